This is an optimization exercise on Yosys and OpenROAD, whose aim is small area, a short achievable clock period and few clock cycles, not a production implementation. The RTL was checked by simulation tests, not by an equivalence proof against the original design. Order is by start time. A run may have started before the one above it ended, and the first run may already hold edits. Not every run is shown, and edits may drop behaviour that the tests do not exercise.

`design.v`:
```
`timescale 1ns / 1ps
module matrix_mult_3x3 #(
    parameter M = 3,
    parameter N = 3,
    parameter P = 3,
    parameter DATA_WIDTH = 32,
    parameter ACC_WIDTH = 66  
)(
    input  wire clk,
    input  wire rst,
    input  wire start,
    input  wire signed [DATA_WIDTH-1:0] a_in,
    input  wire [3:0] a_addr,
    input  wire a_wen,
    input  wire signed [DATA_WIDTH-1:0] b_in,
    input  wire [3:0] b_addr,
    input  wire b_wen,
    output reg signed [ACC_WIDTH-1:0] c_out,
    output reg c_valid,
    output reg done,
    output reg [1:0] row,
    output reg [1:0] col
);
    reg signed [DATA_WIDTH-1:0] a_ram [0:M*N-1];
    reg signed [DATA_WIDTH-1:0] b_ram [0:N*P-1];
    reg signed [ACC_WIDTH-1:0] c_acc;
    localparam STATE_IDLE = 0;
    localparam STATE_RUN  = 1;
    localparam STATE_DONE = 2;
    reg [1:0] state;
    reg [1:0] i_row;  
    reg [1:0] j_col;  
    reg [1:0] k_sum;  
    always @(posedge clk) begin
        if (a_wen) a_ram[a_addr] <= a_in;
        if (b_wen) b_ram[b_addr] <= b_in;
    end
    always @(posedge clk or posedge rst) begin
        if (rst) begin
            state <= STATE_IDLE;
            done <= 0;
            c_valid <= 0;
            c_out <= 0;
            c_acc <= 0;
            i_row <= 0;
            j_col <= 0;
            k_sum <= 0;
            row <= 0;
            col <= 0;
        end else begin
            c_valid <= 0;
            done <= 0;
            case (state)
                STATE_IDLE: begin
                    if (start) begin
                        i_row <= 0;
                        j_col <= 0;
                        k_sum <= 0;
                        c_acc <= 0;  
                        state <= STATE_RUN;
                    end
                end
                STATE_RUN: begin
                    c_acc <= c_acc + (a_ram[i_row*N + k_sum] * b_ram[k_sum*P + j_col]);
                    if (k_sum == N-1) begin
                        c_valid <= 1;  
                        c_out <= c_acc + (a_ram[i_row*N + k_sum] * b_ram[k_sum*P + j_col]);
                        row <= i_row;
                        col <= j_col;
                        c_acc <= 0;  
                        if (j_col == P-1) begin
                            if (i_row == M-1) begin
                                state <= STATE_DONE;  
                            end else begin
                                i_row <= i_row + 1;  
                                j_col <= 0;
                                k_sum <= 0;
                            end
                        end else begin
                            j_col <= j_col + 1;  
                            k_sum <= 0;
                        end
                    end else begin
                        k_sum <= k_sum + 1;
                    end
                end
                STATE_DONE: begin
                    done <= 1;
                    if (!start) begin
                        state <= STATE_IDLE;
                    end
                end
                default: state <= STATE_IDLE;
            endcase
        end
    end
endmodule
module matrix_add_sub_3x3 #(
    parameter M = 3,
    parameter P = 3,
    parameter DATA_WIDTH = 32
)(
    input  wire clk,
    input  wire rst,
    input  wire start,
    input  wire op,  
    input  wire signed [DATA_WIDTH-1:0] a_in,
    input  wire [3:0] a_addr,  
    input  wire a_wen,
    input  wire signed [DATA_WIDTH-1:0] b_in,
    input  wire [3:0] b_addr, 
    input  wire b_wen,
    output reg signed [DATA_WIDTH-1:0] c_out,
    output reg c_valid,
    output reg done,
    output reg [3:0] i_count_out  
);
    localparam MAT_SIZE = M*P;
    reg signed [DATA_WIDTH-1:0] A [0:MAT_SIZE-1];
    reg signed [DATA_WIDTH-1:0] B [0:MAT_SIZE-1];
    reg [3:0] i_count;  
    localparam S_IDLE    = 0;
    localparam S_OUTPUT  = 1;
    localparam S_DONE    = 2;
    reg [1:0] state;
    wire signed [DATA_WIDTH-1:0] result;
    assign result = (op == 0) ? ($signed(A[i_count]) + $signed(B[i_count])) 
                              : ($signed(A[i_count]) - $signed(B[i_count]));
    always @(posedge clk) begin
        if (a_wen) A[a_addr] <= a_in;
        if (b_wen) B[b_addr] <= b_in;
    end
    always @(posedge clk) begin
        if (rst) begin
            i_count_out <= 0;
        end else if (state == S_OUTPUT) begin
             i_count_out <= i_count;
        end
    end
    always @(posedge clk or posedge rst) begin
        if (rst) begin
            state <= S_IDLE;
            i_count <= 0;
            c_valid <= 0;
            done <= 0;
            c_out <= 0;
        end else begin
            c_valid <= 0;  
            done <= 0;     
            case (state)
                S_IDLE: begin
                    if (start) begin
                        i_count <= 0;
                        state <= S_OUTPUT;
                    end
                end
                S_OUTPUT: begin
                    c_out <= result;
                    c_valid <= 1; 
                    if (i_count == (MAT_SIZE - 1)) begin
                        state <= S_DONE;  
                    end else begin
                        i_count <= i_count + 1;
                        state <= S_OUTPUT; 
                    end
                end
                S_DONE: begin
                    done <= 1;
                    state <= S_IDLE;
                end
                default: state <= S_IDLE;
            endcase
        end
    end
endmodule
`timescale 1ns / 1ps
module kalman_fsm_3d #(
    parameter DATA_WIDTH = 32,
    parameter K_SCALED = 137
)(
    input  wire clk,
    input  wire rst,
    input  wire start,
    input  wire signed [DATA_WIDTH-1:0] z_in_x,
    input  wire signed [DATA_WIDTH-1:0] z_in_y,
    input  wire signed [DATA_WIDTH-1:0] z_in_z,
    output reg signed [DATA_WIDTH-1:0] x_out_x,
    output reg signed [DATA_WIDTH-1:0] x_out_y,
    output reg signed [DATA_WIDTH-1:0] x_out_z,
    output reg done
);
    localparam W = DATA_WIDTH;
    reg signed [W-1:0] x_state_x, x_state_y, x_state_z;
    reg ready;
    function signed [W-1:0] scale1000;
        input signed [W-1:0] v;
        reg signed [W+9:0] e, m;
        begin
            e = v;
            m = (e <<< 10) - (e <<< 4) - (e <<< 3);
            scale1000 = m[W+9:10];
        end
    endfunction
    function signed [W-1:0] update;
        input signed [W-1:0] xp;
        input signed [W-1:0] err;
        reg signed [W+9:0] p, e, m;
        begin
            p = xp;
            e = err;
            m = (p <<< 10) + (e * K_SCALED);
            update = m[W+9:10];
        end
    endfunction
    wire signed [W-1:0] xp_x = scale1000(x_state_x);
    wire signed [W-1:0] xp_y = scale1000(x_state_y);
    wire signed [W-1:0] xp_z = scale1000(x_state_z);
    wire signed [W-1:0] xn_x = update(xp_x, z_in_x - scale1000(xp_x));
    wire signed [W-1:0] xn_y = update(xp_y, z_in_y - scale1000(xp_y));
    wire signed [W-1:0] xn_z = update(xp_z, z_in_z - scale1000(xp_z));
    wire go = start & ~done & ready;
    always @(posedge clk or posedge rst) begin
        if (rst) begin
            x_state_x <= 0;
            x_state_y <= 0;
            x_state_z <= 0;
            done <= 1'b0;
            ready <= 1'b0;
        end else begin
            ready <= 1'b1;
            if (go) begin
                x_state_x <= xn_x;
                x_state_y <= xn_y;
                x_state_z <= xn_z;
                done <= 1'b1;
            end else if (!start) begin
                done <= 1'b0;
            end
        end
    end
    always @(*) begin
        x_out_x = x_state_x;
        x_out_y = x_state_y;
        x_out_z = x_state_z;
    end
endmodule
```
`run.sh`:
```
#!/bin/bash
# synth_recipe.tcl (not shown) runs the flow's synth.tcl, then flattens the netlist and writes it again
# the make line also repeats each setting of config.mk as NAME=value (left out here)
make -C /OpenROAD-flow-scripts/flow DESIGN_CONFIG=/design/flow/config.mk WORK_HOME=/design/flow/orfs CLKGATE_MAP_FILE= SYNTH_SCRIPT=/design/flow/synth_recipe.tcl finish
```
`constraint.sdc`:
```
create_clock -name core_clock -period 10.0 [get_ports {clk}]
set_input_delay 2.0000 -clock core_clock [delete_from_list [all_inputs] [get_ports {clk}]]
set_output_delay 2.0000 -clock core_clock [all_outputs]
set_load 0.01 [all_outputs]
```
`config.mk`:
```
export PLATFORM = sky130hd
export DESIGN_NAME = kalman_fsm_3d
export DESIGN_NICKNAME = kalman_fsm_3d
export VERILOG_FILES = /design/flow/design.v
export SDC_FILE = /design/flow/constraint.sdc
export NUM_CORES = 4
export LEC_CHECK = 0
export CAP_MARGIN = 20
export CORE_MARGIN = 2
export CORE_UTILIZATION = 40
export PLACE_DENSITY = 0.6
export SLEW_MARGIN = 20
```
==> results of run 1 <==
state kept, by name, summed over array words and instances, names as in the netlist:
name	cells
x_state_x	32
x_state_z	32
done	1
ready	1
x_state_y	32
synth_stat cells, types with 52 or more instances:
| library cell | instances |
|---|---|
| xnor2_1 | 267 |
| nor3_1 | 55 |
| nand3_1 | 89 |
| xor2_1 | 153 |
| nor2_1 | 206 |
| clkbuf_1 | 79 |
| o21a_1 | 52 |
| nand2_1 | 288 |
| a21o_1 | 214 |
| fa_1 | 279 |
| ha_1 | 726 |
| o21bai_1 | 74 |
| dfrtp_1 | 98 |
| a21oi_1 | 386 |
| o21ai_0 | 283 |
| inv_1 | 725 |
kinds of logic (layout without fill, tap and decap cells):
kind of cell | count (synthesis) | count (layout)
other cells | 1 | 1
buf+inv | 815 | 2667
mux | 16 | 16
xor+xnor | 426 | 426
flops | 98 | 98
compound gates | 1320 | 1320
fa+ha+maj | 1007 | 1007
simple gates | 921 | 921
repair_timing:
action / 4_1_cts / 5_1_grt
setup endpoints to repair: 78 / 83
setup buffers: 144 / 85
pin swaps: 419 / 386
gates resized for setup: 543 / 365
hold buffers: 0 / 0
routing by layer:
layer,GRT usage [%],vias up,share of wire [%]
li1,-,19600,-
met1,33.1,18900,44
met2,47.2,558,51
met3,2.73,131,3.3
met4,4.63,0,1.8
met5,0,-,0
worst max-delay path: cells and delay by family, from the launching register on:
family	cells	cell delay [ns]
AOI/OAI and AO/OA	24	3.85
adders and majority gates	10	3.55
DFF	1	0.44
buffers and inverters	13	1.36
xor gates and xnor gates	5	0.91
and+or+nand+nor	5	0.69
final timing paths:
path / slack [ns] / depth (start not counted) / start / to
min: 0.50 / 1 / ready / done
max in group asynchronous: 6.50 / 3 / rst / x_state_y[0]
min reg2reg: 0.50 / 1 / ready / done
max: -0.96 / 57 / x_state_y[7] / x_state_y[31]
max reg2reg: -0.96 / 57 / x_state_y[7] / x_state_y[31]
min in group asynchronous: 2.13 / 2 / rst / x_state_z[13]
final cells by class:
type | count | area (um2)
multi-input combinational | 3691 | 37000
sequential | 98 | 2480
inverter | 726 | 2740
clock buffer | 9 | 225
timing repair buffer | 1925 | 15100
clock inverter | 7 | 93.8
fill | 7720 | 32500
tap | 1243 | 1560
metrics by stage:
step | setup slack (ns) | setup TNS [ns]
3_3_place_gp | -1.22 | -50.43
5_1_grt | -1.62 | -68.86
6_report | -0.962 | -31.49
4_1_cts | -0.801 | -22.58
3_5_place_dp | -1.35 | -58.94
2_1_floorplan | -0.569 | -2.68
==> results.py, run 1 <==
metrics = {
    "status": {
        "status": "complete, but fails checks",
        "violations": "setup timing",
    },
    "cts": {
        "clkTransAtPathRegs_ns": 0.09,
        "clock-sinks": 98,
        "htreeDepth": 3,
        "clockBufferDepth": 2,
        "cts_tree": "done",
        "cts_made_buffers": 9,
        "cts_root_buf": "clkbuf_16",
        "clock_latency_ns": 0.39,
    },
    "detailed_routing": {
        "routed_wirelength_um": 126000,
        "drcViolationCount": 0,
        "vias": 39200,
        "viasPerCell": 5.09,
        "post_drt_wl_per_cell_um": 16.3,
        "ant_nets": 0,
        "drtIter0Drc": 1561,
        "drtPass1Iterations": 5,
    },
    "grt": {
        "gr-total-overflow": 0,
        "groute.usage.overall_pct": 25.9,
        "antenna_found_initial": 1,
        "grt_pass1_wl_um": 201000,
        "grt_max_degree": 92,
        "grt_pass1_vias": 40200,
    },
    "logic_synthesis": {
        "syn_avg_cell_area_um2": 8.05,
        "ys_seq_area_share_pct": 6.61,
        "synth_fa_ha_area_share_pct": 39.6,
        "yosysTopAreaCell": "ha_1",
        "synth_nets": 5708,
        "synth_edf_count": 0,
        "synthTopCellsByArea": "ha_1 24%, fa_1 15%, inv_1 7.3%, dfrtp_1 6.6%, xnor2_1 6.3%",
        "ys_ff_latch": 98,
        "synthCells": 4604,
        "synth_xor_area_share_pct": 10.3,
        "synth_top_family_by_area": "adder cells",
        "synth.area.mux_share_pct": 0.442,
        "synth_compound_area_share_pct": 22.8,
        "yosys_warnings": 1,
        "ys_types": 97,
        "synth_simple_gate_area_share_pct": 11.9,
        "async_flop_share_pct": 100,
        "synth_top_cell_area_share_pct": 24.5,
        "ys_dominant_reg_cell": "dfrtp_1",
        "syn-cell-area_mm2": 0.0371,
    },
    "sta": {
        "hold_viol": 0,
        "fin_crit_ns": 10.96,
        "rsz0062_at_grt": "yes",
        "clock_skew_ns": 0.0184,
        "tightest_slew_ns": 0.926,
        "setup_viol_count_final": 60,
        "setup_ws_ns": -0.962,
        "fmax_mhz": 91.2,
        "slew_violations": 0,
        "min_period_over_period_pct": 110,
        "max-slew-margin-rel_pct": 38.2,
        "hold_ws_ns": 0.495,
    },
    "critical_path": {
        "cp-end-kind": "flip-flop",
        "crit_top_cell": "buf_4",
        "arrival_ns": 11.20,
        "crit_path_max_incr_delay_ns": 0.55,
        "cp_slowest_cell": "fa_1",
        "cp.required_ns": 10.24,
        "start_kind": "flip-flop",
        "crit_path_max_fanout": 4,
        "critical_path_class": "reg2reg",
    },
    "cells_and_area": {
        "final-instance-count-excl-fill": 7699,
        "num_antenna_cells": 0,
        "drive_gt1_share_pct": 41.1,
        "final_common_cell": "buf_4",
        "fin_util_pct": 64.6,
        "nets": 7555,
        "final_area_mm2": 0.0593,
        "mostFrequentLayoutCells": "1676 x buf_4, 634 x inv_1, 589 x ha_1",
        "area_growth_pct": 59.9,
    },
    "placement": {
        "port_buffers": 195,
        "gp_congestion": 0.923,
        "place_hpwl_um": 103000,
        "dp.cells": 7476,
        "place_area_mm2": 0.0528,
    },
    "floorplanning": {
        "die_area_mm2": 0.0952,
        "core.rowCount": 111,
        "start_util_pct": 40.4,
        "die_y_um": 308,
        "die_w_um": 308,
        "num_io_pins": 196,
        "core_area_mm2": 0.0918,
    },
    "job": {
        "max-cap-violations": 0,
    },
    "min_path": {
        "hp-class": "reg2reg",
    },
}
Testbench counts, summed over its fixed seeds: cycles 4,088.
Power of run 1 is left out: the tool's default activity adds up to more than one toggle a clock period on the data nets, which glitch-free logic cannot reach.
==> run 2, diff against run 1 <==
--- a/design.v
+++ b/design.v
@@ -193,2 +193,3 @@
     reg signed [W-1:0] x_state_x, x_state_y, x_state_z;
+    reg signed [W-1:0] hx_x, hx_y, hx_z;
     reg ready;
@@ -217,5 +218,5 @@
     wire signed [W-1:0] xp_z = scale1000(x_state_z);
-    wire signed [W-1:0] xn_x = update(xp_x, z_in_x - scale1000(xp_x));
-    wire signed [W-1:0] xn_y = update(xp_y, z_in_y - scale1000(xp_y));
-    wire signed [W-1:0] xn_z = update(xp_z, z_in_z - scale1000(xp_z));
+    wire signed [W-1:0] xn_x = update(xp_x, z_in_x - hx_x);
+    wire signed [W-1:0] xn_y = update(xp_y, z_in_y - hx_y);
+    wire signed [W-1:0] xn_z = update(xp_z, z_in_z - hx_z);
     wire go = start & ~done & ready;
@@ -240,2 +241,7 @@
     end
+    always @(posedge clk) begin
+        hx_x <= scale1000(xp_x);
+        hx_y <= scale1000(xp_y);
+        hx_z <= scale1000(xp_z);
+    end
     always @(*) begin
==> run 2 against run 1 <==
The run now finishes clean; cell count down 19%; maximum frequency up 19%; critical endpoint is now x_state_z[31]; synthesized cell count grew 4.1%.
==> results.py, run 2 <==
metrics = {
    "critical_path": {
        "arrival_ns": 9.57,
        "crit_top_cell": "ha_1",
        "crit_path_max_incr_delay_ns": 0.48,
        "cp_top_family": "compound AO/OA/AOI/OAI gates",
        "critical_path_class": "in2reg",
        "start_kind": "primary input",
        "crit_path_max_fanout": 4,
        "cp_slowest_cell": "fa_1",
        "cp.required_ns": 10.37,
        "crit_buf_inv": 3,
        "cp-end-kind": "flip-flop",
    },
    "detailed_routing": {
        "drcViolationCount": 0,
        "drtPass1Iterations": 5,
        "vias": 33100,
        "drtIter0Drc": 1778,
        "post_drt_wl_per_cell_um": 16.8,
        "viasPerCell": 5.30,
        "ant_nets": 0,
        "routed_wirelength_um": 105000,
    },
    "grt": {
        "gr-total-overflow": 0,
        "grt_pass1_vias": 32400,
        "grt_max_degree": 96,
        "antenna_found_initial": 2,
        "grt_pass1_wl_um": 169000,
        "groute.usage.overall_pct": 21.2,
    },
    "sta": {
        "tightest_slew_ns": 1.12,
        "rsz0062_at_grt": "no",
        "fmax_mhz": 109,
        "clock_skew_ns": 0.0233,
        "hold_viol": 0,
        "slew_violations": 0,
        "fin_tns_setup_ns": 0,
        "setup_viol_count_final": 0,
        "fin_crit_ns": 9.20,
        "min_period_over_period_pct": 92.0,
        "setup_ws_ns": 0.800,
        "max-slew-margin-rel_pct": 25.0,
    },
    "logic_synthesis": {
        "synthTopCellsByArea": "ha_1 23%, fa_1 15%, inv_1 7.7%, dfrtp_1 6.3%, xnor2_1 5.6%",
        "ys_ff_latch": 194,
        "async_flop_share_pct": 50.5,
        "synthCells": 4792,
        "synth_edf_count": 0,
        "synth_common_cells": "803 x inv_1, 715 x ha_1, 382 x a21oi_1, 331 x nand2_1, 293 x fa_1",
        "ys_seq_area_share_pct": 11.2,
        "syn_avg_cell_area_um2": 8.17,
        "synth_nets": 5899,
        "synth_top_cell_area_share_pct": 22.9,
        "ys_types": 82,
        "yosys_warnings": 1,
        "ys_dominant_reg_cell": "dfrtp_1",
        "yosysTopAreaCell": "ha_1",
        "yosysMostFrequentCell": "inv_1",
        "syn-cell-area_mm2": 0.0391,
    },
    "cells_and_area": {
        "mostFrequentLayoutCells": "802 x inv_1, 715 x ha_1, 382 x a21oi_1",
        "nets": 6054,
        "area_growth_pct": 10.4,
        "final_common_cell": "inv_1",
        "drive_gt1_share_pct": 1.90,
    },
    "cts": {
        "cts_made_buffers": 17,
        "clock_latency_ns": 0.53,
        "postCtsSetupRepairBufs": 0,
        "htreeDepth": 4,
        "cts_root_buf": "clkbuf_16",
        "clockBufferDepth": 2,
        "cts_tree": "done",
        "cts_resized": 0,
        "clkTransAtPathRegs_ns": 0.09,
        "clock-sinks": 194,
        "holdBufCountCts": 0,
    },
    "placement": {
        "place_hpwl_um": 90100,
        "port_buffers": 195,
        "gp_congestion": 0.923,
        "dp_slack_ns": 0.411,
    },
    "floorplanning": {
        "die_y_um": 317,
        "start_util_pct": 40.4,
        "die_area_mm2": 0.100,
        "num_io_pins": 196,
        "core.rowCount": 114,
        "core_area_mm2": 0.0969,
        "die_w_um": 317,
    },
    "min_path": {
        "hp-class": "reg2reg",
    },
    "status": {
        "status": "finished clean",
    },
    "job": {
        "max-cap-violations": 0,
    },
}
-- run 2: cell types whose count changed after synthesis, sizes merged, moves of 14 or more --
cell / before / now
nor2b: 40 / 55
xnor2: 272 / 254
nand2: 288 / 331
o21bai: 74 / 60
xor2: 153 / 183
nor2: 206 / 233
inv: 726 / 804
dfxtp: 0 / 96
fa: 279 / 293
nand3: 89 / 72
-- run 2: cells by family (layout without fill, tap and decap cells) --
| logic type | Yosys count | after routing | share of synthesized area [%] |
|---|---|---|---|
| AOI/OAI and AO/OA | 1271 | 1271 | 20.4 |
| adders and majority gates | 1008 | 1008 | 37.9 |
| and+or+nand+nor | 974 | 974 | 11.7 |
| buffers and inverters | 892 | 1060 | 8.56 |
| xor gates and xnor gates | 437 | 437 | 9.84 |
| DFF | 194 | 194 | 11.2 |
| muxes | 15 | 15 | 0.406 |
| other | 1 | 2 | 0.00958 |
-- run 2: final cells by class --
cell class / count / area (um2)
clock inverter: 15 / 218
timing repair buffer: 224 / 2170
multi-input combinational: 3706 / 31400
antenna: 1 / 2.50
tap: 1276 / 1600
sequential: 194 / 4370
fill: 9843 / 53600
clock buffer: 17 / 425
inverter: 804 / 3020
-- run 2: layer usage --
metal  GRT usage, %  vias to the layer above  wire (um)
met4           5.32                        0       2120
met5              0                        -          0
met3           3.47                       96       5200
met1           27.5                    15700      47600
met2           36.7                      633      50200
li1               -                    16600          -
-- run 2: worst paths after layout --
check / slack [ns] / cells past startpoint / startpoint / end
worst max-delay path: 0.80 / 31 / z_in_z[2] / x_state_z[31]
worst min-delay path: 0.50 / 1 / ready / done
worst max register to register: 2.23 / 27 / x_state_z[0] / hx_z[30]
worst min register to register: 0.50 / 1 / ready / done
max in group asynchronous: 6.80 / 3 / rst / x_state_y[18]
min in group asynchronous: 1.89 / 2 / rst / x_state_x[8]
-- run 2: per-stage QoR --
step	utilization, %	hold WS (ns)	cells	instance area (um2)
after floorplan	-	0.451	4792	39100
after global placement	44.0	0.458	6204	42600
after detailed placement	44.0	0.478	6204	42600
after CTS	44.6	0.501	6236	43200
after global routing	44.6	0.519	6236	43200
final	44.6	0.496	6237	43200
Testbench counts for the RTL of run 2, summed over its fixed seeds: cycles 4,088.
Power of run 2 is left out for the same reason.
==> run 3, diff against run 2 <==
--- a/design.v
+++ b/design.v
@@ -191,32 +191,15 @@
 );
-    localparam W = DATA_WIDTH;
-    reg signed [W-1:0] x_state_x, x_state_y, x_state_z;
-    reg signed [W-1:0] hx_x, hx_y, hx_z;
+    reg [31:0] x_state_x, x_state_y, x_state_z;
+    reg [31:0] xp_x, xp_y, xp_z;
+    reg [31:0] hx_x, hx_y, hx_z;
     reg ready;
-    function signed [W-1:0] scale1000;
-        input signed [W-1:0] v;
-        reg signed [W+9:0] e, m;
-        begin
-            e = v;
-            m = (e <<< 10) - (e <<< 4) - (e <<< 3);
-            scale1000 = m[W+9:10];
-        end
-    endfunction
-    function signed [W-1:0] update;
-        input signed [W-1:0] xp;
-        input signed [W-1:0] err;
-        reg signed [W+9:0] p, e, m;
-        begin
-            p = xp;
-            e = err;
-            m = (p <<< 10) + (e * K_SCALED);
-            update = m[W+9:10];
-        end
-    endfunction
-    wire signed [W-1:0] xp_x = scale1000(x_state_x);
-    wire signed [W-1:0] xp_y = scale1000(x_state_y);
-    wire signed [W-1:0] xp_z = scale1000(x_state_z);
-    wire signed [W-1:0] xn_x = update(xp_x, z_in_x - hx_x);
-    wire signed [W-1:0] xn_y = update(xp_y, z_in_y - hx_y);
-    wire signed [W-1:0] xn_z = update(xp_z, z_in_z - hx_z);
+    wire [31:0] xpn_x, xpn_y, xpn_z;
+    wire [31:0] hxn_x, hxn_y, hxn_z;
+    wire [31:0] xn_x, xn_y, xn_z;
+    kalman_axis ax (.x(x_state_x), .z(z_in_x), .xp(xp_x), .hx(hx_x),
+                    .xp_next(xpn_x), .hx_next(hxn_x), .x_new(xn_x));
+    kalman_axis ay (.x(x_state_y), .z(z_in_y), .xp(xp_y), .hx(hx_y),
+                    .xp_next(xpn_y), .hx_next(hxn_y), .x_new(xn_y));
+    kalman_axis az (.x(x_state_z), .z(z_in_z), .xp(xp_z), .hx(hx_z),
+                    .xp_next(xpn_z), .hx_next(hxn_z), .x_new(xn_z));
     wire go = start & ~done & ready;
@@ -242,5 +225,4 @@
     always @(posedge clk) begin
-        hx_x <= scale1000(xp_x);
-        hx_y <= scale1000(xp_y);
-        hx_z <= scale1000(xp_z);
+        xp_x <= xpn_x; xp_y <= xpn_y; xp_z <= xpn_z;
+        hx_x <= hxn_x; hx_y <= hxn_y; hx_z <= hxn_z;
     end
@@ -252 +234,1254 @@
 endmodule
+module kalman_axis (
+    input  wire [31:0] x,         
+    input  wire [31:0] z,         
+    input  wire [31:0] xp,        
+    input  wire [31:0] hx,        
+    output wire [31:0] xp_next,
+    output wire [31:0] hx_next,
+    output wire [31:0] x_new
+);
+    wire [31:0] err;
+    wire n1 = x[24] ^ x[31];
+    wire n2 = x[24] & x[31];
+    wire n3 = 1'b1 ^ ~x[0];
+    wire n4 = 1'b1 & ~x[0];
+    wire n5 = ~x[1] ^ ~x[2];
+    wire n6 = ~x[1] & ~x[2];
+    wire n7 = ~x[2] ^ ~x[3];
+    wire n8 = ~x[2] & ~x[3];
+    wire n9 = ~x[3] ^ ~x[4];
+    wire n10 = ~x[3] & ~x[4];
+    wire n11 = ~x[4] ^ ~x[5];
+    wire n12 = ~x[4] & ~x[5];
+    wire n13 = ~x[5] ^ ~x[6];
+    wire n14 = ~x[5] & ~x[6];
+    wire n15 = x[0] ^ ~x[6] ^ ~x[7];
+    wire n16 = (x[0] & ~x[6]) | (x[0] & ~x[7]) | (~x[6] & ~x[7]);
+    wire n17 = x[1] ^ ~x[7] ^ ~x[8];
+    wire n18 = (x[1] & ~x[7]) | (x[1] & ~x[8]) | (~x[7] & ~x[8]);
+    wire n19 = x[2] ^ ~x[8] ^ ~x[9];
+    wire n20 = (x[2] & ~x[8]) | (x[2] & ~x[9]) | (~x[8] & ~x[9]);
+    wire n21 = x[3] ^ ~x[9] ^ ~x[10];
+    wire n22 = (x[3] & ~x[9]) | (x[3] & ~x[10]) | (~x[9] & ~x[10]);
+    wire n23 = x[4] ^ ~x[10] ^ ~x[11];
+    wire n24 = (x[4] & ~x[10]) | (x[4] & ~x[11]) | (~x[10] & ~x[11]);
+    wire n25 = x[5] ^ ~x[11] ^ ~x[12];
+    wire n26 = (x[5] & ~x[11]) | (x[5] & ~x[12]) | (~x[11] & ~x[12]);
+    wire n27 = x[6] ^ ~x[12] ^ ~x[13];
+    wire n28 = (x[6] & ~x[12]) | (x[6] & ~x[13]) | (~x[12] & ~x[13]);
+    wire n29 = x[7] ^ ~x[13] ^ ~x[14];
+    wire n30 = (x[7] & ~x[13]) | (x[7] & ~x[14]) | (~x[13] & ~x[14]);
+    wire n31 = x[8] ^ ~x[14] ^ ~x[15];
+    wire n32 = (x[8] & ~x[14]) | (x[8] & ~x[15]) | (~x[14] & ~x[15]);
+    wire n33 = x[9] ^ ~x[15] ^ ~x[16];
+    wire n34 = (x[9] & ~x[15]) | (x[9] & ~x[16]) | (~x[15] & ~x[16]);
+    wire n35 = x[10] ^ ~x[16] ^ ~x[17];
+    wire n36 = (x[10] & ~x[16]) | (x[10] & ~x[17]) | (~x[16] & ~x[17]);
+    wire n37 = x[11] ^ ~x[17] ^ ~x[18];
+    wire n38 = (x[11] & ~x[17]) | (x[11] & ~x[18]) | (~x[17] & ~x[18]);
+    wire n39 = x[12] ^ ~x[18] ^ ~x[19];
+    wire n40 = (x[12] & ~x[18]) | (x[12] & ~x[19]) | (~x[18] & ~x[19]);
+    wire n41 = x[13] ^ ~x[19] ^ ~x[20];
+    wire n42 = (x[13] & ~x[19]) | (x[13] & ~x[20]) | (~x[19] & ~x[20]);
+    wire n43 = x[14] ^ ~x[20] ^ ~x[21];
+    wire n44 = (x[14] & ~x[20]) | (x[14] & ~x[21]) | (~x[20] & ~x[21]);
+    wire n45 = x[15] ^ ~x[21] ^ ~x[22];
+    wire n46 = (x[15] & ~x[21]) | (x[15] & ~x[22]) | (~x[21] & ~x[22]);
+    wire n47 = x[16] ^ ~x[22] ^ ~x[23];
+    wire n48 = (x[16] & ~x[22]) | (x[16] & ~x[23]) | (~x[22] & ~x[23]);
+    wire n49 = x[17] ^ ~x[23] ^ ~x[24];
+    wire n50 = (x[17] & ~x[23]) | (x[17] & ~x[24]) | (~x[23] & ~x[24]);
+    wire n51 = x[18] ^ ~x[24] ^ ~x[25];
+    wire n52 = (x[18] & ~x[24]) | (x[18] & ~x[25]) | (~x[24] & ~x[25]);
+    wire n53 = x[19] ^ ~x[25] ^ ~x[26];
+    wire n54 = (x[19] & ~x[25]) | (x[19] & ~x[26]) | (~x[25] & ~x[26]);
+    wire n55 = x[20] ^ ~x[26] ^ ~x[27];
+    wire n56 = (x[20] & ~x[26]) | (x[20] & ~x[27]) | (~x[26] & ~x[27]);
+    wire n57 = x[21] ^ ~x[27] ^ ~x[28];
+    wire n58 = (x[21] & ~x[27]) | (x[21] & ~x[28]) | (~x[27] & ~x[28]);
+    wire n59 = x[22] ^ ~x[28] ^ ~x[29];
+    wire n60 = (x[22] & ~x[28]) | (x[22] & ~x[29]) | (~x[28] & ~x[29]);
+    wire n61 = x[23] ^ ~x[29] ^ ~x[30];
+    wire n62 = (x[23] & ~x[29]) | (x[23] & ~x[30]) | (~x[29] & ~x[30]);
+    wire n63 = 1'b1 ^ ~x[30] ^ n1;
+    wire n64 = (1'b1 & ~x[30]) | (1'b1 & n1) | (~x[30] & n1);
+    wire n65 = x[25] ^ x[31] ^ n2;
+    wire n66 = (x[25] & x[31]) | (x[25] & n2) | (x[31] & n2);
+    wire n67 = x[26] ^ 1'b1;
+    wire n68 = x[26] & 1'b1;
+    wire n69 = x[27] ^ 1'b1;
+    wire n70 = x[27] & 1'b1;
+    wire n71 = x[28] ^ 1'b1;
+    wire n72 = x[28] & 1'b1;
+    wire n73 = x[29] ^ 1'b1;
+    wire n74 = x[29] & 1'b1;
+    wire n75 = x[30] ^ 1'b1;
+    wire n76 = x[30] & 1'b1;
+    wire n77 = 1'b1 ^ ~x[0];
+    wire n78 = 1'b1 & ~x[0];
+    wire n79 = ~x[1] ^ n3;
+    wire n80 = ~x[1] & n3;
+    wire n81 = n5 ^ n4;
+    wire n82 = n5 & n4;
+    wire n83 = n7 ^ n6;
+    wire n84 = n7 & n6;
+    wire n85 = n9 ^ n8;
+    wire n86 = n9 & n8;
+    wire n87 = n11 ^ n10;
+    wire n88 = n11 & n10;
+    wire n89 = n13 ^ n12;
+    wire n90 = n13 & n12;
+    wire n91 = n15 ^ n14;
+    wire n92 = n15 & n14;
+    wire n93 = n17 ^ n16;
+    wire n94 = n17 & n16;
+    wire n95 = n19 ^ n18;
+    wire n96 = n19 & n18;
+    wire n97 = n21 ^ n20;
+    wire n98 = n21 & n20;
+    wire n99 = n23 ^ n22;
+    wire n100 = n23 & n22;
+    wire n101 = n25 ^ n24;
+    wire n102 = n25 & n24;
+    wire n103 = n27 ^ n26;
+    wire n104 = n27 & n26;
+    wire n105 = n29 ^ n28;
+    wire n106 = n29 & n28;
+    wire n107 = n31 ^ n30;
+    wire n108 = n31 & n30;
+    wire n109 = n33 ^ n32;
+    wire n110 = n33 & n32;
+    wire n111 = n35 ^ n34;
+    wire n112 = n35 & n34;
+    wire n113 = n37 ^ n36;
+    wire n114 = n37 & n36;
+    wire n115 = n39 ^ n38;
+    wire n116 = n39 & n38;
+    wire n117 = n41 ^ n40;
+    wire n118 = n41 & n40;
+    wire n119 = n43 ^ n42;
+    wire n120 = n43 & n42;
+    wire n121 = n45 ^ n44;
+    wire n122 = n45 & n44;
+    wire n123 = n47 ^ n46;
+    wire n124 = n47 & n46;
+    wire n125 = n49 ^ n48;
+    wire n126 = n49 & n48;
+    wire n127 = n51 ^ n50;
+    wire n128 = n51 & n50;
+    wire n129 = n53 ^ n52;
+    wire n130 = n53 & n52;
+    wire n131 = n55 ^ n54;
+    wire n132 = n55 & n54;
+    wire n133 = n57 ^ n56;
+    wire n134 = n57 & n56;
+    wire n135 = n59 ^ n58;
+    wire n136 = n59 & n58;
+    wire n137 = n61 ^ n60;
+    wire n138 = n61 & n60;
+    wire n139 = n63 ^ n62;
+    wire n140 = n63 & n62;
+    wire n141 = n65 ^ n64;
+    wire n142 = n65 & n64;
+    wire n143 = n67 ^ n66;
+    wire n144 = n67 & n66;
+    wire n145 = n69 ^ n68;
+    wire n146 = n69 & n68;
+    wire n147 = n71 ^ n70;
+    wire n148 = n71 & n70;
+    wire n149 = n73 ^ n72;
+    wire n150 = n73 & n72;
+    wire n151 = n75 ^ n74;
+    wire n152 = n75 & n74;
+    wire n153 = ~x[31] ^ n76;
+    wire n154 = ~x[31] & n76;
+    wire n155 = n82 | (n81 & n80);
+    wire n156 = n81 & n79;
+    wire n157 = n86 | (n85 & n84);
+    wire n158 = n85 & n83;
+    wire n159 = n90 | (n89 & n88);
+    wire n160 = n89 & n87;
+    wire n161 = n94 | (n93 & n92);
+    wire n162 = n93 & n91;
+    wire n163 = n98 | (n97 & n96);
+    wire n164 = n97 & n95;
+    wire n165 = n102 | (n101 & n100);
+    wire n166 = n101 & n99;
+    wire n167 = n106 | (n105 & n104);
+    wire n168 = n105 & n103;
+    wire n169 = n110 | (n109 & n108);
+    wire n170 = n109 & n107;
+    wire n171 = n114 | (n113 & n112);
+    wire n172 = n113 & n111;
+    wire n173 = n118 | (n117 & n116);
+    wire n174 = n117 & n115;
+    wire n175 = n122 | (n121 & n120);
+    wire n176 = n121 & n119;
+    wire n177 = n126 | (n125 & n124);
+    wire n178 = n125 & n123;
+    wire n179 = n130 | (n129 & n128);
+    wire n180 = n129 & n127;
+    wire n181 = n134 | (n133 & n132);
+    wire n182 = n133 & n131;
+    wire n183 = n138 | (n137 & n136);
+    wire n184 = n137 & n135;
+    wire n185 = n142 | (n141 & n140);
+    wire n186 = n141 & n139;
+    wire n187 = n146 | (n145 & n144);
+    wire n188 = n145 & n143;
+    wire n189 = n150 | (n149 & n148);
+    wire n190 = n149 & n147;
+    wire n191 = n154 | (n153 & n152);
+    wire n192 = n153 & n151;
+    wire n193 = n157 | (n158 & n155);
+    wire n194 = n158 & n156;
+    wire n195 = n161 | (n162 & n159);
+    wire n196 = n162 & n160;
+    wire n197 = n165 | (n166 & n163);
+    wire n198 = n166 & n164;
+    wire n199 = n169 | (n170 & n167);
+    wire n200 = n170 & n168;
+    wire n201 = n173 | (n174 & n171);
+    wire n202 = n174 & n172;
+    wire n203 = n177 | (n178 & n175);
+    wire n204 = n178 & n176;
+    wire n205 = n181 | (n182 & n179);
+    wire n206 = n182 & n180;
+    wire n207 = n185 | (n186 & n183);
+    wire n208 = n186 & n184;
+    wire n209 = n189 | (n190 & n187);
+    wire n210 = n190 & n188;
+    wire n211 = n193 | (n194 & n78);
+    wire n212 = n197 | (n198 & n195);
+    wire n213 = n198 & n196;
+    wire n214 = n201 | (n202 & n199);
+    wire n215 = n202 & n200;
+    wire n216 = n205 | (n206 & n203);
+    wire n217 = n206 & n204;
+    wire n218 = n209 | (n210 & n207);
+    wire n219 = n210 & n208;
+    wire n220 = n212 | (n213 & n211);
+    wire n221 = n216 | (n217 & n214);
+    wire n222 = n217 & n215;
+    wire n223 = n221 | (n222 & n220);
+    wire n224 = n214 | (n215 & n220);
+    wire n225 = n218 | (n219 & n223);
+    wire n226 = n195 | (n196 & n211);
+    wire n227 = n199 | (n200 & n220);
+    wire n228 = n203 | (n204 & n224);
+    wire n229 = n207 | (n208 & n223);
+    wire n230 = n155 | (n156 & n78);
+    wire n231 = n159 | (n160 & n211);
+    wire n232 = n163 | (n164 & n226);
+    wire n233 = n167 | (n168 & n220);
+    wire n234 = n171 | (n172 & n227);
+    wire n235 = n175 | (n176 & n224);
+    wire n236 = n179 | (n180 & n228);
+    wire n237 = n183 | (n184 & n223);
+    wire n238 = n187 | (n188 & n229);
+    wire n239 = n191 | (n192 & n225);
+    wire n240 = n80 | (n79 & n78);
+    wire n241 = n84 | (n83 & n230);
+    wire n242 = n88 | (n87 & n211);
+    wire n243 = n92 | (n91 & n231);
+    wire n244 = n96 | (n95 & n226);
+    wire n245 = n100 | (n99 & n232);
+    wire n246 = n104 | (n103 & n220);
+    wire n247 = n108 | (n107 & n233);
+    wire n248 = n112 | (n111 & n227);
+    wire n249 = n116 | (n115 & n234);
+    wire n250 = n120 | (n119 & n224);
+    wire n251 = n124 | (n123 & n235);
+    wire n252 = n128 | (n127 & n228);
+    wire n253 = n132 | (n131 & n236);
+    wire n254 = n136 | (n135 & n223);
+    wire n255 = n140 | (n139 & n237);
+    wire n256 = n144 | (n143 & n229);
+    wire n257 = n148 | (n147 & n238);
+    wire n258 = n152 | (n151 & n225);
+    wire n259 = n91 ^ n231;
+    wire n260 = n93 ^ n243;
+    wire n261 = n95 ^ n226;
+    wire n262 = n97 ^ n244;
+    wire n263 = n99 ^ n232;
+    wire n264 = n101 ^ n245;
+    wire n265 = n103 ^ n220;
+    wire n266 = n105 ^ n246;
+    wire n267 = n107 ^ n233;
+    wire n268 = n109 ^ n247;
+    wire n269 = n111 ^ n227;
+    wire n270 = n113 ^ n248;
+    wire n271 = n115 ^ n234;
+    wire n272 = n117 ^ n249;
+    wire n273 = n119 ^ n224;
+    wire n274 = n121 ^ n250;
+    wire n275 = n123 ^ n235;
+    wire n276 = n125 ^ n251;
+    wire n277 = n127 ^ n228;
+    wire n278 = n129 ^ n252;
+    wire n279 = n131 ^ n236;
+    wire n280 = n133 ^ n253;
+    wire n281 = n135 ^ n223;
+    wire n282 = n137 ^ n254;
+    wire n283 = n139 ^ n237;
+    wire n284 = n141 ^ n255;
+    wire n285 = n143 ^ n229;
+    wire n286 = n145 ^ n256;
+    wire n287 = n147 ^ n238;
+    wire n288 = n149 ^ n257;
+    wire n289 = n151 ^ n225;
+    wire n290 = n153 ^ n258;
+    assign xp_next = {n290, n289, n288, n287, n286, n285, n284, n283, n282, n281, n280, n279, n278, n277, n276, n275, n274, n273, n272, n271, n270, n269, n268, n267, n266, n265, n264, n263, n262, n261, n260, n259};
+    wire n291 = 1'b1 ^ xp_next[24];
+    wire n292 = 1'b1 & xp_next[24];
+    wire n293 = 1'b1 ^ ~xp_next[0];
+    wire n294 = 1'b1 & ~xp_next[0];
+    wire n295 = ~xp_next[1] ^ ~xp_next[2];
+    wire n296 = ~xp_next[1] & ~xp_next[2];
+    wire n297 = ~xp_next[2] ^ ~xp_next[3];
+    wire n298 = ~xp_next[2] & ~xp_next[3];
+    wire n299 = ~xp_next[3] ^ ~xp_next[4];
+    wire n300 = ~xp_next[3] & ~xp_next[4];
+    wire n301 = ~xp_next[4] ^ ~xp_next[5];
+    wire n302 = ~xp_next[4] & ~xp_next[5];
+    wire n303 = ~xp_next[5] ^ ~xp_next[6];
+    wire n304 = ~xp_next[5] & ~xp_next[6];
+    wire n305 = xp_next[0] ^ ~xp_next[6] ^ ~xp_next[7];
+    wire n306 = (xp_next[0] & ~xp_next[6]) | (xp_next[0] & ~xp_next[7]) | (~xp_next[6] & ~xp_next[7]);
+    wire n307 = xp_next[1] ^ ~xp_next[7] ^ ~xp_next[8];
+    wire n308 = (xp_next[1] & ~xp_next[7]) | (xp_next[1] & ~xp_next[8]) | (~xp_next[7] & ~xp_next[8]);
+    wire n309 = xp_next[2] ^ ~xp_next[8] ^ ~xp_next[9];
+    wire n310 = (xp_next[2] & ~xp_next[8]) | (xp_next[2] & ~xp_next[9]) | (~xp_next[8] & ~xp_next[9]);
+    wire n311 = xp_next[3] ^ ~xp_next[9] ^ ~xp_next[10];
+    wire n312 = (xp_next[3] & ~xp_next[9]) | (xp_next[3] & ~xp_next[10]) | (~xp_next[9] & ~xp_next[10]);
+    wire n313 = xp_next[4] ^ ~xp_next[10] ^ ~xp_next[11];
+    wire n314 = (xp_next[4] & ~xp_next[10]) | (xp_next[4] & ~xp_next[11]) | (~xp_next[10] & ~xp_next[11]);
+    wire n315 = xp_next[5] ^ ~xp_next[11] ^ ~xp_next[12];
+    wire n316 = (xp_next[5] & ~xp_next[11]) | (xp_next[5] & ~xp_next[12]) | (~xp_next[11] & ~xp_next[12]);
+    wire n317 = xp_next[6] ^ ~xp_next[12] ^ ~xp_next[13];
+    wire n318 = (xp_next[6] & ~xp_next[12]) | (xp_next[6] & ~xp_next[13]) | (~xp_next[12] & ~xp_next[13]);
+    wire n319 = xp_next[7] ^ ~xp_next[13] ^ ~xp_next[14];
+    wire n320 = (xp_next[7] & ~xp_next[13]) | (xp_next[7] & ~xp_next[14]) | (~xp_next[13] & ~xp_next[14]);
+    wire n321 = xp_next[8] ^ ~xp_next[14] ^ ~xp_next[15];
+    wire n322 = (xp_next[8] & ~xp_next[14]) | (xp_next[8] & ~xp_next[15]) | (~xp_next[14] & ~xp_next[15]);
+    wire n323 = xp_next[9] ^ ~xp_next[15] ^ ~xp_next[16];
+    wire n324 = (xp_next[9] & ~xp_next[15]) | (xp_next[9] & ~xp_next[16]) | (~xp_next[15] & ~xp_next[16]);
+    wire n325 = xp_next[10] ^ ~xp_next[16] ^ ~xp_next[17];
+    wire n326 = (xp_next[10] & ~xp_next[16]) | (xp_next[10] & ~xp_next[17]) | (~xp_next[16] & ~xp_next[17]);
+    wire n327 = xp_next[11] ^ ~xp_next[17] ^ ~xp_next[18];
+    wire n328 = (xp_next[11] & ~xp_next[17]) | (xp_next[11] & ~xp_next[18]) | (~xp_next[17] & ~xp_next[18]);
+    wire n329 = xp_next[12] ^ ~xp_next[18] ^ ~xp_next[19];
+    wire n330 = (xp_next[12] & ~xp_next[18]) | (xp_next[12] & ~xp_next[19]) | (~xp_next[18] & ~xp_next[19]);
+    wire n331 = xp_next[13] ^ ~xp_next[19] ^ ~xp_next[20];
+    wire n332 = (xp_next[13] & ~xp_next[19]) | (xp_next[13] & ~xp_next[20]) | (~xp_next[19] & ~xp_next[20]);
+    wire n333 = xp_next[14] ^ ~xp_next[20] ^ ~xp_next[21];
+    wire n334 = (xp_next[14] & ~xp_next[20]) | (xp_next[14] & ~xp_next[21]) | (~xp_next[20] & ~xp_next[21]);
+    wire n335 = xp_next[15] ^ ~xp_next[21] ^ ~xp_next[22];
+    wire n336 = (xp_next[15] & ~xp_next[21]) | (xp_next[15] & ~xp_next[22]) | (~xp_next[21] & ~xp_next[22]);
+    wire n337 = xp_next[16] ^ ~xp_next[22] ^ ~xp_next[23];
+    wire n338 = (xp_next[16] & ~xp_next[22]) | (xp_next[16] & ~xp_next[23]) | (~xp_next[22] & ~xp_next[23]);
+    wire n339 = xp_next[17] ^ ~xp_next[23] ^ ~xp_next[24];
+    wire n340 = (xp_next[17] & ~xp_next[23]) | (xp_next[17] & ~xp_next[24]) | (~xp_next[23] & ~xp_next[24]);
+    wire n341 = xp_next[18] ^ ~xp_next[24] ^ ~xp_next[25];
+    wire n342 = (xp_next[18] & ~xp_next[24]) | (xp_next[18] & ~xp_next[25]) | (~xp_next[24] & ~xp_next[25]);
+    wire n343 = xp_next[19] ^ ~xp_next[25] ^ ~xp_next[26];
+    wire n344 = (xp_next[19] & ~xp_next[25]) | (xp_next[19] & ~xp_next[26]) | (~xp_next[25] & ~xp_next[26]);
+    wire n345 = xp_next[20] ^ ~xp_next[26] ^ ~xp_next[27];
+    wire n346 = (xp_next[20] & ~xp_next[26]) | (xp_next[20] & ~xp_next[27]) | (~xp_next[26] & ~xp_next[27]);
+    wire n347 = xp_next[21] ^ ~xp_next[27] ^ ~xp_next[28];
+    wire n348 = (xp_next[21] & ~xp_next[27]) | (xp_next[21] & ~xp_next[28]) | (~xp_next[27] & ~xp_next[28]);
+    wire n349 = xp_next[22] ^ ~xp_next[28] ^ ~xp_next[29];
+    wire n350 = (xp_next[22] & ~xp_next[28]) | (xp_next[22] & ~xp_next[29]) | (~xp_next[28] & ~xp_next[29]);
+    wire n351 = xp_next[23] ^ ~xp_next[29] ^ ~xp_next[30];
+    wire n352 = (xp_next[23] & ~xp_next[29]) | (xp_next[23] & ~xp_next[30]) | (~xp_next[29] & ~xp_next[30]);
+    wire n353 = xp_next[31] ^ ~xp_next[30] ^ n291;
+    wire n354 = (xp_next[31] & ~xp_next[30]) | (xp_next[31] & n291) | (~xp_next[30] & n291);
+    wire n355 = xp_next[25] ^ xp_next[31] ^ n292;
+    wire n356 = (xp_next[25] & xp_next[31]) | (xp_next[25] & n292) | (xp_next[31] & n292);
+    wire n357 = 1'b1 ^ xp_next[26];
+    wire n358 = 1'b1 & xp_next[26];
+    wire n359 = 1'b1 ^ xp_next[27];
+    wire n360 = 1'b1 & xp_next[27];
+    wire n361 = 1'b1 ^ xp_next[28];
+    wire n362 = 1'b1 & xp_next[28];
+    wire n363 = 1'b1 ^ xp_next[29];
+    wire n364 = 1'b1 & xp_next[29];
+    wire n365 = 1'b1 ^ xp_next[30];
+    wire n366 = 1'b1 & xp_next[30];
+    wire n367 = 1'b1 ^ ~xp_next[0];
+    wire n368 = 1'b1 & ~xp_next[0];
+    wire n369 = ~xp_next[1] ^ n293;
+    wire n370 = ~xp_next[1] & n293;
+    wire n371 = n295 ^ n294;
+    wire n372 = n295 & n294;
+    wire n373 = n297 ^ n296;
+    wire n374 = n297 & n296;
+    wire n375 = n299 ^ n298;
+    wire n376 = n299 & n298;
+    wire n377 = n301 ^ n300;
+    wire n378 = n301 & n300;
+    wire n379 = n303 ^ n302;
+    wire n380 = n303 & n302;
+    wire n381 = n305 ^ n304;
+    wire n382 = n305 & n304;
+    wire n383 = n307 ^ n306;
+    wire n384 = n307 & n306;
+    wire n385 = n309 ^ n308;
+    wire n386 = n309 & n308;
+    wire n387 = n311 ^ n310;
+    wire n388 = n311 & n310;
+    wire n389 = n313 ^ n312;
+    wire n390 = n313 & n312;
+    wire n391 = n315 ^ n314;
+    wire n392 = n315 & n314;
+    wire n393 = n317 ^ n316;
+    wire n394 = n317 & n316;
+    wire n395 = n319 ^ n318;
+    wire n396 = n319 & n318;
+    wire n397 = n321 ^ n320;
+    wire n398 = n321 & n320;
+    wire n399 = n323 ^ n322;
+    wire n400 = n323 & n322;
+    wire n401 = n325 ^ n324;
+    wire n402 = n325 & n324;
+    wire n403 = n327 ^ n326;
+    wire n404 = n327 & n326;
+    wire n405 = n329 ^ n328;
+    wire n406 = n329 & n328;
+    wire n407 = n331 ^ n330;
+    wire n408 = n331 & n330;
+    wire n409 = n333 ^ n332;
+    wire n410 = n333 & n332;
+    wire n411 = n335 ^ n334;
+    wire n412 = n335 & n334;
+    wire n413 = n337 ^ n336;
+    wire n414 = n337 & n336;
+    wire n415 = n339 ^ n338;
+    wire n416 = n339 & n338;
+    wire n417 = n341 ^ n340;
+    wire n418 = n341 & n340;
+    wire n419 = n343 ^ n342;
+    wire n420 = n343 & n342;
+    wire n421 = n345 ^ n344;
+    wire n422 = n345 & n344;
+    wire n423 = n347 ^ n346;
+    wire n424 = n347 & n346;
+    wire n425 = n349 ^ n348;
+    wire n426 = n349 & n348;
+    wire n427 = n351 ^ n350;
+    wire n428 = n351 & n350;
+    wire n429 = n353 ^ n352;
+    wire n430 = n353 & n352;
+    wire n431 = n355 ^ n354;
+    wire n432 = n355 & n354;
+    wire n433 = n357 ^ n356;
+    wire n434 = n357 & n356;
+    wire n435 = n359 ^ n358;
+    wire n436 = n359 & n358;
+    wire n437 = n361 ^ n360;
+    wire n438 = n361 & n360;
+    wire n439 = n363 ^ n362;
+    wire n440 = n363 & n362;
+    wire n441 = n365 ^ n364;
+    wire n442 = n365 & n364;
+    wire n443 = ~xp_next[31] ^ n366;
+    wire n444 = ~xp_next[31] & n366;
+    wire n445 = n372 | (n371 & n370);
+    wire n446 = n371 & n369;
+    wire n447 = n376 | (n375 & n374);
+    wire n448 = n375 & n373;
+    wire n449 = n380 | (n379 & n378);
+    wire n450 = n379 & n377;
+    wire n451 = n384 | (n383 & n382);
+    wire n452 = n383 & n381;
+    wire n453 = n388 | (n387 & n386);
+    wire n454 = n387 & n385;
+    wire n455 = n392 | (n391 & n390);
+    wire n456 = n391 & n389;
+    wire n457 = n396 | (n395 & n394);
+    wire n458 = n395 & n393;
+    wire n459 = n400 | (n399 & n398);
+    wire n460 = n399 & n397;
+    wire n461 = n404 | (n403 & n402);
+    wire n462 = n403 & n401;
+    wire n463 = n408 | (n407 & n406);
+    wire n464 = n407 & n405;
+    wire n465 = n412 | (n411 & n410);
+    wire n466 = n411 & n409;
+    wire n467 = n416 | (n415 & n414);
+    wire n468 = n415 & n413;
+    wire n469 = n420 | (n419 & n418);
+    wire n470 = n419 & n417;
+    wire n471 = n424 | (n423 & n422);
+    wire n472 = n423 & n421;
+    wire n473 = n428 | (n427 & n426);
+    wire n474 = n427 & n425;
+    wire n475 = n432 | (n431 & n430);
+    wire n476 = n431 & n429;
+    wire n477 = n436 | (n435 & n434);
+    wire n478 = n435 & n433;
+    wire n479 = n440 | (n439 & n438);
+    wire n480 = n439 & n437;
+    wire n481 = n444 | (n443 & n442);
+    wire n482 = n443 & n441;
+    wire n483 = n447 | (n448 & n445);
+    wire n484 = n448 & n446;
+    wire n485 = n451 | (n452 & n449);
+    wire n486 = n452 & n450;
+    wire n487 = n455 | (n456 & n453);
+    wire n488 = n456 & n454;
+    wire n489 = n459 | (n460 & n457);
+    wire n490 = n460 & n458;
+    wire n491 = n463 | (n464 & n461);
+    wire n492 = n464 & n462;
+    wire n493 = n467 | (n468 & n465);
+    wire n494 = n468 & n466;
+    wire n495 = n471 | (n472 & n469);
+    wire n496 = n472 & n470;
+    wire n497 = n475 | (n476 & n473);
+    wire n498 = n476 & n474;
+    wire n499 = n479 | (n480 & n477);
+    wire n500 = n480 & n478;
+    wire n501 = n483 | (n484 & n368);
+    wire n502 = n487 | (n488 & n485);
+    wire n503 = n488 & n486;
+    wire n504 = n491 | (n492 & n489);
+    wire n505 = n492 & n490;
+    wire n506 = n495 | (n496 & n493);
+    wire n507 = n496 & n494;
+    wire n508 = n499 | (n500 & n497);
+    wire n509 = n500 & n498;
+    wire n510 = n502 | (n503 & n501);
+    wire n511 = n506 | (n507 & n504);
+    wire n512 = n507 & n505;
+    wire n513 = n511 | (n512 & n510);
+    wire n514 = n504 | (n505 & n510);
+    wire n515 = n508 | (n509 & n513);
+    wire n516 = n485 | (n486 & n501);
+    wire n517 = n489 | (n490 & n510);
+    wire n518 = n493 | (n494 & n514);
+    wire n519 = n497 | (n498 & n513);
+    wire n520 = n445 | (n446 & n368);
+    wire n521 = n449 | (n450 & n501);
+    wire n522 = n453 | (n454 & n516);
+    wire n523 = n457 | (n458 & n510);
+    wire n524 = n461 | (n462 & n517);
+    wire n525 = n465 | (n466 & n514);
+    wire n526 = n469 | (n470 & n518);
+    wire n527 = n473 | (n474 & n513);
+    wire n528 = n477 | (n478 & n519);
+    wire n529 = n481 | (n482 & n515);
+    wire n530 = n370 | (n369 & n368);
+    wire n531 = n374 | (n373 & n520);
+    wire n532 = n378 | (n377 & n501);
+    wire n533 = n382 | (n381 & n521);
+    wire n534 = n386 | (n385 & n516);
+    wire n535 = n390 | (n389 & n522);
+    wire n536 = n394 | (n393 & n510);
+    wire n537 = n398 | (n397 & n523);
+    wire n538 = n402 | (n401 & n517);
+    wire n539 = n406 | (n405 & n524);
+    wire n540 = n410 | (n409 & n514);
+    wire n541 = n414 | (n413 & n525);
+    wire n542 = n418 | (n417 & n518);
+    wire n543 = n422 | (n421 & n526);
+    wire n544 = n426 | (n425 & n513);
+    wire n545 = n430 | (n429 & n527);
+    wire n546 = n434 | (n433 & n519);
+    wire n547 = n438 | (n437 & n528);
+    wire n548 = n442 | (n441 & n515);
+    wire n549 = n381 ^ n521;
+    wire n550 = n383 ^ n533;
+    wire n551 = n385 ^ n516;
+    wire n552 = n387 ^ n534;
+    wire n553 = n389 ^ n522;
+    wire n554 = n391 ^ n535;
+    wire n555 = n393 ^ n510;
+    wire n556 = n395 ^ n536;
+    wire n557 = n397 ^ n523;
+    wire n558 = n399 ^ n537;
+    wire n559 = n401 ^ n517;
+    wire n560 = n403 ^ n538;
+    wire n561 = n405 ^ n524;
+    wire n562 = n407 ^ n539;
+    wire n563 = n409 ^ n514;
+    wire n564 = n411 ^ n540;
+    wire n565 = n413 ^ n525;
+    wire n566 = n415 ^ n541;
+    wire n567 = n417 ^ n518;
+    wire n568 = n419 ^ n542;
+    wire n569 = n421 ^ n526;
+    wire n570 = n423 ^ n543;
+    wire n571 = n425 ^ n513;
+    wire n572 = n427 ^ n544;
+    wire n573 = n429 ^ n527;
+    wire n574 = n431 ^ n545;
+    wire n575 = n433 ^ n519;
+    wire n576 = n435 ^ n546;
+    wire n577 = n437 ^ n528;
+    wire n578 = n439 ^ n547;
+    wire n579 = n441 ^ n515;
+    wire n580 = n443 ^ n548;
+    assign hx_next = {n580, n579, n578, n577, n576, n575, n574, n573, n572, n571, n570, n569, n568, n567, n566, n565, n564, n563, n562, n561, n560, n559, n558, n557, n556, n555, n554, n553, n552, n551, n550, n549};
+    wire n581 = 1'b1 ^ ~hx[0];
+    wire n582 = 1'b1 & ~hx[0];
+    wire n583 = ~hx[1] ^ z[1];
+    wire n584 = ~hx[1] & z[1];
+    wire n585 = ~hx[2] ^ z[2];
+    wire n586 = ~hx[2] & z[2];
+    wire n587 = ~hx[3] ^ z[3];
+    wire n588 = ~hx[3] & z[3];
+    wire n589 = ~hx[4] ^ z[4];
+    wire n590 = ~hx[4] & z[4];
+    wire n591 = ~hx[5] ^ z[5];
+    wire n592 = ~hx[5] & z[5];
+    wire n593 = ~hx[6] ^ z[6];
+    wire n594 = ~hx[6] & z[6];
+    wire n595 = ~hx[7] ^ z[7];
+    wire n596 = ~hx[7] & z[7];
+    wire n597 = ~hx[8] ^ z[8];
+    wire n598 = ~hx[8] & z[8];
+    wire n599 = ~hx[9] ^ z[9];
+    wire n600 = ~hx[9] & z[9];
+    wire n601 = ~hx[10] ^ z[10];
+    wire n602 = ~hx[10] & z[10];
+    wire n603 = ~hx[11] ^ z[11];
+    wire n604 = ~hx[11] & z[11];
+    wire n605 = ~hx[12] ^ z[12];
+    wire n606 = ~hx[12] & z[12];
+    wire n607 = ~hx[13] ^ z[13];
+    wire n608 = ~hx[13] & z[13];
+    wire n609 = ~hx[14] ^ z[14];
+    wire n610 = ~hx[14] & z[14];
+    wire n611 = ~hx[15] ^ z[15];
+    wire n612 = ~hx[15] & z[15];
+    wire n613 = ~hx[16] ^ z[16];
+    wire n614 = ~hx[16] & z[16];
+    wire n615 = ~hx[17] ^ z[17];
+    wire n616 = ~hx[17] & z[17];
+    wire n617 = ~hx[18] ^ z[18];
+    wire n618 = ~hx[18] & z[18];
+    wire n619 = ~hx[19] ^ z[19];
+    wire n620 = ~hx[19] & z[19];
+    wire n621 = ~hx[20] ^ z[20];
+    wire n622 = ~hx[20] & z[20];
+    wire n623 = ~hx[21] ^ z[21];
+    wire n624 = ~hx[21] & z[21];
+    wire n625 = ~hx[22] ^ z[22];
+    wire n626 = ~hx[22] & z[22];
+    wire n627 = ~hx[23] ^ z[23];
+    wire n628 = ~hx[23] & z[23];
+    wire n629 = ~hx[24] ^ z[24];
+    wire n630 = ~hx[24] & z[24];
+    wire n631 = ~hx[25] ^ z[25];
+    wire n632 = ~hx[25] & z[25];
+    wire n633 = ~hx[26] ^ z[26];
+    wire n634 = ~hx[26] & z[26];
+    wire n635 = ~hx[27] ^ z[27];
+    wire n636 = ~hx[27] & z[27];
+    wire n637 = ~hx[28] ^ z[28];
+    wire n638 = ~hx[28] & z[28];
+    wire n639 = ~hx[29] ^ z[29];
+    wire n640 = ~hx[29] & z[29];
+    wire n641 = ~hx[30] ^ z[30];
+    wire n642 = ~hx[30] & z[30];
+    wire n643 = hx[31] ^ ~z[31];
+    wire n644 = z[0] ^ n581;
+    wire n645 = z[0] & n581;
+    wire n646 = n583 ^ n582;
+    wire n647 = n583 & n582;
+    wire n648 = n585 ^ n584;
+    wire n649 = n585 & n584;
+    wire n650 = n587 ^ n586;
+    wire n651 = n587 & n586;
+    wire n652 = n589 ^ n588;
+    wire n653 = n589 & n588;
+    wire n654 = n591 ^ n590;
+    wire n655 = n591 & n590;
+    wire n656 = n593 ^ n592;
+    wire n657 = n593 & n592;
+    wire n658 = n595 ^ n594;
+    wire n659 = n595 & n594;
+    wire n660 = n597 ^ n596;
+    wire n661 = n597 & n596;
+    wire n662 = n599 ^ n598;
+    wire n663 = n599 & n598;
+    wire n664 = n601 ^ n600;
+    wire n665 = n601 & n600;
+    wire n666 = n603 ^ n602;
+    wire n667 = n603 & n602;
+    wire n668 = n605 ^ n604;
+    wire n669 = n605 & n604;
+    wire n670 = n607 ^ n606;
+    wire n671 = n607 & n606;
+    wire n672 = n609 ^ n608;
+    wire n673 = n609 & n608;
+    wire n674 = n611 ^ n610;
+    wire n675 = n611 & n610;
+    wire n676 = n613 ^ n612;
+    wire n677 = n613 & n612;
+    wire n678 = n615 ^ n614;
+    wire n679 = n615 & n614;
+    wire n680 = n617 ^ n616;
+    wire n681 = n617 & n616;
+    wire n682 = n619 ^ n618;
+    wire n683 = n619 & n618;
+    wire n684 = n621 ^ n620;
+    wire n685 = n621 & n620;
+    wire n686 = n623 ^ n622;
+    wire n687 = n623 & n622;
+    wire n688 = n625 ^ n624;
+    wire n689 = n625 & n624;
+    wire n690 = n627 ^ n626;
+    wire n691 = n627 & n626;
+    wire n692 = n629 ^ n628;
+    wire n693 = n629 & n628;
+    wire n694 = n631 ^ n630;
+    wire n695 = n631 & n630;
+    wire n696 = n633 ^ n632;
+    wire n697 = n633 & n632;
+    wire n698 = n635 ^ n634;
+    wire n699 = n635 & n634;
+    wire n700 = n637 ^ n636;
+    wire n701 = n637 & n636;
+    wire n702 = n639 ^ n638;
+    wire n703 = n639 & n638;
+    wire n704 = n641 ^ n640;
+    wire n705 = n641 & n640;
+    wire n706 = n643 ^ n642;
+    wire n707 = n643 & n642;
+    wire n708 = n647 | (n646 & n645);
+    wire n709 = n646 & n644;
+    wire n710 = n651 | (n650 & n649);
+    wire n711 = n650 & n648;
+    wire n712 = n655 | (n654 & n653);
+    wire n713 = n654 & n652;
+    wire n714 = n659 | (n658 & n657);
+    wire n715 = n658 & n656;
+    wire n716 = n663 | (n662 & n661);
+    wire n717 = n662 & n660;
+    wire n718 = n667 | (n666 & n665);
+    wire n719 = n666 & n664;
+    wire n720 = n671 | (n670 & n669);
+    wire n721 = n670 & n668;
+    wire n722 = n675 | (n674 & n673);
+    wire n723 = n674 & n672;
+    wire n724 = n679 | (n678 & n677);
+    wire n725 = n678 & n676;
+    wire n726 = n683 | (n682 & n681);
+    wire n727 = n682 & n680;
+    wire n728 = n687 | (n686 & n685);
+    wire n729 = n686 & n684;
+    wire n730 = n691 | (n690 & n689);
+    wire n731 = n690 & n688;
+    wire n732 = n695 | (n694 & n693);
+    wire n733 = n694 & n692;
+    wire n734 = n699 | (n698 & n697);
+    wire n735 = n698 & n696;
+    wire n736 = n703 | (n702 & n701);
+    wire n737 = n702 & n700;
+    wire n738 = n707 | (n706 & n705);
+    wire n739 = n706 & n704;
+    wire n740 = n710 | (n711 & n708);
+    wire n741 = n711 & n709;
+    wire n742 = n714 | (n715 & n712);
+    wire n743 = n715 & n713;
+    wire n744 = n718 | (n719 & n716);
+    wire n745 = n719 & n717;
+    wire n746 = n722 | (n723 & n720);
+    wire n747 = n723 & n721;
+    wire n748 = n726 | (n727 & n724);
+    wire n749 = n727 & n725;
+    wire n750 = n730 | (n731 & n728);
+    wire n751 = n731 & n729;
+    wire n752 = n734 | (n735 & n732);
+    wire n753 = n735 & n733;
+    wire n754 = n738 | (n739 & n736);
+    wire n755 = n739 & n737;
+    wire n756 = n742 | (n743 & n740);
+    wire n757 = n743 & n741;
+    wire n758 = n746 | (n747 & n744);
+    wire n759 = n747 & n745;
+    wire n760 = n750 | (n751 & n748);
+    wire n761 = n751 & n749;
+    wire n762 = n754 | (n755 & n752);
+    wire n763 = n755 & n753;
+    wire n764 = n758 | (n759 & n756);
+    wire n765 = n759 & n757;
+    wire n766 = n762 | (n763 & n760);
+    wire n767 = n763 & n761;
+    wire n768 = n766 | (n767 & n764);
+    wire n769 = n767 & n765;
+    wire n770 = n760 | (n761 & n764);
+    wire n771 = n761 & n765;
+    wire n772 = n744 | (n745 & n756);
+    wire n773 = n745 & n757;
+    wire n774 = n748 | (n749 & n764);
+    wire n775 = n749 & n765;
+    wire n776 = n752 | (n753 & n770);
+    wire n777 = n753 & n771;
+    wire n778 = n712 | (n713 & n740);
+    wire n779 = n713 & n741;
+    wire n780 = n716 | (n717 & n756);
+    wire n781 = n717 & n757;
+    wire n782 = n720 | (n721 & n772);
+    wire n783 = n721 & n773;
+    wire n784 = n724 | (n725 & n764);
+    wire n785 = n725 & n765;
+    wire n786 = n728 | (n729 & n774);
+    wire n787 = n729 & n775;
+    wire n788 = n732 | (n733 & n770);
+    wire n789 = n733 & n771;
+    wire n790 = n736 | (n737 & n776);
+    wire n791 = n737 & n777;
+    wire n792 = n649 | (n648 & n708);
+    wire n793 = n648 & n709;
+    wire n794 = n653 | (n652 & n740);
+    wire n795 = n652 & n741;
+    wire n796 = n657 | (n656 & n778);
+    wire n797 = n656 & n779;
+    wire n798 = n661 | (n660 & n756);
+    wire n799 = n660 & n757;
+    wire n800 = n665 | (n664 & n780);
+    wire n801 = n664 & n781;
+    wire n802 = n669 | (n668 & n772);
+    wire n803 = n668 & n773;
+    wire n804 = n673 | (n672 & n782);
+    wire n805 = n672 & n783;
+    wire n806 = n677 | (n676 & n764);
+    wire n807 = n676 & n765;
+    wire n808 = n681 | (n680 & n784);
+    wire n809 = n680 & n785;
+    wire n810 = n685 | (n684 & n774);
+    wire n811 = n684 & n775;
+    wire n812 = n689 | (n688 & n786);
+    wire n813 = n688 & n787;
+    wire n814 = n693 | (n692 & n770);
+    wire n815 = n692 & n771;
+    wire n816 = n697 | (n696 & n788);
+    wire n817 = n696 & n789;
+    wire n818 = n701 | (n700 & n776);
+    wire n819 = n700 & n777;
+    wire n820 = n705 | (n704 & n790);
+    wire n821 = n704 & n791;
+    wire n822 = n646 ^ n645;
+    wire n823 = n648 ^ n708;
+    wire n824 = n650 ^ n792;
+    wire n825 = n652 ^ n740;
+    wire n826 = n654 ^ n794;
+    wire n827 = n656 ^ n778;
+    wire n828 = n658 ^ n796;
+    wire n829 = n660 ^ n756;
+    wire n830 = n662 ^ n798;
+    wire n831 = n664 ^ n780;
+    wire n832 = n666 ^ n800;
+    wire n833 = n668 ^ n772;
+    wire n834 = n670 ^ n802;
+    wire n835 = n672 ^ n782;
+    wire n836 = n674 ^ n804;
+    wire n837 = n676 ^ n764;
+    wire n838 = n678 ^ n806;
+    wire n839 = n680 ^ n784;
+    wire n840 = n682 ^ n808;
+    wire n841 = n684 ^ n774;
+    wire n842 = n686 ^ n810;
+    wire n843 = n688 ^ n786;
+    wire n844 = n690 ^ n812;
+    wire n845 = n692 ^ n770;
+    wire n846 = n694 ^ n814;
+    wire n847 = n696 ^ n788;
+    wire n848 = n698 ^ n816;
+    wire n849 = n700 ^ n776;
+    wire n850 = n702 ^ n818;
+    wire n851 = n704 ^ n790;
+    wire n852 = n706 ^ n820;
+    assign err = {n852, n851, n850, n849, n848, n847, n846, n845, n844, n843, n842, n841, n840, n839, n838, n837, n836, n835, n834, n833, n832, n831, n830, n829, n828, n827, n826, n825, n824, n823, n822, n644};
+    wire n853 = xp[21] ^ 1'b1;
+    wire n854 = xp[21] & 1'b1;
+    wire n855 = xp[22] ^ 1'b1;
+    wire n856 = xp[22] & 1'b1;
+    wire n857 = xp[23] ^ 1'b1;
+    wire n858 = xp[23] & 1'b1;
+    wire n859 = xp[0] ^ err[10];
+    wire n860 = xp[0] & err[10];
+    wire n861 = xp[1] ^ err[11] ^ err[8];
+    wire n862 = (xp[1] & err[11]) | (xp[1] & err[8]) | (err[11] & err[8]);
+    wire n863 = xp[2] ^ err[12] ^ err[9];
+    wire n864 = (xp[2] & err[12]) | (xp[2] & err[9]) | (err[12] & err[9]);
+    wire n865 = xp[3] ^ err[13] ^ err[10];
+    wire n866 = (xp[3] & err[13]) | (xp[3] & err[10]) | (err[13] & err[10]);
+    wire n867 = xp[4] ^ err[14] ^ err[11];
+    wire n868 = (xp[4] & err[14]) | (xp[4] & err[11]) | (err[14] & err[11]);
+    wire n869 = xp[5] ^ err[15] ^ err[12];
+    wire n870 = (xp[5] & err[15]) | (xp[5] & err[12]) | (err[15] & err[12]);
+    wire n871 = xp[6] ^ err[16] ^ err[13];
+    wire n872 = (xp[6] & err[16]) | (xp[6] & err[13]) | (err[16] & err[13]);
+    wire n873 = xp[7] ^ err[17] ^ err[14];
+    wire n874 = (xp[7] & err[17]) | (xp[7] & err[14]) | (err[17] & err[14]);
+    wire n875 = xp[8] ^ err[18] ^ err[15];
+    wire n876 = (xp[8] & err[18]) | (xp[8] & err[15]) | (err[18] & err[15]);
+    wire n877 = xp[9] ^ err[19] ^ err[16];
+    wire n878 = (xp[9] & err[19]) | (xp[9] & err[16]) | (err[19] & err[16]);
+    wire n879 = xp[10] ^ err[20] ^ err[17];
+    wire n880 = (xp[10] & err[20]) | (xp[10] & err[17]) | (err[20] & err[17]);
+    wire n881 = xp[11] ^ err[21] ^ err[18];
+    wire n882 = (xp[11] & err[21]) | (xp[11] & err[18]) | (err[21] & err[18]);
+    wire n883 = xp[12] ^ err[22] ^ err[19];
+    wire n884 = (xp[12] & err[22]) | (xp[12] & err[19]) | (err[22] & err[19]);
+    wire n885 = xp[13] ^ err[23] ^ err[20];
+    wire n886 = (xp[13] & err[23]) | (xp[13] & err[20]) | (err[23] & err[20]);
+    wire n887 = xp[14] ^ err[24] ^ err[21];
+    wire n888 = (xp[14] & err[24]) | (xp[14] & err[21]) | (err[24] & err[21]);
+    wire n889 = xp[15] ^ err[25] ^ err[22];
+    wire n890 = (xp[15] & err[25]) | (xp[15] & err[22]) | (err[25] & err[22]);
+    wire n891 = xp[16] ^ err[26] ^ err[23];
+    wire n892 = (xp[16] & err[26]) | (xp[16] & err[23]) | (err[26] & err[23]);
+    wire n893 = xp[17] ^ err[27] ^ err[24];
+    wire n894 = (xp[17] & err[27]) | (xp[17] & err[24]) | (err[27] & err[24]);
+    wire n895 = xp[18] ^ err[28] ^ err[25];
+    wire n896 = (xp[18] & err[28]) | (xp[18] & err[25]) | (err[28] & err[25]);
+    wire n897 = xp[19] ^ err[29] ^ err[26];
+    wire n898 = (xp[19] & err[29]) | (xp[19] & err[26]) | (err[29] & err[26]);
+    wire n899 = xp[20] ^ err[30] ^ err[27];
+    wire n900 = (xp[20] & err[30]) | (xp[20] & err[27]) | (err[30] & err[27]);
+    wire n901 = n853 ^ err[28] ^ err[24];
+    wire n902 = (n853 & err[28]) | (n853 & err[24]) | (err[28] & err[24]);
+    wire n903 = n855 ^ n854 ^ err[29];
+    wire n904 = (n855 & n854) | (n855 & err[29]) | (n854 & err[29]);
+    wire n905 = n857 ^ n856 ^ err[30];
+    wire n906 = (n857 & n856) | (n857 & err[30]) | (n856 & err[30]);
+    wire n907 = xp[24] ^ n858 ^ err[27];
+    wire n908 = (xp[24] & n858) | (xp[24] & err[27]) | (n858 & err[27]);
+    wire n909 = xp[25] ^ 1'b1;
+    wire n910 = xp[25] & 1'b1;
+    wire n911 = xp[26] ^ 1'b1;
+    wire n912 = xp[26] & 1'b1;
+    wire n913 = xp[27] ^ 1'b1;
+    wire n914 = xp[27] & 1'b1;
+    wire n915 = err[7] ^ err[4];
+    wire n916 = err[7] & err[4];
+    wire n917 = err[8] ^ err[5] ^ err[1];
+    wire n918 = (err[8] & err[5]) | (err[8] & err[1]) | (err[5] & err[1]);
+    wire n919 = err[9] ^ err[6] ^ err[2];
+    wire n920 = (err[9] & err[6]) | (err[9] & err[2]) | (err[6] & err[2]);
+    wire n921 = err[7] ^ err[3] ^ n859;
+    wire n922 = (err[7] & err[3]) | (err[7] & n859) | (err[3] & n859);
+    wire n923 = err[4] ^ n860 ^ n861;
+    wire n924 = (err[4] & n860) | (err[4] & n861) | (n860 & n861);
+    wire n925 = err[5] ^ n862 ^ n863;
+    wire n926 = (err[5] & n862) | (err[5] & n863) | (n862 & n863);
+    wire n927 = err[6] ^ n864 ^ n865;
+    wire n928 = (err[6] & n864) | (err[6] & n865) | (n864 & n865);
+    wire n929 = err[7] ^ n866 ^ n867;
+    wire n930 = (err[7] & n866) | (err[7] & n867) | (n866 & n867);
+    wire n931 = err[8] ^ n868 ^ n869;
+    wire n932 = (err[8] & n868) | (err[8] & n869) | (n868 & n869);
+    wire n933 = err[9] ^ n870 ^ n871;
+    wire n934 = (err[9] & n870) | (err[9] & n871) | (n870 & n871);
+    wire n935 = err[10] ^ n872 ^ n873;
+    wire n936 = (err[10] & n872) | (err[10] & n873) | (n872 & n873);
+    wire n937 = err[11] ^ n874 ^ n875;
+    wire n938 = (err[11] & n874) | (err[11] & n875) | (n874 & n875);
+    wire n939 = err[12] ^ n876 ^ n877;
+    wire n940 = (err[12] & n876) | (err[12] & n877) | (n876 & n877);
+    wire n941 = err[13] ^ n878 ^ n879;
+    wire n942 = (err[13] & n878) | (err[13] & n879) | (n878 & n879);
+    wire n943 = err[14] ^ n880 ^ n881;
+    wire n944 = (err[14] & n880) | (err[14] & n881) | (n880 & n881);
+    wire n945 = err[15] ^ n882 ^ n883;
+    wire n946 = (err[15] & n882) | (err[15] & n883) | (n882 & n883);
+    wire n947 = err[16] ^ n884 ^ n885;
+    wire n948 = (err[16] & n884) | (err[16] & n885) | (n884 & n885);
+    wire n949 = err[17] ^ n886 ^ n887;
+    wire n950 = (err[17] & n886) | (err[17] & n887) | (n886 & n887);
+    wire n951 = err[18] ^ n888 ^ n889;
+    wire n952 = (err[18] & n888) | (err[18] & n889) | (n888 & n889);
+    wire n953 = err[19] ^ n890 ^ n891;
+    wire n954 = (err[19] & n890) | (err[19] & n891) | (n890 & n891);
+    wire n955 = err[20] ^ n892 ^ n893;
+    wire n956 = (err[20] & n892) | (err[20] & n893) | (n892 & n893);
+    wire n957 = err[21] ^ n894 ^ n895;
+    wire n958 = (err[21] & n894) | (err[21] & n895) | (n894 & n895);
+    wire n959 = err[22] ^ n896 ^ n897;
+    wire n960 = (err[22] & n896) | (err[22] & n897) | (n896 & n897);
+    wire n961 = err[23] ^ n898 ^ n899;
+    wire n962 = (err[23] & n898) | (err[23] & n899) | (n898 & n899);
+    wire n963 = ~err[31] ^ n900 ^ n901;
+    wire n964 = (~err[31] & n900) | (~err[31] & n901) | (n900 & n901);
+    wire n965 = err[25] ^ n902 ^ n903;
+    wire n966 = (err[25] & n902) | (err[25] & n903) | (n902 & n903);
+    wire n967 = err[26] ^ n904 ^ n905;
+    wire n968 = (err[26] & n904) | (err[26] & n905) | (n904 & n905);
+    wire n969 = ~err[31] ^ n906 ^ n907;
+    wire n970 = (~err[31] & n906) | (~err[31] & n907) | (n906 & n907);
+    wire n971 = n909 ^ err[28] ^ n908;
+    wire n972 = (n909 & err[28]) | (n909 & n908) | (err[28] & n908);
+    wire n973 = n911 ^ n910 ^ err[29];
+    wire n974 = (n911 & n910) | (n911 & err[29]) | (n910 & err[29]);
+    wire n975 = n913 ^ n912 ^ err[30];
+    wire n976 = (n913 & n912) | (n913 & err[30]) | (n912 & err[30]);
+    wire n977 = xp[28] ^ n914 ^ ~err[31];
+    wire n978 = (xp[28] & n914) | (xp[28] & ~err[31]) | (n914 & ~err[31]);
+    wire n979 = xp[29] ^ 1'b1;
+    wire n980 = xp[29] & 1'b1;
+    wire n981 = xp[30] ^ 1'b1;
+    wire n982 = xp[30] & 1'b1;
+    wire n983 = err[3] ^ err[0];
+    wire n984 = err[3] & err[0];
+    wire n985 = err[4] ^ err[1];
+    wire n986 = err[4] & err[1];
+    wire n987 = err[5] ^ err[2];
+    wire n988 = err[5] & err[2];
+    wire n989 = err[6] ^ err[3];
+    wire n990 = err[6] & err[3];
+    wire n991 = err[0] ^ n915;
+    wire n992 = err[0] & n915;
+    wire n993 = n917 ^ n916;
+    wire n994 = n917 & n916;
+    wire n995 = n919 ^ n918;
+    wire n996 = n919 & n918;
+    wire n997 = n921 ^ n920;
+    wire n998 = n921 & n920;
+    wire n999 = n923 ^ n922;
+    wire n1000 = n923 & n922;
+    wire n1001 = n925 ^ n924;
+    wire n1002 = n925 & n924;
+    wire n1003 = n927 ^ n926;
+    wire n1004 = n927 & n926;
+    wire n1005 = n929 ^ n928;
+    wire n1006 = n929 & n928;
+    wire n1007 = n931 ^ n930;
+    wire n1008 = n931 & n930;
+    wire n1009 = n933 ^ n932;
+    wire n1010 = n933 & n932;
+    wire n1011 = n935 ^ n934;
+    wire n1012 = n935 & n934;
+    wire n1013 = n937 ^ n936;
+    wire n1014 = n937 & n936;
+    wire n1015 = n939 ^ n938;
+    wire n1016 = n939 & n938;
+    wire n1017 = n941 ^ n940;
+    wire n1018 = n941 & n940;
+    wire n1019 = n943 ^ n942;
+    wire n1020 = n943 & n942;
+    wire n1021 = n945 ^ n944;
+    wire n1022 = n945 & n944;
+    wire n1023 = n947 ^ n946;
+    wire n1024 = n947 & n946;
+    wire n1025 = n949 ^ n948;
+    wire n1026 = n949 & n948;
+    wire n1027 = n951 ^ n950;
+    wire n1028 = n951 & n950;
+    wire n1029 = n953 ^ n952;
+    wire n1030 = n953 & n952;
+    wire n1031 = n955 ^ n954;
+    wire n1032 = n955 & n954;
+    wire n1033 = n957 ^ n956;
+    wire n1034 = n957 & n956;
+    wire n1035 = n959 ^ n958;
+    wire n1036 = n959 & n958;
+    wire n1037 = n961 ^ n960;
+    wire n1038 = n961 & n960;
+    wire n1039 = n963 ^ n962;
+    wire n1040 = n963 & n962;
+    wire n1041 = n965 ^ n964;
+    wire n1042 = n965 & n964;
+    wire n1043 = n967 ^ n966;
+    wire n1044 = n967 & n966;
+    wire n1045 = n969 ^ n968;
+    wire n1046 = n969 & n968;
+    wire n1047 = n971 ^ n970;
+    wire n1048 = n971 & n970;
+    wire n1049 = n973 ^ n972;
+    wire n1050 = n973 & n972;
+    wire n1051 = n975 ^ n974;
+    wire n1052 = n975 & n974;
+    wire n1053 = n977 ^ n976;
+    wire n1054 = n977 & n976;
+    wire n1055 = n979 ^ n978;
+    wire n1056 = n979 & n978;
+    wire n1057 = n981 ^ n980;
+    wire n1058 = n981 & n980;
+    wire n1059 = ~xp[31] ^ n982;
+    wire n1060 = ~xp[31] & n982;
+    wire n1061 = err[1] & err[0];
+    wire n1062 = n983 & err[2];
+    wire n1063 = n988 | (n987 & n986);
+    wire n1064 = n987 & n985;
+    wire n1065 = n992 | (n991 & n990);
+    wire n1066 = n991 & n989;
+    wire n1067 = n996 | (n995 & n994);
+    wire n1068 = n995 & n993;
+    wire n1069 = n1000 | (n999 & n998);
+    wire n1070 = n999 & n997;
+    wire n1071 = n1004 | (n1003 & n1002);
+    wire n1072 = n1003 & n1001;
+    wire n1073 = n1008 | (n1007 & n1006);
+    wire n1074 = n1007 & n1005;
+    wire n1075 = n1012 | (n1011 & n1010);
+    wire n1076 = n1011 & n1009;
+    wire n1077 = n1016 | (n1015 & n1014);
+    wire n1078 = n1015 & n1013;
+    wire n1079 = n1020 | (n1019 & n1018);
+    wire n1080 = n1019 & n1017;
+    wire n1081 = n1024 | (n1023 & n1022);
+    wire n1082 = n1023 & n1021;
+    wire n1083 = n1028 | (n1027 & n1026);
+    wire n1084 = n1027 & n1025;
+    wire n1085 = n1032 | (n1031 & n1030);
+    wire n1086 = n1031 & n1029;
+    wire n1087 = n1036 | (n1035 & n1034);
+    wire n1088 = n1035 & n1033;
+    wire n1089 = n1040 | (n1039 & n1038);
+    wire n1090 = n1039 & n1037;
+    wire n1091 = n1044 | (n1043 & n1042);
+    wire n1092 = n1043 & n1041;
+    wire n1093 = n1048 | (n1047 & n1046);
+    wire n1094 = n1047 & n1045;
+    wire n1095 = n1052 | (n1051 & n1050);
+    wire n1096 = n1051 & n1049;
+    wire n1097 = n1056 | (n1055 & n1054);
+    wire n1098 = n1055 & n1053;
+    wire n1099 = n1060 | (n1059 & n1058);
+    wire n1100 = n1059 & n1057;
+    wire n1101 = n1062 & n1061;
+    wire n1102 = n1065 | (n1066 & n1063);
+    wire n1103 = n1066 & n1064;
+    wire n1104 = n1069 | (n1070 & n1067);
+    wire n1105 = n1070 & n1068;
+    wire n1106 = n1073 | (n1074 & n1071);
+    wire n1107 = n1074 & n1072;
+    wire n1108 = n1077 | (n1078 & n1075);
+    wire n1109 = n1078 & n1076;
+    wire n1110 = n1081 | (n1082 & n1079);
+    wire n1111 = n1082 & n1080;
+    wire n1112 = n1085 | (n1086 & n1083);
+    wire n1113 = n1086 & n1084;
+    wire n1114 = n1089 | (n1090 & n1087);
+    wire n1115 = n1090 & n1088;
+    wire n1116 = n1093 | (n1094 & n1091);
+    wire n1117 = n1094 & n1092;
+    wire n1118 = n1097 | (n1098 & n1095);
+    wire n1119 = n1098 & n1096;
+    wire n1120 = n1102 | (n1103 & n984);
+    wire n1121 = n1103 & n1101;
+    wire n1122 = n1106 | (n1107 & n1104);
+    wire n1123 = n1107 & n1105;
+    wire n1124 = n1110 | (n1111 & n1108);
+    wire n1125 = n1111 & n1109;
+    wire n1126 = n1114 | (n1115 & n1112);
+    wire n1127 = n1115 & n1113;
+    wire n1128 = n1118 | (n1119 & n1116);
+    wire n1129 = n1119 & n1117;
+    wire n1130 = n1122 | (n1123 & n1120);
+    wire n1131 = n1123 & n1121;
+    wire n1132 = n1126 | (n1127 & n1124);
+    wire n1133 = n1127 & n1125;
+    wire n1134 = n1132 | (n1133 & n1130);
+    wire n1135 = n1133 & n1131;
+    wire n1136 = n1124 | (n1125 & n1130);
+    wire n1137 = n1125 & n1131;
+    wire n1138 = n1128 | (n1129 & n1134);
+    wire n1139 = n1129 & n1135;
+    wire n1140 = n1104 | (n1105 & n1120);
+    wire n1141 = n1105 & n1121;
+    wire n1142 = n1108 | (n1109 & n1130);
+    wire n1143 = n1109 & n1131;
+    wire n1144 = n1112 | (n1113 & n1136);
+    wire n1145 = n1113 & n1137;
+    wire n1146 = n1116 | (n1117 & n1134);
+    wire n1147 = n1117 & n1135;
+    wire n1148 = n1063 | (n1064 & n984);
+    wire n1149 = n1064 & n1101;
+    wire n1150 = n1067 | (n1068 & n1120);
+    wire n1151 = n1068 & n1121;
+    wire n1152 = n1071 | (n1072 & n1140);
+    wire n1153 = n1072 & n1141;
+    wire n1154 = n1075 | (n1076 & n1130);
+    wire n1155 = n1076 & n1131;
+    wire n1156 = n1079 | (n1080 & n1142);
+    wire n1157 = n1080 & n1143;
+    wire n1158 = n1083 | (n1084 & n1136);
+    wire n1159 = n1084 & n1137;
+    wire n1160 = n1087 | (n1088 & n1144);
+    wire n1161 = n1088 & n1145;
+    wire n1162 = n1091 | (n1092 & n1134);
+    wire n1163 = n1092 & n1135;
+    wire n1164 = n1095 | (n1096 & n1146);
+    wire n1165 = n1096 & n1147;
+    wire n1166 = n1099 | (n1100 & n1138);
+    wire n1167 = n1100 & n1139;
+    wire n1168 = err[2] & n1061;
+    wire n1169 = n986 | (n985 & n984);
+    wire n1170 = n985 & n1101;
+    wire n1171 = n990 | (n989 & n1148);
+    wire n1172 = n989 & n1149;
+    wire n1173 = n994 | (n993 & n1120);
+    wire n1174 = n993 & n1121;
+    wire n1175 = n998 | (n997 & n1150);
+    wire n1176 = n997 & n1151;
+    wire n1177 = n1002 | (n1001 & n1140);
+    wire n1178 = n1001 & n1141;
+    wire n1179 = n1006 | (n1005 & n1152);
+    wire n1180 = n1005 & n1153;
+    wire n1181 = n1010 | (n1009 & n1130);
+    wire n1182 = n1009 & n1131;
+    wire n1183 = n1014 | (n1013 & n1154);
+    wire n1184 = n1013 & n1155;
+    wire n1185 = n1018 | (n1017 & n1142);
+    wire n1186 = n1017 & n1143;
+    wire n1187 = n1022 | (n1021 & n1156);
+    wire n1188 = n1021 & n1157;
+    wire n1189 = n1026 | (n1025 & n1136);
+    wire n1190 = n1025 & n1137;
+    wire n1191 = n1030 | (n1029 & n1158);
+    wire n1192 = n1029 & n1159;
+    wire n1193 = n1034 | (n1033 & n1144);
+    wire n1194 = n1033 & n1145;
+    wire n1195 = n1038 | (n1037 & n1160);
+    wire n1196 = n1037 & n1161;
+    wire n1197 = n1042 | (n1041 & n1134);
+    wire n1198 = n1041 & n1135;
+    wire n1199 = n1046 | (n1045 & n1162);
+    wire n1200 = n1045 & n1163;
+    wire n1201 = n1050 | (n1049 & n1146);
+    wire n1202 = n1049 & n1147;
+    wire n1203 = n1054 | (n1053 & n1164);
+    wire n1204 = n1053 & n1165;
+    wire n1205 = n1058 | (n1057 & n1138);
+    wire n1206 = n1057 & n1139;
+    wire n1207 = n997 ^ n1150;
+    wire n1208 = n999 ^ n1175;
+    wire n1209 = n1001 ^ n1140;
+    wire n1210 = n1003 ^ n1177;
+    wire n1211 = n1005 ^ n1152;
+    wire n1212 = n1007 ^ n1179;
+    wire n1213 = n1009 ^ n1130;
+    wire n1214 = n1011 ^ n1181;
+    wire n1215 = n1013 ^ n1154;
+    wire n1216 = n1015 ^ n1183;
+    wire n1217 = n1017 ^ n1142;
+    wire n1218 = n1019 ^ n1185;
+    wire n1219 = n1021 ^ n1156;
+    wire n1220 = n1023 ^ n1187;
+    wire n1221 = n1025 ^ n1136;
+    wire n1222 = n1027 ^ n1189;
+    wire n1223 = n1029 ^ n1158;
+    wire n1224 = n1031 ^ n1191;
+    wire n1225 = n1033 ^ n1144;
+    wire n1226 = n1035 ^ n1193;
+    wire n1227 = n1037 ^ n1160;
+    wire n1228 = n1039 ^ n1195;
+    wire n1229 = n1041 ^ n1134;
+    wire n1230 = n1043 ^ n1197;
+    wire n1231 = n1045 ^ n1162;
+    wire n1232 = n1047 ^ n1199;
+    wire n1233 = n1049 ^ n1146;
+    wire n1234 = n1051 ^ n1201;
+    wire n1235 = n1053 ^ n1164;
+    wire n1236 = n1055 ^ n1203;
+    wire n1237 = n1057 ^ n1138;
+    wire n1238 = n1059 ^ n1205;
+    assign x_new = {n1238, n1237, n1236, n1235, n1234, n1233, n1232, n1231, n1230, n1229, n1228, n1227, n1226, n1225, n1224, n1223, n1222, n1221, n1220, n1219, n1218, n1217, n1216, n1215, n1214, n1213, n1212, n1211, n1210, n1209, n1208, n1207};
+endmodule
==> run 3 against run 2 <==
Still clean; die area decreased by 11%; first-iteration DRC count shrank 53%; worst setup slack got worse by 0.034 ns; utilization grew 1.2 points; maximum frequency is 0.37% lower; routed wire length shrank 25%; hold slack got worse by 0.020 ns; global-route usage shrank 2.7 points; critical path depth grew 3.
==> results.py, run 3 <==
metrics = {
    "logic_synthesis": {
        "ys_dominant_reg_cell": "dfxtp_1",
        "ys_types": 76,
        "yosysTopAreaCell": "fa_1",
        "synth_common_cells": "875 x inv_1, 567 x ha_1, 498 x fa_1, 192 x dfxtp_1, 165 x a21oi_1",
        "syn-cell-area_mm2": 0.0348,
        "yosys_warnings": 1,
        "synth_top_cell_area_share_pct": 28.6,
        "synthCells": 3489,
        "synthTopCellsByArea": "fa_1 29%, ha_1 20%, dfxtp_1 11%, inv_1 9.4%, dfrtp_1 7.0%",
        "ys_ff_latch": 290,
        "ys_seq_area_share_pct": 18.1,
        "async_flop_share_pct": 33.8,
        "synth_nets": 4653,
        "synth_edf_count": 0,
        "syn_avg_cell_area_um2": 9.98,
        "yosysMostFrequentCell": "inv_1",
    },
    "critical_path": {
        "crit_buf_inv": 3,
        "arrival_ns": 9.63,
        "cp-startpoint": "z_in_y[2]",
        "reg2reg_slack_ns": 2.08,
        "cp_top_family": "compound AO/OA/AOI/OAI gates",
        "reg2reg_from": "x_state_z[10]",
        "cp.required_ns": 10.40,
        "crit_path_max_incr_delay_ns": 0.57,
        "cp_slowest_cell": "fa_1",
        "critical_path_class": "in2reg",
        "crit_path_max_fanout": 4,
        "r2r_end": "hx_z[29]",
        "start_kind": "primary input",
        "critical_path_cell_count": 34,
        "cp-end-kind": "flip-flop",
        "reg2regPathDepth": 29,
    },
    "detailed_routing": {
        "highest_layer": "met4",
        "post_drt_wl_per_cell_um": 16.2,
        "drtPass1Iterations": 5,
        "drcViolationCount": 0,
        "vias": 23400,
        "wl_met3_um": 2760,
        "drtIter0Drc": 839,
        "routed_wirelength_um": 79200,
        "route.met2.wl_um": 36700,
        "viasPerCell": 4.77,
        "met1_length_um": 37900,
        "ant_nets": 0,
    },
    "floorplanning": {
        "die_y_um": 299,
        "core.rowCount": 108,
        "die_w_um": 299,
        "core_area_mm2": 0.0865,
        "start_util_pct": 40.3,
        "num_io_pins": 196,
        "die_area_mm2": 0.0894,
    },
    "cells_and_area": {
        "final_common_cell": "inv_1",
        "nets": 4876,
        "mostFrequentLayoutCells": "874 x inv_1, 567 x ha_1, 498 x fa_1",
        "num_antenna_cells": 0,
        "area_growth_pct": 13.7,
        "drive_gt1_share_pct": 4.27,
        "fin_util_pct": 45.8,
    },
    "cts": {
        "cts_tree": "done",
        "cts_made_buffers": 42,
        "clock-sinks": 290,
        "cts_resized": 0,
        "holdBufCountCts": 0,
        "clock_latency_ns": 0.56,
        "cts_root_buf": "clkbuf_16",
        "postCtsSetupRepairBufs": 0,
        "clockBufferDepth": 3,
        "htreeDepth": 2,
        "clkTransAtPathRegs_ns": 0.05,
    },
    "sta": {
        "slew_violations": 0,
        "fmax_mhz": 108,
        "setup_viol_count_final": 0,
        "clock_skew_ns": 0.0246,
        "fin_tns_setup_ns": 0,
        "max-slew-margin-rel_pct": 35.3,
        "hold_ws_ns": 0.475,
        "setup_ws_ns": 0.766,
        "hold_viol": 0,
        "rsz0062_at_grt": "no",
        "min_period_over_period_pct": 92.3,
        "tightest_slew_ns": 0.946,
        "fin_crit_ns": 9.23,
    },
    "placement": {
        "gp_congestion": 0.847,
        "place_hpwl_um": 68700,
        "port_buffers": 195,
        "dp_slack_ns": 0.136,
    },
    "grt": {
        "gr-total-overflow": 0,
        "grt_pass1_vias": 25000,
        "grt_pass1_wl_um": 132000,
        "grt_max_degree": 82,
        "groute.usage.overall_pct": 18.5,
        "antenna_found_initial": 0,
    },
    "min_path": {
        "hold_path_depth": 1,
        "hp-class": "reg2reg",
        "hp-start": "ready",
        "worst_hold_path.endpoint": "done",
    },
    "status": {
        "status": "finished clean",
    },
    "job": {
        "max-cap-violations": 0,
    },
}
-- run 3: cell count changes after synthesis, moves of 98 or more --
cell | before | now
fa_1 | 293 | 498
a21o_1 | 222 | 124
ha_1 | 715 | 567
nor2_1 | 233 | 90
a21oi_1 | 382 | 165
o21ai_0 | 263 | 121
xnor2_1 | 251 | 81
nand2_1 | 331 | 106
-- run 3: worst max path at each step --
| stage | end | slack, ns |
|---|---|---|
| after floorplan | x_state_y[28] | 1.23 |
| after global placement | x_state_y[31] | 0.22 |
| after detailed placement | x_state_y[31] | 0.14 |
| after global routing | x_state_y[31] | 0.02 |
| after CTS | x_state_y[31] | 0.75 |
| final | x_state_y[31] | 0.77 |
-- run 3: layout make-up --
class	instances	area, um2
inverters	875	3290
clock inverters	18	219
fillers	8266	46900
multi-input cells	2289	25000
clock buffers	60	1210
flip-flops and latches	290	6300
repair buffers	214	2090
well taps	1155	1450
-- run 3: cell families (layout without fill, tap and decap cells) --
logic type,after synthesis,count (layout),synth area share (%)
AOI/OAI and AO/OA,570,570,10.6
xor gates and xnor gates,216,216,5.43
DFF,290,290,18.1
muxes,33,33,1.07
buffers and inverters,910,1167,10.0
and+or+nand+nor,401,401,5.71
adders and majority gates,1068,1068,49.1
other,1,1,0.0108
-- run 3: worst reg2reg max path: cells and delay by family (launching register included) --
family / cells / cell delay [ns]
xor gates and xnor gates: 2 / 0.77
adders and majority gates: 6 / 2.45
AOI/OAI and AO/OA: 12 / 2.80
and+or+nand+nor: 7 / 1.06
DFF: 1 / 0.51
buffers and inverters: 2 / 0.21
-- run 3: per-layer routing --
layer  track usage [%]  vias up
met5                 0        -
met4              4.20        0
met3              2.41       85
met2              30.5      293
met1              25.9    11400
li1                  -    11600
-- run 3: through the flow --
| stage | area [um2] | std cells |
|---|---|---|
| 3_5_place_dp | 38200 | 4823 |
| 6_report | 39600 | 4901 |
| 4_1_cts | 39600 | 4901 |
| 2_1_floorplan | 34800 | 3489 |
| 5_1_grt | 39600 | 4901 |
| 3_3_place_gp | 38200 | 4823 |
Testbench counts for the RTL of run 3, summed over its fixed seeds: cycles 4,088.
Power of run 3 is left out for the same reason.
--- run 4: outline of the changes from run 3 ---
design.v: 1487 -> 1543 lines; modules unchanged: 2
  kalman_fsm_3d: edited, 58 -> 55 lines
  kalman_axis: edited, 1253 -> 1312 lines, shown in part
==> module kalman_fsm_3d, changes in run 4 <==
@@ -17,13 +17,11 @@
     reg [31:0] xp_x, xp_y, xp_z;
-    reg [31:0] hx_x, hx_y, hx_z;
     reg ready;
     wire [31:0] xpn_x, xpn_y, xpn_z;
-    wire [31:0] hxn_x, hxn_y, hxn_z;
     wire [31:0] xn_x, xn_y, xn_z;
-    kalman_axis ax (.x(x_state_x), .z(z_in_x), .xp(xp_x), .hx(hx_x),
-                    .xp_next(xpn_x), .hx_next(hxn_x), .x_new(xn_x));
-    kalman_axis ay (.x(x_state_y), .z(z_in_y), .xp(xp_y), .hx(hx_y),
-                    .xp_next(xpn_y), .hx_next(hxn_y), .x_new(xn_y));
-    kalman_axis az (.x(x_state_z), .z(z_in_z), .xp(xp_z), .hx(hx_z),
-                    .xp_next(xpn_z), .hx_next(hxn_z), .x_new(xn_z));
+    kalman_axis ax (.x(x_state_x), .z(z_in_x), .xp(xp_x), 
+                    .xp_next(xpn_x), .x_new(xn_x));
+    kalman_axis ay (.x(x_state_y), .z(z_in_y), .xp(xp_y), 
+                    .xp_next(xpn_y), .x_new(xn_y));
+    kalman_axis az (.x(x_state_z), .z(z_in_z), .xp(xp_z), 
+                    .xp_next(xpn_z), .x_new(xn_z));
     wire go = start & ~done & ready;
@@ -50,3 +48,2 @@
         xp_x <= xpn_x; xp_y <= xpn_y; xp_z <= xpn_z;
-        hx_x <= hxn_x; hx_y <= hxn_y; hx_z <= hxn_z;
     end
==> module kalman_axis as of run 4, first 45 of 1312 lines <==
module kalman_axis (
    input  wire [31:0] x,         
    input  wire [31:0] z,         
    input  wire [31:0] xp,        
    output wire [31:0] xp_next,
    output wire [31:0] x_new
);
    wire [31:0] err;
    wire n1 = x[24] ^ ~x[30];
    wire n2 = x[24] & ~x[30];
    wire n3 = x[0] ^ x[1];
    wire n4 = x[0] | x[1];
    wire n5 = x[1] ^ x[2];
    wire n6 = x[1] | x[2];
    wire n7 = x[2] ^ x[3];
    wire n8 = x[2] | x[3];
    wire n9 = x[3] ^ x[4];
    wire n10 = x[3] | x[4];
    wire n11 = x[4] ^ x[5];
    wire n12 = x[4] | x[5];
    wire n13 = x[5] ^ x[6];
    wire n14 = x[5] | x[6];
    wire n15 = ~x[0] ^ x[6] ^ x[7];
    wire n16 = (~x[0] & x[6]) | (~x[0] & x[7]) | (x[6] & x[7]);
    wire n17 = ~x[1] ^ x[7] ^ x[8];
    wire n18 = (~x[1] & x[7]) | (~x[1] & x[8]) | (x[7] & x[8]);
    wire n19 = ~x[2] ^ x[8] ^ x[9];
    wire n20 = (~x[2] & x[8]) | (~x[2] & x[9]) | (x[8] & x[9]);
    wire n21 = ~x[3] ^ x[9] ^ x[10];
    wire n22 = (~x[3] & x[9]) | (~x[3] & x[10]) | (x[9] & x[10]);
    wire n23 = ~x[4] ^ x[10] ^ x[11];
    wire n24 = (~x[4] & x[10]) | (~x[4] & x[11]) | (x[10] & x[11]);
    wire n25 = ~x[5] ^ x[11] ^ x[12];
    wire n26 = (~x[5] & x[11]) | (~x[5] & x[12]) | (x[11] & x[12]);
    wire n27 = ~x[6] ^ x[12] ^ x[13];
    wire n28 = (~x[6] & x[12]) | (~x[6] & x[13]) | (x[12] & x[13]);
    wire n29 = ~x[7] ^ x[13] ^ x[14];
    wire n30 = (~x[7] & x[13]) | (~x[7] & x[14]) | (x[13] & x[14]);
    wire n31 = ~x[8] ^ x[14] ^ x[15];
    wire n32 = (~x[8] & x[14]) | (~x[8] & x[15]) | (x[14] & x[15]);
    wire n33 = ~x[9] ^ x[15] ^ x[16];
    wire n34 = (~x[9] & x[15]) | (~x[9] & x[16]) | (x[15] & x[16]);
    wire n35 = ~x[10] ^ x[16] ^ x[17];
    wire n36 = (~x[10] & x[16]) | (~x[10] & x[17]) | (x[16] & x[17]);
    wire n37 = ~x[11] ^ x[17] ^ x[18];
==> run 4 against run 3 <==
Critical path type unchanged; still clean; largest cell class unchanged; non-clock buffer count fell by 6; register-to-register slack got worse by 0.68 ns; synthesized cell count fell by 6.8%; area after synthesis fell by 13%; critical endpoint unchanged.
==> results.py, run 4 <==
metrics = {
    "sta": {
        "min_period_over_period_pct": 93.0,
        "clock_skew_ns": 0.0140,
        "rsz0062_at_grt": "no",
        "fmax_mhz": 108,
        "fin_crit_ns": 9.30,
        "max-slew-margin-rel_pct": 34.0,
        "setup_viol_count_final": 0,
        "hold_viol": 0,
        "slew_violations": 0,
        "tightest_slew_ns": 0.989,
        "fin_tns_setup_ns": 0,
    },
    "grt": {
        "grt_pass1_vias": 22600,
        "groute.usage.overall_pct": 19.4,
        "antenna_found_initial": 0,
        "grt_max_degree": 102,
        "grt_pass1_wl_um": 118000,
        "gr-total-overflow": 0,
    },
    "critical_path": {
        "cp-startpoint": "z_in_y[1]",
        "crit_buf_inv": 6,
        "cp.required_ns": 10.32,
        "start_kind": "primary input",
        "arrival_ns": 9.62,
        "reg2reg_from": "xp_y[1]",
        "crit_path_max_fanout": 5,
        "cp_top_family": "compound AO/OA/AOI/OAI gates",
        "critical_path_class": "in2reg",
        "crit_path_max_incr_delay_ns": 0.53,
        "cp_slowest_cell": "or4_1",
        "cp-end-kind": "flip-flop",
        "crit_top_cell": "inv_1",
    },
    "cts": {
        "clock_latency_ns": 0.47,
        "holdBufCountCts": 0,
        "clock-sinks": 194,
        "cts_resized": 0,
        "cts_made_buffers": 17,
        "cts_tree": "done",
        "htreeDepth": 4,
        "cts_root_buf": "clkbuf_16",
        "postCtsSetupRepairBufs": 0,
        "clockBufferDepth": 2,
        "clkTransAtPathRegs_ns": 0.08,
    },
    "detailed_routing": {
        "drcViolationCount": 0,
        "post_drt_wl_per_cell_um": 16.3,
        "drtPass1Iterations": 5,
        "viasPerCell": 4.90,
        "vias": 21700,
        "routed_wirelength_um": 72000,
        "drtIter0Drc": 939,
        "ant_nets": 0,
    },
    "min_path": {
        "hp-class": "reg2reg",
        "hp-start": "ready",
    },
    "cells_and_area": {
        "drive_gt1_share_pct": 2.20,
        "nets": 4423,
        "num_antenna_cells": 0,
        "final_common_cell": "inv_1",
        "mostFrequentLayoutCells": "785 x inv_1, 456 x ha_1, 423 x fa_1",
        "area_growth_pct": 12.1,
    },
    "logic_synthesis": {
        "synth_nets": 4231,
        "synth_top_cell_area_share_pct": 28.0,
        "ys_ff_latch": 194,
        "synthTopCellsByArea": "fa_1 28%, ha_1 19%, inv_1 9.8%, dfrtp_1 8.1%, dfxtp_1 6.4%",
        "synth_edf_count": 0,
        "synthCells": 3253,
        "synth_common_cells": "786 x inv_1, 456 x ha_1, 423 x fa_1, 167 x nand2_1, 164 x a21oi_1",
        "yosysMostFrequentCell": "inv_1",
        "ys_seq_area_share_pct": 14.5,
        "syn-cell-area_mm2": 0.0302,
        "yosysTopAreaCell": "fa_1",
        "yosys_warnings": 1,
        "syn_avg_cell_area_um2": 9.29,
        "ys_types": 72,
        "ys_dominant_reg_cell": "dfrtp_1",
        "async_flop_share_pct": 50.5,
    },
    "job": {
        "max-cap-violations": 0,
    },
    "placement": {
        "gp_congestion": 0.928,
        "port_buffers": 195,
        "place_hpwl_um": 63300,
    },
    "floorplanning": {
        "core_area_mm2": 0.0746,
        "die_area_mm2": 0.0778,
        "die_w_um": 279,
        "core.rowCount": 100,
        "die_y_um": 279,
        "start_util_pct": 40.5,
        "num_io_pins": 196,
    },
    "status": {
        "status": "finished clean",
    },
}
## run 4: area by class of cell
| class | instances | area [um2] |
|---|---|---|
| Fill cell | 7324 | 40700 |
| Multi-Input combinational cell | 2237 | 22700 |
| Sequential cell | 194 | 4370 |
| Inverter | 787 | 2960 |
| Timing Repair Buffer | 208 | 2050 |
| Tap cell | 969 | 1210 |
| Clock buffer | 19 | 453 |
| Clock inverter | 13 | 120 |
## run 4: routing by layer
| metal | share of wire [%] | vias to the layer above | track usage (%) | wire length, um |
|---|---|---|---|---|
| li1 | - | 10800 | - | - |
| met1 | 47 | 10500 | 26.5 | 33500 |
| met2 | 48 | 293 | 32.9 | 34400 |
| met3 | 4.5 | 46 | 3.12 | 3270 |
| met4 | 1.1 | 0 | 3.41 | 811 |
| met5 | 0 | - | 0 | 0 |
## run 4: per-stage QoR
step | util [%] | worst slack (ns) | hold WS, ns | instances | instance area, um2
after global routing | 45.4 | 0.208 | 0.501 | 4427 | 33900
after floorplan | - | 1.36 | 0.451 | 3253 | 30200
after CTS | 45.4 | 0.731 | 0.492 | 4427 | 33900
after detailed placement | 44.6 | 0.230 | 0.473 | 4395 | 33300
final | 45.4 | 0.703 | 0.495 | 4427 | 33900
after global placement | 44.6 | 0.275 | 0.461 | 4395 | 33300
## run 4: worst register-to-register path, delay by kind of cell, from the launching register on
kind	cells	cell delay [ns]
DFF	1	0.39
buffers and inverters	6	0.55
and+or+nand+nor	6	1.92
adders and majority gates	7	2.91
AOI/OAI and AO/OA	11	2.36
xor gates and xnor gates	2	0.34
## run 4: kinds of logic after synthesis
group | count (synthesis) | synth area share, %
AOI/OAI and AO/OA | 607 | 12.9
xor gates and xnor gates | 264 | 7.65
and+or+nand+nor | 483 | 7.54
DFF | 194 | 14.5
other | 1 | 0.0124
adders and majority gates | 879 | 46.9
buffers and inverters | 822 | 10.4
muxes | 3 | 0.112
## run 4: path summary, 6_finish.rpt
check / slack [ns] / cells after the start / end
hold reg to reg: 0.49 / 1 / done
max in group asynchronous: 6.80 / 3 / x_state_z[7]
setup / recovery: 0.70 / 30 / x_state_y[31]
hold / removal: 0.49 / 1 / done
setup reg to reg: 1.40 / 32 / x_state_y[31]
min in group asynchronous: 2.00 / 2 / done
Testbench counts for the RTL of run 4, summed over its fixed seeds: cycles 4,088.
Power of run 4 is left out for the same reason.
==> run 5, diff against run 4 <==
--- a/config.mk
+++ b/config.mk
@@ -7,2 +7,3 @@
 export LEC_CHECK = 0
+export ABC_CLOCK_PERIOD_IN_PS = 6000
 export CAP_MARGIN = 20
==> run 5 against run 4 <==
Global-route usage unchanged; synthesized cell count is the same; first-iteration DRC count unchanged; critical path depth did not move; worst setup slack is the same; via count stayed put; critical path type unchanged; critical endpoint unchanged.
==> results.py, run 5 <==
metrics = {
    "critical_path": {
        "crit_top_cell": "inv_1",
        "cp-startpoint": "z_in_y[1]",
        "cp.required_ns": 10.32,
        "reg2reg_slack_ns": 1.40,
        "critical_path_class": "in2reg",
        "arrival_ns": 9.62,
        "crit_path_max_fanout": 5,
        "cp-end-kind": "flip-flop",
        "start_kind": "primary input",
        "crit_path_max_incr_delay_ns": 0.53,
        "reg2reg_from": "xp_y[1]",
        "cp_slowest_cell": "or4_1",
    },
    "cts": {
        "clock-sinks": 194,
        "clkTransAtPathRegs_ns": 0.08,
        "cts_root_buf": "clkbuf_16",
        "holdBufCountCts": 0,
        "htreeDepth": 4,
        "cts_tree": "done",
        "clockBufferDepth": 2,
        "cts_made_buffers": 17,
        "clock_latency_ns": 0.47,
        "cts_resized": 0,
        "postCtsSetupRepairBufs": 0,
    },
    "placement": {
        "dp_slack_ns": 0.230,
        "port_buffers": 195,
        "place_hpwl_um": 63300,
        "gp_congestion": 0.928,
        "dp.cells": 4395,
    },
    "detailed_routing": {
        "post_drt_wl_per_cell_um": 16.3,
        "drcViolationCount": 0,
        "drtPass1Iterations": 5,
        "routed_wirelength_um": 72000,
        "ant_nets": 0,
        "drtIter0Drc": 939,
        "vias": 21700,
        "viasPerCell": 4.90,
    },
    "logic_synthesis": {
        "synth_nets": 4231,
        "synth_edf_count": 0,
        "ys_dominant_reg_cell": "dfrtp_1",
        "synthTopCellsByArea": "fa_1 28%, ha_1 19%, inv_1 9.8%, dfrtp_1 8.1%, dfxtp_1 6.4%",
        "ys_ff_latch": 194,
        "ys_seq_area_share_pct": 14.5,
        "ys_types": 72,
        "syn_avg_cell_area_um2": 9.29,
        "synth_common_cells": "786 x inv_1, 456 x ha_1, 423 x fa_1, 167 x nand2_1, 164 x a21oi_1",
        "synth_top_cell_area_share_pct": 28.0,
        "async_flop_share_pct": 50.5,
        "yosysTopAreaCell": "fa_1",
        "syn-cell-area_mm2": 0.0302,
        "yosysMostFrequentCell": "inv_1",
        "synthCells": 3253,
        "yosys_warnings": 1,
    },
    "sta": {
        "setup_ws_ns": 0.703,
        "clock_skew_ns": 0.0140,
        "fin_tns_setup_ns": 0,
        "hold_ws_ns": 0.495,
        "max-slew-margin-rel_pct": 34.0,
        "tightest_slew_ns": 0.989,
        "fmax_mhz": 108,
        "rsz0062_at_grt": "no",
        "slew_violations": 0,
        "setup_viol_count_final": 0,
        "min_period_over_period_pct": 93.0,
        "fin_crit_ns": 9.30,
        "hold_viol": 0,
    },
    "min_path": {
        "hp-class": "reg2reg",
        "hp-start": "ready",
    },
    "job": {
        "max-cap-violations": 0,
    },
    "floorplanning": {
        "core.rowCount": 100,
        "num_io_pins": 196,
        "die_area_mm2": 0.0778,
        "core_area_mm2": 0.0746,
        "die_w_um": 279,
        "die_y_um": 279,
        "start_util_pct": 40.5,
    },
    "grt": {
        "grt_pass1_wl_um": 118000,
        "grt_max_degree": 102,
        "antenna_found_initial": 0,
        "grt_pass1_vias": 22600,
        "groute.usage.overall_pct": 19.4,
        "gr-total-overflow": 0,
    },
    "cells_and_area": {
        "final-instance-count-excl-fill": 4427,
        "num_antenna_cells": 0,
        "nets": 4423,
        "drive_gt1_share_pct": 2.20,
        "mostFrequentLayoutCells": "785 x inv_1, 456 x ha_1, 423 x fa_1",
        "final_common_cell": "inv_1",
        "area_growth_pct": 12.1,
    },
    "status": {
        "status": "finished clean",
    },
}
## run 5: cell counts after synthesis
Identical to the previous run, type by type.
## run 5: cells by family (layout without fill, tap and decap cells)
group                    Yosys count  in the layout  share of synthesized area, %
flip-flops                       194            194                          14.5
other                              1              1                        0.0124
buffers and inverters            822           1027                          10.4
multiplexers                       3              3                         0.112
XOR/XNOR                         264            264                          7.65
adder cells (fa/ha/maj)          879            879                          46.9
AO/OA/AOI/OAI                    607            607                          12.9
AND/OR/NAND/NOR                  483            483                          7.54
## run 5: worst max-delay path: cells and delay by family
family / cells / cell delay, ns
compound gates: 11 / 2.36
fa+ha+maj: 5 / 2.09
buf+inv: 6 / 0.91
xor+xnor: 2 / 0.34
simple gates: 6 / 1.92
## run 5: final timing paths
| path | to | cells past startpoint |
|---|---|---|
| setup / recovery | x_state_y[31] | 30 |
| hold / removal | done | 1 |
| setup reg to reg | x_state_y[31] | 32 |
| hold reg to reg | done | 1 |
| max in group asynchronous | x_state_z[7] | 3 |
| min in group asynchronous | done | 2 |
## run 5: stage by stage
step	util [%]	instance area [um2]
floorplan	-	30200
global placement	44.6	33300
detailed placement	44.6	33300
CTS	45.4	33900
global route	45.4	33900
finish	45.4	33900
## run 5: layer usage
layer | track usage [%] | wire [um] | up-vias
li1 | - | - | 10800
met4 | 3.41 | 811 | 0
met1 | 26.5 | 33500 | 10500
met5 | 0 | 0 | -
met3 | 3.12 | 3270 | 46
met2 | 32.9 | 34400 | 293
## run 5: area by class of cell
cell class,count,area (um2)
Multi-Input combinational cell,2237,22700
Fill cell,7324,40700
Timing Repair Buffer,208,2050
Clock buffer,19,453
Sequential cell,194,4370
Inverter,787,2960
Tap cell,969,1210
Clock inverter,13,120
Power of run 5 is left out for the same reason.
==> run 6, diff against run 5 <==
==> flow/run.sh (new file) <==
#!/bin/bash
# The standard layout (standard.sh: ORFS synthesis to finish, all
# settings from config.mk), except that the port buffers that global
# placement inserts on every input and output are the smallest buffer
# (buf_1) instead of the cell buffer_ports picks by default
# (clkdlybuf4s50_1, a delay cell).  Every port is still buffered.
# ORFS writes each tool's log under orfs/logs/; make's own output goes to
# standard.log here.
set -euo pipefail
export BUFFER_PORTS_ARGS="-buffer_cell sky130_fd_sc_hd__buf_1"
bash standard.sh > standard.log 2>&1
==> standard.sh (new file) <==
#!/bin/bash
# synth_recipe.tcl (not shown) runs the flow's synth.tcl, then flattens the netlist and writes it again
# the make line also repeats each setting of config.mk as NAME=value (left out here)
make -C /OpenROAD-flow-scripts/flow DESIGN_CONFIG=/design/flow/config.mk WORK_HOME=/design/flow/orfs CLKGATE_MAP_FILE= SYNTH_SCRIPT=/design/flow/synth_recipe.tcl "${@:-finish}"
--- a/config.mk
+++ b/config.mk
@@ -7,3 +7,2 @@
 export LEC_CHECK = 0
-export ABC_CLOCK_PERIOD_IN_PS = 6000
 export CAP_MARGIN = 20
removed: run.sh
==> run 6 against run 5 <==
Register-to-register slack worse by 0.18 ns; non-clock buffer count decreased by 8; worst setup slack gained 0.27 ns; clock skew about the same; largest cell class unchanged; highest routed layer unchanged.
==> results.py, run 6 <==
metrics = {
    "critical_path": {
        "start_kind": "primary input",
        "cp.required_ns": 10.35,
        "reg2reg_slack_ns": 1.22,
        "cp-end-kind": "flip-flop",
        "critical_path_class": "in2reg",
        "arrival_ns": 9.38,
        "cp_slowest_cell": "fa_1",
        "crit_top_cell": "inv_1",
        "crit_path_max_fanout": 5,
        "crit_path_max_incr_delay_ns": 0.53,
    },
    "placement": {
        "port_buffers": 195,
        "place_area_mm2": 0.0320,
        "gp_congestion": 0.889,
        "place_hpwl_um": 63600,
    },
    "status": {
        "status": "finished clean",
    },
    "floorplanning": {
        "die_area_mm2": 0.0778,
        "die_y_um": 279,
        "core_area_mm2": 0.0746,
        "die_w_um": 279,
        "start_util_pct": 40.5,
        "core.rowCount": 100,
        "num_io_pins": 196,
    },
    "cells_and_area": {
        "mostFrequentLayoutCells": "785 x inv_1, 456 x ha_1, 423 x fa_1",
        "drive_gt1_share_pct": 1.94,
        "num_antenna_cells": 0,
        "final_area_mm2": 0.0326,
        "area_growth_pct": 7.92,
        "nets": 4415,
        "final_common_cell": "inv_1",
    },
    "job": {
        "max-cap-violations": 0,
    },
    "logic_synthesis": {
        "synth_top_cell_area_share_pct": 28.0,
        "yosysTopAreaCell": "fa_1",
        "yosys_warnings": 1,
        "async_flop_share_pct": 50.5,
        "syn-cell-area_mm2": 0.0302,
        "ys_types": 72,
        "synth_common_cells": "786 x inv_1, 456 x ha_1, 423 x fa_1, 167 x nand2_1, 164 x a21oi_1",
        "synthTopCellsByArea": "fa_1 28%, ha_1 19%, inv_1 9.8%, dfrtp_1 8.1%, dfxtp_1 6.4%",
        "synth_edf_count": 0,
        "synth_nets": 4231,
        "synthCells": 3253,
        "syn_avg_cell_area_um2": 9.29,
        "yosysMostFrequentCell": "inv_1",
        "ys_ff_latch": 194,
        "ys_seq_area_share_pct": 14.5,
        "ys_dominant_reg_cell": "dfrtp_1",
    },
    "sta": {
        "fmax_mhz": 111,
        "clock_skew_ns": 0.0140,
        "max-slew-margin-rel_pct": 34.4,
        "rsz0062_at_grt": "no",
        "fin_tns_setup_ns": 0,
        "hold_viol": 0,
        "tightest_slew_ns": 0.983,
        "setup_viol_count_final": 0,
        "fin_crit_ns": 9.03,
        "slew_violations": 0,
        "min_period_over_period_pct": 90.3,
    },
    "grt": {
        "grt_pass1_wl_um": 117000,
        "groute.usage.overall_pct": 19.3,
        "grt_max_degree": 102,
        "grt_pass1_vias": 22700,
        "gr-total-overflow": 0,
        "antenna_found_initial": 0,
    },
    "detailed_routing": {
        "vias": 21800,
        "viasPerCell": 4.93,
        "drtPass1Iterations": 5,
        "drcViolationCount": 0,
        "post_drt_wl_per_cell_um": 16.3,
        "ant_nets": 0,
        "routed_wirelength_um": 72000,
        "drtIter0Drc": 971,
    },
    "cts": {
        "postCtsSetupRepairBufs": 0,
        "clock-sinks": 194,
        "cts_root_buf": "clkbuf_16",
        "holdBufCountCts": 0,
        "cts_made_buffers": 17,
        "cts_tree": "done",
        "htreeDepth": 4,
        "clock_latency_ns": 0.49,
        "clkTransAtPathRegs_ns": 0.09,
        "clockBufferDepth": 2,
        "cts_resized": 0,
    },
    "min_path": {
        "hp-class": "reg2reg",
    },
}
run 6: cell families after synthesis:
family	Yosys count	share of synthesized area [%]
fa+ha+maj	879	46.9
buf+inv	822	10.4
compound gates	607	12.9
simple gates	483	7.54
xor+xnor	264	7.65
flops	194	14.5
mux	3	0.112
other cells	1	0.0124
run 6: metrics by stage:
stage               worst slack [ns]  util, %  hold WS [ns]  cells
floorplan                       1.36        -         0.451   3253
finish                         0.971     43.7         0.501   4419
global placement               0.559     42.9         0.475   4387
global route                   0.351     43.7         0.514   4419
detailed placement             0.411     42.9         0.478   4387
CTS                            0.974     43.7         0.497   4419
run 6: final timing paths:
kind                            startpoint            end  cells after the start
worst max-delay path             z_in_y[1]  x_state_y[31]                     30
worst min-delay path                 ready           done                      1
worst max register to register     xp_y[1]  x_state_y[31]                     32
worst min register to register       ready           done                      1
max in group asynchronous              rst  x_state_y[27]                      3
min in group asynchronous              rst          ready                      2
run 6: final cells by class:
cell class	instances	area (um2)
fill	7497	42000
timing repair buffer	200	769
tap	969	1210
inverter	787	2960
sequential	194	4370
clock inverter	12	139
clock buffer	20	457
multi-input combinational	2237	22700
run 6: routing by layer:
| metal | wire length [um] | share of wire [%] | track usage, % |
|---|---|---|---|
| met3 | 3750 | 5.2 | 3.80 |
| met5 | 0 | 0 | 0 |
| met1 | 32600 | 45 | 25.4 |
| met2 | 34700 | 48 | 33.2 |
| met4 | 935 | 1.3 | 3.61 |
run 6: worst max-delay path: cells and delay by family:
family                   cells  cell delay, ns
adder cells (fa/ha/maj)      5            2.09
AO/OA/AOI/OAI               11            2.48
XOR/XNOR                     2            0.34
buffers and inverters        6            0.54
AND/OR/NAND/NOR              6            1.94
Power of run 6 is left out for the same reason.
==> run 7, diff against run 6 <==
==> design.v (replaced) <==
`timescale 1ns / 1ps
module matrix_mult_3x3 #(
    parameter M = 3,
    parameter N = 3,
    parameter P = 3,
    parameter DATA_WIDTH = 32,
    parameter ACC_WIDTH = 66  
)(
    input  wire clk,
    input  wire rst,
    input  wire start,
    input  wire signed [DATA_WIDTH-1:0] a_in,
    input  wire [3:0] a_addr,
    input  wire a_wen,
    input  wire signed [DATA_WIDTH-1:0] b_in,
    input  wire [3:0] b_addr,
    input  wire b_wen,
    output reg signed [ACC_WIDTH-1:0] c_out,
    output reg c_valid,
    output reg done,
    output reg [1:0] row,
    output reg [1:0] col
);
    reg signed [DATA_WIDTH-1:0] a_ram [0:M*N-1];
    reg signed [DATA_WIDTH-1:0] b_ram [0:N*P-1];
    reg signed [ACC_WIDTH-1:0] c_acc;
    localparam STATE_IDLE = 0;
    localparam STATE_RUN  = 1;
    localparam STATE_DONE = 2;
    reg [1:0] state;
    reg [1:0] i_row;  
    reg [1:0] j_col;  
    reg [1:0] k_sum;  
    always @(posedge clk) begin
        if (a_wen) a_ram[a_addr] <= a_in;
        if (b_wen) b_ram[b_addr] <= b_in;
    end
    always @(posedge clk or posedge rst) begin
        if (rst) begin
            state <= STATE_IDLE;
            done <= 0;
            c_valid <= 0;
            c_out <= 0;
            c_acc <= 0;
            i_row <= 0;
            j_col <= 0;
            k_sum <= 0;
            row <= 0;
            col <= 0;
        end else begin
            c_valid <= 0;
            done <= 0;
            case (state)
                STATE_IDLE: begin
                    if (start) begin
                        i_row <= 0;
                        j_col <= 0;
                        k_sum <= 0;
                        c_acc <= 0;  
                        state <= STATE_RUN;
                    end
                end
                STATE_RUN: begin
                    c_acc <= c_acc + (a_ram[i_row*N + k_sum] * b_ram[k_sum*P + j_col]);
                    if (k_sum == N-1) begin
                        c_valid <= 1;  
                        c_out <= c_acc + (a_ram[i_row*N + k_sum] * b_ram[k_sum*P + j_col]);
                        row <= i_row;
                        col <= j_col;
                        c_acc <= 0;  
                        if (j_col == P-1) begin
                            if (i_row == M-1) begin
                                state <= STATE_DONE;  
                            end else begin
                                i_row <= i_row + 1;  
                                j_col <= 0;
                                k_sum <= 0;
                            end
                        end else begin
                            j_col <= j_col + 1;  
                            k_sum <= 0;
                        end
                    end else begin
                        k_sum <= k_sum + 1;
                    end
                end
                STATE_DONE: begin
                    done <= 1;
                    if (!start) begin
                        state <= STATE_IDLE;
                    end
                end
                default: state <= STATE_IDLE;
            endcase
        end
    end
endmodule
module matrix_add_sub_3x3 #(
    parameter M = 3,
    parameter P = 3,
    parameter DATA_WIDTH = 32
)(
    input  wire clk,
    input  wire rst,
    input  wire start,
    input  wire op,  
    input  wire signed [DATA_WIDTH-1:0] a_in,
    input  wire [3:0] a_addr,  
    input  wire a_wen,
    input  wire signed [DATA_WIDTH-1:0] b_in,
    input  wire [3:0] b_addr, 
    input  wire b_wen,
    output reg signed [DATA_WIDTH-1:0] c_out,
    output reg c_valid,
    output reg done,
    output reg [3:0] i_count_out  
);
    localparam MAT_SIZE = M*P;
    reg signed [DATA_WIDTH-1:0] A [0:MAT_SIZE-1];
    reg signed [DATA_WIDTH-1:0] B [0:MAT_SIZE-1];
    reg [3:0] i_count;  
    localparam S_IDLE    = 0;
    localparam S_OUTPUT  = 1;
    localparam S_DONE    = 2;
    reg [1:0] state;
    wire signed [DATA_WIDTH-1:0] result;
    assign result = (op == 0) ? ($signed(A[i_count]) + $signed(B[i_count])) 
                              : ($signed(A[i_count]) - $signed(B[i_count]));
    always @(posedge clk) begin
        if (a_wen) A[a_addr] <= a_in;
        if (b_wen) B[b_addr] <= b_in;
    end
    always @(posedge clk) begin
        if (rst) begin
            i_count_out <= 0;
        end else if (state == S_OUTPUT) begin
             i_count_out <= i_count;
        end
    end
    always @(posedge clk or posedge rst) begin
        if (rst) begin
            state <= S_IDLE;
            i_count <= 0;
            c_valid <= 0;
            done <= 0;
            c_out <= 0;
        end else begin
            c_valid <= 0;  
            done <= 0;     
            case (state)
                S_IDLE: begin
                    if (start) begin
                        i_count <= 0;
                        state <= S_OUTPUT;
                    end
                end
                S_OUTPUT: begin
                    c_out <= result;
                    c_valid <= 1; 
                    if (i_count == (MAT_SIZE - 1)) begin
                        state <= S_DONE;  
                    end else begin
                        i_count <= i_count + 1;
                        state <= S_OUTPUT; 
                    end
                end
                S_DONE: begin
                    done <= 1;
                    state <= S_IDLE;
                end
                default: state <= S_IDLE;
            endcase
        end
    end
endmodule
`timescale 1ns / 1ps
module kalman_fsm_3d #(
    parameter DATA_WIDTH = 32,
    parameter K_SCALED = 137
)(
    input  wire clk,
    input  wire rst,
    input  wire start,
    input  wire signed [DATA_WIDTH-1:0] z_in_x,
    input  wire signed [DATA_WIDTH-1:0] z_in_y,
    input  wire signed [DATA_WIDTH-1:0] z_in_z,
    output reg signed [DATA_WIDTH-1:0] x_out_x,
    output reg signed [DATA_WIDTH-1:0] x_out_y,
    output reg signed [DATA_WIDTH-1:0] x_out_z,
    output reg done
);
    reg [31:0] x_state_x, x_state_y, x_state_z;
    reg [31:0] xp_x, xp_y, xp_z;
    wire [31:0] xpn_x, xpn_y, xpn_z;
    wire [31:0] xn_x, xn_y, xn_z;
    kalman_axis ax (.x(x_state_x), .z(z_in_x), .xp(xp_x),
                    .xp_next(xpn_x), .x_new(xn_x));
    kalman_axis ay (.x(x_state_y), .z(z_in_y), .xp(xp_y),
                    .xp_next(xpn_y), .x_new(xn_y));
    kalman_axis az (.x(x_state_z), .z(z_in_z), .xp(xp_z),
                    .xp_next(xpn_z), .x_new(xn_z));
    always @(posedge clk or posedge rst) begin
        if (rst) begin
            xp_x <= 0;
            xp_y <= 0;
            xp_z <= 0;
            done <= 1'b0;
        end else begin
            if (start && !done) begin
                done <= 1'b1;
            end else if (!start) begin
                done <= 1'b0;
            end
            if (done && !start) begin
                xp_x <= xpn_x;
                xp_y <= xpn_y;
                xp_z <= xpn_z;
            end
        end
    end
    always @(posedge clk) begin
        x_state_x <= xn_x;
        x_state_y <= xn_y;
        x_state_z <= xn_z;
    end
    always @(*) begin
        x_out_x = x_state_x;
        x_out_y = x_state_y;
        x_out_z = x_state_z;
    end
endmodule
module kalman_axis (
    input  wire [31:0] x,         
    input  wire [31:0] z,         
    input  wire [31:0] xp,        
    output wire [31:0] xp_next,
    output wire [31:0] x_new
);
    wire [31:0] err;
    wire n1 = x[24] ^ ~x[30];
    wire n2 = x[24] & ~x[30];
    wire n3 = x[0] ^ x[1];
    wire n4 = x[0] | x[1];
    wire n5 = x[1] ^ x[2];
    wire n6 = x[1] | x[2];
    wire n7 = x[2] ^ x[3];
    wire n8 = x[2] | x[3];
    wire n9 = x[3] ^ x[4];
    wire n10 = x[3] | x[4];
    wire n11 = x[4] ^ x[5];
    wire n12 = x[4] | x[5];
    wire n13 = x[5] ^ x[6];
    wire n14 = x[5] | x[6];
    wire n15 = ~x[0] ^ x[6] ^ x[7];
    wire n16 = (~x[0] & x[6]) | (~x[0] & x[7]) | (x[6] & x[7]);
    wire n17 = ~x[1] ^ x[7] ^ x[8];
    wire n18 = (~x[1] & x[7]) | (~x[1] & x[8]) | (x[7] & x[8]);
    wire n19 = ~x[2] ^ x[8] ^ x[9];
    wire n20 = (~x[2] & x[8]) | (~x[2] & x[9]) | (x[8] & x[9]);
    wire n21 = ~x[3] ^ x[9] ^ x[10];
    wire n22 = (~x[3] & x[9]) | (~x[3] & x[10]) | (x[9] & x[10]);
    wire n23 = ~x[4] ^ x[10] ^ x[11];
    wire n24 = (~x[4] & x[10]) | (~x[4] & x[11]) | (x[10] & x[11]);
    wire n25 = ~x[5] ^ x[11] ^ x[12];
    wire n26 = (~x[5] & x[11]) | (~x[5] & x[12]) | (x[11] & x[12]);
    wire n27 = ~x[6] ^ x[12] ^ x[13];
    wire n28 = (~x[6] & x[12]) | (~x[6] & x[13]) | (x[12] & x[13]);
    wire n29 = ~x[7] ^ x[13] ^ x[14];
    wire n30 = (~x[7] & x[13]) | (~x[7] & x[14]) | (x[13] & x[14]);
    wire n31 = ~x[8] ^ x[14] ^ x[15];
    wire n32 = (~x[8] & x[14]) | (~x[8] & x[15]) | (x[14] & x[15]);
    wire n33 = ~x[9] ^ x[15] ^ x[16];
    wire n34 = (~x[9] & x[15]) | (~x[9] & x[16]) | (x[15] & x[16]);
    wire n35 = ~x[10] ^ x[16] ^ x[17];
    wire n36 = (~x[10] & x[16]) | (~x[10] & x[17]) | (x[16] & x[17]);
    wire n37 = ~x[11] ^ x[17] ^ x[18];
    wire n38 = (~x[11] & x[17]) | (~x[11] & x[18]) | (x[17] & x[18]);
    wire n39 = ~x[12] ^ x[18] ^ x[19];
    wire n40 = (~x[12] & x[18]) | (~x[12] & x[19]) | (x[18] & x[19]);
    wire n41 = ~x[13] ^ x[19] ^ x[20];
    wire n42 = (~x[13] & x[19]) | (~x[13] & x[20]) | (x[19] & x[20]);
    wire n43 = ~x[14] ^ x[20] ^ x[21];
    wire n44 = (~x[14] & x[20]) | (~x[14] & x[21]) | (x[20] & x[21]);
    wire n45 = ~x[15] ^ x[21] ^ x[22];
    wire n46 = (~x[15] & x[21]) | (~x[15] & x[22]) | (x[21] & x[22]);
    wire n47 = ~x[16] ^ x[22] ^ x[23];
    wire n48 = (~x[16] & x[22]) | (~x[16] & x[23]) | (x[22] & x[23]);
    wire n49 = ~x[17] ^ x[23] ^ x[24];
    wire n50 = (~x[17] & x[23]) | (~x[17] & x[24]) | (x[23] & x[24]);
    wire n51 = ~x[18] ^ x[24] ^ x[25];
    wire n52 = (~x[18] & x[24]) | (~x[18] & x[25]) | (x[24] & x[25]);
    wire n53 = ~x[19] ^ x[25] ^ x[26];
    wire n54 = (~x[19] & x[25]) | (~x[19] & x[26]) | (x[25] & x[26]);
    wire n55 = ~x[20] ^ x[26] ^ x[27];
    wire n56 = (~x[20] & x[26]) | (~x[20] & x[27]) | (x[26] & x[27]);
    wire n57 = ~x[21] ^ x[27] ^ x[28];
    wire n58 = (~x[21] & x[27]) | (~x[21] & x[28]) | (x[27] & x[28]);
    wire n59 = ~x[22] ^ x[28] ^ x[29];
    wire n60 = (~x[22] & x[28]) | (~x[22] & x[29]) | (x[28] & x[29]);
    wire n61 = ~x[23] ^ x[29] ^ x[30];
    wire n62 = (~x[23] & x[29]) | (~x[23] & x[30]) | (x[29] & x[30]);
    wire n63 = x[31] ^ 1'b1 ^ n1;
    wire n64 = (x[31] & 1'b1) | (x[31] & n1) | (1'b1 & n1);
    wire n65 = x[25] ^ x[31] ^ n2;
    wire n66 = (x[25] & x[31]) | (x[25] & n2) | (x[31] & n2);
    wire n67 = x[26] ^ 1'b1;
    wire n68 = x[26] & 1'b1;
    wire n69 = x[27] ^ 1'b1;
    wire n70 = x[27] & 1'b1;
    wire n71 = x[28] ^ 1'b1;
    wire n72 = x[28] & 1'b1;
    wire n73 = x[29] ^ 1'b1;
    wire n74 = x[29] & 1'b1;
    wire n75 = x[30] ^ 1'b1;
    wire n76 = x[30] & 1'b1;
    wire n77 = n5 ^ ~n4;
    wire n78 = n5 & ~n4;
    wire n79 = n7 ^ ~n6;
    wire n80 = n7 & ~n6;
    wire n81 = n9 ^ ~n8;
    wire n82 = n9 & ~n8;
    wire n83 = n11 ^ ~n10;
    wire n84 = n11 & ~n10;
    wire n85 = n13 ^ ~n12;
    wire n86 = n13 & ~n12;
    wire n87 = ~n15 ^ ~n14;
    wire n88 = ~n15 & ~n14;
    wire n89 = ~n17 ^ ~n16;
    wire n90 = ~n17 & ~n16;
    wire n91 = ~n19 ^ ~n18;
    wire n92 = ~n19 & ~n18;
    wire n93 = ~n21 ^ ~n20;
    wire n94 = ~n21 & ~n20;
    wire n95 = ~n23 ^ ~n22;
    wire n96 = ~n23 & ~n22;
    wire n97 = ~n25 ^ ~n24;
    wire n98 = ~n25 & ~n24;
    wire n99 = ~n27 ^ ~n26;
    wire n100 = ~n27 & ~n26;
    wire n101 = ~n29 ^ ~n28;
    wire n102 = ~n29 & ~n28;
    wire n103 = ~n31 ^ ~n30;
    wire n104 = ~n31 & ~n30;
    wire n105 = ~n33 ^ ~n32;
    wire n106 = ~n33 & ~n32;
    wire n107 = ~n35 ^ ~n34;
    wire n108 = ~n35 & ~n34;
    wire n109 = ~n37 ^ ~n36;
    wire n110 = ~n37 & ~n36;
    wire n111 = ~n39 ^ ~n38;
    wire n112 = ~n39 & ~n38;
    wire n113 = ~n41 ^ ~n40;
    wire n114 = ~n41 & ~n40;
    wire n115 = ~n43 ^ ~n42;
    wire n116 = ~n43 & ~n42;
    wire n117 = ~n45 ^ ~n44;
    wire n118 = ~n45 & ~n44;
    wire n119 = ~n47 ^ ~n46;
    wire n120 = ~n47 & ~n46;
    wire n121 = ~n49 ^ ~n48;
    wire n122 = ~n49 & ~n48;
    wire n123 = ~n51 ^ ~n50;
    wire n124 = ~n51 & ~n50;
    wire n125 = ~n53 ^ ~n52;
    wire n126 = ~n53 & ~n52;
    wire n127 = ~n55 ^ ~n54;
    wire n128 = ~n55 & ~n54;
    wire n129 = ~n57 ^ ~n56;
    wire n130 = ~n57 & ~n56;
    wire n131 = ~n59 ^ ~n58;
    wire n132 = ~n59 & ~n58;
    wire n133 = ~n61 ^ ~n60;
    wire n134 = ~n61 & ~n60;
    wire n135 = n63 ^ ~n62;
    wire n136 = n63 & ~n62;
    wire n137 = n65 ^ n64;
    wire n138 = n65 & n64;
    wire n139 = n67 ^ n66;
    wire n140 = n67 & n66;
    wire n141 = n69 ^ n68;
    wire n142 = n69 & n68;
    wire n143 = n71 ^ n70;
    wire n144 = n71 & n70;
    wire n145 = n73 ^ n72;
    wire n146 = n73 & n72;
    wire n147 = n75 ^ n74;
    wire n148 = n75 & n74;
    wire n149 = ~x[31] ^ n76;
    wire n150 = ~x[31] & n76;
    wire n151 = n3 | (~n3 & ~x[0]);
    wire n152 = ~n3 & x[0];
    wire n153 = n80 | (n79 & n78);
    wire n154 = n79 & n77;
    wire n155 = n84 | (n83 & n82);
    wire n156 = n83 & n81;
    wire n157 = n88 | (n87 & n86);
    wire n158 = n87 & n85;
    wire n159 = n92 | (n91 & n90);
    wire n160 = n91 & n89;
    wire n161 = n96 | (n95 & n94);
    wire n162 = n95 & n93;
    wire n163 = n100 | (n99 & n98);
    wire n164 = n99 & n97;
    wire n165 = n104 | (n103 & n102);
    wire n166 = n103 & n101;
    wire n167 = n108 | (n107 & n106);
    wire n168 = n107 & n105;
    wire n169 = n112 | (n111 & n110);
    wire n170 = n111 & n109;
    wire n171 = n116 | (n115 & n114);
    wire n172 = n115 & n113;
    wire n173 = n120 | (n119 & n118);
    wire n174 = n119 & n117;
    wire n175 = n124 | (n123 & n122);
    wire n176 = n123 & n121;
    wire n177 = n128 | (n127 & n126);
    wire n178 = n127 & n125;
    wire n179 = n132 | (n131 & n130);
    wire n180 = n131 & n129;
    wire n181 = n136 | (n135 & n134);
    wire n182 = n135 & n133;
    wire n183 = n140 | (n139 & n138);
    wire n184 = n139 & n137;
    wire n185 = n144 | (n143 & n142);
    wire n186 = n143 & n141;
    wire n187 = n148 | (n147 & n146);
    wire n188 = n147 & n145;
    wire n189 = n78 | (n77 & n151);
    wire n190 = n77 & n152;
    wire n191 = n153 | (n154 & n151);
    wire n192 = n154 & n152;
    wire n193 = n86 | (n85 & n155);
    wire n194 = n85 & n156;
    wire n195 = n157 | (n158 & n155);
    wire n196 = n158 & n156;
    wire n197 = n94 | (n93 & n159);
    wire n198 = n93 & n160;
    wire n199 = n161 | (n162 & n159);
    wire n200 = n162 & n160;
    wire n201 = n102 | (n101 & n163);
    wire n202 = n101 & n164;
    wire n203 = n165 | (n166 & n163);
    wire n204 = n166 & n164;
    wire n205 = n110 | (n109 & n167);
    wire n206 = n109 & n168;
    wire n207 = n169 | (n170 & n167);
    wire n208 = n170 & n168;
    wire n209 = n118 | (n117 & n171);
    wire n210 = n117 & n172;
    wire n211 = n173 | (n174 & n171);
    wire n212 = n174 & n172;
    wire n213 = n126 | (n125 & n175);
    wire n214 = n125 & n176;
    wire n215 = n177 | (n178 & n175);
    wire n216 = n178 & n176;
    wire n217 = n134 | (n133 & n179);
    wire n218 = n133 & n180;
    wire n219 = n181 | (n182 & n179);
    wire n220 = n182 & n180;
    wire n221 = n142 | (n141 & n183);
    wire n222 = n141 & n184;
    wire n223 = n185 | (n186 & n183);
    wire n224 = n186 & n184;
    wire n225 = n150 | (n149 & n187);
    wire n226 = n149 & n188;
    wire n227 = n90 | (n89 & n195);
    wire n228 = n89 & n196;
    wire n229 = n159 | (n160 & n195);
    wire n230 = n160 & n196;
    wire n231 = n197 | (n198 & n195);
    wire n232 = n198 & n196;
    wire n233 = n199 | (n200 & n195);
    wire n234 = n200 & n196;
    wire n235 = n106 | (n105 & n203);
    wire n236 = n105 & n204;
    wire n237 = n167 | (n168 & n203);
    wire n238 = n168 & n204;
    wire n239 = n205 | (n206 & n203);
    wire n240 = n206 & n204;
    wire n241 = n207 | (n208 & n203);
    wire n242 = n208 & n204;
    wire n243 = n122 | (n121 & n211);
    wire n244 = n121 & n212;
    wire n245 = n175 | (n176 & n211);
    wire n246 = n176 & n212;
    wire n247 = n213 | (n214 & n211);
    wire n248 = n214 & n212;
    wire n249 = n215 | (n216 & n211);
    wire n250 = n216 & n212;
    wire n251 = n138 | (n137 & n219);
    wire n252 = n137 & n220;
    wire n253 = n183 | (n184 & n219);
    wire n254 = n184 & n220;
    wire n255 = n221 | (n222 & n219);
    wire n256 = n222 & n220;
    wire n257 = n223 | (n224 & n219);
    wire n258 = n224 & n220;
    wire n259 = n82 | (n81 & n191);
    wire n260 = n155 | (n156 & n191);
    wire n261 = n193 | (n194 & n191);
    wire n262 = n195 | (n196 & n191);
    wire n263 = n227 | (n228 & n191);
    wire n264 = n229 | (n230 & n191);
    wire n265 = n231 | (n232 & n191);
    wire n266 = n233 | (n234 & n191);
    wire n267 = n114 | (n113 & n241);
    wire n268 = n113 & n242;
    wire n269 = n171 | (n172 & n241);
    wire n270 = n172 & n242;
    wire n271 = n209 | (n210 & n241);
    wire n272 = n210 & n242;
    wire n273 = n211 | (n212 & n241);
    wire n274 = n212 & n242;
    wire n275 = n243 | (n244 & n241);
    wire n276 = n244 & n242;
    wire n277 = n245 | (n246 & n241);
    wire n278 = n246 & n242;
    wire n279 = n247 | (n248 & n241);
    wire n280 = n248 & n242;
    wire n281 = n249 | (n250 & n241);
    wire n282 = n250 & n242;
    wire n283 = n146 | (n145 & n257);
    wire n284 = n145 & n258;
    wire n285 = n187 | (n188 & n257);
    wire n286 = n188 & n258;
    wire n287 = n225 | (n226 & n257);
    wire n288 = n226 & n258;
    wire n289 = n98 | (n97 & n266);
    wire n290 = n163 | (n164 & n266);
    wire n291 = n201 | (n202 & n266);
    wire n292 = n203 | (n204 & n266);
    wire n293 = n235 | (n236 & n266);
    wire n294 = n237 | (n238 & n266);
    wire n295 = n239 | (n240 & n266);
    wire n296 = n241 | (n242 & n266);
    wire n297 = n267 | (n268 & n266);
    wire n298 = n269 | (n270 & n266);
    wire n299 = n271 | (n272 & n266);
    wire n300 = n273 | (n274 & n266);
    wire n301 = n275 | (n276 & n266);
    wire n302 = n277 | (n278 & n266);
    wire n303 = n279 | (n280 & n266);
    wire n304 = n281 | (n282 & n266);
    wire n305 = n130 | (n129 & n304);
    wire n306 = n179 | (n180 & n304);
    wire n307 = n217 | (n218 & n304);
    wire n308 = n219 | (n220 & n304);
    wire n309 = n251 | (n252 & n304);
    wire n310 = n253 | (n254 & n304);
    wire n311 = n255 | (n256 & n304);
    wire n312 = n257 | (n258 & n304);
    wire n313 = n283 | (n284 & n304);
    wire n314 = n285 | (n286 & n304);
    wire n315 = n287 | (n288 & n304);
    wire n316 = n87 ^ n261;
    wire n317 = n89 ^ n262;
    wire n318 = n91 ^ n263;
    wire n319 = n93 ^ n264;
    wire n320 = n95 ^ n265;
    wire n321 = n97 ^ n266;
    wire n322 = n99 ^ n289;
    wire n323 = n101 ^ n290;
    wire n324 = n103 ^ n291;
    wire n325 = n105 ^ n292;
    wire n326 = n107 ^ n293;
    wire n327 = n109 ^ n294;
    wire n328 = n111 ^ n295;
    wire n329 = n113 ^ n296;
    wire n330 = n115 ^ n297;
    wire n331 = n117 ^ n298;
    wire n332 = n119 ^ n299;
    wire n333 = n121 ^ n300;
    wire n334 = n123 ^ n301;
    wire n335 = n125 ^ n302;
    wire n336 = n127 ^ n303;
    wire n337 = n129 ^ n304;
    wire n338 = n131 ^ n305;
    wire n339 = n133 ^ n306;
    wire n340 = n135 ^ n307;
    wire n341 = n137 ^ n308;
    wire n342 = n139 ^ n309;
    wire n343 = n141 ^ n310;
    wire n344 = n143 ^ n311;
    wire n345 = n145 ^ n312;
    wire n346 = n147 ^ n313;
    wire n347 = n149 ^ n314;
    assign xp_next = {n347, n346, n345, n344, n343, n342, n341, n340, n339, n338, n337, n336, n335, n334, n333, n332, n331, n330, n329, n328, n327, n326, n325, n324, n323, n322, n321, n320, n319, n318, n317, n316};
    wire n348 = ~xp[0] ^ xp[6];
    wire n349 = ~xp[0] & xp[6];
    wire n350 = ~xp[1] ^ xp[7];
    wire n351 = ~xp[1] & xp[7];
    wire n352 = ~xp[2] ^ xp[8];
    wire n353 = ~xp[2] & xp[8];
    wire n354 = ~xp[3] ^ xp[9];
    wire n355 = ~xp[3] & xp[9];
    wire n356 = ~xp[4] ^ xp[10];
    wire n357 = ~xp[4] & xp[10];
    wire n358 = ~xp[5] ^ xp[11];
    wire n359 = ~xp[5] & xp[11];
    wire n360 = ~xp[6] ^ xp[12];
    wire n361 = ~xp[6] & xp[12];
    wire n362 = ~xp[7] ^ xp[13];
    wire n363 = ~xp[7] & xp[13];
    wire n364 = ~xp[8] ^ xp[14];
    wire n365 = ~xp[8] & xp[14];
    wire n366 = ~xp[9] ^ xp[15];
    wire n367 = ~xp[9] & xp[15];
    wire n368 = ~xp[10] ^ xp[16];
    wire n369 = ~xp[10] & xp[16];
    wire n370 = ~xp[11] ^ xp[17];
    wire n371 = ~xp[11] & xp[17];
    wire n372 = ~xp[12] ^ xp[18];
    wire n373 = ~xp[12] & xp[18];
    wire n374 = ~xp[13] ^ xp[19];
    wire n375 = ~xp[13] & xp[19];
    wire n376 = ~xp[14] ^ xp[20];
    wire n377 = ~xp[14] & xp[20];
    wire n378 = ~xp[15] ^ xp[21];
    wire n379 = ~xp[15] & xp[21];
    wire n380 = ~xp[16] ^ xp[22];
    wire n381 = ~xp[16] & xp[22];
    wire n382 = ~xp[17] ^ xp[23];
    wire n383 = ~xp[17] & xp[23];
    wire n384 = ~xp[18] ^ xp[24];
    wire n385 = ~xp[18] & xp[24];
    wire n386 = ~xp[19] ^ xp[25];
    wire n387 = ~xp[19] & xp[25];
    wire n388 = ~xp[20] ^ xp[26];
    wire n389 = ~xp[20] & xp[26];
    wire n390 = ~xp[21] ^ xp[27];
    wire n391 = ~xp[21] & xp[27];
    wire n392 = ~xp[22] ^ xp[28];
    wire n393 = ~xp[22] & xp[28];
    wire n394 = ~xp[23] ^ xp[29];
    wire n395 = ~xp[23] & xp[29];
    wire n396 = xp[24] ^ xp[31] ^ 1'b0;
    wire n397 = (xp[24] & xp[31]) | (xp[24] & 1'b0) | (xp[31] & 1'b0);
    wire n398 = xp[7] ^ 1'b1;
    wire n399 = xp[7] & 1'b1;
    wire n400 = xp[8] ^ n350 ^ n349;
    wire n401 = (xp[8] & n350) | (xp[8] & n349) | (n350 & n349);
    wire n402 = xp[9] ^ n352 ^ n351;
    wire n403 = (xp[9] & n352) | (xp[9] & n351) | (n352 & n351);
    wire n404 = xp[10] ^ n354 ^ n353;
    wire n405 = (xp[10] & n354) | (xp[10] & n353) | (n354 & n353);
    wire n406 = xp[11] ^ n356 ^ n355;
    wire n407 = (xp[11] & n356) | (xp[11] & n355) | (n356 & n355);
    wire n408 = xp[12] ^ n358 ^ n357;
    wire n409 = (xp[12] & n358) | (xp[12] & n357) | (n358 & n357);
    wire n410 = xp[13] ^ n360 ^ n359;
    wire n411 = (xp[13] & n360) | (xp[13] & n359) | (n360 & n359);
    wire n412 = xp[14] ^ n362 ^ n361;
    wire n413 = (xp[14] & n362) | (xp[14] & n361) | (n362 & n361);
    wire n414 = xp[15] ^ n364 ^ n363;
    wire n415 = (xp[15] & n364) | (xp[15] & n363) | (n364 & n363);
    wire n416 = xp[16] ^ n366 ^ n365;
    wire n417 = (xp[16] & n366) | (xp[16] & n365) | (n366 & n365);
    wire n418 = xp[17] ^ n368 ^ n367;
    wire n419 = (xp[17] & n368) | (xp[17] & n367) | (n368 & n367);
    wire n420 = xp[18] ^ n370 ^ n369;
    wire n421 = (xp[18] & n370) | (xp[18] & n369) | (n370 & n369);
    wire n422 = xp[19] ^ n372 ^ n371;
    wire n423 = (xp[19] & n372) | (xp[19] & n371) | (n372 & n371);
    wire n424 = xp[20] ^ n374 ^ n373;
    wire n425 = (xp[20] & n374) | (xp[20] & n373) | (n374 & n373);
    wire n426 = xp[21] ^ n376 ^ n375;
    wire n427 = (xp[21] & n376) | (xp[21] & n375) | (n376 & n375);
    wire n428 = xp[22] ^ n378 ^ n377;
    wire n429 = (xp[22] & n378) | (xp[22] & n377) | (n378 & n377);
    wire n430 = xp[23] ^ n380 ^ n379;
    wire n431 = (xp[23] & n380) | (xp[23] & n379) | (n380 & n379);
    wire n432 = xp[24] ^ n382 ^ n381;
    wire n433 = (xp[24] & n382) | (xp[24] & n381) | (n382 & n381);
    wire n434 = xp[25] ^ n384 ^ n383;
    wire n435 = (xp[25] & n384) | (xp[25] & n383) | (n384 & n383);
    wire n436 = xp[26] ^ n386 ^ n385;
    wire n437 = (xp[26] & n386) | (xp[26] & n385) | (n386 & n385);
    wire n438 = xp[27] ^ n388 ^ n387;
    wire n439 = (xp[27] & n388) | (xp[27] & n387) | (n388 & n387);
    wire n440 = xp[28] ^ n390 ^ n389;
    wire n441 = (xp[28] & n390) | (xp[28] & n389) | (n390 & n389);
    wire n442 = xp[29] ^ n392 ^ n391;
    wire n443 = (xp[29] & n392) | (xp[29] & n391) | (n392 & n391);
    wire n444 = xp[30] ^ n394 ^ n393;
    wire n445 = (xp[30] & n394) | (xp[30] & n393) | (n394 & n393);
    wire n446 = xp[30] ^ n395 ^ ~n396;
    wire n447 = (xp[30] & n395) | (xp[30] & ~n396) | (n395 & ~n396);
    wire n448 = xp[25] ^ xp[31] ^ n397;
    wire n449 = (xp[25] & xp[31]) | (xp[25] & n397) | (xp[31] & n397);
    wire n450 = ~xp[26] ^ 1'b1;
    wire n451 = ~xp[26] & 1'b1;
    wire n452 = ~xp[27] ^ 1'b1;
    wire n453 = ~xp[27] & 1'b1;
    wire n454 = ~xp[28] ^ 1'b1;
    wire n455 = ~xp[28] & 1'b1;
    wire n456 = ~xp[29] ^ 1'b1;
    wire n457 = ~xp[29] & 1'b1;
    wire n458 = ~xp[30] ^ 1'b1;
    wire n459 = ~xp[30] & 1'b1;
    wire n460 = xp[31] ^ 1'b1;
    wire n461 = xp[0] ^ xp[1];
    wire n462 = xp[0] & xp[1];
    wire n463 = xp[1] ^ xp[2] ^ 1'b1;
    wire n464 = (xp[1] & xp[2]) | (xp[1] & 1'b1) | (xp[2] & 1'b1);
    wire n465 = xp[2] ^ xp[3] ^ 1'b1;
    wire n466 = (xp[2] & xp[3]) | (xp[2] & 1'b1) | (xp[3] & 1'b1);
    wire n467 = xp[3] ^ xp[4] ^ 1'b1;
    wire n468 = (xp[3] & xp[4]) | (xp[3] & 1'b1) | (xp[4] & 1'b1);
    wire n469 = xp[4] ^ xp[5] ^ 1'b1;
    wire n470 = (xp[4] & xp[5]) | (xp[4] & 1'b1) | (xp[5] & 1'b1);
    wire n471 = xp[5] ^ xp[6] ^ 1'b1;
    wire n472 = (xp[5] & xp[6]) | (xp[5] & 1'b1) | (xp[6] & 1'b1);
    wire n473 = n348 ^ n398 ^ z[0];
    wire n474 = (n348 & n398) | (n348 & z[0]) | (n398 & z[0]);
    wire n475 = n399 ^ n400 ^ z[1];
    wire n476 = (n399 & n400) | (n399 & z[1]) | (n400 & z[1]);
    wire n477 = n401 ^ n402 ^ z[2];
    wire n478 = (n401 & n402) | (n401 & z[2]) | (n402 & z[2]);
    wire n479 = n403 ^ n404 ^ z[3];
    wire n480 = (n403 & n404) | (n403 & z[3]) | (n404 & z[3]);
    wire n481 = n405 ^ n406 ^ z[4];
    wire n482 = (n405 & n406) | (n405 & z[4]) | (n406 & z[4]);
    wire n483 = n407 ^ n408 ^ z[5];
    wire n484 = (n407 & n408) | (n407 & z[5]) | (n408 & z[5]);
    wire n485 = n409 ^ n410 ^ z[6];
    wire n486 = (n409 & n410) | (n409 & z[6]) | (n410 & z[6]);
    wire n487 = n411 ^ n412 ^ z[7];
    wire n488 = (n411 & n412) | (n411 & z[7]) | (n412 & z[7]);
    wire n489 = n413 ^ n414 ^ z[8];
    wire n490 = (n413 & n414) | (n413 & z[8]) | (n414 & z[8]);
    wire n491 = n415 ^ n416 ^ z[9];
    wire n492 = (n415 & n416) | (n415 & z[9]) | (n416 & z[9]);
    wire n493 = n417 ^ n418 ^ z[10];
    wire n494 = (n417 & n418) | (n417 & z[10]) | (n418 & z[10]);
    wire n495 = n419 ^ n420 ^ z[11];
    wire n496 = (n419 & n420) | (n419 & z[11]) | (n420 & z[11]);
    wire n497 = n421 ^ n422 ^ z[12];
    wire n498 = (n421 & n422) | (n421 & z[12]) | (n422 & z[12]);
    wire n499 = n423 ^ n424 ^ z[13];
    wire n500 = (n423 & n424) | (n423 & z[13]) | (n424 & z[13]);
    wire n501 = n425 ^ n426 ^ z[14];
    wire n502 = (n425 & n426) | (n425 & z[14]) | (n426 & z[14]);
    wire n503 = n427 ^ n428 ^ z[15];
    wire n504 = (n427 & n428) | (n427 & z[15]) | (n428 & z[15]);
    wire n505 = n429 ^ n430 ^ z[16];
    wire n506 = (n429 & n430) | (n429 & z[16]) | (n430 & z[16]);
    wire n507 = n431 ^ n432 ^ z[17];
    wire n508 = (n431 & n432) | (n431 & z[17]) | (n432 & z[17]);
    wire n509 = n433 ^ n434 ^ z[18];
    wire n510 = (n433 & n434) | (n433 & z[18]) | (n434 & z[18]);
    wire n511 = n435 ^ n436 ^ z[19];
    wire n512 = (n435 & n436) | (n435 & z[19]) | (n436 & z[19]);
    wire n513 = n437 ^ n438 ^ z[20];
    wire n514 = (n437 & n438) | (n437 & z[20]) | (n438 & z[20]);
    wire n515 = n439 ^ n440 ^ z[21];
    wire n516 = (n439 & n440) | (n439 & z[21]) | (n440 & z[21]);
    wire n517 = n441 ^ n442 ^ z[22];
    wire n518 = (n441 & n442) | (n441 & z[22]) | (n442 & z[22]);
    wire n519 = n443 ^ n444 ^ z[23];
    wire n520 = (n443 & n444) | (n443 & z[23]) | (n444 & z[23]);
    wire n521 = n445 ^ n446 ^ z[24];
    wire n522 = (n445 & n446) | (n445 & z[24]) | (n446 & z[24]);
    wire n523 = ~n448 ^ n447 ^ z[25];
    wire n524 = (~n448 & n447) | (~n448 & z[25]) | (n447 & z[25]);
    wire n525 = n450 ^ ~n449 ^ z[26];
    wire n526 = (n450 & ~n449) | (n450 & z[26]) | (~n449 & z[26]);
    wire n527 = n452 ^ n451 ^ z[27];
    wire n528 = (n452 & n451) | (n452 & z[27]) | (n451 & z[27]);
    wire n529 = n454 ^ n453 ^ z[28];
    wire n530 = (n454 & n453) | (n454 & z[28]) | (n453 & z[28]);
    wire n531 = n456 ^ n455 ^ z[29];
    wire n532 = (n456 & n455) | (n456 & z[29]) | (n455 & z[29]);
    wire n533 = n458 ^ n457 ^ z[30];
    wire n534 = (n458 & n457) | (n458 & z[30]) | (n457 & z[30]);
    wire n535 = n460 ^ n459 ^ ~z[31];
    wire n536 = n463 ^ n462;
    wire n537 = n463 & n462;
    wire n538 = n465 ^ n464;
    wire n539 = n465 & n464;
    wire n540 = n467 ^ n466;
    wire n541 = n467 & n466;
    wire n542 = n469 ^ n468;
    wire n543 = n469 & n468;
    wire n544 = n471 ^ n470;
    wire n545 = n471 & n470;
    wire n546 = n473 ^ n472;
    wire n547 = n473 & n472;
    wire n548 = n475 ^ n474;
    wire n549 = n475 & n474;
    wire n550 = n477 ^ n476;
    wire n551 = n477 & n476;
    wire n552 = n479 ^ n478;
    wire n553 = n479 & n478;
    wire n554 = n481 ^ n480;
    wire n555 = n481 & n480;
    wire n556 = n483 ^ n482;
    wire n557 = n483 & n482;
    wire n558 = n485 ^ n484;
    wire n559 = n485 & n484;
    wire n560 = n487 ^ n486;
    wire n561 = n487 & n486;
    wire n562 = n489 ^ n488;
    wire n563 = n489 & n488;
    wire n564 = n491 ^ n490;
    wire n565 = n491 & n490;
    wire n566 = n493 ^ n492;
    wire n567 = n493 & n492;
    wire n568 = n495 ^ n494;
    wire n569 = n495 & n494;
    wire n570 = n497 ^ n496;
    wire n571 = n497 & n496;
    wire n572 = n499 ^ n498;
    wire n573 = n499 & n498;
    wire n574 = n501 ^ n500;
    wire n575 = n501 & n500;
    wire n576 = n503 ^ n502;
    wire n577 = n503 & n502;
    wire n578 = n505 ^ n504;
    wire n579 = n505 & n504;
    wire n580 = n507 ^ n506;
    wire n581 = n507 & n506;
    wire n582 = n509 ^ n508;
    wire n583 = n509 & n508;
    wire n584 = n511 ^ n510;
    wire n585 = n511 & n510;
    wire n586 = n513 ^ n512;
    wire n587 = n513 & n512;
    wire n588 = n515 ^ n514;
    wire n589 = n515 & n514;
    wire n590 = n517 ^ n516;
    wire n591 = n517 & n516;
    wire n592 = n519 ^ n518;
    wire n593 = n519 & n518;
    wire n594 = n521 ^ n520;
    wire n595 = n521 & n520;
    wire n596 = n523 ^ n522;
    wire n597 = n523 & n522;
    wire n598 = n525 ^ n524;
    wire n599 = n525 & n524;
    wire n600 = n527 ^ n526;
    wire n601 = n527 & n526;
    wire n602 = n529 ^ n528;
    wire n603 = n529 & n528;
    wire n604 = n531 ^ n530;
    wire n605 = n531 & n530;
    wire n606 = n533 ^ n532;
    wire n607 = n533 & n532;
    wire n608 = n535 ^ n534;
    wire n609 = n535 & n534;
    wire n610 = 1'b1 & 1'b1;
    wire n611 = n461 | (~n461 & xp[0]);
    wire n612 = ~n461 & ~xp[0];
    wire n613 = n539 | (n538 & n537);
    wire n614 = n538 & n536;
    wire n615 = n543 | (n542 & n541);
    wire n616 = n542 & n540;
    wire n617 = n547 | (n546 & n545);
    wire n618 = n546 & n544;
    wire n619 = n551 | (n550 & n549);
    wire n620 = n550 & n548;
    wire n621 = n555 | (n554 & n553);
    wire n622 = n554 & n552;
    wire n623 = n559 | (n558 & n557);
    wire n624 = n558 & n556;
    wire n625 = n563 | (n562 & n561);
    wire n626 = n562 & n560;
    wire n627 = n567 | (n566 & n565);
    wire n628 = n566 & n564;
    wire n629 = n571 | (n570 & n569);
    wire n630 = n570 & n568;
    wire n631 = n575 | (n574 & n573);
    wire n632 = n574 & n572;
    wire n633 = n579 | (n578 & n577);
    wire n634 = n578 & n576;
    wire n635 = n583 | (n582 & n581);
    wire n636 = n582 & n580;
    wire n637 = n587 | (n586 & n585);
    wire n638 = n586 & n584;
    wire n639 = n591 | (n590 & n589);
    wire n640 = n590 & n588;
    wire n641 = n595 | (n594 & n593);
    wire n642 = n594 & n592;
    wire n643 = n599 | (n598 & n597);
    wire n644 = n598 & n596;
    wire n645 = n603 | (n602 & n601);
    wire n646 = n602 & n600;
    wire n647 = n607 | (n606 & n605);
    wire n648 = n606 & n604;
    wire n649 = n537 | (n536 & n611);
    wire n650 = n536 & n612;
    wire n651 = n613 | (n614 & n611);
    wire n652 = n614 & n612;
    wire n653 = n545 | (n544 & n615);
    wire n654 = n544 & n616;
    wire n655 = n617 | (n618 & n615);
    wire n656 = n618 & n616;
    wire n657 = n553 | (n552 & n619);
    wire n658 = n552 & n620;
    wire n659 = n621 | (n622 & n619);
    wire n660 = n622 & n620;
    wire n661 = n561 | (n560 & n623);
    wire n662 = n560 & n624;
    wire n663 = n625 | (n626 & n623);
    wire n664 = n626 & n624;
    wire n665 = n569 | (n568 & n627);
    wire n666 = n568 & n628;
    wire n667 = n629 | (n630 & n627);
    wire n668 = n630 & n628;
    wire n669 = n577 | (n576 & n631);
    wire n670 = n576 & n632;
    wire n671 = n633 | (n634 & n631);
    wire n672 = n634 & n632;
    wire n673 = n585 | (n584 & n635);
    wire n674 = n584 & n636;
    wire n675 = n637 | (n638 & n635);
    wire n676 = n638 & n636;
    wire n677 = n593 | (n592 & n639);
    wire n678 = n592 & n640;
    wire n679 = n641 | (n642 & n639);
    wire n680 = n642 & n640;
    wire n681 = n601 | (n600 & n643);
    wire n682 = n600 & n644;
    wire n683 = n645 | (n646 & n643);
    wire n684 = n646 & n644;
    wire n685 = n609 | (n608 & n647);
    wire n686 = n608 & n648;
    wire n687 = n549 | (n548 & n655);
    wire n688 = n548 & n656;
    wire n689 = n619 | (n620 & n655);
    wire n690 = n620 & n656;
    wire n691 = n657 | (n658 & n655);
    wire n692 = n658 & n656;
    wire n693 = n659 | (n660 & n655);
    wire n694 = n660 & n656;
    wire n695 = n565 | (n564 & n663);
    wire n696 = n564 & n664;
    wire n697 = n627 | (n628 & n663);
    wire n698 = n628 & n664;
    wire n699 = n665 | (n666 & n663);
    wire n700 = n666 & n664;
    wire n701 = n667 | (n668 & n663);
    wire n702 = n668 & n664;
    wire n703 = n581 | (n580 & n671);
    wire n704 = n580 & n672;
    wire n705 = n635 | (n636 & n671);
    wire n706 = n636 & n672;
    wire n707 = n673 | (n674 & n671);
    wire n708 = n674 & n672;
    wire n709 = n675 | (n676 & n671);
    wire n710 = n676 & n672;
    wire n711 = n597 | (n596 & n679);
    wire n712 = n596 & n680;
    wire n713 = n643 | (n644 & n679);
    wire n714 = n644 & n680;
    wire n715 = n681 | (n682 & n679);
    wire n716 = n682 & n680;
    wire n717 = n683 | (n684 & n679);
    wire n718 = n684 & n680;
    wire n719 = n541 | (n540 & n651);
    wire n720 = n615 | (n616 & n651);
    wire n721 = n653 | (n654 & n651);
    wire n722 = n655 | (n656 & n651);
    wire n723 = n687 | (n688 & n651);
    wire n724 = n689 | (n690 & n651);
    wire n725 = n691 | (n692 & n651);
    wire n726 = n693 | (n694 & n651);
    wire n727 = n573 | (n572 & n701);
    wire n728 = n572 & n702;
    wire n729 = n631 | (n632 & n701);
    wire n730 = n632 & n702;
    wire n731 = n669 | (n670 & n701);
    wire n732 = n670 & n702;
    wire n733 = n671 | (n672 & n701);
    wire n734 = n672 & n702;
    wire n735 = n703 | (n704 & n701);
    wire n736 = n704 & n702;
    wire n737 = n705 | (n706 & n701);
    wire n738 = n706 & n702;
    wire n739 = n707 | (n708 & n701);
    wire n740 = n708 & n702;
    wire n741 = n709 | (n710 & n701);
    wire n742 = n710 & n702;
    wire n743 = n605 | (n604 & n717);
    wire n744 = n604 & n718;
    wire n745 = n647 | (n648 & n717);
    wire n746 = n648 & n718;
    wire n747 = n685 | (n686 & n717);
    wire n748 = n686 & n718;
    wire n749 = n557 | (n556 & n726);
    wire n750 = n623 | (n624 & n726);
    wire n751 = n661 | (n662 & n726);
    wire n752 = n663 | (n664 & n726);
    wire n753 = n695 | (n696 & n726);
    wire n754 = n697 | (n698 & n726);
    wire n755 = n699 | (n700 & n726);
    wire n756 = n701 | (n702 & n726);
    wire n757 = n727 | (n728 & n726);
    wire n758 = n729 | (n730 & n726);
    wire n759 = n731 | (n732 & n726);
    wire n760 = n733 | (n734 & n726);
    wire n761 = n735 | (n736 & n726);
    wire n762 = n737 | (n738 & n726);
    wire n763 = n739 | (n740 & n726);
    wire n764 = n741 | (n742 & n726);
    wire n765 = n589 | (n588 & n764);
    wire n766 = n639 | (n640 & n764);
    wire n767 = n677 | (n678 & n764);
    wire n768 = n679 | (n680 & n764);
    wire n769 = n711 | (n712 & n764);
    wire n770 = n713 | (n714 & n764);
    wire n771 = n715 | (n716 & n764);
    wire n772 = n717 | (n718 & n764);
    wire n773 = n743 | (n744 & n764);
    wire n774 = n745 | (n746 & n764);
    wire n775 = n747 | (n748 & n764);
    wire n776 = n546 ^ n721;
    wire n777 = n548 ^ n722;
    wire n778 = n550 ^ n723;
    wire n779 = n552 ^ n724;
    wire n780 = n554 ^ n725;
    wire n781 = n556 ^ n726;
    wire n782 = n558 ^ n749;
    wire n783 = n560 ^ n750;
    wire n784 = n562 ^ n751;
    wire n785 = n564 ^ n752;
    wire n786 = n566 ^ n753;
    wire n787 = n568 ^ n754;
    wire n788 = n570 ^ n755;
    wire n789 = n572 ^ n756;
    wire n790 = n574 ^ n757;
    wire n791 = n576 ^ n758;
    wire n792 = n578 ^ n759;
    wire n793 = n580 ^ n760;
    wire n794 = n582 ^ n761;
    wire n795 = n584 ^ n762;
    wire n796 = n586 ^ n763;
    wire n797 = n588 ^ n764;
    wire n798 = n590 ^ n765;
    wire n799 = n592 ^ n766;
    wire n800 = n594 ^ n767;
    wire n801 = n596 ^ n768;
    wire n802 = n598 ^ n769;
    wire n803 = n600 ^ n770;
    wire n804 = n602 ^ n771;
    wire n805 = n604 ^ n772;
    wire n806 = n606 ^ n773;
    wire n807 = n608 ^ n774;
    assign err = {n807, n806, n805, n804, n803, n802, n801, n800, n799, n798, n797, n796, n795, n794, n793, n792, n791, n790, n789, n788, n787, n786, n785, n784, n783, n782, n781, n780, n779, n778, n777, n776};
    wire n808 = xp[21] ^ 1'b1;
    wire n809 = xp[21] & 1'b1;
    wire n810 = xp[22] ^ 1'b1;
    wire n811 = xp[22] & 1'b1;
    wire n812 = xp[23] ^ 1'b1;
    wire n813 = xp[23] & 1'b1;
    wire n814 = xp[0] ^ err[10];
    wire n815 = xp[0] & err[10];
    wire n816 = xp[1] ^ err[11] ^ err[8];
    wire n817 = (xp[1] & err[11]) | (xp[1] & err[8]) | (err[11] & err[8]);
    wire n818 = xp[2] ^ err[12] ^ err[9];
    wire n819 = (xp[2] & err[12]) | (xp[2] & err[9]) | (err[12] & err[9]);
    wire n820 = xp[3] ^ err[13] ^ err[10];
    wire n821 = (xp[3] & err[13]) | (xp[3] & err[10]) | (err[13] & err[10]);
    wire n822 = xp[4] ^ err[14] ^ err[11];
    wire n823 = (xp[4] & err[14]) | (xp[4] & err[11]) | (err[14] & err[11]);
    wire n824 = xp[5] ^ err[15] ^ err[12];
    wire n825 = (xp[5] & err[15]) | (xp[5] & err[12]) | (err[15] & err[12]);
    wire n826 = xp[6] ^ err[16] ^ err[13];
    wire n827 = (xp[6] & err[16]) | (xp[6] & err[13]) | (err[16] & err[13]);
    wire n828 = xp[7] ^ err[17] ^ err[14];
    wire n829 = (xp[7] & err[17]) | (xp[7] & err[14]) | (err[17] & err[14]);
    wire n830 = xp[8] ^ err[18] ^ err[15];
    wire n831 = (xp[8] & err[18]) | (xp[8] & err[15]) | (err[18] & err[15]);
    wire n832 = xp[9] ^ err[19] ^ err[16];
    wire n833 = (xp[9] & err[19]) | (xp[9] & err[16]) | (err[19] & err[16]);
    wire n834 = xp[10] ^ err[20] ^ err[17];
    wire n835 = (xp[10] & err[20]) | (xp[10] & err[17]) | (err[20] & err[17]);
    wire n836 = xp[11] ^ err[21] ^ err[18];
    wire n837 = (xp[11] & err[21]) | (xp[11] & err[18]) | (err[21] & err[18]);
    wire n838 = xp[12] ^ err[22] ^ err[19];
    wire n839 = (xp[12] & err[22]) | (xp[12] & err[19]) | (err[22] & err[19]);
    wire n840 = xp[13] ^ err[23] ^ err[20];
    wire n841 = (xp[13] & err[23]) | (xp[13] & err[20]) | (err[23] & err[20]);
    wire n842 = xp[14] ^ err[24] ^ err[21];
    wire n843 = (xp[14] & err[24]) | (xp[14] & err[21]) | (err[24] & err[21]);
    wire n844 = xp[15] ^ err[25] ^ err[22];
    wire n845 = (xp[15] & err[25]) | (xp[15] & err[22]) | (err[25] & err[22]);
    wire n846 = xp[16] ^ err[26] ^ err[23];
    wire n847 = (xp[16] & err[26]) | (xp[16] & err[23]) | (err[26] & err[23]);
    wire n848 = xp[17] ^ err[27] ^ err[24];
    wire n849 = (xp[17] & err[27]) | (xp[17] & err[24]) | (err[27] & err[24]);
    wire n850 = xp[18] ^ err[28] ^ err[25];
    wire n851 = (xp[18] & err[28]) | (xp[18] & err[25]) | (err[28] & err[25]);
    wire n852 = xp[19] ^ err[29] ^ err[26];
    wire n853 = (xp[19] & err[29]) | (xp[19] & err[26]) | (err[29] & err[26]);
    wire n854 = xp[20] ^ err[30] ^ err[27];
    wire n855 = (xp[20] & err[30]) | (xp[20] & err[27]) | (err[30] & err[27]);
    wire n856 = n808 ^ ~err[31] ^ err[28];
    wire n857 = (n808 & ~err[31]) | (n808 & err[28]) | (~err[31] & err[28]);
    wire n858 = n810 ^ n809 ^ err[29];
    wire n859 = (n810 & n809) | (n810 & err[29]) | (n809 & err[29]);
    wire n860 = n812 ^ n811 ^ err[30];
    wire n861 = (n812 & n811) | (n812 & err[30]) | (n811 & err[30]);
    wire n862 = xp[24] ^ n813 ^ ~err[31];
    wire n863 = (xp[24] & n813) | (xp[24] & ~err[31]) | (n813 & ~err[31]);
    wire n864 = xp[25] ^ 1'b1;
    wire n865 = xp[25] & 1'b1;
    wire n866 = xp[26] ^ 1'b1;
    wire n867 = xp[26] & 1'b1;
    wire n868 = xp[27] ^ 1'b1;
    wire n869 = xp[27] & 1'b1;
    wire n870 = err[7] ^ err[4];
    wire n871 = err[7] & err[4];
    wire n872 = err[8] ^ err[5] ^ err[1];
    wire n873 = (err[8] & err[5]) | (err[8] & err[1]) | (err[5] & err[1]);
    wire n874 = err[9] ^ err[6] ^ err[2];
    wire n875 = (err[9] & err[6]) | (err[9] & err[2]) | (err[6] & err[2]);
    wire n876 = err[7] ^ err[3] ^ n814;
    wire n877 = (err[7] & err[3]) | (err[7] & n814) | (err[3] & n814);
    wire n878 = err[4] ^ n815 ^ n816;
    wire n879 = (err[4] & n815) | (err[4] & n816) | (n815 & n816);
    wire n880 = err[5] ^ n817 ^ n818;
    wire n881 = (err[5] & n817) | (err[5] & n818) | (n817 & n818);
    wire n882 = err[6] ^ n819 ^ n820;
    wire n883 = (err[6] & n819) | (err[6] & n820) | (n819 & n820);
    wire n884 = err[7] ^ n821 ^ n822;
    wire n885 = (err[7] & n821) | (err[7] & n822) | (n821 & n822);
    wire n886 = err[8] ^ n823 ^ n824;
    wire n887 = (err[8] & n823) | (err[8] & n824) | (n823 & n824);
    wire n888 = err[9] ^ n825 ^ n826;
    wire n889 = (err[9] & n825) | (err[9] & n826) | (n825 & n826);
    wire n890 = err[10] ^ n827 ^ n828;
    wire n891 = (err[10] & n827) | (err[10] & n828) | (n827 & n828);
    wire n892 = err[11] ^ n829 ^ n830;
    wire n893 = (err[11] & n829) | (err[11] & n830) | (n829 & n830);
    wire n894 = err[12] ^ n831 ^ n832;
    wire n895 = (err[12] & n831) | (err[12] & n832) | (n831 & n832);
    wire n896 = err[13] ^ n833 ^ n834;
    wire n897 = (err[13] & n833) | (err[13] & n834) | (n833 & n834);
    wire n898 = err[14] ^ n835 ^ n836;
    wire n899 = (err[14] & n835) | (err[14] & n836) | (n835 & n836);
    wire n900 = err[15] ^ n837 ^ n838;
    wire n901 = (err[15] & n837) | (err[15] & n838) | (n837 & n838);
    wire n902 = err[16] ^ n839 ^ n840;
    wire n903 = (err[16] & n839) | (err[16] & n840) | (n839 & n840);
    wire n904 = err[17] ^ n841 ^ n842;
    wire n905 = (err[17] & n841) | (err[17] & n842) | (n841 & n842);
    wire n906 = err[18] ^ n843 ^ n844;
    wire n907 = (err[18] & n843) | (err[18] & n844) | (n843 & n844);
    wire n908 = err[19] ^ n845 ^ n846;
    wire n909 = (err[19] & n845) | (err[19] & n846) | (n845 & n846);
    wire n910 = err[20] ^ n847 ^ n848;
    wire n911 = (err[20] & n847) | (err[20] & n848) | (n847 & n848);
    wire n912 = err[21] ^ n849 ^ n850;
    wire n913 = (err[21] & n849) | (err[21] & n850) | (n849 & n850);
    wire n914 = err[22] ^ n851 ^ n852;
    wire n915 = (err[22] & n851) | (err[22] & n852) | (n851 & n852);
    wire n916 = err[23] ^ n853 ^ n854;
    wire n917 = (err[23] & n853) | (err[23] & n854) | (n853 & n854);
    wire n918 = err[24] ^ n855 ^ n856;
    wire n919 = (err[24] & n855) | (err[24] & n856) | (n855 & n856);
    wire n920 = err[25] ^ n857 ^ n858;
    wire n921 = (err[25] & n857) | (err[25] & n858) | (n857 & n858);
    wire n922 = err[26] ^ n859 ^ n860;
    wire n923 = (err[26] & n859) | (err[26] & n860) | (n859 & n860);
    wire n924 = err[27] ^ n861 ^ n862;
    wire n925 = (err[27] & n861) | (err[27] & n862) | (n861 & n862);
    wire n926 = n864 ^ err[28] ^ n863;
    wire n927 = (n864 & err[28]) | (n864 & n863) | (err[28] & n863);
    wire n928 = n866 ^ n865 ^ err[29];
    wire n929 = (n866 & n865) | (n866 & err[29]) | (n865 & err[29]);
    wire n930 = n868 ^ n867 ^ err[30];
    wire n931 = (n868 & n867) | (n868 & err[30]) | (n867 & err[30]);
    wire n932 = xp[28] ^ n869 ^ ~err[31];
    wire n933 = (xp[28] & n869) | (xp[28] & ~err[31]) | (n869 & ~err[31]);
    wire n934 = xp[29] ^ 1'b1;
    wire n935 = xp[29] & 1'b1;
    wire n936 = xp[30] ^ 1'b1;
    wire n937 = xp[30] & 1'b1;
    wire n938 = err[3] ^ err[0];
    wire n939 = err[3] & err[0];
    wire n940 = err[4] ^ err[1];
    wire n941 = err[4] & err[1];
    wire n942 = err[5] ^ err[2];
    wire n943 = err[5] & err[2];
    wire n944 = err[6] ^ err[3];
    wire n945 = err[6] & err[3];
    wire n946 = err[0] ^ n870;
    wire n947 = err[0] & n870;
    wire n948 = n872 ^ n871;
    wire n949 = n872 & n871;
    wire n950 = n874 ^ n873;
    wire n951 = n874 & n873;
    wire n952 = n876 ^ n875;
    wire n953 = n876 & n875;
    wire n954 = n878 ^ n877;
    wire n955 = n878 & n877;
    wire n956 = n880 ^ n879;
    wire n957 = n880 & n879;
    wire n958 = n882 ^ n881;
    wire n959 = n882 & n881;
    wire n960 = n884 ^ n883;
    wire n961 = n884 & n883;
    wire n962 = n886 ^ n885;
    wire n963 = n886 & n885;
    wire n964 = n888 ^ n887;
    wire n965 = n888 & n887;
    wire n966 = n890 ^ n889;
    wire n967 = n890 & n889;
    wire n968 = n892 ^ n891;
    wire n969 = n892 & n891;
    wire n970 = n894 ^ n893;
    wire n971 = n894 & n893;
    wire n972 = n896 ^ n895;
    wire n973 = n896 & n895;
    wire n974 = n898 ^ n897;
    wire n975 = n898 & n897;
    wire n976 = n900 ^ n899;
    wire n977 = n900 & n899;
    wire n978 = n902 ^ n901;
    wire n979 = n902 & n901;
    wire n980 = n904 ^ n903;
    wire n981 = n904 & n903;
    wire n982 = n906 ^ n905;
    wire n983 = n906 & n905;
    wire n984 = n908 ^ n907;
    wire n985 = n908 & n907;
    wire n986 = n910 ^ n909;
    wire n987 = n910 & n909;
    wire n988 = n912 ^ n911;
    wire n989 = n912 & n911;
    wire n990 = n914 ^ n913;
    wire n991 = n914 & n913;
    wire n992 = n916 ^ n915;
    wire n993 = n916 & n915;
    wire n994 = n918 ^ n917;
    wire n995 = n918 & n917;
    wire n996 = n920 ^ n919;
    wire n997 = n920 & n919;
    wire n998 = n922 ^ n921;
    wire n999 = n922 & n921;
    wire n1000 = n924 ^ n923;
    wire n1001 = n924 & n923;
    wire n1002 = n926 ^ n925;
    wire n1003 = n926 & n925;
    wire n1004 = n928 ^ n927;
    wire n1005 = n928 & n927;
    wire n1006 = n930 ^ n929;
    wire n1007 = n930 & n929;
    wire n1008 = n932 ^ n931;
    wire n1009 = n932 & n931;
    wire n1010 = n934 ^ n933;
    wire n1011 = n934 & n933;
    wire n1012 = n936 ^ n935;
    wire n1013 = n936 & n935;
    wire n1014 = ~xp[31] ^ n937;
    wire n1015 = ~xp[31] & n937;
    wire n1016 = err[2] & err[1];
    wire n1017 = n941 | (n940 & n939);
    wire n1018 = n940 & n938;
    wire n1019 = n945 | (n944 & n943);
    wire n1020 = n944 & n942;
    wire n1021 = n949 | (n948 & n947);
    wire n1022 = n948 & n946;
    wire n1023 = n953 | (n952 & n951);
    wire n1024 = n952 & n950;
    wire n1025 = n957 | (n956 & n955);
    wire n1026 = n956 & n954;
    wire n1027 = n961 | (n960 & n959);
    wire n1028 = n960 & n958;
    wire n1029 = n965 | (n964 & n963);
    wire n1030 = n964 & n962;
    wire n1031 = n969 | (n968 & n967);
    wire n1032 = n968 & n966;
    wire n1033 = n973 | (n972 & n971);
    wire n1034 = n972 & n970;
    wire n1035 = n977 | (n976 & n975);
    wire n1036 = n976 & n974;
    wire n1037 = n981 | (n980 & n979);
    wire n1038 = n980 & n978;
    wire n1039 = n985 | (n984 & n983);
    wire n1040 = n984 & n982;
    wire n1041 = n989 | (n988 & n987);
    wire n1042 = n988 & n986;
    wire n1043 = n993 | (n992 & n991);
    wire n1044 = n992 & n990;
    wire n1045 = n997 | (n996 & n995);
    wire n1046 = n996 & n994;
    wire n1047 = n1001 | (n1000 & n999);
    wire n1048 = n1000 & n998;
    wire n1049 = n1005 | (n1004 & n1003);
    wire n1050 = n1004 & n1002;
    wire n1051 = n1009 | (n1008 & n1007);
    wire n1052 = n1008 & n1006;
    wire n1053 = n1013 | (n1012 & n1011);
    wire n1054 = n1012 & n1010;
    wire n1055 = n943 | (n942 & n1017);
    wire n1056 = n942 & n1018;
    wire n1057 = n1019 | (n1020 & n1017);
    wire n1058 = n1020 & n1018;
    wire n1059 = n951 | (n950 & n1021);
    wire n1060 = n950 & n1022;
    wire n1061 = n1023 | (n1024 & n1021);
    wire n1062 = n1024 & n1022;
    wire n1063 = n959 | (n958 & n1025);
    wire n1064 = n958 & n1026;
    wire n1065 = n1027 | (n1028 & n1025);
    wire n1066 = n1028 & n1026;
    wire n1067 = n967 | (n966 & n1029);
    wire n1068 = n966 & n1030;
    wire n1069 = n1031 | (n1032 & n1029);
    wire n1070 = n1032 & n1030;
    wire n1071 = n975 | (n974 & n1033);
    wire n1072 = n974 & n1034;
    wire n1073 = n1035 | (n1036 & n1033);
    wire n1074 = n1036 & n1034;
    wire n1075 = n983 | (n982 & n1037);
    wire n1076 = n982 & n1038;
    wire n1077 = n1039 | (n1040 & n1037);
    wire n1078 = n1040 & n1038;
    wire n1079 = n991 | (n990 & n1041);
    wire n1080 = n990 & n1042;
    wire n1081 = n1043 | (n1044 & n1041);
    wire n1082 = n1044 & n1042;
    wire n1083 = n999 | (n998 & n1045);
    wire n1084 = n998 & n1046;
    wire n1085 = n1047 | (n1048 & n1045);
    wire n1086 = n1048 & n1046;
    wire n1087 = n1007 | (n1006 & n1049);
    wire n1088 = n1006 & n1050;
    wire n1089 = n1051 | (n1052 & n1049);
    wire n1090 = n1052 & n1050;
    wire n1091 = n1015 | (n1014 & n1053);
    wire n1092 = n1014 & n1054;
    wire n1093 = n955 | (n954 & n1061);
    wire n1094 = n954 & n1062;
    wire n1095 = n1025 | (n1026 & n1061);
    wire n1096 = n1026 & n1062;
    wire n1097 = n1063 | (n1064 & n1061);
    wire n1098 = n1064 & n1062;
    wire n1099 = n1065 | (n1066 & n1061);
    wire n1100 = n1066 & n1062;
    wire n1101 = n971 | (n970 & n1069);
    wire n1102 = n970 & n1070;
    wire n1103 = n1033 | (n1034 & n1069);
    wire n1104 = n1034 & n1070;
    wire n1105 = n1071 | (n1072 & n1069);
    wire n1106 = n1072 & n1070;
    wire n1107 = n1073 | (n1074 & n1069);
    wire n1108 = n1074 & n1070;
    wire n1109 = n987 | (n986 & n1077);
    wire n1110 = n986 & n1078;
    wire n1111 = n1041 | (n1042 & n1077);
    wire n1112 = n1042 & n1078;
    wire n1113 = n1079 | (n1080 & n1077);
    wire n1114 = n1080 & n1078;
    wire n1115 = n1081 | (n1082 & n1077);
    wire n1116 = n1082 & n1078;
    wire n1117 = n1003 | (n1002 & n1085);
    wire n1118 = n1002 & n1086;
    wire n1119 = n1049 | (n1050 & n1085);
    wire n1120 = n1050 & n1086;
    wire n1121 = n1087 | (n1088 & n1085);
    wire n1122 = n1088 & n1086;
    wire n1123 = n1089 | (n1090 & n1085);
    wire n1124 = n1090 & n1086;
    wire n1125 = n947 | (n946 & n1057);
    wire n1126 = n1021 | (n1022 & n1057);
    wire n1127 = n1059 | (n1060 & n1057);
    wire n1128 = n1061 | (n1062 & n1057);
    wire n1129 = n1093 | (n1094 & n1057);
    wire n1130 = n1095 | (n1096 & n1057);
    wire n1131 = n1097 | (n1098 & n1057);
    wire n1132 = n1099 | (n1100 & n1057);
    wire n1133 = n979 | (n978 & n1107);
    wire n1134 = n978 & n1108;
    wire n1135 = n1037 | (n1038 & n1107);
    wire n1136 = n1038 & n1108;
    wire n1137 = n1075 | (n1076 & n1107);
    wire n1138 = n1076 & n1108;
    wire n1139 = n1077 | (n1078 & n1107);
    wire n1140 = n1078 & n1108;
    wire n1141 = n1109 | (n1110 & n1107);
    wire n1142 = n1110 & n1108;
    wire n1143 = n1111 | (n1112 & n1107);
    wire n1144 = n1112 & n1108;
    wire n1145 = n1113 | (n1114 & n1107);
    wire n1146 = n1114 & n1108;
    wire n1147 = n1115 | (n1116 & n1107);
    wire n1148 = n1116 & n1108;
    wire n1149 = n1011 | (n1010 & n1123);
    wire n1150 = n1010 & n1124;
    wire n1151 = n1053 | (n1054 & n1123);
    wire n1152 = n1054 & n1124;
    wire n1153 = n1091 | (n1092 & n1123);
    wire n1154 = n1092 & n1124;
    wire n1155 = n963 | (n962 & n1132);
    wire n1156 = n1029 | (n1030 & n1132);
    wire n1157 = n1067 | (n1068 & n1132);
    wire n1158 = n1069 | (n1070 & n1132);
    wire n1159 = n1101 | (n1102 & n1132);
    wire n1160 = n1103 | (n1104 & n1132);
    wire n1161 = n1105 | (n1106 & n1132);
    wire n1162 = n1107 | (n1108 & n1132);
    wire n1163 = n1133 | (n1134 & n1132);
    wire n1164 = n1135 | (n1136 & n1132);
    wire n1165 = n1137 | (n1138 & n1132);
    wire n1166 = n1139 | (n1140 & n1132);
    wire n1167 = n1141 | (n1142 & n1132);
    wire n1168 = n1143 | (n1144 & n1132);
    wire n1169 = n1145 | (n1146 & n1132);
    wire n1170 = n1147 | (n1148 & n1132);
    wire n1171 = n995 | (n994 & n1170);
    wire n1172 = n1045 | (n1046 & n1170);
    wire n1173 = n1083 | (n1084 & n1170);
    wire n1174 = n1085 | (n1086 & n1170);
    wire n1175 = n1117 | (n1118 & n1170);
    wire n1176 = n1119 | (n1120 & n1170);
    wire n1177 = n1121 | (n1122 & n1170);
    wire n1178 = n1123 | (n1124 & n1170);
    wire n1179 = n1149 | (n1150 & n1170);
    wire n1180 = n1151 | (n1152 & n1170);
    wire n1181 = n1153 | (n1154 & n1170);
    wire n1182 = n952 ^ n1127;
    wire n1183 = n954 ^ n1128;
    wire n1184 = n956 ^ n1129;
    wire n1185 = n958 ^ n1130;
    wire n1186 = n960 ^ n1131;
    wire n1187 = n962 ^ n1132;
    wire n1188 = n964 ^ n1155;
    wire n1189 = n966 ^ n1156;
    wire n1190 = n968 ^ n1157;
    wire n1191 = n970 ^ n1158;
    wire n1192 = n972 ^ n1159;
    wire n1193 = n974 ^ n1160;
    wire n1194 = n976 ^ n1161;
    wire n1195 = n978 ^ n1162;
    wire n1196 = n980 ^ n1163;
    wire n1197 = n982 ^ n1164;
    wire n1198 = n984 ^ n1165;
    wire n1199 = n986 ^ n1166;
    wire n1200 = n988 ^ n1167;
    wire n1201 = n990 ^ n1168;
    wire n1202 = n992 ^ n1169;
    wire n1203 = n994 ^ n1170;
    wire n1204 = n996 ^ n1171;
    wire n1205 = n998 ^ n1172;
    wire n1206 = n1000 ^ n1173;
    wire n1207 = n1002 ^ n1174;
    wire n1208 = n1004 ^ n1175;
    wire n1209 = n1006 ^ n1176;
    wire n1210 = n1008 ^ n1177;
    wire n1211 = n1010 ^ n1178;
    wire n1212 = n1012 ^ n1179;
    wire n1213 = n1014 ^ n1180;
    assign x_new = {n1213, n1212, n1211, n1210, n1209, n1208, n1207, n1206, n1205, n1204, n1203, n1202, n1201, n1200, n1199, n1198, n1197, n1196, n1195, n1194, n1193, n1192, n1191, n1190, n1189, n1188, n1187, n1186, n1185, n1184, n1183, n1182};
endmodule
==> run.sh (new file) <==
#!/bin/bash
# synth_recipe.tcl (not shown) runs the flow's synth.tcl, then flattens the netlist and writes it again
# the make line also repeats each setting of config.mk as NAME=value (left out here)
make -C /OpenROAD-flow-scripts/flow DESIGN_CONFIG=/design/flow/config.mk WORK_HOME=/design/flow/orfs CLKGATE_MAP_FILE= SYNTH_SCRIPT=/design/flow/synth_recipe.tcl finish
removed: flow/run.sh
removed: standard.sh
==> run 7 against run 6 <==
Maximum frequency up 0.43%; sequential share of layout area is 0.54 points lower; sequential cell count decreased by 1; area after synthesis down 0.27%; clock-buffer cell count down 1; routed wire length down 1.2%; die area fell by 0.27%; utilization is 1.6 points higher; first-iteration DRC count rose by 0.62%; clock skew rose by 0.0045 ns.
==> results.py, run 7 <==
metrics = {
    "logic_synthesis": {
        "ys_types": 73,
        "synth_simple_gate_area_share_pct": 8.27,
        "async_flop_share_pct": 50.3,
        "syn-cell-area_mm2": 0.0301,
        "synthTopCellsByArea": "fa_1 28%, ha_1 19%, inv_1 9.8%, dfrtp_1 8.1%, dfxtp_1 6.4%",
        "synth_common_cells": "790 x inv_1, 447 x ha_1, 423 x fa_1, 177 x nand2_1, 156 x a21oi_1",
        "synth_top_family_by_area": "adder cells",
        "synthCells": 3271,
        "synth_top_cell_area_share_pct": 28.1,
        "yosys_warnings": 1,
        "synth_edf_count": 0,
        "synth_compound_area_share_pct": 12.6,
        "syn_avg_cell_area_um2": 9.21,
        "synth_xor_area_share_pct": 7.44,
        "yosysMostFrequentCell": "inv_1",
        "ys_dominant_reg_cell": "dfrtp_1",
        "synth.area.mux_share_pct": 0.141,
        "yosysTopAreaCell": "fa_1",
        "ys_ff_latch": 193,
        "synth_nets": 4240,
        "synth_fa_ha_area_share_pct": 46.7,
        "ys_seq_area_share_pct": 14.4,
    },
    "min_path": {
        "hp-class": "reg2reg",
        "hp-start": "xp_x[4]",
        "hold_path_depth": 2,
        "worst_hold_path.endpoint": "xp_x[4]",
    },
    "cts": {
        "cts_resized": 0,
        "postCtsSetupRepairBufs": 0,
        "cts_tree": "done",
        "cts_root_buf": "clkbuf_16",
        "clkTransAtPathRegs_ns": 0.07,
        "cts_made_buffers": 17,
        "htreeDepth": 4,
        "clock_latency_ns": 0.50,
        "holdBufCountCts": 0,
        "clock-sinks": 193,
        "clockBufferDepth": 2,
    },
    "sta": {
        "rsz0062_at_grt": "no",
        "min_period_over_period_pct": 89.9,
        "hold_viol": 0,
        "max-slew-margin-rel_pct": 33.1,
        "slew_violations": 0,
        "fin_tns_setup_ns": 0,
        "tightest_slew_ns": 0.990,
        "fmax_mhz": 111,
        "fin_crit_ns": 8.99,
        "clock_skew_ns": 0.0185,
        "setup_viol_count_final": 0,
    },
    "grt": {
        "grt_pass1_wl_um": 116000,
        "grt_max_degree": 100,
        "gr-total-overflow": 0,
        "grt_busiest_layer": "met2",
        "met2_usage_pct": 33.2,
        "antenna_found_initial": 2,
        "grt_pass1_vias": 22600,
        "groute.usage.overall_pct": 19.2,
        "met1_usage_pct": 25.5,
        "grt_util_met3_pct": 3.14,
    },
    "cells_and_area": {
        "drive_gt1_share_pct": 1.90,
        "multi_input_area_mm2": 0.0226,
        "area_growth_pct": 12.1,
        "fillers": 7321,
        "mostFrequentLayoutCells": "789 x inv_1, 447 x ha_1, 423 x fa_1",
        "num_antenna_cells": 0,
        "seqCellArea_mm2": 0.00435,
        "final_common_cell": "inv_1",
        "nets": 4424,
    },
    "detailed_routing": {
        "post_drt_wl_per_cell_um": 16.0,
        "drcViolationCount": 0,
        "drtPass1Iterations": 5,
        "routed_wirelength_um": 71100,
        "viasPerCell": 4.90,
        "drtIter0Drc": 977,
        "ant_nets": 0,
        "vias": 21700,
    },
    "critical_path": {
        "reg2regPathDepth": 27,
        "crit_top_cell": "fa_1",
        "arrival_ns": 9.36,
        "start_kind": "primary input",
        "r2r_end": "x_state_y[29]",
        "crit_path_max_fanout": 6,
        "cp-end-kind": "flip-flop",
        "cp.required_ns": 10.37,
        "cp_slowest_cell": "o41ai_1",
        "crit_buf_inv": 3,
        "reg2reg_from": "xp_y[7]",
        "cp_top_family": "compound AO/OA/AOI/OAI gates",
        "critical_path_class": "in2reg",
        "reg2reg_slack_ns": 1.55,
        "crit_path_max_incr_delay_ns": 0.92,
    },
    "floorplanning": {
        "die_area_mm2": 0.0775,
        "num_io_pins": 196,
        "die_w_um": 278,
        "core_area_mm2": 0.0746,
        "start_util_pct": 40.4,
        "core.rowCount": 100,
        "die_y_um": 278,
    },
    "status": {
        "status": "finished clean",
    },
    "placement": {
        "place_hpwl_um": 62500,
        "gp_congestion": 0.866,
        "port_buffers": 195,
    },
    "job": {
        "max-cap-violations": 0,
    },
}
## run 7: logic make-up (layout without fill, tap and decap cells)
group / after synthesis / in the layout
DFF: 193 / 193
adders and majority gates: 870 / 870
and+or+nand+nor: 524 / 524
muxes: 4 / 4
AOI/OAI and AO/OA: 598 / 598
buffers and inverters: 827 / 1024
xor gates and xnor gates: 255 / 255
## run 7: final cells by class
type | instances | share of cell area (%)
Clock buffer | 19 | 1.31
Tap cell | 969 | 3.59
Multi-Input combinational cell | 2251 | 67.0
Clock inverter | 13 | 0.504
Timing Repair Buffer | 202 | 5.93
Sequential cell | 193 | 12.9
Inverter | 790 | 8.78
## run 7: worst min-delay path: stages (launching register included)
cell and delay (ns):
dfrtp_1 0.35, nand2_1 0.05, o21ai_0 0.06
## run 7: worst max path at each step
stage | startpoint | endpoint | slack [ns] | cells past startpoint
after floorplan | z_in_y[5] | x_state_y[29] | 1.76 | 28
after global placement | z_in_y[0] | x_state_y[29] | 0.63 | 27
after detailed placement | z_in_y[0] | x_state_y[29] | 0.57 | 27
after CTS | z_in_y[0] | x_state_y[29] | 1.09 | 27
after global routing | z_in_z[1] | x_state_z[30] | 0.48 | 29
final | z_in_y[0] | x_state_y[29] | 1.01 | 27
## run 7: stage by stage
stage / instance area [um2] / utilization (%) / hold WS, ns / cells / setup slack (ns)
floorplan: 30100 / - / 0.450 / 3271 / 1.76
global placement: 33200 / 44.5 / 0.465 / 4405 / 0.626
detailed placement: 33200 / 44.5 / 0.472 / 4405 / 0.569
CTS: 33800 / 45.3 / 0.490 / 4437 / 1.09
global route: 33800 / 45.3 / 0.540 / 4437 / 0.483
finish: 33800 / 45.3 / 0.484 / 4437 / 1.01
## run 7: per-layer routing
layer	part of all wire [%]	vias to the layer above
li1	-	10800
met1	46	10600
met2	49	286
met3	3.9	50
met4	1.3	4
met5	0.032	-
Testbench counts for the RTL of run 7, summed over its fixed seeds: cycles 4,088.
Power of run 7 is left out for the same reason.
==> run 8, diff against run 7 <==
==> design.v: back to that of run 4 <==
==> flow/run.sh (new file) <==
#!/bin/bash
# The standard layout (standard.sh: ORFS synthesis to finish, all
# settings from config.mk), except that the port buffers that global
# placement inserts on every input and output are the smallest buffer
# (buf_1) instead of the cell buffer_ports picks by default
# (clkdlybuf4s50_1, a delay cell).  Every port is still buffered.
# ORFS writes each tool's log under orfs/logs/; make's own output goes to
# standard.log here.
set -euo pipefail
export BUFFER_PORTS_ARGS="-buffer_cell sky130_fd_sc_hd__buf_1"
bash standard.sh > standard.log 2>&1
==> standard.sh (new file) <==
#!/bin/bash
# synth_recipe.tcl (not shown) runs the flow's synth.tcl, then flattens the netlist and writes it again
# the make line also repeats each setting of config.mk as NAME=value (left out here)
make -C /OpenROAD-flow-scripts/flow DESIGN_CONFIG=/design/flow/config.mk WORK_HOME=/design/flow/orfs CLKGATE_MAP_FILE= SYNTH_SCRIPT=/design/flow/synth_recipe.tcl "${@:-finish}"
--- a/config.mk
+++ b/config.mk
@@ -11,2 +11,3 @@
 export PLACE_DENSITY = 0.6
+export SETUP_SLACK_MARGIN = 2.0
 export SLEW_MARGIN = 20
removed: run.sh
==> run 8 against run 7 <==
Worst setup slack better by 0.89 ns; area after synthesis increased by 0.27%; cell count grew 1.0%; largest cell class unchanged; critical endpoint is now x_state_y[28]; utilization increased by 0.82 points; register-to-register slack improved by 0.53 ns; routed wire length rose by 4.5%.
==> results.py, run 8 <==
metrics = {
    "detailed_routing": {
        "viasPerCell": 4.95,
        "vias": 22200,
        "routed_wirelength_um": 74300,
        "drtPass1Iterations": 5,
        "drcViolationCount": 0,
        "drtIter0Drc": 1041,
        "post_drt_wl_per_cell_um": 16.6,
        "ant_nets": 0,
    },
    "cts": {
        "htreeDepth": 4,
        "holdBufCountCts": 0,
        "cts_made_buffers": 17,
        "cts_tree": "done",
        "clock_latency_ns": 0.51,
        "clockBufferDepth": 2,
        "clkTransAtPathRegs_ns": 0.08,
        "clock-sinks": 194,
        "cts_root_buf": "clkbuf_16",
    },
    "sta": {
        "tightest_slew_ns": 0.862,
        "fin_tns_setup_ns": 0,
        "hold_viol": 0,
        "rsz0062_at_grt": "yes",
        "fin_crit_ns": 8.10,
        "max-slew-margin-rel_pct": 42.5,
        "fmax_mhz": 123,
        "slew_violations": 0,
        "clock_skew_ns": 0.0186,
        "min_period_over_period_pct": 81.0,
        "setup_viol_count_final": 0,
    },
    "cells_and_area": {
        "mostFrequentLayoutCells": "771 x inv_1, 422 x ha_1, 415 x fa_1",
        "drive_gt1_share_pct": 8.74,
        "area_growth_pct": 13.8,
        "num_antenna_cells": 0,
        "fin_util_pct": 46.1,
        "final_common_cell": "inv_1",
        "nets": 4479,
    },
    "job": {
        "max-cap-violations": 0,
    },
    "logic_synthesis": {
        "synth_common_cells": "786 x inv_1, 456 x ha_1, 423 x fa_1, 167 x nand2_1, 164 x a21oi_1",
        "yosysTopAreaCell": "fa_1",
        "syn-cell-area_mm2": 0.0302,
        "syn_avg_cell_area_um2": 9.29,
        "synth_top_cell_area_share_pct": 28.0,
        "yosys_warnings": 1,
        "ys_ff_latch": 194,
        "ys_dominant_reg_cell": "dfrtp_1",
        "async_flop_share_pct": 50.5,
        "ys_types": 72,
        "ys_seq_area_share_pct": 14.5,
        "synth_edf_count": 0,
        "synthCells": 3253,
        "synth_nets": 4231,
        "yosysMostFrequentCell": "inv_1",
        "synthTopCellsByArea": "fa_1 28%, ha_1 19%, inv_1 9.8%, dfrtp_1 8.1%, dfxtp_1 6.4%",
    },
    "floorplanning": {
        "die_area_mm2": 0.0778,
        "core_area_mm2": 0.0746,
        "core.rowCount": 100,
        "num_io_pins": 196,
        "die_y_um": 279,
        "die_w_um": 279,
        "start_util_pct": 40.5,
    },
    "grt": {
        "antenna_found_initial": 2,
        "groute.usage.overall_pct": 19.4,
        "gr-total-overflow": 0,
        "grt_pass1_wl_um": 118000,
        "grt_max_degree": 94,
        "grt_pass1_vias": 22800,
    },
    "status": {
        "status": "finished clean",
    },
    "placement": {
        "port_buffers": 195,
        "place_hpwl_um": 63600,
        "gp_congestion": 0.895,
    },
    "min_path": {
        "hp-class": "reg2reg",
    },
    "critical_path": {
        "cp.required_ns": 10.37,
        "cp-end-kind": "flip-flop",
        "start_kind": "primary input",
        "crit_path_max_fanout": 4,
        "critical_path_class": "in2reg",
        "arrival_ns": 8.47,
    },
}
run 8: cell count changes after synthesis, sizes merged, moves of 9 or more:
cell / before / now
nand3: 48 / 30
a21o: 104 / 121
nor2b: 34 / 19
a21boi: 15 / 2
o21ai: 162 / 151
nand2: 177 / 167
a21oi: 157 / 166
ha: 447 / 456
run 8: layout make-up:
cell class,count,area [um2]
clock buffers,21,460
clock inverters,11,95.1
fillers,7297,40200
inverters,787,2960
multi-input cells,2237,24000
flip-flops and latches,194,4370
well taps,969,1210
repair buffers,264,1260
run 8: final timing paths:
check / slack [ns] / start / to / cells after the start
max in group asynchronous: 7.19 / rst / x_state_y[22] / 3
min reg2reg: 0.49 / ready / done / 1
min: 0.49 / ready / done / 1
max reg2reg: 2.08 / xp_y[9] / x_state_y[28] / 28
max: 1.90 / z_in_y[1] / x_state_y[28] / 27
min in group asynchronous: 1.61 / rst / done / 2
run 8: critical path, cell delays in order:
cell and delay [ns]:
buf_1 0.08, inv_2 0.04, fa_1 0.52, inv_2 0.05, ha_4 0.28, o21a_1 0.13
nor2_2 0.05, a2111oi_4 0.38, o2111ai_2 0.20, o22ai_2 0.26, a41o_1 0.28, a21o_1 0.17
fa_2 0.49, fa_1 0.54, fa_1 0.46, ha_4 0.31, nand3_2 0.10, or4_4 0.44
or3_4 0.38, or4_4 0.44, a21oi_4 0.20, nor3_4 0.07, buf_4 0.14, nor2_2 0.13
buf_4 0.13, xnor2_1 0.10, o21ai_1 0.07
run 8: routing by layer:
layer,share of wire [%],track usage (%)
met5,0.036,0
met4,1.3,3.96
met3,4.8,3.64
met2,49,33.6
met1,45,25.3
run 8: logic make-up after synthesis:
| family | synth area share, % |
|---|---|
| AOI/OAI and AO/OA | 12.9 |
| buffers and inverters | 10.4 |
| DFF | 14.5 |
| other | 0.0124 |
| and+or+nand+nor | 7.54 |
| xor gates and xnor gates | 7.65 |
| muxes | 0.112 |
| adders and majority gates | 46.9 |
run 8: timing repair:
item / 4_1_cts / 5_1_grt
endpoints found under the setup margin: 28 / 61
pin swaps: 23 / 130
gates resized for setup: 45 / 142
buffers inserted: 13 / 53
run 8: metrics by stage:
| step | std cells | area (um2) | setup WS, ns | hold WS, ns |
|---|---|---|---|---|
| 2_1_floorplan | 3253 | 30500 | 1.86 | 0.451 |
| 3_3_place_gp | 4385 | 32200 | 1.12 | 0.476 |
| 3_5_place_dp | 4385 | 32200 | 1.01 | 0.474 |
| 4_1_cts | 4430 | 33200 | 1.92 | 0.492 |
| 5_1_grt | 4483 | 34400 | 1.67 | 0.513 |
| 6_report | 4483 | 34400 | 1.90 | 0.489 |
Testbench counts for the RTL of run 8, summed over its fixed seeds: cycles 4,088.
Power of run 8 is left out for the same reason.
==> run 9, diff against run 8 <==
==> design.v: back to that of run 7 <==
--- a/config.mk
+++ b/config.mk
@@ -11,3 +11,3 @@
 export PLACE_DENSITY = 0.6
-export SETUP_SLACK_MARGIN = 2.0
+export SETUP_SLACK_MARGIN = 3
 export SLEW_MARGIN = 20
==> run 9 against run 8 <==
Routed wire length up 2.9%; hold slack got worse by 0.0060 ns; area after synthesis down 0.27%; synthesized cell count is 0.55% higher; clock-buffer cell count is the same; critical path type unchanged; die area decreased by 0.27%; global-route usage up 0.87 points; critical path depth rose by 2.
==> results.py, run 9 <==
metrics = {
    "floorplanning": {
        "start_util_pct": 40.4,
        "num_io_pins": 196,
        "die_w_um": 278,
        "die_y_um": 278,
        "die_area_mm2": 0.0775,
        "core.rowCount": 100,
        "core_area_mm2": 0.0746,
    },
    "logic_synthesis": {
        "synth_common_cells": "790 x inv_1, 447 x ha_1, 423 x fa_1, 177 x nand2_1, 156 x a21oi_1",
        "synth_nets": 4240,
        "ys_types": 73,
        "yosys_warnings": 1,
        "syn-cell-area_mm2": 0.0301,
        "synthCells": 3271,
        "ys_dominant_reg_cell": "dfrtp_1",
        "ys_ff_latch": 193,
        "synth_edf_count": 0,
        "async_flop_share_pct": 50.3,
        "synth_top_cell_area_share_pct": 28.1,
        "ys_seq_area_share_pct": 14.4,
        "syn_avg_cell_area_um2": 9.21,
        "yosysTopAreaCell": "fa_1",
        "synthTopCellsByArea": "fa_1 28%, ha_1 19%, inv_1 9.8%, dfrtp_1 8.1%, dfxtp_1 6.4%",
        "yosysMostFrequentCell": "inv_1",
    },
    "cts": {
        "cts_tree": "done",
        "clock-sinks": 193,
        "cts_made_buffers": 17,
        "clock_latency_ns": 0.50,
        "clkTransAtPathRegs_ns": 0.08,
        "cts_root_buf": "clkbuf_16",
        "clockBufferDepth": 2,
        "htreeDepth": 4,
    },
    "status": {
        "status": "finished clean",
    },
    "sta": {
        "tightest_slew_ns": 0.953,
        "rsz0062_at_grt": "yes",
        "max-slew-margin-rel_pct": 36.4,
        "fmax_mhz": 126,
        "clock_skew_ns": 0.0181,
        "hold_viol": 0,
        "hold_ws_ns": 0.483,
        "setup_viol_count_final": 0,
        "slew_violations": 0,
        "fin_tns_setup_ns": 0,
        "min_period_over_period_pct": 79.3,
        "fin_crit_ns": 7.93,
    },
    "detailed_routing": {
        "routed_wirelength_um": 76500,
        "vias": 22600,
        "drtPass1Iterations": 5,
        "drcViolationCount": 0,
        "wl_met3_um": 3270,
        "viasPerCell": 4.93,
        "ant_nets": 0,
        "route.met2.wl_um": 36700,
        "met1_length_um": 34600,
        "drtIter0Drc": 878,
        "highest_layer": "met5",
        "post_drt_wl_per_cell_um": 16.7,
    },
    "grt": {
        "grt_pass1_vias": 23300,
        "grt_max_degree": 94,
        "grt_pass1_wl_um": 123000,
        "groute.usage.overall_pct": 20.3,
        "antenna_found_initial": 2,
        "gr-total-overflow": 0,
    },
    "placement": {
        "dp.cells": 4401,
        "port_buffers": 195,
        "gp_congestion": 0.880,
        "place_hpwl_um": 64000,
    },
    "cells_and_area": {
        "seqCellArea_mm2": 0.00436,
        "fillers": 7132,
        "area_growth_pct": 18.8,
        "num_antenna_cells": 0,
        "nets": 4559,
        "final_common_cell": "inv_1",
        "mostFrequentLayoutCells": "769 x inv_1, 415 x fa_1, 390 x ha_1",
        "multi_input_area_mm2": 0.0248,
        "final-instance-count-excl-fill": 4572,
        "drive_gt1_share_pct": 14.2,
    },
    "critical_path": {
        "arrival_ns": 8.31,
        "cp_top_family": "compound AO/OA/AOI/OAI gates",
        "start_kind": "primary input",
        "crit_path_max_incr_delay_ns": 0.57,
        "crit_path_max_fanout": 4,
        "crit_buf_inv": 5,
        "critical_path_class": "in2reg",
        "cp_slowest_cell": "fa_1",
        "reg2reg_slack_ns": 2.15,
        "cp-end-kind": "flip-flop",
        "cp.required_ns": 10.39,
    },
    "job": {
        "max-cap-violations": 0,
    },
    "min_path": {
        "hp-class": "reg2reg",
    },
}
==> run 9: cell count changes after synthesis, moves of 7 or more <==
cell	change
ha_1	-9
o21ai_1	-8
nand2_1	+10
a211oi_1	+7
nand3_1	+18
o21ai_0	+21
a21o_1	-17
a21oi_1	-8
a21boi_0	+14
o21bai_1	-7
nor2b_1	+14
==> run 9: cells by family after synthesis <==
| logic type | synth area share, % |
|---|---|
| buf+inv | 10.5 |
| fa+ha+maj | 46.7 |
| compound gates | 12.6 |
| xor+xnor | 7.44 |
| flops | 14.4 |
| mux | 0.141 |
| simple gates | 8.27 |
==> run 9: routing by layer <==
metal / vias to the layer above / global-route usage [%]
li1: 11100 / -
met1: 11000 / 26.9
met2: 350 / 34.3
met3: 91 / 3.29
met4: 4 / 5.58
met5: - / 0
==> run 9: path summary, 6_finish.rpt <==
kind | from | to | cells after the start
max | z_in_y[6] | x_state_y[28] | 29
min | xp_x[4] | xp_x[4] | 2
max reg2reg | xp_y[6] | x_state_y[28] | 31
min reg2reg | xp_x[4] | xp_x[4] | 2
max in group asynchronous | rst | xp_y[1] | 3
min in group asynchronous | rst | xp_y[22] | 2
==> run 9: metrics by stage <==
step / area, um2 / setup slack, ns / utilization (%)
detailed placement: 32700 / 1.53 / 43.8
floorplan: 30900 / 2.17 / -
finish: 35800 / 2.07 / 48.0
global route: 35800 / 1.83 / 48.0
CTS: 34800 / 2.18 / 46.7
global placement: 32700 / 1.60 / 43.8
==> run 9: layout make-up <==
type | count | area share, %
tap | 969 | 3.39
timing repair buffer | 337 | 5.31
multi-input combinational | 2251 | 69.3
inverter | 790 | 8.32
sequential | 193 | 12.2
clock buffer | 21 | 1.29
clock inverter | 11 | 0.259
==> run 9: timing repair <==
| item | 4_1_cts | 5_1_grt |
|---|---|---|
| resized for setup | 159 | 119 |
| pin swaps | 148 | 129 |
| hold buffers | 0 | 0 |
| setup endpoints to repair | 68 | 80 |
| setup buffers | 87 | 52 |
==> run 9: worst reg2reg max path, delay by kind of cell (launching register included) <==
kind / cells / cell delay (ns)
AOI/OAI and AO/OA: 12 / 2.94
adders and majority gates: 7 / 2.90
and+or+nand+nor: 5 / 0.63
buffers and inverters: 5 / 0.56
DFF: 1 / 0.49
xor gates and xnor gates: 2 / 0.22
Testbench counts for the RTL of run 9, summed over its fixed seeds: cycles 4,088.
Power of run 9 is left out for the same reason.
==> run 10, diff against run 9 <==
--- a/config.mk
+++ b/config.mk
@@ -11,3 +11,3 @@
 export PLACE_DENSITY = 0.6
-export SETUP_SLACK_MARGIN = 3
+export SETUP_SLACK_MARGIN = 4
 export SLEW_MARGIN = 20
==> run 10 against run 9 <==
Sequential share of layout area shrank 0.23 points; clock-buffer cell count up 2; register-to-register slack improved by 0.04 ns; first-iteration DRC count grew 1.4%; utilization grew 0.92 points; synthesized cell count did not move; worst setup slack better by 0.038 ns; hold slack better by 0.0021 ns; maximum frequency grew 0.48%; critical endpoint is now x_state_y[30]; largest cell class unchanged; highest routed layer unchanged.
==> results.py, run 10 <==
metrics = {
    "grt": {
        "gr-total-overflow": 0,
        "grt_pass1_wl_um": 123000,
        "grt_max_degree": 94,
        "antenna_found_initial": 2,
        "grt_pass1_vias": 23700,
        "groute.usage.overall_pct": 20.4,
    },
    "sta": {
        "fmax_mhz": 127,
        "min_period_over_period_pct": 78.9,
        "fin_crit_ns": 7.89,
        "tightest_slew_ns": 0.903,
        "clock_skew_ns": 0.0177,
        "rsz0062_at_grt": "yes",
        "setup_viol_count_final": 0,
        "fin_tns_setup_ns": 0,
        "max-slew-margin-rel_pct": 39.8,
        "slew_violations": 0,
        "hold_viol": 0,
    },
    "cells_and_area": {
        "mostFrequentLayoutCells": "758 x inv_1, 411 x fa_1, 393 x ha_1",
        "area_growth_pct": 21.1,
        "drive_gt1_share_pct": 16.3,
        "num_antenna_cells": 0,
        "seqCellArea_mm2": 0.00435,
        "nets": 4602,
        "final_common_cell": "inv_1",
        "multi_input_area_mm2": 0.0251,
        "fillers": 7003,
    },
    "critical_path": {
        "arrival_ns": 8.28,
        "start_kind": "primary input",
        "cp-end-kind": "flip-flop",
        "critical_path_class": "in2reg",
        "cp_slowest_cell": "fa_1",
        "crit_path_max_incr_delay_ns": 0.58,
        "crit_path_max_fanout": 4,
        "cp.required_ns": 10.39,
    },
    "logic_synthesis": {
        "synth_compound_area_share_pct": 12.6,
        "synth_top_cell_area_share_pct": 28.1,
        "synth_common_cells": "790 x inv_1, 447 x ha_1, 423 x fa_1, 177 x nand2_1, 156 x a21oi_1",
        "synthTopCellsByArea": "fa_1 28%, ha_1 19%, inv_1 9.8%, dfrtp_1 8.1%, dfxtp_1 6.4%",
        "ys_types": 73,
        "async_flop_share_pct": 50.3,
        "syn_avg_cell_area_um2": 9.21,
        "synthCells": 3271,
        "synth.area.mux_share_pct": 0.141,
        "yosys_warnings": 1,
        "synth_nets": 4240,
        "synth_fa_ha_area_share_pct": 46.7,
        "yosysMostFrequentCell": "inv_1",
        "ys_dominant_reg_cell": "dfrtp_1",
        "synth_edf_count": 0,
        "synth_top_family_by_area": "adder cells",
        "syn-cell-area_mm2": 0.0301,
        "synth_xor_area_share_pct": 7.44,
        "synth_simple_gate_area_share_pct": 8.27,
        "yosysTopAreaCell": "fa_1",
        "ys_seq_area_share_pct": 14.4,
        "ys_ff_latch": 193,
    },
    "cts": {
        "htreeDepth": 4,
        "cts_made_buffers": 17,
        "cts_tree": "done",
        "clock_latency_ns": 0.50,
        "holdBufCountCts": 0,
        "clkTransAtPathRegs_ns": 0.07,
        "clockBufferDepth": 2,
        "clock-sinks": 193,
        "cts_root_buf": "clkbuf_16",
    },
    "floorplanning": {
        "num_io_pins": 196,
        "die_area_mm2": 0.0775,
        "start_util_pct": 40.4,
        "die_y_um": 278,
        "die_w_um": 278,
        "core_area_mm2": 0.0746,
        "core.rowCount": 100,
    },
    "placement": {
        "port_buffers": 195,
        "gp_congestion": 0.881,
        "place_hpwl_um": 64100,
    },
    "min_path": {
        "hp-class": "reg2reg",
    },
    "detailed_routing": {
        "ant_nets": 0,
        "routed_wirelength_um": 77500,
        "drtIter0Drc": 890,
        "viasPerCell": 4.94,
        "vias": 22800,
        "post_drt_wl_per_cell_um": 16.8,
        "drtPass1Iterations": 5,
        "drcViolationCount": 0,
    },
    "status": {
        "status": "finished clean",
    },
    "job": {
        "max-cap-violations": 0,
    },
}
==> run 10: path summary, 6_finish.rpt <==
| path | startpoint | end | depth (start not counted) | slack (ns) |
|---|---|---|---|---|
| max in group asynchronous | rst | xp_y[1] | 3 | 7.00 |
| worst min-delay path | xp_x[4] | xp_x[4] | 2 | 0.49 |
| min in group asynchronous | rst | done | 2 | 1.57 |
| worst min register to register | xp_x[4] | xp_x[4] | 2 | 0.49 |
| worst max-delay path | z_in_y[6] | x_state_y[30] | 27 | 2.11 |
| worst max register to register | xp_y[6] | x_state_y[30] | 29 | 2.19 |
==> run 10: what timing repair did <==
action | CTS | global route
buffers inserted | 121 | 61
setup endpoints to repair | 89 | 92
pin swaps | 159 | 130
hold endpoints to repair | 0 | 0
gates resized for setup | 200 | 147
==> run 10: area by class of cell <==
| cell class | instances | area share (%) |
|---|---|---|
| Timing Repair Buffer | 380 | 6.31 |
| Sequential cell | 193 | 11.9 |
| Multi-Input combinational cell | 2251 | 68.8 |
| Clock inverter | 9 | 0.199 |
| Inverter | 790 | 8.15 |
| Tap cell | 969 | 3.32 |
| Clock buffer | 23 | 1.28 |
==> run 10: worst max-delay path: cells and delay by family <==
kind / cells / cell delay, ns
buffers and inverters: 3 / 0.20
XOR/XNOR: 2 / 0.22
AO/OA/AOI/OAI: 11 / 2.94
adder cells (fa/ha/maj): 5 / 2.09
AND/OR/NAND/NOR: 6 / 0.84
==> run 10: logic make-up after synthesis <==
| family | Yosys count |
|---|---|
| fa+ha+maj | 870 |
| buf+inv | 827 |
| compound gates | 598 |
| simple gates | 524 |
| xor+xnor | 255 |
| flops | 193 |
| mux | 4 |
==> run 10: routing by layer <==
| metal | part of all wire, % | up-vias | wire, um | GRT usage [%] |
|---|---|---|---|---|
| met4 | 2.1 | 4 | 1590 | 5.02 |
| met2 | 49 | 290 | 37900 | 34.8 |
| met1 | 45 | 11200 | 34900 | 26.6 |
| met5 | 0.025 | - | 19 | 0 |
| met3 | 3.9 | 81 | 3020 | 3.89 |
| li1 | - | 11200 | - | - |
==> run 10: metrics by stage <==
stage / util [%] / hold slack [ns] / std cells / setup WS [ns] / cell area, um2
floorplan: - / 0.450 / 3271 / 2.17 / 31000
global placement: 43.9 / 0.464 / 4401 / 1.62 / 32700
detailed placement: 43.9 / 0.475 / 4401 / 1.46 / 32700
CTS: 47.4 / 0.490 / 4554 / 2.15 / 35400
global route: 48.9 / 0.520 / 4615 / 1.86 / 36500
finish: 48.9 / 0.485 / 4615 / 2.11 / 36500
Power of run 10 is left out for the same reason.
==> run 11, diff against run 10 <==
--- a/config.mk
+++ b/config.mk
@@ -11,3 +11,3 @@
 export PLACE_DENSITY = 0.6
-export SETUP_SLACK_MARGIN = 4
+export SETUP_SLACK_MARGIN = 2
 export SLEW_MARGIN = 20
==> run 11 against run 10 <==
Worst setup slack got worse by 0.032 ns; first-iteration DRC count fell by 5.4%; global-route usage fell by 1.1 points; utilization fell by 3.9 points; die area did not move; clock skew fell by 0.0029 ns; sequential share of layout area rose by 1.0 points; still clean; critical path type unchanged; final area fell by 7.9%; hold slack improved by 0.0058 ns; area after synthesis did not move.
==> results.py, run 11 <==
metrics = {
    "cts": {
        "clkTransAtPathRegs_ns": 0.07,
        "cts_made_buffers": 17,
        "clock-sinks": 193,
        "cts_tree": "done",
        "htreeDepth": 4,
        "cts_root_buf": "clkbuf_16",
        "clockBufferDepth": 2,
        "holdBufCountCts": 0,
        "clock_latency_ns": 0.48,
    },
    "cells_and_area": {
        "final_common_cell": "inv_1",
        "nets": 4455,
        "mostFrequentLayoutCells": "788 x inv_1, 436 x ha_1, 420 x fa_1",
        "area_growth_pct": 11.5,
        "seqCellArea_mm2": 0.00435,
        "drive_gt1_share_pct": 6.17,
        "multi_input_area_mm2": 0.0235,
        "fillers": 7312,
    },
    "placement": {
        "gp_congestion": 0.863,
        "place_hpwl_um": 62600,
        "port_buffers": 195,
    },
    "sta": {
        "slew_violations": 0,
        "fin_crit_ns": 7.92,
        "setup_viol_count_final": 0,
        "fin_tns_setup_ns": 0,
        "hold_viol": 0,
        "min_period_over_period_pct": 79.2,
        "rsz0062_at_grt": "yes",
        "clock_skew_ns": 0.0148,
        "fmax_mhz": 126,
        "max-slew-margin-rel_pct": 33.6,
        "tightest_slew_ns": 0.996,
    },
    "detailed_routing": {
        "vias": 22000,
        "drcViolationCount": 0,
        "ant_nets": 0,
        "wl_met3_um": 3240,
        "met1_length_um": 33000,
        "route.met2.wl_um": 35200,
        "drtIter0Drc": 842,
        "viasPerCell": 4.92,
        "routed_wirelength_um": 72500,
        "highest_layer": "met5",
        "post_drt_wl_per_cell_um": 16.2,
        "drtPass1Iterations": 5,
    },
    "logic_synthesis": {
        "yosysTopAreaCell": "fa_1",
        "async_flop_share_pct": 50.3,
        "synth_nets": 4240,
        "synthCells": 3271,
        "synth_top_cell_area_share_pct": 28.1,
        "syn-cell-area_mm2": 0.0301,
        "yosys_warnings": 1,
        "ys_dominant_reg_cell": "dfrtp_1",
        "synth_common_cells": "790 x inv_1, 447 x ha_1, 423 x fa_1, 177 x nand2_1, 156 x a21oi_1",
        "ys_types": 73,
        "synthTopCellsByArea": "fa_1 28%, ha_1 19%, inv_1 9.8%, dfrtp_1 8.1%, dfxtp_1 6.4%",
        "ys_seq_area_share_pct": 14.4,
        "ys_ff_latch": 193,
        "syn_avg_cell_area_um2": 9.21,
        "yosysMostFrequentCell": "inv_1",
        "synth_edf_count": 0,
    },
    "critical_path": {
        "cp-end-kind": "flip-flop",
        "critical_path_class": "in2reg",
        "arrival_ns": 8.29,
        "start_kind": "primary input",
        "reg2reg_from": "xp_y[7]",
        "crit_path_max_fanout": 4,
        "cp.required_ns": 10.37,
        "cp-startpoint": "z_in_y[6]",
    },
    "grt": {
        "grt_pass1_wl_um": 117000,
        "groute.usage.overall_pct": 19.3,
        "grt_pass1_vias": 22500,
        "antenna_found_initial": 2,
        "gr-total-overflow": 0,
        "grt_max_degree": 114,
    },
    "job": {
        "max-cap-violations": 0,
    },
    "floorplanning": {
        "core_area_mm2": 0.0746,
        "core.rowCount": 100,
        "start_util_pct": 40.4,
        "die_y_um": 278,
        "die_w_um": 278,
        "die_area_mm2": 0.0775,
        "num_io_pins": 196,
    },
    "min_path": {
        "hp-class": "reg2reg",
        "hp-start": "xp_x[4]",
    },
    "status": {
        "status": "finished clean",
    },
}
## run 11: stage by stage
step | area (um2) | hold WS [ns] | instances | setup WS [ns] | utilization [%]
final | 33600 | 0.491 | 4469 | 2.08 | 45.0
after global routing | 33600 | 0.516 | 4468 | 1.81 | 45.0
after CTS | 32900 | 0.491 | 4449 | 1.92 | 44.1
after detailed placement | 32000 | 0.475 | 4401 | 1.04 | 42.9
after global placement | 32000 | 0.466 | 4401 | 0.989 | 42.9
after floorplan | 30200 | 0.450 | 3271 | 1.95 | -
## run 11: critical path, stage by stage
cell and delay, ns:
buf_1 0.09, fa_1 0.60, ha_4 0.23, a21o_1 0.15, a21o_1 0.20, a2111oi_4 0.35, o41ai_4 0.16, o41a_1 0.43
a21oi_2 0.20, nor2b_2 0.07, o21a_1 0.20, nor2_2 0.15, xnor2_2 0.11, fa_1 0.51, inv_1 0.05, fa_1 0.49
inv_2 0.05, ha_4 0.27, nand4_1 0.13, nor3_2 0.13, nand4b_1 0.18, a21o_1 0.27, a2111o_1 0.46, a211o_1 0.29
a31o_1 0.26, nor2b_4 0.14, xnor2_2 0.12
## run 11: timing repair
action,CTS,global route
pin swaps,22,43
resized for setup,45,105
endpoints found under the hold margin,0,0
endpoints found under the setup margin,30,45
setup buffers,16,19
## run 11: cells by family after synthesis
kind of cell,Yosys count,share of synthesized area [%]
flip-flops,193,14.4
AO/OA/AOI/OAI,598,12.6
AND/OR/NAND/NOR,524,8.27
buffers and inverters,827,10.5
XOR/XNOR,255,7.44
adder cells (fa/ha/maj),870,46.7
multiplexers,4,0.141
## run 11: area by class of cell
cell class	count	share of cell area, %
antenna	1	0.00745
sequential	193	12.9
inverter	790	8.84
tap	969	3.61
timing repair buffer	233	3.03
clock buffer	20	1.33
clock inverter	12	0.376
multi-input combinational	2251	69.9
## run 11: final timing paths
kind,endpoint,slack (ns),cells past startpoint
worst max-delay path,x_state_y[30],2.08,27
worst min-delay path,xp_x[4],0.49,2
worst max register to register,x_state_y[30],2.22,29
worst min register to register,xp_x[4],0.49,2
max in group asynchronous,xp_z[14],7.13,3
min in group asynchronous,done,1.60,2
## run 11: routing by layer
layer	track usage [%]	vias up
li1	-	10900
met1	25.1	10700
met2	33.5	292
met3	3.77	63
met4	3.68	4
met5	0	-
Power of run 11 is left out for the same reason.
==> run 12, diff against run 11 <==
--- a/config.mk
+++ b/config.mk
@@ -11,3 +11,3 @@
 export PLACE_DENSITY = 0.6
-export SETUP_SLACK_MARGIN = 2
+export SETUP_SLACK_MARGIN = 1.5
 export SLEW_MARGIN = 20
==> run 12 against run 11 <==
Still clean on timing, DRC and antenna; sequential share of layout area rose by 0.38 points; routed wire length fell by 2.1%; cell count is 0.67% lower; synthesized cell count is the same; global-route usage fell by 0.17 points; final area decreased by 2.8%.
==> results.py, run 12 <==
metrics = {
    "status": {
        "status": "finished clean",
    },
    "sta": {
        "rsz0062_at_grt": "yes",
        "max-slew-margin-rel_pct": 38.7,
        "fmax_mhz": 122,
        "fin_crit_ns": 8.22,
        "slew_violations": 0,
        "clock_skew_ns": 0.0152,
        "setup_ws_ns": 1.78,
        "tightest_slew_ns": 0.919,
        "min_period_over_period_pct": 82.2,
        "fin_tns_setup_ns": 0,
        "setup_viol_count_final": 0,
        "hold_viol": 0,
    },
    "logic_synthesis": {
        "synthCells": 3271,
        "ys_seq_area_share_pct": 14.4,
        "yosysTopAreaCell": "fa_1",
        "yosys_warnings": 1,
        "ys_types": 73,
        "synth_common_cells": "790 x inv_1, 447 x ha_1, 423 x fa_1, 177 x nand2_1, 156 x a21oi_1",
        "synth_top_cell_area_share_pct": 28.1,
        "ys_dominant_reg_cell": "dfrtp_1",
        "async_flop_share_pct": 50.3,
        "syn_avg_cell_area_um2": 9.21,
        "synthTopCellsByArea": "fa_1 28%, ha_1 19%, inv_1 9.8%, dfrtp_1 8.1%, dfxtp_1 6.4%",
        "ys_ff_latch": 193,
        "synth_nets": 4240,
        "syn-cell-area_mm2": 0.0301,
        "synth_edf_count": 0,
        "yosysMostFrequentCell": "inv_1",
    },
    "cells_and_area": {
        "fin_util_pct": 43.8,
        "final_common_cell": "inv_1",
        "nets": 4424,
        "drive_gt1_share_pct": 2.54,
        "mostFrequentLayoutCells": "789 x inv_1, 447 x ha_1, 421 x fa_1",
        "area_growth_pct": 8.30,
    },
    "grt": {
        "grt_max_degree": 98,
        "gr-total-overflow": 0,
        "grt_pass1_wl_um": 116000,
        "groute.usage.overall_pct": 19.1,
        "grt_pass1_vias": 22400,
        "antenna_found_initial": 2,
    },
    "placement": {
        "place_hpwl_um": 62500,
        "dp_slack_ns": 1.06,
        "gp_congestion": 0.873,
        "port_buffers": 195,
    },
    "cts": {
        "cts_root_buf": "clkbuf_16",
        "clock-sinks": 193,
        "htreeDepth": 4,
        "holdBufCountCts": 0,
        "cts_made_buffers": 17,
        "clock_latency_ns": 0.50,
        "clkTransAtPathRegs_ns": 0.08,
        "clockBufferDepth": 2,
        "cts_tree": "done",
    },
    "critical_path": {
        "start_kind": "primary input",
        "critical_path_class": "in2reg",
        "crit_path_max_incr_delay_ns": 0.59,
        "reg2regPathDepth": 35,
        "cp.required_ns": 10.38,
        "cp_slowest_cell": "fa_1",
        "cp-end-kind": "flip-flop",
        "arrival_ns": 8.60,
        "crit_path_max_fanout": 4,
    },
    "floorplanning": {
        "die_w_um": 278,
        "num_io_pins": 196,
        "die_y_um": 278,
        "start_util_pct": 40.4,
        "core_area_mm2": 0.0746,
        "die_area_mm2": 0.0775,
        "core.rowCount": 100,
    },
    "detailed_routing": {
        "vias": 21700,
        "routed_wirelength_um": 71000,
        "post_drt_wl_per_cell_um": 16.0,
        "drtPass1Iterations": 6,
        "drcViolationCount": 0,
        "ant_nets": 0,
        "drtIter0Drc": 928,
        "viasPerCell": 4.89,
    },
    "min_path": {
        "hold_path_depth": 2,
        "hp-class": "reg2reg",
    },
    "job": {
        "max-cap-violations": 0,
    },
}
-- run 12: cell count changes in the layout (fill, tap and decap cells not counted), sizes merged --
cell    delta
buf       -31
inv        +3
clkbuf     -2
bufinv     -1
diode      +1
-- run 12: cell families (layout without fill, tap and decap cells) --
family          Yosys count  count (layout)  share of synthesized area [%]
fa+ha+maj               870             870                           46.7
buf+inv                 827            1024                           10.5
compound gates          598             598                           12.6
simple gates            524             524                           8.27
xor+xnor                255             255                           7.44
flops                   193             193                           14.4
mux                       4               4                          0.141
other cells               0               2                              0
-- run 12: metrics by stage --
stage	instance area, um2	instances	hold slack, ns
finish	32600	4439	0.481
global route	32600	4437	0.521
CTS	32500	4434	0.491
detailed placement	31900	4402	0.474
global placement	31900	4402	0.463
floorplan	30100	3271	0.450
-- run 12: worst paths after layout --
kind | slack [ns] | start | endpoint
min in group asynchronous | 1.57 | rst | done
max | 1.78 | z_in_y[5] | x_state_y[29]
min | 0.48 | xp_x[4] | xp_x[4]
min reg2reg | 0.48 | xp_x[4] | xp_x[4]
max in group asynchronous | 7.06 | rst | xp_y[12]
max reg2reg | 1.94 | xp_y[8] | x_state_y[29]
-- run 12: repair_timing --
action | CTS | global route
resized for setup | 0 | 32
endpoints found under the setup margin | 0 | 28
setup buffers | 0 | 3
-- run 12: final cells by class --
type / instances / area, um2
timing repair buffer: 202 / 785
fill: 7427 / 41900
clock inverter: 14 / 120
clock buffer: 18 / 429
sequential: 193 / 4350
tap: 969 / 1210
antenna: 2 / 5.00
inverter: 790 / 2970
multi-input combinational: 2251 / 22800
-- run 12: worst max-delay path, delay by kind of cell --
kind	cells	cell delay, ns
compound gates	18	3.66
simple gates	3	0.35
xor+xnor	1	0.12
buf+inv	6	0.45
fa+ha+maj	5	2.01
-- run 12: layer usage --
layer  wire (um)  global-route usage, %
met1       32800                   25.1
met2       34000                   32.7
met3        3010                   3.62
met4        1150                   4.33
met5           0                      0
Power of run 12 is left out for the same reason.
==> run 13, diff against run 12 <==
--- a/config.mk
+++ b/config.mk
@@ -10,4 +10,5 @@
 export CORE_UTILIZATION = 40
+export CTS_BUF_LIST = sky130_fd_sc_hd__clkbuf_4 sky130_fd_sc_hd__clkbuf_8
 export PLACE_DENSITY = 0.6
-export SETUP_SLACK_MARGIN = 1.5
+export SETUP_SLACK_MARGIN = 2
 export SLEW_MARGIN = 20
==> run 13 against run 12 <==
Clock skew grew 0.0096 ns; global-route usage barely moved; area after synthesis did not move; worst setup slack better by 0.17 ns; via count rose by 1.2%; routed wire length is 1.8% higher; clock-buffer cell count is 2 higher; synthesized cell count is the same; highest routed layer is now met5.
==> results.py, run 13 <==
metrics = {
    "detailed_routing": {
        "routed_wirelength_um": 72300,
        "drtIter0Drc": 851,
        "vias": 21900,
        "drtPass1Iterations": 5,
        "drcViolationCount": 0,
        "post_drt_wl_per_cell_um": 16.2,
        "ant_nets": 0,
        "viasPerCell": 4.91,
    },
    "sta": {
        "min_period_over_period_pct": 80.5,
        "hold_ws_ns": 0.500,
        "tightest_slew_ns": 1.01,
        "fmax_mhz": 124,
        "rsz0062_at_grt": "yes",
        "max-slew-margin-rel_pct": 32.5,
        "slew_violations": 0,
        "setup_viol_count_final": 0,
        "fin_crit_ns": 8.05,
        "clock_skew_ns": 0.0248,
        "hold_viol": 0,
        "fin_tns_setup_ns": 0,
    },
    "grt": {
        "gr-total-overflow": 0,
        "grt_busiest_layer": "met2",
        "grt_max_degree": 114,
        "grt_util_met3_pct": 3.69,
        "antenna_found_initial": 3,
        "grt_pass1_vias": 22400,
        "met1_usage_pct": 25.1,
        "groute.usage.overall_pct": 19.2,
        "met2_usage_pct": 33.2,
        "grt_pass1_wl_um": 116000,
    },
    "logic_synthesis": {
        "ys_seq_area_share_pct": 14.4,
        "synth_compound_area_share_pct": 12.6,
        "synth_fa_ha_area_share_pct": 46.7,
        "synth_nets": 4240,
        "synth_top_family_by_area": "adder cells",
        "yosysMostFrequentCell": "inv_1",
        "synth_simple_gate_area_share_pct": 8.27,
        "yosys_warnings": 1,
        "synthTopCellsByArea": "fa_1 28%, ha_1 19%, inv_1 9.8%, dfrtp_1 8.1%, dfxtp_1 6.4%",
        "syn-cell-area_mm2": 0.0301,
        "yosysTopAreaCell": "fa_1",
        "ys_types": 73,
        "synthCells": 3271,
        "synth.area.mux_share_pct": 0.141,
        "ys_dominant_reg_cell": "dfrtp_1",
        "synth_common_cells": "790 x inv_1, 447 x ha_1, 423 x fa_1, 177 x nand2_1, 156 x a21oi_1",
        "synth_top_cell_area_share_pct": 28.1,
        "syn_avg_cell_area_um2": 9.21,
        "synth_edf_count": 0,
        "async_flop_share_pct": 50.3,
        "ys_ff_latch": 193,
        "synth_xor_area_share_pct": 7.44,
    },
    "cts": {
        "cts_root_buf": "clkbuf_8",
        "holdBufCountCts": 0,
        "clock-sinks": 193,
        "clkTransAtPathRegs_ns": 0.11,
        "htreeDepth": 4,
        "clockBufferDepth": 2,
        "cts_made_buffers": 17,
        "cts_tree": "done",
        "clock_latency_ns": 0.57,
    },
    "critical_path": {
        "arrival_ns": 8.51,
        "cp-end-kind": "flip-flop",
        "crit_path_max_fanout": 4,
        "cp.required_ns": 10.46,
        "critical_path_class": "in2reg",
        "reg2reg_slack_ns": 2.03,
        "reg2reg_from": "xp_y[7]",
        "reg2regPathDepth": 27,
        "start_kind": "primary input",
        "r2r_end": "x_state_y[30]",
    },
    "cells_and_area": {
        "final_area_mm2": 0.0333,
        "final_common_cell": "inv_1",
        "area_growth_pct": 10.6,
        "final-instance-count-excl-fill": 4470,
        "drive_gt1_share_pct": 6.17,
        "nets": 4456,
        "mostFrequentLayoutCells": "783 x inv_1, 434 x ha_1, 421 x fa_1",
    },
    "floorplanning": {
        "core.rowCount": 100,
        "core_area_mm2": 0.0746,
        "die_w_um": 278,
        "die_y_um": 278,
        "start_util_pct": 40.4,
        "num_io_pins": 196,
        "die_area_mm2": 0.0775,
    },
    "placement": {
        "dp.cells": 4401,
        "place_hpwl_um": 62600,
        "place_area_mm2": 0.0320,
        "gp_congestion": 0.863,
        "port_buffers": 195,
    },
    "min_path": {
        "hold_path_depth": 2,
        "hp-class": "reg2reg",
        "worst_hold_path.endpoint": "xp_z[4]",
        "hp-start": "xp_z[4]",
    },
    "status": {
        "status": "finished clean",
    },
    "job": {
        "max-cap-violations": 0,
    },
}
-- run 13: cell types whose count changed in the layout (fill, tap and decap cells not counted), moves of 10 or more --
cell | before | now
a21oi_1 | 153 | 131
a21oi_2 | 4 | 24
buf_4 | 7 | 38
clkbuf_16 | 17 | 0
clkbuf_8 | 0 | 18
ha_1 | 447 | 434
ha_4 | 0 | 10
-- run 13: worst max-delay path by stage --
stage | slack (ns) | from | to | cells after the start
5_1_grt | 1.75 | z_in_y[5] | x_state_y[30] | 29
6_report | 1.95 | z_in_y[5] | x_state_y[30] | 26
2_1_floorplan | 1.95 | z_in_y[6] | x_state_y[29] | 26
4_1_cts | 1.91 | z_in_y[6] | x_state_y[30] | 27
3_5_place_dp | 1.04 | z_in_z[1] | x_state_z[31] | 27
3_3_place_gp | 0.99 | z_in_z[1] | x_state_z[31] | 27
-- run 13: per-layer routing --
layer  routed length (um)  vias to the layer above
met5                   22                        -
met4                  906                        4
met3                 2840                       54
met2                35200                      254
met1                33300                    10700
li1                     -                    10900
-- run 13: critical path, stage by stage --
cell,delay [ns]
buf_1,0.06
inv_1,0.05
fa_1,0.53
inv_1,0.06
ha_2,0.18
a21o_1,0.15
a21o_1,0.20
a2111oi_4,0.36
o41ai_4,0.18
o41a_1,0.54
a21oi_2,0.26
nor2b_2,0.08
o21a_1,0.22
nor2_2,0.30
fa_1,0.46
fa_1,0.44
ha_1,0.37
nand4_1,0.16
nor3_2,0.13
nand4b_1,0.19
a21o_1,0.25
a2111o_1,0.51
a211o_1,0.29
a31o_1,0.26
nor2b_4,0.14
xnor2_2,0.12
-- run 13: layout make-up --
class,count,area (um2)
Antenna cell,1,2.50
Clock buffer,20,263
Clock inverter,12,126
Fill cell,7338,41200
Inverter,790,2980
Multi-Input combinational cell,2251,23400
Sequential cell,193,4360
Tap cell,969,1210
Timing Repair Buffer,234,1030
-- run 13: logic make-up (layout without fill, tap and decap cells) --
family | after synthesis | after routing
and+or+nand+nor | 524 | 524
AOI/OAI and AO/OA | 598 | 598
buffers and inverters | 827 | 1056
other | 0 | 1
DFF | 193 | 193
muxes | 4 | 4
adders and majority gates | 870 | 870
xor gates and xnor gates | 255 | 255
-- run 13: metrics by stage --
| step | setup slack, ns | utilization, % |
|---|---|---|
| after floorplan | 1.95 | - |
| after global placement | 0.989 | 42.9 |
| after detailed placement | 1.04 | 42.9 |
| after CTS | 1.91 | 43.5 |
| after global routing | 1.75 | 44.7 |
| final | 1.95 | 44.7 |
-- run 13: timing repair --
| item | 4_1_cts | 5_1_grt |
|---|---|---|
| gates resized for setup | 20 | 125 |
| endpoints found under the setup margin | 25 | 48 |
| pin swaps | 3 | 46 |
| buffers inserted | 1 | 35 |
Power of run 13 is left out for the same reason.
==> run 14, diff against run 13 <==
--- a/config.mk
+++ b/config.mk
@@ -9,5 +9,4 @@
 export CORE_MARGIN = 2
-export CORE_UTILIZATION = 40
-export CTS_BUF_LIST = sky130_fd_sc_hd__clkbuf_4 sky130_fd_sc_hd__clkbuf_8
-export PLACE_DENSITY = 0.6
+export CORE_UTILIZATION = 60
+export PLACE_DENSITY = 0.75
 export SETUP_SLACK_MARGIN = 2
==> run 14 against run 13 <==
Still clean; first-iteration DRC count increased by 25%; worst setup slack improved by 0.087 ns; sequential share of layout area decreased by 0.055 points; non-clock buffer count increased by 8; synthesized cell count unchanged; maximum frequency increased by 1.1%; sequential cell count unchanged; register-to-register slack improved by 0.12 ns; largest cell class unchanged.
==> results.py, run 14 <==
metrics = {
    "sta": {
        "clock_skew_ns": 0.0162,
        "rsz0062_at_grt": "yes",
        "hold_viol": 0,
        "fin_tns_setup_ns": 0,
        "setup_viol_count_final": 0,
        "min_period_over_period_pct": 79.7,
        "fmax_mhz": 126,
        "max-slew-margin-rel_pct": 41.8,
        "slew_violations": 0,
        "fin_crit_ns": 7.97,
        "tightest_slew_ns": 0.873,
    },
    "floorplanning": {
        "num_io_pins": 196,
        "die_w_um": 228,
        "start_util_pct": 60.4,
        "die_y_um": 228,
        "core_area_mm2": 0.0499,
        "core.rowCount": 82,
        "die_area_mm2": 0.0520,
    },
    "critical_path": {
        "crit_path_max_fanout": 4,
        "cp-end-kind": "flip-flop",
        "critical_path_class": "in2reg",
        "start_kind": "primary input",
        "reg2regPathDepth": 29,
        "cp.required_ns": 10.37,
        "crit_top_cell": "inv_1",
        "cp_slowest_cell": "fa_1",
        "arrival_ns": 8.33,
        "crit_path_max_incr_delay_ns": 0.50,
    },
    "logic_synthesis": {
        "synth_edf_count": 0,
        "syn_avg_cell_area_um2": 9.21,
        "yosysMostFrequentCell": "inv_1",
        "ys_types": 73,
        "async_flop_share_pct": 50.3,
        "yosys_warnings": 1,
        "yosysTopAreaCell": "fa_1",
        "ys_seq_area_share_pct": 14.4,
        "synth_nets": 4240,
        "synthTopCellsByArea": "fa_1 28%, ha_1 19%, inv_1 9.8%, dfrtp_1 8.1%, dfxtp_1 6.4%",
        "syn-cell-area_mm2": 0.0301,
        "ys_ff_latch": 193,
        "synthCells": 3271,
        "ys_dominant_reg_cell": "dfrtp_1",
        "synth_common_cells": "790 x inv_1, 447 x ha_1, 423 x fa_1, 177 x nand2_1, 156 x a21oi_1",
        "synth_top_cell_area_share_pct": 28.1,
    },
    "cts": {
        "cts_root_buf": "clkbuf_16",
        "clock_latency_ns": 0.47,
        "holdBufCountCts": 0,
        "clock-sinks": 193,
        "cts_made_buffers": 17,
        "clockBufferDepth": 2,
        "htreeDepth": 4,
        "cts_tree": "done",
        "clkTransAtPathRegs_ns": 0.08,
    },
    "cells_and_area": {
        "mostFrequentLayoutCells": "785 x inv_1, 426 x ha_1, 420 x fa_1",
        "seqCellArea_mm2": 0.00435,
        "area_growth_pct": 10.8,
        "multi_input_area_mm2": 0.0236,
        "drive_gt1_share_pct": 6.96,
        "final_area_mm2": 0.0334,
        "final_common_cell": "inv_1",
        "fillers": 4062,
        "nets": 4464,
        "fin_util_pct": 67.0,
    },
    "grt": {
        "gr-total-overflow": 0,
        "antenna_found_initial": 2,
        "grt_pass1_wl_um": 116000,
        "grt_max_degree": 85,
        "grt_pass1_vias": 23800,
        "groute.usage.overall_pct": 28.0,
    },
    "status": {
        "status": "finished clean",
    },
    "placement": {
        "port_buffers": 195,
        "place_hpwl_um": 59200,
        "place_area_mm2": 0.0316,
        "gp_congestion": 0.916,
    },
    "detailed_routing": {
        "drcViolationCount": 0,
        "viasPerCell": 5.43,
        "ant_nets": 0,
        "vias": 22700,
        "drtIter0Drc": 1065,
        "drtPass1Iterations": 5,
        "routed_wirelength_um": 71100,
        "post_drt_wl_per_cell_um": 17.0,
    },
    "min_path": {
        "hp-class": "reg2reg",
        "hold_path_depth": 2,
    },
    "job": {
        "max-cap-violations": 0,
    },
}
[run 14: cell counts after synthesis]
Identical to the previous run, type by type.
[run 14: logic make-up (layout without fill, tap and decap cells)]
family                   after synthesis  count (layout)  share of synthesized area, %
XOR/XNOR                             255             255                          7.44
AND/OR/NAND/NOR                      524             524                          8.27
adder cells (fa/ha/maj)              870             870                          46.7
other                                  0               1                             0
AO/OA/AOI/OAI                        598             598                          12.6
buffers and inverters                827            1064                          10.5
flip-flops                           193             193                          14.4
multiplexers                           4               4                         0.141
[run 14: critical path, delay by kind of cell]
family	cells	cell delay [ns]
adder cells (fa/ha/maj)	5	1.92
XOR/XNOR	2	0.23
AND/OR/NAND/NOR	6	0.83
buffers and inverters	5	0.28
AO/OA/AOI/OAI	11	3.09
[run 14: per-stage QoR]
step / hold WS (ns) / setup WS [ns] / std cells
after floorplan: 0.450 / 1.95 / 3271
after global placement: 0.466 / 1.26 / 4103
after detailed placement: 0.470 / 1.17 / 4104
after CTS: 0.486 / 2.00 / 4163
after global routing: 0.537 / 1.81 / 4180
final: 0.484 / 2.03 / 4181
[run 14: metal layers]
layer / vias to the layer above / part of all wire [%] / track usage (%)
li1: 10900 / - / -
met1: 11100 / 42 / 35.2
met2: 518 / 50 / 49.6
met3: 144 / 4.6 / 4.26
met4: 0 / 3.0 / 9.13
met5: - / 0 / 0
[run 14: worst paths after layout]
| path | startpoint | endpoint | slack [ns] |
|---|---|---|---|
| setup / recovery | z_in_y[5] | x_state_y[30] | 2.03 |
| hold / removal | xp_x[4] | xp_x[4] | 0.48 |
| setup reg to reg | xp_y[6] | x_state_y[30] | 2.15 |
| hold reg to reg | xp_x[4] | xp_x[4] | 0.48 |
| max in group asynchronous | rst | xp_y[8] | 7.01 |
| min in group asynchronous | rst | xp_x[21] | 1.61 |
[run 14: repair_timing]
action	CTS	global route
pin swaps	39	62
endpoints found under the setup margin	23	48
setup buffers	27	17
gates resized for setup	55	114
endpoints found under the hold margin	0	0
[run 14: area by class of cell]
class / count / area share [%]
Antenna cell: 1 / 0.00749
Multi-Input combinational cell: 2251 / 70.5
Timing Repair Buffer: 242 / 3.31
Tap cell: 672 / 2.52
Inverter: 790 / 8.89
Clock buffer: 18 / 1.31
Clock inverter: 14 / 0.427
Sequential cell: 193 / 13.0
Power of run 14 is left out for the same reason.
==> run 15, diff against run 14 <==
==> design.v (replaced) <==
`timescale 1ns / 1ps
module matrix_mult_3x3 #(
    parameter M = 3,
    parameter N = 3,
    parameter P = 3,
    parameter DATA_WIDTH = 32,
    parameter ACC_WIDTH = 66  
)(
    input  wire clk,
    input  wire rst,
    input  wire start,
    input  wire signed [DATA_WIDTH-1:0] a_in,
    input  wire [3:0] a_addr,
    input  wire a_wen,
    input  wire signed [DATA_WIDTH-1:0] b_in,
    input  wire [3:0] b_addr,
    input  wire b_wen,
    output reg signed [ACC_WIDTH-1:0] c_out,
    output reg c_valid,
    output reg done,
    output reg [1:0] row,
    output reg [1:0] col
);
    reg signed [DATA_WIDTH-1:0] a_ram [0:M*N-1];
    reg signed [DATA_WIDTH-1:0] b_ram [0:N*P-1];
    reg signed [ACC_WIDTH-1:0] c_acc;
    localparam STATE_IDLE = 0;
    localparam STATE_RUN  = 1;
    localparam STATE_DONE = 2;
    reg [1:0] state;
    reg [1:0] i_row;  
    reg [1:0] j_col;  
    reg [1:0] k_sum;  
    always @(posedge clk) begin
        if (a_wen) a_ram[a_addr] <= a_in;
        if (b_wen) b_ram[b_addr] <= b_in;
    end
    always @(posedge clk or posedge rst) begin
        if (rst) begin
            state <= STATE_IDLE;
            done <= 0;
            c_valid <= 0;
            c_out <= 0;
            c_acc <= 0;
            i_row <= 0;
            j_col <= 0;
            k_sum <= 0;
            row <= 0;
            col <= 0;
        end else begin
            c_valid <= 0;
            done <= 0;
            case (state)
                STATE_IDLE: begin
                    if (start) begin
                        i_row <= 0;
                        j_col <= 0;
                        k_sum <= 0;
                        c_acc <= 0;  
                        state <= STATE_RUN;
                    end
                end
                STATE_RUN: begin
                    c_acc <= c_acc + (a_ram[i_row*N + k_sum] * b_ram[k_sum*P + j_col]);
                    if (k_sum == N-1) begin
                        c_valid <= 1;  
                        c_out <= c_acc + (a_ram[i_row*N + k_sum] * b_ram[k_sum*P + j_col]);
                        row <= i_row;
                        col <= j_col;
                        c_acc <= 0;  
                        if (j_col == P-1) begin
                            if (i_row == M-1) begin
                                state <= STATE_DONE;  
                            end else begin
                                i_row <= i_row + 1;  
                                j_col <= 0;
                                k_sum <= 0;
                            end
                        end else begin
                            j_col <= j_col + 1;  
                            k_sum <= 0;
                        end
                    end else begin
                        k_sum <= k_sum + 1;
                    end
                end
                STATE_DONE: begin
                    done <= 1;
                    if (!start) begin
                        state <= STATE_IDLE;
                    end
                end
                default: state <= STATE_IDLE;
            endcase
        end
    end
endmodule
module matrix_add_sub_3x3 #(
    parameter M = 3,
    parameter P = 3,
    parameter DATA_WIDTH = 32
)(
    input  wire clk,
    input  wire rst,
    input  wire start,
    input  wire op,  
    input  wire signed [DATA_WIDTH-1:0] a_in,
    input  wire [3:0] a_addr,  
    input  wire a_wen,
    input  wire signed [DATA_WIDTH-1:0] b_in,
    input  wire [3:0] b_addr, 
    input  wire b_wen,
    output reg signed [DATA_WIDTH-1:0] c_out,
    output reg c_valid,
    output reg done,
    output reg [3:0] i_count_out  
);
    localparam MAT_SIZE = M*P;
    reg signed [DATA_WIDTH-1:0] A [0:MAT_SIZE-1];
    reg signed [DATA_WIDTH-1:0] B [0:MAT_SIZE-1];
    reg [3:0] i_count;  
    localparam S_IDLE    = 0;
    localparam S_OUTPUT  = 1;
    localparam S_DONE    = 2;
    reg [1:0] state;
    wire signed [DATA_WIDTH-1:0] result;
    assign result = (op == 0) ? ($signed(A[i_count]) + $signed(B[i_count])) 
                              : ($signed(A[i_count]) - $signed(B[i_count]));
    always @(posedge clk) begin
        if (a_wen) A[a_addr] <= a_in;
        if (b_wen) B[b_addr] <= b_in;
    end
    always @(posedge clk) begin
        if (rst) begin
            i_count_out <= 0;
        end else if (state == S_OUTPUT) begin
             i_count_out <= i_count;
        end
    end
    always @(posedge clk or posedge rst) begin
        if (rst) begin
            state <= S_IDLE;
            i_count <= 0;
            c_valid <= 0;
            done <= 0;
            c_out <= 0;
        end else begin
            c_valid <= 0;  
            done <= 0;     
            case (state)
                S_IDLE: begin
                    if (start) begin
                        i_count <= 0;
                        state <= S_OUTPUT;
                    end
                end
                S_OUTPUT: begin
                    c_out <= result;
                    c_valid <= 1; 
                    if (i_count == (MAT_SIZE - 1)) begin
                        state <= S_DONE;  
                    end else begin
                        i_count <= i_count + 1;
                        state <= S_OUTPUT; 
                    end
                end
                S_DONE: begin
                    done <= 1;
                    state <= S_IDLE;
                end
                default: state <= S_IDLE;
            endcase
        end
    end
endmodule
`timescale 1ns / 1ps
module kalman_fsm_3d #(
    parameter DATA_WIDTH = 32,
    parameter K_SCALED = 137
)(
    input  wire clk,
    input  wire rst,
    input  wire start,
    input  wire signed [DATA_WIDTH-1:0] z_in_x,
    input  wire signed [DATA_WIDTH-1:0] z_in_y,
    input  wire signed [DATA_WIDTH-1:0] z_in_z,
    output reg signed [DATA_WIDTH-1:0] x_out_x,
    output reg signed [DATA_WIDTH-1:0] x_out_y,
    output reg signed [DATA_WIDTH-1:0] x_out_z,
    output reg done
);
    reg [31:0] x_state_x, x_state_y, x_state_z;
    reg [31:0] xp_x, xp_y, xp_z;
    wire [31:0] sum_x, sum_y, sum_z;
    wire [31:0] xn_x, xn_y, xn_z;
    kalman_axis ax (.sel(done), .x(x_state_x), .z(z_in_x), .xp(xp_x),
                    .sum(sum_x), .x_new(xn_x));
    kalman_axis ay (.sel(done), .x(x_state_y), .z(z_in_y), .xp(xp_y),
                    .sum(sum_y), .x_new(xn_y));
    kalman_axis az (.sel(done), .x(x_state_z), .z(z_in_z), .xp(xp_z),
                    .sum(sum_z), .x_new(xn_z));
    always @(posedge clk or posedge rst) begin
        if (rst) begin
            xp_x <= 0;
            xp_y <= 0;
            xp_z <= 0;
            done <= 1'b0;
        end else begin
            if (start && !done) begin
                done <= 1'b1;
            end else if (!start) begin
                done <= 1'b0;
            end
            if (done && !start) begin
                xp_x <= sum_x;
                xp_y <= sum_y;
                xp_z <= sum_z;
            end
        end
    end
    always @(posedge clk) begin
        if (!done) begin
            x_state_x <= xn_x;
            x_state_y <= xn_y;
            x_state_z <= xn_z;
        end
    end
    always @(*) begin
        x_out_x = x_state_x;
        x_out_y = x_state_y;
        x_out_z = x_state_z;
    end
endmodule
module kalman_axis (
    input  wire        sel,       
    input  wire [31:0] x,         
    input  wire [31:0] z,         
    input  wire [31:0] xp,        
    output wire [31:0] sum,       
    output wire [31:0] x_new
);
    wire [31:0] u = sel ? x : z;
    wire [31:0] v = sel ? 32'd0 : xp;
    wire [31:0] w = sel ? ~x : xp;
    wire [10:0] k = sel ? 11'd24 : 11'd1023;
    wire n1 = ~v[0] ^ w[6];
    wire n2 = ~v[0] & w[6];
    wire n3 = ~v[1] ^ w[7];
    wire n4 = ~v[1] & w[7];
    wire n5 = ~v[2] ^ w[8];
    wire n6 = ~v[2] & w[8];
    wire n7 = ~v[3] ^ w[9];
    wire n8 = ~v[3] & w[9];
    wire n9 = ~v[4] ^ w[10];
    wire n10 = ~v[4] & w[10];
    wire n11 = ~v[5] ^ w[11];
    wire n12 = ~v[5] & w[11];
    wire n13 = ~v[6] ^ w[12];
    wire n14 = ~v[6] & w[12];
    wire n15 = ~v[7] ^ w[13];
    wire n16 = ~v[7] & w[13];
    wire n17 = ~v[8] ^ w[14];
    wire n18 = ~v[8] & w[14];
    wire n19 = ~v[9] ^ w[15];
    wire n20 = ~v[9] & w[15];
    wire n21 = ~v[10] ^ w[16];
    wire n22 = ~v[10] & w[16];
    wire n23 = ~v[11] ^ w[17];
    wire n24 = ~v[11] & w[17];
    wire n25 = ~v[12] ^ w[18];
    wire n26 = ~v[12] & w[18];
    wire n27 = ~v[13] ^ w[19];
    wire n28 = ~v[13] & w[19];
    wire n29 = ~v[14] ^ w[20];
    wire n30 = ~v[14] & w[20];
    wire n31 = ~v[15] ^ w[21];
    wire n32 = ~v[15] & w[21];
    wire n33 = ~v[16] ^ w[22];
    wire n34 = ~v[16] & w[22];
    wire n35 = ~v[17] ^ w[23];
    wire n36 = ~v[17] & w[23];
    wire n37 = ~v[18] ^ w[24];
    wire n38 = ~v[18] & w[24];
    wire n39 = ~v[19] ^ w[25];
    wire n40 = ~v[19] & w[25];
    wire n41 = ~v[20] ^ w[26];
    wire n42 = ~v[20] & w[26];
    wire n43 = ~v[21] ^ w[27];
    wire n44 = ~v[21] & w[27];
    wire n45 = ~v[22] ^ w[28];
    wire n46 = ~v[22] & w[28];
    wire n47 = ~v[23] ^ w[29];
    wire n48 = ~v[23] & w[29];
    wire n49 = v[24] ^ 1'b0 ^ w[31];
    wire n50 = (v[24] & 1'b0) | (v[24] & w[31]) | (1'b0 & w[31]);
    wire n51 = w[7] ^ ~k[10];
    wire n52 = w[7] & ~k[10];
    wire n53 = w[8] ^ n3 ^ n2;
    wire n54 = (w[8] & n3) | (w[8] & n2) | (n3 & n2);
    wire n55 = w[9] ^ n5 ^ n4;
    wire n56 = (w[9] & n5) | (w[9] & n4) | (n5 & n4);
    wire n57 = w[10] ^ n7 ^ n6;
    wire n58 = (w[10] & n7) | (w[10] & n6) | (n7 & n6);
    wire n59 = w[11] ^ n9 ^ n8;
    wire n60 = (w[11] & n9) | (w[11] & n8) | (n9 & n8);
    wire n61 = w[12] ^ n11 ^ n10;
    wire n62 = (w[12] & n11) | (w[12] & n10) | (n11 & n10);
    wire n63 = w[13] ^ n13 ^ n12;
    wire n64 = (w[13] & n13) | (w[13] & n12) | (n13 & n12);
    wire n65 = w[14] ^ n15 ^ n14;
    wire n66 = (w[14] & n15) | (w[14] & n14) | (n15 & n14);
    wire n67 = w[15] ^ n17 ^ n16;
    wire n68 = (w[15] & n17) | (w[15] & n16) | (n17 & n16);
    wire n69 = w[16] ^ n19 ^ n18;
    wire n70 = (w[16] & n19) | (w[16] & n18) | (n19 & n18);
    wire n71 = w[17] ^ n21 ^ n20;
    wire n72 = (w[17] & n21) | (w[17] & n20) | (n21 & n20);
    wire n73 = w[18] ^ n23 ^ n22;
    wire n74 = (w[18] & n23) | (w[18] & n22) | (n23 & n22);
    wire n75 = w[19] ^ n25 ^ n24;
    wire n76 = (w[19] & n25) | (w[19] & n24) | (n25 & n24);
    wire n77 = w[20] ^ n27 ^ n26;
    wire n78 = (w[20] & n27) | (w[20] & n26) | (n27 & n26);
    wire n79 = w[21] ^ n29 ^ n28;
    wire n80 = (w[21] & n29) | (w[21] & n28) | (n29 & n28);
    wire n81 = w[22] ^ n31 ^ n30;
    wire n82 = (w[22] & n31) | (w[22] & n30) | (n31 & n30);
    wire n83 = w[23] ^ n33 ^ n32;
    wire n84 = (w[23] & n33) | (w[23] & n32) | (n33 & n32);
    wire n85 = w[24] ^ n35 ^ n34;
    wire n86 = (w[24] & n35) | (w[24] & n34) | (n35 & n34);
    wire n87 = w[25] ^ n37 ^ n36;
    wire n88 = (w[25] & n37) | (w[25] & n36) | (n37 & n36);
    wire n89 = w[26] ^ n39 ^ n38;
    wire n90 = (w[26] & n39) | (w[26] & n38) | (n39 & n38);
    wire n91 = w[27] ^ n41 ^ n40;
    wire n92 = (w[27] & n41) | (w[27] & n40) | (n41 & n40);
    wire n93 = w[28] ^ n43 ^ n42;
    wire n94 = (w[28] & n43) | (w[28] & n42) | (n43 & n42);
    wire n95 = w[29] ^ n45 ^ n44;
    wire n96 = (w[29] & n45) | (w[29] & n44) | (n45 & n44);
    wire n97 = w[30] ^ n47 ^ n46;
    wire n98 = (w[30] & n47) | (w[30] & n46) | (n47 & n46);
    wire n99 = w[30] ^ n48 ^ ~n49;
    wire n100 = (w[30] & n48) | (w[30] & ~n49) | (n48 & ~n49);
    wire n101 = v[25] ^ w[31] ^ n50;
    wire n102 = (v[25] & w[31]) | (v[25] & n50) | (w[31] & n50);
    wire n103 = 1'b1 ^ ~v[26];
    wire n104 = 1'b1 & ~v[26];
    wire n105 = 1'b1 ^ ~v[27];
    wire n106 = 1'b1 & ~v[27];
    wire n107 = 1'b1 ^ ~v[28];
    wire n108 = 1'b1 & ~v[28];
    wire n109 = 1'b1 ^ ~v[29];
    wire n110 = 1'b1 & ~v[29];
    wire n111 = 1'b1 ^ ~v[30];
    wire n112 = 1'b1 & ~v[30];
    wire n113 = 1'b1 ^ v[31];
    wire n114 = w[0] ^ w[1];
    wire n115 = w[0] & w[1];
    wire n116 = w[1] ^ w[2] ^ k[5];
    wire n117 = (w[1] & w[2]) | (w[1] & k[5]) | (w[2] & k[5]);
    wire n118 = w[2] ^ w[3] ^ k[6];
    wire n119 = (w[2] & w[3]) | (w[2] & k[6]) | (w[3] & k[6]);
    wire n120 = w[3] ^ w[4] ^ k[7];
    wire n121 = (w[3] & w[4]) | (w[3] & k[7]) | (w[4] & k[7]);
    wire n122 = w[4] ^ w[5] ^ k[8];
    wire n123 = (w[4] & w[5]) | (w[4] & k[8]) | (w[5] & k[8]);
    wire n124 = w[5] ^ w[6] ^ k[9];
    wire n125 = (w[5] & w[6]) | (w[5] & k[9]) | (w[6] & k[9]);
    wire n126 = n1 ^ n51 ^ u[0];
    wire n127 = (n1 & n51) | (n1 & u[0]) | (n51 & u[0]);
    wire n128 = n52 ^ n53 ^ u[1];
    wire n129 = (n52 & n53) | (n52 & u[1]) | (n53 & u[1]);
    wire n130 = n54 ^ n55 ^ u[2];
    wire n131 = (n54 & n55) | (n54 & u[2]) | (n55 & u[2]);
    wire n132 = n56 ^ n57 ^ u[3];
    wire n133 = (n56 & n57) | (n56 & u[3]) | (n57 & u[3]);
    wire n134 = n58 ^ n59 ^ u[4];
    wire n135 = (n58 & n59) | (n58 & u[4]) | (n59 & u[4]);
    wire n136 = n60 ^ n61 ^ u[5];
    wire n137 = (n60 & n61) | (n60 & u[5]) | (n61 & u[5]);
    wire n138 = n62 ^ n63 ^ u[6];
    wire n139 = (n62 & n63) | (n62 & u[6]) | (n63 & u[6]);
    wire n140 = n64 ^ n65 ^ u[7];
    wire n141 = (n64 & n65) | (n64 & u[7]) | (n65 & u[7]);
    wire n142 = n66 ^ n67 ^ u[8];
    wire n143 = (n66 & n67) | (n66 & u[8]) | (n67 & u[8]);
    wire n144 = n68 ^ n69 ^ u[9];
    wire n145 = (n68 & n69) | (n68 & u[9]) | (n69 & u[9]);
    wire n146 = n70 ^ n71 ^ u[10];
    wire n147 = (n70 & n71) | (n70 & u[10]) | (n71 & u[10]);
    wire n148 = n72 ^ n73 ^ u[11];
    wire n149 = (n72 & n73) | (n72 & u[11]) | (n73 & u[11]);
    wire n150 = n74 ^ n75 ^ u[12];
    wire n151 = (n74 & n75) | (n74 & u[12]) | (n75 & u[12]);
    wire n152 = n76 ^ n77 ^ u[13];
    wire n153 = (n76 & n77) | (n76 & u[13]) | (n77 & u[13]);
    wire n154 = n78 ^ n79 ^ u[14];
    wire n155 = (n78 & n79) | (n78 & u[14]) | (n79 & u[14]);
    wire n156 = n80 ^ n81 ^ u[15];
    wire n157 = (n80 & n81) | (n80 & u[15]) | (n81 & u[15]);
    wire n158 = n82 ^ n83 ^ u[16];
    wire n159 = (n82 & n83) | (n82 & u[16]) | (n83 & u[16]);
    wire n160 = n84 ^ n85 ^ u[17];
    wire n161 = (n84 & n85) | (n84 & u[17]) | (n85 & u[17]);
    wire n162 = n86 ^ n87 ^ u[18];
    wire n163 = (n86 & n87) | (n86 & u[18]) | (n87 & u[18]);
    wire n164 = n88 ^ n89 ^ u[19];
    wire n165 = (n88 & n89) | (n88 & u[19]) | (n89 & u[19]);
    wire n166 = n90 ^ n91 ^ u[20];
    wire n167 = (n90 & n91) | (n90 & u[20]) | (n91 & u[20]);
    wire n168 = n92 ^ n93 ^ u[21];
    wire n169 = (n92 & n93) | (n92 & u[21]) | (n93 & u[21]);
    wire n170 = n94 ^ n95 ^ u[22];
    wire n171 = (n94 & n95) | (n94 & u[22]) | (n95 & u[22]);
    wire n172 = n96 ^ n97 ^ u[23];
    wire n173 = (n96 & n97) | (n96 & u[23]) | (n97 & u[23]);
    wire n174 = n98 ^ n99 ^ u[24];
    wire n175 = (n98 & n99) | (n98 & u[24]) | (n99 & u[24]);
    wire n176 = ~n101 ^ n100 ^ u[25];
    wire n177 = (~n101 & n100) | (~n101 & u[25]) | (n100 & u[25]);
    wire n178 = n103 ^ ~n102 ^ u[26];
    wire n179 = (n103 & ~n102) | (n103 & u[26]) | (~n102 & u[26]);
    wire n180 = n105 ^ n104 ^ u[27];
    wire n181 = (n105 & n104) | (n105 & u[27]) | (n104 & u[27]);
    wire n182 = n107 ^ n106 ^ u[28];
    wire n183 = (n107 & n106) | (n107 & u[28]) | (n106 & u[28]);
    wire n184 = n109 ^ n108 ^ u[29];
    wire n185 = (n109 & n108) | (n109 & u[29]) | (n108 & u[29]);
    wire n186 = n111 ^ n110 ^ u[30];
    wire n187 = (n111 & n110) | (n111 & u[30]) | (n110 & u[30]);
    wire n188 = n113 ^ n112 ^ ~u[31];
    wire n189 = w[0] ^ k[3];
    wire n190 = w[0] & k[3];
    wire n191 = k[4] ^ n114;
    wire n192 = k[4] & n114;
    wire n193 = n116 ^ n115;
    wire n194 = n116 & n115;
    wire n195 = n118 ^ n117;
    wire n196 = n118 & n117;
    wire n197 = n120 ^ n119;
    wire n198 = n120 & n119;
    wire n199 = n122 ^ n121;
    wire n200 = n122 & n121;
    wire n201 = n124 ^ n123;
    wire n202 = n124 & n123;
    wire n203 = n126 ^ n125;
    wire n204 = n126 & n125;
    wire n205 = n128 ^ n127;
    wire n206 = n128 & n127;
    wire n207 = n130 ^ n129;
    wire n208 = n130 & n129;
    wire n209 = n132 ^ n131;
    wire n210 = n132 & n131;
    wire n211 = n134 ^ n133;
    wire n212 = n134 & n133;
    wire n213 = n136 ^ n135;
    wire n214 = n136 & n135;
    wire n215 = n138 ^ n137;
    wire n216 = n138 & n137;
    wire n217 = n140 ^ n139;
    wire n218 = n140 & n139;
    wire n219 = n142 ^ n141;
    wire n220 = n142 & n141;
    wire n221 = n144 ^ n143;
    wire n222 = n144 & n143;
    wire n223 = n146 ^ n145;
    wire n224 = n146 & n145;
    wire n225 = n148 ^ n147;
    wire n226 = n148 & n147;
    wire n227 = n150 ^ n149;
    wire n228 = n150 & n149;
    wire n229 = n152 ^ n151;
    wire n230 = n152 & n151;
    wire n231 = n154 ^ n153;
    wire n232 = n154 & n153;
    wire n233 = n156 ^ n155;
    wire n234 = n156 & n155;
    wire n235 = n158 ^ n157;
    wire n236 = n158 & n157;
    wire n237 = n160 ^ n159;
    wire n238 = n160 & n159;
    wire n239 = n162 ^ n161;
    wire n240 = n162 & n161;
    wire n241 = n164 ^ n163;
    wire n242 = n164 & n163;
    wire n243 = n166 ^ n165;
    wire n244 = n166 & n165;
    wire n245 = n168 ^ n167;
    wire n246 = n168 & n167;
    wire n247 = n170 ^ n169;
    wire n248 = n170 & n169;
    wire n249 = n172 ^ n171;
    wire n250 = n172 & n171;
    wire n251 = n174 ^ n173;
    wire n252 = n174 & n173;
    wire n253 = n176 ^ n175;
    wire n254 = n176 & n175;
    wire n255 = n178 ^ n177;
    wire n256 = n178 & n177;
    wire n257 = n180 ^ n179;
    wire n258 = n180 & n179;
    wire n259 = n182 ^ n181;
    wire n260 = n182 & n181;
    wire n261 = n184 ^ n183;
    wire n262 = n184 & n183;
    wire n263 = n186 ^ n185;
    wire n264 = n186 & n185;
    wire n265 = n188 ^ n187;
    wire n266 = n188 & n187;
    wire n267 = k[2] & k[1];
    wire n268 = n192 | (n191 & n190);
    wire n269 = n191 & n189;
    wire n270 = n196 | (n195 & n194);
    wire n271 = n195 & n193;
    wire n272 = n200 | (n199 & n198);
    wire n273 = n199 & n197;
    wire n274 = n204 | (n203 & n202);
    wire n275 = n203 & n201;
    wire n276 = n208 | (n207 & n206);
    wire n277 = n207 & n205;
    wire n278 = n212 | (n211 & n210);
    wire n279 = n211 & n209;
    wire n280 = n216 | (n215 & n214);
    wire n281 = n215 & n213;
    wire n282 = n220 | (n219 & n218);
    wire n283 = n219 & n217;
    wire n284 = n224 | (n223 & n222);
    wire n285 = n223 & n221;
    wire n286 = n228 | (n227 & n226);
    wire n287 = n227 & n225;
    wire n288 = n232 | (n231 & n230);
    wire n289 = n231 & n229;
    wire n290 = n236 | (n235 & n234);
    wire n291 = n235 & n233;
    wire n292 = n240 | (n239 & n238);
    wire n293 = n239 & n237;
    wire n294 = n244 | (n243 & n242);
    wire n295 = n243 & n241;
    wire n296 = n248 | (n247 & n246);
    wire n297 = n247 & n245;
    wire n298 = n252 | (n251 & n250);
    wire n299 = n251 & n249;
    wire n300 = n256 | (n255 & n254);
    wire n301 = n255 & n253;
    wire n302 = n260 | (n259 & n258);
    wire n303 = n259 & n257;
    wire n304 = n264 | (n263 & n262);
    wire n305 = n263 & n261;
    wire n306 = n194 | (n193 & n268);
    wire n307 = n193 & n269;
    wire n308 = n270 | (n271 & n268);
    wire n309 = n271 & n269;
    wire n310 = n202 | (n201 & n272);
    wire n311 = n201 & n273;
    wire n312 = n274 | (n275 & n272);
    wire n313 = n275 & n273;
    wire n314 = n210 | (n209 & n276);
    wire n315 = n209 & n277;
    wire n316 = n278 | (n279 & n276);
    wire n317 = n279 & n277;
    wire n318 = n218 | (n217 & n280);
    wire n319 = n217 & n281;
    wire n320 = n282 | (n283 & n280);
    wire n321 = n283 & n281;
    wire n322 = n226 | (n225 & n284);
    wire n323 = n225 & n285;
    wire n324 = n286 | (n287 & n284);
    wire n325 = n287 & n285;
    wire n326 = n234 | (n233 & n288);
    wire n327 = n233 & n289;
    wire n328 = n290 | (n291 & n288);
    wire n329 = n291 & n289;
    wire n330 = n242 | (n241 & n292);
    wire n331 = n241 & n293;
    wire n332 = n294 | (n295 & n292);
    wire n333 = n295 & n293;
    wire n334 = n250 | (n249 & n296);
    wire n335 = n249 & n297;
    wire n336 = n298 | (n299 & n296);
    wire n337 = n299 & n297;
    wire n338 = n258 | (n257 & n300);
    wire n339 = n257 & n301;
    wire n340 = n302 | (n303 & n300);
    wire n341 = n303 & n301;
    wire n342 = n266 | (n265 & n304);
    wire n343 = n265 & n305;
    wire n344 = n206 | (n205 & n312);
    wire n345 = n205 & n313;
    wire n346 = n276 | (n277 & n312);
    wire n347 = n277 & n313;
    wire n348 = n314 | (n315 & n312);
    wire n349 = n315 & n313;
    wire n350 = n316 | (n317 & n312);
    wire n351 = n317 & n313;
    wire n352 = n222 | (n221 & n320);
    wire n353 = n221 & n321;
    wire n354 = n284 | (n285 & n320);
    wire n355 = n285 & n321;
    wire n356 = n322 | (n323 & n320);
    wire n357 = n323 & n321;
    wire n358 = n324 | (n325 & n320);
    wire n359 = n325 & n321;
    wire n360 = n238 | (n237 & n328);
    wire n361 = n237 & n329;
    wire n362 = n292 | (n293 & n328);
    wire n363 = n293 & n329;
    wire n364 = n330 | (n331 & n328);
    wire n365 = n331 & n329;
    wire n366 = n332 | (n333 & n328);
    wire n367 = n333 & n329;
    wire n368 = n254 | (n253 & n336);
    wire n369 = n253 & n337;
    wire n370 = n300 | (n301 & n336);
    wire n371 = n301 & n337;
    wire n372 = n338 | (n339 & n336);
    wire n373 = n339 & n337;
    wire n374 = n340 | (n341 & n336);
    wire n375 = n341 & n337;
    wire n376 = n198 | (n197 & n308);
    wire n377 = n272 | (n273 & n308);
    wire n378 = n310 | (n311 & n308);
    wire n379 = n312 | (n313 & n308);
    wire n380 = n344 | (n345 & n308);
    wire n381 = n346 | (n347 & n308);
    wire n382 = n348 | (n349 & n308);
    wire n383 = n350 | (n351 & n308);
    wire n384 = n230 | (n229 & n358);
    wire n385 = n229 & n359;
    wire n386 = n288 | (n289 & n358);
    wire n387 = n289 & n359;
    wire n388 = n326 | (n327 & n358);
    wire n389 = n327 & n359;
    wire n390 = n328 | (n329 & n358);
    wire n391 = n329 & n359;
    wire n392 = n360 | (n361 & n358);
    wire n393 = n361 & n359;
    wire n394 = n362 | (n363 & n358);
    wire n395 = n363 & n359;
    wire n396 = n364 | (n365 & n358);
    wire n397 = n365 & n359;
    wire n398 = n366 | (n367 & n358);
    wire n399 = n367 & n359;
    wire n400 = n262 | (n261 & n374);
    wire n401 = n261 & n375;
    wire n402 = n304 | (n305 & n374);
    wire n403 = n305 & n375;
    wire n404 = n342 | (n343 & n374);
    wire n405 = n343 & n375;
    wire n406 = n214 | (n213 & n383);
    wire n407 = n280 | (n281 & n383);
    wire n408 = n318 | (n319 & n383);
    wire n409 = n320 | (n321 & n383);
    wire n410 = n352 | (n353 & n383);
    wire n411 = n354 | (n355 & n383);
    wire n412 = n356 | (n357 & n383);
    wire n413 = n358 | (n359 & n383);
    wire n414 = n384 | (n385 & n383);
    wire n415 = n386 | (n387 & n383);
    wire n416 = n388 | (n389 & n383);
    wire n417 = n390 | (n391 & n383);
    wire n418 = n392 | (n393 & n383);
    wire n419 = n394 | (n395 & n383);
    wire n420 = n396 | (n397 & n383);
    wire n421 = n398 | (n399 & n383);
    wire n422 = n246 | (n245 & n421);
    wire n423 = n296 | (n297 & n421);
    wire n424 = n334 | (n335 & n421);
    wire n425 = n336 | (n337 & n421);
    wire n426 = n368 | (n369 & n421);
    wire n427 = n370 | (n371 & n421);
    wire n428 = n372 | (n373 & n421);
    wire n429 = n374 | (n375 & n421);
    wire n430 = n400 | (n401 & n421);
    wire n431 = n402 | (n403 & n421);
    wire n432 = n404 | (n405 & n421);
    wire n433 = n203 ^ n378;
    wire n434 = n205 ^ n379;
    wire n435 = n207 ^ n380;
    wire n436 = n209 ^ n381;
    wire n437 = n211 ^ n382;
    wire n438 = n213 ^ n383;
    wire n439 = n215 ^ n406;
    wire n440 = n217 ^ n407;
    wire n441 = n219 ^ n408;
    wire n442 = n221 ^ n409;
    wire n443 = n223 ^ n410;
    wire n444 = n225 ^ n411;
    wire n445 = n227 ^ n412;
    wire n446 = n229 ^ n413;
    wire n447 = n231 ^ n414;
    wire n448 = n233 ^ n415;
    wire n449 = n235 ^ n416;
    wire n450 = n237 ^ n417;
    wire n451 = n239 ^ n418;
    wire n452 = n241 ^ n419;
    wire n453 = n243 ^ n420;
    wire n454 = n245 ^ n421;
    wire n455 = n247 ^ n422;
    wire n456 = n249 ^ n423;
    wire n457 = n251 ^ n424;
    wire n458 = n253 ^ n425;
    wire n459 = n255 ^ n426;
    wire n460 = n257 ^ n427;
    wire n461 = n259 ^ n428;
    wire n462 = n261 ^ n429;
    wire n463 = n263 ^ n430;
    wire n464 = n265 ^ n431;
    assign sum = {n464, n463, n462, n461, n460, n459, n458, n457, n456, n455, n454, n453, n452, n451, n450, n449, n448, n447, n446, n445, n444, n443, n442, n441, n440, n439, n438, n437, n436, n435, n434, n433};
    wire n465 = xp[21] ^ 1'b1;
    wire n466 = xp[21] & 1'b1;
    wire n467 = xp[22] ^ 1'b1;
    wire n468 = xp[22] & 1'b1;
    wire n469 = xp[23] ^ 1'b1;
    wire n470 = xp[23] & 1'b1;
    wire n471 = xp[0] ^ sum[10];
    wire n472 = xp[0] & sum[10];
    wire n473 = xp[1] ^ sum[11] ^ sum[8];
    wire n474 = (xp[1] & sum[11]) | (xp[1] & sum[8]) | (sum[11] & sum[8]);
    wire n475 = xp[2] ^ sum[12] ^ sum[9];
    wire n476 = (xp[2] & sum[12]) | (xp[2] & sum[9]) | (sum[12] & sum[9]);
    wire n477 = xp[3] ^ sum[13] ^ sum[10];
    wire n478 = (xp[3] & sum[13]) | (xp[3] & sum[10]) | (sum[13] & sum[10]);
    wire n479 = xp[4] ^ sum[14] ^ sum[11];
    wire n480 = (xp[4] & sum[14]) | (xp[4] & sum[11]) | (sum[14] & sum[11]);
    wire n481 = xp[5] ^ sum[15] ^ sum[12];
    wire n482 = (xp[5] & sum[15]) | (xp[5] & sum[12]) | (sum[15] & sum[12]);
    wire n483 = xp[6] ^ sum[16] ^ sum[13];
    wire n484 = (xp[6] & sum[16]) | (xp[6] & sum[13]) | (sum[16] & sum[13]);
    wire n485 = xp[7] ^ sum[17] ^ sum[14];
    wire n486 = (xp[7] & sum[17]) | (xp[7] & sum[14]) | (sum[17] & sum[14]);
    wire n487 = xp[8] ^ sum[18] ^ sum[15];
    wire n488 = (xp[8] & sum[18]) | (xp[8] & sum[15]) | (sum[18] & sum[15]);
    wire n489 = xp[9] ^ sum[19] ^ sum[16];
    wire n490 = (xp[9] & sum[19]) | (xp[9] & sum[16]) | (sum[19] & sum[16]);
    wire n491 = xp[10] ^ sum[20] ^ sum[17];
    wire n492 = (xp[10] & sum[20]) | (xp[10] & sum[17]) | (sum[20] & sum[17]);
    wire n493 = xp[11] ^ sum[21] ^ sum[18];
    wire n494 = (xp[11] & sum[21]) | (xp[11] & sum[18]) | (sum[21] & sum[18]);
    wire n495 = xp[12] ^ sum[22] ^ sum[19];
    wire n496 = (xp[12] & sum[22]) | (xp[12] & sum[19]) | (sum[22] & sum[19]);
    wire n497 = xp[13] ^ sum[23] ^ sum[20];
    wire n498 = (xp[13] & sum[23]) | (xp[13] & sum[20]) | (sum[23] & sum[20]);
    wire n499 = xp[14] ^ sum[24] ^ sum[21];
    wire n500 = (xp[14] & sum[24]) | (xp[14] & sum[21]) | (sum[24] & sum[21]);
    wire n501 = xp[15] ^ sum[25] ^ sum[22];
    wire n502 = (xp[15] & sum[25]) | (xp[15] & sum[22]) | (sum[25] & sum[22]);
    wire n503 = xp[16] ^ sum[26] ^ sum[23];
    wire n504 = (xp[16] & sum[26]) | (xp[16] & sum[23]) | (sum[26] & sum[23]);
    wire n505 = xp[17] ^ sum[27] ^ sum[24];
    wire n506 = (xp[17] & sum[27]) | (xp[17] & sum[24]) | (sum[27] & sum[24]);
    wire n507 = xp[18] ^ sum[28] ^ sum[25];
    wire n508 = (xp[18] & sum[28]) | (xp[18] & sum[25]) | (sum[28] & sum[25]);
    wire n509 = xp[19] ^ sum[29] ^ sum[26];
    wire n510 = (xp[19] & sum[29]) | (xp[19] & sum[26]) | (sum[29] & sum[26]);
    wire n511 = xp[20] ^ sum[30] ^ sum[27];
    wire n512 = (xp[20] & sum[30]) | (xp[20] & sum[27]) | (sum[30] & sum[27]);
    wire n513 = n465 ^ ~sum[31] ^ sum[28];
    wire n514 = (n465 & ~sum[31]) | (n465 & sum[28]) | (~sum[31] & sum[28]);
    wire n515 = n467 ^ n466 ^ sum[29];
    wire n516 = (n467 & n466) | (n467 & sum[29]) | (n466 & sum[29]);
    wire n517 = n469 ^ n468 ^ sum[30];
    wire n518 = (n469 & n468) | (n469 & sum[30]) | (n468 & sum[30]);
    wire n519 = xp[24] ^ n470 ^ ~sum[31];
    wire n520 = (xp[24] & n470) | (xp[24] & ~sum[31]) | (n470 & ~sum[31]);
    wire n521 = xp[25] ^ 1'b1;
    wire n522 = xp[25] & 1'b1;
    wire n523 = xp[26] ^ 1'b1;
    wire n524 = xp[26] & 1'b1;
    wire n525 = xp[27] ^ 1'b1;
    wire n526 = xp[27] & 1'b1;
    wire n527 = sum[7] ^ sum[4];
    wire n528 = sum[7] & sum[4];
    wire n529 = sum[8] ^ sum[5] ^ sum[1];
    wire n530 = (sum[8] & sum[5]) | (sum[8] & sum[1]) | (sum[5] & sum[1]);
    wire n531 = sum[9] ^ sum[6] ^ sum[2];
    wire n532 = (sum[9] & sum[6]) | (sum[9] & sum[2]) | (sum[6] & sum[2]);
    wire n533 = sum[7] ^ sum[3] ^ n471;
    wire n534 = (sum[7] & sum[3]) | (sum[7] & n471) | (sum[3] & n471);
    wire n535 = sum[4] ^ n472 ^ n473;
    wire n536 = (sum[4] & n472) | (sum[4] & n473) | (n472 & n473);
    wire n537 = sum[5] ^ n474 ^ n475;
    wire n538 = (sum[5] & n474) | (sum[5] & n475) | (n474 & n475);
    wire n539 = sum[6] ^ n476 ^ n477;
    wire n540 = (sum[6] & n476) | (sum[6] & n477) | (n476 & n477);
    wire n541 = sum[7] ^ n478 ^ n479;
    wire n542 = (sum[7] & n478) | (sum[7] & n479) | (n478 & n479);
    wire n543 = sum[8] ^ n480 ^ n481;
    wire n544 = (sum[8] & n480) | (sum[8] & n481) | (n480 & n481);
    wire n545 = sum[9] ^ n482 ^ n483;
    wire n546 = (sum[9] & n482) | (sum[9] & n483) | (n482 & n483);
    wire n547 = sum[10] ^ n484 ^ n485;
    wire n548 = (sum[10] & n484) | (sum[10] & n485) | (n484 & n485);
    wire n549 = sum[11] ^ n486 ^ n487;
    wire n550 = (sum[11] & n486) | (sum[11] & n487) | (n486 & n487);
    wire n551 = sum[12] ^ n488 ^ n489;
    wire n552 = (sum[12] & n488) | (sum[12] & n489) | (n488 & n489);
    wire n553 = sum[13] ^ n490 ^ n491;
    wire n554 = (sum[13] & n490) | (sum[13] & n491) | (n490 & n491);
    wire n555 = sum[14] ^ n492 ^ n493;
    wire n556 = (sum[14] & n492) | (sum[14] & n493) | (n492 & n493);
    wire n557 = sum[15] ^ n494 ^ n495;
    wire n558 = (sum[15] & n494) | (sum[15] & n495) | (n494 & n495);
    wire n559 = sum[16] ^ n496 ^ n497;
    wire n560 = (sum[16] & n496) | (sum[16] & n497) | (n496 & n497);
    wire n561 = sum[17] ^ n498 ^ n499;
    wire n562 = (sum[17] & n498) | (sum[17] & n499) | (n498 & n499);
    wire n563 = sum[18] ^ n500 ^ n501;
    wire n564 = (sum[18] & n500) | (sum[18] & n501) | (n500 & n501);
    wire n565 = sum[19] ^ n502 ^ n503;
    wire n566 = (sum[19] & n502) | (sum[19] & n503) | (n502 & n503);
    wire n567 = sum[20] ^ n504 ^ n505;
    wire n568 = (sum[20] & n504) | (sum[20] & n505) | (n504 & n505);
    wire n569 = sum[21] ^ n506 ^ n507;
    wire n570 = (sum[21] & n506) | (sum[21] & n507) | (n506 & n507);
    wire n571 = sum[22] ^ n508 ^ n509;
    wire n572 = (sum[22] & n508) | (sum[22] & n509) | (n508 & n509);
    wire n573 = sum[23] ^ n510 ^ n511;
    wire n574 = (sum[23] & n510) | (sum[23] & n511) | (n510 & n511);
    wire n575 = sum[24] ^ n512 ^ n513;
    wire n576 = (sum[24] & n512) | (sum[24] & n513) | (n512 & n513);
    wire n577 = sum[25] ^ n514 ^ n515;
    wire n578 = (sum[25] & n514) | (sum[25] & n515) | (n514 & n515);
    wire n579 = sum[26] ^ n516 ^ n517;
    wire n580 = (sum[26] & n516) | (sum[26] & n517) | (n516 & n517);
    wire n581 = sum[27] ^ n518 ^ n519;
    wire n582 = (sum[27] & n518) | (sum[27] & n519) | (n518 & n519);
    wire n583 = n521 ^ sum[28] ^ n520;
    wire n584 = (n521 & sum[28]) | (n521 & n520) | (sum[28] & n520);
    wire n585 = n523 ^ n522 ^ sum[29];
    wire n586 = (n523 & n522) | (n523 & sum[29]) | (n522 & sum[29]);
    wire n587 = n525 ^ n524 ^ sum[30];
    wire n588 = (n525 & n524) | (n525 & sum[30]) | (n524 & sum[30]);
    wire n589 = xp[28] ^ n526 ^ ~sum[31];
    wire n590 = (xp[28] & n526) | (xp[28] & ~sum[31]) | (n526 & ~sum[31]);
    wire n591 = xp[29] ^ 1'b1;
    wire n592 = xp[29] & 1'b1;
    wire n593 = xp[30] ^ 1'b1;
    wire n594 = xp[30] & 1'b1;
    wire n595 = sum[3] ^ sum[0];
    wire n596 = sum[3] & sum[0];
    wire n597 = sum[4] ^ sum[1];
    wire n598 = sum[4] & sum[1];
    wire n599 = sum[5] ^ sum[2];
    wire n600 = sum[5] & sum[2];
    wire n601 = sum[6] ^ sum[3];
    wire n602 = sum[6] & sum[3];
    wire n603 = sum[0] ^ n527;
    wire n604 = sum[0] & n527;
    wire n605 = n529 ^ n528;
    wire n606 = n529 & n528;
    wire n607 = n531 ^ n530;
    wire n608 = n531 & n530;
    wire n609 = n533 ^ n532;
    wire n610 = n533 & n532;
    wire n611 = n535 ^ n534;
    wire n612 = n535 & n534;
    wire n613 = n537 ^ n536;
    wire n614 = n537 & n536;
    wire n615 = n539 ^ n538;
    wire n616 = n539 & n538;
    wire n617 = n541 ^ n540;
    wire n618 = n541 & n540;
    wire n619 = n543 ^ n542;
    wire n620 = n543 & n542;
    wire n621 = n545 ^ n544;
    wire n622 = n545 & n544;
    wire n623 = n547 ^ n546;
    wire n624 = n547 & n546;
    wire n625 = n549 ^ n548;
    wire n626 = n549 & n548;
    wire n627 = n551 ^ n550;
    wire n628 = n551 & n550;
    wire n629 = n553 ^ n552;
    wire n630 = n553 & n552;
    wire n631 = n555 ^ n554;
    wire n632 = n555 & n554;
    wire n633 = n557 ^ n556;
    wire n634 = n557 & n556;
    wire n635 = n559 ^ n558;
    wire n636 = n559 & n558;
    wire n637 = n561 ^ n560;
    wire n638 = n561 & n560;
    wire n639 = n563 ^ n562;
    wire n640 = n563 & n562;
    wire n641 = n565 ^ n564;
    wire n642 = n565 & n564;
    wire n643 = n567 ^ n566;
    wire n644 = n567 & n566;
    wire n645 = n569 ^ n568;
    wire n646 = n569 & n568;
    wire n647 = n571 ^ n570;
    wire n648 = n571 & n570;
    wire n649 = n573 ^ n572;
    wire n650 = n573 & n572;
    wire n651 = n575 ^ n574;
    wire n652 = n575 & n574;
    wire n653 = n577 ^ n576;
    wire n654 = n577 & n576;
    wire n655 = n579 ^ n578;
    wire n656 = n579 & n578;
    wire n657 = n581 ^ n580;
    wire n658 = n581 & n580;
    wire n659 = n583 ^ n582;
    wire n660 = n583 & n582;
    wire n661 = n585 ^ n584;
    wire n662 = n585 & n584;
    wire n663 = n587 ^ n586;
    wire n664 = n587 & n586;
    wire n665 = n589 ^ n588;
    wire n666 = n589 & n588;
    wire n667 = n591 ^ n590;
    wire n668 = n591 & n590;
    wire n669 = n593 ^ n592;
    wire n670 = n593 & n592;
    wire n671 = ~xp[31] ^ n594;
    wire n672 = ~xp[31] & n594;
    wire n673 = sum[2] & sum[1];
    wire n674 = n598 | (n597 & n596);
    wire n675 = n597 & n595;
    wire n676 = n602 | (n601 & n600);
    wire n677 = n601 & n599;
    wire n678 = n606 | (n605 & n604);
    wire n679 = n605 & n603;
    wire n680 = n610 | (n609 & n608);
    wire n681 = n609 & n607;
    wire n682 = n614 | (n613 & n612);
    wire n683 = n613 & n611;
    wire n684 = n618 | (n617 & n616);
    wire n685 = n617 & n615;
    wire n686 = n622 | (n621 & n620);
    wire n687 = n621 & n619;
    wire n688 = n626 | (n625 & n624);
    wire n689 = n625 & n623;
    wire n690 = n630 | (n629 & n628);
    wire n691 = n629 & n627;
    wire n692 = n634 | (n633 & n632);
    wire n693 = n633 & n631;
    wire n694 = n638 | (n637 & n636);
    wire n695 = n637 & n635;
    wire n696 = n642 | (n641 & n640);
    wire n697 = n641 & n639;
    wire n698 = n646 | (n645 & n644);
    wire n699 = n645 & n643;
    wire n700 = n650 | (n649 & n648);
    wire n701 = n649 & n647;
    wire n702 = n654 | (n653 & n652);
    wire n703 = n653 & n651;
    wire n704 = n658 | (n657 & n656);
    wire n705 = n657 & n655;
    wire n706 = n662 | (n661 & n660);
    wire n707 = n661 & n659;
    wire n708 = n666 | (n665 & n664);
    wire n709 = n665 & n663;
    wire n710 = n670 | (n669 & n668);
    wire n711 = n669 & n667;
    wire n712 = n600 | (n599 & n674);
    wire n713 = n599 & n675;
    wire n714 = n676 | (n677 & n674);
    wire n715 = n677 & n675;
    wire n716 = n608 | (n607 & n678);
    wire n717 = n607 & n679;
    wire n718 = n680 | (n681 & n678);
    wire n719 = n681 & n679;
    wire n720 = n616 | (n615 & n682);
    wire n721 = n615 & n683;
    wire n722 = n684 | (n685 & n682);
    wire n723 = n685 & n683;
    wire n724 = n624 | (n623 & n686);
    wire n725 = n623 & n687;
    wire n726 = n688 | (n689 & n686);
    wire n727 = n689 & n687;
    wire n728 = n632 | (n631 & n690);
    wire n729 = n631 & n691;
    wire n730 = n692 | (n693 & n690);
    wire n731 = n693 & n691;
    wire n732 = n640 | (n639 & n694);
    wire n733 = n639 & n695;
    wire n734 = n696 | (n697 & n694);
    wire n735 = n697 & n695;
    wire n736 = n648 | (n647 & n698);
    wire n737 = n647 & n699;
    wire n738 = n700 | (n701 & n698);
    wire n739 = n701 & n699;
    wire n740 = n656 | (n655 & n702);
    wire n741 = n655 & n703;
    wire n742 = n704 | (n705 & n702);
    wire n743 = n705 & n703;
    wire n744 = n664 | (n663 & n706);
    wire n745 = n663 & n707;
    wire n746 = n708 | (n709 & n706);
    wire n747 = n709 & n707;
    wire n748 = n672 | (n671 & n710);
    wire n749 = n671 & n711;
    wire n750 = n612 | (n611 & n718);
    wire n751 = n611 & n719;
    wire n752 = n682 | (n683 & n718);
    wire n753 = n683 & n719;
    wire n754 = n720 | (n721 & n718);
    wire n755 = n721 & n719;
    wire n756 = n722 | (n723 & n718);
    wire n757 = n723 & n719;
    wire n758 = n628 | (n627 & n726);
    wire n759 = n627 & n727;
    wire n760 = n690 | (n691 & n726);
    wire n761 = n691 & n727;
    wire n762 = n728 | (n729 & n726);
    wire n763 = n729 & n727;
    wire n764 = n730 | (n731 & n726);
    wire n765 = n731 & n727;
    wire n766 = n644 | (n643 & n734);
    wire n767 = n643 & n735;
    wire n768 = n698 | (n699 & n734);
    wire n769 = n699 & n735;
    wire n770 = n736 | (n737 & n734);
    wire n771 = n737 & n735;
    wire n772 = n738 | (n739 & n734);
    wire n773 = n739 & n735;
    wire n774 = n660 | (n659 & n742);
    wire n775 = n659 & n743;
    wire n776 = n706 | (n707 & n742);
    wire n777 = n707 & n743;
    wire n778 = n744 | (n745 & n742);
    wire n779 = n745 & n743;
    wire n780 = n746 | (n747 & n742);
    wire n781 = n747 & n743;
    wire n782 = n604 | (n603 & n714);
    wire n783 = n678 | (n679 & n714);
    wire n784 = n716 | (n717 & n714);
    wire n785 = n718 | (n719 & n714);
    wire n786 = n750 | (n751 & n714);
    wire n787 = n752 | (n753 & n714);
    wire n788 = n754 | (n755 & n714);
    wire n789 = n756 | (n757 & n714);
    wire n790 = n636 | (n635 & n764);
    wire n791 = n635 & n765;
    wire n792 = n694 | (n695 & n764);
    wire n793 = n695 & n765;
    wire n794 = n732 | (n733 & n764);
    wire n795 = n733 & n765;
    wire n796 = n734 | (n735 & n764);
    wire n797 = n735 & n765;
    wire n798 = n766 | (n767 & n764);
    wire n799 = n767 & n765;
    wire n800 = n768 | (n769 & n764);
    wire n801 = n769 & n765;
    wire n802 = n770 | (n771 & n764);
    wire n803 = n771 & n765;
    wire n804 = n772 | (n773 & n764);
    wire n805 = n773 & n765;
    wire n806 = n668 | (n667 & n780);
    wire n807 = n667 & n781;
    wire n808 = n710 | (n711 & n780);
    wire n809 = n711 & n781;
    wire n810 = n748 | (n749 & n780);
    wire n811 = n749 & n781;
    wire n812 = n620 | (n619 & n789);
    wire n813 = n686 | (n687 & n789);
    wire n814 = n724 | (n725 & n789);
    wire n815 = n726 | (n727 & n789);
    wire n816 = n758 | (n759 & n789);
    wire n817 = n760 | (n761 & n789);
    wire n818 = n762 | (n763 & n789);
    wire n819 = n764 | (n765 & n789);
    wire n820 = n790 | (n791 & n789);
    wire n821 = n792 | (n793 & n789);
    wire n822 = n794 | (n795 & n789);
    wire n823 = n796 | (n797 & n789);
    wire n824 = n798 | (n799 & n789);
    wire n825 = n800 | (n801 & n789);
    wire n826 = n802 | (n803 & n789);
    wire n827 = n804 | (n805 & n789);
    wire n828 = n652 | (n651 & n827);
    wire n829 = n702 | (n703 & n827);
    wire n830 = n740 | (n741 & n827);
    wire n831 = n742 | (n743 & n827);
    wire n832 = n774 | (n775 & n827);
    wire n833 = n776 | (n777 & n827);
    wire n834 = n778 | (n779 & n827);
    wire n835 = n780 | (n781 & n827);
    wire n836 = n806 | (n807 & n827);
    wire n837 = n808 | (n809 & n827);
    wire n838 = n810 | (n811 & n827);
    wire n839 = n609 ^ n784;
    wire n840 = n611 ^ n785;
    wire n841 = n613 ^ n786;
    wire n842 = n615 ^ n787;
    wire n843 = n617 ^ n788;
    wire n844 = n619 ^ n789;
    wire n845 = n621 ^ n812;
    wire n846 = n623 ^ n813;
    wire n847 = n625 ^ n814;
    wire n848 = n627 ^ n815;
    wire n849 = n629 ^ n816;
    wire n850 = n631 ^ n817;
    wire n851 = n633 ^ n818;
    wire n852 = n635 ^ n819;
    wire n853 = n637 ^ n820;
    wire n854 = n639 ^ n821;
    wire n855 = n641 ^ n822;
    wire n856 = n643 ^ n823;
    wire n857 = n645 ^ n824;
    wire n858 = n647 ^ n825;
    wire n859 = n649 ^ n826;
    wire n860 = n651 ^ n827;
    wire n861 = n653 ^ n828;
    wire n862 = n655 ^ n829;
    wire n863 = n657 ^ n830;
    wire n864 = n659 ^ n831;
    wire n865 = n661 ^ n832;
    wire n866 = n663 ^ n833;
    wire n867 = n665 ^ n834;
    wire n868 = n667 ^ n835;
    wire n869 = n669 ^ n836;
    wire n870 = n671 ^ n837;
    assign x_new = {n870, n869, n868, n867, n866, n865, n864, n863, n862, n861, n860, n859, n858, n857, n856, n855, n854, n853, n852, n851, n850, n849, n848, n847, n846, n845, n844, n843, n842, n841, n840, n839};
endmodule
--- a/config.mk
+++ b/config.mk
@@ -9,4 +9,4 @@
 export CORE_MARGIN = 2
-export CORE_UTILIZATION = 60
-export PLACE_DENSITY = 0.75
+export CORE_UTILIZATION = 40
+export PLACE_DENSITY = 0.6
 export SETUP_SLACK_MARGIN = 2
==> run 15 against run 14 <==
Highest routed layer is now met5; still clean on timing, DRC and antenna; critical path type is now reg2reg; routed wire length is 16% higher; first-iteration DRC count is 14% higher; non-clock buffer count up 181; maximum frequency shrank 3.6%; via count shrank 3.6%.
==> results.py, run 15 <==
metrics = {
    "status": {
        "status": "finished clean",
    },
    "critical_path": {
        "cp_top_family": "adder cells",
        "crit_path_max_fanout": 15,
        "crit_path_max_incr_delay_ns": 0.59,
        "reg2reg_slack_ns": 1.73,
        "arrival_ns": 8.56,
        "r2r_end": "x_state_z[21]",
        "reg2reg_from": "done",
        "crit_buf_inv": 10,
        "crit_top_cell": "inv_1",
        "cp_slowest_cell": "or4_4",
        "reg2regPathDepth": 35,
        "start_kind": "flip-flop",
        "critical_path_class": "reg2reg",
        "cp.required_ns": 10.29,
        "cp-end-kind": "flip-flop",
    },
    "cts": {
        "clock_latency_ns": 0.52,
        "cts_root_buf": "clkbuf_16",
        "holdBufCountCts": 0,
        "clockBufferDepth": 2,
        "cts_tree": "done",
        "clkTransAtPathRegs_ns": 0.09,
        "cts_made_buffers": 17,
        "clock-sinks": 193,
        "htreeDepth": 4,
    },
    "sta": {
        "clock_skew_ns": 0.0182,
        "rsz0062_at_grt": "yes",
        "min_period_over_period_pct": 82.7,
        "max-slew-margin-rel_pct": 46.8,
        "tightest_slew_ns": 0.798,
        "fin_crit_ns": 8.27,
        "setup_viol_count_final": 0,
        "fin_tns_setup_ns": 0,
        "slew_violations": 0,
        "fmax_mhz": 121,
        "hold_viol": 0,
        "setup_ws_ns": 1.73,
    },
    "cells_and_area": {
        "drive_gt1_share_pct": 20.3,
        "mostFrequentLayoutCells": "728 x inv_1, 339 x fa_1, 239 x nand2_1",
        "fillers": 6309,
        "final_common_cell": "inv_1",
        "nets": 4168,
        "area_growth_pct": 27.1,
    },
    "detailed_routing": {
        "drtIter0Drc": 1209,
        "post_drt_wl_per_cell_um": 18.8,
        "drtPass1Iterations": 5,
        "ant_nets": 0,
        "drcViolationCount": 0,
        "routed_wirelength_um": 82300,
        "vias": 21900,
        "viasPerCell": 5.01,
    },
    "logic_synthesis": {
        "syn_avg_cell_area_um2": 9.09,
        "ys_types": 72,
        "synth_top_cell_area_share_pct": 25.2,
        "yosys_warnings": 1,
        "syn-cell-area_mm2": 0.0277,
        "synthTopCellsByArea": "fa_1 25%, ha_1 13%, edfxtp_1 10%, inv_1 10%, dfrtp_1 8.8%",
        "synthCells": 3044,
        "synth_edf_count": 96,
        "synth_common_cells": "758 x inv_1, 348 x fa_1, 294 x ha_1, 265 x nand2_1, 164 x o21ai_0",
        "yosysTopAreaCell": "fa_1",
        "ys_seq_area_share_pct": 19.2,
        "ys_ff_latch": 193,
        "async_flop_share_pct": 50.3,
        "ys_dominant_reg_cell": "dfrtp_1",
        "yosysMostFrequentCell": "inv_1",
        "synth_nets": 3785,
    },
    "min_path": {
        "hold_path_depth": 2,
        "worst_hold_path.endpoint": "xp_y[31]",
        "hp-start": "xp_y[31]",
        "hp-class": "reg2reg",
    },
    "placement": {
        "place_hpwl_um": 60100,
        "port_buffers": 195,
        "gp_congestion": 0.869,
        "dp_slack_ns": 0.485,
    },
    "floorplanning": {
        "die_w_um": 267,
        "die_area_mm2": 0.0713,
        "num_io_pins": 196,
        "core_area_mm2": 0.0686,
        "die_y_um": 267,
        "start_util_pct": 40.4,
        "core.rowCount": 96,
    },
    "grt": {
        "gr-total-overflow": 0,
        "antenna_found_initial": 5,
        "grt_pass1_wl_um": 127000,
        "groute.usage.overall_pct": 23.5,
        "grt_pass1_vias": 22800,
        "grt_max_degree": 63,
    },
    "job": {
        "max-cap-violations": 0,
    },
}
run 15: cell count changes after synthesis, moves of 40 or more:
cell      before  now
fa_1         423  348
a21boi_0      15   55
nand2_1      177  265
ha_1         447  294
dfxtp_1       96    0
edfxtp_1       0   96
run 15: worst max-delay path by stage:
stage                         start       endpoint  cells after the start
final                          done  x_state_z[21]                     35
after global routing           done  x_state_x[31]                     41
after CTS                      done  x_state_z[31]                     35
after detailed placement       done  x_state_x[31]                     38
after global placement    z_in_z[2]  x_state_z[31]                     32
after floorplan                done  x_state_z[21]                     38
run 15: timing repair:
action	CTS	global route
resized for setup	319	188
gates cloned	17	1
pin swaps	163	93
setup endpoints to repair	81	66
setup buffers	119	70
run 15: logic make-up (layout without fill, tap and decap cells):
logic type      count (synthesis)  in the layout  synth area share [%]
buf+inv                       820           1216                  11.1
mux                            60             60                  2.35
fa+ha+maj                     647            647                  38.6
flops                         193            193                  19.2
compound gates                568            568                  13.3
xor+xnor                      204            204                  6.46
other cells                     0              1                     0
simple gates                  552            552                  8.97
run 15: worst register-to-register path: cells and delay by family (launching register included):
family / cells / cell delay [ns]
AOI/OAI and AO/OA: 8 / 1.62
xor gates and xnor gates: 1 / 0.25
adders and majority gates: 8 / 3.35
buffers and inverters: 10 / 0.87
DFF: 1 / 0.53
and+or+nand+nor: 8 / 1.41
run 15: routing by layer:
layer | vias up | share of wire (%) | track usage (%)
li1 | 10500 | - | -
met3 | 111 | 4.8 | 4.47
met5 | - | 0.043 | 0
met4 | 6 | 2.4 | 6.77
met1 | 10900 | 44 | 30.6
met2 | 438 | 49 | 39.6
run 15: metrics by stage:
stage	instance area, um2	hold slack (ns)	util (%)	instances
5_1_grt	35200	0.568	51.3	4372
6_report	35200	0.545	51.3	4372
3_3_place_gp	30100	0.500	43.8	4132
4_1_cts	33700	0.535	49.1	4300
2_1_floorplan	28200	0.471	-	3044
3_5_place_dp	30100	0.514	43.8	4132
run 15: layout make-up:
cell class,count,area (um2),share of cell area (%)
multi-input cells,2031,22000,62.6
inverters,758,2870,8.17
flip-flops and latches,193,5310,15.1
clock buffers,17,425,1.21
clock inverters,15,195,0.555
repair inverters,3,41.3,0.117
repair buffers,423,3150,8.95
diodes,1,2.50,0.00711
well taps,931,1160,3.31
Testbench counts for the RTL of run 15, summed over its fixed seeds: cycles 4,088.
Power of run 15 is left out for the same reason.
==> run 16, diff against run 15 <==
--- a/config.mk
+++ b/config.mk
@@ -11,3 +11,3 @@
 export PLACE_DENSITY = 0.6
-export SETUP_SLACK_MARGIN = 2
+export SETUP_SLACK_MARGIN = 0
 export SLEW_MARGIN = 20
==> run 16 against run 15 <==
Die area is the same; global-route usage decreased by 2.3 points; clock skew fell by 0.0024 ns; sequential share of layout area rose by 2.4 points; clock-buffer cell count grew 4; worst setup slack got worse by 1.1 ns; utilization shrank 7.0 points; area after synthesis unchanged; hold slack got worse by 0.020 ns; via count fell by 6.2%.
==> results.py, run 16 <==
metrics = {
    "logic_synthesis": {
        "synthCells": 3044,
        "synth_simple_gate_area_share_pct": 8.97,
        "async_flop_share_pct": 50.3,
        "yosysTopAreaCell": "fa_1",
        "yosys_warnings": 1,
        "synth_common_cells": "758 x inv_1, 348 x fa_1, 294 x ha_1, 265 x nand2_1, 164 x o21ai_0",
        "syn-cell-area_mm2": 0.0277,
        "synth_compound_area_share_pct": 13.3,
        "synth.area.mux_share_pct": 2.35,
        "synth_edf_count": 96,
        "synth_fa_ha_area_share_pct": 38.6,
        "synth_nets": 3785,
        "syn_avg_cell_area_um2": 9.09,
        "synth_top_family_by_area": "adder cells",
        "synthTopCellsByArea": "fa_1 25%, ha_1 13%, edfxtp_1 10%, inv_1 10%, dfrtp_1 8.8%",
        "synth_xor_area_share_pct": 6.46,
        "ys_types": 72,
        "synth_top_cell_area_share_pct": 25.2,
        "ys_ff_latch": 193,
        "yosysMostFrequentCell": "inv_1",
        "ys_dominant_reg_cell": "dfrtp_1",
        "ys_seq_area_share_pct": 19.2,
    },
    "cts": {
        "cts_resized": 0,
        "postCtsSetupRepairBufs": 0,
        "htreeDepth": 4,
        "cts_root_buf": "clkbuf_16",
        "clock-sinks": 193,
        "cts_tree": "done",
        "clockBufferDepth": 2,
        "cts_made_buffers": 17,
        "clkTransAtPathRegs_ns": 0.08,
        "holdBufCountCts": 0,
        "clock_latency_ns": 0.51,
    },
    "critical_path": {
        "r2r_end": "x_state_y[31]",
        "start_kind": "flip-flop",
        "cp_slowest_cell": "dfrtp_4",
        "critical_path_class": "reg2reg",
        "endpoint": "x_state_y[31]",
        "cp-startpoint": "done",
        "reg2regPathDepth": 36,
        "cp.required_ns": 10.25,
        "cp-end-kind": "flip-flop",
        "reg2reg_from": "done",
        "arrival_ns": 9.59,
        "crit_path_max_incr_delay_ns": 0.57,
        "reg2reg_slack_ns": 0.65,
        "crit_path_max_fanout": 26,
    },
    "grt": {
        "groute.usage.overall_pct": 21.2,
        "grt_pass1_wl_um": 116000,
        "grt_max_degree": 64,
        "antenna_found_initial": 7,
        "gr-total-overflow": 0,
        "grt_pass1_vias": 21300,
    },
    "placement": {
        "place_hpwl_um": 60600,
        "port_buffers": 195,
        "dp.cells": 4154,
        "gp_congestion": 0.864,
        "dp_slack_ns": 0.299,
    },
    "sta": {
        "max-slew-margin-rel_pct": 35.5,
        "fin_crit_ns": 9.35,
        "min_period_over_period_pct": 93.5,
        "setup_ws_ns": 0.653,
        "slew_violations": 0,
        "clock_skew_ns": 0.0158,
        "hold_viol": 0,
        "setup_viol_count_final": 0,
        "tightest_slew_ns": 0.967,
        "fmax_mhz": 107,
        "fin_tns_setup_ns": 0,
    },
    "cells_and_area": {
        "seqCellArea_mm2": 0.00531,
        "fin_util_pct": 44.3,
        "final_common_cell": "inv_1",
        "area_growth_pct": 9.82,
        "drive_gt1_share_pct": 4.45,
        "final-instance-count-excl-fill": 4189,
        "nets": 3984,
        "fillers": 6725,
        "multi_input_area_mm2": 0.0193,
        "mostFrequentLayoutCells": "756 x inv_1, 348 x fa_1, 294 x ha_1",
    },
    "floorplanning": {
        "die_area_mm2": 0.0713,
        "num_io_pins": 196,
        "start_util_pct": 40.4,
        "die_w_um": 267,
        "core_area_mm2": 0.0686,
        "die_y_um": 267,
        "core.rowCount": 96,
    },
    "status": {
        "status": "finished clean",
    },
    "detailed_routing": {
        "ant_nets": 0,
        "vias": 20500,
        "routed_wirelength_um": 72200,
        "viasPerCell": 4.90,
        "drtPass1Iterations": 5,
        "drtIter0Drc": 1193,
        "drcViolationCount": 0,
        "post_drt_wl_per_cell_um": 17.2,
    },
    "min_path": {
        "hp-class": "reg2reg",
    },
    "job": {
        "max-cap-violations": 0,
    },
}
run 16: metrics by stage:
stage / hold slack (ns) / cell area [um2]
2_1_floorplan: 0.471 / 27700
3_3_place_gp: 0.498 / 29800
3_5_place_dp: 0.509 / 29800
4_1_cts: 0.529 / 30300
5_1_grt: 0.542 / 30400
6_report: 0.525 / 30400
run 16: final cells by class:
class	count	share of cell area, %
diodes	2	0.0165
clock buffers	21	1.51
clock inverters	11	0.358
inverters	758	9.41
multi-input cells	2031	63.5
flip-flops and latches	193	17.5
well taps	931	3.83
repair buffers	242	3.84
run 16: worst min path at each step:
| stage | startpoint | end | slack [ns] | cells after the start |
|---|---|---|---|---|
| after floorplan | xp_y[7] | xp_y[7] | 0.47 | 2 |
| after global placement | xp_z[7] | xp_z[7] | 0.50 | 2 |
| after detailed placement | xp_x[7] | xp_x[7] | 0.51 | 2 |
| after CTS | xp_x[7] | xp_x[7] | 0.53 | 2 |
| after global routing | xp_x[7] | xp_x[7] | 0.54 | 2 |
| final | xp_z[7] | xp_z[7] | 0.52 | 2 |
run 16: per-layer routing:
layer	GRT usage (%)	wire, um	vias to the layer above
met1	27.6	32100	10000
met4	5.13	1340	10
met5	0	58	-
met2	36.2	35100	348
li1	-	-	10100
met3	4.07	3570	69
run 16: worst max-delay path, delay by kind of cell, from the launching register on:
| family | cells | cell delay (ns) |
|---|---|---|
| AND/OR/NAND/NOR | 6 | 1.03 |
| buffers and inverters | 7 | 0.90 |
| adder cells (fa/ha/maj) | 7 | 2.90 |
| AO/OA/AOI/OAI | 14 | 3.17 |
| XOR/XNOR | 2 | 0.49 |
| flip-flops | 1 | 0.57 |
run 16: cell families after synthesis:
kind of cell | count (synthesis)
AOI/OAI and AO/OA | 568
xor gates and xnor gates | 204
adders and majority gates | 647
buffers and inverters | 820
DFF | 193
muxes | 60
and+or+nand+nor | 552
Power of run 16 is left out for the same reason.
==> run 17, diff against run 16 <==
--- a/config.mk
+++ b/config.mk
@@ -11,3 +11,3 @@
 export PLACE_DENSITY = 0.6
-export SETUP_SLACK_MARGIN = 0
+export SETUP_SLACK_MARGIN = 1
 export SLEW_MARGIN = 20
==> run 17 against run 16 <==
Still clean; non-clock buffer count grew 52; area after synthesis unchanged; routed wire length increased by 6.4%; hold slack better by 0.0017 ns; die area unchanged; via count increased by 1.9%; maximum frequency is 7.7% higher; utilization is 1.8 points higher; cell count increased by 1.3%; global-route usage increased by 0.58 points; sequential share of layout area decreased by 0.69 points; synthesized cell count is the same; largest cell class unchanged.
==> results.py, run 17 <==
metrics = {
    "status": {
        "status": "finished clean",
    },
    "min_path": {
        "hp-start": "xp_z[24]",
        "hp-class": "reg2reg",
        "worst_hold_path.endpoint": "xp_z[24]",
        "hold_path_depth": 2,
    },
    "placement": {
        "port_buffers": 195,
        "gp_congestion": 0.894,
        "place_hpwl_um": 60800,
        "dp.cells": 4154,
    },
    "critical_path": {
        "reg2reg_slack_ns": 1.32,
        "cp-end-kind": "flip-flop",
        "r2r_end": "x_state_z[31]",
        "crit_top_cell": "a21o_1",
        "cp_slowest_cell": "fa_1",
        "cp.required_ns": 10.25,
        "reg2regPathDepth": 35,
        "arrival_ns": 8.93,
        "crit_path_max_incr_delay_ns": 0.53,
        "start_kind": "flip-flop",
        "reg2reg_from": "done",
        "critical_path_class": "reg2reg",
        "crit_path_max_fanout": 13,
    },
    "cells_and_area": {
        "nets": 4039,
        "drive_gt1_share_pct": 9.15,
        "final_common_cell": "inv_1",
        "mostFrequentLayoutCells": "750 x inv_1, 347 x fa_1, 286 x ha_1",
        "area_growth_pct": 14.3,
        "final-instance-count-excl-fill": 4243,
    },
    "cts": {
        "cts_made_buffers": 17,
        "clock-sinks": 193,
        "clkTransAtPathRegs_ns": 0.08,
        "htreeDepth": 4,
        "cts_root_buf": "clkbuf_16",
        "clock_latency_ns": 0.52,
        "holdBufCountCts": 0,
        "cts_tree": "done",
        "clockBufferDepth": 2,
    },
    "detailed_routing": {
        "drtPass1Iterations": 5,
        "drtIter0Drc": 1205,
        "drcViolationCount": 0,
        "viasPerCell": 4.93,
        "routed_wirelength_um": 76900,
        "post_drt_wl_per_cell_um": 18.1,
        "vias": 20900,
        "ant_nets": 0,
    },
    "sta": {
        "fmax_mhz": 115,
        "fin_crit_ns": 8.68,
        "fin_tns_setup_ns": 0,
        "setup_viol_count_final": 0,
        "clock_skew_ns": 0.0150,
        "slew_violations": 0,
        "max-slew-margin-rel_pct": 45.4,
        "rsz0062_at_grt": "yes",
        "min_period_over_period_pct": 86.8,
        "hold_viol": 0,
        "tightest_slew_ns": 0.813,
    },
    "job": {
        "max-cap-violations": 0,
    },
    "floorplanning": {
        "core.rowCount": 96,
        "core_area_mm2": 0.0686,
        "start_util_pct": 40.4,
        "die_y_um": 267,
        "num_io_pins": 196,
        "die_w_um": 267,
        "die_area_mm2": 0.0713,
    },
    "logic_synthesis": {
        "async_flop_share_pct": 50.3,
        "syn-cell-area_mm2": 0.0277,
        "yosys_warnings": 1,
        "synthCells": 3044,
        "synth_top_cell_area_share_pct": 25.2,
        "yosysTopAreaCell": "fa_1",
        "ys_ff_latch": 193,
        "syn_avg_cell_area_um2": 9.09,
        "synthTopCellsByArea": "fa_1 25%, ha_1 13%, edfxtp_1 10%, inv_1 10%, dfrtp_1 8.8%",
        "synth_edf_count": 96,
        "yosysMostFrequentCell": "inv_1",
        "synth_common_cells": "758 x inv_1, 348 x fa_1, 294 x ha_1, 265 x nand2_1, 164 x o21ai_0",
        "ys_types": 72,
        "ys_seq_area_share_pct": 19.2,
        "synth_nets": 3785,
        "ys_dominant_reg_cell": "dfrtp_1",
    },
    "grt": {
        "gr-total-overflow": 0,
        "groute.usage.overall_pct": 21.8,
        "grt_max_degree": 61,
        "antenna_found_initial": 6,
        "grt_pass1_wl_um": 119000,
        "grt_pass1_vias": 21400,
    },
}
run 17: cell counts after synthesis:
No cell type changed its count.
run 17: metrics by stage:
step | utilization, % | setup slack, ns | cell area, um2 | hold slack, ns
finish | 46.1 | 1.32 | 31600 | 0.527
detailed placement | 43.4 | 0.311 | 29800 | 0.509
global placement | 43.4 | 0.309 | 29800 | 0.495
floorplan | - | 1.00 | 27700 | 0.471
global route | 46.1 | 0.902 | 31600 | 0.545
CTS | 44.7 | 1.01 | 30700 | 0.527
run 17: worst max-delay path: cells and delay by family (launching register included):
kind                     cells  cell delay, ns
buffers and inverters        6            0.55
AND/OR/NAND/NOR              3            0.51
AO/OA/AOI/OAI               17            3.72
flip-flops                   1            0.51
XOR/XNOR                     2            0.27
adder cells (fa/ha/maj)      7            2.81
run 17: final cells by class:
class / count / area, um2
Multi-Input combinational cell: 2031 / 19900
Timing Repair inverter: 3 / 31.3
Clock inverter: 14 / 165
Tap cell: 931 / 1160
Timing Repair Buffer: 294 / 1730
Antenna cell: 1 / 2.50
Inverter: 758 / 2870
Clock buffer: 18 / 439
Sequential cell: 193 / 5310
Fill cell: 6662 / 36900
run 17: worst max path at each step:
stage,cells past startpoint,to,startpoint,slack (ns)
floorplan,38,x_state_z[21],done,1.00
global placement,31,x_state_z[31],z_in_z[2],0.31
detailed placement,31,x_state_z[31],z_in_z[2],0.31
CTS,33,x_state_x[29],done,1.01
global route,40,x_state_x[31],done,0.90
finish,35,x_state_z[31],done,1.32
run 17: routing by layer:
| layer | share of wire (%) | vias to the layer above | track usage [%] |
|---|---|---|---|
| met5 | 0.069 | - | 0 |
| met4 | 2.1 | 10 | 6.04 |
| met3 | 4.5 | 90 | 4.17 |
| met2 | 49 | 358 | 36.4 |
| met1 | 45 | 10300 | 28.7 |
| li1 | - | 10200 | - |
run 17: what timing repair did:
action | 4_1_cts | 5_1_grt
pin swaps | 7 | 36
setup endpoints to repair | 31 | 49
gates resized for setup | 37 | 131
buffers inserted | 7 | 40
gates cloned | 3 | 6
run 17: kinds of logic (layout without fill, tap and decap cells):
kind of cell               count (synthesis)  after routing  share of synthesized area (%)
buffers and inverters                    820           1087                           11.1
adders and majority gates                647            647                           38.6
AOI/OAI and AO/OA                        568            568                           13.3
and+or+nand+nor                          552            552                           8.97
xor gates and xnor gates                 204            204                           6.46
DFF                                      193            193                           19.2
muxes                                     60             60                           2.35
other                                      0              1                              0
Power of run 17 is left out for the same reason.
==> run 18, diff against run 17 <==
==> design.v: back to that of run 7 <==
--- a/config.mk
+++ b/config.mk
@@ -7,3 +7,3 @@
 export LEC_CHECK = 0
-export CAP_MARGIN = 20
+export CAP_MARGIN = 0
 export CORE_MARGIN = 2
@@ -11,3 +11,3 @@
 export PLACE_DENSITY = 0.6
-export SETUP_SLACK_MARGIN = 1
-export SLEW_MARGIN = 20
+export SETUP_SLACK_MARGIN = 2
+export SLEW_MARGIN = 0
==> run 18 against run 17 <==
Routed wire length shrank 5.7%; synthesized cell count grew 7.5%; sequential cell count did not move; hold slack lost 0.035 ns; critical path depth is 8 lower; non-clock buffer count shrank 61; cell count up 5.3%; final area up 6.1%; worst setup slack improved by 0.76 ns; clock skew about the same; register-to-register slack better by 0.90 ns; first-iteration DRC count is 30% lower; largest cell class unchanged.
==> results.py, run 18 <==
metrics = {
    "critical_path": {
        "cp_top_family": "compound AO/OA/AOI/OAI gates",
        "critical_path_class": "in2reg",
        "cp.required_ns": 10.37,
        "crit_path_max_fanout": 4,
        "crit_buf_inv": 3,
        "cp-end-kind": "flip-flop",
        "cp_slowest_cell": "fa_1",
        "start_kind": "primary input",
        "crit_path_max_incr_delay_ns": 0.60,
        "arrival_ns": 8.29,
    },
    "detailed_routing": {
        "drtPass1Iterations": 5,
        "drcViolationCount": 0,
        "post_drt_wl_per_cell_um": 16.2,
        "viasPerCell": 4.92,
        "drtIter0Drc": 842,
        "routed_wirelength_um": 72500,
        "ant_nets": 0,
        "vias": 22000,
    },
    "floorplanning": {
        "die_w_um": 278,
        "core.rowCount": 100,
        "num_io_pins": 196,
        "die_y_um": 278,
        "start_util_pct": 40.4,
        "die_area_mm2": 0.0775,
        "core_area_mm2": 0.0746,
    },
    "grt": {
        "met2_usage_pct": 33.5,
        "gr-total-overflow": 0,
        "grt_util_met3_pct": 3.77,
        "grt_pass1_vias": 22500,
        "met1_usage_pct": 25.1,
        "grt_busiest_layer": "met2",
        "grt_max_degree": 114,
        "grt_pass1_wl_um": 117000,
        "antenna_found_initial": 2,
        "groute.usage.overall_pct": 19.3,
    },
    "cts": {
        "cts_made_buffers": 17,
        "holdBufCountCts": 0,
        "cts_tree": "done",
        "clkTransAtPathRegs_ns": 0.07,
        "clock_latency_ns": 0.48,
        "clockBufferDepth": 2,
        "htreeDepth": 4,
        "cts_root_buf": "clkbuf_16",
        "clock-sinks": 193,
    },
    "cells_and_area": {
        "drive_gt1_share_pct": 6.17,
        "final_common_cell": "inv_1",
        "nets": 4455,
        "area_growth_pct": 11.5,
        "fillers": 7312,
        "mostFrequentLayoutCells": "788 x inv_1, 436 x ha_1, 420 x fa_1",
    },
    "placement": {
        "place_hpwl_um": 62600,
        "port_buffers": 195,
        "gp_congestion": 0.863,
    },
    "min_path": {
        "hp-class": "reg2reg",
    },
    "sta": {
        "slew_violations": 0,
        "hold_viol": 0,
        "fin_crit_ns": 7.92,
        "tightest_slew_ns": 0.996,
        "rsz0062_at_grt": "yes",
        "min_period_over_period_pct": 79.2,
        "clock_skew_ns": 0.0148,
        "max-slew-margin-rel_pct": 33.6,
        "fmax_mhz": 126,
        "fin_tns_setup_ns": 0,
        "setup_viol_count_final": 0,
    },
    "logic_synthesis": {
        "yosysTopAreaCell": "fa_1",
        "synthTopCellsByArea": "fa_1 28%, ha_1 19%, inv_1 9.8%, dfrtp_1 8.1%, dfxtp_1 6.4%",
        "ys_dominant_reg_cell": "dfrtp_1",
        "syn-cell-area_mm2": 0.0301,
        "synthCells": 3271,
        "synth_nets": 4240,
        "yosysMostFrequentCell": "inv_1",
        "syn_avg_cell_area_um2": 9.21,
        "async_flop_share_pct": 50.3,
        "synth_top_cell_area_share_pct": 28.1,
        "synth_common_cells": "790 x inv_1, 447 x ha_1, 423 x fa_1, 177 x nand2_1, 156 x a21oi_1",
        "ys_types": 73,
        "ys_seq_area_share_pct": 14.4,
        "ys_ff_latch": 193,
        "synth_edf_count": 0,
        "yosys_warnings": 1,
    },
    "status": {
        "status": "finished clean",
    },
    "job": {
        "max-cap-violations": 0,
    },
}
-- run 18: changes by cell type in the layout (fill, tap and decap cells not counted), moves of 27 or more --
cell and change:
buf_4 -41, a21boi_0 -27, mux2_2 -38, nand2_1 -87, edfxtp_1 -96, fa_1 +73, inv_1 +38, ha_1 +150
a21o_1 +36, dfxtp_1 +96, a21oi_1 +29
-- run 18: stage by stage --
step | hold slack (ns) | utilization, % | setup WS [ns] | cell area (um2) | std cells
after global placement | 0.466 | 42.9 | 0.989 | 32000 | 4401
final | 0.491 | 45.0 | 2.08 | 33600 | 4469
after global routing | 0.516 | 45.0 | 1.81 | 33600 | 4468
after CTS | 0.491 | 44.1 | 1.92 | 32900 | 4449
after detailed placement | 0.475 | 42.9 | 1.04 | 32000 | 4401
after floorplan | 0.450 | - | 1.95 | 30200 | 3271
-- run 18: cell families (layout without fill, tap and decap cells) --
family	after synthesis	after routing	synth area share, %
AOI/OAI and AO/OA	598	598	12.6
xor gates and xnor gates	255	255	7.44
adders and majority gates	870	870	46.7
buffers and inverters	827	1055	10.5
DFF	193	193	14.4
muxes	4	4	0.141
other	0	1	0
and+or+nand+nor	524	524	8.27
-- run 18: layout make-up --
cell class	count	area (um2)	share of cell area, %
Timing Repair Buffer	233	1020	3.03
Multi-Input combinational cell	2251	23500	69.9
Tap cell	969	1210	3.61
Sequential cell	193	4350	12.9
Clock buffer	20	447	1.33
Antenna cell	1	2.50	0.00745
Inverter	790	2970	8.84
Clock inverter	12	126	0.376
-- run 18: worst paths after layout --
kind	startpoint	endpoint	slack [ns]	cells after the start
worst max-delay path	z_in_y[6]	x_state_y[30]	2.08	27
worst min-delay path	xp_x[4]	xp_x[4]	0.49	2
worst max register to register	xp_y[7]	x_state_y[30]	2.22	29
worst min register to register	xp_x[4]	xp_x[4]	0.49	2
max in group asynchronous	rst	xp_z[14]	7.13	3
min in group asynchronous	rst	done	1.60	2
-- run 18: per-layer routing --
layer | up-vias | part of all wire (%)
met1 | 10700 | 45
met2 | 292 | 49
li1 | 10900 | -
met5 | - | 0.030
met3 | 63 | 4.5
met4 | 4 | 1.4
-- run 18: tightest hold or removal path: cells and delay by family (launching register included) --
family	cells	cell delay (ns)
AO/OA/AOI/OAI	1	0.06
flip-flops	1	0.35
AND/OR/NAND/NOR	1	0.05
-- run 18: repair_timing --
action	in CTS	in global routing
gates cloned	0	0
pin swaps	22	43
setup buffers	16	19
gates resized for setup	45	105
endpoints found under the setup margin	30	45
Testbench counts for the RTL of run 18, summed over its fixed seeds: cycles 4,088.
Power of run 18 is left out for the same reason.
==> run 19, diff against run 18 <==
--- a/config.mk
+++ b/config.mk
@@ -7,7 +7,9 @@
 export LEC_CHECK = 0
-export CAP_MARGIN = 0
+export CAP_MARGIN = 20
 export CORE_MARGIN = 2
 export CORE_UTILIZATION = 40
+export GPL_TIMING_DRIVEN = 1
 export PLACE_DENSITY = 0.6
 export SETUP_SLACK_MARGIN = 2
-export SLEW_MARGIN = 0
+export SLEW_MARGIN = 20
+export TNS_END_PERCENT = 100
==> run 19 against run 18 <==
Hold slack stayed put; critical path type unchanged; global-route usage unchanged; cell count stayed put; critical endpoint unchanged; utilization stayed put.
==> results.py, run 19 <==
metrics = {
    "cts": {
        "cts_root_buf": "clkbuf_16",
        "clkTransAtPathRegs_ns": 0.07,
        "clockBufferDepth": 2,
        "cts_made_buffers": 17,
        "clock_latency_ns": 0.48,
        "clock-sinks": 193,
        "htreeDepth": 4,
        "cts_tree": "done",
    },
    "critical_path": {
        "critical_path_class": "in2reg",
        "crit_path_max_fanout": 4,
        "cp-end-kind": "flip-flop",
        "endpoint": "x_state_y[30]",
        "cp.required_ns": 10.37,
        "r2r_end": "x_state_y[30]",
        "reg2reg_from": "xp_y[7]",
        "crit_buf_inv": 3,
        "cp-startpoint": "z_in_y[6]",
        "reg2regPathDepth": 29,
        "arrival_ns": 8.29,
        "crit_path_max_incr_delay_ns": 0.60,
        "cp_top_family": "compound AO/OA/AOI/OAI gates",
        "reg2reg_slack_ns": 2.22,
        "critical_path_cell_count": 27,
        "cp_slowest_cell": "fa_1",
        "start_kind": "primary input",
    },
    "logic_synthesis": {
        "synth_top_cell_area_share_pct": 28.1,
        "synthTopCellsByArea": "fa_1 28%, ha_1 19%, inv_1 9.8%, dfrtp_1 8.1%, dfxtp_1 6.4%",
        "ys_dominant_reg_cell": "dfrtp_1",
        "synth_common_cells": "790 x inv_1, 447 x ha_1, 423 x fa_1, 177 x nand2_1, 156 x a21oi_1",
        "ys_ff_latch": 193,
        "ys_seq_area_share_pct": 14.4,
        "yosys_warnings": 1,
        "synthCells": 3271,
        "async_flop_share_pct": 50.3,
        "yosysMostFrequentCell": "inv_1",
        "syn_avg_cell_area_um2": 9.21,
        "yosysTopAreaCell": "fa_1",
        "syn-cell-area_mm2": 0.0301,
        "synth_nets": 4240,
        "ys_types": 73,
        "synth_edf_count": 0,
    },
    "floorplanning": {
        "core_area_mm2": 0.0746,
        "die_w_um": 278,
        "die_y_um": 278,
        "num_io_pins": 196,
        "core.rowCount": 100,
        "start_util_pct": 40.4,
        "die_area_mm2": 0.0775,
    },
    "placement": {
        "place_hpwl_um": 62600,
        "gp_congestion": 0.863,
        "port_buffers": 195,
    },
    "detailed_routing": {
        "drtPass1Iterations": 5,
        "vias": 22000,
        "drtIter0Drc": 842,
        "routed_wirelength_um": 72500,
        "drcViolationCount": 0,
        "viasPerCell": 4.92,
        "ant_nets": 0,
        "post_drt_wl_per_cell_um": 16.2,
    },
    "grt": {
        "antenna_found_initial": 2,
        "grt_pass1_vias": 22500,
        "groute.usage.overall_pct": 19.3,
        "grt_max_degree": 114,
        "gr-total-overflow": 0,
        "grt_pass1_wl_um": 117000,
    },
    "sta": {
        "tightest_slew_ns": 0.996,
        "fin_crit_ns": 7.92,
        "max-slew-margin-rel_pct": 33.6,
        "setup_viol_count_final": 0,
        "fmax_mhz": 126,
        "clock_skew_ns": 0.0148,
        "min_period_over_period_pct": 79.2,
        "hold_viol": 0,
        "rsz0062_at_grt": "yes",
        "slew_violations": 0,
        "fin_tns_setup_ns": 0,
    },
    "min_path": {
        "hp-class": "reg2reg",
        "hold_path_depth": 2,
    },
    "cells_and_area": {
        "mostFrequentLayoutCells": "788 x inv_1, 436 x ha_1, 420 x fa_1",
        "fin_util_pct": 45.0,
        "area_growth_pct": 11.5,
        "final_common_cell": "inv_1",
        "drive_gt1_share_pct": 6.17,
        "nets": 4455,
    },
    "status": {
        "status": "finished clean",
    },
    "job": {
        "max-cap-violations": 0,
    },
}
run 19: cell counts in the layout (fill, tap and decap cells not counted):
No cell type changed its count.
run 19: layer usage:
metal,up-vias,global-route usage [%],wire (um)
li1,10900,-,-
met1,10700,25.1,33000
met4,4,3.68,1030
met2,292,33.5,35200
met5,-,0,22
met3,63,3.77,3240
run 19: worst min-delay path by stage:
stage / start / to / slack (ns)
after floorplan: xp_x[4] / xp_x[4] / 0.45
after global placement: xp_y[4] / xp_y[4] / 0.47
after detailed placement: xp_x[4] / xp_x[4] / 0.47
after CTS: xp_x[4] / xp_x[4] / 0.49
after global routing: xp_z[4] / xp_z[4] / 0.52
final: xp_x[4] / xp_x[4] / 0.49
run 19: area by class of cell:
cell class | instances | area, um2
Clock inverter | 12 | 126
Timing Repair Buffer | 233 | 1020
Tap cell | 969 | 1210
Sequential cell | 193 | 4350
Antenna cell | 1 | 2.50
Clock buffer | 20 | 447
Multi-Input combinational cell | 2251 | 23500
Inverter | 790 | 2970
Fill cell | 7312 | 41000
run 19: logic make-up after synthesis:
| group | Yosys count | synth area share, % |
|---|---|---|
| buf+inv | 827 | 10.5 |
| simple gates | 524 | 8.27 |
| flops | 193 | 14.4 |
| mux | 4 | 0.141 |
| compound gates | 598 | 12.6 |
| fa+ha+maj | 870 | 46.7 |
| xor+xnor | 255 | 7.44 |
run 19: timing repair:
action                     CTS  global route
setup endpoints to repair   30            45
hold buffers                 0             0
buffers inserted            16            19
pin swaps                   22            43
cloned                       0             0
gates resized for setup     45           105
run 19: metrics by stage:
| stage | hold slack [ns] | area, um2 | instances | setup slack [ns] |
|---|---|---|---|---|
| 2_1_floorplan | 0.450 | 30200 | 3271 | 1.95 |
| 3_3_place_gp | 0.466 | 32000 | 4401 | 0.989 |
| 3_5_place_dp | 0.475 | 32000 | 4401 | 1.04 |
| 4_1_cts | 0.491 | 32900 | 4449 | 1.92 |
| 5_1_grt | 0.516 | 33600 | 4468 | 1.81 |
| 6_report | 0.491 | 33600 | 4469 | 2.08 |
run 19: worst register-to-register path: cells and delay by family (launching register included):
kind,cells,cell delay [ns]
buffers and inverters,3,0.30
AND/OR/NAND/NOR,8,1.05
XOR/XNOR,2,0.23
flip-flops,1,0.50
AO/OA/AOI/OAI,9,2.60
adder cells (fa/ha/maj),7,2.97
Power of run 19 is left out for the same reason.
## Run 20: large edit since run 19, in outline
design.v: 1456 -> 1614 lines; modules unchanged: 3
  kalman_axis: edited, 1225 -> 1383 lines, shown in part
==> module kalman_axis as of run 20, first 45 of 1383 lines <==
module kalman_axis (
    input  wire [31:0] x,         
    input  wire [31:0] z,         
    input  wire [31:0] xp,        
    output wire [31:0] xp_next,
    output wire [31:0] x_new
);
    wire [31:0] err;
    wire n1 = x[24] ^ ~x[30];
    wire n2 = x[24] & ~x[30];
    wire n3 = x[0] ^ x[1];
    wire n4 = x[0] | x[1];
    wire n5 = x[1] ^ x[2];
    wire n6 = x[1] | x[2];
    wire n7 = x[2] ^ x[3];
    wire n8 = x[2] | x[3];
    wire n9 = x[3] ^ x[4];
    wire n10 = x[3] | x[4];
    wire n11 = x[4] ^ x[5];
    wire n12 = x[4] | x[5];
    wire n13 = x[5] ^ x[6];
    wire n14 = x[5] | x[6];
    wire n15 = ~x[0] ^ x[6] ^ x[7];
    wire n16 = (~x[0] & x[6]) | (~x[0] & x[7]) | (x[6] & x[7]);
    wire n17 = ~x[1] ^ x[7] ^ x[8];
    wire n18 = (~x[1] & x[7]) | (~x[1] & x[8]) | (x[7] & x[8]);
    wire n19 = ~x[2] ^ x[8] ^ x[9];
    wire n20 = (~x[2] & x[8]) | (~x[2] & x[9]) | (x[8] & x[9]);
    wire n21 = ~x[3] ^ x[9] ^ x[10];
    wire n22 = (~x[3] & x[9]) | (~x[3] & x[10]) | (x[9] & x[10]);
    wire n23 = ~x[4] ^ x[10] ^ x[11];
    wire n24 = (~x[4] & x[10]) | (~x[4] & x[11]) | (x[10] & x[11]);
    wire n25 = ~x[5] ^ x[11] ^ x[12];
    wire n26 = (~x[5] & x[11]) | (~x[5] & x[12]) | (x[11] & x[12]);
    wire n27 = ~x[6] ^ x[12] ^ x[13];
    wire n28 = (~x[6] & x[12]) | (~x[6] & x[13]) | (x[12] & x[13]);
    wire n29 = ~x[7] ^ x[13] ^ x[14];
    wire n30 = (~x[7] & x[13]) | (~x[7] & x[14]) | (x[13] & x[14]);
    wire n31 = ~x[8] ^ x[14] ^ x[15];
    wire n32 = (~x[8] & x[14]) | (~x[8] & x[15]) | (x[14] & x[15]);
    wire n33 = ~x[9] ^ x[15] ^ x[16];
    wire n34 = (~x[9] & x[15]) | (~x[9] & x[16]) | (x[15] & x[16]);
    wire n35 = ~x[10] ^ x[16] ^ x[17];
    wire n36 = (~x[10] & x[16]) | (~x[10] & x[17]) | (x[16] & x[17]);
    wire n37 = ~x[11] ^ x[17] ^ x[18];
--- a/config.mk
+++ b/config.mk
@@ -10,3 +10,2 @@
 export CORE_UTILIZATION = 40
-export GPL_TIMING_DRIVEN = 1
 export PLACE_DENSITY = 0.6
@@ -14,2 +13 @@
 export SLEW_MARGIN = 20
-export TNS_END_PERCENT = 100
==> run 20 against run 19 <==
Critical path type unchanged; worst setup slack improved by 0.083 ns; synthesized cell count rose by 10%; utilization rose by 0.39 points; critical path depth fell by 1; via count rose by 13%; largest cell class unchanged; global-route usage rose by 0.37 points.
==> results.py, run 20 <==
metrics = {
    "logic_synthesis": {
        "synth_common_cells": "663 x inv_1, 510 x ha_1, 351 x fa_1, 221 x a21oi_1, 207 x xnor2_1",
        "syn_avg_cell_area_um2": 8.91,
        "syn-cell-area_mm2": 0.0321,
        "synth_edf_count": 0,
        "yosysMostFrequentCell": "inv_1",
        "ys_dominant_reg_cell": "dfrtp_1",
        "yosysTopAreaCell": "fa_1",
        "yosys_warnings": 1,
        "ys_seq_area_share_pct": 13.5,
        "synthCells": 3609,
        "synth_top_cell_area_share_pct": 21.9,
        "synthTopCellsByArea": "fa_1 22%, ha_1 20%, inv_1 7.7%, dfrtp_1 7.6%, dfxtp_1 6.0%",
        "ys_ff_latch": 193,
        "async_flop_share_pct": 50.3,
        "synth_nets": 4569,
        "ys_types": 88,
    },
    "cts": {
        "clockBufferDepth": 2,
        "cts_tree": "done",
        "clkTransAtPathRegs_ns": 0.08,
        "clock_latency_ns": 0.50,
        "cts_made_buffers": 17,
        "clock-sinks": 193,
        "cts_root_buf": "clkbuf_16",
        "htreeDepth": 4,
    },
    "floorplanning": {
        "start_util_pct": 40.6,
        "die_area_mm2": 0.0826,
        "core.rowCount": 103,
        "die_w_um": 287,
        "die_y_um": 287,
        "core_area_mm2": 0.0793,
        "num_io_pins": 196,
    },
    "cells_and_area": {
        "final_area_mm2": 0.0360,
        "drive_gt1_share_pct": 7.89,
        "fillers": 7781,
        "area_growth_pct": 12.0,
        "final_common_cell": "inv_1",
        "mostFrequentLayoutCells": "658 x inv_1, 478 x ha_1, 351 x fa_1",
        "nets": 4777,
        "num_antenna_cells": 0,
    },
    "critical_path": {
        "start_kind": "primary input",
        "cp-startpoint": "z_in_x[0]",
        "reg2reg_slack_ns": 2.31,
        "critical_path_class": "in2reg",
        "crit_path_max_fanout": 6,
        "reg2reg_from": "xp_x[2]",
        "arrival_ns": 8.22,
        "r2r_end": "x_state_x[28]",
        "endpoint": "x_state_x[28]",
        "cp.required_ns": 10.39,
        "reg2regPathDepth": 29,
        "cp-end-kind": "flip-flop",
    },
    "sta": {
        "fmax_mhz": 128,
        "max-slew-margin-rel_pct": 42.8,
        "rsz0062_at_grt": "yes",
        "min_period_over_period_pct": 78.4,
        "fin_tns_setup_ns": 0,
        "hold_viol": 0,
        "setup_viol_count_final": 0,
        "clock_skew_ns": 0.0221,
        "fin_crit_ns": 7.84,
        "tightest_slew_ns": 0.858,
        "slew_violations": 0,
    },
    "min_path": {
        "hp-start": "xp_z[5]",
        "hold_path_depth": 1,
        "hp-class": "reg2reg",
    },
    "grt": {
        "groute.usage.overall_pct": 19.7,
        "gr-total-overflow": 0,
        "grt_max_degree": 77,
        "grt_pass1_wl_um": 129000,
        "antenna_found_initial": 0,
        "grt_pass1_vias": 24900,
    },
    "placement": {
        "place_hpwl_um": 69000,
        "port_buffers": 195,
        "place_area_mm2": 0.0340,
        "gp_congestion": 0.887,
    },
    "detailed_routing": {
        "drcViolationCount": 0,
        "drtPass1Iterations": 5,
        "post_drt_wl_per_cell_um": 16.6,
        "viasPerCell": 5.11,
        "drtIter0Drc": 1187,
        "vias": 24900,
        "routed_wirelength_um": 80800,
        "ant_nets": 0,
    },
    "status": {
        "status": "finished clean",
    },
    "job": {
        "max-cap-violations": 0,
    },
}
run 20: what timing repair did:
item	CTS	global route
gates resized for setup	19	177
buffers inserted	4	43
endpoints found under the setup margin	15	49
pin swaps	5	73
hold buffers	0	0
run 20: kinds of logic (layout without fill, tap and decap cells):
logic type,Yosys count,after routing,synth area share [%]
muxes,14,14,0.463
adders and majority gates,870,870,42.0
xor gates and xnor gates,348,348,9.53
and+or+nand+nor,648,648,9.65
AOI/OAI and AO/OA,815,815,16.2
buffers and inverters,721,942,8.60
DFF,193,193,13.5
run 20: worst min path at each step:
stage              end  slack, ns
2_1_floorplan  xp_y[4]       0.47
3_3_place_gp   xp_z[5]       0.49
3_5_place_dp   xp_z[5]       0.50
5_1_grt        xp_z[5]       0.53
6_report       xp_z[5]       0.51
4_1_cts        xp_z[5]       0.51
run 20: final cells by class:
class | instances | area, um2 | share of cell area, %
Multi-Input combinational cell | 2695 | 26100 | 72.5
Sequential cell | 193 | 4350 | 12.1
Inverter | 664 | 2490 | 6.93
Tap cell | 1050 | 1310 | 3.65
Timing Repair Buffer | 246 | 1110 | 3.10
Clock buffer | 20 | 478 | 1.33
Clock inverter | 12 | 161 | 0.448
run 20: metal layers:
layer  vias up  global-route usage [%]  wire length, um
met4         0                    4.27             1450
met2       395                    33.9            39200
met3        79                    3.53             3240
met5         -                       0                0
li1      12400                       -                -
met1     12000                    25.6            36900
run 20: stage by stage:
step                util (%)  std cells  hold slack [ns]  worst slack (ns)
floorplan                  -       3609            0.473              2.02
global placement        42.9       4801            0.491              1.34
detailed placement      42.9       4801            0.495              1.24
CTS                     43.9       4837            0.512              1.99
global route            45.4       4880            0.528              1.93
finish                  45.4       4880            0.509              2.16
run 20: critical path, stage by stage:
cell	delay, ns
buf_1	0.09
fa_1	0.58
ha_4	0.24
a211oi_4	0.27
o21ai_2	0.09
o2111ai_2	0.10
a31oi_2	0.14
o21a_1	0.23
o21ai_2	0.17
nand2_1	0.08
a211oi_2	0.24
nor2_2	0.11
fa_1	0.50
fa_1	0.51
ha_4	0.30
and4_4	0.23
nand2_1	0.07
nor3_2	0.22
nand3_2	0.14
or3_4	0.40
a2111oi_4	0.47
a41oi_4	0.22
o31ai_4	0.39
a21o_1	0.21
a21oi_2	0.07
xnor2_1	0.12
Testbench counts for the RTL of run 20, summed over its fixed seeds: cycles 4,088.
Power of run 20 is left out for the same reason.
==> run 21, diff against run 20 <==
==> design.v (replaced) <==
`timescale 1ns / 1ps
module matrix_mult_3x3 #(
    parameter M = 3,
    parameter N = 3,
    parameter P = 3,
    parameter DATA_WIDTH = 32,
    parameter ACC_WIDTH = 66  
)(
    input  wire clk,
    input  wire rst,
    input  wire start,
    input  wire signed [DATA_WIDTH-1:0] a_in,
    input  wire [3:0] a_addr,
    input  wire a_wen,
    input  wire signed [DATA_WIDTH-1:0] b_in,
    input  wire [3:0] b_addr,
    input  wire b_wen,
    output reg signed [ACC_WIDTH-1:0] c_out,
    output reg c_valid,
    output reg done,
    output reg [1:0] row,
    output reg [1:0] col
);
    reg signed [DATA_WIDTH-1:0] a_ram [0:M*N-1];
    reg signed [DATA_WIDTH-1:0] b_ram [0:N*P-1];
    reg signed [ACC_WIDTH-1:0] c_acc;
    localparam STATE_IDLE = 0;
    localparam STATE_RUN  = 1;
    localparam STATE_DONE = 2;
    reg [1:0] state;
    reg [1:0] i_row;  
    reg [1:0] j_col;  
    reg [1:0] k_sum;  
    always @(posedge clk) begin
        if (a_wen) a_ram[a_addr] <= a_in;
        if (b_wen) b_ram[b_addr] <= b_in;
    end
    always @(posedge clk or posedge rst) begin
        if (rst) begin
            state <= STATE_IDLE;
            done <= 0;
            c_valid <= 0;
            c_out <= 0;
            c_acc <= 0;
            i_row <= 0;
            j_col <= 0;
            k_sum <= 0;
            row <= 0;
            col <= 0;
        end else begin
            c_valid <= 0;
            done <= 0;
            case (state)
                STATE_IDLE: begin
                    if (start) begin
                        i_row <= 0;
                        j_col <= 0;
                        k_sum <= 0;
                        c_acc <= 0;  
                        state <= STATE_RUN;
                    end
                end
                STATE_RUN: begin
                    c_acc <= c_acc + (a_ram[i_row*N + k_sum] * b_ram[k_sum*P + j_col]);
                    if (k_sum == N-1) begin
                        c_valid <= 1;  
                        c_out <= c_acc + (a_ram[i_row*N + k_sum] * b_ram[k_sum*P + j_col]);
                        row <= i_row;
                        col <= j_col;
                        c_acc <= 0;  
                        if (j_col == P-1) begin
                            if (i_row == M-1) begin
                                state <= STATE_DONE;  
                            end else begin
                                i_row <= i_row + 1;  
                                j_col <= 0;
                                k_sum <= 0;
                            end
                        end else begin
                            j_col <= j_col + 1;  
                            k_sum <= 0;
                        end
                    end else begin
                        k_sum <= k_sum + 1;
                    end
                end
                STATE_DONE: begin
                    done <= 1;
                    if (!start) begin
                        state <= STATE_IDLE;
                    end
                end
                default: state <= STATE_IDLE;
            endcase
        end
    end
endmodule
module matrix_add_sub_3x3 #(
    parameter M = 3,
    parameter P = 3,
    parameter DATA_WIDTH = 32
)(
    input  wire clk,
    input  wire rst,
    input  wire start,
    input  wire op,  
    input  wire signed [DATA_WIDTH-1:0] a_in,
    input  wire [3:0] a_addr,  
    input  wire a_wen,
    input  wire signed [DATA_WIDTH-1:0] b_in,
    input  wire [3:0] b_addr, 
    input  wire b_wen,
    output reg signed [DATA_WIDTH-1:0] c_out,
    output reg c_valid,
    output reg done,
    output reg [3:0] i_count_out  
);
    localparam MAT_SIZE = M*P;
    reg signed [DATA_WIDTH-1:0] A [0:MAT_SIZE-1];
    reg signed [DATA_WIDTH-1:0] B [0:MAT_SIZE-1];
    reg [3:0] i_count;  
    localparam S_IDLE    = 0;
    localparam S_OUTPUT  = 1;
    localparam S_DONE    = 2;
    reg [1:0] state;
    wire signed [DATA_WIDTH-1:0] result;
    assign result = (op == 0) ? ($signed(A[i_count]) + $signed(B[i_count])) 
                              : ($signed(A[i_count]) - $signed(B[i_count]));
    always @(posedge clk) begin
        if (a_wen) A[a_addr] <= a_in;
        if (b_wen) B[b_addr] <= b_in;
    end
    always @(posedge clk) begin
        if (rst) begin
            i_count_out <= 0;
        end else if (state == S_OUTPUT) begin
             i_count_out <= i_count;
        end
    end
    always @(posedge clk or posedge rst) begin
        if (rst) begin
            state <= S_IDLE;
            i_count <= 0;
            c_valid <= 0;
            done <= 0;
            c_out <= 0;
        end else begin
            c_valid <= 0;  
            done <= 0;     
            case (state)
                S_IDLE: begin
                    if (start) begin
                        i_count <= 0;
                        state <= S_OUTPUT;
                    end
                end
                S_OUTPUT: begin
                    c_out <= result;
                    c_valid <= 1; 
                    if (i_count == (MAT_SIZE - 1)) begin
                        state <= S_DONE;  
                    end else begin
                        i_count <= i_count + 1;
                        state <= S_OUTPUT; 
                    end
                end
                S_DONE: begin
                    done <= 1;
                    state <= S_IDLE;
                end
                default: state <= S_IDLE;
            endcase
        end
    end
endmodule
`timescale 1ns / 1ps
module kalman_fsm_3d #(
    parameter DATA_WIDTH = 32,
    parameter K_SCALED = 137
)(
    input  wire clk,
    input  wire rst,
    input  wire start,
    input  wire signed [DATA_WIDTH-1:0] z_in_x,
    input  wire signed [DATA_WIDTH-1:0] z_in_y,
    input  wire signed [DATA_WIDTH-1:0] z_in_z,
    output reg signed [DATA_WIDTH-1:0] x_out_x,
    output reg signed [DATA_WIDTH-1:0] x_out_y,
    output reg signed [DATA_WIDTH-1:0] x_out_z,
    output reg done
);
    reg [31:0] x_state_x, x_state_y, x_state_z;
    reg [31:0] xp_x, xp_y, xp_z;
    wire [31:0] xpn_x, xpn_y, xpn_z;
    wire [31:0] xn_x, xn_y, xn_z;
    kalman_axis ax (.x(x_state_x), .z(z_in_x), .xp(xp_x),
                    .xp_next(xpn_x), .x_new(xn_x));
    kalman_axis ay (.x(x_state_y), .z(z_in_y), .xp(xp_y),
                    .xp_next(xpn_y), .x_new(xn_y));
    kalman_axis az (.x(x_state_z), .z(z_in_z), .xp(xp_z),
                    .xp_next(xpn_z), .x_new(xn_z));
    always @(posedge clk or posedge rst) begin
        if (rst) begin
            xp_x <= 0;
            xp_y <= 0;
            xp_z <= 0;
            done <= 1'b0;
        end else begin
            if (start && !done) begin
                done <= 1'b1;
            end else if (!start) begin
                done <= 1'b0;
            end
            if (done && !start) begin
                xp_x <= xpn_x;
                xp_y <= xpn_y;
                xp_z <= xpn_z;
            end
        end
    end
    always @(posedge clk) begin
        x_state_x <= xn_x;
        x_state_y <= xn_y;
        x_state_z <= xn_z;
    end
    always @(*) begin
        x_out_x = x_state_x;
        x_out_y = x_state_y;
        x_out_z = x_state_z;
    end
endmodule
module kalman_axis (
    input  wire [31:0] x,         
    input  wire [31:0] z,         
    input  wire [31:0] xp,        
    output wire [31:0] xp_next,
    output wire [31:0] x_new
);
    wire [31:0] err;
    wire n1 = x[24] ^ ~x[30];
    wire n2 = x[24] & ~x[30];
    wire n3 = x[0] ^ x[1];
    wire n4 = x[0] | x[1];
    wire n5 = x[1] ^ x[2];
    wire n6 = x[1] | x[2];
    wire n7 = x[2] ^ x[3];
    wire n8 = x[2] | x[3];
    wire n9 = x[3] ^ x[4];
    wire n10 = x[3] | x[4];
    wire n11 = x[4] ^ x[5];
    wire n12 = x[4] | x[5];
    wire n13 = x[5] ^ x[6];
    wire n14 = x[5] | x[6];
    wire n15 = ~x[0] ^ x[6] ^ x[7];
    wire n16 = (~x[0] & x[6]) | (~x[0] & x[7]) | (x[6] & x[7]);
    wire n17 = ~x[1] ^ x[7] ^ x[8];
    wire n18 = (~x[1] & x[7]) | (~x[1] & x[8]) | (x[7] & x[8]);
    wire n19 = ~x[2] ^ x[8] ^ x[9];
    wire n20 = (~x[2] & x[8]) | (~x[2] & x[9]) | (x[8] & x[9]);
    wire n21 = ~x[3] ^ x[9] ^ x[10];
    wire n22 = (~x[3] & x[9]) | (~x[3] & x[10]) | (x[9] & x[10]);
    wire n23 = ~x[4] ^ x[10] ^ x[11];
    wire n24 = (~x[4] & x[10]) | (~x[4] & x[11]) | (x[10] & x[11]);
    wire n25 = ~x[5] ^ x[11] ^ x[12];
    wire n26 = (~x[5] & x[11]) | (~x[5] & x[12]) | (x[11] & x[12]);
    wire n27 = ~x[6] ^ x[12] ^ x[13];
    wire n28 = (~x[6] & x[12]) | (~x[6] & x[13]) | (x[12] & x[13]);
    wire n29 = ~x[7] ^ x[13] ^ x[14];
    wire n30 = (~x[7] & x[13]) | (~x[7] & x[14]) | (x[13] & x[14]);
    wire n31 = ~x[8] ^ x[14] ^ x[15];
    wire n32 = (~x[8] & x[14]) | (~x[8] & x[15]) | (x[14] & x[15]);
    wire n33 = ~x[9] ^ x[15] ^ x[16];
    wire n34 = (~x[9] & x[15]) | (~x[9] & x[16]) | (x[15] & x[16]);
    wire n35 = ~x[10] ^ x[16] ^ x[17];
    wire n36 = (~x[10] & x[16]) | (~x[10] & x[17]) | (x[16] & x[17]);
    wire n37 = ~x[11] ^ x[17] ^ x[18];
    wire n38 = (~x[11] & x[17]) | (~x[11] & x[18]) | (x[17] & x[18]);
    wire n39 = ~x[12] ^ x[18] ^ x[19];
    wire n40 = (~x[12] & x[18]) | (~x[12] & x[19]) | (x[18] & x[19]);
    wire n41 = ~x[13] ^ x[19] ^ x[20];
    wire n42 = (~x[13] & x[19]) | (~x[13] & x[20]) | (x[19] & x[20]);
    wire n43 = ~x[14] ^ x[20] ^ x[21];
    wire n44 = (~x[14] & x[20]) | (~x[14] & x[21]) | (x[20] & x[21]);
    wire n45 = ~x[15] ^ x[21] ^ x[22];
    wire n46 = (~x[15] & x[21]) | (~x[15] & x[22]) | (x[21] & x[22]);
    wire n47 = ~x[16] ^ x[22] ^ x[23];
    wire n48 = (~x[16] & x[22]) | (~x[16] & x[23]) | (x[22] & x[23]);
    wire n49 = ~x[17] ^ x[23] ^ x[24];
    wire n50 = (~x[17] & x[23]) | (~x[17] & x[24]) | (x[23] & x[24]);
    wire n51 = ~x[18] ^ x[24] ^ x[25];
    wire n52 = (~x[18] & x[24]) | (~x[18] & x[25]) | (x[24] & x[25]);
    wire n53 = ~x[19] ^ x[25] ^ x[26];
    wire n54 = (~x[19] & x[25]) | (~x[19] & x[26]) | (x[25] & x[26]);
    wire n55 = ~x[20] ^ x[26] ^ x[27];
    wire n56 = (~x[20] & x[26]) | (~x[20] & x[27]) | (x[26] & x[27]);
    wire n57 = ~x[21] ^ x[27] ^ x[28];
    wire n58 = (~x[21] & x[27]) | (~x[21] & x[28]) | (x[27] & x[28]);
    wire n59 = ~x[22] ^ x[28] ^ x[29];
    wire n60 = (~x[22] & x[28]) | (~x[22] & x[29]) | (x[28] & x[29]);
    wire n61 = ~x[23] ^ x[29] ^ x[30];
    wire n62 = (~x[23] & x[29]) | (~x[23] & x[30]) | (x[29] & x[30]);
    wire n63 = x[31] ^ 1'b1 ^ n1;
    wire n64 = (x[31] & 1'b1) | (x[31] & n1) | (1'b1 & n1);
    wire n65 = x[25] ^ x[31] ^ n2;
    wire n66 = (x[25] & x[31]) | (x[25] & n2) | (x[31] & n2);
    wire n67 = x[26] ^ 1'b1;
    wire n68 = x[26] & 1'b1;
    wire n69 = x[27] ^ 1'b1;
    wire n70 = x[27] & 1'b1;
    wire n71 = x[28] ^ 1'b1;
    wire n72 = x[28] & 1'b1;
    wire n73 = x[29] ^ 1'b1;
    wire n74 = x[29] & 1'b1;
    wire n75 = x[30] ^ 1'b1;
    wire n76 = x[30] & 1'b1;
    wire n77 = n5 ^ ~n4;
    wire n78 = n5 & ~n4;
    wire n79 = n7 ^ ~n6;
    wire n80 = n7 & ~n6;
    wire n81 = n9 ^ ~n8;
    wire n82 = n9 & ~n8;
    wire n83 = n11 ^ ~n10;
    wire n84 = n11 & ~n10;
    wire n85 = n13 ^ ~n12;
    wire n86 = n13 & ~n12;
    wire n87 = ~n15 ^ ~n14;
    wire n88 = ~n15 & ~n14;
    wire n89 = ~n17 ^ ~n16;
    wire n90 = ~n17 & ~n16;
    wire n91 = ~n19 ^ ~n18;
    wire n92 = ~n19 & ~n18;
    wire n93 = ~n21 ^ ~n20;
    wire n94 = ~n21 & ~n20;
    wire n95 = ~n23 ^ ~n22;
    wire n96 = ~n23 & ~n22;
    wire n97 = ~n25 ^ ~n24;
    wire n98 = ~n25 & ~n24;
    wire n99 = ~n27 ^ ~n26;
    wire n100 = ~n27 & ~n26;
    wire n101 = ~n29 ^ ~n28;
    wire n102 = ~n29 & ~n28;
    wire n103 = ~n31 ^ ~n30;
    wire n104 = ~n31 & ~n30;
    wire n105 = ~n33 ^ ~n32;
    wire n106 = ~n33 & ~n32;
    wire n107 = ~n35 ^ ~n34;
    wire n108 = ~n35 & ~n34;
    wire n109 = ~n37 ^ ~n36;
    wire n110 = ~n37 & ~n36;
    wire n111 = ~n39 ^ ~n38;
    wire n112 = ~n39 & ~n38;
    wire n113 = ~n41 ^ ~n40;
    wire n114 = ~n41 & ~n40;
    wire n115 = ~n43 ^ ~n42;
    wire n116 = ~n43 & ~n42;
    wire n117 = ~n45 ^ ~n44;
    wire n118 = ~n45 & ~n44;
    wire n119 = ~n47 ^ ~n46;
    wire n120 = ~n47 & ~n46;
    wire n121 = ~n49 ^ ~n48;
    wire n122 = ~n49 & ~n48;
    wire n123 = ~n51 ^ ~n50;
    wire n124 = ~n51 & ~n50;
    wire n125 = ~n53 ^ ~n52;
    wire n126 = ~n53 & ~n52;
    wire n127 = ~n55 ^ ~n54;
    wire n128 = ~n55 & ~n54;
    wire n129 = ~n57 ^ ~n56;
    wire n130 = ~n57 & ~n56;
    wire n131 = ~n59 ^ ~n58;
    wire n132 = ~n59 & ~n58;
    wire n133 = ~n61 ^ ~n60;
    wire n134 = ~n61 & ~n60;
    wire n135 = n63 ^ ~n62;
    wire n136 = n63 & ~n62;
    wire n137 = n65 ^ n64;
    wire n138 = n65 & n64;
    wire n139 = n67 ^ n66;
    wire n140 = n67 & n66;
    wire n141 = n69 ^ n68;
    wire n142 = n69 & n68;
    wire n143 = n71 ^ n70;
    wire n144 = n71 & n70;
    wire n145 = n73 ^ n72;
    wire n146 = n73 & n72;
    wire n147 = n75 ^ n74;
    wire n148 = n75 & n74;
    wire n149 = ~x[31] ^ n76;
    wire n150 = ~x[31] & n76;
    wire n151 = n3 | (~n3 & ~x[0]);
    wire n152 = ~n3 & x[0];
    wire n153 = n80 | (n79 & n78);
    wire n154 = n79 & n77;
    wire n155 = n84 | (n83 & n82);
    wire n156 = n83 & n81;
    wire n157 = n88 | (n87 & n86);
    wire n158 = n87 & n85;
    wire n159 = n92 | (n91 & n90);
    wire n160 = n91 & n89;
    wire n161 = n96 | (n95 & n94);
    wire n162 = n95 & n93;
    wire n163 = n100 | (n99 & n98);
    wire n164 = n99 & n97;
    wire n165 = n104 | (n103 & n102);
    wire n166 = n103 & n101;
    wire n167 = n108 | (n107 & n106);
    wire n168 = n107 & n105;
    wire n169 = n112 | (n111 & n110);
    wire n170 = n111 & n109;
    wire n171 = n116 | (n115 & n114);
    wire n172 = n115 & n113;
    wire n173 = n120 | (n119 & n118);
    wire n174 = n119 & n117;
    wire n175 = n124 | (n123 & n122);
    wire n176 = n123 & n121;
    wire n177 = n128 | (n127 & n126);
    wire n178 = n127 & n125;
    wire n179 = n132 | (n131 & n130);
    wire n180 = n131 & n129;
    wire n181 = n136 | (n135 & n134);
    wire n182 = n135 & n133;
    wire n183 = n140 | (n139 & n138);
    wire n184 = n139 & n137;
    wire n185 = n144 | (n143 & n142);
    wire n186 = n143 & n141;
    wire n187 = n148 | (n147 & n146);
    wire n188 = n147 & n145;
    wire n189 = n78 | (n77 & n151);
    wire n190 = n77 & n152;
    wire n191 = n153 | (n154 & n151);
    wire n192 = n154 & n152;
    wire n193 = n86 | (n85 & n155);
    wire n194 = n85 & n156;
    wire n195 = n157 | (n158 & n155);
    wire n196 = n158 & n156;
    wire n197 = n94 | (n93 & n159);
    wire n198 = n93 & n160;
    wire n199 = n161 | (n162 & n159);
    wire n200 = n162 & n160;
    wire n201 = n102 | (n101 & n163);
    wire n202 = n101 & n164;
    wire n203 = n165 | (n166 & n163);
    wire n204 = n166 & n164;
    wire n205 = n110 | (n109 & n167);
    wire n206 = n109 & n168;
    wire n207 = n169 | (n170 & n167);
    wire n208 = n170 & n168;
    wire n209 = n118 | (n117 & n171);
    wire n210 = n117 & n172;
    wire n211 = n173 | (n174 & n171);
    wire n212 = n174 & n172;
    wire n213 = n126 | (n125 & n175);
    wire n214 = n125 & n176;
    wire n215 = n177 | (n178 & n175);
    wire n216 = n178 & n176;
    wire n217 = n134 | (n133 & n179);
    wire n218 = n133 & n180;
    wire n219 = n181 | (n182 & n179);
    wire n220 = n182 & n180;
    wire n221 = n142 | (n141 & n183);
    wire n222 = n141 & n184;
    wire n223 = n185 | (n186 & n183);
    wire n224 = n186 & n184;
    wire n225 = n150 | (n149 & n187);
    wire n226 = n149 & n188;
    wire n227 = n90 | (n89 & n195);
    wire n228 = n89 & n196;
    wire n229 = n159 | (n160 & n195);
    wire n230 = n160 & n196;
    wire n231 = n197 | (n198 & n195);
    wire n232 = n198 & n196;
    wire n233 = n199 | (n200 & n195);
    wire n234 = n200 & n196;
    wire n235 = n106 | (n105 & n203);
    wire n236 = n105 & n204;
    wire n237 = n167 | (n168 & n203);
    wire n238 = n168 & n204;
    wire n239 = n205 | (n206 & n203);
    wire n240 = n206 & n204;
    wire n241 = n207 | (n208 & n203);
    wire n242 = n208 & n204;
    wire n243 = n122 | (n121 & n211);
    wire n244 = n121 & n212;
    wire n245 = n175 | (n176 & n211);
    wire n246 = n176 & n212;
    wire n247 = n213 | (n214 & n211);
    wire n248 = n214 & n212;
    wire n249 = n215 | (n216 & n211);
    wire n250 = n216 & n212;
    wire n251 = n138 | (n137 & n219);
    wire n252 = n137 & n220;
    wire n253 = n183 | (n184 & n219);
    wire n254 = n184 & n220;
    wire n255 = n221 | (n222 & n219);
    wire n256 = n222 & n220;
    wire n257 = n223 | (n224 & n219);
    wire n258 = n224 & n220;
    wire n259 = n82 | (n81 & n191);
    wire n260 = n155 | (n156 & n191);
    wire n261 = n193 | (n194 & n191);
    wire n262 = n195 | (n196 & n191);
    wire n263 = n227 | (n228 & n191);
    wire n264 = n229 | (n230 & n191);
    wire n265 = n231 | (n232 & n191);
    wire n266 = n233 | (n234 & n191);
    wire n267 = n114 | (n113 & n241);
    wire n268 = n113 & n242;
    wire n269 = n171 | (n172 & n241);
    wire n270 = n172 & n242;
    wire n271 = n209 | (n210 & n241);
    wire n272 = n210 & n242;
    wire n273 = n211 | (n212 & n241);
    wire n274 = n212 & n242;
    wire n275 = n243 | (n244 & n241);
    wire n276 = n244 & n242;
    wire n277 = n245 | (n246 & n241);
    wire n278 = n246 & n242;
    wire n279 = n247 | (n248 & n241);
    wire n280 = n248 & n242;
    wire n281 = n249 | (n250 & n241);
    wire n282 = n250 & n242;
    wire n283 = n146 | (n145 & n257);
    wire n284 = n145 & n258;
    wire n285 = n187 | (n188 & n257);
    wire n286 = n188 & n258;
    wire n287 = n225 | (n226 & n257);
    wire n288 = n226 & n258;
    wire n289 = n98 | (n97 & n266);
    wire n290 = n163 | (n164 & n266);
    wire n291 = n201 | (n202 & n266);
    wire n292 = n203 | (n204 & n266);
    wire n293 = n235 | (n236 & n266);
    wire n294 = n237 | (n238 & n266);
    wire n295 = n239 | (n240 & n266);
    wire n296 = n241 | (n242 & n266);
    wire n297 = n267 | (n268 & n266);
    wire n298 = n269 | (n270 & n266);
    wire n299 = n271 | (n272 & n266);
    wire n300 = n273 | (n274 & n266);
    wire n301 = n275 | (n276 & n266);
    wire n302 = n277 | (n278 & n266);
    wire n303 = n279 | (n280 & n266);
    wire n304 = n281 | (n282 & n266);
    wire n305 = n130 | (n129 & n304);
    wire n306 = n179 | (n180 & n304);
    wire n307 = n217 | (n218 & n304);
    wire n308 = n219 | (n220 & n304);
    wire n309 = n251 | (n252 & n304);
    wire n310 = n253 | (n254 & n304);
    wire n311 = n255 | (n256 & n304);
    wire n312 = n257 | (n258 & n304);
    wire n313 = n283 | (n284 & n304);
    wire n314 = n285 | (n286 & n304);
    wire n315 = n287 | (n288 & n304);
    wire n316 = n87 ^ n261;
    wire n317 = n89 ^ n262;
    wire n318 = n91 ^ n263;
    wire n319 = n93 ^ n264;
    wire n320 = n95 ^ n265;
    wire n321 = n97 ^ n266;
    wire n322 = n99 ^ n289;
    wire n323 = n101 ^ n290;
    wire n324 = n103 ^ n291;
    wire n325 = n105 ^ n292;
    wire n326 = n107 ^ n293;
    wire n327 = n109 ^ n294;
    wire n328 = n111 ^ n295;
    wire n329 = n113 ^ n296;
    wire n330 = n115 ^ n297;
    wire n331 = n117 ^ n298;
    wire n332 = n119 ^ n299;
    wire n333 = n121 ^ n300;
    wire n334 = n123 ^ n301;
    wire n335 = n125 ^ n302;
    wire n336 = n127 ^ n303;
    wire n337 = n129 ^ n304;
    wire n338 = n131 ^ n305;
    wire n339 = n133 ^ n306;
    wire n340 = n135 ^ n307;
    wire n341 = n137 ^ n308;
    wire n342 = n139 ^ n309;
    wire n343 = n141 ^ n310;
    wire n344 = n143 ^ n311;
    wire n345 = n145 ^ n312;
    wire n346 = n147 ^ n313;
    wire n347 = n149 ^ n314;
    assign xp_next = {n347, n346, n345, n344, n343, n342, n341, n340, n339, n338, n337, n336, n335, n334, n333, n332, n331, n330, n329, n328, n327, n326, n325, n324, n323, n322, n321, n320, n319, n318, n317, n316};
    wire n348 = ~xp[0] ^ xp[6];
    wire n349 = ~xp[0] & xp[6];
    wire n350 = ~xp[1] ^ xp[7];
    wire n351 = ~xp[1] & xp[7];
    wire n352 = ~xp[2] ^ xp[8];
    wire n353 = ~xp[2] & xp[8];
    wire n354 = ~xp[3] ^ xp[9];
    wire n355 = ~xp[3] & xp[9];
    wire n356 = ~xp[4] ^ xp[10];
    wire n357 = ~xp[4] & xp[10];
    wire n358 = ~xp[5] ^ xp[11];
    wire n359 = ~xp[5] & xp[11];
    wire n360 = ~xp[6] ^ xp[12];
    wire n361 = ~xp[6] & xp[12];
    wire n362 = ~xp[7] ^ xp[13];
    wire n363 = ~xp[7] & xp[13];
    wire n364 = ~xp[8] ^ xp[14];
    wire n365 = ~xp[8] & xp[14];
    wire n366 = ~xp[9] ^ xp[15];
    wire n367 = ~xp[9] & xp[15];
    wire n368 = ~xp[10] ^ xp[16];
    wire n369 = ~xp[10] & xp[16];
    wire n370 = ~xp[11] ^ xp[17];
    wire n371 = ~xp[11] & xp[17];
    wire n372 = ~xp[12] ^ xp[18];
    wire n373 = ~xp[12] & xp[18];
    wire n374 = ~xp[13] ^ xp[19];
    wire n375 = ~xp[13] & xp[19];
    wire n376 = ~xp[14] ^ xp[20];
    wire n377 = ~xp[14] & xp[20];
    wire n378 = ~xp[15] ^ xp[21];
    wire n379 = ~xp[15] & xp[21];
    wire n380 = ~xp[16] ^ xp[22];
    wire n381 = ~xp[16] & xp[22];
    wire n382 = ~xp[17] ^ xp[23];
    wire n383 = ~xp[17] & xp[23];
    wire n384 = ~xp[18] ^ xp[24];
    wire n385 = ~xp[18] & xp[24];
    wire n386 = ~xp[19] ^ xp[25];
    wire n387 = ~xp[19] & xp[25];
    wire n388 = ~xp[20] ^ xp[26];
    wire n389 = ~xp[20] & xp[26];
    wire n390 = ~xp[21] ^ xp[27];
    wire n391 = ~xp[21] & xp[27];
    wire n392 = ~xp[22] ^ xp[28];
    wire n393 = ~xp[22] & xp[28];
    wire n394 = ~xp[23] ^ xp[29];
    wire n395 = ~xp[23] & xp[29];
    wire n396 = xp[24] ^ xp[31] ^ 1'b0;
    wire n397 = (xp[24] & xp[31]) | (xp[24] & 1'b0) | (xp[31] & 1'b0);
    wire n398 = xp[7] ^ 1'b1;
    wire n399 = xp[7] & 1'b1;
    wire n400 = xp[8] ^ n350 ^ n349;
    wire n401 = (xp[8] & n350) | (xp[8] & n349) | (n350 & n349);
    wire n402 = xp[9] ^ n352 ^ n351;
    wire n403 = (xp[9] & n352) | (xp[9] & n351) | (n352 & n351);
    wire n404 = xp[10] ^ n354 ^ n353;
    wire n405 = (xp[10] & n354) | (xp[10] & n353) | (n354 & n353);
    wire n406 = xp[11] ^ n356 ^ n355;
    wire n407 = (xp[11] & n356) | (xp[11] & n355) | (n356 & n355);
    wire n408 = xp[12] ^ n358 ^ n357;
    wire n409 = (xp[12] & n358) | (xp[12] & n357) | (n358 & n357);
    wire n410 = xp[13] ^ n360 ^ n359;
    wire n411 = (xp[13] & n360) | (xp[13] & n359) | (n360 & n359);
    wire n412 = xp[14] ^ n362 ^ n361;
    wire n413 = (xp[14] & n362) | (xp[14] & n361) | (n362 & n361);
    wire n414 = xp[15] ^ n364 ^ n363;
    wire n415 = (xp[15] & n364) | (xp[15] & n363) | (n364 & n363);
    wire n416 = xp[16] ^ n366 ^ n365;
    wire n417 = (xp[16] & n366) | (xp[16] & n365) | (n366 & n365);
    wire n418 = xp[17] ^ n368 ^ n367;
    wire n419 = (xp[17] & n368) | (xp[17] & n367) | (n368 & n367);
    wire n420 = xp[18] ^ n370 ^ n369;
    wire n421 = (xp[18] & n370) | (xp[18] & n369) | (n370 & n369);
    wire n422 = xp[19] ^ n372 ^ n371;
    wire n423 = (xp[19] & n372) | (xp[19] & n371) | (n372 & n371);
    wire n424 = xp[20] ^ n374 ^ n373;
    wire n425 = (xp[20] & n374) | (xp[20] & n373) | (n374 & n373);
    wire n426 = xp[21] ^ n376 ^ n375;
    wire n427 = (xp[21] & n376) | (xp[21] & n375) | (n376 & n375);
    wire n428 = xp[22] ^ n378 ^ n377;
    wire n429 = (xp[22] & n378) | (xp[22] & n377) | (n378 & n377);
    wire n430 = xp[23] ^ n380 ^ n379;
    wire n431 = (xp[23] & n380) | (xp[23] & n379) | (n380 & n379);
    wire n432 = xp[24] ^ n382 ^ n381;
    wire n433 = (xp[24] & n382) | (xp[24] & n381) | (n382 & n381);
    wire n434 = xp[25] ^ n384 ^ n383;
    wire n435 = (xp[25] & n384) | (xp[25] & n383) | (n384 & n383);
    wire n436 = xp[26] ^ n386 ^ n385;
    wire n437 = (xp[26] & n386) | (xp[26] & n385) | (n386 & n385);
    wire n438 = xp[27] ^ n388 ^ n387;
    wire n439 = (xp[27] & n388) | (xp[27] & n387) | (n388 & n387);
    wire n440 = xp[28] ^ n390 ^ n389;
    wire n441 = (xp[28] & n390) | (xp[28] & n389) | (n390 & n389);
    wire n442 = xp[29] ^ n392 ^ n391;
    wire n443 = (xp[29] & n392) | (xp[29] & n391) | (n392 & n391);
    wire n444 = xp[30] ^ n394 ^ n393;
    wire n445 = (xp[30] & n394) | (xp[30] & n393) | (n394 & n393);
    wire n446 = xp[30] ^ n395 ^ ~n396;
    wire n447 = (xp[30] & n395) | (xp[30] & ~n396) | (n395 & ~n396);
    wire n448 = xp[25] ^ xp[31] ^ n397;
    wire n449 = (xp[25] & xp[31]) | (xp[25] & n397) | (xp[31] & n397);
    wire n450 = ~xp[26] ^ 1'b1;
    wire n451 = ~xp[26] & 1'b1;
    wire n452 = ~xp[27] ^ 1'b1;
    wire n453 = ~xp[27] & 1'b1;
    wire n454 = ~xp[28] ^ 1'b1;
    wire n455 = ~xp[28] & 1'b1;
    wire n456 = ~xp[29] ^ 1'b1;
    wire n457 = ~xp[29] & 1'b1;
    wire n458 = ~xp[30] ^ 1'b1;
    wire n459 = ~xp[30] & 1'b1;
    wire n460 = xp[31] ^ 1'b1;
    wire n461 = xp[0] ^ xp[1];
    wire n462 = xp[0] & xp[1];
    wire n463 = xp[1] ^ xp[2] ^ 1'b1;
    wire n464 = (xp[1] & xp[2]) | (xp[1] & 1'b1) | (xp[2] & 1'b1);
    wire n465 = xp[2] ^ xp[3] ^ 1'b1;
    wire n466 = (xp[2] & xp[3]) | (xp[2] & 1'b1) | (xp[3] & 1'b1);
    wire n467 = xp[3] ^ xp[4] ^ 1'b1;
    wire n468 = (xp[3] & xp[4]) | (xp[3] & 1'b1) | (xp[4] & 1'b1);
    wire n469 = xp[4] ^ xp[5] ^ 1'b1;
    wire n470 = (xp[4] & xp[5]) | (xp[4] & 1'b1) | (xp[5] & 1'b1);
    wire n471 = xp[5] ^ xp[6] ^ 1'b1;
    wire n472 = (xp[5] & xp[6]) | (xp[5] & 1'b1) | (xp[6] & 1'b1);
    wire n473 = n348 ^ n398 ^ z[0];
    wire n474 = (n348 & n398) | (n348 & z[0]) | (n398 & z[0]);
    wire n475 = n399 ^ n400 ^ z[1];
    wire n476 = (n399 & n400) | (n399 & z[1]) | (n400 & z[1]);
    wire n477 = n401 ^ n402 ^ z[2];
    wire n478 = (n401 & n402) | (n401 & z[2]) | (n402 & z[2]);
    wire n479 = n403 ^ n404 ^ z[3];
    wire n480 = (n403 & n404) | (n403 & z[3]) | (n404 & z[3]);
    wire n481 = n405 ^ n406 ^ z[4];
    wire n482 = (n405 & n406) | (n405 & z[4]) | (n406 & z[4]);
    wire n483 = n407 ^ n408 ^ z[5];
    wire n484 = (n407 & n408) | (n407 & z[5]) | (n408 & z[5]);
    wire n485 = n409 ^ n410 ^ z[6];
    wire n486 = (n409 & n410) | (n409 & z[6]) | (n410 & z[6]);
    wire n487 = n411 ^ n412 ^ z[7];
    wire n488 = (n411 & n412) | (n411 & z[7]) | (n412 & z[7]);
    wire n489 = n413 ^ n414 ^ z[8];
    wire n490 = (n413 & n414) | (n413 & z[8]) | (n414 & z[8]);
    wire n491 = n415 ^ n416 ^ z[9];
    wire n492 = (n415 & n416) | (n415 & z[9]) | (n416 & z[9]);
    wire n493 = n417 ^ n418 ^ z[10];
    wire n494 = (n417 & n418) | (n417 & z[10]) | (n418 & z[10]);
    wire n495 = n419 ^ n420 ^ z[11];
    wire n496 = (n419 & n420) | (n419 & z[11]) | (n420 & z[11]);
    wire n497 = n421 ^ n422 ^ z[12];
    wire n498 = (n421 & n422) | (n421 & z[12]) | (n422 & z[12]);
    wire n499 = n423 ^ n424 ^ z[13];
    wire n500 = (n423 & n424) | (n423 & z[13]) | (n424 & z[13]);
    wire n501 = n425 ^ n426 ^ z[14];
    wire n502 = (n425 & n426) | (n425 & z[14]) | (n426 & z[14]);
    wire n503 = n427 ^ n428 ^ z[15];
    wire n504 = (n427 & n428) | (n427 & z[15]) | (n428 & z[15]);
    wire n505 = n429 ^ n430 ^ z[16];
    wire n506 = (n429 & n430) | (n429 & z[16]) | (n430 & z[16]);
    wire n507 = n431 ^ n432 ^ z[17];
    wire n508 = (n431 & n432) | (n431 & z[17]) | (n432 & z[17]);
    wire n509 = n433 ^ n434 ^ z[18];
    wire n510 = (n433 & n434) | (n433 & z[18]) | (n434 & z[18]);
    wire n511 = n435 ^ n436 ^ z[19];
    wire n512 = (n435 & n436) | (n435 & z[19]) | (n436 & z[19]);
    wire n513 = n437 ^ n438 ^ z[20];
    wire n514 = (n437 & n438) | (n437 & z[20]) | (n438 & z[20]);
    wire n515 = n439 ^ n440 ^ z[21];
    wire n516 = (n439 & n440) | (n439 & z[21]) | (n440 & z[21]);
    wire n517 = n441 ^ n442 ^ z[22];
    wire n518 = (n441 & n442) | (n441 & z[22]) | (n442 & z[22]);
    wire n519 = n443 ^ n444 ^ z[23];
    wire n520 = (n443 & n444) | (n443 & z[23]) | (n444 & z[23]);
    wire n521 = n445 ^ n446 ^ z[24];
    wire n522 = (n445 & n446) | (n445 & z[24]) | (n446 & z[24]);
    wire n523 = ~n448 ^ n447 ^ z[25];
    wire n524 = (~n448 & n447) | (~n448 & z[25]) | (n447 & z[25]);
    wire n525 = n450 ^ ~n449 ^ z[26];
    wire n526 = (n450 & ~n449) | (n450 & z[26]) | (~n449 & z[26]);
    wire n527 = n452 ^ n451 ^ z[27];
    wire n528 = (n452 & n451) | (n452 & z[27]) | (n451 & z[27]);
    wire n529 = n454 ^ n453 ^ z[28];
    wire n530 = (n454 & n453) | (n454 & z[28]) | (n453 & z[28]);
    wire n531 = n456 ^ n455 ^ z[29];
    wire n532 = (n456 & n455) | (n456 & z[29]) | (n455 & z[29]);
    wire n533 = n458 ^ n457 ^ z[30];
    wire n534 = (n458 & n457) | (n458 & z[30]) | (n457 & z[30]);
    wire n535 = n460 ^ n459 ^ ~z[31];
    wire n536 = n463 ^ n462;
    wire n537 = n463 & n462;
    wire n538 = n465 ^ n464;
    wire n539 = n465 & n464;
    wire n540 = n467 ^ n466;
    wire n541 = n467 & n466;
    wire n542 = n469 ^ n468;
    wire n543 = n469 & n468;
    wire n544 = n471 ^ n470;
    wire n545 = n471 & n470;
    wire n546 = n473 ^ n472;
    wire n547 = n473 & n472;
    wire n548 = n475 ^ n474;
    wire n549 = n475 & n474;
    wire n550 = n477 ^ n476;
    wire n551 = n477 & n476;
    wire n552 = n479 ^ n478;
    wire n553 = n479 & n478;
    wire n554 = n481 ^ n480;
    wire n555 = n481 & n480;
    wire n556 = n483 ^ n482;
    wire n557 = n483 & n482;
    wire n558 = n485 ^ n484;
    wire n559 = n485 & n484;
    wire n560 = n487 ^ n486;
    wire n561 = n487 & n486;
    wire n562 = n489 ^ n488;
    wire n563 = n489 & n488;
    wire n564 = n491 ^ n490;
    wire n565 = n491 & n490;
    wire n566 = n493 ^ n492;
    wire n567 = n493 & n492;
    wire n568 = n495 ^ n494;
    wire n569 = n495 & n494;
    wire n570 = n497 ^ n496;
    wire n571 = n497 & n496;
    wire n572 = n499 ^ n498;
    wire n573 = n499 & n498;
    wire n574 = n501 ^ n500;
    wire n575 = n501 & n500;
    wire n576 = n503 ^ n502;
    wire n577 = n503 & n502;
    wire n578 = n505 ^ n504;
    wire n579 = n505 & n504;
    wire n580 = n507 ^ n506;
    wire n581 = n507 & n506;
    wire n582 = n509 ^ n508;
    wire n583 = n509 & n508;
    wire n584 = n511 ^ n510;
    wire n585 = n511 & n510;
    wire n586 = n513 ^ n512;
    wire n587 = n513 & n512;
    wire n588 = n515 ^ n514;
    wire n589 = n515 & n514;
    wire n590 = n517 ^ n516;
    wire n591 = n517 & n516;
    wire n592 = n519 ^ n518;
    wire n593 = n519 & n518;
    wire n594 = n521 ^ n520;
    wire n595 = n521 & n520;
    wire n596 = n523 ^ n522;
    wire n597 = n523 & n522;
    wire n598 = n525 ^ n524;
    wire n599 = n525 & n524;
    wire n600 = n527 ^ n526;
    wire n601 = n527 & n526;
    wire n602 = n529 ^ n528;
    wire n603 = n529 & n528;
    wire n604 = n531 ^ n530;
    wire n605 = n531 & n530;
    wire n606 = n533 ^ n532;
    wire n607 = n533 & n532;
    wire n608 = n535 ^ n534;
    wire n609 = n535 & n534;
    wire n610 = 1'b1 & 1'b1;
    wire n611 = n461 | (~n461 & xp[0]);
    wire n612 = ~n461 & ~xp[0];
    wire n613 = n539 | (n538 & n537);
    wire n614 = n538 & n536;
    wire n615 = n543 | (n542 & n541);
    wire n616 = n542 & n540;
    wire n617 = n547 | (n546 & n545);
    wire n618 = n546 & n544;
    wire n619 = n551 | (n550 & n549);
    wire n620 = n550 & n548;
    wire n621 = n555 | (n554 & n553);
    wire n622 = n554 & n552;
    wire n623 = n559 | (n558 & n557);
    wire n624 = n558 & n556;
    wire n625 = n563 | (n562 & n561);
    wire n626 = n562 & n560;
    wire n627 = n567 | (n566 & n565);
    wire n628 = n566 & n564;
    wire n629 = n571 | (n570 & n569);
    wire n630 = n570 & n568;
    wire n631 = n575 | (n574 & n573);
    wire n632 = n574 & n572;
    wire n633 = n579 | (n578 & n577);
    wire n634 = n578 & n576;
    wire n635 = n583 | (n582 & n581);
    wire n636 = n582 & n580;
    wire n637 = n587 | (n586 & n585);
    wire n638 = n586 & n584;
    wire n639 = n591 | (n590 & n589);
    wire n640 = n590 & n588;
    wire n641 = n595 | (n594 & n593);
    wire n642 = n594 & n592;
    wire n643 = n599 | (n598 & n597);
    wire n644 = n598 & n596;
    wire n645 = n603 | (n602 & n601);
    wire n646 = n602 & n600;
    wire n647 = n607 | (n606 & n605);
    wire n648 = n606 & n604;
    wire n649 = n613 | (n614 & n611);
    wire n650 = n614 & n612;
    wire n651 = n617 | (n618 & n615);
    wire n652 = n618 & n616;
    wire n653 = n621 | (n622 & n619);
    wire n654 = n622 & n620;
    wire n655 = n625 | (n626 & n623);
    wire n656 = n626 & n624;
    wire n657 = n629 | (n630 & n627);
    wire n658 = n630 & n628;
    wire n659 = n633 | (n634 & n631);
    wire n660 = n634 & n632;
    wire n661 = n637 | (n638 & n635);
    wire n662 = n638 & n636;
    wire n663 = n641 | (n642 & n639);
    wire n664 = n642 & n640;
    wire n665 = n645 | (n646 & n643);
    wire n666 = n646 & n644;
    wire n667 = n653 | (n654 & n651);
    wire n668 = n654 & n652;
    wire n669 = n657 | (n658 & n655);
    wire n670 = n658 & n656;
    wire n671 = n661 | (n662 & n659);
    wire n672 = n662 & n660;
    wire n673 = n665 | (n666 & n663);
    wire n674 = n666 & n664;
    wire n675 = n667 | (n668 & n649);
    wire n676 = n671 | (n672 & n669);
    wire n677 = n672 & n670;
    wire n678 = n676 | (n677 & n675);
    wire n679 = n669 | (n670 & n675);
    wire n680 = n673 | (n674 & n678);
    wire n681 = n651 | (n652 & n649);
    wire n682 = n655 | (n656 & n675);
    wire n683 = n659 | (n660 & n679);
    wire n684 = n663 | (n664 & n678);
    wire n685 = n615 | (n616 & n649);
    wire n686 = n619 | (n620 & n681);
    wire n687 = n623 | (n624 & n675);
    wire n688 = n627 | (n628 & n682);
    wire n689 = n631 | (n632 & n679);
    wire n690 = n635 | (n636 & n683);
    wire n691 = n639 | (n640 & n678);
    wire n692 = n643 | (n644 & n684);
    wire n693 = n647 | (n648 & n680);
    wire n694 = n537 | (n536 & n611);
    wire n695 = n541 | (n540 & n649);
    wire n696 = n545 | (n544 & n685);
    wire n697 = n549 | (n548 & n681);
    wire n698 = n553 | (n552 & n686);
    wire n699 = n557 | (n556 & n675);
    wire n700 = n561 | (n560 & n687);
    wire n701 = n565 | (n564 & n682);
    wire n702 = n569 | (n568 & n688);
    wire n703 = n573 | (n572 & n679);
    wire n704 = n577 | (n576 & n689);
    wire n705 = n581 | (n580 & n683);
    wire n706 = n585 | (n584 & n690);
    wire n707 = n589 | (n588 & n678);
    wire n708 = n593 | (n592 & n691);
    wire n709 = n597 | (n596 & n684);
    wire n710 = n601 | (n600 & n692);
    wire n711 = n605 | (n604 & n680);
    wire n712 = n609 | (n608 & n693);
    wire n713 = n546 ^ n696;
    wire n714 = n548 ^ n681;
    wire n715 = n550 ^ n697;
    wire n716 = n552 ^ n686;
    wire n717 = n554 ^ n698;
    wire n718 = n556 ^ n675;
    wire n719 = n558 ^ n699;
    wire n720 = n560 ^ n687;
    wire n721 = n562 ^ n700;
    wire n722 = n564 ^ n682;
    wire n723 = n566 ^ n701;
    wire n724 = n568 ^ n688;
    wire n725 = n570 ^ n702;
    wire n726 = n572 ^ n679;
    wire n727 = n574 ^ n703;
    wire n728 = n576 ^ n689;
    wire n729 = n578 ^ n704;
    wire n730 = n580 ^ n683;
    wire n731 = n582 ^ n705;
    wire n732 = n584 ^ n690;
    wire n733 = n586 ^ n706;
    wire n734 = n588 ^ n678;
    wire n735 = n590 ^ n707;
    wire n736 = n592 ^ n691;
    wire n737 = n594 ^ n708;
    wire n738 = n596 ^ n684;
    wire n739 = n598 ^ n709;
    wire n740 = n600 ^ n692;
    wire n741 = n602 ^ n710;
    wire n742 = n604 ^ n680;
    wire n743 = n606 ^ n711;
    wire n744 = n608 ^ n693;
    assign err = {n744, n743, n742, n741, n740, n739, n738, n737, n736, n735, n734, n733, n732, n731, n730, n729, n728, n727, n726, n725, n724, n723, n722, n721, n720, n719, n718, n717, n716, n715, n714, n713};
    wire n745 = xp[21] ^ 1'b1;
    wire n746 = xp[21] & 1'b1;
    wire n747 = xp[22] ^ 1'b1;
    wire n748 = xp[22] & 1'b1;
    wire n749 = xp[23] ^ 1'b1;
    wire n750 = xp[23] & 1'b1;
    wire n751 = xp[0] ^ err[10];
    wire n752 = xp[0] & err[10];
    wire n753 = xp[1] ^ err[11] ^ err[8];
    wire n754 = (xp[1] & err[11]) | (xp[1] & err[8]) | (err[11] & err[8]);
    wire n755 = xp[2] ^ err[12] ^ err[9];
    wire n756 = (xp[2] & err[12]) | (xp[2] & err[9]) | (err[12] & err[9]);
    wire n757 = xp[3] ^ err[13] ^ err[10];
    wire n758 = (xp[3] & err[13]) | (xp[3] & err[10]) | (err[13] & err[10]);
    wire n759 = xp[4] ^ err[14] ^ err[11];
    wire n760 = (xp[4] & err[14]) | (xp[4] & err[11]) | (err[14] & err[11]);
    wire n761 = xp[5] ^ err[15] ^ err[12];
    wire n762 = (xp[5] & err[15]) | (xp[5] & err[12]) | (err[15] & err[12]);
    wire n763 = xp[6] ^ err[16] ^ err[13];
    wire n764 = (xp[6] & err[16]) | (xp[6] & err[13]) | (err[16] & err[13]);
    wire n765 = xp[7] ^ err[17] ^ err[14];
    wire n766 = (xp[7] & err[17]) | (xp[7] & err[14]) | (err[17] & err[14]);
    wire n767 = xp[8] ^ err[18] ^ err[15];
    wire n768 = (xp[8] & err[18]) | (xp[8] & err[15]) | (err[18] & err[15]);
    wire n769 = xp[9] ^ err[19] ^ err[16];
    wire n770 = (xp[9] & err[19]) | (xp[9] & err[16]) | (err[19] & err[16]);
    wire n771 = xp[10] ^ err[20] ^ err[17];
    wire n772 = (xp[10] & err[20]) | (xp[10] & err[17]) | (err[20] & err[17]);
    wire n773 = xp[11] ^ err[21] ^ err[18];
    wire n774 = (xp[11] & err[21]) | (xp[11] & err[18]) | (err[21] & err[18]);
    wire n775 = xp[12] ^ err[22] ^ err[19];
    wire n776 = (xp[12] & err[22]) | (xp[12] & err[19]) | (err[22] & err[19]);
    wire n777 = xp[13] ^ err[23] ^ err[20];
    wire n778 = (xp[13] & err[23]) | (xp[13] & err[20]) | (err[23] & err[20]);
    wire n779 = xp[14] ^ err[24] ^ err[21];
    wire n780 = (xp[14] & err[24]) | (xp[14] & err[21]) | (err[24] & err[21]);
    wire n781 = xp[15] ^ err[25] ^ err[22];
    wire n782 = (xp[15] & err[25]) | (xp[15] & err[22]) | (err[25] & err[22]);
    wire n783 = xp[16] ^ err[26] ^ err[23];
    wire n784 = (xp[16] & err[26]) | (xp[16] & err[23]) | (err[26] & err[23]);
    wire n785 = xp[17] ^ err[27] ^ err[24];
    wire n786 = (xp[17] & err[27]) | (xp[17] & err[24]) | (err[27] & err[24]);
    wire n787 = xp[18] ^ err[28] ^ err[25];
    wire n788 = (xp[18] & err[28]) | (xp[18] & err[25]) | (err[28] & err[25]);
    wire n789 = xp[19] ^ err[29] ^ err[26];
    wire n790 = (xp[19] & err[29]) | (xp[19] & err[26]) | (err[29] & err[26]);
    wire n791 = xp[20] ^ err[30] ^ err[27];
    wire n792 = (xp[20] & err[30]) | (xp[20] & err[27]) | (err[30] & err[27]);
    wire n793 = n745 ^ ~err[31] ^ err[28];
    wire n794 = (n745 & ~err[31]) | (n745 & err[28]) | (~err[31] & err[28]);
    wire n795 = n747 ^ n746 ^ err[29];
    wire n796 = (n747 & n746) | (n747 & err[29]) | (n746 & err[29]);
    wire n797 = n749 ^ n748 ^ err[30];
    wire n798 = (n749 & n748) | (n749 & err[30]) | (n748 & err[30]);
    wire n799 = xp[24] ^ n750 ^ ~err[31];
    wire n800 = (xp[24] & n750) | (xp[24] & ~err[31]) | (n750 & ~err[31]);
    wire n801 = xp[25] ^ 1'b1;
    wire n802 = xp[25] & 1'b1;
    wire n803 = xp[26] ^ 1'b1;
    wire n804 = xp[26] & 1'b1;
    wire n805 = xp[27] ^ 1'b1;
    wire n806 = xp[27] & 1'b1;
    wire n807 = err[7] ^ err[4];
    wire n808 = err[7] & err[4];
    wire n809 = err[8] ^ err[5] ^ err[1];
    wire n810 = (err[8] & err[5]) | (err[8] & err[1]) | (err[5] & err[1]);
    wire n811 = err[9] ^ err[6] ^ err[2];
    wire n812 = (err[9] & err[6]) | (err[9] & err[2]) | (err[6] & err[2]);
    wire n813 = err[7] ^ err[3] ^ n751;
    wire n814 = (err[7] & err[3]) | (err[7] & n751) | (err[3] & n751);
    wire n815 = err[4] ^ n752 ^ n753;
    wire n816 = (err[4] & n752) | (err[4] & n753) | (n752 & n753);
    wire n817 = err[5] ^ n754 ^ n755;
    wire n818 = (err[5] & n754) | (err[5] & n755) | (n754 & n755);
    wire n819 = err[6] ^ n756 ^ n757;
    wire n820 = (err[6] & n756) | (err[6] & n757) | (n756 & n757);
    wire n821 = err[7] ^ n758 ^ n759;
    wire n822 = (err[7] & n758) | (err[7] & n759) | (n758 & n759);
    wire n823 = err[8] ^ n760 ^ n761;
    wire n824 = (err[8] & n760) | (err[8] & n761) | (n760 & n761);
    wire n825 = err[9] ^ n762 ^ n763;
    wire n826 = (err[9] & n762) | (err[9] & n763) | (n762 & n763);
    wire n827 = err[10] ^ n764 ^ n765;
    wire n828 = (err[10] & n764) | (err[10] & n765) | (n764 & n765);
    wire n829 = err[11] ^ n766 ^ n767;
    wire n830 = (err[11] & n766) | (err[11] & n767) | (n766 & n767);
    wire n831 = err[12] ^ n768 ^ n769;
    wire n832 = (err[12] & n768) | (err[12] & n769) | (n768 & n769);
    wire n833 = err[13] ^ n770 ^ n771;
    wire n834 = (err[13] & n770) | (err[13] & n771) | (n770 & n771);
    wire n835 = err[14] ^ n772 ^ n773;
    wire n836 = (err[14] & n772) | (err[14] & n773) | (n772 & n773);
    wire n837 = err[15] ^ n774 ^ n775;
    wire n838 = (err[15] & n774) | (err[15] & n775) | (n774 & n775);
    wire n839 = err[16] ^ n776 ^ n777;
    wire n840 = (err[16] & n776) | (err[16] & n777) | (n776 & n777);
    wire n841 = err[17] ^ n778 ^ n779;
    wire n842 = (err[17] & n778) | (err[17] & n779) | (n778 & n779);
    wire n843 = err[18] ^ n780 ^ n781;
    wire n844 = (err[18] & n780) | (err[18] & n781) | (n780 & n781);
    wire n845 = err[19] ^ n782 ^ n783;
    wire n846 = (err[19] & n782) | (err[19] & n783) | (n782 & n783);
    wire n847 = err[20] ^ n784 ^ n785;
    wire n848 = (err[20] & n784) | (err[20] & n785) | (n784 & n785);
    wire n849 = err[21] ^ n786 ^ n787;
    wire n850 = (err[21] & n786) | (err[21] & n787) | (n786 & n787);
    wire n851 = err[22] ^ n788 ^ n789;
    wire n852 = (err[22] & n788) | (err[22] & n789) | (n788 & n789);
    wire n853 = err[23] ^ n790 ^ n791;
    wire n854 = (err[23] & n790) | (err[23] & n791) | (n790 & n791);
    wire n855 = err[24] ^ n792 ^ n793;
    wire n856 = (err[24] & n792) | (err[24] & n793) | (n792 & n793);
    wire n857 = err[25] ^ n794 ^ n795;
    wire n858 = (err[25] & n794) | (err[25] & n795) | (n794 & n795);
    wire n859 = err[26] ^ n796 ^ n797;
    wire n860 = (err[26] & n796) | (err[26] & n797) | (n796 & n797);
    wire n861 = err[27] ^ n798 ^ n799;
    wire n862 = (err[27] & n798) | (err[27] & n799) | (n798 & n799);
    wire n863 = n801 ^ err[28] ^ n800;
    wire n864 = (n801 & err[28]) | (n801 & n800) | (err[28] & n800);
    wire n865 = n803 ^ n802 ^ err[29];
    wire n866 = (n803 & n802) | (n803 & err[29]) | (n802 & err[29]);
    wire n867 = n805 ^ n804 ^ err[30];
    wire n868 = (n805 & n804) | (n805 & err[30]) | (n804 & err[30]);
    wire n869 = xp[28] ^ n806 ^ ~err[31];
    wire n870 = (xp[28] & n806) | (xp[28] & ~err[31]) | (n806 & ~err[31]);
    wire n871 = xp[29] ^ 1'b1;
    wire n872 = xp[29] & 1'b1;
    wire n873 = xp[30] ^ 1'b1;
    wire n874 = xp[30] & 1'b1;
    wire n875 = err[3] ^ err[0];
    wire n876 = err[3] & err[0];
    wire n877 = err[4] ^ err[1];
    wire n878 = err[4] & err[1];
    wire n879 = err[5] ^ err[2];
    wire n880 = err[5] & err[2];
    wire n881 = err[6] ^ err[3];
    wire n882 = err[6] & err[3];
    wire n883 = err[0] ^ n807;
    wire n884 = err[0] & n807;
    wire n885 = n809 ^ n808;
    wire n886 = n809 & n808;
    wire n887 = n811 ^ n810;
    wire n888 = n811 & n810;
    wire n889 = n813 ^ n812;
    wire n890 = n813 & n812;
    wire n891 = n815 ^ n814;
    wire n892 = n815 & n814;
    wire n893 = n817 ^ n816;
    wire n894 = n817 & n816;
    wire n895 = n819 ^ n818;
    wire n896 = n819 & n818;
    wire n897 = n821 ^ n820;
    wire n898 = n821 & n820;
    wire n899 = n823 ^ n822;
    wire n900 = n823 & n822;
    wire n901 = n825 ^ n824;
    wire n902 = n825 & n824;
    wire n903 = n827 ^ n826;
    wire n904 = n827 & n826;
    wire n905 = n829 ^ n828;
    wire n906 = n829 & n828;
    wire n907 = n831 ^ n830;
    wire n908 = n831 & n830;
    wire n909 = n833 ^ n832;
    wire n910 = n833 & n832;
    wire n911 = n835 ^ n834;
    wire n912 = n835 & n834;
    wire n913 = n837 ^ n836;
    wire n914 = n837 & n836;
    wire n915 = n839 ^ n838;
    wire n916 = n839 & n838;
    wire n917 = n841 ^ n840;
    wire n918 = n841 & n840;
    wire n919 = n843 ^ n842;
    wire n920 = n843 & n842;
    wire n921 = n845 ^ n844;
    wire n922 = n845 & n844;
    wire n923 = n847 ^ n846;
    wire n924 = n847 & n846;
    wire n925 = n849 ^ n848;
    wire n926 = n849 & n848;
    wire n927 = n851 ^ n850;
    wire n928 = n851 & n850;
    wire n929 = n853 ^ n852;
    wire n930 = n853 & n852;
    wire n931 = n855 ^ n854;
    wire n932 = n855 & n854;
    wire n933 = n857 ^ n856;
    wire n934 = n857 & n856;
    wire n935 = n859 ^ n858;
    wire n936 = n859 & n858;
    wire n937 = n861 ^ n860;
    wire n938 = n861 & n860;
    wire n939 = n863 ^ n862;
    wire n940 = n863 & n862;
    wire n941 = n865 ^ n864;
    wire n942 = n865 & n864;
    wire n943 = n867 ^ n866;
    wire n944 = n867 & n866;
    wire n945 = n869 ^ n868;
    wire n946 = n869 & n868;
    wire n947 = n871 ^ n870;
    wire n948 = n871 & n870;
    wire n949 = n873 ^ n872;
    wire n950 = n873 & n872;
    wire n951 = ~xp[31] ^ n874;
    wire n952 = ~xp[31] & n874;
    wire n953 = err[2] & err[1];
    wire n954 = n878 | (n877 & n876);
    wire n955 = n877 & n875;
    wire n956 = n882 | (n881 & n880);
    wire n957 = n881 & n879;
    wire n958 = n886 | (n885 & n884);
    wire n959 = n885 & n883;
    wire n960 = n890 | (n889 & n888);
    wire n961 = n889 & n887;
    wire n962 = n894 | (n893 & n892);
    wire n963 = n893 & n891;
    wire n964 = n898 | (n897 & n896);
    wire n965 = n897 & n895;
    wire n966 = n902 | (n901 & n900);
    wire n967 = n901 & n899;
    wire n968 = n906 | (n905 & n904);
    wire n969 = n905 & n903;
    wire n970 = n910 | (n909 & n908);
    wire n971 = n909 & n907;
    wire n972 = n914 | (n913 & n912);
    wire n973 = n913 & n911;
    wire n974 = n918 | (n917 & n916);
    wire n975 = n917 & n915;
    wire n976 = n922 | (n921 & n920);
    wire n977 = n921 & n919;
    wire n978 = n926 | (n925 & n924);
    wire n979 = n925 & n923;
    wire n980 = n930 | (n929 & n928);
    wire n981 = n929 & n927;
    wire n982 = n934 | (n933 & n932);
    wire n983 = n933 & n931;
    wire n984 = n938 | (n937 & n936);
    wire n985 = n937 & n935;
    wire n986 = n942 | (n941 & n940);
    wire n987 = n941 & n939;
    wire n988 = n946 | (n945 & n944);
    wire n989 = n945 & n943;
    wire n990 = n950 | (n949 & n948);
    wire n991 = n949 & n947;
    wire n992 = n956 | (n957 & n954);
    wire n993 = n957 & n955;
    wire n994 = n960 | (n961 & n958);
    wire n995 = n961 & n959;
    wire n996 = n964 | (n965 & n962);
    wire n997 = n965 & n963;
    wire n998 = n968 | (n969 & n966);
    wire n999 = n969 & n967;
    wire n1000 = n972 | (n973 & n970);
    wire n1001 = n973 & n971;
    wire n1002 = n976 | (n977 & n974);
    wire n1003 = n977 & n975;
    wire n1004 = n980 | (n981 & n978);
    wire n1005 = n981 & n979;
    wire n1006 = n984 | (n985 & n982);
    wire n1007 = n985 & n983;
    wire n1008 = n988 | (n989 & n986);
    wire n1009 = n989 & n987;
    wire n1010 = n996 | (n997 & n994);
    wire n1011 = n997 & n995;
    wire n1012 = n1000 | (n1001 & n998);
    wire n1013 = n1001 & n999;
    wire n1014 = n1004 | (n1005 & n1002);
    wire n1015 = n1005 & n1003;
    wire n1016 = n1008 | (n1009 & n1006);
    wire n1017 = n1009 & n1007;
    wire n1018 = n1010 | (n1011 & n992);
    wire n1019 = n1014 | (n1015 & n1012);
    wire n1020 = n1015 & n1013;
    wire n1021 = n1019 | (n1020 & n1018);
    wire n1022 = n1012 | (n1013 & n1018);
    wire n1023 = n1016 | (n1017 & n1021);
    wire n1024 = n994 | (n995 & n992);
    wire n1025 = n998 | (n999 & n1018);
    wire n1026 = n1002 | (n1003 & n1022);
    wire n1027 = n1006 | (n1007 & n1021);
    wire n1028 = n958 | (n959 & n992);
    wire n1029 = n962 | (n963 & n1024);
    wire n1030 = n966 | (n967 & n1018);
    wire n1031 = n970 | (n971 & n1025);
    wire n1032 = n974 | (n975 & n1022);
    wire n1033 = n978 | (n979 & n1026);
    wire n1034 = n982 | (n983 & n1021);
    wire n1035 = n986 | (n987 & n1027);
    wire n1036 = n990 | (n991 & n1023);
    wire n1037 = n880 | (n879 & n954);
    wire n1038 = n884 | (n883 & n992);
    wire n1039 = n888 | (n887 & n1028);
    wire n1040 = n892 | (n891 & n1024);
    wire n1041 = n896 | (n895 & n1029);
    wire n1042 = n900 | (n899 & n1018);
    wire n1043 = n904 | (n903 & n1030);
    wire n1044 = n908 | (n907 & n1025);
    wire n1045 = n912 | (n911 & n1031);
    wire n1046 = n916 | (n915 & n1022);
    wire n1047 = n920 | (n919 & n1032);
    wire n1048 = n924 | (n923 & n1026);
    wire n1049 = n928 | (n927 & n1033);
    wire n1050 = n932 | (n931 & n1021);
    wire n1051 = n936 | (n935 & n1034);
    wire n1052 = n940 | (n939 & n1027);
    wire n1053 = n944 | (n943 & n1035);
    wire n1054 = n948 | (n947 & n1023);
    wire n1055 = n952 | (n951 & n1036);
    wire n1056 = n889 ^ n1039;
    wire n1057 = n891 ^ n1024;
    wire n1058 = n893 ^ n1040;
    wire n1059 = n895 ^ n1029;
    wire n1060 = n897 ^ n1041;
    wire n1061 = n899 ^ n1018;
    wire n1062 = n901 ^ n1042;
    wire n1063 = n903 ^ n1030;
    wire n1064 = n905 ^ n1043;
    wire n1065 = n907 ^ n1025;
    wire n1066 = n909 ^ n1044;
    wire n1067 = n911 ^ n1031;
    wire n1068 = n913 ^ n1045;
    wire n1069 = n915 ^ n1022;
    wire n1070 = n917 ^ n1046;
    wire n1071 = n919 ^ n1032;
    wire n1072 = n921 ^ n1047;
    wire n1073 = n923 ^ n1026;
    wire n1074 = n925 ^ n1048;
    wire n1075 = n927 ^ n1033;
    wire n1076 = n929 ^ n1049;
    wire n1077 = n931 ^ n1021;
    wire n1078 = n933 ^ n1050;
    wire n1079 = n935 ^ n1034;
    wire n1080 = n937 ^ n1051;
    wire n1081 = n939 ^ n1027;
    wire n1082 = n941 ^ n1052;
    wire n1083 = n943 ^ n1035;
    wire n1084 = n945 ^ n1053;
    wire n1085 = n947 ^ n1023;
    wire n1086 = n949 ^ n1054;
    wire n1087 = n951 ^ n1036;
    assign x_new = {n1087, n1086, n1085, n1084, n1083, n1082, n1081, n1080, n1079, n1078, n1077, n1076, n1075, n1074, n1073, n1072, n1071, n1070, n1069, n1068, n1067, n1066, n1065, n1064, n1063, n1062, n1061, n1060, n1059, n1058, n1057, n1056};
endmodule
==> run 21 against run 20 <==
Sequential cell count unchanged; critical path depth is 4 higher; clock-buffer cell count grew 2; register-to-register slack got worse by 0.19 ns; utilization is 0.48 points higher; via count shrank 11%; sequential share of layout area grew 0.20 points; first-iteration DRC count down 37%; clock skew increased by 0.0018 ns; hold slack improved by 0.049 ns; global-route usage shrank 0.23 points; critical endpoint is now x_state_z[30]; largest cell class unchanged.
==> results.py, run 21 <==
metrics = {
    "cts": {
        "clock_latency_ns": 0.50,
        "cts_made_buffers": 17,
        "htreeDepth": 4,
        "clock-sinks": 193,
        "clockBufferDepth": 2,
        "cts_tree": "done",
        "clkTransAtPathRegs_ns": 0.07,
        "cts_root_buf": "clkbuf_16",
        "holdBufCountCts": 0,
    },
    "floorplanning": {
        "core_area_mm2": 0.0771,
        "die_area_mm2": 0.0797,
        "core.rowCount": 102,
        "die_w_um": 282,
        "start_util_pct": 40.2,
        "num_io_pins": 196,
        "die_y_um": 282,
    },
    "grt": {
        "grt_pass1_vias": 23300,
        "gr-total-overflow": 0,
        "groute.usage.overall_pct": 19.4,
        "grt_max_degree": 84,
        "grt_pass1_wl_um": 120000,
        "antenna_found_initial": 0,
    },
    "detailed_routing": {
        "drtIter0Drc": 743,
        "post_drt_wl_per_cell_um": 16.4,
        "viasPerCell": 4.87,
        "ant_nets": 0,
        "routed_wirelength_um": 74800,
        "vias": 22200,
        "drtPass1Iterations": 5,
        "drcViolationCount": 0,
    },
    "placement": {
        "gp_congestion": 0.882,
        "place_hpwl_um": 64500,
        "dp.cells": 4462,
        "port_buffers": 195,
    },
    "critical_path": {
        "reg2regPathDepth": 31,
        "reg2reg_slack_ns": 2.12,
        "crit_path_max_incr_delay_ns": 0.59,
        "crit_path_max_fanout": 4,
        "cp.required_ns": 10.38,
        "crit_buf_inv": 3,
        "start_kind": "primary input",
        "reg2reg_from": "xp_z[7]",
        "cp-end-kind": "flip-flop",
        "cp_top_family": "adder cells",
        "r2r_end": "x_state_z[30]",
        "critical_path_class": "in2reg",
        "arrival_ns": 8.45,
        "cp_slowest_cell": "fa_1",
    },
    "sta": {
        "fmax_mhz": 124,
        "clock_skew_ns": 0.0239,
        "max-slew-margin-rel_pct": 43.6,
        "slew_violations": 0,
        "min_period_over_period_pct": 80.7,
        "fin_tns_setup_ns": 0,
        "setup_viol_count_final": 0,
        "hold_viol": 0,
        "hold_ws_ns": 0.559,
        "fin_crit_ns": 8.07,
        "tightest_slew_ns": 0.847,
        "rsz0062_at_grt": "yes",
    },
    "cells_and_area": {
        "final-instance-count-excl-fill": 4559,
        "mostFrequentLayoutCells": "850 x inv_1, 472 x fa_1, 404 x ha_1",
        "area_growth_pct": 14.2,
        "nets": 4552,
        "final_common_cell": "inv_1",
        "drive_gt1_share_pct": 9.84,
    },
    "logic_synthesis": {
        "synth_common_cells": "883 x inv_1, 501 x fa_1, 447 x ha_1, 164 x nand2_1, 134 x a21oi_1",
        "syn-cell-area_mm2": 0.0310,
        "syn_avg_cell_area_um2": 9.50,
        "yosysTopAreaCell": "fa_1",
        "yosys_warnings": 1,
        "ys_dominant_reg_cell": "dfrtp_1",
        "ys_types": 74,
        "synth_top_cell_area_share_pct": 32.4,
        "async_flop_share_pct": 50.3,
        "synthCells": 3261,
        "synthTopCellsByArea": "fa_1 32%, ha_1 18%, inv_1 11%, dfrtp_1 7.8%, dfxtp_1 6.2%",
        "ys_ff_latch": 193,
        "synth_nets": 4308,
        "ys_seq_area_share_pct": 14.0,
        "synth_edf_count": 0,
        "yosysMostFrequentCell": "inv_1",
    },
    "min_path": {
        "hold_path_depth": 2,
        "hp-start": "xp_x[3]",
        "worst_hold_path.endpoint": "xp_x[3]",
        "hp-class": "reg2reg",
    },
    "status": {
        "status": "finished clean",
    },
    "job": {
        "max-cap-violations": 0,
    },
}
[run 21: tightest hold or removal path, stage by stage (launching register included)]
cell,delay [ns]
dfrtp_1,0.40
nand2_1,0.06
o21ai_0,0.06
[run 21: repair_timing]
action,CTS,global route
endpoints found under the setup margin,34,45
pin swaps,37,131
buffers inserted,12,52
gates resized for setup,46,174
[run 21: final cells by class]
cell class	instances	area [um2]
Sequential cell	193	4350
Antenna cell	1	2.50
Fill cell	7476	41700
Multi-Input combinational cell	2146	24500
Tap cell	1040	1300
Inverter	883	3320
Clock buffer	22	484
Timing Repair Buffer	264	1260
Clock inverter	10	124
[run 21: how the worst max path moves through the flow]
| stage | start | end | slack, ns | depth (start not counted) |
|---|---|---|---|---|
| after floorplan | z_in_y[1] | x_state_y[30] | 2.00 | 29 |
| after CTS | z_in_y[1] | x_state_y[27] | 1.97 | 28 |
| after detailed placement | z_in_y[1] | x_state_y[27] | 0.89 | 29 |
| after global routing | z_in_z[1] | x_state_z[30] | 1.67 | 30 |
| after global placement | z_in_y[1] | x_state_y[27] | 0.96 | 29 |
| final | z_in_z[1] | x_state_z[30] | 1.93 | 30 |
[run 21: routing by layer]
layer	up-vias	GRT usage [%]	wire length, um
li1	10800	-	-
met1	11000	24.7	33100
met2	306	33.7	36700
met3	79	3.98	3410
met4	0	4.86	1540
met5	-	0	0
[run 21: metrics by stage]
| step | setup slack [ns] | area [um2] | util (%) |
|---|---|---|---|
| floorplan | 2.00 | 31300 | - |
| finish | 1.93 | 35400 | 45.9 |
| CTS | 1.97 | 34100 | 44.3 |
| global route | 1.67 | 35400 | 45.9 |
| global placement | 0.955 | 33100 | 43.0 |
| detailed placement | 0.887 | 33100 | 43.0 |
[run 21: logic make-up after synthesis]
| logic type | count (synthesis) | synth area share (%) |
|---|---|---|
| xor gates and xnor gates | 178 | 5.03 |
| DFF | 193 | 14.0 |
| and+or+nand+nor | 453 | 7.13 |
| adders and majority gates | 948 | 50.4 |
| muxes | 2 | 0.0646 |
| buffers and inverters | 922 | 11.4 |
| AOI/OAI and AO/OA | 565 | 11.9 |
Testbench counts for the RTL of run 21, summed over its fixed seeds: cycles 4,088.
Power of run 21 is left out for the same reason.
==> run 22, diff against run 21 <==
==> design.v: back to that of run 7 <==
--- a/config.mk
+++ b/config.mk
@@ -11,3 +11,3 @@
 export PLACE_DENSITY = 0.6
-export SETUP_SLACK_MARGIN = 2
+export SETUP_SLACK_MARGIN = 1.75
 export SLEW_MARGIN = 20
==> run 22 against run 21 <==
Register-to-register slack is essentially flat; non-clock buffer count shrank 48; clock-buffer cell count shrank 4; global-route usage shrank 0.29 points; first-iteration DRC count grew 18%; routed wire length shrank 4.7%; clock skew shrank 0.0087 ns; worst setup slack gained 0.043 ns; critical path type unchanged.
==> results.py, run 22 <==
metrics = {
    "placement": {
        "place_area_mm2": 0.0319,
        "gp_congestion": 0.873,
        "place_hpwl_um": 62500,
        "port_buffers": 195,
    },
    "cells_and_area": {
        "mostFrequentLayoutCells": "789 x inv_1, 439 x ha_1, 421 x fa_1",
        "nets": 4438,
        "final_common_cell": "inv_1",
        "drive_gt1_share_pct": 4.25,
        "final_area_mm2": 0.0330,
        "area_growth_pct": 9.65,
        "fillers": 7396,
    },
    "cts": {
        "htreeDepth": 4,
        "clock-sinks": 193,
        "cts_root_buf": "clkbuf_16",
        "cts_made_buffers": 17,
        "cts_tree": "done",
        "holdBufCountCts": 0,
        "clockBufferDepth": 2,
        "clock_latency_ns": 0.49,
        "clkTransAtPathRegs_ns": 0.08,
    },
    "detailed_routing": {
        "ant_nets": 0,
        "drtPass1Iterations": 5,
        "vias": 21800,
        "post_drt_wl_per_cell_um": 16.0,
        "routed_wirelength_um": 71300,
        "viasPerCell": 4.90,
        "drtIter0Drc": 880,
        "drcViolationCount": 0,
    },
    "critical_path": {
        "reg2reg_from": "xp_y[7]",
        "critical_path_class": "in2reg",
        "crit_path_max_fanout": 4,
        "cp-end-kind": "flip-flop",
        "start_kind": "primary input",
        "r2r_end": "x_state_y[30]",
        "arrival_ns": 8.41,
        "reg2regPathDepth": 27,
        "reg2reg_slack_ns": 2.11,
        "cp.required_ns": 10.38,
    },
    "sta": {
        "tightest_slew_ns": 0.929,
        "max-slew-margin-rel_pct": 38.0,
        "fmax_mhz": 125,
        "min_period_over_period_pct": 80.3,
        "slew_violations": 0,
        "hold_ws_ns": 0.481,
        "rsz0062_at_grt": "yes",
        "fin_crit_ns": 8.03,
        "hold_viol": 0,
        "setup_viol_count_final": 0,
        "fin_tns_setup_ns": 0,
        "clock_skew_ns": 0.0152,
    },
    "logic_synthesis": {
        "synthTopCellsByArea": "fa_1 28%, ha_1 19%, inv_1 9.8%, dfrtp_1 8.1%, dfxtp_1 6.4%",
        "ys_seq_area_share_pct": 14.4,
        "synth_fa_ha_area_share_pct": 46.7,
        "yosysMostFrequentCell": "inv_1",
        "synth_xor_area_share_pct": 7.44,
        "yosys_warnings": 1,
        "synth_top_family_by_area": "adder cells",
        "ys_types": 73,
        "synth_edf_count": 0,
        "synth.area.mux_share_pct": 0.141,
        "ys_dominant_reg_cell": "dfrtp_1",
        "synth_compound_area_share_pct": 12.6,
        "async_flop_share_pct": 50.3,
        "synth_top_cell_area_share_pct": 28.1,
        "synth_common_cells": "790 x inv_1, 447 x ha_1, 423 x fa_1, 177 x nand2_1, 156 x a21oi_1",
        "synth_simple_gate_area_share_pct": 8.27,
        "synthCells": 3271,
        "ys_ff_latch": 193,
        "syn-cell-area_mm2": 0.0301,
        "syn_avg_cell_area_um2": 9.21,
        "synth_nets": 4240,
        "yosysTopAreaCell": "fa_1",
    },
    "floorplanning": {
        "die_area_mm2": 0.0775,
        "core.rowCount": 100,
        "start_util_pct": 40.4,
        "die_y_um": 278,
        "num_io_pins": 196,
        "core_area_mm2": 0.0746,
        "die_w_um": 278,
    },
    "grt": {
        "gr-total-overflow": 0,
        "antenna_found_initial": 2,
        "grt_pass1_vias": 22400,
        "met1_usage_pct": 25.0,
        "grt_max_degree": 98,
        "grt_util_met3_pct": 3.65,
        "met2_usage_pct": 32.7,
        "groute.usage.overall_pct": 19.1,
        "grt_busiest_layer": "met2",
        "grt_pass1_wl_um": 116000,
    },
    "min_path": {
        "worst_hold_path.endpoint": "xp_x[4]",
        "hp-start": "xp_x[4]",
        "hold_path_depth": 2,
        "hp-class": "reg2reg",
    },
    "status": {
        "status": "finished clean",
    },
    "job": {
        "max-cap-violations": 0,
    },
}
run 22: what timing repair did:
action / CTS / global route
endpoints found under the setup margin: 14 / 38
buffers inserted: 1 / 16
pin swaps: 1 / 32
gates resized for setup: 13 / 76
run 22: layout make-up:
cell class                      count  area (um2)  area share (%)
Sequential cell                   193        4350            13.2
Clock buffer                       18         429            1.30
Antenna cell                        2        5.00          0.0151
Clock inverter                     14         120           0.364
Inverter                          790        2970            8.98
Tap cell                          969        1210            3.67
Multi-Input combinational cell   2251       23100            69.8
Timing Repair Buffer              216         890            2.69
run 22: logic make-up after synthesis:
group	count (synthesis)
fa+ha+maj	870
flops	193
compound gates	598
buf+inv	827
mux	4
xor+xnor	255
simple gates	524
run 22: how the worst max path moves through the flow:
stage          startpoint            end  slack, ns  cells past startpoint
4_1_cts         z_in_y[5]  x_state_y[29]       1.66                     33
2_1_floorplan   z_in_y[5]  x_state_y[29]       1.76                     28
3_3_place_gp    z_in_z[1]  x_state_z[31]       1.12                     28
3_5_place_dp    z_in_y[5]  x_state_y[29]       1.06                     33
6_report        z_in_y[5]  x_state_y[30]       1.97                     27
5_1_grt         z_in_x[9]  x_state_x[31]       1.69                     32
run 22: metal layers:
metal,part of all wire (%),wire length (um)
met5,0,0
met4,1.8,1270
met3,4.3,3100
met2,48,34300
met1,46,32700
run 22: stage by stage:
step,setup WS [ns],utilization (%),std cells
final,1.97,44.3,4453
after detailed placement,1.06,42.8,4402
after floorplan,1.76,-,3271
after CTS,1.66,43.6,4435
after global placement,1.12,42.8,4402
after global routing,1.69,44.3,4451
run 22: critical path, cell delays in order:
cell and delay [ns]:
buf_1 0.07, inv_1 0.05, fa_1 0.51, inv_1 0.05
ha_1 0.20, a21o_1 0.18, a21o_1 0.18, a2111oi_2 0.29
o41ai_1 0.13, buf_4 0.16, o41a_1 0.41, nand2b_1 0.18
nand2_1 0.13, a21oi_2 0.18, xnor2_1 0.29, fa_1 0.53
fa_1 0.44, ha_1 0.35, nand4_1 0.17, nor3_2 0.14
nand4b_1 0.18, a21o_1 0.26, a2111o_1 0.50, a211o_1 0.29
a31o_1 0.26, nor2b_4 0.14, xnor2_2 0.12
Testbench counts for the RTL of run 22, summed over its fixed seeds: cycles 4,088.
Power of run 22 is left out for the same reason.
==> run 23, diff against run 22 <==
--- a/config.mk
+++ b/config.mk
@@ -11,3 +11,3 @@
 export PLACE_DENSITY = 0.6
-export SETUP_SLACK_MARGIN = 1.75
+export SETUP_SLACK_MARGIN = 2.25
 export SLEW_MARGIN = 20
==> run 23 against run 22 <==
Still clean on timing, DRC and antenna; global-route usage is 0.65 points higher; critical path depth stayed put; routed wire length is 5.1% higher; clock-buffer cell count is 3 higher; worst setup slack better by 0.26 ns; final area is 3.9% higher; clock skew is 0.0047 ns higher; critical path type unchanged; largest cell class unchanged; highest routed layer unchanged.
==> results.py, run 23 <==
metrics = {
    "cts": {
        "cts_made_buffers": 17,
        "cts_tree": "done",
        "htreeDepth": 4,
        "holdBufCountCts": 0,
        "cts_root_buf": "clkbuf_16",
        "clock_latency_ns": 0.50,
        "clkTransAtPathRegs_ns": 0.08,
        "clockBufferDepth": 2,
        "clock-sinks": 193,
    },
    "detailed_routing": {
        "vias": 22200,
        "wl_met3_um": 2480,
        "viasPerCell": 4.94,
        "routed_wirelength_um": 75000,
        "route.met2.wl_um": 36800,
        "drtPass1Iterations": 5,
        "post_drt_wl_per_cell_um": 16.7,
        "met1_length_um": 34700,
        "ant_nets": 0,
        "drtIter0Drc": 979,
        "drcViolationCount": 0,
        "highest_layer": "met4",
    },
    "critical_path": {
        "crit_path_max_fanout": 5,
        "reg2regPathDepth": 25,
        "cp.required_ns": 10.40,
        "cp-startpoint": "z_in_y[1]",
        "critical_path_class": "in2reg",
        "arrival_ns": 8.17,
        "reg2reg_slack_ns": 2.28,
        "cp-end-kind": "flip-flop",
        "endpoint": "x_state_y[30]",
        "reg2reg_from": "xp_y[6]",
        "r2r_end": "x_state_y[30]",
        "start_kind": "primary input",
    },
    "logic_synthesis": {
        "syn_avg_cell_area_um2": 9.21,
        "async_flop_share_pct": 50.3,
        "synth_edf_count": 0,
        "synthTopCellsByArea": "fa_1 28%, ha_1 19%, inv_1 9.8%, dfrtp_1 8.1%, dfxtp_1 6.4%",
        "synth_nets": 4240,
        "ys_seq_area_share_pct": 14.4,
        "syn-cell-area_mm2": 0.0301,
        "synthCells": 3271,
        "ys_types": 73,
        "synth_common_cells": "790 x inv_1, 447 x ha_1, 423 x fa_1, 177 x nand2_1, 156 x a21oi_1",
        "yosysMostFrequentCell": "inv_1",
        "yosysTopAreaCell": "fa_1",
        "ys_dominant_reg_cell": "dfrtp_1",
        "yosys_warnings": 1,
        "ys_ff_latch": 193,
        "synth_top_cell_area_share_pct": 28.1,
    },
    "sta": {
        "rsz0062_at_grt": "yes",
        "tightest_slew_ns": 0.879,
        "hold_viol": 0,
        "setup_viol_count_final": 0,
        "min_period_over_period_pct": 77.7,
        "slew_violations": 0,
        "clock_skew_ns": 0.0199,
        "fmax_mhz": 129,
        "max-slew-margin-rel_pct": 41.4,
        "fin_crit_ns": 7.77,
        "fin_tns_setup_ns": 0,
    },
    "min_path": {
        "hp-class": "reg2reg",
    },
    "grt": {
        "grt_pass1_wl_um": 119000,
        "grt_max_degree": 96,
        "groute.usage.overall_pct": 19.8,
        "grt_pass1_vias": 22500,
        "gr-total-overflow": 0,
        "antenna_found_initial": 0,
    },
    "status": {
        "status": "finished clean",
    },
    "placement": {
        "gp_congestion": 0.876,
        "port_buffers": 195,
        "place_hpwl_um": 63700,
    },
    "cells_and_area": {
        "mostFrequentLayoutCells": "780 x inv_1, 420 x fa_1, 418 x ha_1",
        "num_antenna_cells": 0,
        "final_common_cell": "inv_1",
        "nets": 4479,
        "drive_gt1_share_pct": 8.88,
        "area_growth_pct": 13.9,
        "fillers": 7296,
    },
    "floorplanning": {
        "start_util_pct": 40.4,
        "die_area_mm2": 0.0775,
        "die_w_um": 278,
        "core.rowCount": 100,
        "core_area_mm2": 0.0746,
        "die_y_um": 278,
        "num_io_pins": 196,
    },
    "job": {
        "max-cap-violations": 0,
    },
}
[run 23: per-layer routing]
metal  GRT usage [%]  up-vias
met5               0        -
met4            3.82        0
met3            2.74       53
met2            34.0      312
met1            26.8    10900
li1                -    10900
[run 23: final cells by class]
| class | count | area [um2] | area share, % |
|---|---|---|---|
| inverters | 790 | 2970 | 8.65 |
| flip-flops and latches | 193 | 4350 | 12.7 |
| clock buffers | 21 | 450 | 1.31 |
| multi-input cells | 2251 | 24000 | 69.9 |
| repair buffers | 257 | 1200 | 3.51 |
| well taps | 969 | 1210 | 3.53 |
| clock inverters | 11 | 145 | 0.423 |
[run 23: critical path, cell delays in order]
cell	delay, ns
buf_1	0.09
fa_1	0.48
ha_1	0.38
a21o_1	0.21
a21oi_1	0.15
nor2_1	0.05
a41o_1	0.28
a21boi_2	0.20
nor2b_1	0.06
o21ai_0	0.16
nand2b_1	0.13
a21oi_2	0.20
xnor2_2	0.14
fa_1	0.58
fa_1	0.42
ha_1	0.36
and4_2	0.28
nand3_2	0.11
nor2_1	0.12
nor3_1	0.08
o21a_1	0.21
a21o_1	0.21
a2111o_1	0.47
a211o_1	0.30
a31o_1	0.22
nor2b_4	0.14
xnor2_2	0.12
[run 23: cell families (layout without fill, tap and decap cells)]
group,count (synthesis),count (layout),share of synthesized area (%)
AOI/OAI and AO/OA,598,598,12.6
xor gates and xnor gates,255,255,7.44
adders and majority gates,870,870,46.7
buffers and inverters,827,1079,10.5
DFF,193,193,14.4
muxes,4,4,0.141
and+or+nand+nor,524,524,8.27
[run 23: stage by stage]
stage	cell area [um2]	util, %	hold WS [ns]	std cells	setup WS, ns
3_3_place_gp	32200	43.2	0.467	4401	1.56
6_report	34300	46.0	0.484	4492	2.23
5_1_grt	34300	46.0	0.526	4492	1.97
3_5_place_dp	32200	43.2	0.475	4401	1.42
4_1_cts	33300	44.7	0.493	4457	2.07
2_1_floorplan	30400	-	0.450	3271	2.17
[run 23: worst min-delay path by stage]
stage            start  endpoint  slack (ns)  cells after the start
3_5_place_dp   xp_x[4]   xp_x[4]        0.47                      2
6_report       xp_x[4]   xp_x[4]        0.48                      2
5_1_grt        xp_z[4]   xp_z[4]        0.53                      2
4_1_cts        xp_x[4]   xp_x[4]        0.49                      2
2_1_floorplan  xp_x[4]   xp_x[4]        0.45                      2
3_3_place_gp   xp_x[4]   xp_x[4]        0.47                      2
[run 23: timing repair]
action	in CTS	in global routing
gates resized for setup	54	139
buffers inserted	24	35
gates cloned	0	0
endpoints found under the setup margin	23	52
pin swaps	35	66
Power of run 23 is left out for the same reason.
==> run 24, diff against run 23 <==
--- a/config.mk
+++ b/config.mk
@@ -10,4 +10,4 @@
 export CORE_UTILIZATION = 40
-export PLACE_DENSITY = 0.6
-export SETUP_SLACK_MARGIN = 2.25
+export PLACE_DENSITY = 0.5
+export SETUP_SLACK_MARGIN = 2
 export SLEW_MARGIN = 20
==> run 24 against run 23 <==
Still clean on timing, DRC and antenna; synthesized cell count stayed put; clock-buffer cell count fell by 3; sequential share of layout area grew 0.20 points; worst setup slack worse by 0.15 ns; highest routed layer unchanged.
==> results.py, run 24 <==
metrics = {
    "cells_and_area": {
        "fillers": 7358,
        "area_growth_pct": 12.1,
        "mostFrequentLayoutCells": "785 x inv_1, 430 x ha_1, 420 x fa_1",
        "seqCellArea_mm2": 0.00435,
        "multi_input_area_mm2": 0.0236,
        "final-instance-count-excl-fill": 4473,
        "drive_gt1_share_pct": 6.88,
        "nets": 4460,
        "final_common_cell": "inv_1",
        "num_antenna_cells": 0,
    },
    "logic_synthesis": {
        "async_flop_share_pct": 50.3,
        "synthTopCellsByArea": "fa_1 28%, ha_1 19%, inv_1 9.8%, dfrtp_1 8.1%, dfxtp_1 6.4%",
        "synth_compound_area_share_pct": 12.6,
        "synth_nets": 4240,
        "ys_seq_area_share_pct": 14.4,
        "yosys_warnings": 1,
        "syn-cell-area_mm2": 0.0301,
        "yosysTopAreaCell": "fa_1",
        "synth_common_cells": "790 x inv_1, 447 x ha_1, 423 x fa_1, 177 x nand2_1, 156 x a21oi_1",
        "ys_types": 73,
        "syn_avg_cell_area_um2": 9.21,
        "ys_dominant_reg_cell": "dfrtp_1",
        "ys_ff_latch": 193,
        "synth_xor_area_share_pct": 7.44,
        "synth_edf_count": 0,
        "synth_fa_ha_area_share_pct": 46.7,
        "synth_top_cell_area_share_pct": 28.1,
        "synth_simple_gate_area_share_pct": 8.27,
        "yosysMostFrequentCell": "inv_1",
        "synth_top_family_by_area": "adder cells",
        "synthCells": 3271,
        "synth.area.mux_share_pct": 0.141,
    },
    "placement": {
        "port_buffers": 195,
        "dp.cells": 4401,
        "place_hpwl_um": 66600,
        "gp_congestion": 0.892,
    },
    "cts": {
        "htreeDepth": 4,
        "clockBufferDepth": 2,
        "holdBufCountCts": 0,
        "cts_root_buf": "clkbuf_16",
        "clock-sinks": 193,
        "clkTransAtPathRegs_ns": 0.09,
        "cts_tree": "done",
        "clock_latency_ns": 0.49,
        "cts_made_buffers": 17,
    },
    "status": {
        "status": "finished clean",
    },
    "sta": {
        "fin_crit_ns": 7.92,
        "fin_tns_setup_ns": 0,
        "hold_viol": 0,
        "clock_skew_ns": 0.0198,
        "fmax_mhz": 126,
        "setup_viol_count_final": 0,
        "min_period_over_period_pct": 79.2,
        "slew_violations": 0,
        "rsz0062_at_grt": "yes",
        "max-slew-margin-rel_pct": 41.5,
        "tightest_slew_ns": 0.877,
    },
    "detailed_routing": {
        "routed_wirelength_um": 76800,
        "drcViolationCount": 0,
        "post_drt_wl_per_cell_um": 17.2,
        "drtIter0Drc": 760,
        "ant_nets": 0,
        "viasPerCell": 4.98,
        "drtPass1Iterations": 5,
        "vias": 22300,
    },
    "critical_path": {
        "arrival_ns": 8.31,
        "reg2reg_from": "xp_y[7]",
        "cp.required_ns": 10.39,
        "r2r_end": "x_state_y[30]",
        "critical_path_class": "in2reg",
        "reg2reg_slack_ns": 2.17,
        "cp-end-kind": "flip-flop",
        "cp-startpoint": "z_in_y[6]",
        "start_kind": "primary input",
        "reg2regPathDepth": 27,
        "crit_path_max_fanout": 4,
    },
    "floorplanning": {
        "start_util_pct": 40.4,
        "die_y_um": 278,
        "die_w_um": 278,
        "core.rowCount": 100,
        "die_area_mm2": 0.0775,
        "num_io_pins": 196,
        "core_area_mm2": 0.0746,
    },
    "min_path": {
        "hp-class": "reg2reg",
        "worst_hold_path.endpoint": "xp_x[4]",
        "hp-start": "xp_x[4]",
        "hold_path_depth": 2,
    },
    "job": {
        "max-cap-violations": 0,
    },
    "grt": {
        "grt_pass1_wl_um": 125000,
        "grt_pass1_vias": 23900,
        "antenna_found_initial": 0,
        "gr-total-overflow": 0,
        "groute.usage.overall_pct": 20.6,
        "grt_max_degree": 87,
    },
}
-- run 24: cell counts after synthesis --
No cell type changed its count.
-- run 24: how the worst max path moves through the flow --
| stage | to |
|---|---|
| after floorplan | x_state_y[29] |
| final | x_state_y[30] |
| after CTS | x_state_y[30] |
| after detailed placement | x_state_y[30] |
| after global placement | x_state_z[31] |
| after global routing | x_state_y[30] |
-- run 24: cell families (layout without fill, tap and decap cells) --
logic type                 Yosys count  in the layout
adders and majority gates          870            870
buffers and inverters              827           1060
AOI/OAI and AO/OA                  598            598
and+or+nand+nor                    524            524
xor gates and xnor gates           255            255
DFF                                193            193
muxes                                4              4
-- run 24: per-layer routing --
layer  wire length, um  vias to the layer above  track usage, %  share of wire, %
met5                 0                        -               0                 0
met4              1860                        0            5.94               2.4
met3              2910                       88            3.39               3.8
met2             39400                      330            37.6                51
met1             32700                    11000            25.0                43
li1                  -                    10900               -                 -
-- run 24: final cells by class --
cell class | instances | share of cell area, %
Timing Repair Buffer | 238 | 3.13
Sequential cell | 193 | 12.9
Multi-Input combinational cell | 2251 | 69.9
Clock buffer | 18 | 1.27
Tap cell | 969 | 3.59
Clock inverter | 14 | 0.492
Inverter | 790 | 8.78
-- run 24: stage by stage --
stage | setup WS, ns | utilization [%] | cell area, um2 | hold slack, ns
CTS | 1.91 | 44.3 | 33000 | 0.503
floorplan | 1.95 | - | 30200 | 0.450
global placement | 1.06 | 42.9 | 32000 | 0.469
global route | 1.86 | 45.3 | 33800 | 0.554
finish | 2.08 | 45.3 | 33800 | 0.496
detailed placement | 1.07 | 42.9 | 32000 | 0.482
-- run 24: repair_timing --
action | in CTS | in global routing
setup buffers | 19 | 21
pin swaps | 43 | 68
gates resized for setup | 55 | 122
setup endpoints to repair | 32 | 52
-- run 24: worst max-delay path: stages --
cell and delay, ns:
buf_1 0.08, fa_1 0.48, ha_4 0.28, a21o_1 0.18
a21o_1 0.18, a2111oi_4 0.40, o41ai_4 0.17, o41a_1 0.38
buf_6 0.16, nand2b_4 0.07, nand2_2 0.09, a21oi_4 0.18
buf_4 0.14, xnor2_2 0.12, fa_1 0.57, fa_1 0.46
ha_4 0.31, nand4_1 0.14, nor3_1 0.16, nand4b_1 0.19
a21o_1 0.28, a2111o_1 0.47, a211o_1 0.30, a31o_1 0.26
nor2b_4 0.14, xnor2_2 0.12
Power of run 24 is left out for the same reason.
==> run 25, diff against run 24 <==
--- a/config.mk
+++ b/config.mk
@@ -10,3 +10,3 @@
 export CORE_UTILIZATION = 40
-export PLACE_DENSITY = 0.5
+export PLACE_DENSITY = 0.75
 export SETUP_SLACK_MARGIN = 2
==> run 25 against run 24 <==
Still clean; hold slack got worse by 0.00093 ns; critical path depth increased by 1; maximum frequency decreased by 1.6%; worst setup slack got worse by 0.13 ns; cell count increased by 0.22%; sequential share of layout area about the same; routed wire length decreased by 4.4%; via count increased by 2.1%; critical path type unchanged; largest cell class unchanged.
==> results.py, run 25 <==
metrics = {
    "status": {
        "status": "finished clean",
    },
    "cells_and_area": {
        "final_common_cell": "inv_1",
        "final_area_mm2": 0.0338,
        "fillers": 7019,
        "multi_input_area_mm2": 0.0236,
        "fin_util_pct": 45.4,
        "drive_gt1_share_pct": 6.86,
        "nets": 4468,
        "area_growth_pct": 12.3,
        "seqCellArea_mm2": 0.00435,
        "mostFrequentLayoutCells": "786 x inv_1, 431 x ha_1, 421 x fa_1",
    },
    "logic_synthesis": {
        "syn-cell-area_mm2": 0.0301,
        "synth_compound_area_share_pct": 12.6,
        "yosysTopAreaCell": "fa_1",
        "synthTopCellsByArea": "fa_1 28%, ha_1 19%, inv_1 9.8%, dfrtp_1 8.1%, dfxtp_1 6.4%",
        "synth_simple_gate_area_share_pct": 8.27,
        "ys_dominant_reg_cell": "dfrtp_1",
        "yosysMostFrequentCell": "inv_1",
        "yosys_warnings": 1,
        "synthCells": 3271,
        "ys_types": 73,
        "synth_top_cell_area_share_pct": 28.1,
        "synth.area.mux_share_pct": 0.141,
        "synth_edf_count": 0,
        "synth_nets": 4240,
        "async_flop_share_pct": 50.3,
        "synth_top_family_by_area": "adder cells",
        "synth_fa_ha_area_share_pct": 46.7,
        "syn_avg_cell_area_um2": 9.21,
        "ys_seq_area_share_pct": 14.4,
        "ys_ff_latch": 193,
        "synth_common_cells": "790 x inv_1, 447 x ha_1, 423 x fa_1, 177 x nand2_1, 156 x a21oi_1",
        "synth_xor_area_share_pct": 7.44,
    },
    "critical_path": {
        "reg2reg_from": "xp_y[7]",
        "critical_path_class": "in2reg",
        "arrival_ns": 8.44,
        "reg2regPathDepth": 28,
        "cp.required_ns": 10.39,
        "cp-end-kind": "flip-flop",
        "crit_path_max_fanout": 4,
        "start_kind": "primary input",
        "cp_slowest_cell": "fa_1",
        "r2r_end": "x_state_y[30]",
        "reg2reg_slack_ns": 2.07,
        "cp-startpoint": "z_in_y[6]",
        "crit_path_max_incr_delay_ns": 0.54,
    },
    "grt": {
        "gr-total-overflow": 0,
        "groute.usage.overall_pct": 19.3,
        "grt_max_degree": 98,
        "antenna_found_initial": 1,
        "grt_pass1_vias": 23500,
        "grt_pass1_wl_um": 119000,
    },
    "min_path": {
        "hp-start": "xp_x[4]",
        "hp-class": "reg2reg",
        "hold_path_depth": 2,
        "worst_hold_path.endpoint": "xp_x[4]",
    },
    "floorplanning": {
        "num_io_pins": 196,
        "die_area_mm2": 0.0775,
        "die_w_um": 278,
        "core_area_mm2": 0.0746,
        "die_y_um": 278,
        "start_util_pct": 40.4,
        "core.rowCount": 100,
    },
    "cts": {
        "cts_root_buf": "clkbuf_16",
        "cts_tree": "done",
        "clock-sinks": 193,
        "cts_made_buffers": 17,
        "clock_latency_ns": 0.50,
        "clockBufferDepth": 2,
        "clkTransAtPathRegs_ns": 0.08,
        "htreeDepth": 4,
        "holdBufCountCts": 0,
    },
    "detailed_routing": {
        "ant_nets": 0,
        "viasPerCell": 5.07,
        "routed_wirelength_um": 73500,
        "drcViolationCount": 0,
        "drtPass1Iterations": 5,
        "drtIter0Drc": 945,
        "vias": 22700,
        "post_drt_wl_per_cell_um": 16.4,
    },
    "job": {
        "max-cap-violations": 0,
    },
    "sta": {
        "rsz0062_at_grt": "yes",
        "clock_skew_ns": 0.0130,
        "min_period_over_period_pct": 80.5,
        "tightest_slew_ns": 0.910,
        "hold_viol": 0,
        "slew_violations": 0,
        "max-slew-margin-rel_pct": 39.3,
        "setup_viol_count_final": 0,
        "fmax_mhz": 124,
        "fin_crit_ns": 8.05,
        "fin_tns_setup_ns": 0,
    },
    "placement": {
        "place_hpwl_um": 62200,
        "place_area_mm2": 0.0320,
        "gp_congestion": 0.919,
        "port_buffers": 195,
    },
}
-- run 25: cell counts after synthesis --
Identical to the previous run, type by type.
-- run 25: cells by family after synthesis --
kind of cell,count (synthesis)
adder cells (fa/ha/maj),870
flip-flops,193
multiplexers,4
AND/OR/NAND/NOR,524
XOR/XNOR,255
AO/OA/AOI/OAI,598
buffers and inverters,827
-- run 25: final cells by class --
type                       instances  share of cell area, %
timing repair buffer             246                   3.31
clock inverter                    15                  0.584
antenna                            2                 0.0148
inverter                         790                   8.77
tap                              969                   3.58
sequential                       193                   12.9
multi-input combinational       2251                   69.6
clock buffer                      17                   1.26
-- run 25: per-layer routing --
metal	track usage [%]	share of wire [%]
met5	0	0
met4	5.31	2.3
met3	4.51	6.2
met2	33.5	49
met1	24.0	42
-- run 25: how the worst max path moves through the flow --
stage | slack, ns | to | depth (start not counted)
2_1_floorplan | 1.95 | x_state_y[29] | 26
3_3_place_gp | 1.17 | x_state_z[31] | 28
3_5_place_dp | 1.09 | x_state_z[31] | 29
4_1_cts | 1.99 | x_state_z[31] | 28
5_1_grt | 1.74 | x_state_y[30] | 31
6_report | 1.95 | x_state_y[30] | 27
-- run 25: metrics by stage --
stage,worst slack (ns),hold slack (ns),instances
floorplan,1.95,0.450,3271
global placement,1.17,0.466,4401
detailed placement,1.09,0.479,4401
CTS,1.99,0.496,4456
global route,1.74,0.522,4481
finish,1.95,0.495,4483
-- run 25: critical path: cells and delay by family --
family	cells	cell delay, ns
AO/OA/AOI/OAI	10	2.75
adder cells (fa/ha/maj)	5	2.12
AND/OR/NAND/NOR	7	1.02
buffers and inverters	4	0.43
XOR/XNOR	1	0.12
-- run 25: timing repair --
action / CTS / global route
gates cloned: 0 / 0
setup buffers: 23 / 25
endpoints found under the hold margin: 0 / 0
endpoints found under the setup margin: 25 / 49
pin swaps: 35 / 75
resized for setup: 47 / 126
Power of run 25 is left out for the same reason.

-- re-timing with driven ports --
The flow's constraints put no driver on any port. The routed layouts listed below were extracted and timed again, unchanged, in two steps.
Step 1 sets driving cells, clkbuf_16 on the clock port and buf_2 on the other inputs (assumed; they add their load-dependent delay and slew).
Step 2 moves the port delays by t, midway between the first and last clock arrival at a register: inputs arrive t later, outputs are due t later. That takes back most of the time a late clock gives input paths.
Three values: ideal, step 1, step 2; two values: the first two.
| run | t, ns | slack for setup (ns) | slew at the worst register clock pin (ns) | worst slew at a driven data input, ns | cell pins on the clock port's net |
|---|---|---|---|---|---|
| run 1 | 0.442 | -0.962 / -0.962 / -0.962 | 0.09 / 0.09 | 0.04 | 1 |
| run 2 | 0.591 | 0.800 / 0.851 / 0.260 | 0.10 / 0.10 | 0.16 | 1 |
| run 3 | 0.618 | 0.766 / 0.809 / 0.191 | 0.06 / 0.06 | 0.04 | 1 |
| run 4 | 0.522 | 0.703 / 0.730 / 0.208 | 0.09 / 0.09 | 0.06 | 1 |
| run 5 | 0.522 | 0.703 / 0.730 / 0.208 | 0.09 / 0.09 | 0.06 | 1 |
| run 6 | 0.540 | 0.971 / 0.999 / 0.459 | 0.09 / 0.09 | 0.06 | 1 |
| run 7 | 0.544 | 1.010 / 1.046 / 0.502 | 0.09 / 0.09 | 0.10 | 1 |
| run 8 | 0.555 | 1.899 / 1.927 / 1.372 | 0.08 / 0.08 | 0.05 | 1 |
| run 9 | 0.546 | 2.073 / 2.109 / 1.564 | 0.09 / 0.09 | 0.11 | 1 |
| run 10 | 0.552 | 2.111 / 2.148 / 1.596 | 0.08 / 0.08 | 0.10 | 1 |
| run 11 | 0.534 | 2.079 / 2.115 / 1.582 | 0.08 / 0.08 | 0.11 | 1 |
| run 12 | 0.550 | 1.781 / 1.820 / 1.269 | 0.08 / 0.08 | 0.11 | 1 |
| run 13 | 0.617 | 1.947 / 1.983 / 1.366 | 0.12 / 0.12 | 0.11 | 1 |
| run 14 | 0.514 | 2.034 / 2.058 / 1.544 | 0.08 / 0.08 | 0.10 | 1 |
| run 15 | 0.565 | 1.734 / 1.734 / 1.245 | 0.09 / 0.09 | 0.11 | 1 |
| run 16 | 0.563 | 0.653 / 0.653 / 0.308 | 0.09 / 0.09 | 0.14 | 1 |
| run 17 | 0.569 | 1.321 / 1.321 / 0.953 | 0.09 / 0.09 | 0.12 | 1 |
| run 18 | 0.534 | 2.079 / 2.115 / 1.582 | 0.08 / 0.08 | 0.11 | 1 |
| run 19 | 0.534 | 2.079 / 2.115 / 1.582 | 0.08 / 0.08 | 0.11 | 1 |
| run 20 | 0.550 | 2.162 / 2.194 / 1.644 | 0.09 / 0.09 | 0.04 | 1 |
| run 21 | 0.548 | 1.928 / 1.961 / 1.413 | 0.08 / 0.08 | 0.06 | 1 |
| run 22 | 0.547 | 1.972 / 2.006 / 1.459 | 0.08 / 0.08 | 0.11 | 1 |
| run 23 | 0.554 | 2.229 / 2.270 / 1.715 | 0.08 / 0.08 | 0.11 | 1 |
| run 24 | 0.543 | 2.077 / 2.117 / 1.574 | 0.09 / 0.09 | 0.04 | 1 |
| run 25 | 0.543 | 1.948 / 1.981 / 1.438 | 0.08 / 0.08 | 0.12 | 1 |
For run 13, which loses most, drivers alone change the setup slack by +0.036 ns; drivers and shift together by -0.581 ns.
